From an optimization exercise on the open Yosys and OpenROAD flow, aimed at small area and a short achievable clock period; shortcuts taken in it are not production practice. Where RTL was checked, it was by simulation tests only, not by an equivalence proof against the original. Runs are listed by start time; runs that overlapped did not see each other's results, and the first one shown may already differ from the original design. Not every run is shown, and edits may drop behaviour that the tests do not exercise. The RTL of runs 2 to 6, 13 and 14 was laid out without a check of its function. The clock cells of runs 36 to 44 and 46 to 49 come from the design's own scripts or RTL, not from TritonCTS. The clock input has no modelled driver; a real chip could not lean on it and would need a root buffer or a full tree.

--- flow/design.v ---
`timescale 1ns/10ps
module FP_MUL(CLK, RESET, ENABLE, DATA_IN, DATA_OUT, READY);
input         CLK;
input         RESET;
input         ENABLE;
input   [7:0] DATA_IN;
output  [7:0] DATA_OUT;
output        READY;
reg     [7:0] DATA_OUT;
reg           READY;
reg     [6:0] t;
always @(posedge CLK) begin
	if (RESET || t == 7'd72)
		t <= 7'd0;
	else
		t <= t + 7'd1;
end
reg op;
always @(posedge CLK) begin
	if (t == 7'd16)
		op <= ENABLE;
end
reg    [51:0] A;
reg    [10:0] E;
reg           s;
reg    [48:0] B;
always @(posedge CLK) begin
	if (t == 7'd1) A[7:0]   <= DATA_IN;
	if (t == 7'd2) A[15:8]  <= DATA_IN;
	if (t == 7'd3) A[23:16] <= DATA_IN;
	if (t == 7'd4) A[31:24] <= DATA_IN;
	if (t == 7'd5) A[39:32] <= DATA_IN;
	if (t == 7'd6) A[47:40] <= DATA_IN;
	if (t == 7'd7) A[51:48] <= DATA_IN[3:0];
end
always @(posedge CLK) begin
	if (t == 7'd7)
		E[3:0] <= DATA_IN[7:4];
	else if (t == 7'd8)
		E[10:4] <= DATA_IN[6:0];
	else if (t == 7'd17)
		E <= E + B[48:38] + 11'd1025;    
end
always @(posedge CLK) begin
	if (t == 7'd8)
		s <= DATA_IN[7];
	else if (t == 7'd16)
		s <= s ^ DATA_IN[7];
end
integer k, j;
always @(posedge CLK) begin
	B <= {2'b00, B[48:2]};
	for (k = 0; k < 8; k = k + 1)
		if (t == 7'd9 + k)
			for (j = 0; j < 8; j = j + 1)
				if (6*k + j < 49)
					B[6*k + j] <= DATA_IN[j];
end
reg    [54:0] S;
reg    [52:0] C;
reg           cser;
reg           cflag;
reg           rc;
wire          run = (t >= 7'd10) && (t <= 7'd62);
wire          b0  = (t <= 7'd35) ? B[0] : (t == 7'd36);    
wire          b1  = (t <= 7'd35) & B[1];
wire   [52:0] MA  = {1'b1, A};
wire   [56:0] pp0 = b0 ? {4'd0, MA} : 57'd0;
wire   [56:0] pp1 = b1 ? {3'd0, MA, 1'b0} : 57'd0;
wire   [56:0] Sx  = {2'd0, S};
wire   [56:0] Cx  = {4'd0, C};
wire   [56:0] sum1 = Sx ^ Cx ^ pp0;
wire   [56:0] car1 = {(Sx[55:0] & Cx[55:0]) | (Sx[55:0] & pp0[55:0]) | (Cx[55:0] & pp0[55:0]), 1'b0};
wire   [56:0] sum2 = sum1 ^ car1 ^ pp1;
wire   [56:0] car2 = {(sum1[55:0] & car1[55:0]) | (sum1[55:0] & pp1[55:0]) | (car1[55:0] & pp1[55:0]), 1'b0};
wire          out0 = sum2[0] ^ cser;
wire          k0   = sum2[0] & cser;
wire          out1 = sum2[1] ^ car2[1] ^ k0;
wire          cout = (sum2[1] & car2[1]) | (sum2[1] & k0) | (car2[1] & k0);
wire          ins1 = (t >= 7'd35) & out1;
wire          ins0 = (t >= 7'd36) & out0;
always @(posedge CLK) begin
	if (run) begin
		S    <= {ins1, ins0, sum2[54:2]};
		C    <= car2[54:2];
		cser <= cout;
	end else begin
		S    <= {8'd0, S[54:8]};
		C    <= 53'd0;
		cser <= 1'b0;
	end
end
wire    [7:0] win = cflag ? S[9:2] : S[8:1];
wire    [8:0] inc = {1'b0, win} + {8'd0, rc};
wire    [4:0] lo  = {1'b0, win[3:0]} + {4'd0, rc};
wire    [4:0] hi  = {1'b0, E[3:0]} + {4'd0, cflag};
wire    [6:0] eh  = E[10:4] + {6'd0, rc};
always @(posedge CLK) begin
	if (t == 7'd62)
		cflag <= out1;
end
always @(posedge CLK) begin
	if (t == 7'd62) begin
		rc <= out1 ? S[3] : S[2];
	end else if (t == 7'd69) begin
		rc <= hi[4];
	end else begin
		rc <= inc[8];
	end
end
always @(posedge CLK) begin
	if (t == 7'd69)
		DATA_OUT <= {hi[3:0], lo[3:0]};
	else if (t == 7'd70)
		DATA_OUT <= {s, eh};
	else
		DATA_OUT <= inc[7:0];
end
always @(posedge CLK) begin
	if (RESET)
		READY <= 1'b0;
	else
		READY <= op && (t >= 7'd63) && (t <= 7'd70);
end
endmodule
--- flow/run.sh ---
#!/bin/bash
# synth_recipe.tcl (not shown) runs the flow's synth.tcl, then flattens the netlist and writes it again
# the make line also repeats each setting of config.mk as NAME=value (left out here)
make -C /OpenROAD-flow-scripts/flow DESIGN_CONFIG=/design/flow/config.mk WORK_HOME=/design/flow/orfs CLKGATE_MAP_FILE= SYNTH_SCRIPT=/design/flow/synth_recipe.tcl finish
--- flow/config.mk ---
export PLATFORM = sky130hd
export DESIGN_NAME = FP_MUL
export DESIGN_NICKNAME = FP_MUL
export VERILOG_FILES = /design/flow/design.v
export SDC_FILE = /design/flow/constraint.sdc
export NUM_CORES = 4
export LEC_CHECK = 0
export CAP_MARGIN = 20
export CORE_MARGIN = 2
export CORE_UTILIZATION = 40
export SLEW_MARGIN = 20
--- flow/constraint.sdc ---
create_clock -name core_clock -period 12.5 [get_ports {CLK}]
set_input_delay 2.5000 -clock core_clock [delete_from_list [all_inputs] [get_ports {CLK}]]
set_output_delay 2.5000 -clock core_clock [all_outputs]
set_load 0.01 [all_outputs]
==> results.cfg, run 1 <==
[status]
outcome = complete, no violations

[synthesis]
synth-edff-count = 66
ys_types = 60
synth_nets = 1311
synth-compound-area-share = 0.0528
syn_area_mm2 = 0.0124
seq_area_frac_synth = 0.444
synthXorXnorAreaFrac = 0.0177
yosys.area_share.simple = 0.146
muxShareOfSynthArea = 0.0558
synth_async_sr_flop_share = 0
syn_inst = 1162
synth_top_family_by_area = adder cells
yosysWarnings = 1
synth_seq_cells = 241
postSynthAreaPerCell_um2 = 10.6
synthAdderAreaFrac = 0.205
ys.flop_type = dfxtp_1

[worst_setup_path]
regToRegSetupSlack_ns = 8.35
timing.critical_path.mode_cell = fa_1
max_stage_delay_ns = 0.52
endpoint_kind = flop
crit_path_start_kind = flop
cp_max_fo = 53
critPathRequiredTime_ns = 12.92
path_cells = or3_1 -> a221oi_2 -> a31oi_2 -> o21ai_4 -> buf_4 -> nand2_1 -> fa_1 -> inv_1 -> fa_1 -> ha_1 -> nor2_1 -> a21oi_1 -> mux2_2
slowest_stage = buf_4
critPathKind = flop to flop
startpoint = t[3]$_SDFF_PP0_
rr_worst_depth = 13
r2r_end = rc$_DFF_P_
crit_path_end = rc$_DFF_P_
cp_data_arrival_time_ns = 4.58
worst_r2r_startpoint = t[3]$_SDFF_PP0_

[routing]
ant_nets = 0
wl_per_cell_um = 15.8
drc = 0
drt_iter0_markers = 522
routed_wirelength_um = 25100
via_count = 7584
viasPerCell = 4.79
firstDrtPassIters = 4

[timing]
finalSetupViolCount = 0
relSlewSlack = 0.383
fin_skew_ns = 0.0105
hold_viol = 0
rsz0062_at_grt = no
max_freq_ghz = 0.241
drv_slew = 0
post-route-period-util = 0.332
max_slew.worst_pin.slew_ns = 0.923
setup_tns_ns = 0
period_minus_slack_ns = 4.15

[global_route]
antenna_found_initial = 0
grt_max_degree = 88
grt.overflow.total = 0
grt_pass1_vias = 7893
grt_pass1_wl_um = 41800
track_usage = 0.160

[floorplan]
core-area_mm2 = 0.0305
die-width_um = 180
rows = 64
start_util = 0.405
dieArea_mm2 = 0.0323
fp.dieH_um = 180
ios = 20

[placed_design]
place.gp.congestion = 0.850
post-dp-hpwl_um = 17000
dp.cells = 1534
io_buffers = 19

[layout]
syn_to_final_growth_pct = 11.6
drive_gt1_frac = 0.0825
fillers = 2837
fin_nets = 1316
antenna_cells = 0
multi_input_area_mm2 = 0.00592
register_area_mm2 = 0.00549
fin_cells = 1584

[worst_hold_path]
min_path_type = flop to flop

[clock_network]
cts_hold_buf = 0
cts.htree.levels = 1
cts_root_buf = clkbuf_16
clk_pin_slew_ns = 0.06
cts_num_sinks = 241
cts_tree = yes
clockBufferDepth = 3
clk_latency_ns = 0.53
cts_resized = 0
cts_made_buffers = 27
postCtsSetupBuffers = 0

[flow_run]
maxCapViolCount = 0
==> per-stage QoR <==
step	hold slack (ns)	setup WS (ns)	util	cell area, µm²
after floorplan	0.426	9.02	-	12400
after global placement	0.435	8.40	0.421	12800
after detailed placement	0.442	8.36	0.421	12800
after CTS	0.457	8.36	0.452	13800
after global routing	0.465	8.06	0.452	13800
final	0.453	8.35	0.452	13800
==> sequential cells by signal, summed over array words and instances (netlist names) <==
| signal | flops |
|---|---|
| A | 52 |
| E | 11 |
| t | 7 |
| rc | 1 |
| s | 1 |
| cser | 1 |
| B | 49 |
| C | 53 |
| op | 1 |
| cflag | 1 |
| READY | 1 |
| S | 55 |
| DATA_OUT | 8 |
==> layout by cell type (no fill, tap or decap), drive strengths merged, types with 8 or more instances in the layout <==
cell / netlist / layout
a21oi: 29 / 29
and2: 127 / 127
and3: 8 / 8
clkbuf: 13 / 37
clkdlybuf4s50: 0 / 19
clkinv: 1 / 8
dfxtp: 175 / 175
edfxtp: 66 / 66
fa: 107 / 107
ha: 31 / 31
inv: 193 / 194
mux2: 47 / 47
mux2i: 16 / 16
nand2: 114 / 114
nand3: 18 / 18
nand4: 10 / 10
nor2: 39 / 39
o21ai: 51 / 51
xnor2: 16 / 16
xor2: 9 / 9
==> logic make-up after synthesis <==
group           after synthesis
mux                          63
xor+xnor                     25
simple gates                345
flops                       241
fa+ha+maj                   138
buf+inv                     241
compound gates              109
==> synth_stat cells, types with 24 or more instances <==
cell      count  area share
o21ai_1      28       0.011
dfxtp_1     175        0.28
fa_1        107        0.17
nor2_1       36       0.011
and2_1      127       0.064
buf_2        24      0.0097
edfxtp_1     66        0.16
nand2_1     114       0.035
ha_1         31       0.031
a21oi_1      29       0.012
mux2_2       41       0.037
inv_1       193       0.059
==> worst min-delay path by stage <==
stage / start / to / slack (ns) / depth (start not counted)
2_1_floorplan: S[54]$_SDFF_PN0_ / S[52]$_SDFF_PN0_ / 0.43 / 1
3_3_place_gp: B[35]$_DFF_P_ / B[33]$_DFF_P_ / 0.44 / 1
3_5_place_dp: B[28]$_DFF_P_ / B[26]$_DFF_P_ / 0.44 / 1
4_1_cts: B[4]$_DFF_P_ / B[2]$_DFF_P_ / 0.46 / 1
5_1_grt: B[5]$_DFF_P_ / B[3]$_DFF_P_ / 0.46 / 1
6_report: B[31]$_DFF_P_ / B[29]$_DFF_P_ / 0.45 / 1
==> final cells by class <==
class / count / area share
multi-input cells: 680 / 0.429
flip-flops and latches: 241 / 0.398
clock buffers: 37 / 0.0553
inverters: 194 / 0.0528
well taps: 396 / 0.0359
repair buffers: 23 / 0.0160
clock inverters: 13 / 0.0138
==> worst max-delay path: cells and delay by family (launching register included) <==
| family | cells | cell delay, ns |
|---|---|---|
| adders and majority gates | 3 | 1.33 |
| and+or+nand+nor | 3 | 0.69 |
| AOI/OAI and AO/OA | 4 | 0.66 |
| buffers and inverters | 2 | 0.57 |
| DFF | 1 | 0.50 |
| muxes | 1 | 0.26 |
==> layer usage <==
metal	up-vias	wire length, µm	GRT usage	part of all wire
li1	3697	-	-	-
met1	3753	11800	0.216	0.47
met2	92	12000	0.270	0.48
met3	42	789	0.0233	0.031
met4	0	490	0.0433	0.020
met5	-	0	0	0
Power of run 1 is not shown: the default activity estimate is doubtful for this run.
==> run 2, diff against run 1 <==
--- a/flow/design.v
+++ b/flow/design.v
@@ -56,39 +56,45 @@
 				if (6*k + j < 49)
 					B[6*k + j] <= DATA_IN[j];
+	if (t == 7'd17)
+		B[48:36] <= 13'd1;
 end
-reg    [54:0] S;
-reg    [52:0] C;
+reg    [54:0] Sn;
+reg    [52:0] Cn;
 reg           cser;
 reg           cflag;
 reg           rc;
 wire          run = (t >= 7'd10) && (t <= 7'd62);
-wire          b0  = (t <= 7'd35) ? B[0] : (t == 7'd36);    
-wire          b1  = (t <= 7'd35) & B[1];
-wire   [52:0] MA  = {1'b1, A};
-wire   [56:0] pp0 = b0 ? {4'd0, MA} : 57'd0;
-wire   [56:0] pp1 = b1 ? {3'd0, MA, 1'b0} : 57'd0;
-wire   [56:0] Sx  = {2'd0, S};
-wire   [56:0] Cx  = {4'd0, C};
-wire   [56:0] sum1 = Sx ^ Cx ^ pp0;
-wire   [56:0] car1 = {(Sx[55:0] & Cx[55:0]) | (Sx[55:0] & pp0[55:0]) | (Cx[55:0] & pp0[55:0]), 1'b0};
-wire   [56:0] sum2 = sum1 ^ car1 ^ pp1;
-wire   [56:0] car2 = {(sum1[55:0] & car1[55:0]) | (sum1[55:0] & pp1[55:0]) | (car1[55:0] & pp1[55:0]), 1'b0};
-wire          out0 = sum2[0] ^ cser;
-wire          k0   = sum2[0] & cser;
-wire          out1 = sum2[1] ^ car2[1] ^ k0;
-wire          cout = (sum2[1] & car2[1]) | (sum2[1] & k0) | (car2[1] & k0);
+wire          b0  = B[0];
+wire          b1  = B[1];
+wire   [52:0] MA   = {1'b1, A};
+wire   [56:0] pp0n = ~({57{b0}} & {4'd0, MA});
+wire   [56:0] pp1n = ~({57{b1}} & {3'd0, MA, 1'b0});
+wire   [56:0] Sxn  = {2'b11, Sn};
+wire   [56:0] Cxn  = {4'b1111, Cn};
+wire   [56:0] sum1n = Sxn ^ Cxn ^ pp0n;
+wire   [56:0] car1n = {(Sxn[55:0] & Cxn[55:0]) | (Sxn[55:0] & pp0n[55:0]) | (Cxn[55:0] & pp0n[55:0]), 1'b1};
+wire   [56:0] sum2n = sum1n ^ car1n ^ pp1n;
+wire   [56:0] car2n = {(sum1n[55:0] & car1n[55:0]) | (sum1n[55:0] & pp1n[55:0]) | (car1n[55:0] & pp1n[55:0]), 1'b1};
+wire          s20  = ~sum2n[0];
+wire          s21  = ~sum2n[1];
+wire          c21  = ~car2n[1];
+wire          out0 = s20 ^ cser;
+wire          k0   = s20 & cser;
+wire          out1 = s21 ^ c21 ^ k0;
+wire          cout = (s21 & c21) | (s21 & k0) | (c21 & k0);
 wire          ins1 = (t >= 7'd35) & out1;
 wire          ins0 = (t >= 7'd36) & out0;
 always @(posedge CLK) begin
 	if (run) begin
-		S    <= {ins1, ins0, sum2[54:2]};
-		C    <= car2[54:2];
+		Sn   <= {~ins1, ~ins0, sum2n[54:2]};
+		Cn   <= car2n[54:2];
 		cser <= cout;
 	end else begin
-		S    <= {8'd0, S[54:8]};
-		C    <= 53'd0;
+		Sn   <= {8'hff, Sn[54:8]};
+		Cn   <= {53{1'b1}};
 		cser <= 1'b0;
 	end
 end
+wire   [54:0] S = ~Sn;
 wire    [7:0] win = cflag ? S[9:2] : S[8:1];
 wire    [8:0] inc = {1'b0, win} + {8'd0, rc};
--- a/flow/config.mk
+++ b/flow/config.mk
@@ -6,6 +6,8 @@
 export NUM_CORES = 4
 export LEC_CHECK = 0
+export ABC_AREA = 1
 export CAP_MARGIN = 20
 export CORE_MARGIN = 2
 export CORE_UTILIZATION = 40
+export CTS_BUF_LIST = sky130_fd_sc_hd__clkbuf_2 sky130_fd_sc_hd__clkbuf_4
 export SLEW_MARGIN = 20
==> results.cfg, run 2 <==
[timing]
hold_viol = 0
period_minus_slack_ns = 4.01
rsz0062_at_grt = no
max_freq_ghz = 0.249
fin_skew_ns = 0.0436
drv_slew = 0
holdWs_ns = 0.431
setup_tns_ns = 0
setup_slack_ns = 8.49
finalSetupViolCount = 0
relSlewSlack = 0.386
post-route-period-util = 0.321
max_slew.worst_pin.slew_ns = 0.916

[worst_setup_path]
crit_family = buffers and inverters
cp.depth = 1
worst_r2r_startpoint = B[0]$_DFF_P_
worst-path-buf-inv = 1
rr_worst_depth = 9
cp_max_fo = 1
cp_data_arrival_time_ns = 1.51
crit_path_start_kind = flop
slowest_stage = clkdlybuf4s50_1
path_cells = clkdlybuf4s50_1
startpoint = READY$_SDFF_PP0_
critPathRequiredTime_ns = 10.00
max_stage_delay_ns = 0.53
endpoint_kind = output port
critPathKind = flop to output port

[synthesis]
yosysMostFrequentCell = nand2_1
synth_seq_cells = 241
ys.flop_type = dfxtp_1
yosysTopAreaCell = dfxtp_1
syn_inst = 1205
yosysWarnings = 1
synth-edff-count = 66
synth_async_sr_flop_share = 0
seq_area_frac_synth = 0.465
synth_area_leaders = dfxtp_1 30%, fa_1 18%, edfxtp_1 17%
synth_nets = 1354
ys_types = 43
synthTopCellsByCount = 404 x nand2_1, 175 x dfxtp_1, 107 x fa_1
syn_area_mm2 = 0.0118
synth_top_area_frac = 0.297
postSynthAreaPerCell_um2 = 9.80

[clock_network]
cts_root_buf = clkbuf_4
cts_made_buffers = 66
cts_tree = yes
postCtsSetupBuffers = 0
cts_resized = 0
cts_num_sinks = 241
cts.htree.levels = 3
clockBufferDepth = 3
cts_hold_buf = 0
clk_latency_ns = 0.67
clk_pin_slew_ns = 0.07

[floorplan]
die-width_um = 176
fp.dieH_um = 176
rows = 62
core-area_mm2 = 0.0289
start_util = 0.409
dieArea_mm2 = 0.0309
ios = 20

[layout]
reg_top3 = Sn x55, Cn x53, A x52
fin_nets = 1408
syn_to_final_growth_pct = 11.4
final_cell_mix = 404 x nand2_1, 173 x dfxtp_1, 109 x clkbuf_4
drive_gt1_frac = 0.140
final_common_cell = nand2_1
fin_cells = 1696
largest_reg_flops = 55
largest-register = Sn

[global_route]
grt_max_degree = 96
grt_pass1_vias = 8300
antenna_found_initial = 1
track_usage = 0.182
grt.overflow.total = 0
grt_pass1_wl_um = 43900

[routing]
drc = 0
routed_wirelength_um = 26300
wl_met2_um = 12400
drt_iter0_markers = 464
met1_length_um = 12100
viasPerCell = 4.79
route.met3.wl_um = 1470
top_layer_used = met4
via_count = 8123
firstDrtPassIters = 5
ant_nets = 0
wl_per_cell_um = 15.5

[worst_hold_path]
worstHoldStart = B[28]$_DFF_P_
holdPathStages = 2
min_path_type = flop to flop

[placed_design]
place.gp.congestion = 0.906
io_buffers = 19
dp.cells = 1575
post-dp-hpwl_um = 18500
preCtsSetupSlack_ns = 8.40

[status]
outcome = complete, no violations

[flow_run]
maxCapViolCount = 0
run 2: path summary, 6_finish.rpt:
kind                         to  slack, ns
hold / removal    B[26]$_DFF_P_       0.43
setup / recovery          READY       8.49
setup reg to reg     rc$_DFF_P_       9.48
hold reg to reg   B[26]$_DFF_P_       0.43
run 2: through the flow:
step	util	area, µm²
floorplan	-	11800
global placement	0.425	12300
detailed placement	0.425	12300
CTS	0.456	13100
global route	0.456	13100
finish	0.456	13100
run 2: layout make-up:
type,count,area (µm²)
Antenna cell,1,2.50
Clock buffer,109,818
Clock inverter,11,72.6
Fill cell,2796,15700
Inverter,86,325
Multi-Input combinational cell,841,5740
Sequential cell,241,5490
Tap cell,384,480
Timing Repair Buffer,23,220
run 2: cell families after synthesis:
kind of cell | share of synthesized area
XOR/XNOR | 0.00445
AND/OR/NAND/NOR | 0.212
buffers and inverters | 0.0494
flip-flops | 0.465
multiplexers | 0.00170
adder cells (fa/ha/maj) | 0.214
AO/OA/AOI/OAI | 0.0533
run 2: layer usage:
| layer | vias to the layer above | track usage |
|---|---|---|
| li1 | 3982 | - |
| met1 | 3910 | 0.250 |
| met2 | 198 | 0.290 |
| met3 | 33 | 0.0374 |
| met4 | 0 | 0.0610 |
| met5 | - | 0 |
Power of run 2 is not shown: the default activity estimate is doubtful for this run.
==> run 3, diff against run 2 <==
--- a/flow/config.mk
+++ b/flow/config.mk
@@ -6,8 +6,6 @@
 export NUM_CORES = 4
 export LEC_CHECK = 0
-export ABC_AREA = 1
 export CAP_MARGIN = 20
 export CORE_MARGIN = 2
 export CORE_UTILIZATION = 40
-export CTS_BUF_LIST = sky130_fd_sc_hd__clkbuf_2 sky130_fd_sc_hd__clkbuf_4
 export SLEW_MARGIN = 20
==> results.cfg, run 3 <==
[status]
outcome = complete, no violations

[clock_network]
cts_made_buffers = 28
cts_hold_buf = 0
cts_tree = yes
cts_resized = 0
clk_pin_slew_ns = 0.06
clockBufferDepth = 3
cts.htree.levels = 1
postCtsSetupBuffers = 0
clk_latency_ns = 0.53
cts_num_sinks = 241
cts_root_buf = clkbuf_16

[synthesis]
yosysMostFrequentCell = dfxtp_1
synth_area_leaders = dfxtp_1 30%, fa_1 18%, edfxtp_1 17%
synth_async_sr_flop_share = 0
syn_area_mm2 = 0.0119
ys.flop_type = dfxtp_1
synth-edff-count = 66
synthTopCellsByCount = 175 x dfxtp_1, 142 x nand2_1, 107 x fa_1
synth_nets = 1114
synth_seq_cells = 241
postSynthAreaPerCell_um2 = 12.3
seq_area_frac_synth = 0.462
yosysWarnings = 1
ys_types = 64
yosysTopAreaCell = dfxtp_1
synth_top_area_frac = 0.295
syn_inst = 965

[timing]
hold_viol = 0
fin_skew_ns = 0.00975
setup_tns_ns = 0
finalSetupViolCount = 0
max_freq_ghz = 0.251
max_slew.worst_pin.slew_ns = 0.975
period_minus_slack_ns = 3.98
drv_slew = 0
relSlewSlack = 0.348
post-route-period-util = 0.318
rsz0062_at_grt = no

[global_route]
antenna_found_initial = 0
grt_max_degree = 71
grt_pass1_vias = 7040
grt_pass1_wl_um = 39400
track_usage = 0.162
grt.overflow.total = 0

[floorplan]
fp.dieH_um = 176
start_util = 0.404
core-area_mm2 = 0.0294
rows = 63
dieArea_mm2 = 0.0311
ios = 20
die-width_um = 176

[routing]
wl_per_cell_um = 17.4
ant_nets = 0
firstDrtPassIters = 4
via_count = 6801
drc = 0
drt_iter0_markers = 368
routed_wirelength_um = 24100
viasPerCell = 4.92

[layout]
reg_top3 = Sn x55, Cn x53, A x52
final_common_cell = dfxtp_1
drive_gt1_frac = 0.139
final_util = 0.450
fin_nets = 1120
final_cell_mix = 173 x dfxtp_1, 142 x nand2_1, 107 x fa_1
syn_to_final_growth_pct = 11.6
fillers = 2650
largest-register = Sn
antenna_cells = 0
largest_reg_flops = 55

[flow_run]
maxCapViolCount = 0

[worst_setup_path]
rr_worst_depth = 5
cp_data_arrival_time_ns = 1.48
slowest_stage = clkdlybuf4s50_1
crit_path_start_kind = flop
max_stage_delay_ns = 0.56
cp.depth = 1
critPathRequiredTime_ns = 10.00
endpoint_kind = output port
cp_max_fo = 1
worst-path-buf-inv = 1
path_cells = clkdlybuf4s50_1
crit_family = buffers and inverters
critPathKind = flop to output port

[worst_hold_path]
min_path_type = flop to flop
holdPathStages = 1

[placed_design]
place.gp.congestion = 0.778
io_buffers = 19
post-dp-hpwl_um = 16100
run 3: layer usage:
metal / GRT usage / wire length (µm)
met4: 0.0334 / 286
met5: 0 / 0
met1: 0.229 / 11300
met3: 0.0220 / 690
met2: 0.268 / 11800
run 3: worst paths after layout:
check / start / endpoint / slack [ns]
max reg2reg: t[2]$_SDFF_PP0_ / Sn[14]$_DFF_P_ / 9.32
max: READY$_SDFF_PP0_ / READY / 8.52
min reg2reg: B[13]$_DFF_P_ / B[11]$_DFF_P_ / 0.45
min: B[13]$_DFF_P_ / B[11]$_DFF_P_ / 0.45
run 3: logic make-up after synthesis:
family	count (synthesis)	synth area share
mux	92	0.100
simple gates	310	0.128
flops	241	0.462
compound gates	86	0.0472
xor+xnor	24	0.0177
buf+inv	74	0.0312
fa+ha+maj	138	0.213
run 3: stage by stage:
stage | instances | instance area, µm² | setup WS, ns | hold slack [ns]
6_report | 1383 | 13200 | 8.52 | 0.449
5_1_grt | 1383 | 13200 | 8.47 | 0.469
4_1_cts | 1383 | 13200 | 8.45 | 0.454
3_5_place_dp | 1331 | 12300 | 8.37 | 0.439
3_3_place_gp | 1331 | 12300 | 8.41 | 0.434
2_1_floorplan | 965 | 11900 | 9.30 | 0.410
run 3: layout make-up:
| type | instances | area, µm² | share of cell area |
|---|---|---|---|
| Tap cell | 390 | 488 | 0.0368 |
| Timing Repair Buffer | 26 | 243 | 0.0183 |
| Clock buffer | 36 | 771 | 0.0582 |
| Clock inverter | 16 | 141 | 0.0107 |
| Sequential cell | 241 | 5490 | 0.414 |
| Multi-Input combinational cell | 650 | 6020 | 0.455 |
| Inverter | 24 | 90.1 | 0.00680 |
Power of run 3 is not shown: the default activity estimate is doubtful for this run.
==> run 4, diff against run 3 <==
==> flow/flow/run.sh (new file) <==
#!/bin/bash
# Standard ORFS layout with fast port buffers and a larger setup margin for repair_timing.
set -euo pipefail
bash standard.sh "BUFFER_PORTS_ARGS=-buffer_cell sky130_fd_sc_hd__buf_2" SETUP_SLACK_MARGIN=9 finish > make_finish.log 2>&1
==> flow/standard.sh (new file) <==
#!/bin/bash
# synth_recipe.tcl (not shown) runs the flow's synth.tcl, then flattens the netlist and writes it again
# the make line also repeats each setting of config.mk as NAME=value (left out here)
make -C /OpenROAD-flow-scripts/flow DESIGN_CONFIG=/design/flow/config.mk WORK_HOME=/design/flow/orfs CLKGATE_MAP_FILE= SYNTH_SCRIPT=/design/flow/synth_recipe.tcl "${@:-finish}"
removed: flow/run.sh
==> results.cfg, run 4 <==
[status]
outcome = complete, no violations

[floorplan]
start_util = 0.404
rows = 63
fp.dieH_um = 176
core-area_mm2 = 0.0294
ios = 20
die-width_um = 176
dieArea_mm2 = 0.0311

[synthesis]
postSynthAreaPerCell_um2 = 12.3
syn_area_mm2 = 0.0119
yosysWarnings = 1
synth_nets = 1114
seq_area_frac_synth = 0.462
synth_async_sr_flop_share = 0
synthTopCellsByCount = 175 x dfxtp_1, 142 x nand2_1, 107 x fa_1
ys.flop_type = dfxtp_1
yosysMostFrequentCell = dfxtp_1
ys_types = 64
yosysTopAreaCell = dfxtp_1
syn_inst = 965
synth_area_leaders = dfxtp_1 30%, fa_1 18%, edfxtp_1 17%
synth_top_area_frac = 0.295
synth-edff-count = 66
synth_seq_cells = 241

[layout]
final_common_cell = dfxtp_1
final_cell_mix = 169 x dfxtp_1, 142 x nand2_1, 107 x fa_1
drive_gt1_frac = 0.158
fin_area_mm2 = 0.0131
syn_to_final_growth_pct = 10.7
antenna_cells = 0
fin_nets = 1120
largest_reg_flops = 55
reg_top3 = Sn x55, Cn x53, A x52
largest-register = Sn

[routing]
wl_per_cell_um = 17.1
drc = 0
routed_wirelength_um = 23700
drt_iter0_markers = 484
via_count = 6866
ant_nets = 0
viasPerCell = 4.96
firstDrtPassIters = 4

[timing]
rsz0062_at_grt = yes
drv_slew = 0
relSlewSlack = 0.427
finalSetupViolCount = 0
fin_skew_ns = 0.0224
max_slew.worst_pin.slew_ns = 0.856
holdWs_ns = 0.446
setup_slack_ns = 9.00
period_minus_slack_ns = 3.50
hold_viol = 0
max_freq_ghz = 0.286
post-route-period-util = 0.280
setup_tns_ns = 0

[clock_network]
clk_pin_slew_ns = 0.06
cts.htree.levels = 1
cts_tree = yes
clockBufferDepth = 3
cts_made_buffers = 28
postCtsSetupBuffers = 0
cts_num_sinks = 241
clk_latency_ns = 0.54
cts_root_buf = clkbuf_16

[worst_setup_path]
critPathRequiredTime_ns = 10.00
worst-path-buf-inv = 1
slowest_stage = dfxtp_4
r2r_end = Sn[41]$_DFF_P_
cp_max_fo = 1
cp_data_arrival_time_ns = 1.00
path_cells = buf_6
worst_r2r_startpoint = t[2]$_SDFF_PP0_
critPathKind = flop to output port
max_stage_delay_ns = 0.35
endpoint_kind = output port
crit_family = flip-flops
rr_worst_depth = 5
regToRegSetupSlack_ns = 9.36
crit_path_start_kind = flop

[global_route]
grt_pass1_vias = 6991
grt_pass1_wl_um = 38800
grt.overflow.total = 0
track_usage = 0.160
grt_max_degree = 59
antenna_found_initial = 0

[placed_design]
io_buffers = 19
place.gp.congestion = 0.748
post-dp-hpwl_um = 15900
post_dp_cell_area_mm2 = 0.0122
preCtsSetupSlack_ns = 9.12

[worst_hold_path]
min_path_type = flop to flop
hold_end = Sn[52]$_SDFF_PP1_
holdPathStages = 1
worstHoldStart = Sn[54]$_SDFF_PP1_

[flow_run]
maxCapViolCount = 0
-- run 4: worst register-to-register path: cells and delay by family, from the launching register on --
family	cells	cell delay (ns)
AO/OA/AOI/OAI	1	0.77
buffers and inverters	1	0.67
flip-flops	1	0.65
AND/OR/NAND/NOR	2	0.57
multiplexers	1	0.37
-- run 4: cell families (layout without fill, tap and decap cells) --
logic type,after synthesis,in the layout,share of synthesized area
fa+ha+maj,138,138,0.213
mux,92,92,0.100
compound gates,86,86,0.0472
flops,241,241,0.462
buf+inv,74,102,0.0312
simple gates,310,310,0.128
xor+xnor,24,24,0.0177
-- run 4: stage by stage --
stage / cells / utilization
2_1_floorplan: 965 / -
3_3_place_gp: 1331 / 0.416
3_5_place_dp: 1331 / 0.416
4_1_cts: 1383 / 0.447
5_1_grt: 1383 / 0.447
6_report: 1383 / 0.447
-- run 4: metal layers --
layer,GRT usage,up-vias,wire [µm]
met5,0,-,0
met4,0.0372,0,324
met3,0.0261,25,924
met2,0.260,112,11300
met1,0.225,3462,11100
li1,-,3267,-
-- run 4: worst max-delay path by stage --
stage | from | endpoint | cells past startpoint
global placement | DATA_IN[6] | B[42]$_SDFF_PP0_ | 3
CTS | READY$_SDFF_PP0_ | READY | 1
global route | READY$_SDFF_PP0_ | READY | 1
detailed placement | DATA_IN[6] | B[42]$_SDFF_PP0_ | 3
finish | READY$_SDFF_PP0_ | READY | 1
floorplan | DATA_IN[5] | E[9]$_DFFE_PP_ | 3
-- run 4: final cells by class --
type,instances,area [µm²]
fill,2656,16300
multi-input combinational,650,6020
sequential,241,5500
clock buffer,44,801
tap,390,488
timing repair buffer,26,160
inverter,24,90.1
clock inverter,8,85.1
-- run 4: what timing repair did --
| action | 4_1_cts | 5_1_grt |
|---|---|---|
| cloned | 0 | 0 |
| setup endpoints to repair | 1 | 4 |
| gates resized for setup | 4 | 4 |
| hold buffers | 0 | 0 |
Power of run 4 is not shown: the default activity estimate is doubtful for this run.
==> run 5, diff against run 4 <==
==> flow/flow/run.sh (replaced) <==
#!/bin/bash
# Standard ORFS layout with fast port buffers and a larger setup margin for repair_timing.
set -euo pipefail
bash standard.sh "BUFFER_PORTS_ARGS=-buffer_cell sky130_fd_sc_hd__buf_2" SETUP_SLACK_MARGIN=0 finish > make_finish.log 2>&1
==> results.cfg, run 5 <==
[timing]
rsz0062_at_grt = no
drv_slew = 0
hold_viol = 0
fin_skew_ns = 0.0222
setup_tns_ns = 0
period_minus_slack_ns = 3.56
post-route-period-util = 0.285
max_slew.worst_pin.slew_ns = 0.856
finalSetupViolCount = 0
max_freq_ghz = 0.281
relSlewSlack = 0.427

[worst_setup_path]
cp_max_fo = 1
crit_path_start_kind = flop
worst-path-buf-inv = 1
endpoint_kind = output port
cp_data_arrival_time_ns = 1.06
critPathKind = flop to output port
slowest_stage = dfxtp_1
max_stage_delay_ns = 0.37
path_cells = buf_2
crit_family = flip-flops
critPathRequiredTime_ns = 10.00

[clock_network]
cts_root_buf = clkbuf_16
postCtsSetupBuffers = 0
cts_num_sinks = 241
clockBufferDepth = 3
clk_pin_slew_ns = 0.06
cts.htree.levels = 1
cts_hold_buf = 0
clk_latency_ns = 0.54
cts_resized = 0
cts_tree = yes
cts_made_buffers = 28

[floorplan]
rows = 63
dieArea_mm2 = 0.0311
start_util = 0.404
core-area_mm2 = 0.0294
ios = 20
die-width_um = 176
fp.dieH_um = 176

[synthesis]
syn_inst = 965
synthTopCellsByCount = 175 x dfxtp_1, 142 x nand2_1, 107 x fa_1
synth_seq_cells = 241
synth-edff-count = 66
ys.flop_type = dfxtp_1
synth_nets = 1114
seq_area_frac_synth = 0.462
ys_types = 64
synth_top_area_frac = 0.295
postSynthAreaPerCell_um2 = 12.3
synth_area_leaders = dfxtp_1 30%, fa_1 18%, edfxtp_1 17%
yosysWarnings = 1
yosysTopAreaCell = dfxtp_1
synth_async_sr_flop_share = 0
syn_area_mm2 = 0.0119
yosysMostFrequentCell = dfxtp_1

[layout]
final_common_cell = dfxtp_1
final_cell_mix = 173 x dfxtp_1, 142 x nand2_1, 107 x fa_1
fillers = 2661
fin_area_mm2 = 0.0131
reg_top3 = Sn x55, Cn x53, A x52
largest-register = Sn
register_area_mm2 = 0.00549
fin_nets = 1120
syn_to_final_growth_pct = 10.6
drive_gt1_frac = 0.154
largest_reg_flops = 55
antenna_cells = 0
multi_input_area_mm2 = 0.00602

[global_route]
grt.overflow.total = 0
antenna_found_initial = 0
grt_max_degree = 59
track_usage = 0.160
grt_pass1_vias = 6988
grt_pass1_wl_um = 38800

[placed_design]
place.gp.congestion = 0.748
post_dp_cell_area_mm2 = 0.0122
io_buffers = 19
post-dp-hpwl_um = 15900

[routing]
firstDrtPassIters = 5
via_count = 6870
ant_nets = 0
drt_iter0_markers = 480
drc = 0
routed_wirelength_um = 23700
wl_per_cell_um = 17.1
viasPerCell = 4.97

[worst_hold_path]
min_path_type = flop to flop

[status]
outcome = complete, no violations

[flow_run]
maxCapViolCount = 0
[run 5: cell counts after synthesis]
Identical to the previous run, type by type.
[run 5: cells by family after synthesis]
| group | after synthesis | synth area share |
|---|---|---|
| buf+inv | 74 | 0.0312 |
| mux | 92 | 0.100 |
| flops | 241 | 0.462 |
| xor+xnor | 24 | 0.0177 |
| simple gates | 310 | 0.128 |
| compound gates | 86 | 0.0472 |
| fa+ha+maj | 138 | 0.213 |
[run 5: final cells by class]
cell class	instances	area share
multi-input cells	650	0.459
flip-flops and latches	241	0.418
clock buffers	44	0.0610
well taps	390	0.0372
repair buffers	26	0.0113
inverters	24	0.00687
clock inverters	8	0.00648
[run 5: metrics by stage]
| step | cells | util | hold slack, ns | worst slack (ns) |
|---|---|---|---|---|
| floorplan | 965 | - | 0.410 | 9.30 |
| global placement | 1331 | 0.416 | 0.425 | 9.14 |
| detailed placement | 1331 | 0.416 | 0.432 | 9.12 |
| CTS | 1383 | 0.446 | 0.446 | 8.89 |
| global route | 1383 | 0.446 | 0.461 | 8.89 |
| finish | 1383 | 0.446 | 0.446 | 8.94 |
[run 5: layer usage]
layer / track usage / vias to the layer above / part of all wire
li1: - / 3264 / -
met1: 0.226 / 3461 / 0.47
met2: 0.260 / 120 / 0.48
met3: 0.0261 / 25 / 0.039
met4: 0.0372 / 0 / 0.014
met5: 0 / - / 0
[run 5: final timing paths]
path | startpoint | endpoint | slack, ns | cells past startpoint
min reg2reg | Sn[54]$_SDFF_PP1_ | Sn[52]$_SDFF_PP1_ | 0.45 | 1
min | Sn[54]$_SDFF_PP1_ | Sn[52]$_SDFF_PP1_ | 0.45 | 1
max | READY$_SDFF_PP0_ | READY | 8.94 | 1
max reg2reg | t[2]$_SDFF_PP0_ | Sn[41]$_DFF_P_ | 9.36 | 5
Power of run 5 is not shown: the default activity estimate is doubtful for this run.
==> run 6, diff against run 5 <==
==> flow/flow/run.sh (replaced) <==
#!/bin/bash
# Standard ORFS layout with fast port buffers and a larger setup margin for repair_timing.
set -euo pipefail
bash standard.sh "BUFFER_PORTS_ARGS=-buffer_cell sky130_fd_sc_hd__buf_2" SETUP_SLACK_MARGIN=8 finish > make_finish.log 2>&1
==> results.cfg, run 6 <==
[floorplan]
dieArea_mm2 = 0.0311
ios = 20
start_util = 0.404
rows = 63
core-area_mm2 = 0.0294
fp.dieH_um = 176
die-width_um = 176

[timing]
finalSetupViolCount = 0
hold_viol = 0
drv_slew = 0
rsz0062_at_grt = no
period_minus_slack_ns = 3.56
fin_skew_ns = 0.0222
relSlewSlack = 0.427
post-route-period-util = 0.285
max_freq_ghz = 0.281
setup_tns_ns = 0
max_slew.worst_pin.slew_ns = 0.856

[placed_design]
place.gp.congestion = 0.748
post-dp-hpwl_um = 15900
io_buffers = 19
post_dp_cell_area_mm2 = 0.0122

[synthesis]
yosysMostFrequentCell = dfxtp_1
synth-compound-area-share = 0.0472
synth_nets = 1114
muxShareOfSynthArea = 0.100
synth_area_leaders = dfxtp_1 30%, fa_1 18%, edfxtp_1 17%
ys_types = 64
synth_seq_cells = 241
yosys.area_share.simple = 0.128
synth_top_family_by_area = adder cells
synth-edff-count = 66
postSynthAreaPerCell_um2 = 12.3
synthTopCellsByCount = 175 x dfxtp_1, 142 x nand2_1, 107 x fa_1
synthAdderAreaFrac = 0.213
synthXorXnorAreaFrac = 0.0177
yosysTopAreaCell = dfxtp_1
yosysWarnings = 1
syn_inst = 965
ys.flop_type = dfxtp_1
synth_top_area_frac = 0.295
synth_async_sr_flop_share = 0
seq_area_frac_synth = 0.462
syn_area_mm2 = 0.0119

[global_route]
antenna_found_initial = 0
grt.overflow.total = 0
grt_pass1_wl_um = 38800
track_usage = 0.160
grt_pass1_vias = 6988
grt_max_degree = 59

[routing]
viasPerCell = 4.97
drt_iter0_markers = 480
ant_nets = 0
via_count = 6870
firstDrtPassIters = 5
wl_per_cell_um = 17.1
drc = 0
routed_wirelength_um = 23700

[clock_network]
postCtsSetupBuffers = 0
cts.htree.levels = 1
cts_tree = yes
cts_resized = 0
cts_hold_buf = 0
cts_made_buffers = 28
clk_pin_slew_ns = 0.06
clockBufferDepth = 3
cts_num_sinks = 241
clk_latency_ns = 0.54
cts_root_buf = clkbuf_16

[layout]
drive_gt1_frac = 0.154
final_common_cell = dfxtp_1
largest-register = Sn
fin_area_mm2 = 0.0131
antenna_cells = 0
reg_top3 = Sn x55, Cn x53, A x52
syn_to_final_growth_pct = 10.6
final_cell_mix = 173 x dfxtp_1, 142 x nand2_1, 107 x fa_1
fin_nets = 1120
largest_reg_flops = 55

[worst_hold_path]
worstHoldStart = Sn[54]$_SDFF_PP1_
hold_end = Sn[52]$_SDFF_PP1_
min_path_type = flop to flop
holdPathStages = 1

[worst_setup_path]
cp_max_fo = 1
crit_family = flip-flops
worst_r2r_startpoint = t[2]$_SDFF_PP0_
regToRegSetupSlack_ns = 9.36
r2r_end = Sn[41]$_DFF_P_
cp.depth = 1
max_stage_delay_ns = 0.37
cp_data_arrival_time_ns = 1.06
crit_path_start_kind = flop
slowest_stage = dfxtp_1
worst-path-buf-inv = 1
rr_worst_depth = 5
path_cells = buf_2
critPathKind = flop to output port
endpoint_kind = output port
startpoint = READY$_SDFF_PP0_
critPathRequiredTime_ns = 10.00

[status]
outcome = complete, no violations

[flow_run]
maxCapViolCount = 0
-- run 6: cell counts in the layout (fill, tap and decap cells not counted) --
No cell type changed its count.
-- run 6: through the flow --
stage	setup WS (ns)	util	std cells	hold slack, ns
after floorplan	9.30	-	965	0.410
after global placement	9.14	0.416	1331	0.425
after detailed placement	9.12	0.416	1331	0.432
after CTS	8.89	0.446	1383	0.446
after global routing	8.89	0.446	1383	0.461
final	8.94	0.446	1383	0.446
-- run 6: worst register-to-register path, delay by kind of cell, from the launching register on --
kind,cells,cell delay [ns]
buffers and inverters,1,0.67
and+or+nand+nor,2,0.58
muxes,1,0.37
DFF,1,0.64
AOI/OAI and AO/OA,1,0.77
-- run 6: worst max path at each step --
stage	endpoint	slack (ns)
6_report	READY	8.94
3_5_place_dp	B[42]$_SDFF_PP0_	9.12
5_1_grt	READY	8.89
4_1_cts	READY	8.89
2_1_floorplan	E[9]$_DFFE_PP_	9.30
3_3_place_gp	B[42]$_SDFF_PP0_	9.14
-- run 6: final cells by class --
class / count / area (µm²)
repair buffers: 26 / 148
inverters: 24 / 90.1
fillers: 2661 / 16300
clock inverters: 8 / 85.1
well taps: 390 / 488
multi-input cells: 650 / 6020
flip-flops and latches: 241 / 5490
clock buffers: 44 / 801
-- run 6: logic make-up (layout without fill, tap and decap cells) --
kind of cell             Yosys count  count (layout)
AO/OA/AOI/OAI                     86              86
XOR/XNOR                          24              24
adder cells (fa/ha/maj)          138             138
buffers and inverters             74             102
flip-flops                       241             241
multiplexers                      92              92
AND/OR/NAND/NOR                  310             310
-- run 6: routing by layer --
| layer | global-route usage | wire, µm | part of all wire | vias up |
|---|---|---|---|---|
| li1 | - | - | - | 3264 |
| met2 | 0.260 | 11300 | 0.48 | 120 |
| met4 | 0.0372 | 324 | 0.014 | 0 |
| met1 | 0.226 | 11100 | 0.47 | 3461 |
| met5 | 0 | 0 | 0 | - |
| met3 | 0.0261 | 926 | 0.039 | 25 |
Power of run 6 is not shown: the default activity estimate is doubtful for this run.
==> run 7, diff against run 6 <==
--- a/flow/design.v
+++ b/flow/design.v
@@ -24,5 +24,6 @@
 reg    [10:0] E;
 reg           s;
-reg    [48:0] B;
+reg    [39:0] B;
+wire    [4:0] elo = {1'b0, E[3:0]} + {1'b0, DATA_OUT[7:4]} + 5'd1;
 always @(posedge CLK) begin
 	if (t == 7'd1) A[7:0]   <= DATA_IN;
@@ -37,8 +38,10 @@
 	if (t == 7'd7)
 		E[3:0] <= DATA_IN[7:4];
-	else if (t == 7'd8)
+	else if (t == 7'd16)
+		E[3:0] <= elo[3:0];
+	if (t == 7'd8)
 		E[10:4] <= DATA_IN[6:0];
 	else if (t == 7'd17)
-		E <= E + B[48:38] + 11'd1025;    
+		E[10:4] <= E[10:4] + DATA_OUT[6:0] + {6'd0, rc} + 7'h40;
 end
 always @(posedge CLK) begin
@@ -50,12 +53,12 @@
 integer k, j;
 always @(posedge CLK) begin
-	B <= {2'b00, B[48:2]};
-	for (k = 0; k < 8; k = k + 1)
+	B <= {2'b00, B[39:2]};
+	for (k = 0; k < 7; k = k + 1)
 		if (t == 7'd9 + k)
 			for (j = 0; j < 8; j = j + 1)
-				if (6*k + j < 49)
+				if (6*k + j < 40)
 					B[6*k + j] <= DATA_IN[j];
-	if (t == 7'd17)
-		B[48:36] <= 13'd1;
+	if (t == 7'd16)
+		B[38] <= 1'b1;
 end
 reg    [54:0] Sn;
@@ -65,6 +68,8 @@
 reg           rc;
 wire          run = (t >= 7'd10) && (t <= 7'd62);
-wire          b0  = B[0];
-wire          b1  = B[1];
+reg           g;       
+always @(posedge CLK) g <= !RESET && (t >= 7'd9) && (t <= 7'd35);
+wire          b0  = B[0] & g;
+wire          b1  = B[1] & g;
 wire   [52:0] MA   = {1'b1, A};
 wire   [56:0] pp0n = ~({57{b0}} & {4'd0, MA});
@@ -86,13 +91,10 @@
 wire          ins0 = (t >= 7'd36) & out0;
 always @(posedge CLK) begin
-	if (run) begin
-		Sn   <= {~ins1, ~ins0, sum2n[54:2]};
-		Cn   <= car2n[54:2];
-		cser <= cout;
-	end else begin
-		Sn   <= {8'hff, Sn[54:8]};
-		Cn   <= {53{1'b1}};
-		cser <= 1'b0;
-	end
+	Cn   <= car2n[54:2];
+	cser <= cout;
+	if (run)
+		Sn <= {~ins1, ~ins0, sum2n[54:2]};
+	else
+		Sn <= {8'hff, Sn[54:8]};
 end
 wire   [54:0] S = ~Sn;
@@ -107,5 +109,7 @@
 end
 always @(posedge CLK) begin
-	if (t == 7'd62) begin
+	if (t == 7'd16) begin
+		rc <= elo[4];
+	end else if (t == 7'd62) begin
 		rc <= out1 ? S[3] : S[2];
 	end else if (t == 7'd69) begin
@@ -116,5 +120,7 @@
 end
 always @(posedge CLK) begin
-	if (t == 7'd69)
+	if (t == 7'd15 || t == 7'd16)
+		DATA_OUT <= DATA_IN;
+	else if (t == 7'd69)
 		DATA_OUT <= {hi[3:0], lo[3:0]};
 	else if (t == 7'd70)
==> flow/flow/run.sh (replaced) <==
#!/bin/bash
# Standard ORFS layout with fast port buffers and a larger setup margin for repair_timing.
set -euo pipefail
bash standard.sh "BUFFER_PORTS_ARGS=-buffer_cell sky130_fd_sc_hd__buf_2" SETUP_SLACK_MARGIN=9.3 CTS_CLUSTER_SIZE=30 CTS_CLUSTER_DIAMETER=100 finish > make_finish.log 2>&1
==> results.cfg, run 7 <==
[layout]
largest-register = Sn
fillers = 2512
largest_reg_flops = 55
drive_gt1_frac = 0.123
syn_to_final_growth_pct = 7.88
reg_top3 = Sn x55, Cn x53, A x52
fin_nets = 1017
final_common_cell = dfxtp_1
final_util = 0.439
fin_cells = 1219
final_cell_mix = 159 x dfxtp_1, 140 x nand2_1, 109 x fa_1

[global_route]
track_usage = 0.160
grt_max_degree = 54
grt_pass1_wl_um = 36200
grt_pass1_vias = 6622
antenna_found_initial = 0
grt.overflow.total = 0

[timing]
max_freq_ghz = 0.288
setup_tns_ns = 0
period_minus_slack_ns = 3.47
finalSetupViolCount = 0
fin_skew_ns = 0.0276
drv_slew = 0
post-route-period-util = 0.278
max_slew.worst_pin.slew_ns = 1.03
rsz0062_at_grt = yes
relSlewSlack = 0.310
hold_viol = 0

[floorplan]
rows = 60
start_util = 0.407
die-width_um = 170
core-area_mm2 = 0.0270
fp.dieH_um = 170
dieArea_mm2 = 0.0287
ios = 20

[clock_network]
clk_latency_ns = 0.48
cts_num_sinks = 233
cts_made_buffers = 12
clk_pin_slew_ns = 0.11
clockBufferDepth = 3
cts_hold_buf = 0
cts.htree.levels = 1
cts_root_buf = clkbuf_16
cts_tree = yes

[worst_setup_path]
critPathRequiredTime_ns = 10.00
cp_max_fo = 2
worst-path-buf-inv = 1
r2r_end = rc$_DFF_P_
crit_path_start_kind = flop
path_cells = buf_6
regToRegSetupSlack_ns = 9.55
slowest_stage = dfxtp_2
critPathKind = flop to output port
rr_worst_depth = 9
cp_data_arrival_time_ns = 0.97
crit_family = flip-flops
worst_r2r_startpoint = g$_DFF_P_
max_stage_delay_ns = 0.38
endpoint_kind = output port

[routing]
wl_per_cell_um = 17.8
viasPerCell = 5.02
ant_nets = 0
drc = 0
via_count = 6121
drt_iter0_markers = 459
firstDrtPassIters = 4
routed_wirelength_um = 21700

[synthesis]
synth_async_sr_flop_share = 0
syn_inst = 868
synth_seq_cells = 233
yosysWarnings = 1
synthTopCellsByCount = 167 x dfxtp_1, 140 x nand2_1, 109 x fa_1
ys_types = 60
yosysTopAreaCell = dfxtp_1
synth_top_area_frac = 0.305
yosysMostFrequentCell = dfxtp_1
synth_nets = 1014
postSynthAreaPerCell_um2 = 12.6
ys.flop_type = dfxtp_1
syn_area_mm2 = 0.0110
synth-edff-count = 66
seq_area_frac_synth = 0.486
synth_area_leaders = dfxtp_1 30%, fa_1 20%, edfxtp_1 18%

[placed_design]
io_buffers = 19
dp.cells = 1192
post-dp-hpwl_um = 14900
place.gp.congestion = 0.809

[worst_hold_path]
hold_end = B[0]$_DFF_P_
min_path_type = flop to flop
worstHoldStart = B[2]$_DFF_P_
holdPathStages = 1

[status]
outcome = complete, no violations

[flow_run]
maxCapViolCount = 0
-- run 7: cell types whose count changed in the layout (fill, tap and decap cells not counted), moves of 6 or more --
cell,change
clkbuf_1,-7
or2_2,+8
or2_1,-59
nor2_1,-15
clkbuf_16,-15
buf_2,-8
mux2_4,-47
mux2i_1,+6
mux2_1,+44
buf_6,+9
xor2_1,-6
dfxtp_1,-14
-- run 7: area by class of cell --
cell class                 count  area [µm²]  share of cell area
multi-input combinational    566        5340               0.452
sequential                   233        5340               0.451
tap                          341         427              0.0361
clock buffer                  18         344              0.0291
timing repair buffer          29         224              0.0189
inverter                      29         109             0.00921
clock inverter                 2        40.0             0.00339
antenna                        1        2.50            0.000212
-- run 7: worst max path at each step --
stage,end,startpoint,cells past startpoint
CTS,DATA_OUT[7],DATA_OUT[7]$_DFF_P_,1
global placement,E[5]$_DFFE_PP_,DATA_IN[1],2
floorplan,E[3]$_DFFE_PP_,DATA_IN[7],2
finish,DATA_OUT[7],DATA_OUT[7]$_DFF_P_,1
global route,DATA_OUT[7],DATA_OUT[7]$_DFF_P_,1
detailed placement,E[6]$_DFFE_PP_,DATA_IN[2],2
-- run 7: stage by stage --
step	area, µm²	hold WS, ns	setup WS [ns]
after floorplan	11000	0.411	9.31
after global placement	11300	0.435	9.17
after detailed placement	11300	0.441	9.15
after CTS	11800	0.438	9.02
after global routing	11800	0.468	9.00
final	11800	0.436	9.03
-- run 7: cell families after synthesis --
group / Yosys count / share of synthesized area
DFF: 233 / 0.486
xor gates and xnor gates: 20 / 0.0160
buffers and inverters: 69 / 0.0277
and+or+nand+nor: 236 / 0.0983
AOI/OAI and AO/OA: 75 / 0.0434
adders and majority gates: 135 / 0.229
muxes: 100 / 0.100
-- run 7: repair_timing --
item                                    CTS  global route
pin swaps                                 0             0
cloned                                    0             0
endpoints found under the setup margin    9            11
gates resized for setup                  16             2
buffers inserted                          5             1
-- run 7: per-layer routing --
metal	vias to the layer above	track usage	wire, µm	share of wire
met1	3104	0.239	10800	0.50
li1	2932	-	-	-
met5	-	0	0	0
met2	71	0.257	10000	0.46
met4	0	0.0245	266	0.012
met3	14	0.0177	653	0.030
Power of run 7 is not shown: the default activity estimate is doubtful for this run.
==> run 8, diff against run 7 <==
==> flow/flow/run.sh (replaced) <==
#!/bin/bash
# Standard ORFS layout with fast port buffers and a larger setup margin for repair_timing.
set -euo pipefail
bash standard.sh "BUFFER_PORTS_ARGS=-buffer_cell sky130_fd_sc_hd__buf_2" SETUP_SLACK_MARGIN=9.3 CTS_CLUSTER_SIZE=20 CTS_CLUSTER_DIAMETER=60 finish > make_finish.log 2>&1
==> results.cfg, run 8 <==
[synthesis]
seq_area_frac_synth = 0.486
syn_area_mm2 = 0.0110
synth_top_area_frac = 0.305
syn_inst = 868
synth_async_sr_flop_share = 0
yosysTopAreaCell = dfxtp_1
synth_nets = 1014
synth_area_leaders = dfxtp_1 30%, fa_1 20%, edfxtp_1 18%
ys_types = 60
yosysMostFrequentCell = dfxtp_1
synth-edff-count = 66
ys.flop_type = dfxtp_1
postSynthAreaPerCell_um2 = 12.6
yosysWarnings = 1
synthTopCellsByCount = 167 x dfxtp_1, 140 x nand2_1, 109 x fa_1
synth_seq_cells = 233

[timing]
drv_slew = 0
fin_skew_ns = 0.0154
post-route-period-util = 0.278
hold_viol = 0
max_slew.worst_pin.slew_ns = 1.02
finalSetupViolCount = 0
relSlewSlack = 0.317
holdWs_ns = 0.446
setup_tns_ns = 0
max_freq_ghz = 0.288
period_minus_slack_ns = 3.47
rsz0062_at_grt = yes

[clock_network]
clockBufferDepth = 3
clk_latency_ns = 0.51
clk_pin_slew_ns = 0.07
cts_tree = yes
cts_made_buffers = 20
cts_root_buf = clkbuf_16
cts_num_sinks = 233
cts.htree.levels = 1

[layout]
antenna_cells = 0
largest-register = Sn
fin_cells = 1233
fin_area_mm2 = 0.0121
fillers = 2482
final_common_cell = dfxtp_1
reg_top3 = Sn x55, Cn x53, A x52
syn_to_final_growth_pct = 10.4
largest_reg_flops = 55
multi_input_area_mm2 = 0.00534
drive_gt1_frac = 0.141
final_cell_mix = 159 x dfxtp_1, 140 x nand2_1, 109 x fa_1
register_area_mm2 = 0.00534
fin_nets = 1025

[global_route]
grtUsageMet2 = 0.258
gr-usage-met3 = 0.0208
track_usage = 0.162
grt_util_met1 = 0.241
grt_pass1_vias = 6688
grt_busiest_layer = met2
antenna_found_initial = 0
grt_max_degree = 54
grt_pass1_wl_um = 36500
grt.overflow.total = 0

[worst_hold_path]
holdPathStages = 1
worstHoldStart = B[2]$_DFF_P_
hold_end = B[0]$_DFF_P_
min_path_type = flop to flop

[placed_design]
post-dp-hpwl_um = 14900
place.gp.congestion = 0.809
io_buffers = 19
dp.cells = 1192
post_dp_cell_area_mm2 = 0.0113

[routing]
ant_nets = 0
via_count = 6212
wl_per_cell_um = 17.8
firstDrtPassIters = 4
viasPerCell = 5.04
drc = 0
drt_iter0_markers = 459
routed_wirelength_um = 22000

[worst_setup_path]
critPathKind = flop to output port
max_stage_delay_ns = 0.36
path_cells = buf_6
endpoint_kind = output port
regToRegSetupSlack_ns = 9.53
crit_family = flip-flops
cp_data_arrival_time_ns = 0.97
crit_path_start_kind = flop
rr_worst_depth = 7
cp_max_fo = 2
critPathRequiredTime_ns = 10.00
worst_r2r_startpoint = cflag$_DFFE_PP_
r2r_end = DATA_OUT[7]$_DFF_P_
slowest_stage = dfxtp_2
worst-path-buf-inv = 1

[floorplan]
die-width_um = 170
fp.dieH_um = 170
start_util = 0.407
ios = 20
core-area_mm2 = 0.0270
rows = 60
dieArea_mm2 = 0.0287

[status]
outcome = complete, no violations

[flow_run]
maxCapViolCount = 0
run 8: cell types whose count changed in the layout (fill, tap and decap cells not counted), moves of 3 or more:
cell,before,now
clkbuf_16,13,21
clkbuf_1,5,2
inv_6,0,3
inv_8,0,4
run 8: layout make-up:
class | instances | share of cell area
flip-flops and latches | 233 | 0.441
clock buffers | 23 | 0.0440
well taps | 341 | 0.0353
inverters | 29 | 0.00900
clock inverters | 12 | 0.0107
multi-input cells | 566 | 0.441
repair buffers | 29 | 0.0185
run 8: how the worst max path moves through the flow:
| stage | start | end | slack [ns] | cells after the start |
|---|---|---|---|---|
| detailed placement | DATA_IN[2] | E[6]$_DFFE_PP_ | 9.15 | 2 |
| floorplan | DATA_IN[7] | E[3]$_DFFE_PP_ | 9.31 | 2 |
| CTS | DATA_OUT[5]$_DFF_P_ | DATA_OUT[5] | 9.01 | 1 |
| finish | DATA_OUT[7]$_DFF_P_ | DATA_OUT[7] | 9.03 | 1 |
| global route | DATA_OUT[7]$_DFF_P_ | DATA_OUT[7] | 9.00 | 1 |
| global placement | DATA_IN[1] | E[5]$_DFFE_PP_ | 9.17 | 2 |
run 8: logic make-up (layout without fill, tap and decap cells):
family / Yosys count / in the layout / synth area share
simple gates: 236 / 236 / 0.0983
flops: 233 / 233 / 0.486
fa+ha+maj: 135 / 135 / 0.229
mux: 100 / 100 / 0.100
compound gates: 75 / 75 / 0.0434
buf+inv: 69 / 93 / 0.0277
xor+xnor: 20 / 20 / 0.0160
run 8: stage by stage:
step	utilization	setup WS, ns
2_1_floorplan	-	9.31
3_3_place_gp	0.420	9.17
3_5_place_dp	0.420	9.15
4_1_cts	0.449	9.01
5_1_grt	0.449	9.00
6_report	0.449	9.03
run 8: routing by layer:
metal / part of all wire / vias up
li1: - / 2957
met3: 0.036 / 20
met5: 0 / -
met4: 0.016 / 0
met2: 0.46 / 98
met1: 0.49 / 3137
run 8: timing repair:
item / CTS / global route
cloned: 0 / 0
buffers inserted: 6 / 0
setup endpoints to repair: 9 / 10
resized for setup: 17 / 1
hold buffers: 0 / 0
Power of run 8 is not shown: the default activity estimate is doubtful for this run.
==> run 9, diff against run 8 <==
==> flow/flow/run.sh (replaced) <==
#!/bin/bash
# Standard ORFS layout with fast port buffers and a larger setup margin for repair_timing.
set -euo pipefail
bash standard.sh "BUFFER_PORTS_ARGS=-buffer_cell sky130_fd_sc_hd__buf_2" SETUP_SLACK_MARGIN=9 finish > make_finish.log 2>&1
==> results.cfg, run 9 <==
[global_route]
grt_util_met1 = 0.241
grt.overflow.total = 0
track_usage = 0.162
antenna_found_initial = 0
gr-usage-met3 = 0.0217
grt_pass1_wl_um = 36500
grtUsageMet2 = 0.256
grt_pass1_vias = 6724
grt_max_degree = 54
grt_busiest_layer = met2

[clock_network]
cts_made_buffers = 24
cts_num_sinks = 233
cts_root_buf = clkbuf_16
clk_latency_ns = 0.52
clockBufferDepth = 3
cts_tree = yes
cts_hold_buf = 0
cts.htree.levels = 1
clk_pin_slew_ns = 0.06

[routing]
routed_wirelength_um = 22000
drc = 0
ant_nets = 0
wl_per_cell_um = 17.8
via_count = 6258
drt_iter0_markers = 460
viasPerCell = 5.06
firstDrtPassIters = 5

[worst_setup_path]
startpoint = DATA_OUT[5]$_DFF_P_
cp_data_arrival_time_ns = 0.99
worst_r2r_startpoint = g$_DFF_P_
path_cells = buf_2
cp_max_fo = 3
crit_family = flip-flops
max_stage_delay_ns = 0.35
crit_path_start_kind = flop
worst-path-buf-inv = 1
endpoint_kind = output port
critPathKind = flop to output port
slowest_stage = dfxtp_4
critPathRequiredTime_ns = 10.00

[floorplan]
die-width_um = 170
dieArea_mm2 = 0.0287
core-area_mm2 = 0.0270
ios = 20
start_util = 0.407
fp.dieH_um = 170
rows = 60

[timing]
holdWs_ns = 0.449
drv_slew = 0
max_freq_ghz = 0.286
rsz0062_at_grt = yes
hold_viol = 0
relSlewSlack = 0.287
max_slew.worst_pin.slew_ns = 1.07
setup_tns_ns = 0
finalSetupViolCount = 0
post-route-period-util = 0.279
fin_skew_ns = 0.00908
period_minus_slack_ns = 3.49

[synthesis]
seq_area_frac_synth = 0.486
yosysMostFrequentCell = dfxtp_1
yosysTopAreaCell = dfxtp_1
synth_nets = 1014
syn_inst = 868
synth-edff-count = 66
synth_area_leaders = dfxtp_1 30%, fa_1 20%, edfxtp_1 18%
postSynthAreaPerCell_um2 = 12.6
synthTopCellsByCount = 167 x dfxtp_1, 140 x nand2_1, 109 x fa_1
syn_area_mm2 = 0.0110
ys.flop_type = dfxtp_1
synth_seq_cells = 233
synth_top_area_frac = 0.305
synth_async_sr_flop_share = 0
ys_types = 60
yosysWarnings = 1

[layout]
drive_gt1_frac = 0.138
largest_reg_flops = 55
final_common_cell = dfxtp_1
fillers = 2456
reg_top3 = Sn x55, Cn x53, A x52
antenna_cells = 0
largest-register = Sn
fin_nets = 1025
syn_to_final_growth_pct = 11.0
final_cell_mix = 159 x dfxtp_1, 140 x nand2_1, 109 x fa_1

[worst_hold_path]
worstHoldStart = B[35]$_DFF_P_
min_path_type = flop to flop

[placed_design]
io_buffers = 19
post-dp-hpwl_um = 14900
place.gp.congestion = 0.809

[status]
outcome = complete, no violations

[flow_run]
maxCapViolCount = 0
## run 9: cell counts after synthesis
Identical to the previous run, type by type.
## run 9: per-stage QoR
step | util | instance area [µm²] | instances | setup slack, ns
after detailed placement | 0.420 | 11300 | 1192 | 9.15
after floorplan | - | 11000 | 868 | 9.31
after global placement | 0.420 | 11300 | 1192 | 9.17
after global routing | 0.451 | 12200 | 1237 | 8.99
final | 0.451 | 12200 | 1237 | 9.01
after CTS | 0.450 | 12100 | 1236 | 8.97
## run 9: kinds of logic (layout without fill, tap and decap cells)
family / after synthesis / after routing / share of synthesized area
xor+xnor: 20 / 20 / 0.0160
flops: 233 / 233 / 0.486
compound gates: 75 / 75 / 0.0434
buf+inv: 69 / 97 / 0.0277
mux: 100 / 100 / 0.100
simple gates: 236 / 236 / 0.0983
fa+ha+maj: 135 / 135 / 0.229
## run 9: path summary, 6_finish.rpt
check	end	slack (ns)	depth (start not counted)
max	DATA_OUT[5]	9.01	1
min	B[33]$_DFF_P_	0.45	1
max reg2reg	rc$_DFF_P_	9.42	9
min reg2reg	B[33]$_DFF_P_	0.45	1
## run 9: area by class of cell
cell class	count	area [µm²]	area share
Multi-Input combinational cell	566	5340	0.439
Tap cell	341	427	0.0351
Inverter	29	109	0.00895
Clock buffer	34	679	0.0559
Clock inverter	9	105	0.00864
Timing Repair Buffer	25	165	0.0136
Sequential cell	233	5340	0.439
## run 9: routing by layer
metal	up-vias	wire (µm)
met5	-	0
met4	0	323
met3	27	807
met2	115	10100
met1	3149	10800
li1	2967	-
## run 9: what timing repair did
action	CTS	global route
cloned	0	0
setup buffers	1	1
endpoints found under the setup margin	6	7
resized for setup	8	5
Power of run 9 is not shown: the default activity estimate is doubtful for this run.
==> run 10, diff against run 9 <==
==> flow/flow/run.sh (replaced) <==
#!/bin/bash
set -euo pipefail
bash standard.sh "BUFFER_PORTS_ARGS=-buffer_cell sky130_fd_sc_hd__buf_2" SETUP_SLACK_MARGIN=9.5 CTS_CLUSTER_SIZE=30 CTS_CLUSTER_DIAMETER=100 CTS_BUF_LIST=sky130_fd_sc_hd__clkbuf_16 finish > make_finish.log 2>&1
==> results.cfg, run 10 <==
[worst_setup_path]
worst-path-buf-inv = 1
critPathRequiredTime_ns = 10.00
cp.depth = 1
regToRegSetupSlack_ns = 9.62
rr_worst_depth = 6
r2r_end = Sn[11]$_DFF_P_
max_stage_delay_ns = 0.38
cp_max_fo = 2
critPathKind = flop to output port
endpoint_kind = output port
startpoint = DATA_OUT[4]$_DFF_P_
crit_path_start_kind = flop
crit_family = flip-flops
path_cells = buf_6
slowest_stage = dfxtp_2
worst_r2r_startpoint = t[3]$_SDFF_PP0_
cp_data_arrival_time_ns = 0.97

[synthesis]
synthTopCellsByCount = 167 x dfxtp_1, 140 x nand2_1, 109 x fa_1
syn_inst = 868
synth_nets = 1014
synth_area_leaders = dfxtp_1 30%, fa_1 20%, edfxtp_1 18%
synth-edff-count = 66
ys_types = 60
yosysTopAreaCell = dfxtp_1
postSynthAreaPerCell_um2 = 12.6
yosysMostFrequentCell = dfxtp_1
synth_async_sr_flop_share = 0
seq_area_frac_synth = 0.486
ys.flop_type = dfxtp_1
yosysWarnings = 1
synth_top_area_frac = 0.305
syn_area_mm2 = 0.0110
synth_seq_cells = 233

[global_route]
grt_pass1_wl_um = 35800
grt_pass1_vias = 6356
grt.overflow.total = 0
track_usage = 0.160
grt_max_degree = 54
antenna_found_initial = 0

[flow_run]
maxCapViolCount = 0

[layout]
syn_to_final_growth_pct = 7.89
final_common_cell = dfxtp_1
largest-register = Sn
reg_top3 = Sn x55, Cn x53, A x52
largest_reg_flops = 55
final_util = 0.439
antenna_cells = 0
final_cell_mix = 158 x dfxtp_1, 140 x nand2_1, 109 x fa_1
drive_gt1_frac = 0.127
fin_nets = 1018

[timing]
relSlewSlack = 0.333
post-route-period-util = 0.278
max_slew.worst_pin.slew_ns = 0.997
fin_skew_ns = 0.0228
rsz0062_at_grt = yes
setup_tns_ns = 0
period_minus_slack_ns = 3.47
holdWs_ns = 0.454
finalSetupViolCount = 0
drv_slew = 0
setup_slack_ns = 9.03
max_freq_ghz = 0.288
hold_viol = 0

[placed_design]
preCtsSetupSlack_ns = 9.14
io_buffers = 19
place.gp.congestion = 0.809
post-dp-hpwl_um = 14900

[routing]
routed_wirelength_um = 22000
firstDrtPassIters = 5
drc = 0
wl_per_cell_um = 18.1
drt_iter0_markers = 370
ant_nets = 0
via_count = 6188
viasPerCell = 5.08

[clock_network]
cts_num_sinks = 233
clk_pin_slew_ns = 0.12
cts_hold_buf = 0
clockBufferDepth = 3
clk_latency_ns = 0.48
cts_made_buffers = 11
cts.htree.levels = 1
cts_tree = yes
cts_root_buf = clkbuf_16

[floorplan]
dieArea_mm2 = 0.0287
fp.dieH_um = 170
core-area_mm2 = 0.0270
start_util = 0.407
die-width_um = 170
ios = 20
rows = 60

[status]
outcome = complete, no violations

[worst_hold_path]
worstHoldStart = Sn[54]$_SDFF_PP1_
min_path_type = flop to flop
hold_end = Sn[52]$_SDFF_PP1_
holdPathStages = 1
==> run 10: cell counts after synthesis <==
No cell type changed its count.
==> run 10: final cells by class <==
| cell class | instances | area [µm²] |
|---|---|---|
| fillers | 2487 | 15100 |
| multi-input cells | 566 | 5350 |
| flip-flops and latches | 233 | 5340 |
| well taps | 341 | 427 |
| clock buffers | 11 | 275 |
| repair buffers | 31 | 272 |
| inverters | 29 | 109 |
| clock inverters | 6 | 50.0 |
==> run 10: cells by family (layout without fill, tap and decap cells) <==
kind of cell	count (synthesis)	after routing	share of synthesized area
adders and majority gates	135	135	0.229
and+or+nand+nor	236	236	0.0983
muxes	100	100	0.100
buffers and inverters	69	77	0.0277
AOI/OAI and AO/OA	75	75	0.0434
DFF	233	233	0.486
xor gates and xnor gates	20	20	0.0160
==> run 10: layer usage <==
metal,track usage,vias up,share of wire
li1,-,2926,-
met1,0.240,3133,0.50
met2,0.248,105,0.45
met3,0.0252,24,0.037
met4,0.0308,0,0.018
met5,0,-,0
==> run 10: stage by stage <==
stage                     std cells  cell area, µm²
after floorplan                 868           11000
after global placement         1192           11300
after detailed placement       1192           11300
after CTS                      1215           11800
after global routing           1217           11800
final                          1217           11800
==> run 10: worst max path at each step <==
| stage | end | slack, ns |
|---|---|---|
| after CTS | DATA_OUT[6] | 9.01 |
| after detailed placement | E[5]$_DFFE_PP_ | 9.14 |
| after global routing | DATA_OUT[7] | 9.00 |
| final | DATA_OUT[4] | 9.03 |
| after global placement | E[5]$_DFFE_PP_ | 9.15 |
| after floorplan | DATA_OUT[6]$_DFF_P_ | 9.37 |
==> run 10: what timing repair did <==
action                                  in CTS  in global routing
hold endpoints to repair                     0                  0
setup buffers                                6                  1
endpoints found under the setup margin      12                 66
gates resized for setup                     20                  4
pin swaps                                    0                  0
gates cloned                                 0                  1
Power of run 10 is not shown: the default activity estimate is doubtful for this run.
==> run 11, diff against run 10 <==
==> flow/flow/run.sh (replaced) <==
#!/bin/bash
set -euo pipefail
bash standard.sh "BUFFER_PORTS_ARGS=-buffer_cell sky130_fd_sc_hd__buf_2" \
  SETUP_SLACK_MARGIN=9.3 CTS_CLUSTER_SIZE=30 CTS_CLUSTER_DIAMETER=100 \
  finish > make_finish.log 2>&1
==> results.cfg, run 11 <==
[synthesis]
syn_area_mm2 = 0.0110
ys.flop_type = dfxtp_1
synth_nets = 1014
synth_async_sr_flop_share = 0
postSynthAreaPerCell_um2 = 12.6
synth-edff-count = 66
synth_top_area_frac = 0.305
synthTopCellsByCount = 167 x dfxtp_1, 140 x nand2_1, 109 x fa_1
seq_area_frac_synth = 0.486
synth_area_leaders = dfxtp_1 30%, fa_1 20%, edfxtp_1 18%
yosysMostFrequentCell = dfxtp_1
synth_seq_cells = 233
yosysWarnings = 1
yosysTopAreaCell = dfxtp_1
syn_inst = 868
ys_types = 60

[layout]
drive_gt1_frac = 0.123
reg_top3 = Sn x55, Cn x53, A x52
largest-register = Sn
register_area_mm2 = 0.00534
syn_to_final_growth_pct = 7.88
multi_input_area_mm2 = 0.00534
final_cell_mix = 159 x dfxtp_1, 140 x nand2_1, 109 x fa_1
largest_reg_flops = 55
final_common_cell = dfxtp_1
fillers = 2512
fin_nets = 1017
fin_area_mm2 = 0.0118

[timing]
finalSetupViolCount = 0
max_slew.worst_pin.slew_ns = 1.03
max_freq_ghz = 0.288
holdWs_ns = 0.436
drv_slew = 0
post-route-period-util = 0.278
relSlewSlack = 0.310
hold_viol = 0
period_minus_slack_ns = 3.47
setup_tns_ns = 0
fin_skew_ns = 0.0276
rsz0062_at_grt = yes

[worst_setup_path]
crit_family = flip-flops
critPathRequiredTime_ns = 10.00
path_cells = buf_6
rr_worst_depth = 9
slowest_stage = dfxtp_2
cp_data_arrival_time_ns = 0.97
critPathKind = flop to output port
worst_r2r_startpoint = g$_DFF_P_
max_stage_delay_ns = 0.38
r2r_end = rc$_DFF_P_
cp_max_fo = 2
worst-path-buf-inv = 1
regToRegSetupSlack_ns = 9.55
crit_path_start_kind = flop
endpoint_kind = output port

[floorplan]
ios = 20
core-area_mm2 = 0.0270
start_util = 0.407
fp.dieH_um = 170
dieArea_mm2 = 0.0287
rows = 60
die-width_um = 170

[placed_design]
post_dp_cell_area_mm2 = 0.0113
place.gp.congestion = 0.809
post-dp-hpwl_um = 14900
io_buffers = 19

[global_route]
track_usage = 0.160
grt_util_met1 = 0.239
grt_pass1_vias = 6622
grt.overflow.total = 0
grtUsageMet2 = 0.257
grt_pass1_wl_um = 36200
gr-usage-met3 = 0.0177
grt_max_degree = 54
antenna_found_initial = 0
grt_busiest_layer = met2

[clock_network]
clk_latency_ns = 0.48
cts_hold_buf = 0
clockBufferDepth = 3
cts_root_buf = clkbuf_16
cts_made_buffers = 12
cts_num_sinks = 233
cts_tree = yes
cts.htree.levels = 1
clk_pin_slew_ns = 0.11

[routing]
via_count = 6121
routed_wirelength_um = 21700
ant_nets = 0
firstDrtPassIters = 4
drc = 0
drt_iter0_markers = 459
viasPerCell = 5.02
wl_per_cell_um = 17.8

[worst_hold_path]
worstHoldStart = B[2]$_DFF_P_
holdPathStages = 1
min_path_type = flop to flop
hold_end = B[0]$_DFF_P_

[flow_run]
maxCapViolCount = 0

[status]
outcome = complete, no violations
[run 11: cell counts after synthesis]
No cell type changed its count.
[run 11: logic make-up after synthesis]
family          count (synthesis)  share of synthesized area
xor+xnor                       20                     0.0160
buf+inv                        69                     0.0277
mux                           100                      0.100
flops                         233                      0.486
simple gates                  236                     0.0983
fa+ha+maj                     135                      0.229
compound gates                 75                     0.0434
[run 11: cell type report]
class,count,share of cell area
inverters,29,0.00921
repair buffers,29,0.0189
multi-input cells,566,0.452
clock buffers,18,0.0291
flip-flops and latches,233,0.451
diodes,1,0.000212
clock inverters,2,0.00339
well taps,341,0.0361
[run 11: repair_timing]
action | in CTS | in global routing
resized for setup | 16 | 2
setup endpoints to repair | 9 | 11
setup buffers | 5 | 1
[run 11: metrics by stage]
step	instances	setup slack, ns	utilization
final	1219	9.03	0.439
after floorplan	868	9.31	-
after global routing	1218	9.00	0.439
after CTS	1217	9.02	0.438
after global placement	1192	9.17	0.420
after detailed placement	1192	9.15	0.420
[run 11: layer usage]
metal  vias up  part of all wire
met4         0             0.012
met3        14             0.030
met5         -                 0
met1      3104              0.50
li1       2932                 -
met2        71              0.46
[run 11: worst max-delay path by stage]
stage	from	endpoint	slack, ns	cells past startpoint
detailed placement	DATA_IN[2]	E[6]$_DFFE_PP_	9.15	2
global placement	DATA_IN[1]	E[5]$_DFFE_PP_	9.17	2
finish	DATA_OUT[7]$_DFF_P_	DATA_OUT[7]	9.03	1
global route	DATA_OUT[7]$_DFF_P_	DATA_OUT[7]	9.00	1
floorplan	DATA_IN[7]	E[3]$_DFFE_PP_	9.31	2
CTS	DATA_OUT[7]$_DFF_P_	DATA_OUT[7]	9.02	1
Power of run 11 is not shown: the default activity estimate is doubtful for this run.
==> run 12, diff against run 11 <==
==> flow/flow/run.sh (replaced) <==
#!/bin/bash
# Standard ORFS layout (standard.sh) with these changes:
#  - port buffers use buf_2 instead of the default pick (a slow delay cell);
#  - after CTS, the clock tree's middle level is removed (collapse_clk.tcl), so
#    the clock reaches every register through two buffers instead of three.
# Each tool's output goes to a log file in this folder; ORFS keeps its step logs in orfs/logs.
set -euo pipefail
VARS=("BUFFER_PORTS_ARGS=-buffer_cell sky130_fd_sc_hd__buf_2"
      SETUP_SLACK_MARGIN=9.3 CTS_CLUSTER_SIZE=30 CTS_CLUSTER_DIAMETER=100)
bash standard.sh "${VARS[@]}" cts > make_cts.log 2>&1
R=orfs/results/sky130hd/FP_MUL/base
CTS_ODB=$R/4_cts.odb openroad -no_init -exit flow/collapse_clk.tcl > collapse_clk.log 2>&1
bash standard.sh "${VARS[@]}" finish > make_finish.log 2>&1
==> flow/flow/collapse_clk.tcl (new file) <==
# Remove the intermediate levels of the clock tree that CTS built: every clock
# buffer that is fed by another buffer and drives only clock buffers is taken
# out, and its loads are moved to the net that feeds it. The root buffer then
# drives the leaf buffers directly; every register keeps the same number of
# buffers between it and the clock port.
read_db $::env(CTS_ODB)
set block [ord::get_db_block]
proc is_clkbuf {inst} { string match "sky130_fd_sc_hd__clkbuf_*" [[$inst getMaster] getName] }
set removed 0
set changed 1
while {$changed} {
  set changed 0
  foreach inst [$block getInsts] {
    if {![is_clkbuf $inst]} continue
    set in [$inst findITerm A]
    set out [$inst findITerm X]
    set innet [$in getNet]
    set outnet [$out getNet]
    if {$innet eq "NULL" || $outnet eq "NULL"} continue
    if {[llength [$innet getBTerms]] > 0} continue
    set drv ""
    foreach it [$innet getITerms] { if {[$it isOutputSignal]} { set drv [$it getInst] } }
    if {$drv eq "" || ![is_clkbuf $drv]} continue
    set ok 1
    set loads {}
    foreach it [$outnet getITerms] {
      if {[$it isOutputSignal]} continue
      if {![is_clkbuf [$it getInst]]} { set ok 0; break }
      lappend loads $it
    }
    if {!$ok || [llength $loads] == 0} continue
    foreach it $loads { $it disconnect; $it connect $innet }
    $in disconnect
    $out disconnect
    puts "removed [$inst getName] ([llength $loads] loads moved to [$innet getName])"
    odb::dbInst_destroy $inst
    odb::dbNet_destroy $outnet
    incr removed
    set changed 1
    break
  }
}
puts "removed $removed clock buffers"
write_db $::env(CTS_ODB)
==> results.cfg, run 12 <==
[status]
outcome = complete, no violations

[worst_setup_path]
worst_r2r_startpoint = cflag$_DFFE_PP_
rr_worst_depth = 7
r2r_end = DATA_OUT[7]$_DFF_P_
worst-path-buf-inv = 1
critPathRequiredTime_ns = 10.00
startpoint = DATA_OUT[7]$_DFF_P_
cp_data_arrival_time_ns = 0.91
max_stage_delay_ns = 0.38
cp_max_fo = 2
endpoint_kind = output port
crit_path_end = DATA_OUT[7]
slowest_stage = dfxtp_2
crit_path_start_kind = flop
critPathKind = flop to output port
path_cells = buf_6
regToRegSetupSlack_ns = 9.48
crit_family = flip-flops
cp.depth = 1

[worst_hold_path]
min_path_type = flop to flop
holdPathStages = 1

[clock_network]
cts.htree.levels = 1
cts_made_buffers = 12
cts_hold_buf = 0
clk_pin_slew_ns = 0.12
cts_num_sinks = 233
clockBufferDepth = 3
clk_latency_ns = 0.43
cts_tree = yes
cts_root_buf = clkbuf_16

[routing]
via_count = 6152
viasPerCell = 5.06
drt_iter0_markers = 435
ant_nets = 0
drc = 0
firstDrtPassIters = 4
wl_per_cell_um = 17.8
routed_wirelength_um = 21700

[synthesis]
muxShareOfSynthArea = 0.100
synth_async_sr_flop_share = 0
synthTopCellsByCount = 167 x dfxtp_1, 140 x nand2_1, 109 x fa_1
postSynthAreaPerCell_um2 = 12.6
seq_area_frac_synth = 0.486
synthXorXnorAreaFrac = 0.0160
yosys.area_share.simple = 0.0983
synth_seq_cells = 233
syn_area_mm2 = 0.0110
synthAdderAreaFrac = 0.229
yosysTopAreaCell = dfxtp_1
synth-edff-count = 66
synth_area_leaders = dfxtp_1 30%, fa_1 20%, edfxtp_1 18%
ys_types = 60
synth_top_area_frac = 0.305
ys.flop_type = dfxtp_1
syn_inst = 868
yosysWarnings = 1
yosysMostFrequentCell = dfxtp_1
synth_nets = 1014
synth-compound-area-share = 0.0434
synth_top_family_by_area = adder cells

[layout]
drive_gt1_frac = 0.120
reg_top3 = Sn x55, Cn x53, A x52
syn_to_final_growth_pct = 7.33
fin_nets = 1014
largest_reg_flops = 55
final_common_cell = dfxtp_1
largest-register = Sn
antenna_cells = 0
final_cell_mix = 159 x dfxtp_1, 140 x nand2_1, 109 x fa_1

[floorplan]
rows = 60
ios = 20
dieArea_mm2 = 0.0287
core-area_mm2 = 0.0270
die-width_um = 170
start_util = 0.407
fp.dieH_um = 170

[global_route]
track_usage = 0.165
antenna_found_initial = 0
grt_max_degree = 54
grt.overflow.total = 0
grt_pass1_vias = 6595
grt_pass1_wl_um = 36100

[flow_run]
maxCapViolCount = 0

[timing]
setup_slack_ns = 9.09
post-route-period-util = 0.273
rsz0062_at_grt = yes
period_minus_slack_ns = 3.41
max_freq_ghz = 0.293
hold_viol = 0
finalSetupViolCount = 0
drv_slew = 0
relSlewSlack = 0.308
setup_tns_ns = 0
fin_skew_ns = 0.0275
max_slew.worst_pin.slew_ns = 1.04

[placed_design]
preCtsSetupSlack_ns = 9.15
place.gp.congestion = 0.809
io_buffers = 19
post-dp-hpwl_um = 14900
run 12: worst min-delay path by stage:
stage                            startpoint                end  slack, ns
after CTS                      B[2]$_DFF_P_       B[0]$_DFF_P_       0.44
after global placement        B[16]$_DFF_P_      B[14]$_DFF_P_       0.44
after global routing           B[2]$_DFF_P_       B[0]$_DFF_P_       0.47
after floorplan           Sn[54]$_SDFF_PP1_  Sn[52]$_SDFF_PP1_       0.41
after detailed placement      B[10]$_DFF_P_       B[8]$_DFF_P_       0.44
final                          B[2]$_DFF_P_       B[0]$_DFF_P_       0.43
run 12: layer usage:
layer / vias to the layer above / share of wire / GRT usage
met1: 3125 / 0.50 / 0.239
met2: 84 / 0.46 / 0.257
met3: 16 / 0.034 / 0.0366
li1: 2927 / - / -
met5: - / 0 / 0
met4: 0 / 0.0094 / 0.0301
run 12: metrics by stage:
step                      hold WS (ns)  cells  instance area, µm²  utilization
after floorplan                  0.411    868               11000            -
after global placement           0.435   1192               11300        0.420
after detailed placement         0.441   1192               11300        0.420
after CTS                        0.438   1217               11800        0.438
after global routing             0.468   1215               11800        0.437
final                            0.435   1215               11800        0.437
run 12: final cells by class:
type                    count  area [µm²]
multi-input cells         566        5340
inverters                  29         109
well taps                 341         427
clock buffers              16         294
fillers                  2518       15200
repair buffers             28         216
clock inverters             2        40.0
flip-flops and latches    233        5340
run 12: logic make-up (layout without fill, tap and decap cells):
| group | after synthesis | count (layout) |
|---|---|---|
| and+or+nand+nor | 236 | 236 |
| DFF | 233 | 233 |
| adders and majority gates | 135 | 135 |
| muxes | 100 | 100 |
| AOI/OAI and AO/OA | 75 | 75 |
| buffers and inverters | 69 | 75 |
| xor gates and xnor gates | 20 | 20 |
run 12: repair_timing:
item | CTS | global route
buffers inserted | 5 | 0
setup endpoints to repair | 9 | 10
cloned | 0 | 0
gates resized for setup | 16 | 2
Power of run 12 is not shown: the default activity estimate is doubtful for this run.
==> run 13, diff against run 12 <==
--- a/flow/design.v
+++ b/flow/design.v
@@ -61,38 +61,53 @@
 	if (t == 7'd16)
 		B[38] <= 1'b1;
+	if (t < 7'd9 || t > 7'd35)
+		B[1:0] <= 2'b00;
 end
 reg    [54:0] Sn;
-reg    [52:0] Cn;
-reg           cser;
+reg    [26:0] Kn;
 reg           cflag;
 reg           rc;
 wire          run = (t >= 7'd10) && (t <= 7'd62);
-reg           g;       
-always @(posedge CLK) g <= !RESET && (t >= 7'd9) && (t <= 7'd35);
-wire          b0  = B[0] & g;
-wire          b1  = B[1] & g;
+wire          b0  = B[0];
+wire          b1  = B[1];
 wire   [52:0] MA   = {1'b1, A};
-wire   [56:0] pp0n = ~({57{b0}} & {4'd0, MA});
-wire   [56:0] pp1n = ~({57{b1}} & {3'd0, MA, 1'b0});
-wire   [56:0] Sxn  = {2'b11, Sn};
-wire   [56:0] Cxn  = {4'b1111, Cn};
-wire   [56:0] sum1n = Sxn ^ Cxn ^ pp0n;
-wire   [56:0] car1n = {(Sxn[55:0] & Cxn[55:0]) | (Sxn[55:0] & pp0n[55:0]) | (Cxn[55:0] & pp0n[55:0]), 1'b1};
-wire   [56:0] sum2n = sum1n ^ car1n ^ pp1n;
-wire   [56:0] car2n = {(sum1n[55:0] & car1n[55:0]) | (sum1n[55:0] & pp1n[55:0]) | (car1n[55:0] & pp1n[55:0]), 1'b1};
-wire          s20  = ~sum2n[0];
-wire          s21  = ~sum2n[1];
-wire          c21  = ~car2n[1];
-wire          out0 = s20 ^ cser;
-wire          k0   = s20 & cser;
-wire          out1 = s21 ^ c21 ^ k0;
-wire          cout = (s21 & c21) | (s21 & k0) | (c21 & k0);
+wire   [55:0] pp0n = ~({56{b0}} & {3'd0, MA});
+wire   [55:0] pp1n = ~({56{b1}} & {2'd0, MA, 1'b0});
+wire   [55:0] Sxn  = {1'b1, Sn};
+wire   [55:0] s1n;
+wire   [55:0] c1n;
+assign c1n[0]  = 1'b1;
+assign s1n[0]  = ~(Sxn[0] ^ pp0n[0]);
+assign c1n[1]  = Sxn[0] | pp0n[0];
+assign s1n[53] = ~(Sxn[53] ^ pp1n[53]);
+assign c1n[54] = Sxn[53] | pp1n[53];
+assign s1n[54] = Sxn[54];
+assign c1n[55] = 1'b1;
+assign s1n[55] = 1'b1;
+genvar i;
+generate for (i = 1; i < 53; i = i + 1) begin : row
+	FP_MUL_fa fa (.a(Sxn[i]), .b(pp0n[i]), .c(pp1n[i]), .s(s1n[i]), .co(c1n[i+1]));
+end endgenerate
+wire   [54:0] rn;
+wire   [26:0] kn;       
+wire   [27:0] hn;
+assign rn[0] = ~(s1n[0] ^ Kn[0]);
+assign hn[0] = s1n[0] | Kn[0];
+assign rn[54] = ~(s1n[54] ^ c1n[54]);
+genvar m;
+generate for (m = 0; m < 27; m = m + 1) begin : pair
+	if (m > 0) begin : l
+		FP_MUL_fa lo (.a(s1n[2*m]), .b(c1n[2*m]), .c(Kn[m]), .s(rn[2*m]), .co(hn[m]));
+	end
+	FP_MUL_fa hi (.a(s1n[2*m+1]), .b(c1n[2*m+1]), .c(hn[m]), .s(rn[2*m+1]), .co(kn[m]));
+end endgenerate
+wire          out0 = ~rn[0];
+wire          out1 = ~rn[1];
 wire          ins1 = (t >= 7'd35) & out1;
 wire          ins0 = (t >= 7'd36) & out0;
 always @(posedge CLK) begin
-	Cn   <= car2n[54:2];
-	cser <= cout;
+	Kn <= kn;
 	if (run)
-		Sn <= {~ins1, ~ins0, sum2n[54:2]};
+		Sn <= {~ins1, ~ins0, rn[54:2]};
 	else
 		Sn <= {8'hff, Sn[54:8]};
@@ -136,2 +151,8 @@
 end
 endmodule
+module FP_MUL_fa(a, b, c, s, co);
+input  a, b, c;
+output s, co;
+assign s  = a ^ b ^ c;
+assign co = (a & b) | (a & c) | (b & c);
+endmodule
--- a/flow/flow/run.sh
+++ b/flow/flow/run.sh
@@ -7,5 +7,5 @@
 set -euo pipefail
 VARS=("BUFFER_PORTS_ARGS=-buffer_cell sky130_fd_sc_hd__buf_2"
-      SETUP_SLACK_MARGIN=9.3 CTS_CLUSTER_SIZE=30 CTS_CLUSTER_DIAMETER=100)
+      SETUP_SLACK_MARGIN=9.3 SYNTH_HIERARCHICAL=1 ABC_AREA=1 CTS_CLUSTER_SIZE=30 CTS_CLUSTER_DIAMETER=100)
 bash standard.sh "${VARS[@]}" cts > make_cts.log 2>&1
 R=orfs/results/sky130hd/FP_MUL/base
==> results.cfg, run 13 <==
[worst_setup_path]
cp_data_arrival_time_ns = 0.91
critPathRequiredTime_ns = 10.00
critPathKind = flop to output port
path_cells = buf_6
endpoint_kind = output port
rr_worst_depth = 6
r2r_end = Sn[49]$_SDFF_PN1_
worst_r2r_startpoint = B[0]$_SDFF_PP0_
regToRegSetupSlack_ns = 9.46
crit_path_start_kind = flop
crit_family = flip-flops
slowest_stage = dfxtp_2
max_stage_delay_ns = 0.38
worst-path-buf-inv = 1
cp_max_fo = 2

[synthesis]
muxShareOfSynthArea = 0
synth_top_family_by_area = adder cells
yosysWarnings = 7
synthXorXnorAreaFrac = 0.0100
synth_async_sr_flop_share = 0
synth_top_area_frac = 0.266
synth_area_leaders = dfxtp_1 27%, fa_1 21%, edfxtp_1 19%
synthAdderAreaFrac = 0.239
synth-compound-area-share = 0.0635
syn_inst = 1039
synthTopCellsByCount = 345 x nand2_1, 139 x dfxtp_1, 108 x fa_1
yosys.area_share.simple = 0.185
seq_area_frac_synth = 0.455
synth_nets = 1185
syn_area_mm2 = 0.0105
ys_types = 36
synth_seq_cells = 205
yosysTopAreaCell = dfxtp_1
yosysMostFrequentCell = nand2_1
synth-edff-count = 66
ys.flop_type = dfxtp_1
postSynthAreaPerCell_um2 = 10.1

[placed_design]
place.gp.congestion = 0.870
post-dp-hpwl_um = 16400
io_buffers = 19

[global_route]
grt_pass1_vias = 7043
grt_pass1_wl_um = 38200
grt.overflow.total = 0
antenna_found_initial = 0
grt_max_degree = 53
track_usage = 0.178

[timing]
hold_viol = 0
period_minus_slack_ns = 3.41
fin_skew_ns = 0.0407
max_slew.worst_pin.slew_ns = 0.862
setup_tns_ns = 0
drv_slew = 0
max_freq_ghz = 0.293
relSlewSlack = 0.423
post-route-period-util = 0.273
rsz0062_at_grt = yes
finalSetupViolCount = 0

[routing]
viasPerCell = 4.88
ant_nets = 0
drc = 0
firstDrtPassIters = 5
wl_per_cell_um = 16.5
drt_iter0_markers = 519
routed_wirelength_um = 23000
via_count = 6782

[clock_network]
clk_latency_ns = 0.44
cts.htree.levels = 1
cts_num_sinks = 205
cts_hold_buf = 0
clk_pin_slew_ns = 0.11
cts_tree = yes
cts_made_buffers = 12
clockBufferDepth = 3
cts_root_buf = clkbuf_16

[layout]
drive_gt1_frac = 0.0882
fin_nets = 1195
reg_top3 = Sn x55, A x52, B x40
final_cell_mix = 345 x nand2_1, 128 x dfxtp_1, 108 x fa_1
syn_to_final_growth_pct = 7.70
fillers = 2488
final_common_cell = nand2_1
largest_reg_flops = 55
largest-register = Sn
antenna_cells = 0

[worst_hold_path]
hold_end = B[26]$_DFF_P_
worstHoldStart = B[28]$_DFF_P_
min_path_type = flop to flop
holdPathStages = 2

[floorplan]
die-width_um = 166
core-area_mm2 = 0.0259
dieArea_mm2 = 0.0275
start_util = 0.404
fp.dieH_um = 166
ios = 20
rows = 59

[flow_run]
maxCapViolCount = 0

[status]
outcome = complete, no violations
[run 13: worst max-delay path by stage]
stage | start | end | slack (ns) | cells after the start
2_1_floorplan | DATA_IN[7] | B[19]$_DFF_P_ | 9.50 | 4
3_5_place_dp | DATA_IN[6] | B[18]$_DFF_P_ | 9.02 | 5
3_3_place_gp | DATA_IN[6] | B[18]$_DFF_P_ | 9.04 | 5
6_report | DATA_OUT[7]$_DFF_P_ | DATA_OUT[7] | 9.09 | 1
4_1_cts | DATA_OUT[4]$_DFF_P_ | DATA_OUT[4] | 9.00 | 1
5_1_grt | DATA_OUT[4]$_DFF_P_ | DATA_OUT[4] | 9.06 | 1
[run 13: worst reg2reg max path, stage by stage (launching register included)]
cell and delay (ns):
dfxtp_2 0.71, buf_4 0.45, nand2_1 0.14, fa_1 0.52, fa_1 0.45, fa_1 0.43
or2_1 0.22
[run 13: layout make-up]
cell class | count | area, µm² | area share
clock buffer | 15 | 290 | 0.0257
tap | 335 | 419 | 0.0371
sequential | 205 | 4790 | 0.424
inverter | 81 | 309 | 0.0274
timing repair buffer | 28 | 219 | 0.0194
multi-input combinational | 723 | 5210 | 0.462
clock inverter | 3 | 47.5 | 0.00421
[run 13: cells by family (layout without fill, tap and decap cells)]
logic type,count (synthesis),after routing
simple gates,454,454
fa+ha+maj,135,135
compound gates,122,122
buf+inv,111,127
flops,205,205
xor+xnor,12,12
[run 13: per-layer routing]
| layer | wire, µm | vias to the layer above | GRT usage |
|---|---|---|---|
| met3 | 762 | 19 | 0.0284 |
| met4 | 308 | 0 | 0.0476 |
| met5 | 0 | - | 0 |
| met2 | 11200 | 102 | 0.291 |
| li1 | - | 3338 | - |
| met1 | 10600 | 3323 | 0.246 |
[run 13: what timing repair did]
action	in CTS	in global routing
setup buffers	4	0
setup endpoints to repair	9	9
gates resized for setup	21	0
[run 13: per-module statistics from Yosys (local to each module, per instance)]
module | times used | flops+latches | cells inside | cell area (µm²)
FP_MUL | 1 | 205 | 934 | 8370
FP_MUL_fa | 105 | 0 | 1 | 20.0
[run 13: stage by stage]
stage | area (µm²) | std cells | util | setup slack, ns | hold WS [ns]
floorplan | 10500 | 1039 | - | 9.50 | 0.406
global placement | 10800 | 1368 | 0.418 | 9.04 | 0.408
detailed placement | 10800 | 1368 | 0.418 | 9.02 | 0.417
CTS | 11300 | 1392 | 0.437 | 9.00 | 0.444
global route | 11300 | 1390 | 0.435 | 9.06 | 0.455
finish | 11300 | 1390 | 0.435 | 9.09 | 0.443
Power of run 13 is not shown: the default activity estimate is doubtful for this run.
==> run 14, diff against run 13 <==
--- a/flow/flow/run.sh
+++ b/flow/flow/run.sh
@@ -7,5 +7,5 @@
 set -euo pipefail
 VARS=("BUFFER_PORTS_ARGS=-buffer_cell sky130_fd_sc_hd__buf_2"
-      SETUP_SLACK_MARGIN=9.3 SYNTH_HIERARCHICAL=1 ABC_AREA=1 CTS_CLUSTER_SIZE=30 CTS_CLUSTER_DIAMETER=100)
+      SETUP_SLACK_MARGIN=9.3 SYNTH_HIERARCHICAL=1 CTS_CLUSTER_SIZE=30 CTS_CLUSTER_DIAMETER=100)
 bash standard.sh "${VARS[@]}" cts > make_cts.log 2>&1
 R=orfs/results/sky130hd/FP_MUL/base
==> results.cfg, run 14 <==
[clock_network]
clk_latency_ns = 0.41
clk_pin_slew_ns = 0.12
clockBufferDepth = 3
cts.htree.levels = 1
cts_num_sinks = 205
cts_made_buffers = 11
cts_root_buf = clkbuf_16
cts_tree = yes
cts_hold_buf = 0

[synthesis]
yosysMostFrequentCell = dfxtp_1
ys.flop_type = dfxtp_1
muxShareOfSynthArea = 0.114
synth_area_leaders = dfxtp_1 27%, fa_1 21%, edfxtp_1 19%
synth_nets = 983
synthTopCellsByCount = 139 x dfxtp_1, 135 x nand2_1, 108 x fa_1
yosysTopAreaCell = dfxtp_1
synth_top_area_frac = 0.265
synth-compound-area-share = 0.0442
syn_area_mm2 = 0.0105
postSynthAreaPerCell_um2 = 12.5
synthAdderAreaFrac = 0.239
syn_inst = 837
synth-edff-count = 66
ys_types = 56
synth_async_sr_flop_share = 0
synth_seq_cells = 205
seq_area_frac_synth = 0.455
yosysWarnings = 7
yosys.area_share.simple = 0.102
synth_top_family_by_area = adder cells
synthXorXnorAreaFrac = 0.0192

[floorplan]
ios = 20
fp.dieH_um = 166
start_util = 0.405
die-width_um = 166
rows = 59
core-area_mm2 = 0.0259
dieArea_mm2 = 0.0275

[worst_setup_path]
worst-path-buf-inv = 1
slowest_stage = dfxtp_2
endpoint_kind = output port
cp_max_fo = 2
max_stage_delay_ns = 0.38
critPathKind = flop to output port
critPathRequiredTime_ns = 10.00
path_cells = buf_6
crit_path_start_kind = flop
cp_data_arrival_time_ns = 0.90
crit_family = flip-flops

[global_route]
grt_pass1_vias = 6255
gr-usage-met3 = 0.0331
track_usage = 0.164
grt_util_met1 = 0.228
grt_max_degree = 56
grt_busiest_layer = met2
grt.overflow.total = 0
grtUsageMet2 = 0.264
antenna_found_initial = 0
grt_pass1_wl_um = 34800

[routing]
ant_nets = 0
drc = 0
viasPerCell = 4.99
routed_wirelength_um = 21400
wl_per_cell_um = 18.1
firstDrtPassIters = 4
via_count = 5903
drt_iter0_markers = 268

[timing]
finalSetupViolCount = 0
setup_tns_ns = 0
rsz0062_at_grt = yes
fin_skew_ns = 0.0243
relSlewSlack = 0.395
max_freq_ghz = 0.294
period_minus_slack_ns = 3.40
drv_slew = 0
post-route-period-util = 0.272
hold_viol = 0
max_slew.worst_pin.slew_ns = 0.904

[layout]
syn_to_final_growth_pct = 8.08
largest-register = Sn
fillers = 2384
drive_gt1_frac = 0.171
fin_nets = 990
antenna_cells = 0
final_common_cell = nand2_1
final_cell_mix = 135 x nand2_1, 128 x dfxtp_1, 108 x fa_1
largest_reg_flops = 55
reg_top3 = Sn x55, A x52, B x40
final_util = 0.437

[placed_design]
post-dp-hpwl_um = 14800
place.gp.congestion = 0.794
io_buffers = 19

[status]
outcome = complete, no violations

[flow_run]
maxCapViolCount = 0

[worst_hold_path]
min_path_type = flop to flop
[run 14: changes by cell type in the layout (fill, tap and decap cells not counted), moves of 22 or more]
cell | previous run | this run
inv_1 | 68 | 29
mux2_2 | 0 | 31
mux2_4 | 0 | 42
mux2i_1 | 0 | 22
nand2_1 | 345 | 135
o21ai_0 | 66 | 27
[run 14: path summary, 6_finish.rpt]
| path | slack, ns | cells after the start | start | to |
|---|---|---|---|---|
| setup / recovery | 9.10 | 1 | DATA_OUT[7]$_DFF_P_ | DATA_OUT[7] |
| hold / removal | 0.46 | 1 | B[13]$_DFF_P_ | B[11]$_DFF_P_ |
| setup reg to reg | 9.43 | 7 | t[0]$_SDFF_PP0_ | Sn[10]$_DFF_P_ |
| hold reg to reg | 0.46 | 1 | B[13]$_DFF_P_ | B[11]$_DFF_P_ |
[run 14: what timing repair did]
action / in CTS / in global routing
buffers inserted: 5 / 5
endpoints found under the setup margin: 9 / 64
endpoints found under the hold margin: 0 / 0
resized for setup: 22 / 1
[run 14: kinds of logic after synthesis]
logic type / after synthesis
simple gates: 236
buf+inv: 66
xor+xnor: 23
mux: 95
compound gates: 77
flops: 205
fa+ha+maj: 135
[run 14: Yosys stat by module, one instance, submodules excluded]
module / flops+latches / cell area [µm²] / copies in the design / cells
FP_MUL: 205 / 8380 / 1 / 732
FP_MUL_fa: 0 / 20.0 / 105 / 1
[run 14: area by class of cell]
class	instances	area (µm²)	area share
Timing Repair Buffer	33	273	0.0241
Inverter	29	109	0.00961
Tap cell	335	419	0.0370
Clock buffer	12	258	0.0228
Sequential cell	205	4790	0.423
Clock inverter	3	33.8	0.00298
Multi-Input combinational cell	566	5450	0.481
[run 14: per-layer routing]
layer / share of wire / vias up
met5: 0 / -
met4: 0.014 / 0
met3: 0.027 / 14
met2: 0.49 / 62
met1: 0.47 / 3001
li1: - / 2826
[run 14: per-stage QoR]
step / hold slack, ns / instances / setup slack (ns) / instance area, µm²
floorplan: 0.433 / 837 / 9.31 / 10500
global placement: 0.437 / 1157 / 9.17 / 10800
detailed placement: 0.440 / 1157 / 9.15 / 10800
CTS: 0.466 / 1179 / 9.02 / 11300
global route: 0.479 / 1183 / 9.08 / 11300
finish: 0.460 / 1183 / 9.10 / 11300
Power of run 14 is not shown: the default activity estimate is doubtful for this run.
==> run 15, diff against run 14 <==
--- a/flow/design.v
+++ b/flow/design.v
@@ -115,8 +115,11 @@
 wire   [54:0] S = ~Sn;
 wire    [7:0] win = cflag ? S[9:2] : S[8:1];
-wire    [8:0] inc = {1'b0, win} + {8'd0, rc};
-wire    [4:0] lo  = {1'b0, win[3:0]} + {4'd0, rc};
-wire    [4:0] hi  = {1'b0, E[3:0]} + {4'd0, cflag};
-wire    [6:0] eh  = E[10:4] + {6'd0, rc};
+wire    [7:0] X   = (t == 7'd70) ? {s, E[10:4]} :
+                    (t == 7'd69) ? {E[3:0], win[3:0]} : win;
+wire    [4:0] lo  = {1'b0, X[3:0]} + {4'd0, rc};
+wire          c4  = (t == 7'd69) ? cflag : lo[4];
+wire    [3:0] hi  = {1'b0, X[6:4]} + {3'd0, c4};
+wire          b7  = (t == 7'd70) ? X[7] : X[7] ^ hi[3];
+wire          c8  = X[7] & hi[3];
 always @(posedge CLK) begin
 	if (t == 7'd62)
@@ -124,23 +127,16 @@
 end
 always @(posedge CLK) begin
-	if (t == 7'd16) begin
+	if (t == 7'd16)
 		rc <= elo[4];
-	end else if (t == 7'd62) begin
+	else if (t == 7'd62)
 		rc <= out1 ? S[3] : S[2];
-	end else if (t == 7'd69) begin
-		rc <= hi[4];
-	end else begin
-		rc <= inc[8];
-	end
+	else
+		rc <= c8;
 end
 always @(posedge CLK) begin
 	if (t == 7'd15 || t == 7'd16)
 		DATA_OUT <= DATA_IN;
-	else if (t == 7'd69)
-		DATA_OUT <= {hi[3:0], lo[3:0]};
-	else if (t == 7'd70)
-		DATA_OUT <= {s, eh};
 	else
-		DATA_OUT <= inc[7:0];
+		DATA_OUT <= {b7, hi[2:0], lo[3:0]};
 end
 always @(posedge CLK) begin
--- a/flow/flow/run.sh
+++ b/flow/flow/run.sh
@@ -2,4 +2,6 @@
 # Standard ORFS layout (standard.sh) with these changes:
 #  - port buffers use buf_2 instead of the default pick (a slow delay cell);
+#  - the design is synthesized module by module (SYNTH_HIERARCHICAL=1, then
+#    flattened by synth_recipe.tcl) so each FP_MUL_fa instance maps to one fa cell;
 #  - after CTS, the clock tree's middle level is removed (collapse_clk.tcl), so
 #    the clock reaches every register through two buffers instead of three.
@@ -7,5 +9,5 @@
 set -euo pipefail
 VARS=("BUFFER_PORTS_ARGS=-buffer_cell sky130_fd_sc_hd__buf_2"
-      SETUP_SLACK_MARGIN=9.3 SYNTH_HIERARCHICAL=1 CTS_CLUSTER_SIZE=30 CTS_CLUSTER_DIAMETER=100)
+      SETUP_SLACK_MARGIN=9.3 SYNTH_HIERARCHICAL=1 ABC_AREA=1 CTS_CLUSTER_SIZE=30 CTS_CLUSTER_DIAMETER=100)
 bash standard.sh "${VARS[@]}" cts > make_cts.log 2>&1
 R=orfs/results/sky130hd/FP_MUL/base
==> results.cfg, run 15 <==
[status]
outcome = complete, no violations

[layout]
final_cell_mix = 350 x nand2_1, 128 x dfxtp_1, 108 x fa_1
largest-register = Sn
reg_top3 = Sn x55, A x52, B x40
drive_gt1_frac = 0.0681
antenna_cells = 0
largest_reg_flops = 55
final_common_cell = nand2_1
syn_to_final_growth_pct = 7.61
fin_nets = 1154
fin_area_mm2 = 0.0109
fillers = 2425

[global_route]
grt_pass1_wl_um = 36700
track_usage = 0.180
antenna_found_initial = 0
grt_pass1_vias = 6889
grt_max_degree = 54
grt.overflow.total = 0

[synthesis]
synth_seq_cells = 205
synth_async_sr_flop_share = 0
synth-edff-count = 66
yosysMostFrequentCell = nand2_1
ys_types = 34
synth_area_leaders = dfxtp_1 27%, fa_1 21%, edfxtp_1 20%
yosysTopAreaCell = dfxtp_1
synth_nets = 1149
seq_area_frac_synth = 0.469
syn_inst = 1004
synth_top_area_frac = 0.274
synthTopCellsByCount = 351 x nand2_1, 139 x dfxtp_1, 108 x fa_1
yosysWarnings = 7
syn_area_mm2 = 0.0102
ys.flop_type = dfxtp_1
postSynthAreaPerCell_um2 = 10.1

[timing]
hold_viol = 0
period_minus_slack_ns = 3.39
post-route-period-util = 0.271
max_slew.worst_pin.slew_ns = 0.959
drv_slew = 0
max_freq_ghz = 0.295
rsz0062_at_grt = yes
finalSetupViolCount = 0
fin_skew_ns = 0.0163
setup_tns_ns = 0
relSlewSlack = 0.359

[routing]
wl_per_cell_um = 16.4
via_count = 6516
routed_wirelength_um = 22000
drc = 0
firstDrtPassIters = 5
drt_iter0_markers = 485
ant_nets = 0
viasPerCell = 4.85

[placed_design]
post-dp-hpwl_um = 15700
io_buffers = 19
place.gp.congestion = 0.890
post_dp_cell_area_mm2 = 0.0105

[clock_network]
cts_made_buffers = 11
cts.htree.levels = 1
clockBufferDepth = 3
clk_pin_slew_ns = 0.12
cts_tree = yes
cts_num_sinks = 205
cts_hold_buf = 0
cts_root_buf = clkbuf_16
clk_latency_ns = 0.41

[worst_setup_path]
cp_max_fo = 2
regToRegSetupSlack_ns = 9.59
cp_data_arrival_time_ns = 0.89
worst-path-buf-inv = 1
path_cells = buf_6
critPathRequiredTime_ns = 10.00
critPathKind = flop to output port
crit_family = flip-flops
crit_path_start_kind = flop
endpoint_kind = output port
slowest_stage = dfxtp_4
max_stage_delay_ns = 0.37

[floorplan]
fp.dieH_um = 163
die-width_um = 163
start_util = 0.406
core-area_mm2 = 0.0250
ios = 20
dieArea_mm2 = 0.0267
rows = 58

[flow_run]
maxCapViolCount = 0

[worst_hold_path]
min_path_type = flop to flop
-- run 15: cell count changes after synthesis, sizes merged, moves of 6 or more --
cell,before,now
clkbuf,30,16
nor2b,8,0
mux2,73,0
nand2,135,356
buf,7,19
nor3b,6,0
o211ai,2,14
xnor2,13,5
inv,29,72
mux2i,22,0
o21ai,27,69
nor2,33,53
-- run 15: cell type report --
cell class	count	area, µm²	area share
flip-flops and latches	205	4790	0.438
clock buffers	12	268	0.0245
inverters	73	277	0.0253
repair buffers	29	239	0.0219
well taps	330	413	0.0378
multi-input cells	691	4920	0.450
clock inverters	3	35.0	0.00320
-- run 15: repair_timing --
action,CTS,global route
gates resized for setup,20,1
endpoints found under the setup margin,9,11
endpoints found under the hold margin,0,0
cloned,0,0
setup buffers,5,1
-- run 15: layer usage --
metal,up-vias,track usage,routed length [µm]
met5,-,0,0
met2,112,0.288,10400
met3,19,0.0325,843
met1,3198,0.258,10500
met4,0,0.0374,251
li1,3187,-,-
-- run 15: cells by family after synthesis --
family          count (synthesis)  share of synthesized area
buf+inv                       108                     0.0479
simple gates                  437                      0.170
fa+ha+maj                     134                      0.245
compound gates                110                     0.0592
xor+xnor                       10                    0.00862
flops                         205                      0.469
-- run 15: stage by stage --
stage               cells  setup WS (ns)  utilization  hold WS, ns
global route         1343           9.08        0.437        0.458
global placement     1321           9.13        0.419        0.408
finish               1343           9.11        0.437        0.441
floorplan            1004           9.51            -        0.406
CTS                  1343           9.03        0.437        0.445
detailed placement   1321           9.09        0.419        0.420
-- run 15: worst paths after layout --
check / cells past startpoint / start / endpoint
worst max-delay path: 1 / DATA_OUT[5]$_DFF_P_ / DATA_OUT[5]
worst min-delay path: 2 / B[16]$_DFF_P_ / B[14]$_DFF_P_
worst max register to register: 16 / t[3]$_SDFF_PP0_ / DATA_OUT[7]$_DFF_P_
worst min register to register: 2 / B[16]$_DFF_P_ / B[14]$_DFF_P_
-- run 15: per-module statistics from Yosys, one instance, submodules excluded --
| module | area [µm²] | flip-flops and latches | times used |
|---|---|---|---|
| FP_MUL_fa | 20.0 | 0 | 105 |
| FP_MUL | 8060 | 205 | 1 |
Power of run 15 is not shown: the default activity estimate is doubtful for this run.
==> run 16, diff against run 15 <==
==> flow/flow/run.sh (replaced) <==
#!/bin/bash
# Standard ORFS layout (standard.sh) with these changes:
#  - port buffers use buf_2 instead of the default pick (a slow delay cell);
#  - after CTS, the clock tree's middle level is removed (collapse_clk.tcl), so
#    the clock reaches every register through two buffers instead of three.
# Each tool's output goes to a log file in this folder; ORFS keeps its step logs in orfs/logs.
set -euo pipefail
VARS=("BUFFER_PORTS_ARGS=-buffer_cell sky130_fd_sc_hd__buf_2"
      SETUP_SLACK_MARGIN=9.3 SYNTH_HIERARCHICAL=1 CTS_CLUSTER_SIZE=30 CTS_CLUSTER_DIAMETER=100)
bash standard.sh "${VARS[@]}" cts > make_cts.log 2>&1
R=orfs/results/sky130hd/FP_MUL/base
CTS_ODB=$R/4_cts.odb openroad -no_init -exit flow/collapse_clk.tcl > collapse_clk.log 2>&1
bash standard.sh "${VARS[@]}" finish > make_finish.log 2>&1
==> results.cfg, run 16 <==
[synthesis]
ys.flop_type = dfxtp_1
yosysTopAreaCell = dfxtp_1
synthTopCellsByCount = 149 x nand2_1, 139 x dfxtp_1, 108 x fa_1
synth_top_area_frac = 0.274
postSynthAreaPerCell_um2 = 12.3
synth_nets = 970
syn_inst = 825
syn_area_mm2 = 0.0102
synth_async_sr_flop_share = 0
seq_area_frac_synth = 0.469
yosysWarnings = 7
yosysMostFrequentCell = nand2_1
ys_types = 52
synth_seq_cells = 205
synth_area_leaders = dfxtp_1 27%, fa_1 21%, edfxtp_1 19%
synth-edff-count = 66

[worst_setup_path]
r2r_end = DATA_OUT[7]$_DFF_P_
regToRegSetupSlack_ns = 9.50
path_cells = buf_6
critPathKind = flop to output port
worst_r2r_startpoint = t[0]$_SDFF_PP0_
cp_data_arrival_time_ns = 0.90
slowest_stage = dfxtp_4
rr_worst_depth = 12
cp_max_fo = 2
crit_family = flip-flops
worst-path-buf-inv = 1
max_stage_delay_ns = 0.38
endpoint_kind = output port
crit_path_start_kind = flop
critPathRequiredTime_ns = 10.00

[timing]
max_freq_ghz = 0.294
fin_skew_ns = 0.0202
period_minus_slack_ns = 3.40
drv_slew = 0
setup_tns_ns = 0
rsz0062_at_grt = yes
hold_viol = 0
holdWs_ns = 0.426
post-route-period-util = 0.272
relSlewSlack = 0.401
max_slew.worst_pin.slew_ns = 0.895
finalSetupViolCount = 0

[layout]
drive_gt1_frac = 0.163
largest_reg_flops = 55
fin_nets = 969
final_cell_mix = 149 x nand2_1, 125 x dfxtp_1, 108 x fa_1
antenna_cells = 0
reg_top3 = Sn x55, A x52, B x40
final_common_cell = nand2_1
largest-register = Sn
fin_area_mm2 = 0.0109
final_util = 0.436
syn_to_final_growth_pct = 7.38

[clock_network]
cts.htree.levels = 1
cts_num_sinks = 205
cts_made_buffers = 11
clk_latency_ns = 0.41
clockBufferDepth = 3
clk_pin_slew_ns = 0.11
cts_tree = yes
cts_root_buf = clkbuf_16

[global_route]
grt.overflow.total = 0
grtUsageMet2 = 0.260
track_usage = 0.170
gr-usage-met3 = 0.0272
grt_pass1_wl_um = 34100
grt_pass1_vias = 6050
antenna_found_initial = 0
grt_util_met1 = 0.253
grt_busiest_layer = met2
grt_max_degree = 56

[routing]
routed_wirelength_um = 20800
wl_per_cell_um = 18.0
viasPerCell = 4.94
drc = 0
drt_iter0_markers = 424
via_count = 5716
ant_nets = 0
firstDrtPassIters = 4

[status]
outcome = complete, no violations

[worst_hold_path]
worstHoldStart = B[16]$_DFF_P_
min_path_type = flop to flop
hold_end = B[14]$_DFF_P_
holdPathStages = 2

[floorplan]
die-width_um = 163
ios = 20
start_util = 0.406
dieArea_mm2 = 0.0267
rows = 58
fp.dieH_um = 163
core-area_mm2 = 0.0250

[placed_design]
post-dp-hpwl_um = 14300
post_dp_cell_area_mm2 = 0.0105
place.gp.congestion = 0.847
io_buffers = 19

[flow_run]
maxCapViolCount = 0
[run 16: cell families (layout without fill, tap and decap cells)]
logic type / count (synthesis) / in the layout / share of synthesized area
simple gates: 232 / 232 / 0.0991
flops: 205 / 205 / 0.469
fa+ha+maj: 134 / 134 / 0.245
mux: 91 / 91 / 0.0984
compound gates: 77 / 77 / 0.0454
buf+inv: 69 / 72 / 0.0292
xor+xnor: 17 / 17 / 0.0146
[run 16: how the worst max path moves through the flow]
stage,to,start,slack [ns],depth (start not counted)
after global placement,E[5]$_DFFE_PP_,DATA_IN[1],9.15,2
final,DATA_OUT[2],DATA_OUT[2]$_DFF_P_,9.10,1
after CTS,DATA_OUT[2],DATA_OUT[2]$_DFF_P_,9.03,1
after detailed placement,E[5]$_DFFE_PP_,DATA_IN[1],9.15,2
after floorplan,E[3]$_DFFE_PP_,DATA_IN[7],9.31,2
after global routing,DATA_OUT[2],DATA_OUT[2]$_DFF_P_,9.08,1
[run 16: what timing repair did]
item                       CTS  global route
hold endpoints to repair     0             0
gates resized for setup     21             4
setup endpoints to repair   12            12
pin swaps                    0             0
hold buffers                 0             0
buffers inserted             7             0
[run 16: metal layers]
| layer | routed length (µm) | share of wire | up-vias |
|---|---|---|---|
| met3 | 688 | 0.033 | 14 |
| met1 | 10400 | 0.50 | 2876 |
| li1 | - | - | 2738 |
| met2 | 9500 | 0.46 | 88 |
| met5 | 0 | 0 | - |
| met4 | 235 | 0.011 | 0 |
[run 16: worst register-to-register path, stage by stage, from the launching register on]
cell and delay [ns]:
dfxtp_1 0.46, or3b_4 0.46, or2_4 0.32, o21ai_0 0.18
ha_1 0.20, ha_1 0.18, nand2_1 0.06, o31ai_1 0.22
ha_1 0.21, and3_1 0.15, ha_1 0.22, mux2i_1 0.12
o21ai_0 0.08
[run 16: stage by stage]
step / setup slack, ns / cells
5_1_grt: 9.08 / 1158
3_3_place_gp: 9.15 / 1136
4_1_cts: 9.03 / 1160
6_report: 9.10 / 1158
2_1_floorplan: 9.31 / 825
3_5_place_dp: 9.15 / 1136
[run 16: area by class of cell]
type                    instances  area (µm²)
clock buffers                  11         233
clock inverters                 4        45.0
fillers                      2329       14100
inverters                      29         109
multi-input cells             551        5110
flip-flops and latches        205        4790
well taps                     330         413
repair buffers                 28         213
[run 16: modules after synthesis, one instance, submodules excluded]
| module | flops+latches | cell area [µm²] |
|---|---|---|
| FP_MUL | 205 | 8070 |
| FP_MUL_fa | 0 | 20.0 |
Power of run 16 is not shown: the default activity estimate is doubtful for this run.
==> run 17, diff against run 16 <==
--- a/flow/flow/run.sh
+++ b/flow/flow/run.sh
@@ -7,5 +7,5 @@
 set -euo pipefail
 VARS=("BUFFER_PORTS_ARGS=-buffer_cell sky130_fd_sc_hd__buf_2"
-      SETUP_SLACK_MARGIN=9.3 SYNTH_HIERARCHICAL=1 CTS_CLUSTER_SIZE=30 CTS_CLUSTER_DIAMETER=100)
+      SETUP_SLACK_MARGIN=9.0 SYNTH_HIERARCHICAL=1 CTS_CLUSTER_SIZE=30 CTS_CLUSTER_DIAMETER=100)
 bash standard.sh "${VARS[@]}" cts > make_cts.log 2>&1
 R=orfs/results/sky130hd/FP_MUL/base
==> results.cfg, run 17 <==
[layout]
drive_gt1_frac = 0.147
largest_reg_flops = 55
antenna_cells = 0
fin_cells = 1151
largest-register = Sn
final_cell_mix = 149 x nand2_1, 130 x dfxtp_1, 108 x fa_1
syn_to_final_growth_pct = 6.19
fin_nets = 962
final_common_cell = nand2_1
reg_top3 = Sn x55, A x52, B x40

[status]
outcome = complete, no violations

[global_route]
grt_max_degree = 56
grtUsageMet2 = 0.257
grt.overflow.total = 0
gr-usage-met3 = 0.0272
antenna_found_initial = 0
grt_util_met1 = 0.251
track_usage = 0.168
grt_busiest_layer = met2
grt_pass1_vias = 5976
grt_pass1_wl_um = 33800

[routing]
firstDrtPassIters = 5
routed_wirelength_um = 20700
via_count = 5710
wl_per_cell_um = 18.0
drt_iter0_markers = 390
viasPerCell = 4.96
drc = 0
ant_nets = 0

[worst_setup_path]
critPathRequiredTime_ns = 10.00
slowest_stage = dfxtp_2
crit_family = flip-flops
r2r_end = DATA_OUT[7]$_DFF_P_
crit_path_start_kind = flop
cp.depth = 1
critPathKind = flop to output port
path_cells = buf_2
cp_max_fo = 4
endpoint_kind = output port
cp_data_arrival_time_ns = 0.95
regToRegSetupSlack_ns = 9.30
rr_worst_depth = 12
worst-path-buf-inv = 1
max_stage_delay_ns = 0.40
worst_r2r_startpoint = t[5]$_SDFF_PP0_

[worst_hold_path]
min_path_type = flop to flop
worstHoldStart = B[16]$_DFF_P_
holdPathStages = 2
hold_end = B[14]$_DFF_P_

[synthesis]
synth_area_leaders = dfxtp_1 27%, fa_1 21%, edfxtp_1 19%
synth_nets = 970
yosysWarnings = 7
synth_top_area_frac = 0.274
ys.flop_type = dfxtp_1
synthTopCellsByCount = 149 x nand2_1, 139 x dfxtp_1, 108 x fa_1
yosysMostFrequentCell = nand2_1
syn_area_mm2 = 0.0102
synth-edff-count = 66
syn_inst = 825
synth_async_sr_flop_share = 0
ys_types = 52
yosysTopAreaCell = dfxtp_1
postSynthAreaPerCell_um2 = 12.3
seq_area_frac_synth = 0.469
synth_seq_cells = 205

[timing]
fin_skew_ns = 0.0185
max_slew.worst_pin.slew_ns = 0.903
setup_tns_ns = 0
drv_slew = 0
holdWs_ns = 0.426
rsz0062_at_grt = no
max_freq_ghz = 0.290
post-route-period-util = 0.276
period_minus_slack_ns = 3.45
finalSetupViolCount = 0
relSlewSlack = 0.396
setup_slack_ns = 9.05
hold_viol = 0

[placed_design]
dp.cells = 1136
post-dp-hpwl_um = 14300
preCtsSetupSlack_ns = 9.15
place.gp.congestion = 0.847
io_buffers = 19

[clock_network]
cts_tree = yes
cts_num_sinks = 205
cts_hold_buf = 0
postCtsSetupBuffers = 0
clk_pin_slew_ns = 0.11
cts_resized = 4
cts_made_buffers = 11
cts_root_buf = clkbuf_16
cts.htree.levels = 1
clk_latency_ns = 0.40
clockBufferDepth = 3

[floorplan]
fp.dieH_um = 163
die-width_um = 163
rows = 58
dieArea_mm2 = 0.0267
ios = 20
start_util = 0.406
core-area_mm2 = 0.0250

[flow_run]
maxCapViolCount = 0
==> run 17: cell types whose count changed in the layout (fill, tap and decap cells not counted), sizes merged <==
cell	previous run	this run
buf	28	21
==> run 17: stage by stage <==
step	area, µm²	util
after global routing	10800	0.431
final	10800	0.431
after global placement	10500	0.420
after detailed placement	10500	0.420
after floorplan	10200	-
after CTS	10800	0.433
==> run 17: metal layers <==
layer,vias to the layer above,part of all wire
met1,2890,0.51
met2,79,0.46
met3,13,0.024
met5,-,0
li1,2728,-
met4,0,0.011
==> run 17: worst max path at each step <==
| stage | to | slack, ns | from |
|---|---|---|---|
| 3_5_place_dp | E[5]$_DFFE_PP_ | 9.15 | DATA_IN[1] |
| 5_1_grt | DATA_OUT[7]$_DFF_P_ | 9.01 | t[3]$_SDFF_PP0_ |
| 2_1_floorplan | E[3]$_DFFE_PP_ | 9.31 | DATA_IN[7] |
| 6_report | DATA_OUT[5] | 9.05 | DATA_OUT[5]$_DFF_P_ |
| 4_1_cts | DATA_OUT[5] | 8.97 | DATA_OUT[5]$_DFF_P_ |
| 3_3_place_gp | E[5]$_DFFE_PP_ | 9.15 | DATA_IN[1] |
==> run 17: kinds of logic after synthesis <==
group | Yosys count | synth area share
AND/OR/NAND/NOR | 232 | 0.0991
adder cells (fa/ha/maj) | 134 | 0.245
buffers and inverters | 69 | 0.0292
multiplexers | 91 | 0.0984
XOR/XNOR | 17 | 0.0146
AO/OA/AOI/OAI | 77 | 0.0454
flip-flops | 205 | 0.469
==> run 17: cell type report <==
class / instances / area, µm²
clock buffer: 11 / 233
inverter: 29 / 109
timing repair buffer: 21 / 110
clock inverter: 4 / 45.0
multi-input combinational: 551 / 5110
tap: 330 / 413
fill: 2345 / 14200
sequential: 205 / 4780
==> run 17: per-module statistics from Yosys (local to each module, per instance) <==
module	times used	cell area (µm²)	cells inside	flip-flops and latches
FP_MUL	1	8070	720	205
FP_MUL_fa	105	20.0	1	0
Power of run 17 is not shown: the default activity estimate is doubtful for this run.
==> run 18, diff against run 17 <==
--- a/flow/flow/run.sh
+++ b/flow/flow/run.sh
@@ -7,5 +7,5 @@
 set -euo pipefail
 VARS=("BUFFER_PORTS_ARGS=-buffer_cell sky130_fd_sc_hd__buf_2"
-      SETUP_SLACK_MARGIN=9.0 SYNTH_HIERARCHICAL=1 CTS_CLUSTER_SIZE=30 CTS_CLUSTER_DIAMETER=100)
+      SETUP_SLACK_MARGIN=9.6 SYNTH_HIERARCHICAL=1 CTS_CLUSTER_SIZE=30 CTS_CLUSTER_DIAMETER=100)
 bash standard.sh "${VARS[@]}" cts > make_cts.log 2>&1
 R=orfs/results/sky130hd/FP_MUL/base
==> results.cfg, run 18 <==
[worst_setup_path]
cp_max_fo = 2
path_cells = buf_6
critPathRequiredTime_ns = 10.00
worst-path-buf-inv = 1
endpoint_kind = output port
cp_data_arrival_time_ns = 0.90
crit_path_start_kind = flop
critPathKind = flop to output port
slowest_stage = dfxtp_4
max_stage_delay_ns = 0.38
crit_family = flip-flops

[synthesis]
synth_async_sr_flop_share = 0
synth_nets = 970
yosysWarnings = 7
ys_types = 52
synth-edff-count = 66
postSynthAreaPerCell_um2 = 12.3
seq_area_frac_synth = 0.469
synth_area_leaders = dfxtp_1 27%, fa_1 21%, edfxtp_1 19%
syn_inst = 825
synthTopCellsByCount = 149 x nand2_1, 139 x dfxtp_1, 108 x fa_1
synth_top_area_frac = 0.274
yosysTopAreaCell = dfxtp_1
yosysMostFrequentCell = nand2_1
synth_seq_cells = 205
syn_area_mm2 = 0.0102
ys.flop_type = dfxtp_1

[layout]
drive_gt1_frac = 0.190
syn_to_final_growth_pct = 9.16
register_area_mm2 = 0.00480
fillers = 2313
final_common_cell = nand2_1
fin_area_mm2 = 0.0111
multi_input_area_mm2 = 0.00518
fin_nets = 979
largest_reg_flops = 55
reg_top3 = Sn x55, A x52, B x40
largest-register = Sn
antenna_cells = 0
final_cell_mix = 149 x nand2_1, 121 x dfxtp_1, 108 x fa_1

[floorplan]
core-area_mm2 = 0.0250
ios = 20
dieArea_mm2 = 0.0267
fp.dieH_um = 163
die-width_um = 163
start_util = 0.406
rows = 58

[timing]
post-route-period-util = 0.272
period_minus_slack_ns = 3.40
max_freq_ghz = 0.294
hold_viol = 0
drv_slew = 0
max_slew.worst_pin.slew_ns = 0.918
rsz0062_at_grt = yes
finalSetupViolCount = 0
fin_skew_ns = 0.0164
relSlewSlack = 0.387
setup_tns_ns = 0

[global_route]
track_usage = 0.166
grt_max_degree = 56
grt_pass1_wl_um = 33500
grt.overflow.total = 0
grt_pass1_vias = 5921
antenna_found_initial = 0

[clock_network]
cts_made_buffers = 11
cts_tree = yes
cts_root_buf = clkbuf_16
clk_latency_ns = 0.40
cts_num_sinks = 205
clockBufferDepth = 3
cts.htree.levels = 1
clk_pin_slew_ns = 0.11

[routing]
routed_wirelength_um = 20600
viasPerCell = 4.90
ant_nets = 0
wl_per_cell_um = 17.7
firstDrtPassIters = 5
drc = 0
drt_iter0_markers = 451
via_count = 5721

[placed_design]
post_dp_cell_area_mm2 = 0.0106
post-dp-hpwl_um = 14000
io_buffers = 19
place.gp.congestion = 0.808

[worst_hold_path]
min_path_type = flop to flop

[flow_run]
maxCapViolCount = 0

[status]
outcome = complete, no violations
==> run 18: cell counts after synthesis <==
No cell type changed its count.
==> run 18: worst paths after layout <==
path                                     startpoint                  end  slack (ns)  depth (start not counted)
worst max-delay path            DATA_OUT[2]$_DFF_P_          DATA_OUT[2]        9.10                          1
worst min-delay path                  B[12]$_DFF_P_        B[10]$_DFF_P_        0.43                          2
worst max register to register      t[0]$_SDFF_PP0_  DATA_OUT[7]$_DFF_P_        9.72                         14
worst min register to register        B[12]$_DFF_P_        B[10]$_DFF_P_        0.43                          2
==> run 18: metrics by stage <==
stage / hold WS [ns] / std cells / setup WS (ns) / util
4_1_cts: 0.432 / 1159 / 9.01 / 0.441
3_5_place_dp: 0.408 / 1137 / 9.14 / 0.422
3_3_place_gp: 0.406 / 1137 / 9.14 / 0.422
6_report: 0.431 / 1168 / 9.10 / 0.443
5_1_grt: 0.471 / 1168 / 9.07 / 0.443
2_1_floorplan: 0.399 / 825 / 9.37 / -
==> run 18: routing by layer <==
metal / up-vias / part of all wire / global-route usage
met5: - / 0 / 0
met4: 0 / 0.0087 / 0.0422
met3: 10 / 0.027 / 0.0229
met2: 71 / 0.47 / 0.258
met1: 2891 / 0.49 / 0.246
li1: 2749 / - / -
==> run 18: cell families after synthesis <==
kind of cell | Yosys count | synth area share
AO/OA/AOI/OAI | 77 | 0.0454
XOR/XNOR | 17 | 0.0146
adder cells (fa/ha/maj) | 134 | 0.245
buffers and inverters | 69 | 0.0292
flip-flops | 205 | 0.469
multiplexers | 91 | 0.0984
AND/OR/NAND/NOR | 232 | 0.0991
==> run 18: worst register-to-register path: cells and delay by family, from the launching register on <==
kind            cells  cell delay, ns
compound gates      3            0.18
buf+inv             1            0.14
flops               1            0.39
mux                 1            0.14
fa+ha+maj           4            0.82
simple gates        5            0.95
==> run 18: layout make-up <==
| cell class | instances | share of cell area |
|---|---|---|
| Inverter | 29 | 0.00981 |
| Multi-Input combinational cell | 551 | 0.467 |
| Clock inverter | 4 | 0.00440 |
| Timing Repair Buffer | 38 | 0.0277 |
| Tap cell | 330 | 0.0372 |
| Clock buffer | 11 | 0.0210 |
| Sequential cell | 205 | 0.433 |
==> run 18: timing repair <==
| action | CTS | global route |
|---|---|---|
| gates cloned | 0 | 0 |
| hold endpoints to repair | 0 | 0 |
| setup endpoints to repair | 40 | 34 |
| buffers inserted | 5 | 11 |
| pin swaps | 2 | 6 |
| hold buffers | 0 | 0 |
| gates resized for setup | 31 | 14 |
==> run 18: Yosys stat by module, one instance, submodules excluded <==
module / cell area [µm²] / cells / flops+latches / times used
FP_MUL: 8070 / 720 / 205 / 1
FP_MUL_fa: 20.0 / 1 / 0 / 105
Power of run 18 is not shown: the default activity estimate is doubtful for this run.
==> run 19, diff against run 18 <==
==> flow/flow/run.sh (replaced) <==
#!/bin/bash
# Standard ORFS layout (standard.sh) with these changes:
#  - port buffers use buf_2 instead of the default pick (a slow delay cell);
#  - after CTS, the clock tree's middle level is removed (clock_tree.tcl), so
#    the clock reaches every register through two buffers instead of three.
# Each tool's output goes to a log file in this folder; ORFS keeps its step logs in orfs/logs.
set -euo pipefail
VARS=("BUFFER_PORTS_ARGS=-buffer_cell sky130_fd_sc_hd__buf_2"
      SETUP_SLACK_MARGIN=9.3 SYNTH_HIERARCHICAL=1 CTS_CLUSTER_SIZE=30 CTS_CLUSTER_DIAMETER=100)
bash standard.sh "${VARS[@]}" cts > make_cts.log 2>&1
R=orfs/results/sky130hd/FP_MUL/base
CTS_ODB=$R/4_cts.odb openroad -no_init -exit flow/clock_tree.tcl > clock_tree.log 2>&1
bash standard.sh "${VARS[@]}" finish > make_finish.log 2>&1
==> flow/flow/clock_tree.tcl (new file) <==
# Reshape the clock tree that CTS built, keeping every register the same
# number of buffers away from the clock port:
#  1. remove the middle level: each clock buffer that is fed by another buffer
#     and drives only clock buffers is taken out, its loads moved to its input net;
#  2. split the root: the leaf buffers are divided into NROOT groups by position,
#     and each group gets its own root buffer fed from the clock port, placed at
#     the group's centre (the clock port then drives NROOT cells).
read_db $::env(CTS_ODB)
set block [ord::get_db_block]
set nroot [expr {[info exists ::env(NROOT)] ? $::env(NROOT) : 4}]
proc is_clkbuf {inst} { string match "sky130_fd_sc_hd__clkbuf_*" [[$inst getMaster] getName] }

set changed 1
while {$changed} {
  set changed 0
  foreach inst [$block getInsts] {
    if {![is_clkbuf $inst]} continue
    set in [$inst findITerm A]
    set out [$inst findITerm X]
    set innet [$in getNet]
    set outnet [$out getNet]
    if {$innet eq "NULL" || $outnet eq "NULL"} continue
    if {[llength [$innet getBTerms]] > 0} continue
    set drv ""
    foreach it [$innet getITerms] { if {[$it isOutputSignal]} { set drv [$it getInst] } }
    if {$drv eq "" || ![is_clkbuf $drv]} continue
    set ok 1
    set loads {}
    foreach it [$outnet getITerms] {
      if {[$it isOutputSignal]} continue
      if {![is_clkbuf [$it getInst]]} { set ok 0; break }
      lappend loads $it
    }
    if {!$ok || [llength $loads] == 0} continue
    foreach it $loads { $it disconnect; $it connect $innet }
    $in disconnect
    $out disconnect
    puts "removed [$inst getName] ([llength $loads] loads moved to [$innet getName])"
    odb::dbInst_destroy $inst
    odb::dbNet_destroy $outnet
    set changed 1
    break
  }
}

# the root: the clock buffer on the clock port's net
set clknet [$block findNet CLK]
set root ""
foreach it [$clknet getITerms] { if {[is_clkbuf [$it getInst]]} { set root [$it getInst] } }
set rootnet [[$root findITerm X] getNet]
set leaves {}
foreach it [$rootnet getITerms] { if {![$it isOutputSignal]} { lappend leaves $it } }
puts "root [$root getName] drives [llength $leaves] leaf buffers"

# order the leaves by angle around their centre and cut into nroot groups
set cx 0; set cy 0
foreach it $leaves { set b [[$it getInst] getBBox]; set cx [expr {$cx + ([$b xMin]+[$b xMax])/2.0}]; set cy [expr {$cy + ([$b yMin]+[$b yMax])/2.0}] }
set n [llength $leaves]
set cx [expr {$cx / $n}]; set cy [expr {$cy / $n}]
set keyed {}
foreach it $leaves {
  set b [[$it getInst] getBBox]
  set x [expr {([$b xMin]+[$b xMax])/2.0}]; set y [expr {([$b yMin]+[$b yMax])/2.0}]
  lappend keyed [list [expr {atan2($y-$cy, $x-$cx)}] $it $x $y]
}
set keyed [lsort -real -index 0 $keyed]
if {$nroot > $n} { set nroot $n }
set master [$root getMaster]
for {set g 0} {$g < $nroot} {incr g} {
  set lo [expr {($g * $n) / $nroot}]
  set hi [expr {(($g + 1) * $n) / $nroot}]
  set grp [lrange $keyed $lo [expr {$hi - 1}]]
  set gx 0; set gy 0
  foreach e $grp { set gx [expr {$gx + [lindex $e 2]}]; set gy [expr {$gy + [lindex $e 3]}] }
  set gx [expr {int($gx / [llength $grp])}]; set gy [expr {int($gy / [llength $grp])}]
  if {$g == 0} {
    set buf $root
  } else {
    set buf [odb::dbInst_create $block $master "clkroot_$g"]
    set net [odb::dbNet_create $block "clknet_root_$g"]
    $net setSigType CLOCK
    [$buf findITerm A] connect $clknet
    [$buf findITerm X] connect $net
    foreach e $grp { set it [lindex $e 1]; $it disconnect; $it connect $net }
  }
  $buf setLocation $gx $gy
  $buf setPlacementStatus PLACED
  puts "root $g: [$buf getName] drives [llength $grp] leaves at $gx $gy"
}
detailed_placement
check_placement
write_db $::env(CTS_ODB)
removed: flow/flow/collapse_clk.tcl
==> results.cfg, run 19 <==
[status]
outcome = complete, no violations

[routing]
routed_wirelength_um = 20900
via_count = 5766
firstDrtPassIters = 5
wl_per_cell_um = 18.0
drc = 0
drt_iter0_markers = 387
ant_nets = 0
viasPerCell = 4.97

[timing]
max_slew.worst_pin.slew_ns = 0.930
relSlewSlack = 0.378
setup_tns_ns = 0
finalSetupViolCount = 0
max_freq_ghz = 0.303
drv_slew = 0
post-route-period-util = 0.264
hold_viol = 0
fin_skew_ns = 0.0220
period_minus_slack_ns = 3.30
rsz0062_at_grt = yes

[worst_setup_path]
slowest_stage = dfxtp_4
worst-path-buf-inv = 1
crit_family = flip-flops
regToRegSetupSlack_ns = 9.50
r2r_end = DATA_OUT[7]$_DFF_P_
critPathRequiredTime_ns = 10.00
rr_worst_depth = 12
path_cells = buf_6
worst_r2r_startpoint = t[0]$_SDFF_PP0_
crit_path_start_kind = flop
endpoint_kind = output port
max_stage_delay_ns = 0.38
cp_max_fo = 2
cp_data_arrival_time_ns = 0.80
critPathKind = flop to output port

[global_route]
grt_max_degree = 56
grt.overflow.total = 0
track_usage = 0.168
grt_pass1_vias = 6081
antenna_found_initial = 0
grt_pass1_wl_um = 34200

[synthesis]
yosysTopAreaCell = dfxtp_1
syn_area_mm2 = 0.0102
syn_inst = 825
synth_top_area_frac = 0.274
synth_area_leaders = dfxtp_1 27%, fa_1 21%, edfxtp_1 19%
yosysMostFrequentCell = nand2_1
ys_types = 52
ys.flop_type = dfxtp_1
synthTopCellsByCount = 149 x nand2_1, 139 x dfxtp_1, 108 x fa_1
yosysWarnings = 7
seq_area_frac_synth = 0.469
postSynthAreaPerCell_um2 = 12.3
synth_seq_cells = 205
synth-edff-count = 66
synth_nets = 970
synth_async_sr_flop_share = 0

[floorplan]
start_util = 0.406
fp.dieH_um = 163
rows = 58
die-width_um = 163
core-area_mm2 = 0.0250
dieArea_mm2 = 0.0267
ios = 20

[placed_design]
post-dp-hpwl_um = 14300
dp.cells = 1136
place.gp.congestion = 0.847
io_buffers = 19

[worst_hold_path]
hold_end = B[14]$_DFF_P_
min_path_type = flop to flop
holdPathStages = 2
worstHoldStart = B[16]$_DFF_P_

[layout]
fin_nets = 972
largest-register = Sn
final_cell_mix = 149 x nand2_1, 125 x dfxtp_1, 108 x fa_1
final_common_cell = nand2_1
largest_reg_flops = 55
antenna_cells = 0
syn_to_final_growth_pct = 8.12
drive_gt1_frac = 0.166
fin_cells = 1161
reg_top3 = Sn x55, A x52, B x40

[clock_network]
clockBufferDepth = 3
clk_latency_ns = 0.31
cts_num_sinks = 205
cts_hold_buf = 0
cts_tree = yes
cts.htree.levels = 1
cts_root_buf = clkbuf_16
cts_made_buffers = 11
clk_pin_slew_ns = 0.11

[flow_run]
maxCapViolCount = 0
## run 19: cell counts after synthesis
No cell type changed its count.
## run 19: metal layers
metal / GRT usage / share of wire / up-vias
met2: 0.259 / 0.45 / 99
met3: 0.0262 / 0.030 / 17
met1: 0.253 / 0.51 / 2904
met4: 0.0270 / 0.010 / 0
met5: 0 / 0 / -
li1: - / - / 2746
## run 19: tightest hold or removal path: stages, from the launching register on
cell and delay [ns]:
dfxtp_1 0.32, nand2_1 0.04, o21ai_0 0.05
## run 19: per-stage QoR
step | utilization | hold slack (ns) | cell area [µm²] | setup slack, ns
floorplan | - | 0.399 | 10200 | 9.31
global placement | 0.420 | 0.412 | 10500 | 9.15
detailed placement | 0.420 | 0.415 | 10500 | 9.15
CTS | 0.437 | 0.431 | 11000 | 9.03
global route | 0.439 | 0.461 | 11000 | 9.18
finish | 0.439 | 0.430 | 11000 | 9.20
## run 19: worst max path at each step
stage          cells past startpoint           startpoint        endpoint
2_1_floorplan                      2           DATA_IN[7]  E[3]$_DFFE_PP_
3_3_place_gp                       2           DATA_IN[1]  E[5]$_DFFE_PP_
3_5_place_dp                       2           DATA_IN[1]  E[5]$_DFFE_PP_
4_1_cts                            1  DATA_OUT[2]$_DFF_P_     DATA_OUT[2]
5_1_grt                            1  DATA_OUT[1]$_DFF_P_     DATA_OUT[1]
6_report                           1  DATA_OUT[2]$_DFF_P_     DATA_OUT[2]
## run 19: area by class of cell
cell class / instances / area [µm²]
plain buffers: 3 / 75.1
clock buffers: 11 / 233
clock inverters: 4 / 45.0
fillers: 2319 / 14000
inverters: 29 / 109
multi-input cells: 551 / 5110
flip-flops and latches: 205 / 4790
well taps: 330 / 413
repair buffers: 28 / 213
## run 19: what timing repair did
item                       CTS  global route
gates cloned                 0             0
gates resized for setup     21             4
setup endpoints to repair   12            12
setup buffers                7             0
## run 19: cell families after synthesis
kind of cell,share of synthesized area
XOR/XNOR,0.0146
AO/OA/AOI/OAI,0.0454
AND/OR/NAND/NOR,0.0991
flip-flops,0.469
buffers and inverters,0.0292
adder cells (fa/ha/maj),0.245
multiplexers,0.0984
## run 19: per-module statistics from Yosys, one instance, submodules excluded
module     area, µm²  cells inside
FP_MUL_fa       20.0             1
FP_MUL          8070           720
Power of run 19 is not shown: the default activity estimate is doubtful for this run.
==> run 20, diff against run 19 <==
--- a/flow/flow/run.sh
+++ b/flow/flow/run.sh
@@ -7,5 +7,5 @@
 set -euo pipefail
 VARS=("BUFFER_PORTS_ARGS=-buffer_cell sky130_fd_sc_hd__buf_2"
-      SETUP_SLACK_MARGIN=9.3 SYNTH_HIERARCHICAL=1 CTS_CLUSTER_SIZE=30 CTS_CLUSTER_DIAMETER=100)
+      SETUP_SLACK_MARGIN=9.3 SYNTH_HIERARCHICAL=1 CTS_CLUSTER_SIZE=20 CTS_CLUSTER_DIAMETER=80)
 bash standard.sh "${VARS[@]}" cts > make_cts.log 2>&1
 R=orfs/results/sky130hd/FP_MUL/base
==> results.cfg, run 20 <==
[synthesis]
synth_seq_cells = 205
seq_area_frac_synth = 0.469
postSynthAreaPerCell_um2 = 12.3
yosysWarnings = 7
yosysMostFrequentCell = nand2_1
syn_inst = 825
synth_top_area_frac = 0.274
synth_async_sr_flop_share = 0
yosysTopAreaCell = dfxtp_1
ys_types = 52
synth-edff-count = 66
ys.flop_type = dfxtp_1
synth_nets = 970
synth_area_leaders = dfxtp_1 27%, fa_1 21%, edfxtp_1 19%
synthTopCellsByCount = 149 x nand2_1, 139 x dfxtp_1, 108 x fa_1
syn_area_mm2 = 0.0102

[routing]
routed_wirelength_um = 21000
drt_iter0_markers = 406
ant_nets = 0
wl_per_cell_um = 18.0
drc = 0
viasPerCell = 4.94
via_count = 5772
firstDrtPassIters = 5

[worst_setup_path]
worst-path-buf-inv = 1
crit_family = flip-flops
path_cells = buf_6
critPathRequiredTime_ns = 10.00
critPathKind = flop to output port
slowest_stage = dfxtp_4
endpoint_kind = output port
max_stage_delay_ns = 0.37
cp_max_fo = 2
crit_path_start_kind = flop
cp_data_arrival_time_ns = 0.77

[layout]
final_common_cell = nand2_1
final_cell_mix = 149 x nand2_1, 125 x dfxtp_1, 108 x fa_1
reg_top3 = Sn x55, A x52, B x40
largest_reg_flops = 55
largest-register = Sn
drive_gt1_frac = 0.168
syn_to_final_growth_pct = 9.08
fin_nets = 975
fillers = 2301
antenna_cells = 0

[timing]
rsz0062_at_grt = yes
setup_tns_ns = 0
post-route-period-util = 0.262
hold_viol = 0
max_slew.worst_pin.slew_ns = 0.891
finalSetupViolCount = 0
relSlewSlack = 0.404
drv_slew = 0
max_freq_ghz = 0.306
fin_skew_ns = 0.00695
period_minus_slack_ns = 3.27

[global_route]
antenna_found_initial = 0
grt_pass1_vias = 6163
grt_max_degree = 56
track_usage = 0.169
grt_pass1_wl_um = 34400
grt.overflow.total = 0

[placed_design]
io_buffers = 19
post-dp-hpwl_um = 14300
place.gp.congestion = 0.847

[floorplan]
start_util = 0.406
core-area_mm2 = 0.0250
fp.dieH_um = 163
ios = 20
rows = 58
die-width_um = 163
dieArea_mm2 = 0.0267

[clock_network]
clk_latency_ns = 0.29
cts_tree = yes
cts.htree.levels = 1
clockBufferDepth = 3
cts_made_buffers = 14
cts_num_sinks = 205
cts_hold_buf = 0
cts_root_buf = clkbuf_16
clk_pin_slew_ns = 0.08

[status]
outcome = complete, no violations

[flow_run]
maxCapViolCount = 0

[worst_hold_path]
min_path_type = flop to flop
-- run 20: repair_timing --
item / CTS / global route
resized for setup: 22 / 4
setup endpoints to repair: 13 / 12
buffers inserted: 7 / 0
-- run 20: kinds of logic after synthesis --
| kind of cell | count (synthesis) | share of synthesized area |
|---|---|---|
| xor gates and xnor gates | 17 | 0.0146 |
| AOI/OAI and AO/OA | 77 | 0.0454 |
| adders and majority gates | 134 | 0.245 |
| muxes | 91 | 0.0984 |
| buffers and inverters | 69 | 0.0292 |
| and+or+nand+nor | 232 | 0.0991 |
| DFF | 205 | 0.469 |
-- run 20: final timing paths --
| path | slack (ns) | end | depth (start not counted) | startpoint |
|---|---|---|---|---|
| worst max-delay path | 9.23 | DATA_OUT[2] | 1 | DATA_OUT[2]$_DFF_P_ |
| worst min-delay path | 0.43 | B[10]$_DFF_P_ | 2 | B[12]$_DFF_P_ |
| worst max register to register | 9.51 | DATA_OUT[7]$_DFF_P_ | 12 | t[0]$_SDFF_PP0_ |
| worst min register to register | 0.43 | B[10]$_DFF_P_ | 2 | B[12]$_DFF_P_ |
-- run 20: layer usage --
layer  part of all wire  GRT usage
met5                  0          0
met4              0.014     0.0390
met3              0.028     0.0229
met2               0.45      0.258
met1               0.51      0.254
-- run 20: metrics by stage --
step	utilization	hold slack [ns]	cell area, µm²	setup WS, ns	std cells
global route	0.443	0.447	11100	9.20	1168
detailed placement	0.420	0.415	10500	9.15	1136
finish	0.443	0.430	11100	9.23	1168
floorplan	-	0.399	10200	9.31	825
CTS	0.441	0.428	11100	9.04	1167
global placement	0.420	0.412	10500	9.15	1136
-- run 20: cell type report --
type / instances / area [µm²] / area share
timing repair buffer: 28 / 213 / 0.0192
sequential: 205 / 4790 / 0.432
tap: 330 / 413 / 0.0372
clock buffer: 19 / 358 / 0.0323
inverter: 29 / 109 / 0.00981
multi-input combinational: 551 / 5110 / 0.461
clock inverter: 3 / 17.5 / 0.00158
buffer: 3 / 75.1 / 0.00677
-- run 20: modules after synthesis, one instance, submodules excluded --
module | flip-flops and latches | area (µm²)
FP_MUL | 205 | 8070
FP_MUL_fa | 0 | 20.0
Power of run 20 is not shown: the default activity estimate is doubtful for this run.
==> run 21, diff against run 20 <==
==> flow/flow/run.sh (replaced) <==
#!/bin/bash
# Standard ORFS layout (standard.sh) with these changes:
#  - port buffers use buf_2 instead of the default pick (a slow delay cell);
#  - the design is synthesized module by module (SYNTH_HIERARCHICAL=1, then
#    flattened by synth_recipe.tcl) so each FP_MUL_fa instance maps to one fa cell;
#  - after CTS, clock_tree.tcl removes the clock tree's middle level and splits
#    its root into four buffers fed by the clock port, so the clock reaches every
#    register through two buffers (the same number for all registers).
# Each tool's output goes to a log file in this folder; ORFS keeps its step logs in orfs/logs.
set -euo pipefail
VARS=("BUFFER_PORTS_ARGS=-buffer_cell sky130_fd_sc_hd__buf_2"
      SETUP_SLACK_MARGIN=9.3 SYNTH_HIERARCHICAL=1 CTS_CLUSTER_SIZE=30 CTS_CLUSTER_DIAMETER=100)
bash standard.sh "${VARS[@]}" cts > make_cts.log 2>&1
R=orfs/results/sky130hd/FP_MUL/base
CTS_ODB=$R/4_cts.odb openroad -no_init -exit flow/clock_tree.tcl > clock_tree.log 2>&1
bash standard.sh "${VARS[@]}" finish > make_finish.log 2>&1
==> results.cfg, run 21 <==
[synthesis]
yosysMostFrequentCell = nand2_1
synth_nets = 970
synth-edff-count = 66
yosysWarnings = 7
ys_types = 52
syn_inst = 825
synth_top_area_frac = 0.274
seq_area_frac_synth = 0.469
synthTopCellsByCount = 149 x nand2_1, 139 x dfxtp_1, 108 x fa_1
postSynthAreaPerCell_um2 = 12.3
synth_async_sr_flop_share = 0
synth_seq_cells = 205
syn_area_mm2 = 0.0102
ys.flop_type = dfxtp_1
yosysTopAreaCell = dfxtp_1
synth_area_leaders = dfxtp_1 27%, fa_1 21%, edfxtp_1 19%

[layout]
final_cell_mix = 149 x nand2_1, 125 x dfxtp_1, 108 x fa_1
largest-register = Sn
antenna_cells = 0
final_common_cell = nand2_1
reg_top3 = Sn x55, A x52, B x40
fin_nets = 972
drive_gt1_frac = 0.166
largest_reg_flops = 55
syn_to_final_growth_pct = 8.12

[worst_setup_path]
critPathRequiredTime_ns = 10.00
startpoint = DATA_OUT[2]$_DFF_P_
critPathKind = flop to output port
r2r_end = DATA_OUT[7]$_DFF_P_
crit_family = flip-flops
crit_path_start_kind = flop
rr_worst_depth = 12
path_cells = buf_6
regToRegSetupSlack_ns = 9.50
crit_path_end = DATA_OUT[2]
cp.depth = 1
worst-path-buf-inv = 1
cp_data_arrival_time_ns = 0.80
slowest_stage = dfxtp_4
endpoint_kind = output port
cp_max_fo = 2
max_stage_delay_ns = 0.38
worst_r2r_startpoint = t[0]$_SDFF_PP0_

[floorplan]
core-area_mm2 = 0.0250
die-width_um = 163
start_util = 0.406
rows = 58
fp.dieH_um = 163
dieArea_mm2 = 0.0267
ios = 20

[timing]
finalSetupViolCount = 0
drv_slew = 0
hold_viol = 0
fin_skew_ns = 0.0220
max_freq_ghz = 0.303
period_minus_slack_ns = 3.30
holdWs_ns = 0.430
post-route-period-util = 0.264
relSlewSlack = 0.378
max_slew.worst_pin.slew_ns = 0.930
setup_tns_ns = 0
rsz0062_at_grt = yes

[routing]
firstDrtPassIters = 5
viasPerCell = 4.97
wl_per_cell_um = 18.0
routed_wirelength_um = 20900
drt_iter0_markers = 387
drc = 0
via_count = 5766
ant_nets = 0

[flow_run]
maxCapViolCount = 0

[clock_network]
clockBufferDepth = 3
cts_made_buffers = 11
clk_pin_slew_ns = 0.11
cts_tree = yes
clk_latency_ns = 0.31
cts.htree.levels = 1
cts_num_sinks = 205
cts_root_buf = clkbuf_16

[global_route]
track_usage = 0.168
grt_max_degree = 56
grt_pass1_wl_um = 34200
grt_pass1_vias = 6081
grt.overflow.total = 0
antenna_found_initial = 0

[placed_design]
post-dp-hpwl_um = 14300
place.gp.congestion = 0.847
io_buffers = 19

[status]
outcome = complete, no violations

[worst_hold_path]
min_path_type = flop to flop
==> run 21: final cells by class <==
type                    instances  area [µm²]
well taps                     330         413
clock buffers                  11         233
flip-flops and latches        205        4790
clock inverters                 4        45.0
fillers                      2319       14000
multi-input cells             551        5110
repair buffers                 28         213
inverters                      29         109
plain buffers                   3        75.1
==> run 21: per-module statistics from Yosys, one instance, submodules excluded <==
module,flops+latches,cells,area (µm²),times used
FP_MUL,205,720,8070,1
FP_MUL_fa,0,1,20.0,105
==> run 21: metrics by stage <==
| step | utilization | instances | instance area (µm²) | setup slack (ns) |
|---|---|---|---|---|
| 2_1_floorplan | - | 825 | 10200 | 9.31 |
| 3_5_place_dp | 0.420 | 1136 | 10500 | 9.15 |
| 4_1_cts | 0.437 | 1160 | 11000 | 9.03 |
| 6_report | 0.439 | 1161 | 11000 | 9.20 |
| 5_1_grt | 0.439 | 1161 | 11000 | 9.18 |
| 3_3_place_gp | 0.420 | 1136 | 10500 | 9.15 |
==> run 21: metal layers <==
metal,part of all wire,GRT usage,up-vias
met4,0.010,0.0270,0
met2,0.45,0.259,99
li1,-,-,2746
met1,0.51,0.253,2904
met5,0,0,-
met3,0.030,0.0262,17
==> run 21: kinds of logic after synthesis <==
logic type / Yosys count / share of synthesized area
AO/OA/AOI/OAI: 77 / 0.0454
adder cells (fa/ha/maj): 134 / 0.245
buffers and inverters: 69 / 0.0292
XOR/XNOR: 17 / 0.0146
AND/OR/NAND/NOR: 232 / 0.0991
multiplexers: 91 / 0.0984
flip-flops: 205 / 0.469
==> run 21: how the worst min path moves through the flow <==
| stage | startpoint | end | slack, ns | cells after the start |
|---|---|---|---|---|
| after global routing | B[12]$_DFF_P_ | B[10]$_DFF_P_ | 0.46 | 2 |
| after floorplan | B[13]$_DFF_P_ | B[11]$_DFF_P_ | 0.40 | 2 |
| after detailed placement | B[12]$_DFF_P_ | B[10]$_DFF_P_ | 0.41 | 2 |
| after CTS | B[16]$_DFF_P_ | B[14]$_DFF_P_ | 0.43 | 2 |
| after global placement | B[5]$_DFF_P_ | B[3]$_DFF_P_ | 0.41 | 2 |
| final | B[16]$_DFF_P_ | B[14]$_DFF_P_ | 0.43 | 2 |
==> run 21: repair_timing <==
item                       CTS  global route
setup buffers                7             0
setup endpoints to repair   12            12
cloned                       0             0
hold endpoints to repair     0             0
pin swaps                    0             0
hold buffers                 0             0
gates resized for setup     21             4
Power of run 21 is not shown: the default activity estimate is doubtful for this run.
==> run 22, diff against run 21 <==
--- a/flow/flow/run.sh
+++ b/flow/flow/run.sh
@@ -10,5 +10,5 @@
 set -euo pipefail
 VARS=("BUFFER_PORTS_ARGS=-buffer_cell sky130_fd_sc_hd__buf_2"
-      SETUP_SLACK_MARGIN=9.3 SYNTH_HIERARCHICAL=1 CTS_CLUSTER_SIZE=30 CTS_CLUSTER_DIAMETER=100)
+      SETUP_SLACK_MARGIN=9.2 SYNTH_HIERARCHICAL=1 CTS_CLUSTER_SIZE=30 CTS_CLUSTER_DIAMETER=100)
 bash standard.sh "${VARS[@]}" cts > make_cts.log 2>&1
 R=orfs/results/sky130hd/FP_MUL/base
==> results.cfg, run 22 <==
[synthesis]
synthTopCellsByCount = 149 x nand2_1, 139 x dfxtp_1, 108 x fa_1
synth_async_sr_flop_share = 0
yosysTopAreaCell = dfxtp_1
synth-edff-count = 66
synth_seq_cells = 205
syn_area_mm2 = 0.0102
syn_inst = 825
postSynthAreaPerCell_um2 = 12.3
synth_nets = 970
ys.flop_type = dfxtp_1
yosysWarnings = 7
ys_types = 52
seq_area_frac_synth = 0.469
yosysMostFrequentCell = nand2_1
synth_top_area_frac = 0.274
synth_area_leaders = dfxtp_1 27%, fa_1 21%, edfxtp_1 19%

[worst_hold_path]
holdPathStages = 2
min_path_type = flop to flop

[clock_network]
cts.htree.levels = 1
clk_pin_slew_ns = 0.11
cts_root_buf = clkbuf_16
cts_tree = yes
clockBufferDepth = 3
clk_latency_ns = 0.31
cts_hold_buf = 0
cts_made_buffers = 11
cts_num_sinks = 205

[worst_setup_path]
crit_family = flip-flops
slowest_stage = dfxtp_4
path_cells = buf_6
cp_data_arrival_time_ns = 0.80
endpoint_kind = output port
rr_worst_depth = 12
cp.depth = 1
critPathKind = flop to output port
worst-path-buf-inv = 1
max_stage_delay_ns = 0.38
crit_path_start_kind = flop
cp_max_fo = 2
critPathRequiredTime_ns = 10.00

[timing]
hold_viol = 0
setup_tns_ns = 0
relSlewSlack = 0.378
fin_skew_ns = 0.0220
period_minus_slack_ns = 3.30
max_freq_ghz = 0.303
drv_slew = 0
post-route-period-util = 0.264
max_slew.worst_pin.slew_ns = 0.930
finalSetupViolCount = 0
rsz0062_at_grt = yes
holdWs_ns = 0.430

[floorplan]
ios = 20
start_util = 0.406
die-width_um = 163
core-area_mm2 = 0.0250
dieArea_mm2 = 0.0267
rows = 58
fp.dieH_um = 163

[layout]
largest_reg_flops = 55
antenna_cells = 0
multi_input_area_mm2 = 0.00511
drive_gt1_frac = 0.166
final_cell_mix = 149 x nand2_1, 125 x dfxtp_1, 108 x fa_1
fin_nets = 972
fillers = 2319
register_area_mm2 = 0.00479
reg_top3 = Sn x55, A x52, B x40
largest-register = Sn
final_common_cell = nand2_1
syn_to_final_growth_pct = 8.12

[flow_run]
maxCapViolCount = 0

[status]
outcome = complete, no violations

[global_route]
grt_pass1_wl_um = 34200
grt_pass1_vias = 6081
antenna_found_initial = 0
track_usage = 0.168
grt.overflow.total = 0
grt_max_degree = 56

[placed_design]
post-dp-hpwl_um = 14300
place.gp.congestion = 0.847
io_buffers = 19

[routing]
drc = 0
viasPerCell = 4.97
ant_nets = 0
firstDrtPassIters = 5
routed_wirelength_um = 20900
drt_iter0_markers = 387
via_count = 5766
wl_per_cell_um = 18.0
-- run 22: cell counts after synthesis --
No cell type changed its count.
-- run 22: per-module statistics from Yosys (local to each module, per instance) --
module	copies in the design	area [µm²]	cells
FP_MUL_fa	105	20.0	1
FP_MUL	1	8070	720
-- run 22: what timing repair did --
action	4_1_cts	5_1_grt
setup endpoints to repair	10	8
buffers inserted	7	0
gates resized for setup	19	6
-- run 22: through the flow --
stage                     cell area [µm²]  instances  utilization  setup WS (ns)
after floorplan                     10200        825            -           9.31
after global placement              10500       1136        0.420           9.15
after detailed placement            10500       1136        0.420           9.15
after CTS                           11000       1160        0.437           9.03
after global routing                11000       1161        0.439           9.18
final                               11000       1161        0.439           9.20
-- run 22: layer usage --
metal  up-vias  GRT usage  share of wire
met4         0     0.0270          0.010
met1      2904      0.253           0.51
li1       2746          -              -
met3        17     0.0262          0.030
met5         -          0              0
met2        99      0.259           0.45
-- run 22: kinds of logic after synthesis --
logic type                 count (synthesis)  share of synthesized area
AOI/OAI and AO/OA                         77                     0.0454
xor gates and xnor gates                  17                     0.0146
adders and majority gates                134                      0.245
buffers and inverters                     69                     0.0292
DFF                                      205                      0.469
muxes                                     91                     0.0984
and+or+nand+nor                          232                     0.0991
-- run 22: cell type report --
cell class,count,area share
Inverter,29,0.00990
Clock inverter,4,0.00410
Timing Repair Buffer,28,0.0193
Tap cell,330,0.0376
Multi-Input combinational cell,551,0.465
Buffer,3,0.00683
Clock buffer,11,0.0212
Sequential cell,205,0.436
-- run 22: tightest hold or removal path, delay by kind of cell, from the launching register on --
| family | cells | cell delay, ns |
|---|---|---|
| AO/OA/AOI/OAI | 1 | 0.05 |
| flip-flops | 1 | 0.32 |
| AND/OR/NAND/NOR | 1 | 0.04 |
-- run 22: worst paths after layout --
kind                        from                   to  slack [ns]
max reg2reg      t[0]$_SDFF_PP0_  DATA_OUT[7]$_DFF_P_        9.50
max          DATA_OUT[2]$_DFF_P_          DATA_OUT[2]        9.20
min                B[16]$_DFF_P_        B[14]$_DFF_P_        0.43
min reg2reg        B[16]$_DFF_P_        B[14]$_DFF_P_        0.43
Power of run 22 is not shown: the default activity estimate is doubtful for this run.
==> run 23, diff against run 22 <==
--- a/flow/flow/run.sh
+++ b/flow/flow/run.sh
@@ -10,5 +10,5 @@
 set -euo pipefail
 VARS=("BUFFER_PORTS_ARGS=-buffer_cell sky130_fd_sc_hd__buf_2"
-      SETUP_SLACK_MARGIN=9.2 SYNTH_HIERARCHICAL=1 CTS_CLUSTER_SIZE=30 CTS_CLUSTER_DIAMETER=100)
+      SETUP_SLACK_MARGIN=9.1 SYNTH_HIERARCHICAL=1 CTS_CLUSTER_SIZE=30 CTS_CLUSTER_DIAMETER=100)
 bash standard.sh "${VARS[@]}" cts > make_cts.log 2>&1
 R=orfs/results/sky130hd/FP_MUL/base
==> results.cfg, run 23 <==
[synthesis]
synth-edff-count = 66
seq_area_frac_synth = 0.469
yosysTopAreaCell = dfxtp_1
synth_area_leaders = dfxtp_1 27%, fa_1 21%, edfxtp_1 19%
synthTopCellsByCount = 149 x nand2_1, 139 x dfxtp_1, 108 x fa_1
synth_async_sr_flop_share = 0
postSynthAreaPerCell_um2 = 12.3
ys.flop_type = dfxtp_1
yosysWarnings = 7
syn_inst = 825
syn_area_mm2 = 0.0102
synth_top_area_frac = 0.274
synth_seq_cells = 205
synth_nets = 970
yosysMostFrequentCell = nand2_1
ys_types = 52

[timing]
fin_skew_ns = 0.0221
max_freq_ghz = 0.303
max_slew.worst_pin.slew_ns = 0.930
finalSetupViolCount = 0
drv_slew = 0
post-route-period-util = 0.264
hold_viol = 0
period_minus_slack_ns = 3.30
setup_tns_ns = 0
relSlewSlack = 0.378
rsz0062_at_grt = no

[worst_setup_path]
cp_data_arrival_time_ns = 0.80
rr_worst_depth = 12
slowest_stage = dfxtp_2
regToRegSetupSlack_ns = 9.33
worst-path-buf-inv = 1
worst_r2r_startpoint = t[5]$_SDFF_PP0_
cp_max_fo = 2
critPathRequiredTime_ns = 10.00
crit_family = flip-flops
crit_path_start_kind = flop
critPathKind = flop to output port
endpoint_kind = output port
max_stage_delay_ns = 0.39
r2r_end = DATA_OUT[7]$_DFF_P_
path_cells = buf_6

[layout]
final_common_cell = nand2_1
largest_reg_flops = 55
drive_gt1_frac = 0.165
register_area_mm2 = 0.00479
final_cell_mix = 149 x nand2_1, 126 x dfxtp_1, 108 x fa_1
multi_input_area_mm2 = 0.00511
fillers = 2322
antenna_cells = 0
syn_to_final_growth_pct = 8.06
fin_nets = 972
reg_top3 = Sn x55, A x52, B x40
largest-register = Sn

[routing]
ant_nets = 0
firstDrtPassIters = 5
via_count = 5771
drc = 0
routed_wirelength_um = 20900
viasPerCell = 4.97
drt_iter0_markers = 419
wl_per_cell_um = 18.0

[clock_network]
cts_made_buffers = 11
cts.htree.levels = 1
clockBufferDepth = 3
cts_hold_buf = 0
cts_tree = yes
cts_num_sinks = 205
clk_latency_ns = 0.31
cts_root_buf = clkbuf_16
clk_pin_slew_ns = 0.11

[placed_design]
place.gp.congestion = 0.847
io_buffers = 19
post-dp-hpwl_um = 14300

[worst_hold_path]
worstHoldStart = B[16]$_DFF_P_
holdPathStages = 2
min_path_type = flop to flop
hold_end = B[14]$_DFF_P_

[global_route]
grt_pass1_vias = 6081
grt.overflow.total = 0
grt_pass1_wl_um = 34200
grt_max_degree = 56
antenna_found_initial = 0
track_usage = 0.168

[floorplan]
die-width_um = 163
fp.dieH_um = 163
rows = 58
dieArea_mm2 = 0.0267
ios = 20
core-area_mm2 = 0.0250
start_util = 0.406

[flow_run]
maxCapViolCount = 0

[status]
outcome = complete, no violations
run 23: per-module statistics from Yosys (local to each module, per instance):
module | area (µm²) | cells | flops+latches | copies in the design
FP_MUL_fa | 20.0 | 1 | 0 | 105
FP_MUL | 8070 | 720 | 205 | 1
run 23: final cells by class:
cell class / count / area share
Clock inverter: 4 / 0.00410
Multi-Input combinational cell: 551 / 0.465
Tap cell: 330 / 0.0376
Timing Repair Buffer: 28 / 0.0194
Clock buffer: 11 / 0.0212
Sequential cell: 205 / 0.436
Buffer: 3 / 0.00683
Inverter: 29 / 0.00991
run 23: logic make-up after synthesis:
logic type                 count (synthesis)  synth area share
and+or+nand+nor                          232            0.0991
adders and majority gates                134             0.245
AOI/OAI and AO/OA                         77            0.0454
DFF                                      205             0.469
muxes                                     91            0.0984
xor gates and xnor gates                  17            0.0146
buffers and inverters                     69            0.0292
run 23: how the worst max path moves through the flow:
| stage | startpoint | end | slack (ns) | cells past startpoint |
|---|---|---|---|---|
| finish | DATA_OUT[2]$_DFF_P_ | DATA_OUT[2] | 9.20 | 1 |
| global route | t[5]$_SDFF_PP0_ | DATA_OUT[7]$_DFF_P_ | 9.11 | 12 |
| CTS | DATA_OUT[2]$_DFF_P_ | DATA_OUT[2] | 9.03 | 1 |
| detailed placement | DATA_IN[1] | E[5]$_DFFE_PP_ | 9.15 | 2 |
| global placement | DATA_IN[1] | E[5]$_DFFE_PP_ | 9.15 | 2 |
| floorplan | DATA_IN[7] | E[3]$_DFFE_PP_ | 9.31 | 2 |
run 23: repair_timing:
action,in CTS,in global routing
buffers inserted,7,0
setup endpoints to repair,9,4
gates resized for setup,17,5
run 23: metal layers:
layer	GRT usage	vias to the layer above	wire length, µm	share of wire
li1	-	2746	-	-
met1	0.253	2916	10600	0.50
met2	0.259	92	9500	0.45
met3	0.0262	17	655	0.031
met4	0.0270	0	214	0.010
met5	0	-	0	0
run 23: stage by stage:
step / instance area [µm²] / util / hold WS [ns] / setup WS [ns] / std cells
2_1_floorplan: 10200 / - / 0.399 / 9.31 / 825
3_3_place_gp: 10500 / 0.420 / 0.412 / 9.15 / 1136
3_5_place_dp: 10500 / 0.420 / 0.415 / 9.15 / 1136
4_1_cts: 10900 / 0.437 / 0.431 / 9.03 / 1160
5_1_grt: 11000 / 0.439 / 0.461 / 9.11 / 1161
6_report: 11000 / 0.439 / 0.431 / 9.20 / 1161
Power of run 23 is not shown: the default activity estimate is doubtful for this run.
==> run 24, diff against run 23 <==
--- a/flow/flow/run.sh
+++ b/flow/flow/run.sh
@@ -10,5 +10,5 @@
 set -euo pipefail
 VARS=("BUFFER_PORTS_ARGS=-buffer_cell sky130_fd_sc_hd__buf_2"
-      SETUP_SLACK_MARGIN=9.1 SYNTH_HIERARCHICAL=1 CTS_CLUSTER_SIZE=30 CTS_CLUSTER_DIAMETER=100)
+      SETUP_SLACK_MARGIN=9.3 SYNTH_HIERARCHICAL=1 CTS_CLUSTER_SIZE=16 CTS_CLUSTER_DIAMETER=60 CTS_BUF_LIST=sky130_fd_sc_hd__clkbuf_8)
 bash standard.sh "${VARS[@]}" cts > make_cts.log 2>&1
 R=orfs/results/sky130hd/FP_MUL/base
--- a/flow/flow/clock_tree.tcl
+++ b/flow/flow/clock_tree.tcl
@@ -66,5 +66,6 @@
 set keyed [lsort -real -index 0 $keyed]
 if {$nroot > $n} { set nroot $n }
-set master [$root getMaster]
+set master [[ord::get_db] findMaster sky130_fd_sc_hd__clkbuf_16]
+$root swapMaster $master
 for {set g 0} {$g < $nroot} {incr g} {
   set lo [expr {($g * $n) / $nroot}]
==> results.cfg, run 24 <==
[worst_setup_path]
slowest_stage = dfxtp_4
worst-path-buf-inv = 1
worst_r2r_startpoint = t[0]$_SDFF_PP0_
regToRegSetupSlack_ns = 9.52
critPathRequiredTime_ns = 10.00
max_stage_delay_ns = 0.37
crit_family = flip-flops
cp_max_fo = 2
r2r_end = DATA_OUT[7]$_DFF_P_
path_cells = buf_6
cp_data_arrival_time_ns = 0.78
rr_worst_depth = 12
endpoint_kind = output port
crit_path_start_kind = flop
critPathKind = flop to output port

[synthesis]
syn_area_mm2 = 0.0102
synth_area_leaders = dfxtp_1 27%, fa_1 21%, edfxtp_1 19%
yosysMostFrequentCell = nand2_1
synth_nets = 970
synth_top_area_frac = 0.274
synth_seq_cells = 205
yosysTopAreaCell = dfxtp_1
seq_area_frac_synth = 0.469
synthTopCellsByCount = 149 x nand2_1, 139 x dfxtp_1, 108 x fa_1
ys.flop_type = dfxtp_1
ys_types = 52
yosysWarnings = 7
syn_inst = 825
synth_async_sr_flop_share = 0
synth-edff-count = 66
postSynthAreaPerCell_um2 = 12.3

[placed_design]
place.gp.congestion = 0.847
io_buffers = 19
preCtsSetupSlack_ns = 9.15
post_dp_cell_area_mm2 = 0.0105
post-dp-hpwl_um = 14300

[global_route]
grt_pass1_wl_um = 34600
grt_max_degree = 56
track_usage = 0.170
grt.overflow.total = 0
grt_pass1_vias = 6155
antenna_found_initial = 0

[floorplan]
dieArea_mm2 = 0.0267
start_util = 0.406
fp.dieH_um = 163
rows = 58
ios = 20
core-area_mm2 = 0.0250
die-width_um = 163

[timing]
post-route-period-util = 0.263
rsz0062_at_grt = yes
relSlewSlack = 0.396
hold_viol = 0
setup_tns_ns = 0
setup_slack_ns = 9.22
max_slew.worst_pin.slew_ns = 0.903
period_minus_slack_ns = 3.28
drv_slew = 0
fin_skew_ns = 0.0235
max_freq_ghz = 0.305
finalSetupViolCount = 0

[routing]
routed_wirelength_um = 21100
ant_nets = 0
firstDrtPassIters = 5
viasPerCell = 4.93
drt_iter0_markers = 433
via_count = 5797
drc = 0
wl_per_cell_um = 17.9

[clock_network]
cts_tree = yes
cts.htree.levels = 1
cts_made_buffers = 18
cts_root_buf = clkbuf_8
cts_hold_buf = 0
clk_latency_ns = 0.31
clk_pin_slew_ns = 0.09
cts_num_sinks = 205
clockBufferDepth = 3

[worst_hold_path]
hold_end = B[10]$_DFF_P_
holdPathStages = 2
min_path_type = flop to flop
worstHoldStart = B[12]$_DFF_P_

[layout]
syn_to_final_growth_pct = 8.53
final_util = 0.441
drive_gt1_frac = 0.174
final_cell_mix = 149 x nand2_1, 125 x dfxtp_1, 108 x fa_1
reg_top3 = Sn x55, A x52, B x40
largest_reg_flops = 55
fillers = 2334
largest-register = Sn
final_common_cell = nand2_1
fin_area_mm2 = 0.0110
fin_nets = 978
register_area_mm2 = 0.00479
multi_input_area_mm2 = 0.00511
antenna_cells = 0

[status]
outcome = complete, no violations

[flow_run]
maxCapViolCount = 0
-- run 24: cell counts after synthesis --
Identical to the previous run, type by type.
-- run 24: what timing repair did --
item,CTS,global route
setup buffers,6,0
setup endpoints to repair,12,12
resized for setup,22,3
-- run 24: logic make-up (layout without fill, tap and decap cells) --
kind of cell,count (synthesis),count (layout),share of synthesized area
AND/OR/NAND/NOR,232,232,0.0991
flip-flops,205,205,0.469
adder cells (fa/ha/maj),134,134,0.245
multiplexers,91,91,0.0984
AO/OA/AOI/OAI,77,77,0.0454
buffers and inverters,69,89,0.0292
XOR/XNOR,17,17,0.0146
-- run 24: worst max path at each step --
| stage | start | end | slack [ns] | depth (start not counted) |
|---|---|---|---|---|
| 2_1_floorplan | DATA_IN[7] | E[3]$_DFFE_PP_ | 9.31 | 2 |
| 5_1_grt | DATA_OUT[5]$_DFF_P_ | DATA_OUT[5] | 9.20 | 1 |
| 3_5_place_dp | DATA_IN[1] | E[5]$_DFFE_PP_ | 9.15 | 2 |
| 4_1_cts | DATA_OUT[2]$_DFF_P_ | DATA_OUT[2] | 8.99 | 1 |
| 6_report | DATA_OUT[2]$_DFF_P_ | DATA_OUT[2] | 9.22 | 1 |
| 3_3_place_gp | DATA_IN[1] | E[5]$_DFFE_PP_ | 9.15 | 2 |
-- run 24: per-module statistics from Yosys (local to each module, per instance) --
module | area, µm² | cells | copies in the design | flops+latches
FP_MUL | 8070 | 720 | 1 | 205
FP_MUL_fa | 20.0 | 1 | 105 | 0
-- run 24: layer usage --
metal  vias up  share of wire  track usage
li1       2760              -            -
met5         -              0            0
met2        96           0.46        0.261
met4         0          0.011       0.0298
met1      2916           0.50        0.254
met3        25          0.031       0.0310
-- run 24: final cells by class --
type                    instances  share of cell area
multi-input cells             551               0.463
repair buffers                 27              0.0186
plain buffers                   3             0.00680
inverters                      29             0.00987
clock buffers                  18              0.0235
well taps                     330              0.0374
clock inverters                12             0.00612
flip-flops and latches        205               0.434
-- run 24: metrics by stage --
stage / std cells / hold slack, ns
detailed placement: 1136 / 0.415
global placement: 1136 / 0.412
floorplan: 825 / 0.399
finish: 1175 / 0.423
CTS: 1174 / 0.426
global route: 1175 / 0.440
Power of run 24 is not shown: the default activity estimate is doubtful for this run.
==> run 25, diff against run 24 <==
--- a/flow/flow/run.sh
+++ b/flow/flow/run.sh
@@ -10,5 +10,5 @@
 set -euo pipefail
 VARS=("BUFFER_PORTS_ARGS=-buffer_cell sky130_fd_sc_hd__buf_2"
-      SETUP_SLACK_MARGIN=9.3 SYNTH_HIERARCHICAL=1 CTS_CLUSTER_SIZE=16 CTS_CLUSTER_DIAMETER=60 CTS_BUF_LIST=sky130_fd_sc_hd__clkbuf_8)
+      SETUP_SLACK_MARGIN=9.3 CORE_UTILIZATION=75 SYNTH_HIERARCHICAL=1 CTS_CLUSTER_SIZE=30 CTS_CLUSTER_DIAMETER=100)
 bash standard.sh "${VARS[@]}" cts > make_cts.log 2>&1
 R=orfs/results/sky130hd/FP_MUL/base
--- a/flow/flow/clock_tree.tcl
+++ b/flow/flow/clock_tree.tcl
@@ -66,6 +66,5 @@
 set keyed [lsort -real -index 0 $keyed]
 if {$nroot > $n} { set nroot $n }
-set master [[ord::get_db] findMaster sky130_fd_sc_hd__clkbuf_16]
-$root swapMaster $master
+set master [$root getMaster]
 for {set g 0} {$g < $nroot} {incr g} {
   set lo [expr {($g * $n) / $nroot}]
==> results.cfg, run 25 <==
[status]
outcome = complete, no violations

[synthesis]
seq_area_frac_synth = 0.469
ys.flop_type = dfxtp_1
yosysTopAreaCell = dfxtp_1
synth_top_area_frac = 0.274
synth_seq_cells = 205
synth-edff-count = 66
yosysWarnings = 7
synth_area_leaders = dfxtp_1 27%, fa_1 21%, edfxtp_1 19%
synth_async_sr_flop_share = 0
syn_inst = 825
synthTopCellsByCount = 149 x nand2_1, 139 x dfxtp_1, 108 x fa_1
yosysMostFrequentCell = nand2_1
ys_types = 52
syn_area_mm2 = 0.0102
postSynthAreaPerCell_um2 = 12.3
synth_nets = 970

[global_route]
antenna_found_initial = 0
grt_pass1_vias = 6534
grt.overflow.total = 0
grt_pass1_wl_um = 34800
grt_max_degree = 54
track_usage = 0.317

[floorplan]
die-width_um = 120
dieArea_mm2 = 0.0145
ios = 20
rows = 42
core-area_mm2 = 0.0132
start_util = 0.768
fp.dieH_um = 120

[placed_design]
place.gp.congestion = 0.929
post-dp-hpwl_um = 15100
io_buffers = 19

[timing]
period_minus_slack_ns = 3.29
setup_tns_ns = 0
relSlewSlack = 0.436
max_freq_ghz = 0.304
hold_viol = 0
post-route-period-util = 0.263
finalSetupViolCount = 0
drv_slew = 0
fin_skew_ns = 0.0173
rsz0062_at_grt = yes
max_slew.worst_pin.slew_ns = 0.843

[routing]
firstDrtPassIters = 5
routed_wirelength_um = 21300
drt_iter0_markers = 542
wl_per_cell_um = 21.2
viasPerCell = 6.13
drc = 0
via_count = 6171
ant_nets = 0

[worst_setup_path]
regToRegSetupSlack_ns = 9.39
slowest_stage = dfxtp_2
critPathRequiredTime_ns = 10.00
crit_path_start_kind = flop
crit_family = flip-flops
critPathKind = flop to output port
max_stage_delay_ns = 0.37
path_cells = buf_6
endpoint_kind = output port
worst-path-buf-inv = 1
cp_data_arrival_time_ns = 0.79
cp_max_fo = 2

[clock_network]
cts.htree.levels = 1
clk_pin_slew_ns = 0.12
cts_made_buffers = 10
cts_tree = yes
cts_hold_buf = 0
cts_num_sinks = 205
clockBufferDepth = 3
cts_root_buf = clkbuf_16
clk_latency_ns = 0.31

[layout]
final_cell_mix = 149 x nand2_1, 127 x dfxtp_1, 108 x fa_1
drive_gt1_frac = 0.161
reg_top3 = Sn x55, A x52, B x40
syn_to_final_growth_pct = 6.08
antenna_cells = 0
final_common_cell = nand2_1
largest_reg_flops = 55
largest-register = Sn
fin_nets = 972

[flow_run]
maxCapViolCount = 0

[worst_hold_path]
min_path_type = flop to flop
## run 25: cell families after synthesis
logic type,synth area share
multiplexers,0.0984
flip-flops,0.469
AND/OR/NAND/NOR,0.0991
AO/OA/AOI/OAI,0.0454
XOR/XNOR,0.0146
adder cells (fa/ha/maj),0.245
buffers and inverters,0.0292
## run 25: per-layer routing
layer | part of all wire | wire length (µm) | vias to the layer above | track usage
li1 | - | - | 2735 | -
met5 | 0 | 0 | - | 0
met2 | 0.50 | 10600 | 236 | 0.506
met3 | 0.070 | 1500 | 45 | 0.0623
met1 | 0.41 | 8800 | 3155 | 0.452
met4 | 0.021 | 456 | 0 | 0.0923
## run 25: modules after synthesis, one instance, submodules excluded
module | area [µm²] | times used | cells
FP_MUL_fa | 20.0 | 105 | 1
FP_MUL | 8070 | 1 | 720
## run 25: final cells by class
type	instances	area (µm²)
Multi-Input combinational cell	551	5110
Sequential cell	205	4780
Fill cell	746	2460
Clock buffer	13	240
Timing Repair Buffer	29	220
Tap cell	176	220
Inverter	29	109
Buffer	3	75.1
Clock inverter	1	30.0
## run 25: final timing paths
path / startpoint / endpoint / cells after the start
worst max-delay path: DATA_OUT[0]$_DFF_P_ / DATA_OUT[0] / 1
worst min-delay path: B[4]$_DFF_P_ / B[2]$_DFF_P_ / 2
worst max register to register: t[0]$_SDFF_PP0_ / DATA_OUT[7]$_DFF_P_ / 12
worst min register to register: B[4]$_DFF_P_ / B[2]$_DFF_P_ / 2
## run 25: what timing repair did
action                                  CTS  global route
gates resized for setup                  17             5
endpoints found under the setup margin   11            13
buffers inserted                          4             2
## run 25: metrics by stage
step	utilization	area, µm²	cells	hold WS [ns]	worst slack (ns)
3_5_place_dp	0.780	10300	984	0.416	9.19
2_1_floorplan	-	10200	825	0.399	9.31
6_report	0.814	10800	1007	0.452	9.21
5_1_grt	0.814	10800	1007	0.460	9.19
4_1_cts	0.810	10700	1004	0.453	9.05
3_3_place_gp	0.780	10300	984	0.414	9.20
Power of run 25 is not shown: the default activity estimate is doubtful for this run.
==> run 26, diff against run 25 <==
--- a/flow/flow/run.sh
+++ b/flow/flow/run.sh
@@ -10,5 +10,5 @@
 set -euo pipefail
 VARS=("BUFFER_PORTS_ARGS=-buffer_cell sky130_fd_sc_hd__buf_2"
-      SETUP_SLACK_MARGIN=9.3 CORE_UTILIZATION=75 SYNTH_HIERARCHICAL=1 CTS_CLUSTER_SIZE=30 CTS_CLUSTER_DIAMETER=100)
+      SETUP_SLACK_MARGIN=9.3 CORE_UTILIZATION=60 SYNTH_HIERARCHICAL=1 CTS_CLUSTER_SIZE=30 CTS_CLUSTER_DIAMETER=100)
 bash standard.sh "${VARS[@]}" cts > make_cts.log 2>&1
 R=orfs/results/sky130hd/FP_MUL/base
==> results.cfg, run 26 <==
[synthesis]
synth_top_area_frac = 0.274
yosysMostFrequentCell = nand2_1
synthTopCellsByCount = 149 x nand2_1, 139 x dfxtp_1, 108 x fa_1
synth_async_sr_flop_share = 0
yosysWarnings = 7
yosysTopAreaCell = dfxtp_1
postSynthAreaPerCell_um2 = 12.3
syn_inst = 825
syn_area_mm2 = 0.0102
seq_area_frac_synth = 0.469
ys.flop_type = dfxtp_1
synth_area_leaders = dfxtp_1 27%, fa_1 21%, edfxtp_1 19%
synth-edff-count = 66
ys_types = 52
synth_nets = 970
synth_seq_cells = 205

[global_route]
antenna_found_initial = 0
track_usage = 0.252
grt_max_degree = 54
grt.overflow.total = 0
grt_pass1_vias = 6244
grt_pass1_wl_um = 34300

[timing]
hold_viol = 0
max_slew.worst_pin.slew_ns = 0.887
drv_slew = 0
finalSetupViolCount = 0
setup_tns_ns = 0
fin_skew_ns = 0.0277
rsz0062_at_grt = yes
post-route-period-util = 0.263
relSlewSlack = 0.409
max_freq_ghz = 0.304
period_minus_slack_ns = 3.29

[clock_network]
cts_hold_buf = 0
clockBufferDepth = 3
cts_num_sinks = 205
cts_tree = yes
cts_root_buf = clkbuf_16
cts.htree.levels = 1
clk_latency_ns = 0.31
cts_made_buffers = 11
clk_pin_slew_ns = 0.11

[worst_hold_path]
min_path_type = flop to flop

[placed_design]
place.gp.congestion = 0.861
io_buffers = 19
post-dp-hpwl_um = 15000

[routing]
wl_per_cell_um = 20.3
firstDrtPassIters = 5
routed_wirelength_um = 21400
drc = 0
via_count = 5914
ant_nets = 0
viasPerCell = 5.63
drt_iter0_markers = 416

[worst_setup_path]
critPathKind = flop to output port
crit_path_start_kind = flop
slowest_stage = dfxtp_2
endpoint_kind = output port
max_stage_delay_ns = 0.38
critPathRequiredTime_ns = 10.00
cp_data_arrival_time_ns = 0.79
worst-path-buf-inv = 1
crit_family = flip-flops
path_cells = buf_6
cp_max_fo = 2

[floorplan]
fp.dieH_um = 134
dieArea_mm2 = 0.0180
die-width_um = 134
core-area_mm2 = 0.0166
rows = 47
start_util = 0.613
ios = 20

[layout]
largest-register = Sn
final_common_cell = nand2_1
drive_gt1_frac = 0.164
reg_top3 = Sn x55, A x52, B x40
final_cell_mix = 149 x nand2_1, 126 x dfxtp_1, 108 x fa_1
largest_reg_flops = 55
syn_to_final_growth_pct = 6.72
antenna_cells = 0
fin_nets = 973

[flow_run]
maxCapViolCount = 0

[status]
outcome = complete, no violations
run 26: cell count changes in the layout (fill, tap and decap cells not counted):
cell,change
bufinv_16,-1
inv_16,+1
dfxtp_4,+1
inv_12,+1
dfxtp_1,-1
or2_4,+1
or2_2,-1
o21ai_2,+1
clkbuf_1,-1
buf_4,-1
run 26: worst paths after layout:
check | end | slack (ns) | cells after the start | from
setup / recovery | DATA_OUT[2] | 9.21 | 1 | DATA_OUT[2]$_DFF_P_
setup reg to reg | DATA_OUT[7]$_DFF_P_ | 9.46 | 12 | t[0]$_SDFF_PP0_
hold reg to reg | B[11]$_DFF_P_ | 0.45 | 2 | B[13]$_DFF_P_
hold / removal | B[11]$_DFF_P_ | 0.45 | 2 | B[13]$_DFF_P_
run 26: final cells by class:
class / instances / area [µm²]
buffer: 3 / 75.1
clock buffer: 12 / 236
clock inverter: 2 / 36.3
fill: 1292 / 5730
inverter: 29 / 109
multi-input combinational: 552 / 5120
sequential: 205 / 4780
tap: 220 / 275
timing repair buffer: 28 / 213
run 26: cells by family after synthesis:
family,Yosys count,share of synthesized area
AO/OA/AOI/OAI,77,0.0454
XOR/XNOR,17,0.0146
adder cells (fa/ha/maj),134,0.245
buffers and inverters,69,0.0292
flip-flops,205,0.469
multiplexers,91,0.0984
AND/OR/NAND/NOR,232,0.0991
run 26: timing repair:
item / 4_1_cts / 5_1_grt
gates cloned: 0 / 1
pin swaps: 0 / 1
buffers inserted: 4 / 1
endpoints found under the setup margin: 12 / 37
resized for setup: 21 / 3
hold endpoints to repair: 0 / 0
run 26: Yosys stat by module (local to each module, per instance):
module     cells  flip-flops and latches  cell area [µm²]  copies in the design
FP_MUL       720                     205             8070                     1
FP_MUL_fa      1                       0             20.0                   105
run 26: per-stage QoR:
stage               worst slack, ns  std cells  cell area, µm²   util  hold WS (ns)
floorplan                      9.31        825           10200      -         0.399
global placement               9.17       1028           10400  0.626         0.408
detailed placement             9.09       1028           10400  0.626         0.424
CTS                            9.03       1048           10800  0.651         0.450
global route                   9.18       1051           10900  0.654         0.477
finish                         9.21       1051           10900  0.654         0.448
run 26: layer usage:
| metal | vias to the layer above | part of all wire | track usage |
|---|---|---|---|
| met1 | 3004 | 0.47 | 0.373 |
| met3 | 28 | 0.039 | 0.0370 |
| met5 | - | 0 | 0 |
| li1 | 2747 | - | - |
| met2 | 135 | 0.48 | 0.398 |
| met4 | 0 | 0.018 | 0.0614 |
Power of run 26 is not shown: the default activity estimate is doubtful for this run.
==> run 27, diff against run 26 <==
--- a/flow/flow/run.sh
+++ b/flow/flow/run.sh
@@ -10,5 +10,5 @@
 set -euo pipefail
 VARS=("BUFFER_PORTS_ARGS=-buffer_cell sky130_fd_sc_hd__buf_2"
-      SETUP_SLACK_MARGIN=9.3 CORE_UTILIZATION=60 SYNTH_HIERARCHICAL=1 CTS_CLUSTER_SIZE=30 CTS_CLUSTER_DIAMETER=100)
+      SETUP_SLACK_MARGIN=9.3 GPL_TIMING_DRIVEN=1 SYNTH_HIERARCHICAL=1 CTS_CLUSTER_SIZE=30 CTS_CLUSTER_DIAMETER=100)
 bash standard.sh "${VARS[@]}" cts > make_cts.log 2>&1
 R=orfs/results/sky130hd/FP_MUL/base
==> results.cfg, run 27 <==
[status]
outcome = complete, no violations

[placed_design]
dp.cells = 1136
place.gp.congestion = 0.847
post_dp_cell_area_mm2 = 0.0105
io_buffers = 19
post-dp-hpwl_um = 14300

[synthesis]
syn_area_mm2 = 0.0102
yosysTopAreaCell = dfxtp_1
syn_inst = 825
synthTopCellsByCount = 149 x nand2_1, 139 x dfxtp_1, 108 x fa_1
synth_async_sr_flop_share = 0
synth_area_leaders = dfxtp_1 27%, fa_1 21%, edfxtp_1 19%
seq_area_frac_synth = 0.469
synth-edff-count = 66
synth_nets = 970
postSynthAreaPerCell_um2 = 12.3
ys_types = 52
yosysMostFrequentCell = nand2_1
yosysWarnings = 7
ys.flop_type = dfxtp_1
synth_seq_cells = 205
synth_top_area_frac = 0.274

[floorplan]
core-area_mm2 = 0.0250
start_util = 0.406
ios = 20
rows = 58
die-width_um = 163
fp.dieH_um = 163
dieArea_mm2 = 0.0267

[worst_setup_path]
max_stage_delay_ns = 0.38
cp_max_fo = 2
worst-path-buf-inv = 1
crit_family = flip-flops
critPathKind = flop to output port
cp_data_arrival_time_ns = 0.80
endpoint_kind = output port
critPathRequiredTime_ns = 10.00
regToRegSetupSlack_ns = 9.50
slowest_stage = dfxtp_4
crit_path_start_kind = flop
path_cells = buf_6

[clock_network]
cts_root_buf = clkbuf_16
clk_latency_ns = 0.31
cts_hold_buf = 0
cts_tree = yes
cts_num_sinks = 205
clockBufferDepth = 3
cts.htree.levels = 1
clk_pin_slew_ns = 0.11
cts_made_buffers = 11

[timing]
finalSetupViolCount = 0
max_freq_ghz = 0.303
max_slew.worst_pin.slew_ns = 0.930
rsz0062_at_grt = yes
period_minus_slack_ns = 3.30
holdWs_ns = 0.430
fin_skew_ns = 0.0220
setup_tns_ns = 0
hold_viol = 0
drv_slew = 0
post-route-period-util = 0.264
relSlewSlack = 0.378

[flow_run]
maxCapViolCount = 0

[routing]
drc = 0
via_count = 5766
firstDrtPassIters = 5
routed_wirelength_um = 20900
drt_iter0_markers = 387
ant_nets = 0
viasPerCell = 4.97
wl_per_cell_um = 18.0

[layout]
final_common_cell = nand2_1
antenna_cells = 0
largest_reg_flops = 55
syn_to_final_growth_pct = 8.12
largest-register = Sn
fin_area_mm2 = 0.0110
fin_nets = 972
fillers = 2319
fin_cells = 1161
final_cell_mix = 149 x nand2_1, 125 x dfxtp_1, 108 x fa_1
reg_top3 = Sn x55, A x52, B x40
drive_gt1_frac = 0.166

[global_route]
antenna_found_initial = 0
grt.overflow.total = 0
grt_max_degree = 56
grt_pass1_vias = 6081
track_usage = 0.168
grt_pass1_wl_um = 34200

[worst_hold_path]
min_path_type = flop to flop
run 27: cell types whose count changed in the layout (fill, tap and decap cells not counted):
cell and change:
dfxtp_4 +3, dfxtp_2 -2, clkbuf_1 -1, clkinv_4 +1, clkinv_8 +1, dfxtp_1 -1
inv_12 -1, inv_16 -1, inv_6 +1, inv_8 +1, o21ai_2 -1
run 27: cells by family after synthesis:
logic type,after synthesis,synth area share
adder cells (fa/ha/maj),134,0.245
buffers and inverters,69,0.0292
XOR/XNOR,17,0.0146
AO/OA/AOI/OAI,77,0.0454
flip-flops,205,0.469
AND/OR/NAND/NOR,232,0.0991
multiplexers,91,0.0984
run 27: modules after synthesis, one instance, submodules excluded:
module     flip-flops and latches  cell area (µm²)  cells
FP_MUL_fa                       0             20.0      1
FP_MUL                        205             8070    720
run 27: path summary, 6_finish.rpt:
kind,startpoint,to,cells past startpoint
worst min-delay path,B[16]$_DFF_P_,B[14]$_DFF_P_,2
worst min register to register,B[16]$_DFF_P_,B[14]$_DFF_P_,2
worst max register to register,t[0]$_SDFF_PP0_,DATA_OUT[7]$_DFF_P_,12
worst max-delay path,DATA_OUT[2]$_DFF_P_,DATA_OUT[2],1
run 27: area by class of cell:
class	count	area, µm²	share of cell area
buffer	3	75.1	0.00683
clock buffer	11	233	0.0212
clock inverter	4	45.0	0.00410
inverter	29	109	0.00990
multi-input combinational	551	5110	0.465
sequential	205	4790	0.436
tap	330	413	0.0376
timing repair buffer	28	213	0.0193
run 27: metrics by stage:
step,setup WS (ns),utilization
after floorplan,9.31,-
after global placement,9.15,0.420
after detailed placement,9.15,0.420
after CTS,9.03,0.437
after global routing,9.18,0.439
final,9.20,0.439
run 27: timing repair:
action,CTS,global route
pin swaps,0,0
endpoints found under the setup margin,12,12
gates resized for setup,21,4
buffers inserted,7,0
run 27: routing by layer:
| layer | GRT usage | share of wire |
|---|---|---|
| met1 | 0.253 | 0.51 |
| met2 | 0.259 | 0.45 |
| met3 | 0.0262 | 0.030 |
| met4 | 0.0270 | 0.010 |
| met5 | 0 | 0 |
Power of run 27 is not shown: the default activity estimate is doubtful for this run.
==> run 28, diff against run 27 <==
--- a/flow/flow/run.sh
+++ b/flow/flow/run.sh
@@ -10,5 +10,5 @@
 set -euo pipefail
 VARS=("BUFFER_PORTS_ARGS=-buffer_cell sky130_fd_sc_hd__buf_2"
-      SETUP_SLACK_MARGIN=9.3 GPL_TIMING_DRIVEN=1 SYNTH_HIERARCHICAL=1 CTS_CLUSTER_SIZE=30 CTS_CLUSTER_DIAMETER=100)
+      SETUP_SLACK_MARGIN=9.3 GPL_ROUTABILITY_DRIVEN=0 GPL_TIMING_DRIVEN=0 SYNTH_HIERARCHICAL=1 CTS_CLUSTER_SIZE=30 CTS_CLUSTER_DIAMETER=100)
 bash standard.sh "${VARS[@]}" cts > make_cts.log 2>&1
 R=orfs/results/sky130hd/FP_MUL/base
==> results.cfg, run 28 <==
[status]
outcome = complete, no violations

[clock_network]
cts_tree = yes
cts.htree.levels = 1
clockBufferDepth = 3
clk_latency_ns = 0.31
cts_num_sinks = 205
cts_hold_buf = 0
cts_root_buf = clkbuf_16
clk_pin_slew_ns = 0.11
cts_made_buffers = 11

[worst_setup_path]
cp_data_arrival_time_ns = 0.78
critPathRequiredTime_ns = 10.00
critPathKind = flop to output port
slowest_stage = dfxtp_2
endpoint_kind = output port
crit_path_start_kind = flop
path_cells = buf_6
cp.depth = 1
crit_family = flip-flops
max_stage_delay_ns = 0.37
cp_max_fo = 2
rr_worst_depth = 15
worst-path-buf-inv = 1

[synthesis]
yosysWarnings = 7
yosysMostFrequentCell = nand2_1
yosysTopAreaCell = dfxtp_1
synth_seq_cells = 205
synth_nets = 970
synth_top_area_frac = 0.274
synth_area_leaders = dfxtp_1 27%, fa_1 21%, edfxtp_1 19%
seq_area_frac_synth = 0.469
synth_async_sr_flop_share = 0
postSynthAreaPerCell_um2 = 12.3
synth-edff-count = 66
ys_types = 52
syn_inst = 825
syn_area_mm2 = 0.0102
ys.flop_type = dfxtp_1
synthTopCellsByCount = 149 x nand2_1, 139 x dfxtp_1, 108 x fa_1

[timing]
setup_tns_ns = 0
setup_slack_ns = 9.22
hold_viol = 0
max_slew.worst_pin.slew_ns = 0.858
post-route-period-util = 0.262
drv_slew = 0
relSlewSlack = 0.427
finalSetupViolCount = 0
rsz0062_at_grt = yes
max_freq_ghz = 0.305
period_minus_slack_ns = 3.28
fin_skew_ns = 0.0156

[routing]
wl_per_cell_um = 17.8
ant_nets = 0
via_count = 5857
drc = 0
routed_wirelength_um = 21400
viasPerCell = 4.88
firstDrtPassIters = 4
drt_iter0_markers = 352

[global_route]
antenna_found_initial = 0
grt_max_degree = 32
track_usage = 0.172
grt_util_met1 = 0.241
grtUsageMet2 = 0.284
grt_pass1_vias = 6284
gr-usage-met3 = 0.0254
grt.overflow.total = 0
grt_pass1_wl_um = 34800
grt_busiest_layer = met2

[placed_design]
dp.cells = 1175
io_buffers = 19
preCtsSetupSlack_ns = 8.72
post_dp_cell_area_mm2 = 0.0107
post-dp-hpwl_um = 15500

[layout]
largest-register = Sn
final_cell_mix = 149 x nand2_1, 128 x dfxtp_1, 108 x fa_1
fin_cells = 1200
fillers = 2315
reg_top3 = Sn x55, A x52, B x40
largest_reg_flops = 55
drive_gt1_frac = 0.193
fin_area_mm2 = 0.0112
fin_nets = 1011
syn_to_final_growth_pct = 10.4
antenna_cells = 0
final_common_cell = nand2_1

[floorplan]
die-width_um = 163
fp.dieH_um = 163
core-area_mm2 = 0.0250
rows = 58
dieArea_mm2 = 0.0267
start_util = 0.406
ios = 20

[worst_hold_path]
min_path_type = flop to flop
holdPathStages = 2

[flow_run]
maxCapViolCount = 0
==> run 28: per-layer routing <==
| layer | up-vias | part of all wire |
|---|---|---|
| li1 | 2823 | - |
| met1 | 2940 | 0.47 |
| met2 | 81 | 0.48 |
| met3 | 13 | 0.036 |
| met4 | 0 | 0.0098 |
| met5 | - | 0 |
==> run 28: kinds of logic (layout without fill, tap and decap cells) <==
group,after synthesis,after routing,share of synthesized area
AOI/OAI and AO/OA,77,77,0.0454
xor gates and xnor gates,17,17,0.0146
adders and majority gates,134,134,0.245
buffers and inverters,69,114,0.0292
DFF,205,205,0.469
muxes,91,91,0.0984
and+or+nand+nor,232,232,0.0991
==> run 28: through the flow <==
| stage | hold WS, ns | utilization |
|---|---|---|
| floorplan | 0.399 | - |
| global placement | 0.405 | 0.426 |
| detailed placement | 0.412 | 0.427 |
| CTS | 0.437 | 0.444 |
| global route | 0.454 | 0.448 |
| finish | 0.435 | 0.448 |
==> run 28: tightest hold or removal path, stage by stage, from the launching register on <==
cell and delay (ns):
dfxtp_1 0.32, nand2_1 0.05, nand2_1 0.04
==> run 28: timing repair <==
item / 4_1_cts / 5_1_grt
buffers inserted: 3 / 4
pin swaps: 0 / 6
endpoints found under the setup margin: 20 / 59
resized for setup: 24 / 41
hold endpoints to repair: 0 / 0
==> run 28: area by class of cell <==
cell class,instances,area [µm²],area share
repair buffers,27,209,0.0186
clock inverters,3,43.8,0.00390
flip-flops and latches,205,4780,0.426
plain buffers,43,289,0.0258
multi-input cells,551,5140,0.458
well taps,330,413,0.0368
inverters,29,109,0.00970
clock buffers,12,236,0.0211
==> run 28: per-module statistics from Yosys (local to each module, per instance) <==
| module | flops+latches | area (µm²) | cells inside |
|---|---|---|---|
| FP_MUL_fa | 0 | 20.0 | 1 |
| FP_MUL | 205 | 8070 | 720 |
==> run 28: worst paths after layout <==
| path | end | slack (ns) | startpoint |
|---|---|---|---|
| max | DATA_OUT[4] | 9.22 | DATA_OUT[4]$_DFF_P_ |
| min | B[11]$_DFF_P_ | 0.44 | B[13]$_DFF_P_ |
| max reg2reg | DATA_OUT[7]$_DFF_P_ | 9.39 | t[0]$_SDFF_PP0_ |
| min reg2reg | B[11]$_DFF_P_ | 0.44 | B[13]$_DFF_P_ |
Power of run 28 is not shown: the default activity estimate is doubtful for this run.
==> run 29, diff against run 28 <==
--- a/flow/flow/run.sh
+++ b/flow/flow/run.sh
@@ -10,5 +10,5 @@
 set -euo pipefail
 VARS=("BUFFER_PORTS_ARGS=-buffer_cell sky130_fd_sc_hd__buf_2"
-      SETUP_SLACK_MARGIN=9.3 GPL_ROUTABILITY_DRIVEN=0 GPL_TIMING_DRIVEN=0 SYNTH_HIERARCHICAL=1 CTS_CLUSTER_SIZE=30 CTS_CLUSTER_DIAMETER=100)
+      SETUP_SLACK_MARGIN=9.3 SYNTH_HIERARCHICAL=1 CTS_CLUSTER_SIZE=12 CTS_CLUSTER_DIAMETER=60)
 bash standard.sh "${VARS[@]}" cts > make_cts.log 2>&1
 R=orfs/results/sky130hd/FP_MUL/base
==> results.cfg, run 29 <==
[status]
outcome = complete, no violations

[routing]
via_count = 5826
wl_per_cell_um = 18.0
drt_iter0_markers = 410
firstDrtPassIters = 5
drc = 0
viasPerCell = 4.94
ant_nets = 0
routed_wirelength_um = 21200

[worst_setup_path]
rr_worst_depth = 12
worst-path-buf-inv = 1
slowest_stage = dfxtp_4
critPathRequiredTime_ns = 10.00
cp_max_fo = 2
crit_path_start_kind = flop
max_stage_delay_ns = 0.35
r2r_end = DATA_OUT[7]$_DFF_P_
worst_r2r_startpoint = t[5]$_SDFF_PP0_
cp_data_arrival_time_ns = 0.77
regToRegSetupSlack_ns = 9.49
crit_family = flip-flops
path_cells = buf_6
endpoint_kind = output port
critPathKind = flop to output port

[timing]
max_freq_ghz = 0.306
finalSetupViolCount = 0
fin_skew_ns = 0.0283
rsz0062_at_grt = yes
relSlewSlack = 0.375
period_minus_slack_ns = 3.27
max_slew.worst_pin.slew_ns = 0.935
setup_tns_ns = 0
drv_slew = 0
hold_viol = 0
post-route-period-util = 0.262

[layout]
drive_gt1_frac = 0.174
register_area_mm2 = 0.00479
final_common_cell = nand2_1
fin_nets = 983
multi_input_area_mm2 = 0.00511
reg_top3 = Sn x55, A x52, B x40
largest-register = Sn
antenna_cells = 0
fillers = 2298
syn_to_final_growth_pct = 10.8
final_cell_mix = 149 x nand2_1, 126 x dfxtp_1, 108 x fa_1
largest_reg_flops = 55

[global_route]
antenna_found_initial = 0
grt_pass1_vias = 6215
grt_pass1_wl_um = 34700
grt_max_degree = 56
grt.overflow.total = 0
track_usage = 0.171

[flow_run]
maxCapViolCount = 0

[synthesis]
ys.flop_type = dfxtp_1
postSynthAreaPerCell_um2 = 12.3
syn_area_mm2 = 0.0102
synth_seq_cells = 205
syn_inst = 825
seq_area_frac_synth = 0.469
yosysTopAreaCell = dfxtp_1
synth-edff-count = 66
synth_top_area_frac = 0.274
synth_area_leaders = dfxtp_1 27%, fa_1 21%, edfxtp_1 19%
yosysMostFrequentCell = nand2_1
synth_async_sr_flop_share = 0
ys_types = 52
yosysWarnings = 7
synthTopCellsByCount = 149 x nand2_1, 139 x dfxtp_1, 108 x fa_1
synth_nets = 970

[placed_design]
io_buffers = 19
place.gp.congestion = 0.847
post-dp-hpwl_um = 14300

[floorplan]
ios = 20
die-width_um = 163
rows = 58
fp.dieH_um = 163
start_util = 0.406
dieArea_mm2 = 0.0267
core-area_mm2 = 0.0250

[worst_hold_path]
min_path_type = flop to flop
hold_end = B[14]$_DFF_P_
holdPathStages = 2
worstHoldStart = B[16]$_DFF_P_

[clock_network]
clk_latency_ns = 0.31
clk_pin_slew_ns = 0.06
clockBufferDepth = 3
cts_num_sinks = 205
cts_made_buffers = 21
cts.htree.levels = 1
cts_tree = yes
cts_root_buf = clkbuf_16
## run 29: cell counts after synthesis
No cell type changed its count.
## run 29: logic make-up after synthesis
group,Yosys count,share of synthesized area
buffers and inverters,69,0.0292
multiplexers,91,0.0984
AO/OA/AOI/OAI,77,0.0454
XOR/XNOR,17,0.0146
flip-flops,205,0.469
adder cells (fa/ha/maj),134,0.245
AND/OR/NAND/NOR,232,0.0991
## run 29: what timing repair did
item                       CTS  global route
cloned                       0             0
resized for setup           20             4
setup endpoints to repair   12            13
hold buffers                 0             0
setup buffers                7             1
hold endpoints to repair     0             0
## run 29: worst register-to-register path: stages, from the launching register on
cell and delay [ns]:
dfxtp_1 0.45, or3b_4 0.49, or2_4 0.32, o21ai_0 0.18
ha_1 0.19, ha_1 0.18, nand2_1 0.06, o31ai_1 0.22
ha_1 0.20, and3_1 0.15, ha_1 0.22, mux2i_1 0.12
o21ai_0 0.09
## run 29: per-module statistics from Yosys, one instance, submodules excluded
module     area [µm²]  flops+latches  times used
FP_MUL_fa        20.0              0         105
FP_MUL           8070            205           1
## run 29: per-stage QoR
step,instances,util,hold slack (ns),instance area [µm²],setup WS (ns)
3_3_place_gp,1136,0.420,0.412,10500,9.15
5_1_grt,1180,0.450,0.448,11300,9.21
6_report,1180,0.450,0.427,11300,9.23
2_1_floorplan,825,-,0.399,10200,9.31
4_1_cts,1178,0.448,0.431,11200,9.03
3_5_place_dp,1136,0.420,0.415,10500,9.15
## run 29: worst max path at each step
stage	cells after the start	start	end	slack (ns)
final	1	DATA_OUT[5]$_DFF_P_	DATA_OUT[5]	9.23
after CTS	1	DATA_OUT[2]$_DFF_P_	DATA_OUT[2]	9.03
after detailed placement	2	DATA_IN[1]	E[5]$_DFFE_PP_	9.15
after floorplan	2	DATA_IN[7]	E[3]$_DFFE_PP_	9.31
after global placement	2	DATA_IN[1]	E[5]$_DFFE_PP_	9.15
after global routing	1	DATA_OUT[5]$_DFF_P_	DATA_OUT[5]	9.21
## run 29: layer usage
metal / wire length [µm] / part of all wire / global-route usage
met5: 0 / 0 / 0
met4: 314 / 0.015 / 0.0342
met3: 729 / 0.034 / 0.0340
met2: 9650 / 0.45 / 0.260
met1: 10500 / 0.50 / 0.255
## run 29: area by class of cell
| type | count | share of cell area |
|---|---|---|
| plain buffers | 3 | 0.00667 |
| flip-flops and latches | 205 | 0.425 |
| clock buffers | 30 | 0.0468 |
| well taps | 330 | 0.0367 |
| clock inverters | 3 | 0.00133 |
| repair buffers | 29 | 0.0196 |
| multi-input cells | 551 | 0.454 |
| inverters | 29 | 0.00966 |
Power of run 29 is not shown: the default activity estimate is doubtful for this run.
==> run 30, diff against run 29 <==
--- a/flow/flow/run.sh
+++ b/flow/flow/run.sh
@@ -10,5 +10,5 @@
 set -euo pipefail
 VARS=("BUFFER_PORTS_ARGS=-buffer_cell sky130_fd_sc_hd__buf_2"
-      SETUP_SLACK_MARGIN=9.3 SYNTH_HIERARCHICAL=1 CTS_CLUSTER_SIZE=12 CTS_CLUSTER_DIAMETER=60)
+      SETUP_SLACK_MARGIN=9.3 SYNTH_HIERARCHICAL=1 CTS_CLUSTER_SIZE=16 CTS_CLUSTER_DIAMETER=60)
 bash standard.sh "${VARS[@]}" cts > make_cts.log 2>&1
 R=orfs/results/sky130hd/FP_MUL/base
==> results.cfg, run 30 <==
[clock_network]
cts_made_buffers = 18
clk_pin_slew_ns = 0.07
cts_tree = yes
clk_latency_ns = 0.30
clockBufferDepth = 3
cts_num_sinks = 205
cts_root_buf = clkbuf_16
cts.htree.levels = 1

[synthesis]
ys.flop_type = dfxtp_1
seq_area_frac_synth = 0.469
synth_top_area_frac = 0.274
ys_types = 52
synth-edff-count = 66
synth_area_leaders = dfxtp_1 27%, fa_1 21%, edfxtp_1 19%
syn_inst = 825
synth_seq_cells = 205
synth_async_sr_flop_share = 0
yosysMostFrequentCell = nand2_1
postSynthAreaPerCell_um2 = 12.3
synthTopCellsByCount = 149 x nand2_1, 139 x dfxtp_1, 108 x fa_1
synth_nets = 970
yosysWarnings = 7
yosysTopAreaCell = dfxtp_1
syn_area_mm2 = 0.0102

[timing]
drv_slew = 0
finalSetupViolCount = 0
relSlewSlack = 0.380
setup_slack_ns = 9.23
hold_viol = 0
post-route-period-util = 0.261
fin_skew_ns = 0.0159
max_freq_ghz = 0.306
period_minus_slack_ns = 3.27
rsz0062_at_grt = yes
max_slew.worst_pin.slew_ns = 0.927
setup_tns_ns = 0

[worst_setup_path]
path_cells = buf_6
cp_max_fo = 2
critPathKind = flop to output port
slowest_stage = dfxtp_4
cp_data_arrival_time_ns = 0.77
rr_worst_depth = 12
max_stage_delay_ns = 0.36
crit_path_start_kind = flop
cp.depth = 1
worst-path-buf-inv = 1
crit_family = flip-flops
endpoint_kind = output port
regToRegSetupSlack_ns = 9.52
critPathRequiredTime_ns = 10.00

[floorplan]
rows = 58
fp.dieH_um = 163
die-width_um = 163
ios = 20
core-area_mm2 = 0.0250
start_util = 0.406
dieArea_mm2 = 0.0267

[worst_hold_path]
min_path_type = flop to flop
holdPathStages = 2

[global_route]
track_usage = 0.171
grt_max_degree = 56
grt_pass1_wl_um = 34700
grt.overflow.total = 0
grt_pass1_vias = 6228
antenna_found_initial = 0

[layout]
largest_reg_flops = 55
fin_nets = 980
antenna_cells = 0
fillers = 2299
final_cell_mix = 149 x nand2_1, 125 x dfxtp_1, 108 x fa_1
reg_top3 = Sn x55, A x52, B x40
drive_gt1_frac = 0.176
final_common_cell = nand2_1
fin_cells = 1177
syn_to_final_growth_pct = 10.4
largest-register = Sn

[placed_design]
place.gp.congestion = 0.847
post-dp-hpwl_um = 14300
io_buffers = 19
preCtsSetupSlack_ns = 9.15
dp.cells = 1136

[status]
outcome = complete, no violations

[routing]
firstDrtPassIters = 5
viasPerCell = 4.93
drt_iter0_markers = 391
ant_nets = 0
drc = 0
wl_per_cell_um = 18.0
routed_wirelength_um = 21200
via_count = 5799

[flow_run]
maxCapViolCount = 0
[run 30: cell counts after synthesis]
Identical to the previous run, type by type.
[run 30: per-layer routing]
layer	up-vias	GRT usage	wire [µm]
li1	2772	-	-
met1	2915	0.254	10700
met2	88	0.265	9670
met3	24	0.0254	537
met4	0	0.0338	231
met5	-	0	0
[run 30: per-stage QoR]
stage,utilization,hold WS [ns],area [µm²]
2_1_floorplan,-,0.399,10200
3_3_place_gp,0.420,0.412,10500
3_5_place_dp,0.420,0.415,10500
4_1_cts,0.447,0.424,11200
5_1_grt,0.449,0.443,11200
6_report,0.449,0.426,11200
[run 30: logic make-up (layout without fill, tap and decap cells)]
kind of cell    count (synthesis)  count (layout)  synth area share
xor+xnor                       17              17            0.0146
simple gates                  232             232            0.0991
fa+ha+maj                     134             134             0.245
flops                         205             205             0.469
mux                            91              91            0.0984
compound gates                 77              77            0.0454
buf+inv                        69              91            0.0292
[run 30: repair_timing]
item,4_1_cts,5_1_grt
hold buffers,0,0
buffers inserted,7,1
endpoints found under the setup margin,12,12
gates resized for setup,21,4
pin swaps,0,0
[run 30: path summary, 6_finish.rpt]
| check | from | endpoint |
|---|---|---|
| worst max-delay path | DATA_OUT[2]$_DFF_P_ | DATA_OUT[2] |
| worst min-delay path | B[16]$_DFF_P_ | B[14]$_DFF_P_ |
| worst max register to register | t[0]$_SDFF_PP0_ | DATA_OUT[7]$_DFF_P_ |
| worst min register to register | B[16]$_DFF_P_ | B[14]$_DFF_P_ |
[run 30: final cells by class]
type | instances | area [µm²] | share of cell area
Timing Repair Buffer | 29 | 220 | 0.0196
Tap cell | 330 | 413 | 0.0368
Sequential cell | 205 | 4790 | 0.427
Clock inverter | 5 | 41.3 | 0.00368
Buffer | 3 | 75.1 | 0.00669
Clock buffer | 25 | 465 | 0.0414
Multi-Input combinational cell | 551 | 5110 | 0.455
Inverter | 29 | 109 | 0.00969
[run 30: per-module statistics from Yosys (local to each module, per instance)]
| module | flops+latches | cells inside | copies in the design |
|---|---|---|---|
| FP_MUL | 205 | 720 | 1 |
| FP_MUL_fa | 0 | 1 | 105 |
Power of run 30 is not shown: the default activity estimate is doubtful for this run.
==> run 31, diff against run 30 <==
--- a/flow/flow/run.sh
+++ b/flow/flow/run.sh
@@ -10,7 +10,7 @@
 set -euo pipefail
 VARS=("BUFFER_PORTS_ARGS=-buffer_cell sky130_fd_sc_hd__buf_2"
-      SETUP_SLACK_MARGIN=9.3 SYNTH_HIERARCHICAL=1 CTS_CLUSTER_SIZE=16 CTS_CLUSTER_DIAMETER=60)
+      SETUP_SLACK_MARGIN=9.3 SYNTH_HIERARCHICAL=1 CTS_CLUSTER_SIZE=30 CTS_CLUSTER_DIAMETER=100)
 bash standard.sh "${VARS[@]}" cts > make_cts.log 2>&1
 R=orfs/results/sky130hd/FP_MUL/base
-CTS_ODB=$R/4_cts.odb openroad -no_init -exit flow/clock_tree.tcl > clock_tree.log 2>&1
+ROOT_INV=sky130_fd_sc_hd__clkinv_16 LEAF_INV=sky130_fd_sc_hd__clkinv_16 CTS_ODB=$R/4_cts.odb openroad -no_init -exit flow/clock_tree.tcl > clock_tree.log 2>&1
 bash standard.sh "${VARS[@]}" finish > make_finish.log 2>&1
--- a/flow/flow/clock_tree.tcl
+++ b/flow/flow/clock_tree.tcl
@@ -88,4 +88,37 @@
   puts "root $g: [$buf getName] drives [llength $grp] leaves at $gx $gy"
 }
+# 3. optionally replace the two levels of buffers by two levels of inverters
+#    (an even number of inversions, so every register still sees the clock's rising edge)
+if {[info exists ::env(ROOT_INV)]} {
+  set db [ord::get_db]
+  set rootinv [$db findMaster $::env(ROOT_INV)]
+  set leafinv [$db findMaster $::env(LEAF_INV)]
+  set roots {}
+  foreach it [$clknet getITerms] { lappend roots [$it getInst] }
+  set todo {}
+  foreach r $roots {
+    lappend todo [list $r $rootinv]
+    foreach it [[[$r findITerm X] getNet] getITerms] {
+      if {![$it isOutputSignal]} { lappend todo [list [$it getInst] $leafinv] }
+    }
+  }
+  foreach e $todo {
+    set old [lindex $e 0]
+    set m [lindex $e 1]
+    set name [$old getName]
+    set a [[$old findITerm A] getNet]
+    set x [[$old findITerm X] getNet]
+    set loc [$old getLocation]
+    [$old findITerm A] disconnect
+    [$old findITerm X] disconnect
+    odb::dbInst_destroy $old
+    set new [odb::dbInst_create $block $m $name]
+    [$new findITerm A] connect $a
+    [$new findITerm Y] connect $x
+    $new setLocation [lindex $loc 0] [lindex $loc 1]
+    $new setPlacementStatus PLACED
+  }
+  puts "replaced [llength $todo] clock buffers by inverters"
+}
 detailed_placement
 check_placement
==> results.cfg, run 31 <==
[worst_setup_path]
cp_max_fo = 16
critPathRequiredTime_ns = 12.41
endpoint_kind = flop
crit_family = multiplexers
cp_data_arrival_time_ns = 3.09
critPathKind = input port to flop
path_cells = buf_2 -> mux2_2
worst-path-buf-inv = 1
crit_path_start_kind = input port
slowest_stage = mux2_2
max_stage_delay_ns = 0.32

[layout]
fillers = 2309
largest-register = Sn
antenna_cells = 0
final_common_cell = nand2_1
drive_gt1_frac = 0.166
largest_reg_flops = 55
final_cell_mix = 149 x nand2_1, 125 x dfxtp_1, 108 x fa_1
final_util = 0.442
syn_to_final_growth_pct = 8.85
reg_top3 = Sn x55, A x52, B x40
fin_nets = 972

[routing]
viasPerCell = 4.95
routed_wirelength_um = 20900
wl_per_cell_um = 18.0
ant_nets = 0
via_count = 5746
drc = 0
drt_iter0_markers = 381
firstDrtPassIters = 5

[timing]
rsz0062_at_grt = no
setup_tns_ns = 0
fin_skew_ns = 0.0167
post-route-period-util = 0.254
finalSetupViolCount = 0
max_slew.worst_pin.slew_ns = 0.912
drv_slew = 0
max_freq_ghz = 0.315
hold_viol = 0
period_minus_slack_ns = 3.18
relSlewSlack = 0.390

[synthesis]
synth_top_area_frac = 0.274
synthTopCellsByCount = 149 x nand2_1, 139 x dfxtp_1, 108 x fa_1
yosysMostFrequentCell = nand2_1
synth_area_leaders = dfxtp_1 27%, fa_1 21%, edfxtp_1 19%
synth_async_sr_flop_share = 0
ys_types = 52
postSynthAreaPerCell_um2 = 12.3
yosysTopAreaCell = dfxtp_1
synth_nets = 970
syn_area_mm2 = 0.0102
synth-edff-count = 66
synth_seq_cells = 205
ys.flop_type = dfxtp_1
yosysWarnings = 7
seq_area_frac_synth = 0.469
syn_inst = 825

[clock_network]
cts_num_sinks = 205
clk_latency_ns = 0.16
clk_pin_slew_ns = 0.07

[floorplan]
core-area_mm2 = 0.0250
dieArea_mm2 = 0.0267
fp.dieH_um = 163
rows = 58
start_util = 0.406
die-width_um = 163
ios = 20

[status]
outcome = complete, no violations

[global_route]
grt.overflow.total = 0
grt_max_degree = 56
track_usage = 0.168
antenna_found_initial = 0
grt_pass1_wl_um = 34200
grt_pass1_vias = 6087

[worst_hold_path]
min_path_type = flop to flop

[placed_design]
place.gp.congestion = 0.847
io_buffers = 19
post-dp-hpwl_um = 14300

[flow_run]
maxCapViolCount = 0
==> run 31: logic make-up after synthesis <==
family / count (synthesis) / synth area share
AOI/OAI and AO/OA: 77 / 0.0454
xor gates and xnor gates: 17 / 0.0146
adders and majority gates: 134 / 0.245
buffers and inverters: 69 / 0.0292
DFF: 205 / 0.469
muxes: 91 / 0.0984
and+or+nand+nor: 232 / 0.0991
==> run 31: worst paths after layout <==
kind,slack (ns),cells past startpoint,startpoint,endpoint
setup / recovery,9.32,2,DATA_IN[1],E[5]$_DFFE_PP_
hold / removal,0.43,2,B[16]$_DFF_P_,B[14]$_DFF_P_
hold reg to reg,0.43,2,B[16]$_DFF_P_,B[14]$_DFF_P_
setup reg to reg,9.52,12,t[0]$_SDFF_PP0_,DATA_OUT[7]$_DFF_P_
==> run 31: routing by layer <==
metal	vias up	routed length (µm)	track usage
met3	17	557	0.0264
met2	82	9550	0.259
li1	2733	-	-
met4	0	221	0.0261
met5	-	0	0
met1	2914	10600	0.253
==> run 31: worst register-to-register path, delay by kind of cell (launching register included) <==
kind	cells	cell delay (ns)
multiplexers	1	0.12
adder cells (fa/ha/maj)	4	0.80
AO/OA/AOI/OAI	3	0.48
AND/OR/NAND/NOR	4	0.99
flip-flops	1	0.44
==> run 31: stage by stage <==
step,cells,hold WS (ns),setup WS [ns],area (µm²)
final,1161,0.426,9.32,11100
after global routing,1161,0.453,9.30,11100
after CTS,1160,0.431,9.03,11000
after detailed placement,1136,0.415,9.15,10500
after global placement,1136,0.412,9.15,10500
after floorplan,825,0.399,9.31,10200
==> run 31: modules after synthesis (local to each module, per instance) <==
module	cell area (µm²)	cells	copies in the design
FP_MUL	8070	720	1
FP_MUL_fa	20.0	1	105
==> run 31: timing repair <==
| item | 4_1_cts | 5_1_grt |
|---|---|---|
| setup buffers | 7 | 0 |
| hold buffers | 0 | 0 |
| gates resized for setup | 21 | 6 |
| endpoints found under the setup margin | 12 | 5 |
==> run 31: layout make-up <==
type                    instances  area (µm²)  share of cell area
well taps                     330         413              0.0373
clock buffers                   2        7.51            0.000678
inverters                      41         469              0.0424
repair buffers                 28         218              0.0197
flip-flops and latches        205        4790               0.433
multi-input cells             551        5120               0.463
clock inverters                 4        45.0             0.00407
Power of run 31 is not shown: the default activity estimate is doubtful for this run.
==> run 32, diff against run 31 <==
--- a/flow/flow/run.sh
+++ b/flow/flow/run.sh
@@ -13,4 +13,4 @@
 bash standard.sh "${VARS[@]}" cts > make_cts.log 2>&1
 R=orfs/results/sky130hd/FP_MUL/base
-ROOT_INV=sky130_fd_sc_hd__clkinv_16 LEAF_INV=sky130_fd_sc_hd__clkinv_16 CTS_ODB=$R/4_cts.odb openroad -no_init -exit flow/clock_tree.tcl > clock_tree.log 2>&1
+ROOT_INV=sky130_fd_sc_hd__clkinv_8 LEAF_INV=sky130_fd_sc_hd__clkinv_16 CTS_ODB=$R/4_cts.odb openroad -no_init -exit flow/clock_tree.tcl > clock_tree.log 2>&1
 bash standard.sh "${VARS[@]}" finish > make_finish.log 2>&1
==> results.cfg, run 32 <==
[floorplan]
die-width_um = 163
start_util = 0.406
rows = 58
dieArea_mm2 = 0.0267
fp.dieH_um = 163
core-area_mm2 = 0.0250
ios = 20

[layout]
fillers = 2316
antenna_cells = 0
final_common_cell = nand2_1
largest-register = Sn
final_util = 0.440
syn_to_final_growth_pct = 8.31
reg_top3 = Sn x55, A x52, B x40
largest_reg_flops = 55
drive_gt1_frac = 0.166
fin_area_mm2 = 0.0110
final_cell_mix = 149 x nand2_1, 125 x dfxtp_1, 108 x fa_1
fin_nets = 972

[worst_setup_path]
max_stage_delay_ns = 0.38
endpoint_kind = output port
worst-path-buf-inv = 1
cp_data_arrival_time_ns = 0.67
rr_worst_depth = 12
crit_path_start_kind = flop
cp_max_fo = 2
slowest_stage = dfxtp_2
critPathKind = flop to output port
path_cells = buf_6
crit_family = flip-flops
critPathRequiredTime_ns = 10.00
cp.depth = 1

[synthesis]
syn_inst = 825
yosysTopAreaCell = dfxtp_1
yosysMostFrequentCell = nand2_1
yosysWarnings = 7
synthTopCellsByCount = 149 x nand2_1, 139 x dfxtp_1, 108 x fa_1
synth_top_area_frac = 0.274
synth_async_sr_flop_share = 0
synth_nets = 970
postSynthAreaPerCell_um2 = 12.3
seq_area_frac_synth = 0.469
synth_seq_cells = 205
ys_types = 52
syn_area_mm2 = 0.0102
ys.flop_type = dfxtp_1
synth-edff-count = 66
synth_area_leaders = dfxtp_1 27%, fa_1 21%, edfxtp_1 19%

[timing]
relSlewSlack = 0.411
max_slew.worst_pin.slew_ns = 0.880
hold_viol = 0
finalSetupViolCount = 0
period_minus_slack_ns = 3.17
max_freq_ghz = 0.315
fin_skew_ns = 0.0124
post-route-period-util = 0.254
holdWs_ns = 0.430
drv_slew = 0
setup_tns_ns = 0
rsz0062_at_grt = no

[routing]
firstDrtPassIters = 5
route.met3.wl_um = 639
wl_per_cell_um = 17.9
drc = 0
ant_nets = 0
via_count = 5754
top_layer_used = met4
drt_iter0_markers = 408
wl_met2_um = 9520
met1_length_um = 10400
viasPerCell = 4.96
routed_wirelength_um = 20800

[global_route]
grt_pass1_vias = 6095
grt_max_degree = 56
track_usage = 0.168
grt.overflow.total = 0
grt_pass1_wl_um = 34100
antenna_found_initial = 0

[clock_network]
cts_hold_buf = 0
cts_num_sinks = 205
clk_pin_slew_ns = 0.07
clk_latency_ns = 0.18

[status]
outcome = complete, no violations

[placed_design]
io_buffers = 19
post-dp-hpwl_um = 14300
post_dp_cell_area_mm2 = 0.0105
place.gp.congestion = 0.847

[worst_hold_path]
min_path_type = flop to flop
holdPathStages = 2

[flow_run]
maxCapViolCount = 0
-- run 32: cell counts after synthesis --
No cell type changed its count.
-- run 32: final cells by class --
class | count | area [µm²] | area share
multi-input cells | 551 | 5120 | 0.465
flip-flops and latches | 205 | 4790 | 0.435
inverters | 41 | 414 | 0.0376
well taps | 330 | 413 | 0.0375
repair buffers | 28 | 218 | 0.0198
clock inverters | 4 | 45.0 | 0.00409
clock buffers | 2 | 7.51 | 0.000682
-- run 32: kinds of logic (layout without fill, tap and decap cells) --
logic type	after synthesis	after routing	synth area share
xor+xnor	17	17	0.0146
mux	91	91	0.0984
buf+inv	69	75	0.0292
flops	205	205	0.469
simple gates	232	232	0.0991
fa+ha+maj	134	134	0.245
compound gates	77	77	0.0454
-- run 32: Yosys stat by module, one instance, submodules excluded --
module | flip-flops and latches | cells | cell area, µm² | times used
FP_MUL | 205 | 720 | 8070 | 1
FP_MUL_fa | 0 | 1 | 20.0 | 105
-- run 32: final timing paths --
check / start / end / slack, ns
worst min register to register: B[16]$_DFF_P_ / B[14]$_DFF_P_ / 0.43
worst max register to register: t[0]$_SDFF_PP0_ / DATA_OUT[7]$_DFF_P_ / 9.52
worst min-delay path: B[16]$_DFF_P_ / B[14]$_DFF_P_ / 0.43
worst max-delay path: DATA_OUT[2]$_DFF_P_ / DATA_OUT[2] / 9.33
-- run 32: per-layer routing --
metal	vias up	global-route usage
met5	-	0
met4	0	0.0270
met3	16	0.0282
met2	101	0.259
met1	2894	0.252
li1	2743	-
-- run 32: repair_timing --
item                       CTS  global route
gates cloned                 0             0
setup buffers                7             0
setup endpoints to repair   12             5
resized for setup           21             6
-- run 32: stage by stage --
stage / instances / setup WS [ns]
after floorplan: 825 / 9.31
after global placement: 1136 / 9.15
after detailed placement: 1136 / 9.15
after CTS: 1160 / 9.03
after global routing: 1161 / 9.30
final: 1161 / 9.33
Power of run 32 is not shown: the default activity estimate is doubtful for this run.
==> run 33, diff against run 32 <==
--- a/flow/design.v
+++ b/flow/design.v
@@ -36,18 +36,18 @@
 end
 always @(posedge CLK) begin
-	if (t == 7'd7)
-		E[3:0] <= DATA_IN[7:4];
+	if (t == 7'd8)
+		E[3:0] <= DATA_OUT[7:4];
 	else if (t == 7'd16)
 		E[3:0] <= elo[3:0];
-	if (t == 7'd8)
-		E[10:4] <= DATA_IN[6:0];
+	if (t == 7'd9)
+		E[10:4] <= DATA_OUT[6:0];
 	else if (t == 7'd17)
 		E[10:4] <= E[10:4] + DATA_OUT[6:0] + {6'd0, rc} + 7'h40;
 end
 always @(posedge CLK) begin
-	if (t == 7'd8)
-		s <= DATA_IN[7];
-	else if (t == 7'd16)
-		s <= s ^ DATA_IN[7];
+	if (t == 7'd9)
+		s <= DATA_OUT[7];
+	else if (t == 7'd17)
+		s <= s ^ DATA_OUT[7];
 end
 integer k, j;
@@ -135,5 +135,5 @@
 end
 always @(posedge CLK) begin
-	if (t == 7'd15 || t == 7'd16)
+	if (t == 7'd7 || t == 7'd8 || t == 7'd15 || t == 7'd16)
 		DATA_OUT <= DATA_IN;
 	else
--- a/flow/flow/run.sh
+++ b/flow/flow/run.sh
@@ -2,5 +2,5 @@
 # Standard ORFS layout (standard.sh) with these changes:
 #  - port buffers use buf_2 instead of the default pick (a slow delay cell);
-#  - the design is synthesized module by module (SYNTH_HIERARCHICAL=1, then
+#  - the design is synthesized module by module (SYNTH_HIERARCHICAL=1 ABC_AREA=1, then
 #    flattened by synth_recipe.tcl) so each FP_MUL_fa instance maps to one fa cell;
 #  - after CTS, clock_tree.tcl removes the clock tree's middle level and splits
@@ -10,5 +10,5 @@
 set -euo pipefail
 VARS=("BUFFER_PORTS_ARGS=-buffer_cell sky130_fd_sc_hd__buf_2"
-      SETUP_SLACK_MARGIN=9.3 SYNTH_HIERARCHICAL=1 CTS_CLUSTER_SIZE=30 CTS_CLUSTER_DIAMETER=100)
+      SETUP_SLACK_MARGIN=9.3 SYNTH_HIERARCHICAL=1 ABC_AREA=1 CTS_CLUSTER_SIZE=30 CTS_CLUSTER_DIAMETER=100)
 bash standard.sh "${VARS[@]}" cts > make_cts.log 2>&1
 R=orfs/results/sky130hd/FP_MUL/base
==> results.cfg, run 33 <==
[routing]
ant_nets = 0
firstDrtPassIters = 4
drc = 0
via_count = 6468
drt_iter0_markers = 436
routed_wirelength_um = 21900
viasPerCell = 4.82
wl_per_cell_um = 16.4

[synthesis]
seq_area_frac_synth = 0.471
ys.flop_type = dfxtp_1
postSynthAreaPerCell_um2 = 10.1
synth_top_area_frac = 0.275
synth_area_leaders = dfxtp_1 28%, fa_1 21%, edfxtp_1 20%
ys_types = 36
synth_seq_cells = 205
yosysMostFrequentCell = nand2_1
synth_async_sr_flop_share = 0
synthTopCellsByCount = 359 x nand2_1, 139 x dfxtp_1, 108 x fa_1
syn_area_mm2 = 0.0101
synth-edff-count = 66
yosysTopAreaCell = dfxtp_1
syn_inst = 997
synth_nets = 1142
yosysWarnings = 7

[global_route]
grt_pass1_wl_um = 36600
track_usage = 0.179
grt_pass1_vias = 6767
grt_max_degree = 54
grt.overflow.total = 0
antenna_found_initial = 0

[layout]
final_common_cell = nand2_1
largest-register = Sn
fin_area_mm2 = 0.0110
largest_reg_flops = 55
fin_nets = 1152
fin_cells = 1341
register_area_mm2 = 0.00479
reg_top3 = Sn x55, A x52, B x40
multi_input_area_mm2 = 0.00492
antenna_cells = 0
syn_to_final_growth_pct = 8.77
final_cell_mix = 358 x nand2_1, 126 x dfxtp_1, 108 x fa_1
fillers = 2393
drive_gt1_frac = 0.0772

[worst_setup_path]
worst-path-buf-inv = 1
crit_path_start_kind = flop
cp_max_fo = 2
max_stage_delay_ns = 0.37
crit_family = flip-flops
cp_data_arrival_time_ns = 0.68
path_cells = buf_6
endpoint_kind = output port
critPathRequiredTime_ns = 10.00
regToRegSetupSlack_ns = 9.56
slowest_stage = dfxtp_4
critPathKind = flop to output port

[timing]
period_minus_slack_ns = 3.18
max_slew.worst_pin.slew_ns = 0.954
post-route-period-util = 0.255
rsz0062_at_grt = no
hold_viol = 0
max_freq_ghz = 0.314
drv_slew = 0
relSlewSlack = 0.364
fin_skew_ns = 0.0194
finalSetupViolCount = 0
setup_tns_ns = 0

[placed_design]
post-dp-hpwl_um = 15600
post_dp_cell_area_mm2 = 0.0105
place.gp.congestion = 0.848
io_buffers = 19
dp.cells = 1315

[floorplan]
start_util = 0.404
die-width_um = 163
core-area_mm2 = 0.0250
dieArea_mm2 = 0.0266
rows = 58
fp.dieH_um = 163
ios = 20

[status]
outcome = complete, no violations

[clock_network]
cts_num_sinks = 205
clk_pin_slew_ns = 0.08
clk_latency_ns = 0.19
cts_hold_buf = 0

[worst_hold_path]
min_path_type = flop to flop

[flow_run]
maxCapViolCount = 0
==> run 33: cell count changes after synthesis, moves of 6 or more <==
| cell | before | now |
|---|---|---|
| clkbuf_1 | 25 | 18 |
| inv_1 | 29 | 60 |
| inv_2 | 0 | 6 |
| mux2_1 | 6 | 0 |
| mux2_2 | 63 | 1 |
| mux2i_1 | 21 | 0 |
| nand2_1 | 149 | 359 |
| nand3_1 | 7 | 20 |
| o211ai_1 | 1 | 12 |
| o21ai_0 | 29 | 56 |
| o21ai_1 | 1 | 12 |
| or2_2 | 7 | 1 |
| xnor2_1 | 14 | 6 |
==> run 33: metal layers <==
| layer | vias up | part of all wire | GRT usage |
|---|---|---|---|
| met5 | - | 0 | 0 |
| li1 | 3189 | - | - |
| met3 | 25 | 0.034 | 0.0256 |
| met2 | 112 | 0.46 | 0.287 |
| met1 | 3142 | 0.48 | 0.257 |
| met4 | 0 | 0.020 | 0.0430 |
==> run 33: cells by family (layout without fill, tap and decap cells) <==
logic type,Yosys count,count (layout),synth area share
AO/OA/AOI/OAI,106,106,0.0568
XOR/XNOR,9,9,0.00779
adder cells (fa/ha/maj),134,134,0.246
buffers and inverters,101,115,0.0434
flip-flops,205,205,0.471
multiplexers,1,1,0.00111
AND/OR/NAND/NOR,441,441,0.174
==> run 33: metrics by stage <==
stage          hold WS [ns]  setup WS, ns  utilization
6_report              0.423          9.32        0.440
5_1_grt               0.441          9.29        0.440
4_1_cts               0.427          9.01        0.438
3_5_place_dp          0.416          9.20        0.418
3_3_place_gp          0.411          9.19        0.418
2_1_floorplan         0.406          9.53            -
==> run 33: Yosys stat by module, one instance, submodules excluded <==
| module | copies in the design | cell area (µm²) |
|---|---|---|
| FP_MUL_fa | 105 | 20.0 |
| FP_MUL | 1 | 8020 |
==> run 33: area by class of cell <==
class | instances | share of cell area
Sequential cell | 205 | 0.436
Inverter | 79 | 0.0508
Tap cell | 330 | 0.0375
Clock buffer | 3 | 0.00296
Multi-Input combinational cell | 691 | 0.447
Clock inverter | 3 | 0.00569
Timing Repair Buffer | 30 | 0.0207
==> run 33: final timing paths <==
check                       from                  end  cells past startpoint
min                B[29]$_DFF_P_        B[27]$_DFF_P_                      2
max          DATA_OUT[4]$_DFF_P_          DATA_OUT[4]                      1
min reg2reg        B[29]$_DFF_P_        B[27]$_DFF_P_                      2
max reg2reg      t[4]$_SDFF_PP0_  DATA_OUT[7]$_DFF_P_                     18
==> run 33: what timing repair did <==
item	in CTS	in global routing
gates resized for setup	21	3
setup endpoints to repair	9	2
setup buffers	8	0
endpoints found under the hold margin	0	0
Power of run 33 is not shown: the default activity estimate is doubtful for this run.
==> run 34, diff against run 33 <==
--- a/flow/flow/run.sh
+++ b/flow/flow/run.sh
@@ -13,4 +13,4 @@
 bash standard.sh "${VARS[@]}" cts > make_cts.log 2>&1
 R=orfs/results/sky130hd/FP_MUL/base
-ROOT_INV=sky130_fd_sc_hd__clkinv_8 LEAF_INV=sky130_fd_sc_hd__clkinv_16 CTS_ODB=$R/4_cts.odb openroad -no_init -exit flow/clock_tree.tcl > clock_tree.log 2>&1
+ROOT_INV=sky130_fd_sc_hd__clkinv_4 LEAF_INV=sky130_fd_sc_hd__clkinv_8 CTS_ODB=$R/4_cts.odb openroad -no_init -exit flow/clock_tree.tcl > clock_tree.log 2>&1
 bash standard.sh "${VARS[@]}" finish > make_finish.log 2>&1
==> results.cfg, run 34 <==
[synthesis]
synth_top_area_frac = 0.275
syn_inst = 997
yosysTopAreaCell = dfxtp_1
synth_area_leaders = dfxtp_1 28%, fa_1 21%, edfxtp_1 20%
synth-edff-count = 66
synth_nets = 1142
syn_area_mm2 = 0.0101
ys_types = 36
seq_area_frac_synth = 0.471
synth_async_sr_flop_share = 0
yosysWarnings = 7
ys.flop_type = dfxtp_1
postSynthAreaPerCell_um2 = 10.1
synth_seq_cells = 205
yosysMostFrequentCell = nand2_1
synthTopCellsByCount = 359 x nand2_1, 139 x dfxtp_1, 108 x fa_1

[global_route]
track_usage = 0.177
grt_pass1_wl_um = 36400
grt_max_degree = 54
antenna_found_initial = 0
grt.overflow.total = 0
grt_pass1_vias = 6725
gr-usage-met3 = 0.0229
grtUsageMet2 = 0.284
grt_busiest_layer = met2
grt_util_met1 = 0.257

[worst_setup_path]
crit_path_start_kind = flop
r2r_end = DATA_OUT[7]$_DFF_P_
max_stage_delay_ns = 0.39
regToRegSetupSlack_ns = 9.57
critPathRequiredTime_ns = 10.00
rr_worst_depth = 18
worst_r2r_startpoint = t[4]$_SDFF_PP0_
cp_data_arrival_time_ns = 0.73
worst-path-buf-inv = 1
path_cells = buf_6
endpoint_kind = output port
critPathKind = flop to output port
cp_max_fo = 2
crit_family = flip-flops
slowest_stage = dfxtp_4

[worst_hold_path]
hold_end = B[27]$_DFF_P_
min_path_type = flop to flop
worstHoldStart = B[29]$_DFF_P_
holdPathStages = 2

[timing]
relSlewSlack = 0.328
period_minus_slack_ns = 3.23
fin_skew_ns = 0.0243
rsz0062_at_grt = yes
setup_tns_ns = 0
hold_viol = 0
holdWs_ns = 0.424
max_freq_ghz = 0.310
max_slew.worst_pin.slew_ns = 1.01
drv_slew = 0
finalSetupViolCount = 0
setup_slack_ns = 9.27
post-route-period-util = 0.258

[routing]
firstDrtPassIters = 7
drc = 0
drt_iter0_markers = 414
viasPerCell = 4.87
via_count = 6527
wl_per_cell_um = 16.3
routed_wirelength_um = 21900
ant_nets = 0

[placed_design]
post-dp-hpwl_um = 15600
preCtsSetupSlack_ns = 9.20
io_buffers = 19
place.gp.congestion = 0.848

[clock_network]
cts_num_sinks = 205
clk_pin_slew_ns = 0.12
clk_latency_ns = 0.22
cts_hold_buf = 0

[layout]
fillers = 2413
syn_to_final_growth_pct = 7.47
reg_top3 = Sn x55, A x52, B x40
largest_reg_flops = 55
final_common_cell = nand2_1
fin_nets = 1152
largest-register = Sn
final_cell_mix = 358 x nand2_1, 126 x dfxtp_1, 108 x fa_1
drive_gt1_frac = 0.0772
antenna_cells = 0
final_util = 0.434

[floorplan]
fp.dieH_um = 163
ios = 20
rows = 58
die-width_um = 163
start_util = 0.404
core-area_mm2 = 0.0250
dieArea_mm2 = 0.0266

[flow_run]
maxCapViolCount = 0

[status]
outcome = complete, no violations
==> run 34: kinds of logic (layout without fill, tap and decap cells) <==
logic type	count (synthesis)	count (layout)	synth area share
buf+inv	101	115	0.0434
simple gates	441	441	0.174
fa+ha+maj	134	134	0.246
xor+xnor	9	9	0.00779
flops	205	205	0.471
mux	1	1	0.00111
compound gates	106	106	0.0568
==> run 34: worst max path at each step <==
stage                        start               to  slack [ns]  cells past startpoint
6_report       DATA_OUT[4]$_DFF_P_      DATA_OUT[4]        9.27                      1
3_3_place_gp            DATA_IN[7]     B[7]$_DFF_P_        9.19                      5
2_1_floorplan                RESET  t[5]$_SDFF_PP0_        9.53                      5
5_1_grt        DATA_OUT[4]$_DFF_P_      DATA_OUT[4]        9.26                      1
4_1_cts        DATA_OUT[4]$_DFF_P_      DATA_OUT[4]        9.01                      1
3_5_place_dp            DATA_IN[7]     B[7]$_DFF_P_        9.20                      5
==> run 34: worst reg2reg max path, delay by kind of cell, from the launching register on <==
family / cells / cell delay (ns)
adders and majority gates: 4 / 0.93
and+or+nand+nor: 9 / 0.87
buffers and inverters: 1 / 0.16
AOI/OAI and AO/OA: 4 / 0.48
DFF: 1 / 0.37
==> run 34: modules after synthesis, one instance, submodules excluded <==
module	area, µm²	copies in the design
FP_MUL_fa	20.0	105
FP_MUL	8020	1
==> run 34: area by class of cell <==
type	instances	area (µm²)	share of cell area
Clock buffer	3	32.5	0.00299
Inverter	79	419	0.0386
Tap cell	330	413	0.0380
Sequential cell	205	4800	0.441
Timing Repair Buffer	30	234	0.0215
Clock inverter	3	62.6	0.00575
Multi-Input combinational cell	691	4920	0.452
==> run 34: metrics by stage <==
step / cell area, µm² / std cells
final: 10900 / 1341
after global routing: 10900 / 1341
after CTS: 11000 / 1340
after detailed placement: 10500 / 1315
after global placement: 10500 / 1315
after floorplan: 10100 / 997
==> run 34: metal layers <==
| metal | wire length [µm] | vias up |
|---|---|---|
| li1 | - | 3189 |
| met1 | 10500 | 3172 |
| met2 | 10100 | 143 |
| met3 | 858 | 23 |
| met4 | 438 | 0 |
| met5 | 0 | - |
==> run 34: timing repair <==
| item | in CTS | in global routing |
|---|---|---|
| endpoints found under the setup margin | 9 | 8 |
| resized for setup | 21 | 5 |
| setup buffers | 8 | 0 |
Power of run 34 is not shown: the default activity estimate is doubtful for this run.
==> run 35, diff against run 34 <==
--- a/flow/flow/run.sh
+++ b/flow/flow/run.sh
@@ -13,4 +13,4 @@
 bash standard.sh "${VARS[@]}" cts > make_cts.log 2>&1
 R=orfs/results/sky130hd/FP_MUL/base
-ROOT_INV=sky130_fd_sc_hd__clkinv_4 LEAF_INV=sky130_fd_sc_hd__clkinv_8 CTS_ODB=$R/4_cts.odb openroad -no_init -exit flow/clock_tree.tcl > clock_tree.log 2>&1
+ROOT_INV=sky130_fd_sc_hd__clkinv_8 LEAF_INV=sky130_fd_sc_hd__clkinv_8 CTS_ODB=$R/4_cts.odb openroad -no_init -exit flow/clock_tree.tcl > clock_tree.log 2>&1
 bash standard.sh "${VARS[@]}" finish > make_finish.log 2>&1
==> results.cfg, run 35 <==
[floorplan]
ios = 20
dieArea_mm2 = 0.0266
core-area_mm2 = 0.0250
die-width_um = 163
start_util = 0.404
fp.dieH_um = 163
rows = 58

[synthesis]
synth_async_sr_flop_share = 0
synth_seq_cells = 205
syn_area_mm2 = 0.0101
synth_area_leaders = dfxtp_1 28%, fa_1 21%, edfxtp_1 20%
yosysTopAreaCell = dfxtp_1
synth-edff-count = 66
ys_types = 36
yosysWarnings = 7
yosysMostFrequentCell = nand2_1
ys.flop_type = dfxtp_1
synthTopCellsByCount = 359 x nand2_1, 139 x dfxtp_1, 108 x fa_1
synth_top_area_frac = 0.275
syn_inst = 997
postSynthAreaPerCell_um2 = 10.1
synth_nets = 1142
seq_area_frac_synth = 0.471

[worst_setup_path]
max_stage_delay_ns = 0.39
path_cells = buf_6
cp_data_arrival_time_ns = 0.69
startpoint = DATA_OUT[4]$_DFF_P_
critPathRequiredTime_ns = 10.00
endpoint_kind = output port
crit_path_start_kind = flop
crit_family = flip-flops
worst-path-buf-inv = 1
worst_r2r_startpoint = t[4]$_SDFF_PP0_
critPathKind = flop to output port
slowest_stage = dfxtp_4
cp_max_fo = 2

[routing]
firstDrtPassIters = 5
wl_per_cell_um = 16.4
drt_iter0_markers = 493
via_count = 6522
drc = 0
viasPerCell = 4.86
routed_wirelength_um = 22000
ant_nets = 0

[placed_design]
post-dp-hpwl_um = 15600
dp.cells = 1315
place.gp.congestion = 0.848
io_buffers = 19

[layout]
drive_gt1_frac = 0.0772
fillers = 2411
antenna_cells = 0
fin_cells = 1341
reg_top3 = Sn x55, A x52, B x40
final_common_cell = nand2_1
largest-register = Sn
fin_nets = 1152
largest_reg_flops = 55
final_cell_mix = 358 x nand2_1, 126 x dfxtp_1, 108 x fa_1
syn_to_final_growth_pct = 7.73

[timing]
relSlewSlack = 0.334
fin_skew_ns = 0.0268
max_freq_ghz = 0.314
finalSetupViolCount = 0
period_minus_slack_ns = 3.19
max_slew.worst_pin.slew_ns = 1.00
post-route-period-util = 0.255
drv_slew = 0
hold_viol = 0
rsz0062_at_grt = no
setup_tns_ns = 0

[global_route]
grt_pass1_wl_um = 36600
grt_pass1_vias = 6737
grt_max_degree = 54
antenna_found_initial = 0
track_usage = 0.178
grt.overflow.total = 0

[status]
outcome = complete, no violations

[flow_run]
maxCapViolCount = 0

[clock_network]
clk_pin_slew_ns = 0.12
cts_num_sinks = 205
clk_latency_ns = 0.18

[worst_hold_path]
min_path_type = flop to flop
worstHoldStart = B[29]$_DFF_P_
run 35: cell count changes in the layout (fill, tap and decap cells not counted):
cell / delta
dfxtp_4: -1
clkinv_8: +4
nand2_2: -1
nand2_4: +1
buf_6: -1
dfxtp_2: +1
clkinv_4: -4
buf_2: +1
run 35: area by class of cell:
cell class,instances,area [µm²],share of cell area
well taps,330,413,0.0379
inverters,79,449,0.0412
clock inverters,3,62.6,0.00574
repair buffers,30,228,0.0209
flip-flops and latches,205,4790,0.440
multi-input cells,691,4920,0.451
clock buffers,3,32.5,0.00298
run 35: logic make-up (layout without fill, tap and decap cells):
family	after synthesis	in the layout	synth area share
XOR/XNOR	9	9	0.00779
adder cells (fa/ha/maj)	134	134	0.246
AO/OA/AOI/OAI	106	106	0.0568
flip-flops	205	205	0.471
multiplexers	1	1	0.00111
AND/OR/NAND/NOR	441	441	0.174
buffers and inverters	101	115	0.0434
run 35: worst paths after layout:
kind,to,cells after the start,slack (ns)
worst max-delay path,DATA_OUT[4],1,9.31
worst min-delay path,B[27]$_DFF_P_,2,0.42
worst max register to register,DATA_OUT[7]$_DFF_P_,18,9.54
worst min register to register,B[27]$_DFF_P_,2,0.42
run 35: per-stage QoR:
stage	utilization	worst slack, ns	cell area (µm²)	hold slack [ns]
final	0.435	9.31	10900	0.422
after global routing	0.435	9.30	10900	0.439
after CTS	0.438	9.01	11000	0.427
after detailed placement	0.418	9.20	10500	0.416
after global placement	0.418	9.19	10500	0.411
after floorplan	-	9.53	10100	0.406
run 35: per-layer routing:
metal / track usage / wire length (µm)
met1: 0.258 / 10600
met2: 0.287 / 10300
met3: 0.0254 / 785
met4: 0.0406 / 384
met5: 0 / 0
run 35: worst register-to-register path: stages, from the launching register on:
cell and delay [ns]:
dfxtp_1 0.37, inv_1 0.16, nand2_1 0.15, nor2_1 0.20
nand2_4 0.15, o21ai_0 0.15, o21ai_0 0.14, ha_1 0.23
ha_1 0.22, nand4_1 0.10, o21ai_0 0.09, ha_1 0.22
nand2_1 0.07, nor2_1 0.05, ha_1 0.26, nand2_1 0.06
nand2_1 0.05, nand2_1 0.06, o21ai_0 0.08
run 35: Yosys stat by module (local to each module, per instance):
module / copies in the design / area, µm² / flip-flops and latches
FP_MUL: 1 / 8020 / 205
FP_MUL_fa: 105 / 20.0 / 0
run 35: repair_timing:
item,CTS,global route
hold endpoints to repair,0,0
resized for setup,21,4
hold buffers,0,0
buffers inserted,8,0
endpoints found under the setup margin,9,3
Power of run 35 is not shown: the default activity estimate is doubtful for this run.
==> run 36, diff against run 35 <==
--- a/flow/flow/run.sh
+++ b/flow/flow/run.sh
@@ -13,4 +13,4 @@
 bash standard.sh "${VARS[@]}" cts > make_cts.log 2>&1
 R=orfs/results/sky130hd/FP_MUL/base
-ROOT_INV=sky130_fd_sc_hd__clkinv_8 LEAF_INV=sky130_fd_sc_hd__clkinv_8 CTS_ODB=$R/4_cts.odb openroad -no_init -exit flow/clock_tree.tcl > clock_tree.log 2>&1
+ROOT_INV=sky130_fd_sc_hd__clkinv_8 LEAF_INV=sky130_fd_sc_hd__clkinv_16 CTS_ODB=$R/4_cts.odb openroad -no_init -exit flow/clock_tree.tcl > clock_tree.log 2>&1
 bash standard.sh "${VARS[@]}" finish > make_finish.log 2>&1
--- a/flow/flow/clock_tree.tcl
+++ b/flow/flow/clock_tree.tcl
@@ -10,4 +10,21 @@
 set nroot [expr {[info exists ::env(NROOT)] ? $::env(NROOT) : 4}]
 proc is_clkbuf {inst} { string match "sky130_fd_sc_hd__clkbuf_*" [[$inst getMaster] getName] }
+
+# CTS's dummy loads (clock cells whose output drives nothing) only add load
+# to the clock nets: remove them.
+foreach inst [$block getInsts] {
+  if {![string match "sky130_fd_sc_hd__clk*" [[$inst getMaster] getName]]} continue
+  set dangling 1
+  set innet "NULL"
+  foreach it [$inst getITerms] {
+    if {[$it isOutputSignal] && [$it getNet] ne "NULL"} { set dangling 0 }
+    if {[$it isInputSignal]} { set innet [$it getNet] }
+  }
+  if {$dangling && $innet ne "NULL"} {
+    puts "removed dummy load [$inst getName]"
+    foreach it [$inst getITerms] { if {[$it getNet] ne "NULL"} { $it disconnect } }
+    odb::dbInst_destroy $inst
+  }
+}
 
 set changed 1
@@ -100,5 +117,5 @@
     lappend todo [list $r $rootinv]
     foreach it [[[$r findITerm X] getNet] getITerms] {
-      if {![$it isOutputSignal]} { lappend todo [list [$it getInst] $leafinv] }
+      if {![$it isOutputSignal] && [is_clkbuf [$it getInst]]} { lappend todo [list [$it getInst] $leafinv] }
     }
   }
==> results.cfg, run 36 <==
[routing]
via_count = 6508
drc = 0
wl_per_cell_um = 16.4
ant_nets = 0
drt_iter0_markers = 448
viasPerCell = 4.87
routed_wirelength_um = 22000
firstDrtPassIters = 5

[synthesis]
synth_seq_cells = 205
syn_area_mm2 = 0.0101
synth_top_area_frac = 0.275
ys.flop_type = dfxtp_1
synth_area_leaders = dfxtp_1 28%, fa_1 21%, edfxtp_1 20%
synth_nets = 1142
postSynthAreaPerCell_um2 = 10.1
synthTopCellsByCount = 359 x nand2_1, 139 x dfxtp_1, 108 x fa_1
yosysTopAreaCell = dfxtp_1
yosysMostFrequentCell = nand2_1
yosysWarnings = 7
seq_area_frac_synth = 0.471
synth-edff-count = 66
syn_inst = 997
ys_types = 36
synth_async_sr_flop_share = 0

[worst_setup_path]
worst-path-buf-inv = 1
max_stage_delay_ns = 0.37
crit_path_start_kind = flop
critPathKind = flop to output port
slowest_stage = dfxtp_4
rr_worst_depth = 18
cp_data_arrival_time_ns = 0.68
worst_r2r_startpoint = t[4]$_SDFF_PP0_
path_cells = buf_6
r2r_end = DATA_OUT[7]$_DFF_P_
regToRegSetupSlack_ns = 9.57
crit_family = flip-flops
endpoint_kind = output port
critPathRequiredTime_ns = 10.00
cp_max_fo = 2

[timing]
drv_slew = 0
rsz0062_at_grt = no
relSlewSlack = 0.356
period_minus_slack_ns = 3.18
max_freq_ghz = 0.314
post-route-period-util = 0.255
fin_skew_ns = 0.0226
hold_viol = 0
finalSetupViolCount = 0
max_slew.worst_pin.slew_ns = 0.965
setup_tns_ns = 0

[layout]
multi_input_area_mm2 = 0.00492
fin_nets = 1152
reg_top3 = Sn x55, A x52, B x40
largest_reg_flops = 55
drive_gt1_frac = 0.0755
final_cell_mix = 358 x nand2_1, 126 x dfxtp_1, 108 x fa_1
register_area_mm2 = 0.00479
syn_to_final_growth_pct = 8.29
fillers = 2393
largest-register = Sn
antenna_cells = 0
final_common_cell = nand2_1

[global_route]
antenna_found_initial = 0
grt_max_degree = 54
grt_pass1_vias = 6767
grt.overflow.total = 0
track_usage = 0.179
grt_pass1_wl_um = 36600

[worst_hold_path]
worstHoldStart = B[17]$_DFF_P_
holdPathStages = 2
min_path_type = flop to flop
hold_end = B[15]$_DFF_P_

[floorplan]
rows = 58
die-width_um = 163
dieArea_mm2 = 0.0266
ios = 20
fp.dieH_um = 163
core-area_mm2 = 0.0250
start_util = 0.404

[status]
outcome = complete, no violations

[clock_network]
cts_num_sinks = 205
clk_pin_slew_ns = 0.08
clk_latency_ns = 0.19

[placed_design]
place.gp.congestion = 0.848
io_buffers = 19
post-dp-hpwl_um = 15600

[flow_run]
maxCapViolCount = 0
## run 36: cell count changes in the layout (fill, tap and decap cells not counted)
| cell | before | now |
|---|---|---|
| clkbuf_1 | 2 | 0 |
| clkbuf_16 | 1 | 0 |
| clkinv_16 | 0 | 8 |
| clkinv_8 | 13 | 4 |
| nand2_2 | 2 | 3 |
| nand2_4 | 1 | 0 |
## run 36: what timing repair did
item                       CTS  global route
hold buffers                 0             0
setup endpoints to repair    9             2
resized for setup           21             3
hold endpoints to repair     0             0
buffers inserted             8             0
## run 36: tightest hold or removal path, stage by stage (launching register included)
cell,delay [ns]
dfxtp_1,0.31
nand2_1,0.04
o21ai_0,0.05
## run 36: worst max-delay path by stage
stage	depth (start not counted)	slack (ns)	endpoint	from
2_1_floorplan	5	9.53	t[5]$_SDFF_PP0_	RESET
3_3_place_gp	5	9.19	B[7]$_DFF_P_	DATA_IN[7]
3_5_place_dp	5	9.20	B[7]$_DFF_P_	DATA_IN[7]
4_1_cts	1	9.01	DATA_OUT[4]	DATA_OUT[4]$_DFF_P_
5_1_grt	16	9.30	rc$_DFF_P_	t[4]$_SDFF_PP0_
6_report	1	9.32	DATA_OUT[4]	DATA_OUT[4]$_DFF_P_
## run 36: layout make-up
cell class | instances | share of cell area
Timing Repair Buffer | 30 | 0.0208
Tap cell | 330 | 0.0377
Sequential cell | 205 | 0.438
Clock inverter | 2 | 0.00423
Multi-Input combinational cell | 691 | 0.449
Inverter | 79 | 0.0511
## run 36: metal layers
layer | track usage | routed length (µm) | up-vias
met3 | 0.0256 | 755 | 25
met4 | 0.0434 | 431 | 0
met5 | 0 | 0 | -
met2 | 0.287 | 10200 | 119
li1 | - | - | 3181
met1 | 0.257 | 10600 | 3183
## run 36: modules after synthesis (local to each module, per instance)
| module | copies in the design | cells inside | flip-flops and latches | area (µm²) |
|---|---|---|---|---|
| FP_MUL | 1 | 892 | 205 | 8020 |
| FP_MUL_fa | 105 | 1 | 0 | 20.0 |
## run 36: cells by family after synthesis
kind of cell	after synthesis	synth area share
DFF	205	0.471
xor gates and xnor gates	9	0.00779
and+or+nand+nor	441	0.174
AOI/OAI and AO/OA	106	0.0568
buffers and inverters	101	0.0434
muxes	1	0.00111
adders and majority gates	134	0.246
## run 36: stage by stage
step                      cell area (µm²)  instances  hold slack (ns)  setup slack (ns)   util
after floorplan                     10100        997            0.406              9.53      -
after global placement              10500       1315            0.411              9.19  0.418
after detailed placement            10500       1315            0.416              9.20  0.418
after CTS                           11000       1340            0.427              9.01  0.438
after global routing                11000       1337            0.441              9.30  0.438
final                               11000       1337            0.415              9.32  0.438
Power of run 36 is not shown: the default activity estimate is doubtful for this run.
==> run 37, diff against run 36 <==
--- a/flow/flow/run.sh
+++ b/flow/flow/run.sh
@@ -2,5 +2,5 @@
 # Standard ORFS layout (standard.sh) with these changes:
 #  - port buffers use buf_2 instead of the default pick (a slow delay cell);
-#  - the design is synthesized module by module (SYNTH_HIERARCHICAL=1 ABC_AREA=1, then
+#  - the design is synthesized module by module (SYNTH_HIERARCHICAL=1, then
 #    flattened by synth_recipe.tcl) so each FP_MUL_fa instance maps to one fa cell;
 #  - after CTS, clock_tree.tcl removes the clock tree's middle level and splits
@@ -10,5 +10,5 @@
 set -euo pipefail
 VARS=("BUFFER_PORTS_ARGS=-buffer_cell sky130_fd_sc_hd__buf_2"
-      SETUP_SLACK_MARGIN=9.3 SYNTH_HIERARCHICAL=1 ABC_AREA=1 CTS_CLUSTER_SIZE=30 CTS_CLUSTER_DIAMETER=100)
+      SETUP_SLACK_MARGIN=9.3 SYNTH_HIERARCHICAL=1 CTS_CLUSTER_SIZE=30 CTS_CLUSTER_DIAMETER=100)
 bash standard.sh "${VARS[@]}" cts > make_cts.log 2>&1
 R=orfs/results/sky130hd/FP_MUL/base
==> results.cfg, run 37 <==
[worst_setup_path]
critPathKind = flop to output port
cp_max_fo = 1
path_cells = buf_2
crit_path_start_kind = flop
critPathRequiredTime_ns = 10.00
max_stage_delay_ns = 0.31
crit_family = flip-flops
cp_data_arrival_time_ns = 0.61
endpoint_kind = output port
slowest_stage = dfxtp_1
worst-path-buf-inv = 1

[clock_network]
cts_hold_buf = 0
clk_pin_slew_ns = 0.07
clk_latency_ns = 0.19
cts_num_sinks = 205

[timing]
period_minus_slack_ns = 3.11
relSlewSlack = 0.320
post-route-period-util = 0.249
rsz0062_at_grt = no
max_freq_ghz = 0.321
fin_skew_ns = 0.0593
drv_slew = 0
max_slew.worst_pin.slew_ns = 1.02
hold_viol = 0
finalSetupViolCount = 0
setup_tns_ns = 0

[layout]
fin_nets = 979
reg_top3 = Sn x55, A x52, B x40
final_cell_mix = 152 x nand2_1, 123 x dfxtp_1, 108 x fa_1
largest_reg_flops = 55
largest-register = Sn
syn_to_final_growth_pct = 9.30
final_common_cell = nand2_1
antenna_cells = 0
drive_gt1_frac = 0.200

[routing]
drc = 0
route.met3.wl_um = 508
drt_iter0_markers = 344
top_layer_used = met4
wl_per_cell_um = 17.8
ant_nets = 0
firstDrtPassIters = 4
via_count = 5829
routed_wirelength_um = 20700
viasPerCell = 5.02
wl_met2_um = 9790
met1_length_um = 10100

[global_route]
grt_pass1_wl_um = 33400
track_usage = 0.162
grt.overflow.total = 0
grt_pass1_vias = 5912
grt_max_degree = 56
antenna_found_initial = 0

[synthesis]
synth-edff-count = 66
synthTopCellsByCount = 152 x nand2_1, 139 x dfxtp_1, 108 x fa_1
yosysWarnings = 7
postSynthAreaPerCell_um2 = 12.8
yosysMostFrequentCell = nand2_1
ys_types = 53
synth_seq_cells = 205
syn_area_mm2 = 0.0103
synth_top_area_frac = 0.270
ys.flop_type = dfxtp_1
syn_inst = 807
synth_area_leaders = dfxtp_1 27%, fa_1 21%, edfxtp_1 19%
synth_nets = 952
seq_area_frac_synth = 0.462
yosysTopAreaCell = dfxtp_1
synth_async_sr_flop_share = 0

[floorplan]
dieArea_mm2 = 0.0271
start_util = 0.409
rows = 58
ios = 20
die-width_um = 165
fp.dieH_um = 165
core-area_mm2 = 0.0253

[worst_hold_path]
min_path_type = flop to flop

[placed_design]
place.gp.congestion = 0.889
post-dp-hpwl_um = 14200
io_buffers = 19

[flow_run]
maxCapViolCount = 0

[status]
outcome = complete, no violations
[run 37: cell types whose count changed after synthesis, moves of 9 or more]
cell / previous run / this run
a21oi_1: 18 / 27
inv_1: 60 / 19
mux2_2: 1 / 35
mux2_4: 0 / 42
mux2i_1: 0 / 19
nand2_1: 359 / 152
nand3_1: 20 / 11
o211ai_1: 12 / 1
o21ai_0: 56 / 10
o21ai_1: 12 / 0
[run 37: metal layers]
metal	track usage	vias up
met3	0.0201	20
li1	-	2758
met4	0.0379	0
met1	0.236	2968
met5	0	-
met2	0.259	83
[run 37: metrics by stage]
step | setup slack, ns | utilization | instances | hold slack, ns | area, µm²
2_1_floorplan | 9.43 | - | 807 | 0.399 | 10300
3_3_place_gp | 9.13 | 0.424 | 1128 | 0.402 | 10700
3_5_place_dp | 9.00 | 0.424 | 1128 | 0.411 | 10700
4_1_cts | 9.03 | 0.442 | 1153 | 0.434 | 11200
5_1_grt | 9.29 | 0.447 | 1162 | 0.436 | 11300
6_report | 9.39 | 0.447 | 1162 | 0.425 | 11300
[run 37: final timing paths]
check / start / to / slack, ns / depth (start not counted)
worst min register to register: B[4]$_DFF_P_ / B[2]$_DFF_P_ / 0.43 / 2
worst min-delay path: B[4]$_DFF_P_ / B[2]$_DFF_P_ / 0.43 / 2
worst max-delay path: READY$_SDFF_PP0_ / READY / 9.39 / 1
worst max register to register: t[4]$_SDFF_PP0_ / DATA_OUT[7]$_DFF_P_ / 9.49 / 14
[run 37: cells by family (layout without fill, tap and decap cells)]
group | count (synthesis) | in the layout | share of synthesized area
buf+inv | 53 | 78 | 0.0250
xor+xnor | 17 | 17 | 0.0144
simple gates | 235 | 235 | 0.0988
flops | 205 | 205 | 0.462
fa+ha+maj | 134 | 134 | 0.241
mux | 97 | 97 | 0.119
compound gates | 66 | 66 | 0.0403
[run 37: per-module statistics from Yosys, one instance, submodules excluded]
module,times used,flops+latches
FP_MUL,1,205
FP_MUL_fa,105,0
[run 37: worst register-to-register path, stage by stage (launching register included)]
cell and delay [ns]:
dfxtp_4 0.37, or3b_4 0.43, nor3_4 0.18, nor2_1 0.07, a21oi_1 0.15, ha_2 0.24
ha_4 0.14, nand2_1 0.05, o31ai_2 0.24, ha_2 0.23, inv_1 0.06, a2111oi_4 0.19
ha_1 0.27, a21boi_1 0.12, a21oi_1 0.07
[run 37: area by class of cell]
type | instances | area, µm²
inverters | 30 | 347
multi-input cells | 549 | 5360
fillers | 2306 | 14000
flip-flops and latches | 205 | 4800
well taps | 330 | 413
repair buffers | 48 | 363
[run 37: timing repair]
action / CTS / global route
pin swaps: 1 / 4
cloned: 0 / 0
buffers inserted: 9 / 14
resized for setup: 23 / 17
endpoints found under the setup margin: 11 / 2
Power of run 37 is not shown: the default activity estimate is doubtful for this run.
==> run 38, diff against run 37 <==
==> flow/flow/run.sh (replaced) <==
#!/bin/bash
# Standard ORFS layout (standard.sh) with these changes:
#  - port buffers use buf_2 instead of the default pick (a slow delay cell);
#  - the design is synthesized module by module (SYNTH_HIERARCHICAL=1, then
#    flattened by synth_recipe.tcl) so each FP_MUL_fa instance maps to one fa cell;
#  - after CTS, clock_tree.tcl removes the clock tree's middle level and splits
#    its root into four buffers fed by the clock port, so the clock reaches every
#    register through two buffers (the same number for all registers); the two
#    levels of buffers are then replaced by two levels of clock inverters, which
#    are faster (an even number of inversions: registers still see the rising edge);
#  - ABC_AREA=1 for the top-level logic.
# Each tool's output goes to a log file in this folder; ORFS keeps its step logs in orfs/logs.
set -euo pipefail
VARS=("BUFFER_PORTS_ARGS=-buffer_cell sky130_fd_sc_hd__buf_2"
      SETUP_SLACK_MARGIN=9.3 SYNTH_HIERARCHICAL=1 ABC_AREA=1 CTS_CLUSTER_SIZE=30 CTS_CLUSTER_DIAMETER=100)
bash standard.sh "${VARS[@]}" cts > make_cts.log 2>&1
R=orfs/results/sky130hd/FP_MUL/base
ROOT_INV=sky130_fd_sc_hd__clkinv_8 LEAF_INV=sky130_fd_sc_hd__clkinv_8 CTS_ODB=$R/4_cts.odb openroad -no_init -exit flow/clock_tree.tcl > clock_tree.log 2>&1
bash standard.sh "${VARS[@]}" finish > make_finish.log 2>&1
==> results.cfg, run 38 <==
[layout]
fin_nets = 1152
syn_to_final_growth_pct = 7.20
largest_reg_flops = 55
drive_gt1_frac = 0.0755
antenna_cells = 0
fin_cells = 1337
fin_area_mm2 = 0.0108
final_cell_mix = 358 x nand2_1, 126 x dfxtp_1, 108 x fa_1
largest-register = Sn
reg_top3 = Sn x55, A x52, B x40
final_common_cell = nand2_1

[worst_setup_path]
max_stage_delay_ns = 0.39
cp_max_fo = 2
worst-path-buf-inv = 1
critPathRequiredTime_ns = 10.00
startpoint = DATA_OUT[4]$_DFF_P_
r2r_end = DATA_OUT[7]$_DFF_P_
endpoint_kind = output port
slowest_stage = dfxtp_4
rr_worst_depth = 18
path_cells = buf_6
crit_path_start_kind = flop
crit_family = flip-flops
cp_data_arrival_time_ns = 0.69
critPathKind = flop to output port
worst_r2r_startpoint = t[4]$_SDFF_PP0_
regToRegSetupSlack_ns = 9.59

[floorplan]
ios = 20
fp.dieH_um = 163
core-area_mm2 = 0.0250
dieArea_mm2 = 0.0266
start_util = 0.404
die-width_um = 163
rows = 58

[clock_network]
cts_hold_buf = 0
clk_pin_slew_ns = 0.12
clk_latency_ns = 0.18
cts_num_sinks = 205

[routing]
via_count = 6490
ant_nets = 0
routed_wirelength_um = 21900
drc = 0
viasPerCell = 4.85
drt_iter0_markers = 454
firstDrtPassIters = 5
wl_per_cell_um = 16.4

[synthesis]
synth_nets = 1142
seq_area_frac_synth = 0.471
synth_area_leaders = dfxtp_1 28%, fa_1 21%, edfxtp_1 20%
synth_async_sr_flop_share = 0
syn_area_mm2 = 0.0101
yosysMostFrequentCell = nand2_1
yosysWarnings = 7
synth_seq_cells = 205
synthTopCellsByCount = 359 x nand2_1, 139 x dfxtp_1, 108 x fa_1
synth_top_area_frac = 0.275
syn_inst = 997
ys_types = 36
synth-edff-count = 66
postSynthAreaPerCell_um2 = 10.1
yosysTopAreaCell = dfxtp_1
ys.flop_type = dfxtp_1

[worst_hold_path]
holdPathStages = 2
min_path_type = flop to flop
hold_end = B[15]$_DFF_P_
worstHoldStart = B[17]$_DFF_P_

[timing]
relSlewSlack = 0.369
finalSetupViolCount = 0
max_slew.worst_pin.slew_ns = 0.947
max_freq_ghz = 0.314
rsz0062_at_grt = no
post-route-period-util = 0.255
fin_skew_ns = 0.0393
hold_viol = 0
drv_slew = 0
period_minus_slack_ns = 3.19
setup_tns_ns = 0

[placed_design]
post-dp-hpwl_um = 15600
dp.cells = 1315
post_dp_cell_area_mm2 = 0.0105
place.gp.congestion = 0.848
io_buffers = 19

[global_route]
grt.overflow.total = 0
track_usage = 0.178
antenna_found_initial = 0
grt_max_degree = 54
grt_pass1_vias = 6737
grt_pass1_wl_um = 36600

[flow_run]
maxCapViolCount = 0

[status]
outcome = complete, no violations
==> run 38: cell count changes after synthesis, moves of 6 or more <==
cell and change:
nand2_1 +207, o21ai_0 +46, mux2_4 -42, inv_1 +41, mux2_2 -34, mux2i_1 -19, o21ai_1 +12, o211ai_1 +11
a21oi_1 -9, nand3_1 +9, inv_2 +6, nor2_1 +6, xor2_1 -6
==> run 38: final cells by class <==
type,count,area (µm²)
Fill cell,2407,14200
Multi-Input combinational cell,691,4920
Sequential cell,205,4790
Inverter,79,449
Tap cell,330,413
Timing Repair Buffer,30,228
Clock inverter,2,46.3
==> run 38: per-module statistics from Yosys (local to each module, per instance) <==
| module | cells | times used | flip-flops and latches | cell area, µm² |
|---|---|---|---|---|
| FP_MUL | 892 | 1 | 205 | 8020 |
| FP_MUL_fa | 1 | 105 | 0 | 20.0 |
==> run 38: how the worst max path moves through the flow <==
stage	cells past startpoint	endpoint
after floorplan	5	t[5]$_SDFF_PP0_
after global placement	5	B[7]$_DFF_P_
after detailed placement	5	B[7]$_DFF_P_
after CTS	1	DATA_OUT[4]
after global routing	16	rc$_DFF_P_
final	1	DATA_OUT[4]
==> run 38: worst min-delay path, stage by stage, from the launching register on <==
cell and delay, ns:
dfxtp_1 0.32, nand2_1 0.04, o21ai_0 0.05
==> run 38: cell families (layout without fill, tap and decap cells) <==
family	Yosys count	after routing	synth area share
flip-flops	205	205	0.471
buffers and inverters	101	111	0.0434
XOR/XNOR	9	9	0.00779
adder cells (fa/ha/maj)	134	134	0.246
AO/OA/AOI/OAI	106	106	0.0568
AND/OR/NAND/NOR	441	441	0.174
multiplexers	1	1	0.00111
==> run 38: through the flow <==
step	hold slack, ns	util	worst slack, ns
final	0.422	0.433	9.31
after global routing	0.439	0.433	9.29
after CTS	0.427	0.438	9.01
after detailed placement	0.416	0.418	9.20
after global placement	0.411	0.418	9.19
after floorplan	0.406	-	9.53
==> run 38: timing repair <==
item / in CTS / in global routing
endpoints found under the setup margin: 9 / 2
gates resized for setup: 21 / 3
buffers inserted: 8 / 0
==> run 38: metal layers <==
layer	vias to the layer above	routed length, µm	global-route usage
met3	25	823	0.0254
li1	3181	-	-
met1	3157	10500	0.257
met4	0	388	0.0406
met2	127	10200	0.288
met5	-	0	0
Power of run 38 is not shown: the default activity estimate is doubtful for this run.
==> run 39, diff against run 38 <==
--- a/flow/flow/run.sh
+++ b/flow/flow/run.sh
@@ -13,5 +13,5 @@
 set -euo pipefail
 VARS=("BUFFER_PORTS_ARGS=-buffer_cell sky130_fd_sc_hd__buf_2"
-      SETUP_SLACK_MARGIN=9.3 SYNTH_HIERARCHICAL=1 ABC_AREA=1 CTS_CLUSTER_SIZE=30 CTS_CLUSTER_DIAMETER=100)
+      SETUP_SLACK_MARGIN=9.7 SYNTH_HIERARCHICAL=1 ABC_AREA=1 CTS_CLUSTER_SIZE=30 CTS_CLUSTER_DIAMETER=100)
 bash standard.sh "${VARS[@]}" cts > make_cts.log 2>&1
 R=orfs/results/sky130hd/FP_MUL/base
==> results.cfg, run 39 <==
[floorplan]
dieArea_mm2 = 0.0266
ios = 20
die-width_um = 163
start_util = 0.404
core-area_mm2 = 0.0250
rows = 58
fp.dieH_um = 163

[timing]
holdWs_ns = 0.438
hold_viol = 0
post-route-period-util = 0.254
fin_skew_ns = 0.0343
relSlewSlack = 0.358
setup_slack_ns = 9.33
max_freq_ghz = 0.315
finalSetupViolCount = 0
rsz0062_at_grt = yes
max_slew.worst_pin.slew_ns = 0.960
setup_tns_ns = 0
period_minus_slack_ns = 3.17
drv_slew = 0

[placed_design]
post-dp-hpwl_um = 15800
io_buffers = 19
place.gp.congestion = 0.865
preCtsSetupSlack_ns = 9.23

[layout]
final_common_cell = nand2_1
reg_top3 = Sn x55, A x52, B x40
syn_to_final_growth_pct = 11.9
fillers = 2419
largest-register = Sn
fin_nets = 1170
antenna_cells = 0
drive_gt1_frac = 0.141
largest_reg_flops = 55
final_cell_mix = 345 x nand2_1, 121 x dfxtp_1, 108 x fa_1

[synthesis]
synth-edff-count = 66
syn_area_mm2 = 0.0101
ys.flop_type = dfxtp_1
ys_types = 36
seq_area_frac_synth = 0.471
synth_seq_cells = 205
synth_nets = 1142
yosysTopAreaCell = dfxtp_1
postSynthAreaPerCell_um2 = 10.1
synthTopCellsByCount = 359 x nand2_1, 139 x dfxtp_1, 108 x fa_1
synth_async_sr_flop_share = 0
synth_top_area_frac = 0.275
yosysMostFrequentCell = nand2_1
yosysWarnings = 7
syn_inst = 997
synth_area_leaders = dfxtp_1 28%, fa_1 21%, edfxtp_1 20%

[routing]
ant_nets = 0
viasPerCell = 4.89
firstDrtPassIters = 6
drc = 0
routed_wirelength_um = 22900
via_count = 6629
wl_per_cell_um = 16.9
drt_iter0_markers = 396

[clock_network]
cts_num_sinks = 205
clk_latency_ns = 0.18
clk_pin_slew_ns = 0.10
cts_hold_buf = 0

[global_route]
antenna_found_initial = 0
track_usage = 0.181
grt.overflow.total = 0
grt_max_degree = 54
grt_pass1_wl_um = 36800
grt_pass1_vias = 6685

[worst_setup_path]
critPathKind = flop to output port
max_stage_delay_ns = 0.38
rr_worst_depth = 7
endpoint_kind = output port
worst-path-buf-inv = 1
crit_path_start_kind = flop
crit_family = flip-flops
critPathRequiredTime_ns = 10.00
worst_r2r_startpoint = B[0]$_SDFF_PP0_
slowest_stage = dfxtp_4
cp_max_fo = 2
r2r_end = Sn[43]$_DFF_P_
path_cells = buf_6
regToRegSetupSlack_ns = 9.86
cp_data_arrival_time_ns = 0.67

[worst_hold_path]
hold_end = B[14]$_DFF_P_
min_path_type = flop to flop
worstHoldStart = B[16]$_DFF_P_
holdPathStages = 2

[status]
outcome = complete, no violations

[flow_run]
maxCapViolCount = 0
[run 39: changes by cell type in the layout (fill, tap and decap cells not counted), sizes merged]
| cell | delta |
|---|---|
| inv | -1 |
| buf | +18 |
| clkinvlp | +2 |
| bufinv | -1 |
[run 39: final cells by class]
class | count | area (µm²) | area share
tap | 330 | 413 | 0.0365
timing repair buffer | 48 | 514 | 0.0454
sequential | 205 | 4820 | 0.426
clock inverter | 2 | 22.5 | 0.00199
multi-input combinational | 691 | 5050 | 0.446
inverter | 79 | 504 | 0.0445
[run 39: tightest hold or removal path, delay by kind of cell, from the launching register on]
kind	cells	cell delay, ns
flip-flops	1	0.32
AO/OA/AOI/OAI	1	0.05
AND/OR/NAND/NOR	1	0.04
[run 39: worst max-delay path by stage]
stage                   startpoint               to  slack [ns]  cells after the start
2_1_floorplan                RESET  t[5]$_SDFF_PP0_        9.62                      5
3_3_place_gp            DATA_IN[6]    B[18]$_DFF_P_        9.27                      5
3_5_place_dp            DATA_IN[6]    B[18]$_DFF_P_        9.23                      5
4_1_cts        DATA_OUT[4]$_DFF_P_      DATA_OUT[4]        9.01                      1
5_1_grt        DATA_OUT[4]$_DFF_P_      DATA_OUT[4]        9.29                      1
6_report       DATA_OUT[4]$_DFF_P_      DATA_OUT[4]        9.33                      1
[run 39: cell families after synthesis]
group                    after synthesis  share of synthesized area
AO/OA/AOI/OAI                        106                     0.0568
XOR/XNOR                               9                    0.00779
adder cells (fa/ha/maj)              134                      0.246
buffers and inverters                101                     0.0434
flip-flops                           205                      0.471
multiplexers                           1                    0.00111
AND/OR/NAND/NOR                      441                      0.174
[run 39: metal layers]
metal | vias to the layer above | global-route usage | part of all wire | routed length [µm]
li1 | 3217 | - | - | -
met1 | 3259 | 0.265 | 0.47 | 10800
met2 | 121 | 0.280 | 0.47 | 10700
met3 | 32 | 0.0279 | 0.038 | 864
met4 | 0 | 0.0519 | 0.024 | 545
met5 | - | 0 | 0 | 0
[run 39: stage by stage]
stage / util / instances / area, µm²
2_1_floorplan: - / 997 / 10200
3_3_place_gp: 0.421 / 1314 / 10600
3_5_place_dp: 0.421 / 1314 / 10600
4_1_cts: 0.440 / 1340 / 11000
5_1_grt: 0.452 / 1355 / 11300
6_report: 0.452 / 1355 / 11300
[run 39: Yosys stat by module (local to each module, per instance)]
| module | flops+latches | cells inside | copies in the design |
|---|---|---|---|
| FP_MUL | 205 | 892 | 1 |
| FP_MUL_fa | 0 | 1 | 105 |
[run 39: repair_timing]
| action | 4_1_cts | 5_1_grt |
|---|---|---|
| gates resized for setup | 20 | 92 |
| pin swaps | 1 | 8 |
| setup buffers | 9 | 18 |
| endpoints found under the setup margin | 40 | 137 |
Power of run 39 is not shown: the default activity estimate is doubtful for this run.
==> run 40, diff against run 39 <==
--- a/flow/flow/run.sh
+++ b/flow/flow/run.sh
@@ -13,5 +13,5 @@
 set -euo pipefail
 VARS=("BUFFER_PORTS_ARGS=-buffer_cell sky130_fd_sc_hd__buf_2"
-      SETUP_SLACK_MARGIN=9.7 SYNTH_HIERARCHICAL=1 ABC_AREA=1 CTS_CLUSTER_SIZE=30 CTS_CLUSTER_DIAMETER=100)
+      SETUP_SLACK_MARGIN=9.5 SYNTH_HIERARCHICAL=1 ABC_AREA=1 CTS_CLUSTER_SIZE=30 CTS_CLUSTER_DIAMETER=100)
 bash standard.sh "${VARS[@]}" cts > make_cts.log 2>&1
 R=orfs/results/sky130hd/FP_MUL/base
==> results.cfg, run 40 <==
[status]
outcome = complete, no violations

[synthesis]
yosysMostFrequentCell = nand2_1
ys.flop_type = dfxtp_1
synth_nets = 1142
ys_types = 36
synth_seq_cells = 205
synth-edff-count = 66
synthTopCellsByCount = 359 x nand2_1, 139 x dfxtp_1, 108 x fa_1
yosysWarnings = 7
synth_top_area_frac = 0.275
synth_area_leaders = dfxtp_1 28%, fa_1 21%, edfxtp_1 20%
synth_async_sr_flop_share = 0
seq_area_frac_synth = 0.471
postSynthAreaPerCell_um2 = 10.1
syn_inst = 997
yosysTopAreaCell = dfxtp_1
syn_area_mm2 = 0.0101

[floorplan]
fp.dieH_um = 163
dieArea_mm2 = 0.0266
rows = 58
ios = 20
start_util = 0.404
die-width_um = 163
core-area_mm2 = 0.0250

[worst_setup_path]
slowest_stage = dfxtp_4
max_stage_delay_ns = 0.39
crit_path_start_kind = flop
cp_max_fo = 2
crit_family = flip-flops
critPathRequiredTime_ns = 10.00
critPathKind = flop to output port
rr_worst_depth = 8
endpoint_kind = output port
worst-path-buf-inv = 1
path_cells = buf_6
worst_r2r_startpoint = B[0]$_SDFF_PP0_
cp_data_arrival_time_ns = 0.69
regToRegSetupSlack_ns = 9.70
r2r_end = rc$_DFF_P_

[routing]
viasPerCell = 4.83
via_count = 6461
ant_nets = 0
drt_iter0_markers = 435
firstDrtPassIters = 4
drc = 0
routed_wirelength_um = 22000
wl_per_cell_um = 16.5

[global_route]
grt_max_degree = 54
antenna_found_initial = 0
track_usage = 0.178
grt_pass1_wl_um = 36600
grt_pass1_vias = 6740
grt.overflow.total = 0

[layout]
reg_top3 = Sn x55, A x52, B x40
final_cell_mix = 357 x nand2_1, 125 x dfxtp_1, 108 x fa_1
syn_to_final_growth_pct = 8.60
final_util = 0.439
register_area_mm2 = 0.00480
drive_gt1_frac = 0.100
antenna_cells = 0
largest-register = Sn
final_common_cell = nand2_1
multi_input_area_mm2 = 0.00497
fillers = 2383
largest_reg_flops = 55
fin_nets = 1152
fin_area_mm2 = 0.0110

[placed_design]
preCtsSetupSlack_ns = 9.20
io_buffers = 19
post_dp_cell_area_mm2 = 0.0105
post-dp-hpwl_um = 15600
place.gp.congestion = 0.848

[timing]
period_minus_slack_ns = 3.19
relSlewSlack = 0.383
setup_tns_ns = 0
hold_viol = 0
fin_skew_ns = 0.0353
rsz0062_at_grt = yes
setup_slack_ns = 9.31
max_freq_ghz = 0.314
max_slew.worst_pin.slew_ns = 0.922
finalSetupViolCount = 0
post-route-period-util = 0.255
drv_slew = 0

[flow_run]
maxCapViolCount = 0

[clock_network]
clk_pin_slew_ns = 0.12
cts_num_sinks = 205
clk_latency_ns = 0.18

[worst_hold_path]
hold_end = B[15]$_DFF_P_
worstHoldStart = B[17]$_DFF_P_
min_path_type = flop to flop
holdPathStages = 2
==> run 40: cell types whose count changed in the layout (fill, tap and decap cells not counted), moves of 4 or more <==
| cell | delta |
|---|---|
| clkinvlp_4 | +4 |
| dfxtp_1 | +4 |
| nand2_1 | +12 |
| inv_4 | -4 |
| buf_4 | -10 |
| dfxtp_4 | -7 |
| nand2_2 | -9 |
==> run 40: how the worst max path moves through the flow <==
stage	to	depth (start not counted)	slack, ns	startpoint
final	DATA_OUT[4]	1	9.31	DATA_OUT[4]$_DFF_P_
after detailed placement	B[7]$_DFF_P_	5	9.20	DATA_IN[7]
after floorplan	t[5]$_SDFF_PP0_	5	9.53	RESET
after global routing	DATA_OUT[4]	1	9.30	DATA_OUT[4]$_DFF_P_
after CTS	DATA_OUT[4]	1	9.01	DATA_OUT[4]$_DFF_P_
after global placement	B[7]$_DFF_P_	5	9.19	DATA_IN[7]
==> run 40: per-module statistics from Yosys (local to each module, per instance) <==
module,copies in the design,flops+latches,cell area [µm²]
FP_MUL_fa,105,0,20.0
FP_MUL,1,205,8020
==> run 40: repair_timing <==
action                                  CTS  global route
endpoints found under the setup margin   12            56
endpoints found under the hold margin     0             0
pin swaps                                 0             2
hold buffers                              0             0
gates resized for setup                  23            71
gates cloned                              0             0
setup buffers                             8             0
==> run 40: through the flow <==
step           std cells  hold WS (ns)
4_1_cts             1340         0.427
3_3_place_gp        1315         0.411
2_1_floorplan        997         0.406
5_1_grt             1337         0.439
3_5_place_dp        1315         0.416
6_report            1337         0.426
==> run 40: per-layer routing <==
layer | vias to the layer above | part of all wire | GRT usage
met5 | - | 0 | 0
met4 | 0 | 0.020 | 0.0406
met3 | 25 | 0.033 | 0.0254
met2 | 102 | 0.47 | 0.288
met1 | 3140 | 0.48 | 0.257
li1 | 3194 | - | -
==> run 40: kinds of logic (layout without fill, tap and decap cells) <==
| group | after synthesis | count (layout) | synth area share |
|---|---|---|---|
| and+or+nand+nor | 441 | 441 | 0.174 |
| adders and majority gates | 134 | 134 | 0.246 |
| AOI/OAI and AO/OA | 106 | 106 | 0.0568 |
| buffers and inverters | 101 | 111 | 0.0434 |
| muxes | 1 | 1 | 0.00111 |
| xor gates and xnor gates | 9 | 9 | 0.00779 |
| DFF | 205 | 205 | 0.471 |
==> run 40: final cells by class <==
cell class / instances / area share
inverter: 79 / 0.0434
timing repair buffer: 30 / 0.0255
clock inverter: 2 / 0.00421
multi-input combinational: 691 / 0.453
sequential: 205 / 0.437
tap: 330 / 0.0376
Power of run 40 is not shown: the default activity estimate is doubtful for this run.
==> run 41, diff against run 40 <==
--- a/flow/flow/run.sh
+++ b/flow/flow/run.sh
@@ -12,6 +12,6 @@
 # Each tool's output goes to a log file in this folder; ORFS keeps its step logs in orfs/logs.
 set -euo pipefail
-VARS=("BUFFER_PORTS_ARGS=-buffer_cell sky130_fd_sc_hd__buf_2"
-      SETUP_SLACK_MARGIN=9.5 SYNTH_HIERARCHICAL=1 ABC_AREA=1 CTS_CLUSTER_SIZE=30 CTS_CLUSTER_DIAMETER=100)
+VARS=("BUFFER_PORTS_ARGS=-buffer_cell sky130_fd_sc_hd__buf_4"
+      SETUP_SLACK_MARGIN=9.3 SYNTH_HIERARCHICAL=1 ABC_AREA=1 CTS_CLUSTER_SIZE=30 CTS_CLUSTER_DIAMETER=100)
 bash standard.sh "${VARS[@]}" cts > make_cts.log 2>&1
 R=orfs/results/sky130hd/FP_MUL/base
==> results.cfg, run 41 <==
[floorplan]
fp.dieH_um = 163
core-area_mm2 = 0.0250
start_util = 0.404
die-width_um = 163
dieArea_mm2 = 0.0266
rows = 58
ios = 20

[worst_setup_path]
crit_path_end = DATA_OUT[4]
crit_family = flip-flops
startpoint = DATA_OUT[4]$_DFF_P_
regToRegSetupSlack_ns = 9.53
slowest_stage = dfxtp_4
cp.depth = 1
endpoint_kind = output port
critPathKind = flop to output port
worst-path-buf-inv = 1
max_stage_delay_ns = 0.37
path_cells = buf_6
r2r_end = DATA_OUT[7]$_DFF_P_
cp_data_arrival_time_ns = 0.69
rr_worst_depth = 17
crit_path_start_kind = flop
cp_max_fo = 2
critPathRequiredTime_ns = 10.00
worst_r2r_startpoint = t[2]$_SDFF_PP0_

[layout]
drive_gt1_frac = 0.0754
syn_to_final_growth_pct = 7.32
fin_area_mm2 = 0.0109
final_common_cell = nand2_1
final_cell_mix = 358 x nand2_1, 127 x dfxtp_1, 108 x fa_1
fin_nets = 1155
antenna_cells = 0
largest_reg_flops = 55
fillers = 2422
reg_top3 = Sn x55, A x52, B x40
largest-register = Sn

[routing]
via_count = 6579
drc = 0
firstDrtPassIters = 6
routed_wirelength_um = 22100
wl_per_cell_um = 16.5
ant_nets = 0
drt_iter0_markers = 421
viasPerCell = 4.92

[timing]
setup_slack_ns = 9.31
max_slew.worst_pin.slew_ns = 0.951
finalSetupViolCount = 0
max_freq_ghz = 0.314
drv_slew = 0
hold_viol = 0
period_minus_slack_ns = 3.19
relSlewSlack = 0.366
setup_tns_ns = 0
rsz0062_at_grt = yes
post-route-period-util = 0.255
fin_skew_ns = 0.0868

[synthesis]
synth_nets = 1142
yosysWarnings = 7
yosysMostFrequentCell = nand2_1
ys_types = 36
ys.flop_type = dfxtp_1
synth_top_area_frac = 0.275
syn_inst = 997
syn_area_mm2 = 0.0101
seq_area_frac_synth = 0.471
yosysTopAreaCell = dfxtp_1
synth-edff-count = 66
synth_async_sr_flop_share = 0
postSynthAreaPerCell_um2 = 10.1
synth_seq_cells = 205
synthTopCellsByCount = 359 x nand2_1, 139 x dfxtp_1, 108 x fa_1
synth_area_leaders = dfxtp_1 28%, fa_1 21%, edfxtp_1 20%

[global_route]
antenna_found_initial = 0
grt_pass1_vias = 6797
grt_max_degree = 54
grt_pass1_wl_um = 36300
grt.overflow.total = 0
track_usage = 0.178

[worst_hold_path]
min_path_type = flop to flop

[clock_network]
cts_num_sinks = 205
clk_latency_ns = 0.20
cts_hold_buf = 0
clk_pin_slew_ns = 0.11

[placed_design]
post_dp_cell_area_mm2 = 0.0105
post-dp-hpwl_um = 15700
preCtsSetupSlack_ns = 9.27
io_buffers = 19
place.gp.congestion = 0.843

[flow_run]
maxCapViolCount = 0

[status]
outcome = complete, no violations
-- run 41: through the flow --
stage                     hold WS (ns)  utilization  instances
after floorplan                  0.406            -        997
after global placement           0.408        0.420       1317
after detailed placement         0.418        0.420       1317
after CTS                        0.435        0.441       1343
after global routing             0.444        0.434       1338
final                            0.413        0.434       1338
-- run 41: final cells by class --
type | count | area (µm²) | area share
Multi-Input combinational cell | 691 | 4920 | 0.453
Sequential cell | 205 | 4790 | 0.441
Inverter | 80 | 465 | 0.0429
Tap cell | 330 | 413 | 0.0380
Timing Repair Buffer | 32 | 274 | 0.0252
-- run 41: worst min-delay path by stage --
stage | start | slack, ns | depth (start not counted) | endpoint
finish | Sn[50]$_SDFF_PN1_ | 0.41 | 2 | Sn[42]$_DFF_P_
global route | Sn[50]$_SDFF_PN1_ | 0.44 | 2 | Sn[42]$_DFF_P_
CTS | B[36]$_DFF_P_ | 0.43 | 2 | B[34]$_DFF_P_
detailed placement | B[25]$_DFF_P_ | 0.42 | 2 | B[23]$_DFF_P_
global placement | B[29]$_DFF_P_ | 0.41 | 2 | B[27]$_DFF_P_
floorplan | B[12]$_DFF_P_ | 0.41 | 2 | B[10]$_DFF_P_
-- run 41: modules after synthesis, one instance, submodules excluded --
module | times used | flip-flops and latches | cell area, µm² | cells inside
FP_MUL | 1 | 205 | 8020 | 892
FP_MUL_fa | 105 | 0 | 20.0 | 1
-- run 41: cells by family (layout without fill, tap and decap cells) --
group	after synthesis	count (layout)	share of synthesized area
multiplexers	1	1	0.00111
AND/OR/NAND/NOR	441	441	0.174
adder cells (fa/ha/maj)	134	134	0.246
buffers and inverters	101	112	0.0434
XOR/XNOR	9	9	0.00779
flip-flops	205	205	0.471
AO/OA/AOI/OAI	106	106	0.0568
-- run 41: what timing repair did --
action / CTS / global route
endpoints found under the setup margin: 9 / 6
resized for setup: 21 / 3
buffers inserted: 7 / 1
-- run 41: routing by layer --
| layer | up-vias | global-route usage | wire length, µm |
|---|---|---|---|
| met3 | 25 | 0.0279 | 776 |
| li1 | 3178 | - | - |
| met2 | 119 | 0.297 | 10700 |
| met5 | - | 0 | 0 |
| met1 | 3257 | 0.248 | 10300 |
| met4 | 0 | 0.0374 | 312 |
Power of run 41 is not shown: the default activity estimate is doubtful for this run.
==> run 42, diff against run 41 <==
--- a/flow/flow/run.sh
+++ b/flow/flow/run.sh
@@ -12,5 +12,5 @@
 # Each tool's output goes to a log file in this folder; ORFS keeps its step logs in orfs/logs.
 set -euo pipefail
-VARS=("BUFFER_PORTS_ARGS=-buffer_cell sky130_fd_sc_hd__buf_4"
+VARS=("BUFFER_PORTS_ARGS=-buffer_cell sky130_fd_sc_hd__buf_6"
       SETUP_SLACK_MARGIN=9.3 SYNTH_HIERARCHICAL=1 ABC_AREA=1 CTS_CLUSTER_SIZE=30 CTS_CLUSTER_DIAMETER=100)
 bash standard.sh "${VARS[@]}" cts > make_cts.log 2>&1
==> results.cfg, run 42 <==
[status]
outcome = complete, no violations

[timing]
relSlewSlack = 0.355
fin_skew_ns = 0.0377
post-route-period-util = 0.254
period_minus_slack_ns = 3.17
hold_viol = 0
rsz0062_at_grt = no
finalSetupViolCount = 0
drv_slew = 0
setup_tns_ns = 0
max_slew.worst_pin.slew_ns = 0.964
max_freq_ghz = 0.315

[layout]
largest-register = Sn
final_cell_mix = 358 x nand2_1, 128 x dfxtp_1, 108 x fa_1
reg_top3 = Sn x55, A x52, B x40
drive_gt1_frac = 0.0744
fin_area_mm2 = 0.0109
fin_nets = 1153
final_common_cell = nand2_1
final_util = 0.435
antenna_cells = 0
syn_to_final_growth_pct = 7.74
largest_reg_flops = 55

[routing]
wl_per_cell_um = 16.3
viasPerCell = 4.85
ant_nets = 0
drc = 0
drt_iter0_markers = 467
routed_wirelength_um = 21800
via_count = 6484
firstDrtPassIters = 5

[synthesis]
synth_top_area_frac = 0.275
synth_seq_cells = 205
yosys.area_share.simple = 0.174
syn_inst = 997
synthXorXnorAreaFrac = 0.00779
synthTopCellsByCount = 359 x nand2_1, 139 x dfxtp_1, 108 x fa_1
synth-compound-area-share = 0.0568
syn_area_mm2 = 0.0101
seq_area_frac_synth = 0.471
synth-edff-count = 66
yosysWarnings = 7
muxShareOfSynthArea = 0.00111
synth_nets = 1142
synth_top_family_by_area = adder cells
synthAdderAreaFrac = 0.246
synth_async_sr_flop_share = 0
synth_area_leaders = dfxtp_1 28%, fa_1 21%, edfxtp_1 20%
postSynthAreaPerCell_um2 = 10.1
yosysMostFrequentCell = nand2_1
ys.flop_type = dfxtp_1
ys_types = 36
yosysTopAreaCell = dfxtp_1

[flow_run]
maxCapViolCount = 0

[worst_setup_path]
r2r_end = rc$_DFF_P_
slowest_stage = dfxtp_4
rr_worst_depth = 8
crit_path_start_kind = flop
worst_r2r_startpoint = B[0]$_SDFF_PP0_
startpoint = READY$_SDFF_PP0_
cp_data_arrival_time_ns = 0.67
max_stage_delay_ns = 0.37
critPathRequiredTime_ns = 10.00
regToRegSetupSlack_ns = 9.64
endpoint_kind = output port
cp_max_fo = 1
critPathKind = flop to output port
path_cells = buf_6
cp.depth = 1
worst-path-buf-inv = 1
crit_family = flip-flops

[floorplan]
core-area_mm2 = 0.0250
fp.dieH_um = 163
ios = 20
die-width_um = 163
start_util = 0.404
dieArea_mm2 = 0.0266
rows = 58

[global_route]
grt_max_degree = 54
track_usage = 0.174
grt.overflow.total = 0
grt_pass1_vias = 6581
grt_pass1_wl_um = 35800
antenna_found_initial = 0

[placed_design]
post-dp-hpwl_um = 15400
io_buffers = 19
place.gp.congestion = 0.837
post_dp_cell_area_mm2 = 0.0106

[worst_hold_path]
hold_end = B[34]$_DFF_P_
worstHoldStart = B[36]$_DFF_P_
min_path_type = flop to flop
holdPathStages = 2

[clock_network]
clk_pin_slew_ns = 0.12
clk_latency_ns = 0.18
cts_num_sinks = 205
run 42: final cells by class:
type                       count  area, µm²
tap                          330        413
inverter                      79        449
multi-input combinational    691       4920
timing repair buffer          31        304
clock inverter                 2       27.5
sequential                   205       4790
fill                        2430      14100
run 42: what timing repair did:
| item | CTS | global route |
|---|---|---|
| setup endpoints to repair | 9 | 2 |
| hold buffers | 0 | 0 |
| gates resized for setup | 14 | 1 |
| setup buffers | 7 | 0 |
run 42: per-module statistics from Yosys, one instance, submodules excluded:
| module | flip-flops and latches | cells inside |
|---|---|---|
| FP_MUL | 205 | 892 |
| FP_MUL_fa | 0 | 1 |
run 42: worst max path at each step:
stage,to,slack [ns]
floorplan,t[5]$_SDFF_PP0_,9.53
global placement,B[31]$_DFF_P_,9.32
detailed placement,B[19]$_DFF_P_,9.31
CTS,READY,9.01
global route,READY,9.30
finish,READY,9.33
run 42: per-stage QoR:
| stage | worst slack, ns | std cells | hold slack (ns) |
|---|---|---|---|
| after floorplan | 9.53 | 997 | 0.406 |
| after global placement | 9.32 | 1317 | 0.409 |
| after detailed placement | 9.31 | 1317 | 0.418 |
| after CTS | 9.01 | 1341 | 0.446 |
| after global routing | 9.30 | 1338 | 0.459 |
| final | 9.33 | 1338 | 0.441 |
run 42: metal layers:
metal / vias to the layer above / global-route usage / wire, µm
met4: 0 / 0.0338 / 230
met2: 95 / 0.285 / 10400
met3: 18 / 0.0254 / 763
met5: - / 0 / 0
met1: 3182 / 0.250 / 10500
li1: 3189 / - / -
run 42: kinds of logic (layout without fill, tap and decap cells):
group / Yosys count / count (layout)
AND/OR/NAND/NOR: 441 / 441
flip-flops: 205 / 205
adder cells (fa/ha/maj): 134 / 134
AO/OA/AOI/OAI: 106 / 106
buffers and inverters: 101 / 112
XOR/XNOR: 9 / 9
multiplexers: 1 / 1
Power of run 42 is not shown: the default activity estimate is doubtful for this run.
==> run 43, diff against run 42 <==
--- a/flow/flow/run.sh
+++ b/flow/flow/run.sh
@@ -9,11 +9,14 @@
 #    levels of buffers are then replaced by two levels of clock inverters, which
 #    are faster (an even number of inversions: registers still see the rising edge);
-#  - ABC_AREA=1 for the top-level logic.
+#  - ABC_AREA=1 for the top-level logic;
+#  - iso_out.tcl puts a small buffer between each output register and its
+#    internal loads, so the register drives little more than its port buffer.
 # Each tool's output goes to a log file in this folder; ORFS keeps its step logs in orfs/logs.
 set -euo pipefail
-VARS=("BUFFER_PORTS_ARGS=-buffer_cell sky130_fd_sc_hd__buf_6"
+VARS=("BUFFER_PORTS_ARGS=-buffer_cell sky130_fd_sc_hd__buf_2"
       SETUP_SLACK_MARGIN=9.3 SYNTH_HIERARCHICAL=1 ABC_AREA=1 CTS_CLUSTER_SIZE=30 CTS_CLUSTER_DIAMETER=100)
 bash standard.sh "${VARS[@]}" cts > make_cts.log 2>&1
 R=orfs/results/sky130hd/FP_MUL/base
 ROOT_INV=sky130_fd_sc_hd__clkinv_8 LEAF_INV=sky130_fd_sc_hd__clkinv_8 CTS_ODB=$R/4_cts.odb openroad -no_init -exit flow/clock_tree.tcl > clock_tree.log 2>&1
+ISO_BUF=sky130_fd_sc_hd__buf_2 CTS_ODB=$R/4_cts.odb openroad -no_init -exit flow/iso_out.tcl > iso_out.log 2>&1
 bash standard.sh "${VARS[@]}" finish > make_finish.log 2>&1
==> flow/flow/iso_out.tcl (new file) <==
# Isolate the output registers from their internal loads: each register that
# drives an output port buffer and other cells gets a small buffer for the
# other cells, so its own load is just the port buffer plus that buffer.
read_db $::env(CTS_ODB)
set block [ord::get_db_block]
set bufm [[ord::get_db] findMaster $::env(ISO_BUF)]
set n 0
foreach bt [$block getBTerms] {
  if {[$bt getIoType] ne "OUTPUT"} continue
  set pnet [$bt getNet]
  # the port buffer driving this port
  set pbuf ""
  foreach it [$pnet getITerms] { if {[$it isOutputSignal]} { set pbuf [$it getInst] } }
  if {$pbuf eq ""} continue
  set qnet [[$pbuf findITerm A] getNet]
  set reg ""
  foreach it [$qnet getITerms] { if {[$it isOutputSignal]} { set reg [$it getInst] } }
  if {$reg eq "" || ![string match "*df*" [[$reg getMaster] getName]]} continue
  set others {}
  foreach it [$qnet getITerms] {
    if {[$it isOutputSignal]} continue
    if {[$it getInst] eq $pbuf} continue
    lappend others $it
  }
  if {[llength $others] == 0} continue
  set name "iso_[$reg getId]"
  set b [odb::dbInst_create $block $bufm $name]
  set net [odb::dbNet_create $block "${name}_net"]
  [$b findITerm A] connect $qnet
  [$b findITerm X] connect $net
  foreach it $others { $it disconnect; $it connect $net }
  set loc [$reg getLocation]
  $b setLocation [lindex $loc 0] [lindex $loc 1]
  $b setPlacementStatus PLACED
  incr n
  puts "isolated [$reg getName]: [llength $others] loads moved behind $name"
}
puts "isolated $n output registers"
detailed_placement
check_placement
write_db $::env(CTS_ODB)
==> results.cfg, run 43 <==
[status]
outcome = complete, no violations

[global_route]
gr-usage-met3 = 0.0251
grt.overflow.total = 0
grt_max_degree = 54
grt_busiest_layer = met2
grt_pass1_wl_um = 36800
antenna_found_initial = 0
grt_util_met1 = 0.257
grt_pass1_vias = 6792
track_usage = 0.180
grtUsageMet2 = 0.290

[worst_setup_path]
critPathKind = flop to output port
max_stage_delay_ns = 0.39
crit_family = flip-flops
startpoint = DATA_OUT[4]$_DFF_P_
regToRegSetupSlack_ns = 9.51
crit_path_start_kind = flop
path_cells = buf_6
r2r_end = DATA_OUT[2]$_DFF_P_
rr_worst_depth = 7
cp_max_fo = 2
worst_r2r_startpoint = t[0]$_SDFF_PP0_
endpoint_kind = output port
slowest_stage = dfxtp_4
worst-path-buf-inv = 1
critPathRequiredTime_ns = 10.00
cp_data_arrival_time_ns = 0.69

[synthesis]
yosysWarnings = 7
ys_types = 36
synth_nets = 1142
syn_inst = 997
synth_seq_cells = 205
postSynthAreaPerCell_um2 = 10.1
yosysMostFrequentCell = nand2_1
ys.flop_type = dfxtp_1
yosysTopAreaCell = dfxtp_1
synth_async_sr_flop_share = 0
synth_area_leaders = dfxtp_1 28%, fa_1 21%, edfxtp_1 20%
seq_area_frac_synth = 0.471
synthTopCellsByCount = 359 x nand2_1, 139 x dfxtp_1, 108 x fa_1
synth_top_area_frac = 0.275
syn_area_mm2 = 0.0101
synth-edff-count = 66

[timing]
rsz0062_at_grt = no
fin_skew_ns = 0.0395
drv_slew = 0
post-route-period-util = 0.255
hold_viol = 0
finalSetupViolCount = 0
max_freq_ghz = 0.313
relSlewSlack = 0.337
setup_slack_ns = 9.31
setup_tns_ns = 0
max_slew.worst_pin.slew_ns = 0.994
period_minus_slack_ns = 3.19

[flow_run]
maxCapViolCount = 0

[routing]
routed_wirelength_um = 22100
ant_nets = 0
drc = 0
viasPerCell = 4.86
wl_per_cell_um = 16.5
drt_iter0_markers = 489
firstDrtPassIters = 4
via_count = 6533

[layout]
fillers = 2407
drive_gt1_frac = 0.0828
final_common_cell = nand2_1
syn_to_final_growth_pct = 7.59
antenna_cells = 0
final_cell_mix = 358 x nand2_1, 126 x dfxtp_1, 108 x fa_1
largest_reg_flops = 55
largest-register = Sn
reg_top3 = Sn x55, A x52, B x40
register_area_mm2 = 0.00479
fin_nets = 1160
multi_input_area_mm2 = 0.00492

[worst_hold_path]
holdPathStages = 2
hold_end = B[0]$_SDFF_PP0_
min_path_type = flop to flop
worstHoldStart = B[2]$_DFF_P_

[floorplan]
dieArea_mm2 = 0.0266
start_util = 0.404
fp.dieH_um = 163
die-width_um = 163
core-area_mm2 = 0.0250
ios = 20
rows = 58

[clock_network]
cts_num_sinks = 205
clk_latency_ns = 0.18
cts_hold_buf = 0
clk_pin_slew_ns = 0.12

[placed_design]
io_buffers = 19
post-dp-hpwl_um = 15600
preCtsSetupSlack_ns = 9.20
place.gp.congestion = 0.848
-- run 43: cell counts after synthesis --
Identical to the previous run, type by type.
-- run 43: worst max-delay path by stage --
stage / end / slack, ns / cells past startpoint
floorplan: t[5]$_SDFF_PP0_ / 9.53 / 5
global placement: B[7]$_DFF_P_ / 9.19 / 5
detailed placement: B[7]$_DFF_P_ / 9.20 / 5
CTS: DATA_OUT[4] / 9.01 / 1
global route: rc$_DFF_P_ / 9.29 / 16
finish: DATA_OUT[4] / 9.31 / 1
-- run 43: repair_timing --
| item | CTS | global route |
|---|---|---|
| buffers inserted | 8 | 0 |
| gates resized for setup | 21 | 3 |
| endpoints found under the setup margin | 9 | 2 |
-- run 43: layout make-up --
type	count	share of cell area
multi-input cells	691	0.452
flip-flops and latches	205	0.440
inverters	79	0.0413
well taps	330	0.0379
repair buffers	30	0.0209
clock inverters	2	0.00425
plain buffers	8	0.00368
-- run 43: through the flow --
stage          instance area (µm²)   util  std cells  hold WS, ns
6_report                     10900  0.435       1345        0.424
2_1_floorplan                10100      -        997        0.406
3_3_place_gp                 10500  0.418       1315        0.411
3_5_place_dp                 10500  0.418       1315        0.416
4_1_cts                      11000  0.438       1340        0.427
5_1_grt                      10900  0.435       1345        0.439
-- run 43: modules after synthesis, one instance, submodules excluded --
module / cell area (µm²) / times used / flops+latches / cells inside
FP_MUL_fa: 20.0 / 105 / 0 / 1
FP_MUL: 8020 / 1 / 205 / 892
-- run 43: cell families (layout without fill, tap and decap cells) --
logic type	after synthesis	count (layout)	share of synthesized area
compound gates	106	106	0.0568
xor+xnor	9	9	0.00779
fa+ha+maj	134	134	0.246
buf+inv	101	119	0.0434
flops	205	205	0.471
mux	1	1	0.00111
simple gates	441	441	0.174
-- run 43: per-layer routing --
layer,up-vias,share of wire
met2,125,0.47
met1,3178,0.48
met3,26,0.037
met4,0,0.019
li1,3204,-
met5,-,0
Power of run 43 is not shown: the default activity estimate is doubtful for this run.
==> run 44, diff against run 43 <==
--- a/flow/flow/run.sh
+++ b/flow/flow/run.sh
@@ -14,5 +14,5 @@
 # Each tool's output goes to a log file in this folder; ORFS keeps its step logs in orfs/logs.
 set -euo pipefail
-VARS=("BUFFER_PORTS_ARGS=-buffer_cell sky130_fd_sc_hd__buf_2"
+VARS=("BUFFER_PORTS_ARGS=-buffer_cell sky130_fd_sc_hd__buf_6"
       SETUP_SLACK_MARGIN=9.3 SYNTH_HIERARCHICAL=1 ABC_AREA=1 CTS_CLUSTER_SIZE=30 CTS_CLUSTER_DIAMETER=100)
 bash standard.sh "${VARS[@]}" cts > make_cts.log 2>&1
--- a/flow/flow/iso_out.tcl
+++ b/flow/flow/iso_out.tcl
@@ -30,5 +30,8 @@
   [$b findITerm X] connect $net
   foreach it $others { $it disconnect; $it connect $net }
-  set loc [$reg getLocation]
+  # the register goes next to its port buffer; the new buffer beside it
+  set loc [$pbuf getLocation]
+  $reg setLocation [lindex $loc 0] [lindex $loc 1]
+  $reg setPlacementStatus PLACED
   $b setLocation [lindex $loc 0] [lindex $loc 1]
   $b setPlacementStatus PLACED
==> results.cfg, run 44 <==
[synthesis]
yosysMostFrequentCell = nand2_1
seq_area_frac_synth = 0.471
synth_seq_cells = 205
yosysTopAreaCell = dfxtp_1
syn_area_mm2 = 0.0101
synth_area_leaders = dfxtp_1 28%, fa_1 21%, edfxtp_1 20%
yosys.area_share.simple = 0.174
synthTopCellsByCount = 359 x nand2_1, 139 x dfxtp_1, 108 x fa_1
synthAdderAreaFrac = 0.246
synth-edff-count = 66
ys.flop_type = dfxtp_1
synth_async_sr_flop_share = 0
synth-compound-area-share = 0.0568
synthXorXnorAreaFrac = 0.00779
yosysWarnings = 7
synth_top_family_by_area = adder cells
synth_nets = 1142
synth_top_area_frac = 0.275
muxShareOfSynthArea = 0.00111
postSynthAreaPerCell_um2 = 10.1
syn_inst = 997
ys_types = 36

[timing]
finalSetupViolCount = 0
relSlewSlack = 0.334
hold_viol = 0
post-route-period-util = 0.255
setup_tns_ns = 0
period_minus_slack_ns = 3.18
max_freq_ghz = 0.314
fin_skew_ns = 0.0419
max_slew.worst_pin.slew_ns = 0.995
rsz0062_at_grt = yes
drv_slew = 0

[routing]
drc = 0
routed_wirelength_um = 22300
firstDrtPassIters = 5
drt_iter0_markers = 458
viasPerCell = 4.87
ant_nets = 0
wl_per_cell_um = 16.5
via_count = 6567

[floorplan]
ios = 20
dieArea_mm2 = 0.0266
core-area_mm2 = 0.0250
start_util = 0.404
die-width_um = 163
rows = 58
fp.dieH_um = 163

[clock_network]
cts_hold_buf = 0
clk_latency_ns = 0.18
clk_pin_slew_ns = 0.12
cts_num_sinks = 205

[worst_setup_path]
rr_worst_depth = 18
critPathKind = flop to output port
startpoint = READY$_SDFF_PP0_
crit_path_end = READY
worst_r2r_startpoint = t[4]$_SDFF_PP0_
cp.depth = 1
endpoint_kind = output port
path_cells = buf_6
slowest_stage = dfxtp_4
cp_max_fo = 1
r2r_end = DATA_OUT[7]$_DFF_P_
regToRegSetupSlack_ns = 9.67
max_stage_delay_ns = 0.38
crit_family = flip-flops
worst-path-buf-inv = 1
crit_path_start_kind = flop
cp_data_arrival_time_ns = 0.68
critPathRequiredTime_ns = 10.00

[global_route]
track_usage = 0.177
gr-usage-met3 = 0.0254
grt_max_degree = 54
grt_pass1_wl_um = 36300
grt_util_met1 = 0.253
antenna_found_initial = 0
grt_pass1_vias = 6621
grt_busiest_layer = met2
grt.overflow.total = 0
grtUsageMet2 = 0.291

[layout]
antenna_cells = 0
drive_gt1_frac = 0.0864
largest-register = Sn
final_cell_mix = 358 x nand2_1, 126 x dfxtp_1, 108 x fa_1
syn_to_final_growth_pct = 8.38
fin_nets = 1164
largest_reg_flops = 55
final_util = 0.438
reg_top3 = Sn x55, A x52, B x40
final_common_cell = nand2_1

[flow_run]
maxCapViolCount = 0

[status]
outcome = complete, no violations

[placed_design]
place.gp.congestion = 0.837
io_buffers = 19
post-dp-hpwl_um = 15400

[worst_hold_path]
min_path_type = flop to flop
holdPathStages = 2
==> run 44: layout make-up <==
class,count,area [µm²]
plain buffers,8,40.0
clock inverters,2,27.5
fillers,2435,14100
inverters,79,449
multi-input cells,691,4920
flip-flops and latches,205,4790
well taps,330,413
repair buffers,34,327
==> run 44: how the worst min path moves through the flow <==
| stage | start | end | slack, ns |
|---|---|---|---|
| after CTS | B[28]$_DFF_P_ | B[26]$_DFF_P_ | 0.45 |
| final | B[17]$_DFF_P_ | B[15]$_DFF_P_ | 0.44 |
| after global routing | B[4]$_DFF_P_ | B[2]$_DFF_P_ | 0.47 |
| after floorplan | B[12]$_DFF_P_ | B[10]$_DFF_P_ | 0.41 |
| after global placement | B[29]$_DFF_P_ | B[27]$_DFF_P_ | 0.41 |
| after detailed placement | B[36]$_DFF_P_ | B[34]$_DFF_P_ | 0.42 |
==> run 44: repair_timing <==
action,CTS,global route
setup buffers,7,3
pin swaps,0,1
setup endpoints to repair,9,3
gates cloned,0,0
resized for setup,14,3
==> run 44: stage by stage <==
step                      hold WS, ns  instance area (µm²)  worst slack (ns)  std cells
after floorplan                 0.406                10100              9.53        997
after global placement          0.409                10600              9.32       1317
after detailed placement        0.418                10600              9.31       1317
after CTS                       0.446                11000              9.01       1341
after global routing            0.466                11000              9.30       1349
final                           0.441                11000              9.32       1349
==> run 44: per-module statistics from Yosys (local to each module, per instance) <==
| module | flip-flops and latches | cell area [µm²] |
|---|---|---|
| FP_MUL | 205 | 8020 |
| FP_MUL_fa | 0 | 20.0 |
==> run 44: cell families after synthesis <==
logic type | Yosys count
adders and majority gates | 134
xor gates and xnor gates | 9
DFF | 205
muxes | 1
buffers and inverters | 101
AOI/OAI and AO/OA | 106
and+or+nand+nor | 441
==> run 44: layer usage <==
layer	share of wire	up-vias
met1	0.47	3236
li1	-	3210
met5	0	-
met3	0.035	20
met2	0.48	101
met4	0.011	0
==> run 44: tightest hold or removal path: stages (launching register included) <==
cell	delay, ns
dfxtp_1	0.33
nand2_1	0.04
o21ai_0	0.05
Power of run 44 is not shown: the default activity estimate is doubtful for this run.
==> run 45, diff against run 44 <==
==> flow/flow/run.sh (replaced) <==
#!/bin/bash
# Standard ORFS layout (standard.sh) with these changes:
#  - port buffers use buf_2 instead of the default pick (a slow delay cell);
#  - the design is synthesized module by module (SYNTH_HIERARCHICAL=1, then
#    flattened by synth_recipe.tcl) so each FP_MUL_fa instance maps to one fa cell;
#  - after CTS, clock_tree.tcl removes the clock tree's middle level and splits
#    its root into four buffers fed by the clock port, so the clock reaches every
#    register through two buffers (the same number for all registers); the two
#    levels of buffers are then replaced by two levels of clock inverters, which
#    are faster (an even number of inversions: registers still see the rising edge);
#  - ABC_AREA=1 for the top-level logic.
# Each tool's output goes to a log file in this folder; ORFS keeps its step logs in orfs/logs.
set -euo pipefail
VARS=("BUFFER_PORTS_ARGS=-buffer_cell sky130_fd_sc_hd__buf_2"
      SETUP_SLACK_MARGIN=9.3 SYNTH_HIERARCHICAL=1 ABC_AREA=1 CTS_CLUSTER_SIZE=24 CTS_CLUSTER_DIAMETER=80)
bash standard.sh "${VARS[@]}" cts > make_cts.log 2>&1
R=orfs/results/sky130hd/FP_MUL/base
ROOT_INV=sky130_fd_sc_hd__clkinv_8 LEAF_INV=sky130_fd_sc_hd__clkinv_8 CTS_ODB=$R/4_cts.odb openroad -no_init -exit flow/clock_tree.tcl > clock_tree.log 2>&1
bash standard.sh "${VARS[@]}" finish > make_finish.log 2>&1
removed: flow/flow/iso_out.tcl
==> results.cfg, run 45 <==
[status]
outcome = complete, no violations

[global_route]
antenna_found_initial = 0
grt_pass1_wl_um = 36700
track_usage = 0.181
grt.overflow.total = 0
grt_pass1_vias = 6749
grt_max_degree = 54

[timing]
rsz0062_at_grt = yes
finalSetupViolCount = 0
hold_viol = 0
post-route-period-util = 0.267
max_freq_ghz = 0.300
drv_slew = 0
period_minus_slack_ns = 3.33
fin_skew_ns = 0.228
setup_tns_ns = 0
max_slew.worst_pin.slew_ns = 0.963
relSlewSlack = 0.358

[worst_setup_path]
r2r_end = DATA_OUT[7]$_DFF_P_
critPathKind = flop to output port
slowest_stage = dfxtp_4
endpoint_kind = output port
crit_path_end = DATA_OUT[1]
cp.depth = 1
rr_worst_depth = 18
crit_family = flip-flops
startpoint = DATA_OUT[1]$_DFF_P_
crit_path_start_kind = flop
max_stage_delay_ns = 0.36
regToRegSetupSlack_ns = 9.54
critPathRequiredTime_ns = 10.00
cp_max_fo = 2
cp_data_arrival_time_ns = 0.83
worst_r2r_startpoint = t[4]$_SDFF_PP0_
worst-path-buf-inv = 1
path_cells = buf_6

[synthesis]
ys.flop_type = dfxtp_1
synthTopCellsByCount = 359 x nand2_1, 139 x dfxtp_1, 108 x fa_1
synth-edff-count = 66
postSynthAreaPerCell_um2 = 10.1
seq_area_frac_synth = 0.471
synth_nets = 1142
yosysTopAreaCell = dfxtp_1
synth_area_leaders = dfxtp_1 28%, fa_1 21%, edfxtp_1 20%
synth_async_sr_flop_share = 0
yosysMostFrequentCell = nand2_1
synth_seq_cells = 205
synth_top_area_frac = 0.275
ys_types = 36
syn_area_mm2 = 0.0101
syn_inst = 997
yosysWarnings = 7

[placed_design]
place.gp.congestion = 0.848
post_dp_cell_area_mm2 = 0.0105
io_buffers = 19
post-dp-hpwl_um = 15600

[floorplan]
rows = 58
die-width_um = 163
core-area_mm2 = 0.0250
dieArea_mm2 = 0.0266
start_util = 0.404
ios = 20
fp.dieH_um = 163

[flow_run]
maxCapViolCount = 0

[layout]
reg_top3 = Sn x55, A x52, B x40
final_common_cell = nand2_1
drive_gt1_frac = 0.0846
fin_nets = 1158
final_cell_mix = 358 x nand2_1, 126 x dfxtp_1, 108 x fa_1
fin_area_mm2 = 0.0110
largest_reg_flops = 55
syn_to_final_growth_pct = 8.97
fillers = 2393
largest-register = Sn
antenna_cells = 0

[routing]
wl_per_cell_um = 16.6
viasPerCell = 4.84
routed_wirelength_um = 22300
firstDrtPassIters = 6
via_count = 6521
drt_iter0_markers = 450
ant_nets = 0
drc = 0

[clock_network]
clk_pin_slew_ns = 0.09
cts_num_sinks = 205
clk_latency_ns = 0.35
cts_hold_buf = 0

[worst_hold_path]
min_path_type = flop to flop
worstHoldStart = B[19]$_DFF_P_
==> run 45: modules after synthesis, one instance, submodules excluded <==
module | flops+latches | cell area, µm² | cells inside | copies in the design
FP_MUL_fa | 0 | 20.0 | 1 | 105
FP_MUL | 205 | 8020 | 892 | 1
==> run 45: cell families (layout without fill, tap and decap cells) <==
logic type | count (synthesis) | in the layout | share of synthesized area
AO/OA/AOI/OAI | 106 | 106 | 0.0568
XOR/XNOR | 9 | 9 | 0.00779
adder cells (fa/ha/maj) | 134 | 134 | 0.246
buffers and inverters | 101 | 121 | 0.0434
flip-flops | 205 | 205 | 0.471
multiplexers | 1 | 1 | 0.00111
AND/OR/NAND/NOR | 441 | 441 | 0.174
==> run 45: layout make-up <==
class	instances	area, µm²	area share
Clock buffer	5	125	0.0113
Clock inverter	6	81.3	0.00738
Inverter	79	449	0.0407
Multi-Input combinational cell	691	4920	0.446
Sequential cell	205	4800	0.435
Tap cell	330	413	0.0375
Timing Repair Buffer	31	244	0.0221
==> run 45: per-layer routing <==
layer | vias up | part of all wire | GRT usage
met5 | - | 0 | 0
met4 | 0 | 0.022 | 0.0575
met3 | 33 | 0.040 | 0.0241
met2 | 133 | 0.46 | 0.285
met1 | 3160 | 0.48 | 0.260
li1 | 3195 | - | -
==> run 45: through the flow <==
stage	hold slack, ns	util	setup slack [ns]	std cells
finish	0.232	0.440	9.17	1347
global route	0.243	0.440	9.13	1347
CTS	0.412	0.443	8.99	1349
detailed placement	0.416	0.418	9.20	1315
global placement	0.411	0.418	9.19	1315
floorplan	0.406	-	9.53	997
==> run 45: what timing repair did <==
item | in CTS | in global routing
hold endpoints to repair | 0 | 0
resized for setup | 21 | 6
setup buffers | 8 | 1
setup endpoints to repair | 9 | 12
==> run 45: how the worst min path moves through the flow <==
stage / to / cells after the start
floorplan: B[10]$_DFF_P_ / 2
global placement: B[27]$_DFF_P_ / 2
detailed placement: B[23]$_DFF_P_ / 2
CTS: B[14]$_DFF_P_ / 2
global route: B[17]$_DFF_P_ / 2
finish: B[17]$_DFF_P_ / 2
Power of run 45 is not shown: the default activity estimate is doubtful for this run.
==> run 46, diff against run 45 <==
--- a/flow/flow/run.sh
+++ b/flow/flow/run.sh
@@ -13,7 +13,7 @@
 set -euo pipefail
 VARS=("BUFFER_PORTS_ARGS=-buffer_cell sky130_fd_sc_hd__buf_2"
-      SETUP_SLACK_MARGIN=9.3 SYNTH_HIERARCHICAL=1 ABC_AREA=1 CTS_CLUSTER_SIZE=24 CTS_CLUSTER_DIAMETER=80)
+      SETUP_SLACK_MARGIN=9.3 SYNTH_HIERARCHICAL=1 ABC_AREA=1 CTS_CLUSTER_SIZE=30 CTS_CLUSTER_DIAMETER=100)
 bash standard.sh "${VARS[@]}" cts > make_cts.log 2>&1
 R=orfs/results/sky130hd/FP_MUL/base
-ROOT_INV=sky130_fd_sc_hd__clkinv_8 LEAF_INV=sky130_fd_sc_hd__clkinv_8 CTS_ODB=$R/4_cts.odb openroad -no_init -exit flow/clock_tree.tcl > clock_tree.log 2>&1
+ROOT_INV=sky130_fd_sc_hd__clkinv_8 LEAF_INV=sky130_fd_sc_hd__clkinv_16 CTS_ODB=$R/4_cts.odb openroad -no_init -exit flow/clock_tree.tcl > clock_tree.log 2>&1
 bash standard.sh "${VARS[@]}" finish > make_finish.log 2>&1
==> results.cfg, run 46 <==
[worst_setup_path]
regToRegSetupSlack_ns = 9.57
crit_family = flip-flops
slowest_stage = dfxtp_4
cp_data_arrival_time_ns = 0.68
max_stage_delay_ns = 0.37
path_cells = buf_6
critPathKind = flop to output port
endpoint_kind = output port
crit_path_start_kind = flop
worst-path-buf-inv = 1
critPathRequiredTime_ns = 10.00
cp_max_fo = 2

[timing]
fin_skew_ns = 0.0226
max_slew.worst_pin.slew_ns = 0.965
relSlewSlack = 0.356
period_minus_slack_ns = 3.18
hold_viol = 0
setup_tns_ns = 0
finalSetupViolCount = 0
drv_slew = 0
post-route-period-util = 0.255
max_freq_ghz = 0.314
rsz0062_at_grt = no

[layout]
fin_nets = 1152
fin_area_mm2 = 0.0110
largest-register = Sn
fin_cells = 1337
final_cell_mix = 358 x nand2_1, 126 x dfxtp_1, 108 x fa_1
reg_top3 = Sn x55, A x52, B x40
drive_gt1_frac = 0.0755
largest_reg_flops = 55
syn_to_final_growth_pct = 8.29
final_util = 0.438
antenna_cells = 0
fillers = 2393
final_common_cell = nand2_1

[synthesis]
yosysTopAreaCell = dfxtp_1
synth_nets = 1142
ys.flop_type = dfxtp_1
postSynthAreaPerCell_um2 = 10.1
syn_inst = 997
synth_top_area_frac = 0.275
seq_area_frac_synth = 0.471
synth_async_sr_flop_share = 0
synthTopCellsByCount = 359 x nand2_1, 139 x dfxtp_1, 108 x fa_1
synth_seq_cells = 205
synth-edff-count = 66
yosysMostFrequentCell = nand2_1
yosysWarnings = 7
synth_area_leaders = dfxtp_1 28%, fa_1 21%, edfxtp_1 20%
syn_area_mm2 = 0.0101
ys_types = 36

[floorplan]
ios = 20
rows = 58
die-width_um = 163
fp.dieH_um = 163
core-area_mm2 = 0.0250
start_util = 0.404
dieArea_mm2 = 0.0266

[worst_hold_path]
min_path_type = flop to flop

[status]
outcome = complete, no violations

[global_route]
grt.overflow.total = 0
grt_max_degree = 54
track_usage = 0.179
grt_pass1_wl_um = 36600
antenna_found_initial = 0
grt_pass1_vias = 6767

[routing]
ant_nets = 0
routed_wirelength_um = 22000
via_count = 6508
wl_per_cell_um = 16.4
drt_iter0_markers = 448
drc = 0
viasPerCell = 4.87
firstDrtPassIters = 5

[clock_network]
clk_latency_ns = 0.19
clk_pin_slew_ns = 0.08
cts_hold_buf = 0
cts_num_sinks = 205

[placed_design]
post_dp_cell_area_mm2 = 0.0105
post-dp-hpwl_um = 15600
dp.cells = 1315
place.gp.congestion = 0.848
io_buffers = 19

[flow_run]
maxCapViolCount = 0
==> run 46: cell counts after synthesis <==
Identical to the previous run, type by type.
==> run 46: cell type report <==
cell class	instances	area (µm²)	area share
clock inverters	2	46.3	0.00423
inverters	79	559	0.0511
multi-input cells	691	4920	0.449
flip-flops and latches	205	4790	0.438
well taps	330	413	0.0377
repair buffers	30	228	0.0208
==> run 46: stage by stage <==
stage	setup slack (ns)	hold WS, ns
2_1_floorplan	9.53	0.406
3_3_place_gp	9.19	0.411
3_5_place_dp	9.20	0.416
5_1_grt	9.30	0.441
6_report	9.32	0.415
4_1_cts	9.01	0.427
==> run 46: cells by family after synthesis <==
| logic type | count (synthesis) | synth area share |
|---|---|---|
| flip-flops | 205 | 0.471 |
| buffers and inverters | 101 | 0.0434 |
| XOR/XNOR | 9 | 0.00779 |
| AND/OR/NAND/NOR | 441 | 0.174 |
| AO/OA/AOI/OAI | 106 | 0.0568 |
| adder cells (fa/ha/maj) | 134 | 0.246 |
| multiplexers | 1 | 0.00111 |
==> run 46: per-module statistics from Yosys (local to each module, per instance) <==
module,cells inside,flip-flops and latches
FP_MUL,892,205
FP_MUL_fa,1,0
==> run 46: path summary, 6_finish.rpt <==
kind / cells past startpoint / startpoint / endpoint
max: 1 / DATA_OUT[4]$_DFF_P_ / DATA_OUT[4]
min reg2reg: 2 / B[17]$_DFF_P_ / B[15]$_DFF_P_
max reg2reg: 18 / t[4]$_SDFF_PP0_ / DATA_OUT[7]$_DFF_P_
min: 2 / B[17]$_DFF_P_ / B[15]$_DFF_P_
==> run 46: repair_timing <==
item | CTS | global route
gates resized for setup | 21 | 3
setup endpoints to repair | 9 | 2
setup buffers | 8 | 0
==> run 46: routing by layer <==
metal	vias up	global-route usage	part of all wire
met5	-	0	0
met4	0	0.0434	0.020
met3	25	0.0256	0.034
met2	119	0.287	0.47
met1	3183	0.257	0.48
li1	3181	-	-
Power of run 46 is not shown: the default activity estimate is doubtful for this run.
==> run 47, diff against run 46 <==
--- a/flow/flow/run.sh
+++ b/flow/flow/run.sh
@@ -13,7 +13,7 @@
 set -euo pipefail
 VARS=("BUFFER_PORTS_ARGS=-buffer_cell sky130_fd_sc_hd__buf_2"
-      SETUP_SLACK_MARGIN=9.3 SYNTH_HIERARCHICAL=1 ABC_AREA=1 CTS_CLUSTER_SIZE=30 CTS_CLUSTER_DIAMETER=100)
+      SETUP_SLACK_MARGIN=9.3 CORE_UTILIZATION=65 SYNTH_HIERARCHICAL=1 ABC_AREA=1 CTS_CLUSTER_SIZE=30 CTS_CLUSTER_DIAMETER=100)
 bash standard.sh "${VARS[@]}" cts > make_cts.log 2>&1
 R=orfs/results/sky130hd/FP_MUL/base
-ROOT_INV=sky130_fd_sc_hd__clkinv_8 LEAF_INV=sky130_fd_sc_hd__clkinv_16 CTS_ODB=$R/4_cts.odb openroad -no_init -exit flow/clock_tree.tcl > clock_tree.log 2>&1
+ROOT_INV=sky130_fd_sc_hd__clkinv_8 LEAF_INV=sky130_fd_sc_hd__clkinv_8 CTS_ODB=$R/4_cts.odb openroad -no_init -exit flow/clock_tree.tcl > clock_tree.log 2>&1
 bash standard.sh "${VARS[@]}" finish > make_finish.log 2>&1
==> results.cfg, run 47 <==
[status]
outcome = complete, no violations

[flow_run]
maxCapViolCount = 0

[layout]
final_cell_mix = 358 x nand2_1, 128 x dfxtp_1, 108 x fa_1
final_common_cell = nand2_1
syn_to_final_growth_pct = 5.45
final_util = 0.702
fin_area_mm2 = 0.0107
largest-register = Sn
largest_reg_flops = 55
antenna_cells = 0
register_area_mm2 = 0.00479
multi_input_area_mm2 = 0.00493
drive_gt1_frac = 0.0746
reg_top3 = Sn x55, A x52, B x40
fillers = 1138
fin_nets = 1151

[worst_setup_path]
cp_data_arrival_time_ns = 0.66
max_stage_delay_ns = 0.38
critPathKind = flop to output port
endpoint_kind = output port
regToRegSetupSlack_ns = 9.56
path_cells = buf_6
crit_family = flip-flops
worst_r2r_startpoint = t[4]$_SDFF_PP0_
worst-path-buf-inv = 1
startpoint = DATA_OUT[7]$_DFF_P_
crit_path_start_kind = flop
cp_max_fo = 2
critPathRequiredTime_ns = 10.00
slowest_stage = dfxtp_2

[floorplan]
dieArea_mm2 = 0.0166
ios = 20
core-area_mm2 = 0.0152
rows = 45
fp.dieH_um = 129
start_util = 0.666
die-width_um = 129

[worst_hold_path]
worstHoldStart = B[29]$_DFF_P_
min_path_type = flop to flop

[global_route]
grt_max_degree = 54
grt_pass1_wl_um = 36100
track_usage = 0.286
grt_pass1_vias = 7096
antenna_found_initial = 0
grt.overflow.total = 0

[routing]
routed_wirelength_um = 21700
wl_per_cell_um = 18.2
firstDrtPassIters = 5
via_count = 6699
viasPerCell = 5.61
drt_iter0_markers = 528
ant_nets = 0
drc = 0

[timing]
setup_tns_ns = 0
rsz0062_at_grt = no
holdWs_ns = 0.437
drv_slew = 0
finalSetupViolCount = 0
max_slew.worst_pin.slew_ns = 0.948
fin_skew_ns = 0.0292
post-route-period-util = 0.253
hold_viol = 0
relSlewSlack = 0.368
period_minus_slack_ns = 3.16
max_freq_ghz = 0.317

[clock_network]
cts_hold_buf = 0
clk_latency_ns = 0.17
cts_num_sinks = 205
clk_pin_slew_ns = 0.12

[synthesis]
synth_seq_cells = 205
synth-edff-count = 66
synth_top_area_frac = 0.275
synth_area_leaders = dfxtp_1 28%, fa_1 21%, edfxtp_1 20%
postSynthAreaPerCell_um2 = 10.1
yosysMostFrequentCell = nand2_1
yosysTopAreaCell = dfxtp_1
synthTopCellsByCount = 359 x nand2_1, 139 x dfxtp_1, 108 x fa_1
syn_inst = 997
ys_types = 36
seq_area_frac_synth = 0.471
yosysWarnings = 7
syn_area_mm2 = 0.0101
synth_async_sr_flop_share = 0
synth_nets = 1142
ys.flop_type = dfxtp_1

[placed_design]
io_buffers = 19
place.gp.congestion = 0.917
post_dp_cell_area_mm2 = 0.0103
post-dp-hpwl_um = 15600
run 47: layout make-up:
cell class | count | share of cell area
Inverter | 79 | 0.0421
Tap cell | 188 | 0.0220
Sequential cell | 205 | 0.449
Multi-Input combinational cell | 691 | 0.462
Timing Repair Buffer | 29 | 0.0206
Clock inverter | 2 | 0.00469
run 47: logic make-up after synthesis:
kind of cell	after synthesis	share of synthesized area
flip-flops	205	0.471
AND/OR/NAND/NOR	441	0.174
multiplexers	1	0.00111
XOR/XNOR	9	0.00779
buffers and inverters	101	0.0434
adder cells (fa/ha/maj)	134	0.246
AO/OA/AOI/OAI	106	0.0568
run 47: worst paths after layout:
check | end | cells after the start
worst max-delay path | DATA_OUT[7] | 1
worst min-delay path | B[27]$_DFF_P_ | 2
worst max register to register | DATA_OUT[7]$_DFF_P_ | 18
worst min register to register | B[27]$_DFF_P_ | 2
run 47: layer usage:
| metal | up-vias | global-route usage | part of all wire |
|---|---|---|---|
| met5 | - | 0 | 0 |
| met4 | 0 | 0.120 | 0.034 |
| met3 | 50 | 0.0362 | 0.049 |
| met2 | 201 | 0.455 | 0.47 |
| met1 | 3264 | 0.404 | 0.45 |
| li1 | 3184 | - | - |
run 47: per-module statistics from Yosys (local to each module, per instance):
| module | cells | times used | flops+latches | area [µm²] |
|---|---|---|---|---|
| FP_MUL | 892 | 1 | 205 | 8020 |
| FP_MUL_fa | 1 | 105 | 0 | 20.0 |
run 47: worst reg2reg max path: cells and delay by family (launching register included):
| family | cells | cell delay [ns] |
|---|---|---|
| compound gates | 4 | 0.47 |
| flops | 1 | 0.37 |
| fa+ha+maj | 4 | 0.96 |
| buf+inv | 1 | 0.16 |
| simple gates | 9 | 0.85 |
run 47: per-stage QoR:
stage / instances / worst slack (ns)
after detailed placement: 1172 / 9.24
after CTS: 1197 / 9.04
after floorplan: 997 / 9.53
after global placement: 1172 / 9.23
after global routing: 1194 / 9.31
final: 1194 / 9.34
run 47: what timing repair did:
item / 4_1_cts / 5_1_grt
gates resized for setup: 18 / 5
buffers inserted: 8 / 0
endpoints found under the setup margin: 9 / 3
pin swaps: 0 / 0
Power of run 47 is not shown: the default activity estimate is doubtful for this run.
==> run 48, diff against run 47 <==
--- a/flow/flow/run.sh
+++ b/flow/flow/run.sh
@@ -9,5 +9,6 @@
 #    levels of buffers are then replaced by two levels of clock inverters, which
 #    are faster (an even number of inversions: registers still see the rising edge);
-#  - ABC_AREA=1 for the top-level logic.
+#  - ABC_AREA=1 for the top-level logic;
+#  - CORE_UTILIZATION=65 (a smaller die, so shorter wires to the ports and in the clock tree).
 # Each tool's output goes to a log file in this folder; ORFS keeps its step logs in orfs/logs.
 set -euo pipefail
==> results.cfg, run 48 <==
[synthesis]
synth_top_area_frac = 0.275
muxShareOfSynthArea = 0.00111
syn_area_mm2 = 0.0101
synthXorXnorAreaFrac = 0.00779
ys.flop_type = dfxtp_1
yosysMostFrequentCell = nand2_1
ys_types = 36
synthAdderAreaFrac = 0.246
yosysWarnings = 7
seq_area_frac_synth = 0.471
synthTopCellsByCount = 359 x nand2_1, 139 x dfxtp_1, 108 x fa_1
synth_async_sr_flop_share = 0
synth_top_family_by_area = adder cells
yosysTopAreaCell = dfxtp_1
synth_nets = 1142
syn_inst = 997
synth_seq_cells = 205
yosys.area_share.simple = 0.174
postSynthAreaPerCell_um2 = 10.1
synth-compound-area-share = 0.0568
synth-edff-count = 66
synth_area_leaders = dfxtp_1 28%, fa_1 21%, edfxtp_1 20%

[timing]
setup_tns_ns = 0
hold_viol = 0
fin_skew_ns = 0.0292
post-route-period-util = 0.253
relSlewSlack = 0.368
rsz0062_at_grt = no
max_freq_ghz = 0.317
period_minus_slack_ns = 3.16
drv_slew = 0
finalSetupViolCount = 0
max_slew.worst_pin.slew_ns = 0.948

[status]
outcome = complete, no violations

[worst_setup_path]
endpoint_kind = output port
cp_data_arrival_time_ns = 0.66
r2r_end = DATA_OUT[7]$_DFF_P_
path_cells = buf_6
crit_family = flip-flops
crit_path_start_kind = flop
max_stage_delay_ns = 0.38
regToRegSetupSlack_ns = 9.56
rr_worst_depth = 18
worst-path-buf-inv = 1
slowest_stage = dfxtp_2
critPathKind = flop to output port
worst_r2r_startpoint = t[4]$_SDFF_PP0_
critPathRequiredTime_ns = 10.00
cp_max_fo = 2

[placed_design]
post-dp-hpwl_um = 15600
io_buffers = 19
place.gp.congestion = 0.917

[layout]
drive_gt1_frac = 0.0746
fillers = 1138
multi_input_area_mm2 = 0.00493
final_cell_mix = 358 x nand2_1, 128 x dfxtp_1, 108 x fa_1
antenna_cells = 0
register_area_mm2 = 0.00479
final_common_cell = nand2_1
syn_to_final_growth_pct = 5.45
fin_nets = 1151
largest-register = Sn
reg_top3 = Sn x55, A x52, B x40
largest_reg_flops = 55

[routing]
viasPerCell = 5.61
wl_per_cell_um = 18.2
routed_wirelength_um = 21700
ant_nets = 0
firstDrtPassIters = 5
via_count = 6699
drc = 0
drt_iter0_markers = 528

[clock_network]
clk_latency_ns = 0.17
cts_num_sinks = 205
clk_pin_slew_ns = 0.12

[worst_hold_path]
holdPathStages = 2
hold_end = B[27]$_DFF_P_
worstHoldStart = B[29]$_DFF_P_
min_path_type = flop to flop

[flow_run]
maxCapViolCount = 0

[floorplan]
fp.dieH_um = 129
dieArea_mm2 = 0.0166
die-width_um = 129
start_util = 0.666
ios = 20
rows = 45
core-area_mm2 = 0.0152

[global_route]
antenna_found_initial = 0
grt_max_degree = 54
grt_pass1_wl_um = 36100
grt_pass1_vias = 7096
grt.overflow.total = 0
track_usage = 0.286
run 48: cells by family after synthesis:
kind of cell / after synthesis
buffers and inverters: 101
flip-flops: 205
adder cells (fa/ha/maj): 134
multiplexers: 1
XOR/XNOR: 9
AO/OA/AOI/OAI: 106
AND/OR/NAND/NOR: 441
run 48: Yosys stat by module (local to each module, per instance):
| module | cells inside | cell area [µm²] | copies in the design | flops+latches |
|---|---|---|---|---|
| FP_MUL | 892 | 8020 | 1 | 205 |
| FP_MUL_fa | 1 | 20.0 | 105 | 0 |
run 48: routing by layer:
metal / up-vias / wire, µm / share of wire / global-route usage
met3: 50 / 1050 / 0.049 / 0.0362
li1: 3184 / - / - / -
met4: 0 / 738 / 0.034 / 0.120
met5: - / 0 / 0 / 0
met2: 201 / 10200 / 0.47 / 0.455
met1: 3264 / 9740 / 0.45 / 0.404
run 48: worst max-delay path by stage:
stage	from	endpoint	cells past startpoint
4_1_cts	DATA_OUT[7]$_DFF_P_	DATA_OUT[7]	1
3_3_place_gp	DATA_IN[7]	B[7]$_DFF_P_	5
2_1_floorplan	RESET	t[5]$_SDFF_PP0_	5
3_5_place_dp	DATA_IN[7]	B[7]$_DFF_P_	5
6_report	DATA_OUT[7]$_DFF_P_	DATA_OUT[7]	1
5_1_grt	t[4]$_SDFF_PP0_	DATA_OUT[7]$_DFF_P_	18
run 48: cell type report:
type,instances,area share
Multi-Input combinational cell,691,0.462
Inverter,79,0.0421
Sequential cell,205,0.449
Timing Repair Buffer,29,0.0206
Clock inverter,2,0.00469
Tap cell,188,0.0220
run 48: metrics by stage:
| stage | cell area, µm² | setup slack (ns) | util | instances | hold WS, ns |
|---|---|---|---|---|---|
| after floorplan | 10100 | 9.53 | - | 997 | 0.406 |
| after global placement | 10300 | 9.23 | 0.676 | 1172 | 0.408 |
| after detailed placement | 10300 | 9.24 | 0.676 | 1172 | 0.417 |
| after CTS | 10800 | 9.04 | 0.709 | 1197 | 0.443 |
| after global routing | 10700 | 9.31 | 0.702 | 1194 | 0.462 |
| final | 10700 | 9.34 | 0.702 | 1194 | 0.437 |
run 48: timing repair:
| item | 4_1_cts | 5_1_grt |
|---|---|---|
| hold buffers | 0 | 0 |
| endpoints found under the setup margin | 9 | 3 |
| resized for setup | 18 | 5 |
| setup buffers | 8 | 0 |
Power of run 48 is not shown: the default activity estimate is doubtful for this run.
==> run 49, diff against run 48 <==
--- a/flow/flow/run.sh
+++ b/flow/flow/run.sh
@@ -10,9 +10,9 @@
 #    are faster (an even number of inversions: registers still see the rising edge);
 #  - ABC_AREA=1 for the top-level logic;
-#  - CORE_UTILIZATION=65 (a smaller die, so shorter wires to the ports and in the clock tree).
+#  - CORE_UTILIZATION=80 (a smaller die, so shorter wires to the ports and in the clock tree).
 # Each tool's output goes to a log file in this folder; ORFS keeps its step logs in orfs/logs.
 set -euo pipefail
 VARS=("BUFFER_PORTS_ARGS=-buffer_cell sky130_fd_sc_hd__buf_2"
-      SETUP_SLACK_MARGIN=9.3 CORE_UTILIZATION=65 SYNTH_HIERARCHICAL=1 ABC_AREA=1 CTS_CLUSTER_SIZE=30 CTS_CLUSTER_DIAMETER=100)
+      SETUP_SLACK_MARGIN=9.3 CORE_UTILIZATION=80 SYNTH_HIERARCHICAL=1 ABC_AREA=1 CTS_CLUSTER_SIZE=30 CTS_CLUSTER_DIAMETER=100)
 bash standard.sh "${VARS[@]}" cts > make_cts.log 2>&1
 R=orfs/results/sky130hd/FP_MUL/base
==> results.cfg, run 49 <==
[synthesis]
postSynthAreaPerCell_um2 = 10.1
synth_top_area_frac = 0.275
seq_area_frac_synth = 0.471
synthTopCellsByCount = 359 x nand2_1, 139 x dfxtp_1, 108 x fa_1
synth_seq_cells = 205
yosysTopAreaCell = dfxtp_1
ys.flop_type = dfxtp_1
yosysMostFrequentCell = nand2_1
syn_area_mm2 = 0.0101
ys_types = 36
synth_async_sr_flop_share = 0
synth_area_leaders = dfxtp_1 28%, fa_1 21%, edfxtp_1 20%
syn_inst = 997
synth-edff-count = 66
synth_nets = 1142
yosysWarnings = 7

[worst_setup_path]
max_stage_delay_ns = 0.20
endpoint_kind = flop
cp_max_fo = 8
worst_r2r_startpoint = t[2]$_SDFF_PP0_
slowest_stage = inv_1
critPathRequiredTime_ns = 12.52
cp_data_arrival_time_ns = 3.20
path_cells = buf_2 -> inv_1 -> nand2_1 -> o211ai_1 -> o21ai_0
critPathKind = input port to flop
crit_path_start_kind = input port
startpoint = DATA_IN[7]

[placed_design]
preCtsSetupSlack_ns = 9.20
post-dp-hpwl_um = 16000
place.gp.congestion = 0.951
io_buffers = 19

[clock_network]
cts_num_sinks = 205
clk_latency_ns = 0.18
cts_hold_buf = 0
clk_pin_slew_ns = 0.10

[timing]
rsz0062_at_grt = no
post-route-period-util = 0.254
drv_slew = 0
period_minus_slack_ns = 3.17
hold_viol = 0
relSlewSlack = 0.352
fin_skew_ns = 0.0516
max_freq_ghz = 0.315
setup_slack_ns = 9.33
setup_tns_ns = 0
finalSetupViolCount = 0
max_slew.worst_pin.slew_ns = 0.972

[global_route]
track_usage = 0.375
grt_max_degree = 54
grt_pass1_wl_um = 37900
antenna_found_initial = 0
grt.overflow.total = 0
grt_pass1_vias = 7529

[routing]
wl_per_cell_um = 20.2
routed_wirelength_um = 23700
drc = 0
firstDrtPassIters = 5
ant_nets = 0
drt_iter0_markers = 744
viasPerCell = 6.06
via_count = 7119

[floorplan]
start_util = 0.812
rows = 41
core-area_mm2 = 0.0125
fp.dieH_um = 116
die-width_um = 116
dieArea_mm2 = 0.0136
ios = 20

[layout]
largest-register = Sn
drive_gt1_frac = 0.0708
final_cell_mix = 358 x nand2_1, 129 x dfxtp_1, 108 x fa_1
syn_to_final_growth_pct = 4.68
largest_reg_flops = 55
register_area_mm2 = 0.00479
fillers = 633
reg_top3 = Sn x55, A x52, B x40
final_common_cell = nand2_1
final_util = 0.850
fin_nets = 1150
multi_input_area_mm2 = 0.00493
antenna_cells = 0

[worst_hold_path]
min_path_type = flop to flop
worstHoldStart = B[29]$_DFF_P_

[flow_run]
maxCapViolCount = 0

[status]
outcome = complete, no violations
## run 49: layout make-up
cell class	instances	share of cell area
timing repair buffer	29	0.0214
sequential	205	0.452
inverter	78	0.0409
tap	172	0.0203
multi-input combinational	691	0.465
## run 49: layer usage
metal | wire length [µm] | track usage | vias to the layer above | part of all wire
met5 | 0 | 0 | - | 0
met4 | 1060 | 0.153 | 0 | 0.045
met3 | 1920 | 0.0727 | 94 | 0.081
met2 | 12100 | 0.651 | 395 | 0.51
met1 | 8590 | 0.466 | 3454 | 0.36
li1 | - | - | 3176 | -
## run 49: metrics by stage
stage	cell area [µm²]	cells	hold slack, ns
6_report	10600	1175	0.415
5_1_grt	10600	1175	0.443
4_1_cts	10700	1180	0.447
3_5_place_dp	10300	1157	0.419
3_3_place_gp	10300	1157	0.411
2_1_floorplan	10100	997	0.406
## run 49: per-module statistics from Yosys (local to each module, per instance)
module | copies in the design | cells | flops+latches | cell area (µm²)
FP_MUL | 1 | 892 | 205 | 8020
FP_MUL_fa | 105 | 1 | 0 | 20.0
## run 49: path summary, 6_finish.rpt
kind | endpoint | slack, ns | depth (start not counted)
max | B[7]$_DFF_P_ | 9.33 | 5
min | B[27]$_DFF_P_ | 0.42 | 2
max reg2reg | DATA_OUT[7]$_DFF_P_ | 9.47 | 17
min reg2reg | B[27]$_DFF_P_ | 0.42 | 2
## run 49: what timing repair did
| item | 4_1_cts | 5_1_grt |
|---|---|---|
| pin swaps | 0 | 0 |
| endpoints found under the hold margin | 0 | 0 |
| buffers inserted | 7 | 0 |
| resized for setup | 22 | 4 |
| endpoints found under the setup margin | 9 | 2 |
| gates cloned | 0 | 0 |
## run 49: cell families (layout without fill, tap and decap cells)
| kind of cell | count (synthesis) | in the layout | share of synthesized area |
|---|---|---|---|
| flip-flops | 205 | 205 | 0.471 |
| XOR/XNOR | 9 | 9 | 0.00779 |
| multiplexers | 1 | 1 | 0.00111 |
| buffers and inverters | 101 | 107 | 0.0434 |
| adder cells (fa/ha/maj) | 134 | 134 | 0.246 |
| AND/OR/NAND/NOR | 441 | 441 | 0.174 |
| AO/OA/AOI/OAI | 106 | 106 | 0.0568 |
## run 49: critical path, delay by kind of cell
family / cells / cell delay, ns
buf+inv: 2 / 0.39
compound gates: 2 / 0.22
simple gates: 1 / 0.08
Power of run 49 is not shown: the default activity estimate is doubtful for this run.

## port drivers added, routing unchanged
No port has a modelled driver above. Below, the same layouts with a new extraction and two added sets of constraints.
Step 1, drivers: a clkbuf_16 drives CLK and a buf_2 each remaining input, both assumed.
Step 2 times the ports against the registers' clock, not the clock port: input delays grow and output delays shrink by t, the midpoint of the rising clock arrivals with the driver on.
Slacks: ideal / step 1 / step 2; pairs: ideal / step 1.
| run | t (ns) | setup WS [ns] | cell pins on the clock port's net |
|---|---|---|---|
| run 1 | 0.575 | 8.346 / 8.346 / 8.346 | 1 |
| run 2 | 0.693 | 8.486 / 8.441 / 8.322 | 1 |
| run 3 | 0.576 | 8.523 / 8.474 / 8.329 | 1 |
| run 4 | 0.582 | 9.001 / 8.953 / 9.109 | 1 |
| run 5 | 0.582 | 8.939 / 8.890 / 9.108 | 1 |
| run 6 | 0.582 | 8.939 / 8.890 / 9.108 | 1 |
| run 7 | 0.516 | 9.029 / 8.981 / 9.152 | 1 |
| run 8 | 0.546 | 9.029 / 8.980 / 9.144 | 1 |
| run 9 | 0.561 | 9.007 / 8.958 / 9.139 | 1 |
| run 10 | 0.521 | 9.029 / 8.980 / 9.163 | 1 |
| run 11 | 0.516 | 9.029 / 8.981 / 9.152 | 1 |
| run 12 | 0.460 | 9.087 / 9.041 / 9.161 | 1 |
| run 13 | 0.468 | 9.086 / 9.035 / 9.025 | 1 |
| run 14 | 0.450 | 9.096 / 9.048 / 9.150 | 1 |
| run 15 | 0.446 | 9.109 / 9.063 / 9.067 | 1 |
| run 16 | 0.441 | 9.099 / 9.056 / 9.165 | 1 |
| run 17 | 0.441 | 9.054 / 9.010 / 9.156 | 1 |
| run 18 | 0.441 | 9.098 / 9.051 / 9.186 | 1 |
| run 19 | 0.392 | 9.204 / 9.113 / 9.151 | 4 |
| run 20 | 0.382 | 9.228 / 9.137 / 9.153 | 4 |
| run 21 | 0.392 | 9.204 / 9.113 / 9.151 | 4 |
| run 22 | 0.392 | 9.204 / 9.113 / 9.151 | 4 |
| run 23 | 0.391 | 9.197 / 9.105 / 9.153 | 4 |
| run 24 | 0.388 | 9.218 / 9.125 / 9.144 | 4 |
| run 25 | 0.386 | 9.210 / 9.126 / 9.207 | 4 |
| run 26 | 0.388 | 9.209 / 9.114 / 9.089 | 4 |
| run 27 | 0.392 | 9.204 / 9.113 / 9.151 | 4 |
| run 28 | 0.395 | 9.223 / 9.128 / 9.009 | 4 |
| run 29 | 0.383 | 9.228 / 9.136 / 9.152 | 4 |
| run 30 | 0.381 | 9.233 / 9.143 / 9.138 | 4 |
| run 31 | 0.363 | 9.321 / 9.143 / 9.151 | 4 |
| run 32 | 0.326 | 9.328 / 9.179 / 9.154 | 4 |
| run 33 | 0.335 | 9.316 / 9.162 / 9.178 | 4 |
| run 34 | 0.312 | 9.272 / 9.169 / 9.174 | 4 |
| run 35 | 0.317 | 9.313 / 9.160 / 9.163 | 4 |
| run 36 | 0.334 | 9.316 / 9.161 / 9.186 | 4 |
| run 37 | 0.306 | 9.388 / 9.236 / 9.214 | 4 |
| run 38 | 0.316 | 9.311 / 9.158 / 9.183 | 4 |
| run 39 | 0.315 | 9.327 / 9.176 / 9.342 | 4 |
| run 40 | 0.313 | 9.314 / 9.161 / 9.351 | 4 |
| run 41 | 0.304 | 9.315 / 9.163 / 9.276 | 4 |
| run 42 | 0.307 | 9.329 / 9.180 / 9.291 | 4 |
| run 43 | 0.311 | 9.310 / 9.160 / 9.183 | 4 |
| run 44 | 0.308 | 9.317 / 9.168 / 9.258 | 4 |
| run 45 | 0.393 | 9.168 / 9.015 / 9.117 | 4 |
| run 46 | 0.334 | 9.316 / 9.161 / 9.186 | 4 |
| run 47 | 0.299 | 9.341 / 9.196 / 9.176 | 4 |
| run 48 | 0.299 | 9.341 / 9.196 / 9.176 | 4 |
| run 49 | 0.295 | 9.327 / 9.187 / 9.127 | 4 |
After both steps every run listed still meets setup and hold. The setup slack of run 28, which loses most, moves by -0.095 ns with the drivers and by -0.214 ns with both steps.
